This design comes from an exercise in tuning for small area, a short achievable clock period and few clock cycles per item on the open sky130 flow, not from production work. Where RTL was checked, it was by simulation tests only, not by an equivalence proof against the original. The runs stand in the order in which they began. Some may have run side by side, so a run need not build on the results above it, and the first need not be the original design. The series may have gaps, and a smaller design here may also do less where the tests do not look. Only the layout flow was run in runs 2, 3, 5, 7 to 10, 12, 13, 15, 17 to 23, 25, 26, 28, 29, 33, 36 to 43, 46 to 54, 56 to 63, 65 to 68, 72, 73, 77 to 80, 82, 83, 85 to 93, 95 to 97, 100, 116, 117, 119, 123 to 126, 132 to 134, 136, 137, 141 and 142; the RTL was not checked for function there. Power and IR drop assume default switching activity.

==> flow/config.mk <==
export PLATFORM = sky130hd
export DESIGN_NAME = Out_of_Order_divider
export DESIGN_NICKNAME = Out_of_Order_divider
export VERILOG_FILES = /design/flow/design.v
export SDC_FILE = /design/flow/constraint.sdc
export NUM_CORES = 4
export LEC_CHECK = 0
export CAP_MARGIN = 20
export CORE_MARGIN = 2
export CORE_UTILIZATION = 40
export PLACE_DENSITY = 0.6
export SLEW_MARGIN = 20
==> flow/constraint.sdc <==
create_clock -name core_clock -period 6.0 [get_ports {clk}]
set_input_delay 1.2000 -clock core_clock [delete_from_list [all_inputs] [get_ports {clk}]]
set_output_delay 1.2000 -clock core_clock [all_outputs]
set_load 0.01 [all_outputs]
==> flow/design.v <==
module single_divider (Xin, Yin, Start, Ack, Clk, Reset, 
				       Quotient, Remainder, tag_in, tag_out, state);
input [7:0] Xin, Yin;
input [2:0] tag_in;
input Start, Ack, Clk, Reset;
output [2:0] state;
output [7:0] Quotient, Remainder;
output [2:0] tag_out;
reg [7:0] Quotient;   
reg [7:0] X, Y;
reg [2:0] state;
reg [2:0] tag_out;
localparam
INITIAL = 3'b001,
COMPUTE	= 3'b010,
DONE_S	= 3'b100;
always @(posedge Clk, posedge Reset) 
  begin  : CU_n_DU
    if (Reset)
       begin
        	state <= INITIAL;
	      X <= 8'hXX;         
	      Y <= 8'hXX;	    
	      Quotient <= 8'hXX;  
       end
    else
       begin
         (* full_case, parallel_case *)
         case (state)
	        INITIAL	: 
	          begin
		         if (Start)
		           state <= COMPUTE;
		           X <= Xin;
		           Y <= Yin;
		           Quotient <= 0;
				   tag_out <= tag_in;
	          end
	        COMPUTE	:
	          begin
		         if (X < Y)
		           state <= DONE_S;
		         if (!(X < Y))
		           begin
		             X <= X - Y;
		             Quotient <= Quotient + 1;
		           end
 	          end
	        DONE_S	:
	          begin  
		         if (Ack)
		           state <= INITIAL;
	          end    
      endcase
    end 
  end
assign Remainder = X;
assign Done = (state == DONE_S) ;
endmodule   
`timescale 1 ns / 100 ps
module Out_of_Order_divider (clk, rst,start, memory_write_complete, dd_addr, dd_data, qr_we, qr_addr, qr_data);
input clk, rst, start;
output memory_write_complete;
output [4:0] dd_addr;
input [15:0] dd_data;
output qr_we;
output [4:0] qr_addr;
output [15:0] qr_data;
reg [4:0] mem_dd_pointer, mem_qr_pointer;  
reg memory_read_complete;
wire memory_write_complete; 
reg [3:0] ack_from_OoE_div, start_from_OoE_div; 
wire [2:0] single_div_states [0:3];  
wire [7:0] dividend_of_OoE_div; 
wire [7:0] divisor_of_OoE_div; 
wire [7:0] quotient_of_OoE_div [0:3]; 
wire [7:0] remainder_of_OoE_div [0:3]; 
wire no_divider_available; 
wire [2:0] rob_tag_from_OoE_div; 
wire [2:0] rob_tag_to_OoE_div [0:3]; 
reg [3:0] rob_wp, rob_rp;
reg [15:0] rob_qr [0:7]; 
reg [7:0] rob_ready; 
wire [3:0] rob_depth;
wire rob_full;
wire stall;
integer i,j,k;
reg found_signal_for_dispatch, found_signal_for_issue_1, found_signal_for_issue_2; 
reg [2:0] state;
localparam
Initial  = 3'b001,
Execution = 3'b010,
Complete = 3'b100,
Qi = 3'b001,
Qc = 3'b010,
Qd = 3'b100;
single_divider divider0 (.Xin(dividend_of_OoE_div), .Yin(divisor_of_OoE_div), .Start(start_from_OoE_div[0]),.Ack(ack_from_OoE_div[0]),.Clk(clk),.Reset(rst),.Quotient(quotient_of_OoE_div[0]), .Remainder(remainder_of_OoE_div[0]), .tag_in(rob_tag_from_OoE_div), .tag_out(rob_tag_to_OoE_div[0]), .state(single_div_states[0]));
single_divider divider1 (.Xin(dividend_of_OoE_div), .Yin(divisor_of_OoE_div), .Start(start_from_OoE_div[1]),.Ack(ack_from_OoE_div[1]),.Clk(clk),.Reset(rst),.Quotient(quotient_of_OoE_div[1]), .Remainder(remainder_of_OoE_div[1]), .tag_in(rob_tag_from_OoE_div), .tag_out(rob_tag_to_OoE_div[1]), .state(single_div_states[1]));
single_divider divider2 (.Xin(dividend_of_OoE_div), .Yin(divisor_of_OoE_div), .Start(start_from_OoE_div[2]),.Ack(ack_from_OoE_div[2]),.Clk(clk),.Reset(rst),.Quotient(quotient_of_OoE_div[2]), .Remainder(remainder_of_OoE_div[2]), .tag_in(rob_tag_from_OoE_div), .tag_out(rob_tag_to_OoE_div[2]), .state(single_div_states[2]));
single_divider divider3 (.Xin(dividend_of_OoE_div), .Yin(divisor_of_OoE_div), .Start(start_from_OoE_div[3]),.Ack(ack_from_OoE_div[3]),.Clk(clk),.Reset(rst),.Quotient(quotient_of_OoE_div[3]), .Remainder(remainder_of_OoE_div[3]), .tag_in(rob_tag_from_OoE_div), .tag_out(rob_tag_to_OoE_div[3]), .state(single_div_states[3]));
assign rob_depth = rob_wp - rob_rp;
assign rob_full = (rob_depth==4'b1000); 
assign no_divider_available = (single_div_states[0]!=Qi)&&(single_div_states[1]!=Qi)&&(single_div_states[2]!=Qi)&&(single_div_states[3]!=Qi);
assign stall = rob_full || no_divider_available;
assign memory_write_complete = (state == Complete);
assign	dd_addr = mem_dd_pointer;
assign	dividend_of_OoE_div = dd_data[15:8]; 
assign	divisor_of_OoE_div  = dd_data[7:0]; 
assign	qr_we = (state == Execution) && (rob_ready[rob_rp[2:0]] == 1'b1);
assign	qr_addr = mem_qr_pointer;
assign	qr_data = rob_qr[rob_rp[2:0]];
assign	rob_tag_from_OoE_div = rob_wp[2:0]; 
always @(posedge clk, posedge rst)
begin
if (rst) 
     begin
	     state <= Initial;
	     mem_dd_pointer <= 5'bxxxxx;  
         mem_qr_pointer <= 5'bxxxxx;
         rob_wp <= 4'bxxxx;
         rob_rp <= 4'bxxxx;
         rob_ready <= 8'hxx;
	     memory_read_complete <= 1'bx;
     end
else
  begin	
    case(state)
      Initial:
        begin
	     mem_dd_pointer <= 5'b00000;
         mem_qr_pointer <= 5'b00000;
         rob_wp <= 4'b0000;
         rob_rp <= 4'b0000;
         rob_ready <= 8'h00;
	     memory_read_complete <= 1'b0;
	     if (start)
	     state <= Execution;
	    end   
      Execution:	   
		begin   
		if ( !stall )
            begin 			 
				rob_wp <= rob_wp + 1; 
				mem_dd_pointer <= mem_dd_pointer + 1; 
				if (mem_dd_pointer == 5'b11111)
					memory_read_complete <= 1'b1;  
     		end
	    if (rob_ready[rob_rp[2:0]] == 1'b1)
          begin		
            rob_ready[rob_rp[2:0]] <= 1'b0; 
			rob_rp <= rob_rp + 1;   
			mem_qr_pointer <= mem_qr_pointer + 1; 
			if (mem_qr_pointer == 5'b11111)
				 state <= Complete; 
		  end
	     found_signal_for_issue_1 = 1'b0;     
	     for (k=0;k<=3;k=k+1)
          begin
              if ((single_div_states[k]== Qd)&&(found_signal_for_issue_1==1'b0))
                 begin
                    rob_qr[rob_tag_to_OoE_div[k]][15:8] <= quotient_of_OoE_div[k];			   
			        rob_qr[rob_tag_to_OoE_div[k]][7:0] <= remainder_of_OoE_div[k];
			        found_signal_for_issue_1 = 1'b1; 
					rob_ready[rob_tag_to_OoE_div[k]] <= 1'b1; 
			     end
		  end	
	   end
      Complete:
	    begin
	    state <= Initial;
	    end
    endcase	
   end	      
end
always@(*)
begin
		found_signal_for_dispatch = 1'b0;
		start_from_OoE_div = 4'b0000;  
        if ((stall == 1'b0)&&(memory_read_complete == 1'b0)&&(state == Execution))
            begin 
	            for (i=0;i<=3;i=i+1) 
					 begin
						  if ((single_div_states[i] == Qi)&&(found_signal_for_dispatch==1'b0))
								begin
									start_from_OoE_div[i] = 1'b1; 
									found_signal_for_dispatch = 1'b1;	 
								end
					 end 
            end	
			found_signal_for_issue_2 = 1'b0; 
			ack_from_OoE_div = 4'b0000;
			for (i=0;i<=3;i=i+1) begin
				if ((single_div_states[i] == Qd)&&(found_signal_for_issue_2==1'b0)) begin
					found_signal_for_issue_2 = 1'b1;
					ack_from_OoE_div[i] = 1'b1;
				end
			end
end
endmodule
==> flow/run.sh <==
#!/bin/bash
# synth_recipe.tcl (not shown) runs the flow's synth.tcl, then flattens the netlist and writes it again
# the make line also repeats each setting of config.mk as NAME=value (left out here)
make -C /OpenROAD-flow-scripts/flow DESIGN_CONFIG=/design/flow/config.mk WORK_HOME=/design/flow/orfs CLKGATE_MAP_FILE= SYNTH_SCRIPT=/design/flow/synth_recipe.tcl finish
==> metrics.md, run 1 <==
| Metric | Value |
|---|---|
| Synthesized flop and latch total | `278` |
| Crit path time final | `4.98 ns` |
| Initial core utilization | `40.5%` |
| Worst-Skew Late Latency | `0.58 ns` |
| Largest net degree at the start of global routing | `106` |
| Flop-to-flop setup slack | `2.44 ns` |
| Final setup vio count | `0` |
| Clock Pin Slew Worst Setup and Hold Paths | `0.05 ns` |
| Syn. warnings | `5` |
| Outcome | `timing/DRC/antenna clean` |
| Hold crit path type | `reg -> reg` |
| Sequential area share after synthesis | `40.7%` |
| Met2 Use GR | `40.3%` |
| Crit start category | `register` |
| Met3 Resource Use GR | `6.49%` |
| Post-synth net total | `2166` |
| Design area | `20800 um2` |
| Via count | `16900` |
| CP dominant cell by count | `ha_1` |
| Full die area | `48800 um2` |
| Req. time, crit path | `4.80 ns` |
| Grt ovf | `0` |
| Met1 GRT Util | `37.0%` |
| RSZ-0062 raised after global routing | `false` |
| Maximum clock insertion buffer count | `3` |
| Core ar. | `46500 um2` |
| Kind of critical path | `reg -> out` |
| Quantity of I/O buffers inserted on ports | `46` |
| Number of global-route vias before repair | `15700` |
| Max Slew Vio Count | `0` |
| Peak Freq | `201 MHz` |
| Max FFs per register | `128` |
| # IOs | `47` |
| Area contributors post-synth | `edfxtp_1 22%, dfrtp_1 18%, mux2i_1 7.1%` |
| Worst path bufs/invs | `3` |
| Number of vias per cell | `6.46` |
| TritonCTS buffer count | `35` |
| Post-route DRC | `0` |
| Clk root buf | `clkbuf_16` |
| Worst Setup End Kind | `output port` |
| Detail Placement HPWL | `44100 um` |
| Antenna Cells | `0` |
| WP depth | `9` |
| Most frequently used flop master after synthesis | `edfxtp_1` |
| Post-CTS setup buffers | `0` |
| Worst EP arrival | `3.78 ns` |
| Hold depth | `2` |
| Worst path top cell family by delay | `buffers and inverters` |
| GP Congestion | `0.886` |
| Cts hold-fix bufs | `0` |
| Post-Syn Area | `18800 um2` |
| CP max stage delay | `0.76 ns` |
| Fin. Hold Viols | `0` |
| Skew final | `0.0361 ns` |
| Global-route wire length before repair | `100000 um` |
| Ys async rst share | `49.6%` |
| Total negative slack | `0 ns` |
| Row count | `79` |
| Critical-path top delay cell | `ha_1` |
| Post-placement cell area | `19500 um2` |
| Max_cap viols | `0` |
| DR iter-0 viols | `2333` |
| CTS tree | `built` |
| Yosys top cell area share | `22.3%` |
| H-tree depth | `2` |
| Syn_area_per_cell | `9.11 um2` |
| Drt total wl | `67500 um` |
| Post-CTS Resized | `0` |
| WL/cell | `25.8 um` |
| CP Cell Sequence | `inv_1, ha_1, ha_1, nor3_1, nand2_1, buf_4, nor2_1, a41oi_1, clkdlybuf4s50_1` |
| Initial antenna violation count | `0` |
| Fillers | `4534` |
| Layout Nets | `2086` |
| Syn Inst Count | `2065` |
| Syn-to-layout area delta | `10.3%` |
| Yosys cell types | `73` |
| Die X | `221 um` |
| CTS sink cnt | `278` |
| TritonRoute pass-1 iters | `7` |
| Worst Max-Slew Pin Slew | `1.26 ns` |
| Overall routing resource usage | `26.7%` |
| GRT busiest layer | `met2` |
| Critical Path Fanout Max | `29` |
| Largest area contributor in the netlist | `edfxtp_1` |
| Slew margin rel. | `16.2%` |
| Die height | `221 um` |
| Post-synth EDFFs | `140` |
| Share of cells above drive strength 1 | `8.85%` |
| DRT antenna net count | `0` |
| Period utilization | `82.9%` |
| R2R depth | `9` |
==> worst paths after layout <==
| kind | start | end |
|---|---|---|
| min reg2reg | divider3.Y[0]$_DFFE_PP0P_ | divider3.Y[0]$_DFFE_PP0P_ |
| max | rob_rp[1]$_DFFE_PP0P_ | qr_data[2] |
| min in group asynchronous | rst | mem_qr_pointer[1]$_DFFE_PP0P_ |
| min | divider3.Y[0]$_DFFE_PP0P_ | divider3.Y[0]$_DFFE_PP0P_ |
| max reg2reg | divider1.X[0]$_DFFE_PP0P_ | divider1.X[6]$_DFFE_PP0P_ |
| max in group asynchronous | rst | divider2.Quotient[6]$_DFFE_PP0P_ |
==> cell type report <==
class                           instances  area (um2)  share of cell area (%)
Clock buffer                           47         992                    4.78
Clock inverter                         16         208                    1.00
Inverter                               74         283                    1.36
Multi-Input combinational cell       1506       10000                    48.3
Sequential cell                       278        7660                    36.9
Tap cell                              607         759                    3.66
Timing Repair Buffer                   90         823                    3.97
==> kinds of logic (layout without fill, tap and decap cells) <==
logic type,after synthesis,after routing,share of synthesized area (%)
compound gates,615,615,22.2
simple gates,604,604,14.4
buf+inv,281,227,6.15
flops,278,278,40.7
mux,160,160,8.75
fa+ha+maj,82,82,5.61
xor+xnor,45,45,2.10
==> through the flow <==
step	setup slack (ns)	utilization (%)	instances	hold WS [ns]
after floorplan	1.03	-	2065	0.452
after global placement	1.79	42.0	2554	0.481
after detailed placement	1.71	42.0	2554	0.475
after CTS	1.12	44.6	2617	0.488
after global routing	0.829	44.7	2618	0.518
final	1.02	44.7	2618	0.485
==> cell usage in the layout, fill, tap and decap left out, types with 9 or more instances in the layout <==
| cell | instances |
|---|---|
| and2_1 | 15 |
| mux2_2 | 26 |
| dfrtp_1 | 132 |
| a211oi_2 | 20 |
| xor2_1 | 16 |
| o21ai_0 | 206 |
| nand2_1 | 242 |
| o2111ai_1 | 10 |
| buf_4 | 42 |
| nand3_1 | 52 |
| a222oi_1 | 16 |
| a21oi_1 | 72 |
| nor2_1 | 166 |
| a31oi_1 | 35 |
| xnor2_1 | 29 |
| nor3_1 | 16 |
| edfxtp_1 | 140 |
| clkbuf_16 | 36 |
| clkdlybuf4s50_1 | 46 |
| o211ai_1 | 48 |
| o21a_1 | 9 |
| inv_1 | 72 |
| ha_1 | 78 |
| nand2b_1 | 12 |
| a311oi_1 | 9 |
| nand4_1 | 10 |
| and3_1 | 29 |
| mux2i_1 | 133 |
| nor2b_1 | 9 |
| o31ai_1 | 9 |
| a211oi_1 | 34 |
| a22oi_1 | 65 |
| a221o_1 | 31 |
==> synth_stat cells, types with 10 or more instances <==
cell	instances
a221o_1	31
dfrtp_1	133
mux2i_1	133
nand3_1	55
o31ai_1	10
xnor2_1	29
nand4_1	10
xor2_1	16
nor3_1	17
nand2b_1	12
and2_1	15
o21ai_0	206
a222oi_1	16
a21oi_1	72
a211oi_2	20
edfxtp_1	140
mux2_2	26
a22oi_1	65
ha_1	78
nand2_1	242
inv_1	73
buf_1	18
a31oi_1	35
o2111ai_1	10
o211ai_1	48
and3_1	29
nor2_1	167
a211oi_1	34
buf_2	24
clkbuf_1	154
==> worst register-to-register path: stages (launching register included) <==
cell and delay (ns):
dfrtp_1 0.71, inv_1 0.15, ha_1 0.27, fa_1 0.41
nor2b_1 0.18, o2111a_1 0.22, o41a_1 0.40, o21ai_0 0.18
nand2_1 0.50, mux2_2 0.41
==> layer usage <==
metal / part of all wire (%) / up-vias / routed length (um)
met4: 4.0 / 0 / 2670
met2: 43 / 1014 / 29100
met3: 11 / 182 / 7690
met5: 0 / - / 0
li1: - / 7426 / -
met1: 42 / 8280 / 28000
Testbench counts, summed over its fixed seeds: cycles 87,457, jobs 192.
Power of run 1 is not shown: the default activity estimate is doubtful for this run.
--- run 2: outline of the changes from run 1 ---
flow/design.v: 199 -> 105 lines; modules unchanged: 0
  single_divider: edited, 59 -> 69 lines, shown in part
  Out_of_Order_divider: edited, 139 -> 35 lines, not shown
==> module single_divider, changes in run 2, first 30 of 129 lines <==
@@ -1,59 +1,69 @@
-module single_divider (Xin, Yin, Start, Ack, Clk, Reset, 
-				       Quotient, Remainder, tag_in, tag_out, state);
-input [7:0] Xin, Yin;
-input [2:0] tag_in;
-input Start, Ack, Clk, Reset;
-output [2:0] state;
-output [7:0] Quotient, Remainder;
-output [2:0] tag_out;
-reg [7:0] Quotient;   
-reg [7:0] X, Y;
-reg [2:0] state;
-reg [2:0] tag_out;
-localparam
-INITIAL = 3'b001,
-COMPUTE	= 3'b010,
-DONE_S	= 3'b100;
-always @(posedge Clk, posedge Reset) 
-  begin  : CU_n_DU
-    if (Reset)
-       begin
-        	state <= INITIAL;
-	      X <= 8'hXX;         
-	      Y <= 8'hXX;	    
-	      Quotient <= 8'hXX;  
-       end
-    else
-       begin
-         (* full_case, parallel_case *)
-         case (state)
==> run 2 against run 1 <==
Fmax fell by 12%. Still clean on timing, DRC and antenna. First-iteration DRC count fell by 98%. Hold slack got worse by 0.15 ns. Highest routed layer unchanged. Final area fell by 81%.
==> metrics.md, run 2 <==
| Metric | Value |
|---|---|
| Outcome | `timing/DRC/antenna clean (unchanged)` |
| Layout Nets | `436 (was 2086)` |
| Synthesized flop and latch total | `54 (was 278)` |
| Worst-Skew Late Latency | `0.31 ns (was 0.58 ns)` |
| Cts hold-fix bufs | `0 (unchanged)` |
| Non-CTS buffers | `47 (was 90)` |
| Final setup vio count | `0 (unchanged)` |
| DR WL met2 | `2890 um (was 29100 um)` |
| Top sig layer | `met4 (unchanged)` |
| Crit start category | `register (unchanged)` |
| Worst path bufs/invs | `2 (was 3)` |
| Core ar. | `7810 um2 (was 46500 um2)` |
| Met1 GRT Util | `19.4% (was 37.0%)` |
| Post-route DRC | `0 (unchanged)` |
| Hold path start | `divider.a3[0]$_DFF_P_ (was divider3.Y[0]$_DFFE_PP0P_)` |
| Syn_area_per_cell | `10.2 um2 (was 9.11 um2)` |
| DRT antenna net count | `0 (unchanged)` |
| Die X | `94.1 um (was 221 um)` |
| Data buffer area share | `11.9% (was 3.97%)` |
| Clk root buf | `clkbuf_8 (was clkbuf_16)` |
| Overall routing resource usage | `15.2% (was 26.7%)` |
| Post-synthesis simple-gate area fraction | `9.33% (was 14.4%)` |
| Worst Setup End Kind | `output port (unchanged)` |
[run 2: cell count changes after synthesis, sizes merged, moves of 120 or more]
cell | before | now
nand2 | 242 | 10
o21ai | 208 | 16
clkbuf | 155 | 0
nor2 | 169 | 26
edfxtp | 140 | 0
mux2i | 133 | 5
dfrtp | 133 | 13
[run 2: per-stage QoR]
step	utilization (%)	area (um2)	total power (uW)	std cells
after floorplan	-	3250	835	319
after global placement	49.0	3820	1040	465
after detailed placement	49.0	3820	1050	465
after CTS	50.4	3940	1300	473
after global routing	50.4	3940	1380	473
final	50.4	3940	1290	473
[run 2: worst paths after layout]
kind | end | slack, ns
max in group asynchronous | wr_ptr[4]$_DFFE_PP0P_ | 4.49
min in group asynchronous | valid[0]$_DFF_PP0_ | 1.20
setup reg to reg | divider.r6[2]$_DFF_P_ | 0.77
setup / recovery | qr_data[6] | 0.36
hold / removal | divider.a6[0]$_DFF_P_ | 0.33
hold reg to reg | divider.a6[0]$_DFF_P_ | 0.33
--- run 3: outline of the changes from run 2 ---
flow/design.v: 105 -> 201 lines; modules unchanged: 1
  single_divider: edited, 69 -> 165 lines, not shown
==> run 3 against run 2 <==
The layout now fails its checks (negative setup slack). Combinational power fell by 8.9%. Sequential power barely moved. Sequential share of layout area fell by 0.46 points. Critical endpoint unchanged.
==> metrics.md, run 3 <==
| Metric | Value |
|---|---|
| Outcome | `failed layout checks (was timing/DRC/antenna clean)` |
| SO Viols | `negative setup slack` |
| M1 WL | `2230 um (was 2970 um)` |
| TritonRoute pass-1 iters | `4 (unchanged)` |
| DRT antenna net count | `0 (unchanged)` |
| Worst path bufs/invs | `6 (was 2)` |
| Non-filler cells, final | `437 (was 473)` |
| Core ar. | `6790 um2 (was 7810 um2)` |
| Hold crit path type | `reg -> reg (unchanged)` |
| Final setup vio count | `9 (was 0)` |
| Compound-Gate Fraction of Synth Area | `7.19% (was 13.4%)` |
| RSZ-0062 raised after global routing | `true (was false)` |
| Kind of critical path | `reg -> out (unchanged)` |
| Post-synth EDFFs | `0 (unchanged)` |
| Setup ws final | `-1.16 ns (was 0.365 ns)` |
| Layout Nets | `399 (was 436)` |
| Overall routing resource usage | `14.8% (was 15.2%)` |
| Total negative slack | `-9.82 ns (was 0 ns)` |
| Post-route DRC | `0 (unchanged)` |
| Non-CTS buffers | `86 (was 47)` |
| GP Congestion | `0.842 (was 0.871)` |
| Register area | `1150 um2 (about the same)` |
| Max_cap viols | `0 (unchanged)` |
run 3: cell count changes after synthesis, sizes merged, moves of 11 or more:
cell and delta:
ha -27, nor2 -16, fa +20, mux2 -11
xnor2 -11, a21oi -13
run 3: through the flow:
step,setup slack (ns),util (%),area (um2)
3_5_place_dp,-1.29,54.5,3700
4_1_cts,-1.24,57.5,3900
5_1_grt,-1.35,59.2,4020
6_report,-1.16,59.2,4020
3_3_place_gp,-1.21,54.5,3700
2_1_floorplan,-0.700,-,2940
run 3: worst paths after layout:
path,cells past startpoint,endpoint,start
setup / recovery,24,qr_data[6],divider.a6[1]$_DFF_P_
hold / removal,0,divider.a6[1]$_DFF_P_,divider.a3[1]$_DFF_P_
setup reg to reg,29,divider.r6[2]$_DFF_P_,divider.a3[4]$_DFF_P_
hold reg to reg,0,divider.a6[1]$_DFF_P_,divider.a3[1]$_DFF_P_
max in group asynchronous,2,valid[1]$_DFF_PP0_,rst
min in group asynchronous,2,rd_ptr[4]$_DFFE_PP0P_,rst
--- run 4: outline of the changes from run 3 ---
flow/design.v: 201 -> 105 lines; modules unchanged: 1
  single_divider: edited, 165 -> 69 lines, not shown
==> run 4 against run 3 <==
The run now finishes clean. Hold slack improved by 0.0018 ns. Die area increased by 15%. Global-route usage increased by 0.40 points. Critical path type unchanged. Largest power group unchanged. Highest routed layer unchanged. Power increased by 4.6%.
==> metrics.md, run 4 <==
| Metric | Value |
|---|---|
| Met1 GRT Util | `19.4% (was 17.7%)` |
| Syn Inst Count | `319 (was 254)` |
| Req. time, crit path | `4.80 ns (about the same)` |
| Yosys cell types | `51 (was 40)` |
| Reg-to-reg endpoint | `divider.r6[2]$_DFF_P_ (unchanged)` |
| Register area | `1150 um2 (about the same)` |
| Cts hold-fix bufs | `0 (unchanged)` |
| Clock Pin Slew Worst Setup and Hold Paths | `0.09 ns (about the same)` |
| Count leader, synth | `dfxtp_1 (unchanged)` |
| Outcome | `timing/DRC/antenna clean (was failed layout checks)` |
| CP dominant cell by count | `mux2_2 (was fa_2)` |
| Fin util | `50.4% (was 59.2%)` |
| CP max stage delay | `0.48 ns (was 0.39 ns)` |
| Hold depth | `0 (unchanged)` |
| DRT antenna net count | `0 (unchanged)` |
| Critical-path top delay cell | `clkdlybuf4s50_1 (was fa_2)` |
| Worst EP arrival | `4.44 ns (was 5.96 ns)` |
| Skew final | `0.00473 ns (was 0.0117 ns)` |
| Layout Nets | `436 (was 399)` |
| Setup ws final | `0.365 ns (was -1.16 ns)` |
| WL/cell | `13.1 um (was 12.2 um)` |
| Maximum clock insertion buffer count | `2 (unchanged)` |
| Hold endpoint | `divider.a6[0]$_DFF_P_ (was divider.a6[1]$_DFF_P_)` |
| # IOs | `47 (unchanged)` |
| RSZ-0062 raised after global routing | `false (was true)` |
| Layout clock buffer count | `5 (was 7)` |
| Period utilization | `93.9% (was 119%)` |
| Met3 Resource Use GR | `2.81% (was 3.11%)` |
| Post-placement cell area | `3820 um2 (was 3700 um2)` |
| TritonCTS buffer count | `5 (unchanged)` |
| Worst path bufs/invs | `2 (was 6)` |
| Hold path start | `divider.a3[0]$_DFF_P_ (was divider.a3[1]$_DFF_P_)` |
| TritonRoute pass-1 iters | `4 (unchanged)` |
| Share of cells above drive strength 1 | `12.1% (was 40.2%)` |
-- run 4: cell count changes after synthesis, sizes merged, moves of 7 or more --
cell,previous run,this run
ha,13,40
fa,27,7
nor2,10,26
a21oi,5,18
mux2,16,27
xnor2,5,16
o21ai,9,16
-- run 4: logic make-up (layout without fill, tap and decap cells) --
logic type                 count (synthesis)  count (layout)  share of synthesized area, %
xor gates and xnor gates                  23              23                          6.20
adders and majority gates                 47              47                          19.7
DFF                                       54              54                          35.3
and+or+nand+nor                           61              61                          9.33
muxes                                     32              32                          11.3
buffers and inverters                     39              91                          4.78
AOI/OAI and AO/OA                         63              63                          13.4
-- run 4: metrics by stage --
stage	total power, uW	cells	hold WS (ns)
4_1_cts	1300	473	0.336
2_1_floorplan	835	319	0.310
5_1_grt	1380	473	0.340
3_3_place_gp	1040	465	0.310
3_5_place_dp	1050	465	0.312
6_report	1290	473	0.334
Testbench counts for the RTL of run 4, summed over its fixed seeds: cycles 6,528, jobs 192.
--- run 5: outline of the changes from run 4 ---
flow/design.v: 105 -> 101 lines; modules unchanged: 0
  single_divider: edited, 69 -> 65 lines, not shown
  Out_of_Order_divider: edited, 35 -> 35 lines, not shown
==> run 5 against run 4 <==
The layout now fails its checks (negative setup slack). Flip-flop and latch count decreased by 22. Critical path depth grew 15. Final cell count is 21% higher. Critical endpoint is now qr_data[2]. Largest power group unchanged.
==> metrics.md, run 5 <==
| Metric | Value |
|---|---|
| Leading cell kind | `multi-input combinational cells (unchanged)` |
| Drt total wl | `8270 um (was 6210 um)` |
| Maximum clock insertion buffer count | `2 (unchanged)` |
| Compound-Gate Fraction of Synth Area | `17.2% (was 13.4%)` |
| Overall routing resource usage | `21.2% (was 15.2%)` |
| Mux share of post-synthesis cell area | `9.93% (was 11.3%)` |
| Post-synthesis adder-cell area fraction | `22.5% (was 19.7%)` |
| Total negative slack | `-13.13 ns (was 0 ns)` |
| Clock Pin Slew Worst Setup and Hold Paths | `0.07 ns (was 0.09 ns)` |
| Post-Syn Area | `2850 um2 (was 3250 um2)` |
| Final setup vio count | `9 (was 0)` |
| TritonRoute pass-1 iters | `4 (unchanged)` |
| Critical Path Fanout Max | `6 (was 10)` |
| Setup ws final | `-1.54 ns (was 0.365 ns)` |
| Share of cells above drive strength 1 | `47.7% (was 12.1%)` |
| Req. time, crit path | `4.80 ns (about the same)` |
| Max_cap viols | `0 (unchanged)` |
| SO Viols | `negative setup slack` |
| CTS sink cnt | `32 (was 54)` |
| Post-synthesis simple-gate area fraction | `13.9% (was 9.33%)` |
| Signal inverters | `38 (was 36)` |
| Via count | `2907 (was 2358)` |
| Outcome | `failed layout checks (was timing/DRC/antenna clean)` |
-- run 5: cell count changes after synthesis, moves of 3 or more --
cell | before | now
nor2b_1 | 4 | 8
a21oi_1 | 18 | 15
nor3_1 | 1 | 5
xor2_1 | 7 | 4
o21a_1 | 2 | 6
mux2_2 | 24 | 18
a221o_1 | 0 | 3
dfxtp_1 | 41 | 20
-- run 5: timing repair --
item                                    in CTS  in global routing
endpoints found under the setup margin      13                 14
gates cloned                                 0                  0
setup buffers                               14                 10
resized for setup                           87                 26
pin swaps                                   22                  8
hold buffers                                 0                  0
-- run 5: critical path, delay by kind of cell (launching register included) --
kind / cells / cell delay [ns]
compound gates: 10 / 2.27
mux: 4 / 1.34
fa+ha+maj: 4 / 1.01
buf+inv: 6 / 0.50
flops: 1 / 0.37
simple gates: 4 / 0.54
-- run 5: routing by layer --
metal  vias up  track usage [%]
met2        78             36.2
met4         0             5.51
met5         -                0
met1      1371             27.5
li1       1435                -
met3        23             4.10
--- run 6: outline of the changes from run 5 ---
flow/design.v: 101 -> 105 lines; modules unchanged: 0
  single_divider: edited, 65 -> 69 lines, not shown
  Out_of_Order_divider: edited, 35 -> 35 lines, not shown
--- a/flow/config.mk
+++ b/flow/config.mk
@@ -5,6 +5,7 @@
 export SDC_FILE = /design/flow/constraint.sdc
 export NUM_CORES = 4
 export LEC_CHECK = 0
+export ABC_AREA = 1
 export CAP_MARGIN = 20
 export CORE_MARGIN = 2
 export CORE_UTILIZATION = 40
==> run 6 against run 5 <==
Now clean on timing, DRC and antenna. Final cell count grew 9.9%. Synthesized cell count grew 52%. Critical endpoint is now qr_data[3]. Clock power grew 27%.
==> metrics.md, run 6 <==
| Metric | Value |
|---|---|
| Outcome | `timing/DRC/antenna clean (was failed layout checks)` |
| TAP cells | `108 (was 96)` |
| Layout clock buffer count | `6 (unchanged)` |
| DR WL met2 | `3430 um (was 4000 um)` |
| Share of cells above drive strength 1 | `4.40% (was 47.7%)` |
| WL/cell | `11.5 um (was 14.4 um)` |
| Largest net degree at the start of global routing | `18 (was 13)` |
| Number of vias per cell | `4.67 (was 5.06)` |
| Most common cell after layout, fill and taps aside | `nand2_1 (was buf_4)` |
| Period utilization | `86.0% (was 126%)` |
| TritonCTS buffer count | `5 (unchanged)` |
| R2R depth | `27 (was 4)` |
| DRT antenna net count | `0 (unchanged)` |
| Worst path top cell family by delay | `simple AND/OR/NAND/NOR gates (was compound AO/OA/AOI/OAI gates)` |
| Full die area | `9620 um2 (was 7810 um2)` |
| CTS tree | `built (unchanged)` |
| Max_cap viols | `0 (unchanged)` |
| Syn-to-layout area delta | `19.7% (was 70.5%)` |
| Drt total wl | `7280 um (was 8270 um)` |
| Clock-cell share | `2.86% (was 2.21%)` |
| Global-route wire length before repair | `12800 um (was 12900 um)` |
| Commonest cells in the netlist | `132 x nand2_1, 82 x inv_1, 41 x dfxtp_1 (was 40 x ha_1, 36 x inv_1, 24 x nor2_1)` |
| Leading cell kind | `multi-input combinational cells (unchanged)` |
-- run 6: per-stage QoR --
stage	instances	util, %	instance area [um2]	setup WS, ns
3_5_place_dp	623	47.7	4120	1.20
3_3_place_gp	623	47.7	4120	1.22
6_report	631	49.1	4240	0.841
5_1_grt	631	49.1	4240	0.566
2_1_floorplan	472	-	3540	2.11
4_1_cts	631	49.1	4240	0.837
-- run 6: cells by family (layout without fill, tap and decap cells) --
| logic type | Yosys count | in the layout | synth area share (%) |
|---|---|---|---|
| AO/OA/AOI/OAI | 33 | 33 | 5.80 |
| XOR/XNOR | 19 | 19 | 4.70 |
| adder cells (fa/ha/maj) | 47 | 47 | 18.1 |
| buffers and inverters | 86 | 137 | 9.40 |
| flip-flops | 54 | 54 | 32.4 |
| AND/OR/NAND/NOR | 231 | 231 | 29.0 |
| multiplexers | 2 | 2 | 0.636 |
Testbench counts for the RTL of run 6, summed over its fixed seeds: cycles 6,528, jobs 192.
--- run 7: outline of the changes from run 6 ---
flow/design.v: 105 -> 113 lines; modules unchanged: 1
  single_divider: edited, 69 -> 77 lines, not shown
--- a/flow/config.mk
+++ b/flow/config.mk
@@ -5,7 +5,6 @@
 export SDC_FILE = /design/flow/constraint.sdc
 export NUM_CORES = 4
 export LEC_CHECK = 0
-export ABC_AREA = 1
 export CAP_MARGIN = 20
 export CORE_MARGIN = 2
 export CORE_UTILIZATION = 40
==> run 7 against run 6 <==
Still clean on timing, DRC and antenna. Clock skew up 0.0055 ns. Non-clock buffer count up 2. Register-to-register slack worse by 0.37 ns. Combinational power down about 10%. Critical path depth down 4. Fmax down 8.8%. Critical path type unchanged. Critical endpoint is now qr_data[2]. Largest power group unchanged.
==> metrics.md, run 7 <==
| Metric | Value |
|---|---|
| Skew final | `0.0128 ns (was 0.00726 ns)` |
| Ys async rst share | `24.1% (unchanged)` |
| Core ar. | `8180 um2 (was 8640 um2)` |
| Post-synthesis simple-gate area fraction | `12.0% (was 29.0%)` |
| Share of cells above drive strength 1 | `11.7% (was 4.40%)` |
| Syn Inst Count | `340 (was 472)` |
| CTS sink cnt | `54 (unchanged)` |
| Full die area | `9100 um2 (was 9620 um2)` |
| CTS tree | `built (unchanged)` |
| Initial antenna violation count | `0 (unchanged)` |
| Antenna Cells | `0 (unchanged)` |
| DRT antenna net count | `0 (unchanged)` |
| Fin Hold WS | `0.335 ns (about the same)` |
| Layout clock buffer count | `5 (was 6)` |
| TritonRoute pass-1 iters | `4 (unchanged)` |
| Post-route DRC | `0 (unchanged)` |
| Sequential area share after synthesis | `34.3% (was 32.4%)` |
| Die height | `95.4 um (was 98.1 um)` |
| Die X | `95.4 um (was 98.1 um)` |
| Share of cell area taken by multi-input logic gates | `49.6% (was 48.6%)` |
| Commonest cells in the netlist | `46 x inv_1, 41 x dfxtp_1, 39 x ha_1 (was 132 x nand2_1, 82 x inv_1, 41 x dfxtp_1)` |
| Outcome | `timing/DRC/antenna clean (unchanged)` |
| Yosys top cell area share | `24.6% (was 23.2%)` |
| DR iter-0 viols | `54 (was 105)` |
| WL/cell | `12.8 um (was 11.5 um)` |
| Peak Freq | `177 MHz (was 194 MHz)` |
| Global-route wire length before repair | `10700 um (was 12800 um)` |
| Area of the multi-input gates | `1990 um2 (was 2060 um2)` |
| Max Slew Vio Count | `0 (unchanged)` |
| CP max stage delay | `0.47 ns (was 0.53 ns)` |
| Fin util | `49.1% (about the same)` |
| Critical Path Fanout Max | `9 (was 10)` |
| Period utilization | `94.2% (was 86.0%)` |
| Flop-to-flop setup slack | `1.15 ns (was 1.52 ns)` |
[run 7: path summary, 6_finish.rpt]
kind                            cells after the start                     to                   from
worst min register to register                      0  divider.q6[4]$_DFF_P_  divider.q3[1]$_DFF_P_
worst max register to register                     18  divider.r6[4]$_DFF_P_  divider.d3[0]$_DFF_P_
max in group asynchronous                           2  rd_ptr[2]$_DFFE_PP0P_                    rst
worst max-delay path                               13             qr_data[2]  divider.d6[1]$_DFF_P_
worst min-delay path                                0  divider.q6[4]$_DFF_P_  divider.q3[1]$_DFF_P_
min in group asynchronous                           2  wr_ptr[4]$_DFFE_PP0P_                    rst
[run 7: per-layer routing]
metal / vias to the layer above / global-route usage [%] / part of all wire, %
met4: 0 / 4.76 / 1.6
met5: - / 0 / 0
met3: 7 / 1.98 / 2.2
li1: 1293 / - / -
met1: 1172 / 17.1 / 46
met2: 29 / 28.1 / 50
--- run 8: outline of the changes from run 7 ---
flow/design.v: 113 -> 109 lines; modules unchanged: 0
  single_divider: edited, 77 -> 73 lines, not shown
  Out_of_Order_divider: edited, 35 -> 35 lines, not shown
==> run 8 against run 7 <==
Final area grew 11%. Still clean. Largest cell class unchanged. Non-clock buffer count decreased by 2. Hold slack lost 0.011 ns. Register-to-register slack better by 1.0 ns. Die area up 9.5%.
==> metrics.md, run 8 <==
| Metric | Value |
|---|---|
| Req. time, crit path | `4.80 ns (about the same)` |
| Detail Placement HPWL | `5350 um (was 5290 um)` |
| Register area | `1550 um2 (was 1150 um2)` |
| Crit path time final | `5.62 ns (was 5.65 ns)` |
| Met1 GRT Util | `19.1% (was 17.1%)` |
| Most frequently used flop master after synthesis | `dfxtp_1 (unchanged)` |
| Share of cells above drive strength 1 | `11.5% (was 11.7%)` |
| Worst path top cell family by delay | `compound AO/OA/AOI/OAI gates (unchanged)` |
| Outcome | `timing/DRC/antenna clean (unchanged)` |
| Sequential area share after synthesis | `42.2% (was 34.3%)` |
| Top sig layer | `met4 (unchanged)` |
| Compound-Gate Fraction of Synth Area | `12.5% (was 15.0%)` |
| Total negative slack | `0 ns (unchanged)` |
| M1 WL | `3150 um (was 2950 um)` |
| Multi-input gates | `233 (was 236)` |
| Most frequent cells in the layout | `60 x dfxtp_1, 46 x clkdlybuf4s50_1, 41 x inv_1, 40 x ha_1 (was 46 x inv_1, 46 x clkdlybuf4s50_1, 41 x dfxtp_1, 39 x ha_1, 24 x nor2_1)` |
| # IOs | `47 (unchanged)` |
| Quantity of I/O buffers inserted on ports | `46 (unchanged)` |
| Final setup vio count | `0 (unchanged)` |
| Die height | `99.9 um (was 95.4 um)` |
| DR WL met2 | `3140 um (was 3200 um)` |
| Area of the multi-input gates | `1960 um2 (was 1990 um2)` |
| Met2 Use GR | `23.4% (was 28.1%)` |
[run 8: timing repair]
action | 4_1_cts | 5_1_grt
endpoints found under the setup margin | 0 | 8
hold endpoints to repair | 0 | 0
setup buffers | 0 | 0
gates resized for setup | 0 | 2
[run 8: path summary, 6_finish.rpt]
kind                                       startpoint  slack [ns]  depth (start not counted)                    end
worst max-delay path            divider.d6[4]$_DFF_P_        0.38                         13             qr_data[6]
worst min-delay path            divider.a4[1]$_DFF_P_        0.32                          0  divider.a6[1]$_DFF_P_
worst max register to register  divider.a4[3]$_DFF_P_        2.17                         13  divider.r6[4]$_DFF_P_
worst min register to register  divider.a4[1]$_DFF_P_        0.32                          0  divider.a6[1]$_DFF_P_
max in group asynchronous                         rst        4.49                          2  wr_ptr[2]$_DFFE_PP0P_
min in group asynchronous                         rst        1.17                          2  rd_ptr[2]$_DFFE_PP0P_
--- run 9: outline of the changes from run 8 ---
flow/design.v: 109 -> 105 lines; modules unchanged: 0
  single_divider: edited, 73 -> 69 lines, not shown
  Out_of_Order_divider: edited, 35 -> 35 lines, not shown
==> run 9 against run 8 <==
The layout now fails its checks (negative setup slack). Via count increased by 6.1%. Register-to-register slack lost 0.92 ns. Critical path depth increased by 11. Synthesized cell count down 7.1%. Sequential power down 27%. Critical endpoint is now qr_data[1]. Largest power group unchanged.
==> metrics.md, run 9 <==
| Metric | Value |
|---|---|
| Leading cell kind | `multi-input combinational cells (unchanged)` |
| WL/cell | `13.2 um (was 13.0 um)` |
| Layout clock buffer count | `7 (was 10)` |
| Clock-cell share | `1.95% (was 4.87%)` |
| Met2 Use GR | `32.6% (was 23.4%)` |
| SO Viols | `negative setup slack` |
| Clock Pin Slew Worst Setup and Hold Paths | `0.09 ns (was 0.08 ns)` |
| Pre-CTS WS | `-0.553 ns (was 0.575 ns)` |
| Hold crit path type | `reg -> reg (unchanged)` |
| Sequential area share after synthesis | `33.9% (was 42.2%)` |
| Design area | `4820 um2 (was 4470 um2)` |
| Slew margin rel. | `64.0% (was 47.8%)` |
| Hold endpoint | `divider.a5[2]$_DFF_P_ (was divider.a6[1]$_DFF_P_)` |
| Final setup vio count | `8 (was 0)` |
| Crit start category | `register (unchanged)` |
| Max_cap viols | `0 (unchanged)` |
| DRT antenna net count | `0 (unchanged)` |
| Met1 GRT Util | `21.8% (was 19.1%)` |
| Setup ws final | `-0.0852 ns (was 0.377 ns)` |
| Outcome | `failed layout checks (was timing/DRC/antenna clean)` |
| Kind of critical path | `reg -> out (unchanged)` |
| Reg-to-reg endpoint | `divider.r5[3]$_DFF_P_ (was divider.r6[4]$_DFF_P_)` |
| Area of the multi-input gates | `2270 um2 (was 1960 um2)` |
run 9: worst max-delay path, stage by stage, from the launching register on:
cell	delay (ns)
dfxtp_2	0.32
inv_2	0.06
ha_4	0.13
inv_2	0.03
fa_2	0.33
a211o_1	0.25
a21oi_2	0.20
a2111oi_4	0.08
buf_4	0.17
mux2i_2	0.20
ha_1	0.29
o21bai_2	0.21
nor2_2	0.08
a21oi_4	0.23
buf_6	0.14
mux2i_4	0.26
ha_4	0.23
nor2b_4	0.12
o31a_1	0.29
o31ai_4	0.25
a21oi_4	0.10
buf_6	0.14
buf_6	0.11
mux2i_2	0.18
buf_2	0.16
run 9: kinds of logic after synthesis:
family | count (synthesis) | share of synthesized area (%)
AO/OA/AOI/OAI | 67 | 14.4
AND/OR/NAND/NOR | 64 | 10.4
flip-flops | 52 | 33.9
adder cells (fa/ha/maj) | 47 | 19.6
buffers and inverters | 45 | 5.55
multiplexers | 31 | 10.5
XOR/XNOR | 21 | 5.63
--- run 10: outline of the changes from run 9 ---
flow/design.v: 105 -> 109 lines; modules unchanged: 0
  single_divider: edited, 69 -> 73 lines, not shown
  Out_of_Order_divider: edited, 35 -> 35 lines, not shown
==> run 10 against run 9 <==
The run now finishes clean. Critical path depth down 10. Final cell count down 6.6%. First-iteration DRC count up 33%. Clock power up 64%. Critical path type is now in -> reg. Critical endpoint is now divider.r3[2]$_DFF_P_.
==> metrics.md, run 10 <==
| Metric | Value |
|---|---|
| Via count | `2517 (was 2760)` |
| Total negative slack | `0 ns (was -0.326 ns)` |
| Worst setup startpoint | `dd_data[3] (was divider.a5[2]$_DFF_P_)` |
| Top sig layer | `met4 (unchanged)` |
| Reg-to-reg endpoint | `divider.r7[5]$_DFF_P_ (was divider.r5[3]$_DFF_P_)` |
| Outcome | `timing/DRC/antenna clean (was failed layout checks)` |
| Post-synth EDFFs | `0 (unchanged)` |
| Hold crit path type | `reg -> reg (unchanged)` |
| Worst setup path end | `divider.r3[2]$_DFF_P_ (was qr_data[1])` |
| Clk root buf | `clkbuf_8 (unchanged)` |
| Overall routing resource usage | `13.9% (was 18.1%)` |
| WL/cell | `12.3 um (was 13.2 um)` |
| CP max stage delay | `0.55 ns (was 0.33 ns)` |
| Initial core utilization | `41.1% (was 41.8%)` |
| Worst path bufs/invs | `1 (was 7)` |
| Cts hold-fix bufs | `0 (unchanged)` |
| Slew margin rel. | `56.2% (was 64.0%)` |
| Period utilization | `87.4% (was 101%)` |
| Critical Path Fanout Max | `4 (was 5)` |
| Hold endpoint | `divider.a5[2]$_DFF_P_ (unchanged)` |
| Die X | `101 um (was 94.4 um)` |
| Maximum clock insertion buffer count | `2 (unchanged)` |
| Core ar. | `9200 um2 (was 7810 um2)` |
[run 10: cell type report]
cell class	count	area (um2)
Tap cell	111	139
Clock inverter	6	38.8
Multi-Input combinational cell	225	1980
Clock buffer	10	128
Sequential cell	77	1610
Timing Repair Buffer	46	460
Inverter	47	176
Fill cell	844	4660
[run 10: logic make-up (layout without fill, tap and decap cells)]
group / after synthesis / after routing / share of synthesized area (%)
buf+inv: 48 / 109 / 4.87
simple gates: 56 / 56 / 8.21
fa+ha+maj: 47 / 47 / 16.9
flops: 77 / 77 / 42.6
xor+xnor: 22 / 22 / 5.10
compound gates: 61 / 61 / 10.9
mux: 39 / 39 / 11.3
[run 10: through the flow]
step | instance area, um2 | setup slack, ns | std cells | total power [uW]
floorplan | 3780 | 1.20 | 350 | 1020
global placement | 4370 | 0.584 | 506 | 1220
detailed placement | 4370 | 0.429 | 506 | 1230
CTS | 4540 | 0.803 | 522 | 1560
global route | 4540 | 0.590 | 522 | 1650
finish | 4540 | 0.756 | 522 | 1540
--- run 11: outline of the changes from run 10 ---
flow/design.v: 109 -> 105 lines; modules unchanged: 0
  single_divider: edited, 73 -> 69 lines, not shown
  Out_of_Order_divider: edited, 35 -> 35 lines, not shown
--- a/flow/config.mk
+++ b/flow/config.mk
@@ -5,8 +5,10 @@
 export SDC_FILE = /design/flow/constraint.sdc
 export NUM_CORES = 4
 export LEC_CHECK = 0
+export ABC_CLOCK_PERIOD_IN_PS = 4000
 export CAP_MARGIN = 20
 export CORE_MARGIN = 2
 export CORE_UTILIZATION = 40
 export PLACE_DENSITY = 0.6
+export SETUP_SLACK_MARGIN = 1.5
 export SLEW_MARGIN = 20
==> run 11 against run 10 <==
Count of clock-buffer cells in the layout shrank 4. Setup slack better by 0.52 ns. Largest power group is now combinational cells. Die area decreased by 14%. Flip-flop and latch count down 23. Power fell by 2.7%. Critical path type is now reg -> reg. Hold slack better by 0.011 ns.
==> metrics.md, run 11 <==
| Metric | Value |
|---|---|
| Signal inverters | `36 (was 47)` |
| Peak Freq | `212 MHz (was 191 MHz)` |
| Final setup vio count | `0 (unchanged)` |
| Grt ovf | `0 (unchanged)` |
| Syn-to-layout area delta | `53.6% (was 20.1%)` |
| CP dominant cell by count | `ha_4` |
| DR WL met2 | `4100 um (was 3100 um)` |
| Slew margin rel. | `67.0% (was 56.2%)` |
| Post-synth net total | `385 (was 416)` |
| WL/cell | `15.1 um (was 12.3 um)` |
| Compound-Gate Fraction of Synth Area | `13.4% (was 10.9%)` |
| Req. time, crit path | `6.21 ns (was 6.24 ns)` |
| Reg-to-reg endpoint | `divider.r6[1]$_DFF_P_ (was divider.r7[5]$_DFF_P_)` |
| Outcome | `timing/DRC/antenna clean (unchanged)` |
| Yosys top cell area share | `25.3% (was 33.4%)` |
| Core ar. | `7810 um2 (was 9200 um2)` |
| Clock Pin Slew Worst Setup and Hold Paths | `0.10 ns (was 0.08 ns)` |
| CTS tree | `built (unchanged)` |
| Cells after DPL | `464 (was 506)` |
| TAP cells | `102 (was 111)` |
| WL met3 | `201 um (was 205 um)` |
| Die X | `94.1 um (was 101 um)` |
| Worst setup path end | `divider.r6[1]$_DFF_P_ (was divider.r3[2]$_DFF_P_)` |
==> run 11: repair_timing <==
action | in CTS | in global routing
setup buffers | 33 | 14
hold endpoints to repair | 0 | 0
endpoints found under the setup margin | 20 | 19
resized for setup | 124 | 66
pin swaps | 38 | 32
==> run 11: where the power goes <==
part	switching [uW]	internal, uW	leakage [uW]
clock network	125	95.2	0.0000478
registers	53.9	418	0.000487
logic	343	467	0.00161
total	521	981	0.00215
==> run 11: worst min-delay path by stage <==
stage,from,to,cells past startpoint
after floorplan,divider.a3[0]$_DFF_P_,divider.a6[0]$_DFF_P_,0
after global placement,divider.a3[0]$_DFF_P_,divider.a6[0]$_DFF_P_,0
after detailed placement,divider.a3[0]$_DFF_P_,divider.a6[0]$_DFF_P_,0
after CTS,divider.a3[0]$_DFF_P_,divider.a6[0]$_DFF_P_,0
after global routing,divider.a3[0]$_DFF_P_,divider.a6[0]$_DFF_P_,0
final,divider.a3[0]$_DFF_P_,divider.a6[0]$_DFF_P_,0
Testbench counts for the RTL of run 11, summed over its fixed seeds: cycles 6,528, jobs 192.
--- run 12: outline of the changes from run 11 ---
flow/design.v: 105 -> 109 lines; modules unchanged: 0
  single_divider: edited, 69 -> 73 lines, not shown
  Out_of_Order_divider: edited, 35 -> 35 lines, not shown
--- a/flow/config.mk
+++ b/flow/config.mk
@@ -5,10 +5,10 @@
 export SDC_FILE = /design/flow/constraint.sdc
 export NUM_CORES = 4
 export LEC_CHECK = 0
-export ABC_CLOCK_PERIOD_IN_PS = 4000
+export ABC_CLOCK_PERIOD_IN_PS = 3000
 export CAP_MARGIN = 20
 export CORE_MARGIN = 2
 export CORE_UTILIZATION = 40
 export PLACE_DENSITY = 0.6
-export SETUP_SLACK_MARGIN = 1.5
+export SETUP_SLACK_MARGIN = 2.5
 export SLEW_MARGIN = 20
==> run 12 against run 11 <==
Area after synthesis grew 13%. Wire length grew 1.4%. Global-route usage shrank 0.33 points. Combinational power grew 5.3%. Utilization shrank 5.4 points. Setup slack gained 0.13 ns. Synthesized cell count grew 10%. Final area grew 3.3%. Critical path type is now reg -> out. Critical endpoint is now qr_data[4]. Largest cell class unchanged. Highest routed layer unchanged.
==> metrics.md, run 12 <==
| Metric | Value |
|---|---|
| Top sig layer | `met4 (unchanged)` |
| Cts hold-fix bufs | `0 (unchanged)` |
| Cells after DPL | `502 (was 464)` |
| Count leader, synth | `dfxtp_1 (unchanged)` |
| Compound-Gate Fraction of Synth Area | `12.5% (was 13.4%)` |
| M1 WL | `3630 um (was 3260 um)` |
| Reg-to-reg endpoint | `divider.r6[5]$_DFF_P_ (was divider.r6[1]$_DFF_P_)` |
| Most frequent cells in the layout | `52 x dfxtp_1, 37 x clkdlybuf4s50_1, 31 x inv_1, 28 x buf_4, 25 x ha_1 (was 37 x buf_4, 34 x clkdlybuf4s50_1, 29 x dfxtp_1)` |
| Total negative slack | `0 ns (unchanged)` |
| Post-synth net total | `418 (was 385)` |
| Peak Freq | `217 MHz (was 212 MHz)` |
| Worst setup path end | `qr_data[4] (was divider.r6[1]$_DFF_P_)` |
| Grt ovf | `0 (unchanged)` |
| DR iter-0 viols | `46 (was 63)` |
| Largest family of logic cells by synthesized area | `adder cells (unchanged)` |
| Slew margin rel. | `65.3% (was 67.0%)` |
| Layout Nets | `501 (was 482)` |
| Mux share of post-synthesis cell area | `8.78% (was 11.3%)` |
| Outcome | `timing/DRC/antenna clean (unchanged)` |
| GRT busiest layer | `met2 (unchanged)` |
| Yosys cell types | `45 (was 51)` |
| Hold crit path type | `reg -> reg (unchanged)` |
| Quantity of I/O buffers inserted on ports | `46 (unchanged)` |
-- run 12: worst reg2reg max path: stages, from the launching register on --
cell	delay, ns
dfxtp_1	0.35
inv_1	0.08
ha_1	0.30
nand2b_1	0.18
a211oi_4	0.28
o21bai_4	0.13
nand4_1	0.17
o311ai_4	0.15
ha_1	0.34
nand4_1	0.14
a2111oi_2	0.38
nor2_1	0.11
buf_4	0.15
inv_2	0.09
mux2_2	0.36
-- run 12: layout make-up --
type / count / area [um2] / area share [%]
multi-input cells: 233 / 2360 / 45.8
clock inverters: 6 / 115 / 2.23
well taps: 108 / 135 / 2.62
inverters: 41 / 161 / 3.13
repair buffers: 76 / 692 / 13.4
clock buffers: 10 / 128 / 2.48
flip-flops and latches: 74 / 1560 / 30.3
-- run 12: repair_timing --
action                                  CTS  global route
endpoints found under the setup margin   17            17
pin swaps                                20            17
resized for setup                        88            28
buffers inserted                         23             7
==> inputs of run 13 (changes only) <==
--- a/flow/config.mk
+++ b/flow/config.mk
@@ -5,7 +5,6 @@
 export SDC_FILE = /design/flow/constraint.sdc
 export NUM_CORES = 4
 export LEC_CHECK = 0
-export ABC_CLOCK_PERIOD_IN_PS = 3000
 export CAP_MARGIN = 20
 export CORE_MARGIN = 2
 export CORE_UTILIZATION = 40
==> run 13 against run 12 <==
Power unchanged. Synthesized cell count unchanged. Register-to-register slack about the same. Largest cell class unchanged. Final area unchanged. Critical endpoint unchanged. Clock skew unchanged. Still clean on timing, DRC and antenna. Flip-flop and latch count did not move. Utilization stayed put. Combinational power is essentially flat. Sequential share of layout area did not move.
==> metrics.md, run 13 <==
| Metric | Value |
|---|---|
| Outcome | `timing/DRC/antenna clean (unchanged)` |
| Leading cell kind | `multi-input combinational cells (unchanged)` |
| Total negative slack | `0 ns (unchanged)` |
| Number of vias per cell | `5.14 (unchanged)` |
| Core ar. | `8810 um2 (unchanged)` |
| Antenna Cells | `0 (unchanged)` |
| Comb power frac | `44.0% (about the same)` |
| WL/cell | `14.5 um (unchanged)` |
| Initial antenna violation count | `0 (unchanged)` |
| Sequential cell area share | `30.3% (unchanged)` |
| Kind of critical path | `reg -> out (unchanged)` |
| Worst setup startpoint | `divider.a6[1]$_DFF_P_ (unchanged)` |
| CTS tree | `built (unchanged)` |
| Hold path start | `divider.a4[1]$_DFF_P_ (unchanged)` |
| Share of cells above drive strength 1 | `33.9% (unchanged)` |
| Syn Inst Count | `352 (unchanged)` |
| Die height | `99.9 um (unchanged)` |
| Most frequently used flop master after synthesis | `dfxtp_1 (unchanged)` |
| Seq power | `621 uW (about the same)` |
| Switch Pwr | `605 uW (unchanged)` |
| H-tree depth | `3 (unchanged)` |
| Largest net degree at the start of global routing | `15 (unchanged)` |
| Non-CTS buffers | `76 (unchanged)` |
==> run 13: logic make-up (layout without fill, tap and decap cells) <==
logic type / count (synthesis) / in the layout / synth area share, %
XOR/XNOR: 23 / 23 / 5.48
flip-flops: 74 / 74 / 42.2
multiplexers: 29 / 29 / 8.78
adder cells (fa/ha/maj): 47 / 47 / 17.4
AND/OR/NAND/NOR: 66 / 66 / 8.82
buffers and inverters: 45 / 133 / 4.83
AO/OA/AOI/OAI: 68 / 68 / 12.5
==> run 13: path summary, 6_finish.rpt <==
| kind | to | slack [ns] | cells past startpoint |
|---|---|---|---|
| setup / recovery | qr_data[4] | 1.40 | 15 |
| hold / removal | divider.a6[1]$_DFF_P_ | 0.33 | 0 |
| setup reg to reg | divider.r6[5]$_DFF_P_ | 2.67 | 14 |
| hold reg to reg | divider.a6[1]$_DFF_P_ | 0.33 | 0 |
| max in group asynchronous | rd_ptr[0]$_DFFE_PP0P_ | 4.45 | 2 |
| min in group asynchronous | rd_ptr[4]$_DFFE_PP0P_ | 1.19 | 2 |
--- run 14: outline of the changes from run 13 ---
flow/design.v: 109 -> 105 lines; modules unchanged: 0
  single_divider: edited, 73 -> 69 lines, not shown
  Out_of_Order_divider: edited, 35 -> 35 lines, not shown
--- a/flow/config.mk
+++ b/flow/config.mk
@@ -9,5 +9,5 @@
 export CORE_MARGIN = 2
 export CORE_UTILIZATION = 40
 export PLACE_DENSITY = 0.6
-export SETUP_SLACK_MARGIN = 2.5
+export SETUP_SLACK_MARGIN = 1.5
 export SLEW_MARGIN = 20
==> run 14 against run 13 <==
Final area down 3.2%. First-iteration DRC count up 37%. Die area down 11%. Power down 22%. Utilization up 5.4 points. Largest cell class unchanged. Highest routed layer unchanged.
==> metrics.md, run 14 <==
| Metric | Value |
|---|---|
| Syn_area_per_cell | `10.2 um2 (was 10.4 um2)` |
| Quantity of I/O buffers inserted on ports | `46 (unchanged)` |
| WL/cell | `15.1 um (was 14.5 um)` |
| Hold crit path type | `reg -> reg (unchanged)` |
| Post-synth EDFFs | `0 (unchanged)` |
| H-tree depth | `2 (was 3)` |
| Seq power | `472 uW (was 621 uW)` |
| Power, Total | `1500 uW (was 1940 uW)` |
| Syn-to-layout area delta | `53.6% (was 40.2%)` |
| Worst EP arrival | `4.94 ns (was 3.40 ns)` |
| Initial core utilization | `41.6% (was 41.7%)` |
| DR iter-0 viols | `63 (was 46)` |
| Ys async rst share | `24.1% (was 18.9%)` |
| Area of the multi-input gates | `2600 um2 (was 2360 um2)` |
| Flop-to-flop setup slack | `1.27 ns (was 2.67 ns)` |
| Fillers | `617 (was 739)` |
| WP depth | `23 (was 15)` |
| Outcome | `timing/DRC/antenna clean (unchanged)` |
| Layout Nets | `482 (was 501)` |
| Total negative slack | `0 ns (unchanged)` |
| Hold endpoint | `divider.a6[0]$_DFF_P_ (was divider.a6[1]$_DFF_P_)` |
| Clock Pin Slew Worst Setup and Hold Paths | `0.10 ns (was 0.08 ns)` |
| CP Cell Sequence | `inv_2, ha_4, inv_2, fa_2, a211oi_2, nor2_2, o2111ai_4, buf_6, nor2_4, a21o_4, ha_4, a32oi_4, a31oi_4, o211ai_4, mux2i_4, ha_4, a21o_1, a21oi_2, a21boi_1, o21a_1, o21ai_4, buf_12, mux2_4 (was inv_2, ha_4, inv_2, fa_2, a211oi_2, o21bai_1, a21oi_1, xnor2_1, mux2_4, ha_4, nand4_1, o21ai_4, buf_6, mux2_4, buf_6)` |
run 14: cell types whose count changed in the layout (fill, tap and decap cells not counted), sizes merged, moves of 4 or more:
cell	previous run	this run
dfxtp	60	41
buf	39	55
inv	41	37
a21oi	23	18
run 14: layer usage:
layer / vias up / wire (um)
met5: - / 0
met4: 0 / 293
met3: 19 / 201
met2: 50 / 4100
met1: 1251 / 3260
li1: 1299 / -
run 14: metrics by stage:
step | cell area (um2) | utilization (%)
CTS | 4610 | 59.1
finish | 4990 | 63.9
floorplan | 3280 | -
global placement | 3850 | 49.3
global route | 4990 | 63.9
detailed placement | 3850 | 49.3
run 14: kinds of logic after synthesis:
kind of cell,count (synthesis),synth area share [%]
buffers and inverters,39,4.78
adders and majority gates,47,19.7
and+or+nand+nor,61,9.33
muxes,32,11.3
DFF,54,35.3
AOI/OAI and AO/OA,63,13.4
xor gates and xnor gates,23,6.20
Testbench counts for the RTL of run 14, summed over its fixed seeds: cycles 6,528, jobs 192.
--- run 15: outline of the changes from run 14 ---
flow/design.v: 105 -> 209 lines; modules unchanged: 1
  single_divider: edited, 69 -> 173 lines, not shown
--- a/flow/config.mk
+++ b/flow/config.mk
@@ -9,5 +9,4 @@
 export CORE_MARGIN = 2
 export CORE_UTILIZATION = 40
 export PLACE_DENSITY = 0.6
-export SETUP_SLACK_MARGIN = 1.5
 export SLEW_MARGIN = 20
==> run 15 against run 14 <==
Sequential power barely moved. Flip-flop and latch count is the same. Fmax decreased by 17%. Via count down 0.65%. Power fell by 15%. Clock skew is 0.0013 ns lower. Largest power group unchanged.
==> metrics.md, run 15 <==
| Metric | Value |
|---|---|
| Skew final | `0.00709 ns (was 0.00844 ns)` |
| Number of global-route vias before repair | `2535 (was 2614)` |
| Syn-to-layout area delta | `22.6% (was 53.6%)` |
| Syn Inst Count | `352 (was 319)` |
| Count leader, synth | `dfxtp_1 (unchanged)` |
| Non-filler cells, final | `508 (was 519)` |
| Max_cap viols | `0 (unchanged)` |
| Initial core utilization | `40.7% (was 41.6%)` |
| Met3 Resource Use GR | `2.71% (was 2.57%)` |
| Die height | `94.9 um (was 94.1 um)` |
| Worst Max-Slew Pin Slew | `0.836 ns (was 0.495 ns)` |
| CP max stage delay | `0.54 ns (was 0.35 ns)` |
| Period utilization | `95.3% (was 78.8%)` |
| Power share of the clock group | `20.5% (was 14.6%)` |
| Critical-path top delay cell | `clkdlybuf4s50_1 (was fa_2)` |
| Clock-cell share | `2.99% (was 1.98%)` |
| Crit start category | `register (unchanged)` |
| Fin Hold WS | `0.337 ns (was 0.334 ns)` |
| Slew margin rel. | `43.8% (was 67.0%)` |
| Most frequently used flop master after synthesis | `dfxtp_1 (unchanged)` |
| Clk root buf | `clkbuf_8 (unchanged)` |
| Row count | `33 (was 32)` |
| Outcome | `timing/DRC/antenna clean (unchanged)` |
[run 15: changes by cell type after synthesis, sizes merged, moves of 7 or more]
cell | before | now
ha | 40 | 30
xor2 | 7 | 19
xnor2 | 16 | 34
inv | 36 | 21
nand2 | 10 | 26
fa | 7 | 0
a21oi | 18 | 10
nand3 | 1 | 9
mux2 | 27 | 4
clkbuf | 0 | 7
[run 15: final timing paths]
check / startpoint / end / slack (ns)
worst max register to register: divider.d3[5]$_DFF_P_ / divider.r6[1]$_DFF_P_ / 0.39
worst min-delay path: divider.a3[1]$_DFF_P_ / divider.a6[1]$_DFF_P_ / 0.34
min in group asynchronous: rst / valid[0]$_DFF_PP0_ / 1.20
worst min register to register: divider.a3[1]$_DFF_P_ / divider.a6[1]$_DFF_P_ / 0.34
max in group asynchronous: rst / rd_ptr[3]$_DFFE_PP0P_ / 4.47
worst max-delay path: divider.r6[0]$_DFF_P_ / qr_data[1] / 0.28
--- run 16: outline of the changes from run 15 ---
flow/design.v: 209 -> 101 lines; modules unchanged: 0
  single_divider: edited, 173 -> 69 lines, not shown
  Out_of_Order_divider: edited, 35 -> 31 lines, not shown
==> run 16 against run 15 <==
Still clean. Flip-flop and latch count is 6 lower. Final area is 5.7% lower. Fmax is 5.1% higher. Clock power is 11% lower. Sequential power is 14% lower. Critical path depth is 4 lower. Clock skew is 0.0038 ns lower. Area after synthesis is 3.2% lower.
==> metrics.md, run 16 <==
| Metric | Value |
|---|---|
| Post-route DRC | `0 (unchanged)` |
| Outcome | `timing/DRC/antenna clean (unchanged)` |
| Largest net degree at the start of global routing | `16 (was 20)` |
| Share of cells above drive strength 1 | `10.4% (was 7.94%)` |
| Full die area | `8740 um2 (was 9010 um2)` |
| TritonCTS buffer count | `5 (unchanged)` |
| DR iter-0 viols | `69 (was 131)` |
| R2R depth | `20 (was 18)` |
| Global-route wire length before repair | `10600 um (was 11300 um)` |
| Row count | `32 (was 33)` |
| Ys async rst share | `14.6% (was 24.1%)` |
| Initial core utilization | `41.5% (was 40.7%)` |
| DRT antenna net count | `0 (unchanged)` |
| Post-synth EDFFs | `0 (unchanged)` |
| Quantity of I/O buffers inserted on ports | `46 (unchanged)` |
| Yosys cell types | `52 (was 57)` |
| Skew final | `0.00325 ns (was 0.00709 ns)` |
| Setup ws final | `0.558 ns (was 0.283 ns)` |
| Power Clock | `232 uW (was 261 uW)` |
| Slew margin rel. | `52.4% (was 43.8%)` |
| Kind of critical path | `reg -> out (unchanged)` |
| Worst path bufs/invs | `2 (was 3)` |
| Worst path top cell family by delay | `compound AO/OA/AOI/OAI gates (unchanged)` |
## run 16: cell types whose count changed after synthesis, sizes merged, moves of 10 or more
cell and delta:
mux2 +20, xnor2 -18, inv +22, a21oi +10, ha +11, xor2 -13
nand2 -13
## run 16: logic make-up (layout without fill, tap and decap cells)
family	Yosys count	count (layout)	share of synthesized area (%)
compound gates	73	73	14.7
simple gates	68	68	10.7
buf+inv	55	97	7.46
fa+ha+maj	48	48	20.4
flops	48	48	31.1
mux	28	28	9.69
xor+xnor	22	22	6.02
## run 16: routing by layer
layer | vias up | global-route usage [%] | part of all wire (%) | routed length [um]
li1 | 1256 | - | - | -
met1 | 1122 | 20.4 | 49 | 3070
met2 | 40 | 25.7 | 46 | 2900
met3 | 7 | 1.93 | 3.0 | 189
met4 | 0 | 4.78 | 1.3 | 82
met5 | - | 0 | 0 | 0
## run 16: cell type report
type	count	area [um2]
clock buffer	5	68.8
inverter	43	161
timing repair buffer	46	460
multi-input combinational	239	1970
fill	726	3900
clock inverter	3	42.5
sequential	48	996
tap	102	128
Testbench counts for the RTL of run 16, summed over its fixed seeds: cycles 6,528, jobs 192.
--- run 17: outline of the changes from run 16 ---
flow/design.v: 101 -> 97 lines; modules unchanged: 0
  single_divider: edited, 69 -> 65 lines, not shown
  Out_of_Order_divider: edited, 31 -> 31 lines, not shown
==> run 17 against run 16 <==
The layout now fails its checks (negative setup slack). Sequential power down 38%. Non-clock buffer count increased by 127. Register-to-register slack improved by 3.1 ns. Setup slack worse by 1.9 ns. Largest cell class unchanged.
==> metrics.md, run 17 <==
| Metric | Value |
|---|---|
| Outcome | `failed layout checks (was timing/DRC/antenna clean)` |
| SO Viols | `negative setup slack` |
| Post-route DRC | `0 (unchanged)` |
| Area contributors post-synth | `ha_1 17%, dfxtp_1 14%, dfrtp_1 6.2% (was dfxtp_1 26%, ha_1 16%, mux2_2 8.4%)` |
| Post-synthesis simple-gate area fraction | `17.3% (was 10.7%)` |
| Final setup vio count | `9 (was 0)` |
| Setup ws final | `-1.30 ns (was 0.558 ns)` |
| Period utilization | `122% (was 90.7%)` |
| Max FFs per register | `8` |
| Drt total wl | `8330 um (was 6240 um)` |
| Worst-Skew Late Latency | `0.26 ns (was 0.30 ns)` |
| Comb power frac | `72.3% (was 49.8%)` |
| Met1 GRT Util | `27.1% (was 20.4%)` |
| Syn_area_per_cell | `8.29 um2 (was 9.37 um2)` |
| Maximum clock insertion buffer count | `2 (unchanged)` |
| Full die area | `7710 um2 (was 8740 um2)` |
| Via count | `2966 (was 2425)` |
| Post-Syn Area | `2810 um2 (was 3200 um2)` |
| DRT antenna net count | `0 (unchanged)` |
| M1 WL | `3660 um (was 3070 um)` |
| Largest net degree at the start of global routing | `15 (was 16)` |
| Data buffer area share | `29.5% (was 12.0%)` |
| FF-to-FF Start | `cnt[0]$_DFFE_PP0P_ (was divider.d3[0]$_DFF_P_)` |
## run 17: cell types whose count changed after synthesis, moves of 4 or more
cell | before | now
a21o_1 | 5 | 9
dfxtp_1 | 41 | 20
xnor2_1 | 16 | 7
nand2b_1 | 2 | 7
mux2_2 | 24 | 10
xor2_1 | 6 | 10
nor2_1 | 23 | 34
## run 17: what timing repair did
| item | 4_1_cts | 5_1_grt |
|---|---|---|
| pin swaps | 26 | 8 |
| endpoints found under the hold margin | 0 | 0 |
| resized for setup | 96 | 22 |
| buffers inserted | 23 | 3 |
| setup endpoints to repair | 12 | 15 |
## run 17: through the flow
step                worst slack [ns]  utilization (%)  hold slack, ns  std cells  power (uW)
floorplan                     -0.953                -           0.502        339         720
global placement               -1.44             63.8           0.548        569        1050
detailed placement             -1.59             63.8           0.557        569        1060
CTS                            -1.25             70.0           0.570        595        1240
global route                   -1.51             71.7           0.619        598        1370
finish                         -1.30             71.7           0.566        598        1280
==> inputs of run 18 (changes only) <==
--- a/flow/design.v
+++ b/flow/design.v
@@ -26,21 +26,21 @@
 wire [3:0] pr3 = {r3, a3[4]};
 wire ge3 = (d3[7:4] == 0) && (pr3 >= d3[3:0]);
 wire [3:0] nr3 = ge3 ? (pr3 - d3[3:0]) : pr3;
-reg [3:0] r4;
-always @(posedge Clk) r4 <= nr3;
-reg [3:0] q4;
-always @(posedge Clk) q4 <= {q3, ge3};
-reg [3:0] a4;
-always @(posedge Clk) a4 <= a3[3:0];
-reg [7:0] d4;
-always @(posedge Clk) d4 <= d3;
+wire [3:0] r4 = nr3;
+wire [3:0] q4 = {q3, ge3};
+wire [3:0] a4 = a3[3:0];
+wire [7:0] d4 = d3;
 wire [4:0] pr4 = {r4, a4[3]};
 wire ge4 = (d4[7:5] == 0) && (pr4 >= d4[4:0]);
 wire [4:0] nr4 = ge4 ? (pr4 - d4[4:0]) : pr4;
-wire [4:0] r5 = nr4;
-wire [4:0] q5 = {q4, ge4};
-wire [2:0] a5 = a4[2:0];
-wire [7:0] d5 = d4;
+reg [4:0] r5;
+always @(posedge Clk) r5 <= nr4;
+reg [4:0] q5;
+always @(posedge Clk) q5 <= {q4, ge4};
+reg [2:0] a5;
+always @(posedge Clk) a5 <= a4[2:0];
+reg [7:0] d5;
+always @(posedge Clk) d5 <= d4;
 wire [5:0] pr5 = {r5, a5[2]};
 wire ge5 = (d5[7:6] == 0) && (pr5 >= d5[5:0]);
 wire [5:0] nr5 = ge5 ? (pr5 - d5[5:0]) : pr5;
==> run 18 against run 17 <==
Hold slack better by 0.0046 ns. Synthesized cell count down 1.8%. Still fails the layout checks on negative setup slack. Area after synthesis up 3.7%. Via count down 3.1%. Combinational power down 2.6%. Flip-flop and latch count up 1.
==> metrics.md, run 18 <==
| Metric | Value |
|---|---|
| Total negative slack | `-1.57 ns (was -10.78 ns)` |
| Final setup vio count | `12 (was 9)` |
| Kind of critical path | `reg -> out (unchanged)` |
| Post-synth EDFFs | `0 (unchanged)` |
| WL met3 | `119 um (was 224 um)` |
| Max_cap viols | `0 (unchanged)` |
| Post-placement cell area | `4180 um2 (was 4330 um2)` |
| Count leader, synth | `inv_1 (unchanged)` |
| Worst Max-Slew Pin Slew | `0.450 ns (was 0.311 ns)` |
| WP depth | `23 (was 28)` |
| Mux share of post-synthesis cell area | `10.5% (was 6.68%)` |
| Fillers | `611 (was 530)` |
| Setup ws final | `-0.208 ns (was -1.30 ns)` |
| Detail Placement HPWL | `6110 um (was 6430 um)` |
| SO Viols | `negative setup slack (unchanged)` |
| Outcome | `failed layout checks (unchanged)` |
| Most common cell after layout, fill and taps aside | `buf_4 (unchanged)` |
| Switching part of the total power | `37.9% (was 39.1%)` |
| Critical Path Fanout Max | `5 (was 6)` |
| Pre-CTS WS | `-0.887 ns (was -1.59 ns)` |
| Design area | `4850 um2 (was 4870 um2)` |
| Worst-Skew Late Latency | `0.26 ns (about the same)` |
| Via count | `2873 (was 2966)` |
| Sequential area share after synthesis | `20.4% (was 20.5%)` |
| Non-filler cells, final | `599 (was 598)` |
| Fin. Hold Viols | `0 (unchanged)` |
| Maximum clock insertion buffer count | `2 (unchanged)` |
| Initial core utilization | `40.8% (was 41.4%)` |
| Hold depth | `1 (unchanged)` |
| Share of cells above drive strength 1 | `47.2% (was 48.0%)` |
| Syn. warnings | `2 (unchanged)` |
| DR iter-0 viols | `32 (was 77)` |
| Post-CTS setup buffers | `24 (was 23)` |
| Worst Setup End Kind | `output port (unchanged)` |
[run 18: cell count changes after synthesis, moves of 3 or more]
| cell | before | now |
|---|---|---|
| mux2i_1 | 6 | 13 |
| xnor2_1 | 7 | 15 |
| nor2_1 | 34 | 21 |
| or2_2 | 4 | 1 |
| o21ai_0 | 19 | 11 |
| nand2b_1 | 7 | 2 |
| a21oi_2 | 0 | 3 |
| nand2_1 | 13 | 16 |
| and2_1 | 3 | 0 |
| and3_1 | 5 | 1 |
| a31oi_1 | 0 | 3 |
[run 18: final cells by class]
| cell class | instances | share of cell area, % |
|---|---|---|
| Sequential cell | 28 | 12.3 |
| Tap cell | 99 | 2.55 |
| Clock buffer | 4 | 1.14 |
| Timing Repair Buffer | 172 | 29.4 |
| Multi-Input combinational cell | 250 | 51.0 |
| Inverter | 46 | 3.56 |
[run 18: routing by layer]
metal,vias to the layer above,global-route usage [%]
met5,-,0
met4,0,4.07
met3,8,1.29
met2,43,39.9
met1,1334,24.8
li1,1488,-
--- run 19: outline of the changes from run 18 ---
flow/design.v: 97 -> 101 lines; modules unchanged: 0
  single_divider: edited, 65 -> 69 lines, not shown
  Out_of_Order_divider: edited, 31 -> 31 lines, not shown
==> run 19 against run 18 <==
The layout still fails its checks (negative setup slack). Power is 6.0% higher. Sequential power grew 66%. First-iteration DRC count increased by 110%. Non-clock buffer count is 77 lower. Global-route usage down 2.5 points. Hold slack worse by 0.23 ns. Final cell count shrank 9.3%. Fmax up 3.2%. Synthesized cell count up 4.5%. Highest routed layer unchanged. Area after synthesis is 12% higher. Combinational power down 22%.
==> metrics.md, run 19 <==
| Metric | Value |
|---|---|
| Outcome | `failed layout checks (unchanged)` |
| Pre-CTS WS | `-0.121 ns (was -0.887 ns)` |
| Most common cell after layout, fill and taps aside | `clkdlybuf4s50_1 (was buf_4)` |
| Hold depth | `0 (was 1)` |
| Via count | `2727 (was 2873)` |
| Post-placement cell area | `4100 um2 (was 4180 um2)` |
| Largest family of logic cells by synthesized area | `adder cells (unchanged)` |
| Setup ws final | `-0.0140 ns (was -0.208 ns)` |
| Worst setup startpoint | `divider.a3[4]$_DFF_P_ (was divider.a5[2]$_DFF_P_)` |
| Crit path time final | `6.01 ns (was 6.21 ns)` |
| Layout Nets | `507 (was 566)` |
| Clk root buf | `clkbuf_8 (unchanged)` |
| Final setup vio count | `2 (was 12)` |
| DR iter-0 viols | `67 (was 32)` |
| Number of global-route vias before repair | `2654 (was 2891)` |
| SO Viols | `negative setup slack (unchanged)` |
| Most frequently used flop master after synthesis | `dfxtp_1 (unchanged)` |
| Design area | `4450 um2 (was 4850 um2)` |
| Critical Path Fanout Max | `5 (unchanged)` |
| Area contributors post-synth | `dfxtp_1 26%, ha_1 16%, dfrtp_1 5.4% (was ha_1 17%, dfxtp_1 14%, dfrtp_1 6.0%)` |
| Antenna Cells | `0 (unchanged)` |
| Worst setup path end | `divider.r7[2]$_DFF_P_ (was qr_data[3])` |
| Flop-to-flop setup slack | `-0.01 ns (was 4.08 ns)` |
==> run 19: cell types whose count changed after synthesis, moves of 4 or more <==
cell | before | now
a21o_1 | 10 | 5
dfxtp_1 | 21 | 42
nand2_1 | 16 | 11
nand2b_1 | 2 | 8
mux2i_1 | 13 | 9
nor2_1 | 21 | 29
o21ai_0 | 11 | 18
==> run 19: cell type report <==
class / count / area, um2 / share of cell area [%]
tap: 102 / 128 / 2.87
multi-input combinational: 245 / 2190 / 49.2
sequential: 49 / 1020 / 22.9
inverter: 44 / 165 / 3.71
timing repair buffer: 95 / 851 / 19.1
clock buffer: 5 / 68.8 / 1.55
clock inverter: 3 / 28.8 / 0.647
==> run 19: metal layers <==
metal / wire, um / part of all wire [%]
met1: 3480 / 45
met2: 3820 / 50
met3: 256 / 3.3
met4: 102 / 1.3
met5: 0 / 0
==> run 19: where the power goes <==
| group | switching (uW) | internal [uW] |
|---|---|---|
| Clock | 131 | 87.5 |
| Combinational | 309 | 393 |
| Sequential | 50.5 | 372 |
==> inputs of run 20 (changes only) <==
--- a/flow/design.v
+++ b/flow/design.v
@@ -19,21 +19,21 @@
 wire [2:0] pr2 = {r2, a2[5]};
 wire ge2 = (d2[7:3] == 0) && (pr2 >= d2[2:0]);
 wire [2:0] nr2 = ge2 ? (pr2 - d2[2:0]) : pr2;
-reg [2:0] r3;
-always @(posedge Clk) r3 <= nr2;
-reg [2:0] q3;
-always @(posedge Clk) q3 <= {q2, ge2};
-reg [4:0] a3;
-always @(posedge Clk) a3 <= a2[4:0];
-reg [7:0] d3;
-always @(posedge Clk) d3 <= d2;
+wire [2:0] r3 = nr2;
+wire [2:0] q3 = {q2, ge2};
+wire [4:0] a3 = a2[4:0];
+wire [7:0] d3 = d2;
 wire [3:0] pr3 = {r3, a3[4]};
 wire ge3 = (d3[7:4] == 0) && (pr3 >= d3[3:0]);
 wire [3:0] nr3 = ge3 ? (pr3 - d3[3:0]) : pr3;
-wire [3:0] r4 = nr3;
-wire [3:0] q4 = {q3, ge3};
-wire [3:0] a4 = a3[3:0];
-wire [7:0] d4 = d3;
+reg [3:0] r4;
+always @(posedge Clk) r4 <= nr3;
+reg [3:0] q4;
+always @(posedge Clk) q4 <= {q3, ge3};
+reg [3:0] a4;
+always @(posedge Clk) a4 <= a3[3:0];
+reg [7:0] d4;
+always @(posedge Clk) d4 <= d3;
 wire [4:0] pr4 = {r4, a4[3]};
 wire ge4 = (d4[7:5] == 0) && (pr4 >= d4[4:0]);
 wire [4:0] nr4 = ge4 ? (pr4 - d4[4:0]) : pr4;
==> run 20 against run 19 <==
Now clean on timing, DRC and antenna. Utilization fell by 6.1 points. Setup slack improved by 0.38 ns. Clock power shrank 6%. Count of clock-buffer cells in the layout did not move. Register-to-register slack better by 0.61 ns. Critical path depth shrank 2. Fmax grew 6.8%. Largest power group unchanged. Highest routed layer unchanged.
==> metrics.md, run 20 <==
| Metric | Value |
|---|---|
| Syn. warnings | `2 (unchanged)` |
| Initial core utilization | `40.8% (was 41.7%)` |
| Global-route wire length before repair | `11700 um (was 12500 um)` |
| Mux share of post-synthesis cell area | `10.1% (was 8.16%)` |
| Comb power frac | `48.7% (was 52.2%)` |
| WL/cell | `13.1 um (was 14.1 um)` |
| Req. time, crit path | `6.19 ns (was 6.21 ns)` |
| CTS tree | `built (unchanged)` |
| Sequential share of power | `34.8% (was 31.5%)` |
| Fillers | `766 (was 729)` |
| Fin Hold WS | `0.336 ns (about the same)` |
| Slew margin rel. | `42.7% (was 51.3%)` |
| Worst setup startpoint | `dd_data[7] (was divider.a3[4]$_DFF_P_)` |
| Crit path time final | `5.63 ns (was 6.01 ns)` |
| Count leader, synth | `dfxtp_1` |
| Quantity of I/O buffers inserted on ports | `46 (unchanged)` |
| CP max stage delay | `0.57 ns (was 0.37 ns)` |
| Worst-Skew Late Latency | `0.30 ns (was 0.32 ns)` |
| Outcome | `timing/DRC/antenna clean (was failed layout checks)` |
| Top sig layer | `met4 (unchanged)` |
| WP depth | `23 (was 25)` |
| Largest net degree at the start of global routing | `19 (unchanged)` |
| Worst path bufs/invs | `4 (was 3)` |
| Row count | `33 (was 32)` |
| P_int | `800 uW (was 852 uW)` |
| Period utilization | `93.9% (was 100%)` |
| Cts hold-fix bufs | `0 (unchanged)` |
| Worst EP arrival | `5.83 ns (was 6.22 ns)` |
| Syn Inst Count | `348 (unchanged)` |
| Number of vias per cell | `4.96 (was 5.02)` |
| Post-CTS Resized | `7 (was 6)` |
| Share of cells above drive strength 1 | `17.4% (was 26.1%)` |
| Final setup vio count | `0 (was 2)` |
| Met1 GRT Util | `22.1% (was 23.5%)` |
## run 20: changes by cell type after synthesis, moves of 2 or more
cell	delta
mux2_1	-2
xor2_1	+2
nand2b_1	-2
o21ai_2	+2
nor4_1	+5
a21oi_1	+2
nor3_1	-4
xnor2_1	-2
mux2_2	+8
a21o_1	+2
a211oi_1	-2
o21ai_0	-4
## run 20: cell type report
class / count / area share, %
Tap cell: 105 / 3.19
Clock inverter: 3 / 0.638
Multi-Input combinational cell: 245 / 50.2
Clock buffer: 5 / 1.67
Sequential cell: 50 / 25.1
Inverter: 43 / 3.92
Timing Repair Buffer: 67 / 15.2
## run 20: stage by stage
stage                     total power [uW]  setup TNS [ns]  instance area [um2]
after floorplan                        831               0                 3300
after global placement                1030           -1.65                 3970
after detailed placement              1040           -2.19                 3970
after CTS                             1250               0                 4090
after global routing                  1340               0                 4120
final                                 1240               0                 4120
--- run 21: outline of the changes from run 20 ---
flow/design.v: 101 -> 93 lines; modules unchanged: 0
  single_divider: edited, 69 -> 61 lines, not shown
  Out_of_Order_divider: edited, 31 -> 31 lines, not shown
==> run 21 against run 20 <==
The layout now fails its checks (negative setup slack). Utilization up 14 points. Largest cell class unchanged. Final cell count up 42%. Sequential share of layout area down 15 points. Die area up 11%. Fmax down 7.7%. Critical endpoint is now qr_data[5]. Clock power down 51%. Flip-flop and latch count down 23.
==> metrics.md, run 21 <==
| Metric | Value |
|---|---|
| Fin. Hold Viols | `0 (unchanged)` |
| Synthesized flop and latch total | `27 (was 50)` |
| Setup ws final | `-0.102 ns (was 0.369 ns)` |
| Cells after DPL | `713 (was 509)` |
| Fin Hold WS | `0.551 ns (was 0.336 ns)` |
| Post-Syn Area | `3670 um2 (was 3300 um2)` |
| Die X | `99.8 um (was 94.8 um)` |
| Hold crit path type | `reg -> reg (unchanged)` |
| Non-filler cells, final | `737 (was 518)` |
| SO Viols | `negative setup slack` |
| Mux share of post-synthesis cell area | `5.32% (was 10.1%)` |
| Data buffer area share | `27.5% (was 15.2%)` |
| Share of cells above drive strength 1 | `36.7% (was 17.4%)` |
| WL/cell | `15.5 um (was 13.1 um)` |
| Outcome | `failed layout checks (was timing/DRC/antenna clean)` |
| Final setup vio count | `5 (was 0)` |
| Global-route wire length before repair | `18500 um (was 11700 um)` |
| Largest family of logic cells by synthesized area | `adder cells (unchanged)` |
| Power share of the clock group | `6.8% (was 16.5%)` |
| CTS sink cnt | `27 (was 50)` |
| Antenna Cells | `0 (unchanged)` |
| Req. time, crit path | `4.80 ns (was 6.19 ns)` |
| Pre-CTS WS | `-0.581 ns (was -0.476 ns)` |
==> run 21: power by group through the flow <==
| stage | Clock [uW] | Sequential [uW] | Combinational, uW |
|---|---|---|---|
| CTS | 103 | 254 | 1080 |
| global route | 112 | 261 | 1230 |
| global placement | 0 | 256 | 1010 |
| detailed placement | 0 | 258 | 1020 |
| finish | 100 | 254 | 1130 |
| floorplan | 0 | 242 | 571 |
==> run 21: critical path, delay by kind of cell, from the launching register on <==
family | cells | cell delay (ns)
AND/OR/NAND/NOR | 3 | 0.61
buffers and inverters | 8 | 0.94
flip-flops | 1 | 0.35
XOR/XNOR | 1 | 0.10
adder cells (fa/ha/maj) | 3 | 1.01
AO/OA/AOI/OAI | 11 | 1.62
==> run 21: routing by layer <==
metal / GRT usage [%] / vias to the layer above / routed length (um)
li1: - / 1970 / -
met1: 27.2 / 1809 / 4810
met2: 43.7 / 67 / 6090
met3: 1.60 / 18 / 287
met4: 7.38 / 0 / 246
met5: 0 / - / 0
--- run 22: outline of the changes from run 21 ---
flow/design.v: 93 -> 92 lines; modules unchanged: 1
  single_divider: edited, 61 -> 60 lines, not shown
==> run 22 against run 21 <==
Still fails the layout checks on negative setup slack. Power up 32%. Non-clock buffer count up 68. First-iteration DRC count up 150%. Fmax down 19%. Largest power group unchanged.
==> metrics.md, run 22 <==
| Metric | Value |
|---|---|
| Outcome | `failed layout checks (unchanged)` |
| SO Viols | `negative setup slack (unchanged)` |
| Quantity of I/O buffers inserted on ports | `46 (unchanged)` |
| DRT antenna net count | `0 (unchanged)` |
| Post-CTS setup buffers | `27 (was 13)` |
| Core ar. | `9770 um2 (was 8810 um2)` |
| Worst path top cell family by delay | `compound AO/OA/AOI/OAI gates (unchanged)` |
| Fin. Hold Viols | `0 (unchanged)` |
| Most frequently used flop master after synthesis | `dfxtp_1 (unchanged)` |
| Syn_area_per_cell | `8.18 um2 (was 8.32 um2)` |
| Power, Total | `1950 uW (was 1480 uW)` |
| P_int | `1100 uW (was 873 uW)` |
| Most common cell after layout, fill and taps aside | `buf_4 (unchanged)` |
| M1 WL | `6160 um (was 4810 um)` |
| Worst-Skew Late Latency | `0.29 ns (was 0.26 ns)` |
| CTS sink cnt | `25 (was 27)` |
| Setup ws final | `-1.53 ns (was -0.102 ns)` |
| Initial antenna violation count | `0 (unchanged)` |
| Post-route DRC | `0 (unchanged)` |
| Most frequent cells in the layout | `196 x buf_4, 44 x ha_1, 40 x inv_1, 36 x clkdlybuf4s50_1, 28 x nor2_1 (was 142 x buf_4, 53 x ha_1, 49 x inv_1, 32 x clkdlybuf4s50_1, 31 x nor2_1)` |
| Max Slew Vio Count | `0 (unchanged)` |
| Critical Path Fanout Max | `8 (unchanged)` |
| Final setup vio count | `10 (was 5)` |
## run 22: cell type report
class                   count  share of cell area (%)
flip-flops and latches     25                    7.57
repair buffers            264                    30.1
well taps                 133                    2.32
multi-input cells         410                    57.0
clock buffers               3                   0.576
inverters                  44                    2.37
clock inverters             1                   0.122
## run 22: final timing paths
| path | start | to | slack, ns | cells after the start |
|---|---|---|---|---|
| setup / recovery | divider.d_p1[1]$_DFF_P_ | qr_data[4] | -1.53 | 28 |
| hold / removal | cnt[4]$_DFFE_PP0P_ | cnt[4]$_DFFE_PP0P_ | 0.56 | 1 |
| setup reg to reg | cnt[0]$_DFFE_PP0P_ | cnt[0]$_DFFE_PP0P_ | 4.18 | 7 |
| hold reg to reg | cnt[4]$_DFFE_PP0P_ | cnt[4]$_DFFE_PP0P_ | 0.56 | 1 |
| max in group asynchronous | rst | cnt[1]$_DFFE_PP0P_ | 4.63 | 2 |
| min in group asynchronous | rst | cnt[3]$_DFFE_PP0P_ | 1.13 | 2 |
--- run 23: outline of the changes from run 22 ---
flow/design.v: 92 -> 93 lines; modules unchanged: 1
  single_divider: edited, 60 -> 61 lines, not shown
==> run 23 against run 22 <==
Still fails the layout checks on negative setup slack. Via count down 23%. Clock skew is 0.015 ns lower. Hold slack gained 0.048 ns. Synthesized cell count shrank 14%. Non-clock buffer count is 59 lower. Wire length is 28% lower. Flip-flop and latch count grew 1. Die area shrank 8.7%. Final area is 19% lower.
==> metrics.md, run 23 <==
| Metric | Value |
|---|---|
| Post-synth net total | `509 (was 590)` |
| RSZ-0062 raised after global routing | `true (unchanged)` |
| SO Viols | `negative setup slack (unchanged)` |
| Via count | `3694 (was 4788)` |
| CP max stage delay | `0.59 ns (was 0.53 ns)` |
| Share of cell area taken by multi-input logic gates | `55.9% (was 57.0%)` |
| Outcome | `failed layout checks (unchanged)` |
| Share of cells above drive strength 1 | `40.8% (was 48.2%)` |
| Count leader, synth | `ha_1 (unchanged)` |
| TritonRoute pass-1 iters | `4 (was 5)` |
| R2R depth | `6 (was 7)` |
| Antenna Cells | `0 (unchanged)` |
| Largest net degree at the start of global routing | `16 (was 17)` |
| Cells after DPL | `687 (was 832)` |
| Hold path start | `cnt[5]$_DFFE_PP0P_ (was cnt[4]$_DFFE_PP0P_)` |
| Switch Pwr | `619 uW (was 850 uW)` |
| Most frequently used flop master after synthesis | `dfxtp_1 (unchanged)` |
| CTS tree | `built (unchanged)` |
| Worst-Skew Late Latency | `0.28 ns (was 0.29 ns)` |
| Die height | `99.8 um (was 104 um)` |
| Final setup vio count | `9 (was 10)` |
| Syn_area_per_cell | `8.68 um2 (was 8.18 um2)` |
| Setup ws final | `-1.61 ns (was -1.53 ns)` |
[run 23: cell count changes in the layout (fill, tap and decap cells not counted), moves of 8 or more]
cell | before | now
a21oi_2 | 15 | 4
buf_4 | 196 | 154
buf_6 | 24 | 11
ha_4 | 21 | 9
inv_1 | 40 | 28
mux2_2 | 2 | 12
nand4_1 | 9 | 1
[run 23: worst max-delay path, delay by kind of cell, from the launching register on]
kind / cells / cell delay, ns
fa+ha+maj: 5 / 1.52
compound gates: 10 / 1.47
buf+inv: 12 / 1.43
mux: 3 / 0.86
flops: 1 / 0.39
simple gates: 4 / 0.31
xor+xnor: 1 / 0.11
[run 23: layer usage]
layer,vias to the layer above,GRT usage [%],share of wire (%),routed length [um]
li1,1877,-,-,-
met1,1718,26.6,43,4630
met2,78,41.5,52,5610
met3,21,2.16,3.2,341
met4,0,6.53,2.0,219
met5,-,0,0,0
[run 23: cell families after synthesis]
logic type / Yosys count
fa+ha+maj: 68
mux: 30
simple gates: 103
compound gates: 105
xor+xnor: 42
flops: 26
buf+inv: 49
==> inputs of run 24 (changes only) <==
==> flow/design.v: back to that of run 16 <==
==> flow/flow/run.sh (new file) <==
#!/bin/bash
# The standard layout, with every input and output port buffered by a
# sky130_fd_sc_hd__buf_2 instead of the resizer's default choice.
set -euo pipefail
bash standard.sh BUFFER_PORTS_ARGS="-buffer_cell sky130_fd_sc_hd__buf_2" finish > standard.log 2>&1
==> flow/standard.sh (new file) <==
#!/bin/bash
# synth_recipe.tcl (not shown) runs the flow's synth.tcl, then flattens the netlist and writes it again
# the make line also repeats each setting of config.mk as NAME=value (left out here)
make -C /OpenROAD-flow-scripts/flow DESIGN_CONFIG=/design/flow/config.mk WORK_HOME=/design/flow/orfs CLKGATE_MAP_FILE= SYNTH_SCRIPT=/design/flow/synth_recipe.tcl "${@:-finish}"
removed: flow/run.sh
==> run 24 against run 23 <==
Now clean on timing, DRC and antenna. Final cell count fell by 33%. Critical endpoint unchanged. Setup slack improved by 2.4 ns. Clock power rose by 26%. Fmax increased by 46%. Critical path type unchanged. Combinational power down 54%. Synthesized cell count down 19%. Flip-flop and latch count increased by 22. Global-route usage shrank 6.8 points. Utilization is 20 points lower.
==> metrics.md, run 24 <==
| Metric | Value |
|---|---|
| Yosys cell types | `52 (was 64)` |
| Post-Syn Area | `3200 um2 (was 3670 um2)` |
| Detail Placement HPWL | `5250 um (was 8580 um)` |
| Skew final | `0.00558 ns (was 0.00279 ns)` |
| Yosys top cell area share | `25.6% (was 19.4%)` |
| P_int | `729 uW (was 965 uW)` |
| Max_cap viols | `0 (unchanged)` |
| Outcome | `timing/DRC/antenna clean (was failed layout checks)` |
| Most frequent cells in the layout | `46 x buf_2, 41 x inv_1, 41 x ha_1, 41 x dfxtp_1, 24 x mux2_2 (was 154 x buf_4, 48 x ha_1, 35 x clkdlybuf4s50_1, 28 x inv_1, 27 x nand2_1)` |
| Fillers | `734 (was 730)` |
| Kind of critical path | `reg -> out (unchanged)` |
| Hold crit path type | `reg -> reg (unchanged)` |
| Worst path top cell family by delay | `compound AO/OA/AOI/OAI gates (was adder cells)` |
| Syn Inst Count | `342 (was 423)` |
| Post-synth net total | `409 (was 509)` |
| Grt ovf | `0 (unchanged)` |
| TritonCTS buffer count | `5 (was 3)` |
| Largest net degree at the start of global routing | `15 (was 16)` |
| Post-CTS setup buffers | `0 (was 29)` |
| Full die area | `8740 um2 (was 9960 um2)` |
| Setup ws final | `0.796 ns (was -1.61 ns)` |
| Most common cell after layout, fill and taps aside | `buf_2 (was buf_4)` |
| Area contributors post-synth | `dfxtp_1 26%, ha_1 16%, mux2_2 8.4% (was ha_1 19%, dfxtp_1 10%, xnor2_1 5.5%)` |
==> run 24: cell count changes in the layout (fill, tap and decap cells not counted), moves of 11 or more <==
cell,delta
mux2_2,+12
buf_2,+42
inv_1,+13
dfxtp_1,+27
buf_6,-11
buf_4,-154
nand2_1,-14
clkdlybuf4s50_1,-35
==> run 24: layer usage <==
layer	routed length, um	global-route usage, %	up-vias
li1	-	-	1250
met1	3040	21.1	1111
met2	2970	25.2	34
met3	173	2.18	7
met4	88	4.04	0
met5	0	0	-
==> run 24: cells by family after synthesis <==
group                    after synthesis  share of synthesized area (%)
XOR/XNOR                              22                           6.02
multiplexers                          28                           9.69
adder cells (fa/ha/maj)               48                           20.4
buffers and inverters                 55                           7.46
AO/OA/AOI/OAI                         73                           14.7
AND/OR/NAND/NOR                       68                           10.7
flip-flops                            48                           31.1
==> run 24: layout make-up <==
type	instances	area share, %
tap	102	3.56
inverter	43	4.50
timing repair buffer	46	6.42
clock buffer	8	2.79
multi-input combinational	239	54.9
sequential	48	27.8
Testbench counts for the RTL of run 24, summed over its fixed seeds: cycles 6,528, jobs 192.
--- run 25: outline of the changes from run 24 ---
flow/design.v: 101 -> 97 lines; modules unchanged: 0
  single_divider: edited, 69 -> 65 lines, not shown
  Out_of_Order_divider: edited, 31 -> 31 lines, not shown
==> flow/flow/run.sh (replaced) <==
#!/bin/bash
# The standard layout, with every input and output port buffered by a
# sky130_fd_sc_hd__buf_1 instead of the resizer's default choice.
set -euo pipefail
bash standard.sh BUFFER_PORTS_ARGS="-buffer_cell sky130_fd_sc_hd__buf_1"  finish > standard.log 2>&1
==> run 25 against run 24 <==
Flip-flop and latch count is 21 lower. Largest cell class unchanged. Now fails the layout checks on negative setup slack. Setup slack worse by 2.2 ns. Critical path depth is 17 higher.
==> metrics.md, run 25 <==
| Metric | Value |
|---|---|
| Max Slew Vio Count | `0 (unchanged)` |
| H-tree depth | `1 (was 2)` |
| SO Viols | `negative setup slack` |
| Worst Max-Slew Pin Slew | `0.321 ns (was 0.662 ns)` |
| CTS tree | `built (unchanged)` |
| Seq cells | `27 (was 48)` |
| TritonRoute pass-1 iters | `4 (was 5)` |
| Final setup vio count | `9 (was 0)` |
| Full die area | `7710 um2 (was 8740 um2)` |
| CTS sink cnt | `27 (was 48)` |
| Period utilization | `123% (was 86.7%)` |
| Peak Freq | `136 MHz (was 192 MHz)` |
| Most common cell after layout, fill and taps aside | `buf_4 (was buf_2)` |
| Outcome | `failed layout checks (was timing/DRC/antenna clean)` |
| Req. time, crit path | `4.80 ns (about the same)` |
| Setup ws final | `-1.37 ns (was 0.796 ns)` |
| Post-synth EDFFs | `0 (unchanged)` |
| Synthesized flop and latch total | `27 (was 48)` |
| Largest net degree at the start of global routing | `16 (was 15)` |
| Clock Pin Slew Worst Setup and Hold Paths | `0.09 ns (was 0.08 ns)` |
| RSZ-0062 raised after global routing | `true (was false)` |
| Skew final | `0.000649 ns (was 0.00558 ns)` |
| # IOs | `47 (unchanged)` |
==> run 25: cell count changes in the layout (fill, tap and decap cells not counted), moves of 7 or more <==
| cell | before | now |
|---|---|---|
| buf_4 | 0 | 112 |
| buf_2 | 46 | 6 |
| buf_1 | 0 | 37 |
| dfxtp_1 | 41 | 15 |
| mux2_2 | 24 | 6 |
| ha_1 | 41 | 24 |
| ha_4 | 0 | 14 |
| buf_6 | 0 | 11 |
| a21oi_1 | 19 | 9 |
| inv_1 | 41 | 31 |
| xnor2_1 | 16 | 7 |
| nor2_2 | 0 | 7 |
==> run 25: logic make-up after synthesis <==
logic type / count (synthesis) / synth area share (%)
AO/OA/AOI/OAI: 82 / 19.2
adder cells (fa/ha/maj): 46 / 22.3
flip-flops: 27 / 20.5
XOR/XNOR: 17 / 5.30
buffers and inverters: 55 / 8.72
multiplexers: 17 / 6.68
AND/OR/NAND/NOR: 95 / 17.3
==> inputs of run 26 (changes only) <==
--- a/flow/design.v
+++ b/flow/design.v
@@ -26,21 +26,21 @@
 wire [3:0] pr3 = {r3, a3[4]};
 wire ge3 = (d3[7:4] == 0) && (pr3 >= d3[3:0]);
 wire [3:0] nr3 = ge3 ? (pr3 - d3[3:0]) : pr3;
-reg [3:0] r4;
-always @(posedge Clk) r4 <= nr3;
-reg [3:0] q4;
-always @(posedge Clk) q4 <= {q3, ge3};
-reg [3:0] a4;
-always @(posedge Clk) a4 <= a3[3:0];
-reg [7:0] d4;
-always @(posedge Clk) d4 <= d3;
+wire [3:0] r4 = nr3;
+wire [3:0] q4 = {q3, ge3};
+wire [3:0] a4 = a3[3:0];
+wire [7:0] d4 = d3;
 wire [4:0] pr4 = {r4, a4[3]};
 wire ge4 = (d4[7:5] == 0) && (pr4 >= d4[4:0]);
 wire [4:0] nr4 = ge4 ? (pr4 - d4[4:0]) : pr4;
-wire [4:0] r5 = nr4;
-wire [4:0] q5 = {q4, ge4};
-wire [2:0] a5 = a4[2:0];
-wire [7:0] d5 = d4;
+reg [4:0] r5;
+always @(posedge Clk) r5 <= nr4;
+reg [4:0] q5;
+always @(posedge Clk) q5 <= {q4, ge4};
+reg [2:0] a5;
+always @(posedge Clk) a5 <= a4[2:0];
+reg [7:0] d5;
+always @(posedge Clk) d5 <= d4;
 wire [5:0] pr5 = {r5, a5[2]};
 wire ge5 = (d5[7:6] == 0) && (pr5 >= d5[5:0]);
 wire [5:0] nr5 = ge5 ? (pr5 - d5[5:0]) : pr5;
==> run 26 against run 25 <==
Fmax grew 21%. Wire length decreased by 7.0%. Critical path depth down 6. Final cell count is 3.2% lower. Still fails the layout checks on negative setup slack. Clock skew about the same. Utilization decreased by 4.9 points. Critical path type unchanged. First-iteration DRC count shrank 19%. Count of clock-buffer cells in the layout did not move. Non-clock buffer count is 19 lower. Final area down 2.5%.
==> metrics.md, run 26 <==
| Metric | Value |
|---|---|
| Total negative slack | `-0.677 ns (was -11.61 ns)` |
| Final setup vio count | `11 (was 9)` |
| Post-placement cell area | `3740 um2 (was 4000 um2)` |
| Syn_area_per_cell | `8.75 um2 (was 8.29 um2)` |
| Worst setup path end | `qr_data[6] (was qr_data[3])` |
| Post-CTS setup buffers | `20 (was 21)` |
| Initial core utilization | `40.8% (was 41.4%)` |
| Overall routing resource usage | `19.6% (was 22.4%)` |
| Fin. Hold Viols | `0 (unchanged)` |
| Layout Nets | `542 (was 564)` |
| Post-CTS Resized | `59 (was 49)` |
| Clk root buf | `clkbuf_8 (unchanged)` |
| CTS sink cnt | `28 (was 27)` |
| Outcome | `failed layout checks (unchanged)` |
| Pre-CTS WS | `-0.497 ns (was -1.39 ns)` |
| Post-synth net total | `398 (was 404)` |
| Worst EP arrival | `4.90 ns (was 6.17 ns)` |
| Core ar. | `7140 um2 (was 6790 um2)` |
| Setup ws final | `-0.103 ns (was -1.37 ns)` |
| Drt total wl | `7930 um (was 8520 um)` |
| Non-filler cells, final | `575 (was 594)` |
| Sequential area share after synthesis | `20.4% (was 20.5%)` |
| Period utilization | `102% (was 123%)` |
| Cells after DPL | `541 (was 563)` |
| Fin Hold WS | `0.570 ns (was 0.562 ns)` |
| Design area | `4510 um2 (was 4620 um2)` |
| Compound-Gate Fraction of Synth Area | `19.2% (about the same)` |
| Initial antenna violation count | `0 (unchanged)` |
| SO Viols | `negative setup slack (unchanged)` |
| Max_cap viols | `0 (unchanged)` |
| Kind of critical path | `reg -> out (unchanged)` |
| Die height | `89.4 um (was 87.8 um)` |
| Detail Placement HPWL | `5780 um (was 6520 um)` |
| Post-route DRC | `0 (unchanged)` |
## run 26: power breakdown
group / switching [uW] / internal [uW]
clock network: 57.8 / 89.3
registers: 39.6 / 216
logic: 381 / 439
## run 26: area by class of cell
cell class	count	area [um2]	share of cell area (%)
clock inverters	1	30.0	0.666
inverters	46	173	3.83
well taps	99	124	2.75
multi-input cells	249	2500	55.4
repair buffers	149	1050	23.2
flip-flops and latches	28	598	13.3
clock buffers	3	41.3	0.916
## run 26: per-layer routing
layer  vias up  track usage, %  routed length, um
met3         8            1.20                149
met4         0            5.02                 77
met1      1277            25.8               3470
met2        37            35.0               4230
met5         -               0                  0
li1       1446               -                  -
## run 26: worst max-delay path, delay by kind of cell, from the launching register on
kind	cells	cell delay, ns
AOI/OAI and AO/OA	7	1.18
buffers and inverters	7	0.77
adders and majority gates	4	1.03
muxes	2	0.65
DFF	1	0.33
and+or+nand+nor	5	0.65
--- run 27: outline of the changes from run 26 ---
flow/design.v: 97 -> 101 lines; modules unchanged: 0
  single_divider: edited, 65 -> 69 lines, not shown
  Out_of_Order_divider: edited, 31 -> 31 lines, not shown
==> flow/flow/run.sh (replaced) <==
#!/bin/bash
# The standard layout, with every input and output port buffered by a
# sky130_fd_sc_hd__buf_1 instead of the resizer's default choice.
set -euo pipefail
bash standard.sh BUFFER_PORTS_ARGS="-buffer_cell sky130_fd_sc_hd__buf_1" finish > standard.log 2>&1
==> run 27 against run 26 <==
Now clean on timing, DRC and antenna. Wire length fell by 18%. Sequential power rose by 59%. Combinational power fell by 36%. Register-to-register slack got worse by 3.1 ns. Fmax rose by 18%. Global-route usage fell by 4.1 points. Hold slack got worse by 0.24 ns. Area after synthesis rose by 9.9%. Power fell by 7.6%. Largest cell class unchanged. Largest power group unchanged.
==> metrics.md, run 27 <==
| Metric | Value |
|---|---|
| Outcome | `timing/DRC/antenna clean (was failed layout checks)` |
| Non-filler cells, final | `486 (was 575)` |
| FF-to-FF Start | `divider.d3[1]$_DFF_P_ (was cnt[0]$_DFFE_PP0P_)` |
| Fin. Hold Viols | `0 (unchanged)` |
| Hold crit path type | `reg -> reg (unchanged)` |
| Sequential area share after synthesis | `31.1% (was 20.4%)` |
| Kind of critical path | `reg -> out (unchanged)` |
| Hold endpoint | `divider.q6[5]$_DFF_P_ (was cnt[4]$_DFFE_PP0P_)` |
| Peak Freq | `193 MHz (was 164 MHz)` |
| Ys async rst share | `14.6% (was 25.0%)` |
| Top Consumer | `combinational cells (unchanged)` |
| Syn. warnings | `2 (unchanged)` |
| Power Clock | `195 uW (was 147 uW)` |
| Met3 Resource Use GR | `2.10% (was 1.20%)` |
| Yosys cell types | `52 (was 55)` |
| # IOs | `47 (unchanged)` |
| Largest area contributor in the netlist | `dfxtp_1 (was ha_1)` |
| CP dominant cell by count | `o21a_1` |
| Worst EP arrival | `3.99 ns (was 4.90 ns)` |
| Period utilization | `86.6% (was 102%)` |
| Synthesized flop and latch total | `48 (was 28)` |
| Largest net degree at the start of global routing | `15 (was 17)` |
| Antenna Cells | `0 (unchanged)` |
run 27: changes by cell type after synthesis, sizes merged, moves of 3 or more:
cell / before / now
a21o: 10 / 5
dfxtp: 21 / 41
mux2: 15 / 24
mux2i: 13 / 4
nand2: 17 / 13
nand3: 6 / 2
nor3: 8 / 5
o2111ai: 3 / 0
o21ai: 14 / 18
o21bai: 4 / 1
o22ai: 0 / 3
run 27: layout make-up:
type	instances	area (um2)	area share, %
flip-flops and latches	48	996	28.3
repair buffers	46	173	4.91
well taps	102	128	3.63
inverters	43	161	4.59
clock buffers	6	82.6	2.35
clock inverters	2	10.0	0.284
multi-input cells	239	1970	55.9
run 27: kinds of logic (layout without fill, tap and decap cells):
group	Yosys count	after routing	share of synthesized area, %
buffers and inverters	55	97	7.46
XOR/XNOR	22	22	6.02
flip-flops	48	48	31.1
AND/OR/NAND/NOR	68	68	10.7
multiplexers	28	28	9.69
AO/OA/AOI/OAI	73	73	14.7
adder cells (fa/ha/maj)	48	48	20.4
Testbench counts for the RTL of run 27, summed over its fixed seeds: cycles 6,528, jobs 192.
==> inputs of run 28 (changes only) <==
--- a/flow/design.v
+++ b/flow/design.v
@@ -44,21 +44,21 @@
 wire [5:0] pr5 = {r5, a5[2]};
 wire ge5 = (d5[7:6] == 0) && (pr5 >= d5[5:0]);
 wire [5:0] nr5 = ge5 ? (pr5 - d5[5:0]) : pr5;
-reg [5:0] r6;
-always @(posedge Clk) r6 <= nr5;
-reg [5:0] q6;
-always @(posedge Clk) q6 <= {q5, ge5};
-reg [1:0] a6;
-always @(posedge Clk) a6 <= a5[1:0];
-reg [7:0] d6;
-always @(posedge Clk) d6 <= d5;
+wire [5:0] r6 = nr5;
+wire [5:0] q6 = {q5, ge5};
+wire [1:0] a6 = a5[1:0];
+wire [7:0] d6 = d5;
 wire [6:0] pr6 = {r6, a6[1]};
 wire ge6 = (d6[7:7] == 0) && (pr6 >= d6[6:0]);
 wire [6:0] nr6 = ge6 ? (pr6 - d6[6:0]) : pr6;
-wire [6:0] r7 = nr6;
-wire [6:0] q7 = {q6, ge6};
-wire [0:0] a7 = a6[0:0];
-wire [7:0] d7 = d6;
+reg [6:0] r7;
+always @(posedge Clk) r7 <= nr6;
+reg [6:0] q7;
+always @(posedge Clk) q7 <= {q6, ge6};
+reg [0:0] a7;
+always @(posedge Clk) a7 <= a6[0:0];
+reg [7:0] d7;
+always @(posedge Clk) d7 <= d6;
 wire [7:0] pr7 = {r7, a7[0]};
 wire ge7 = 1'b1 && (pr7 >= d7[7:0]);
 wire [7:0] nr7 = ge7 ? (pr7 - d7[7:0]) : pr7;
==> flow/flow/run.sh (replaced) <==
#!/bin/bash
# The standard layout, with every input and output port buffered by a
# sky130_fd_sc_hd__buf_1 instead of the resizer's default choice.
set -euo pipefail
bash standard.sh BUFFER_PORTS_ARGS="-buffer_cell sky130_fd_sc_hd__buf_1"  finish > standard.log 2>&1
==> run 28 against run 27 <==
Now fails the layout checks on negative setup slack. Synthesized cell count up 1.8%. Sequential power increased by 4%. Highest routed layer unchanged. Combinational power is 11% higher. Count of clock-buffer cells in the layout shrank 1. Fmax shrank 14%. Die area grew 1.5%. Clock power increased by 9%. Global-route usage up 1.7 points.
==> metrics.md, run 28 <==
| Metric | Value |
|---|---|
| Detail Placement HPWL | `5810 um (was 5280 um)` |
| # IOs | `47 (unchanged)` |
| Max_cap viols | `0 (unchanged)` |
| DR iter-0 viols | `74 (was 61)` |
| Final setup vio count | `4 (was 0)` |
| Sequential share of power | `34.7% (was 36.0%)` |
| Fin Hold WS | `0.338 ns (was 0.330 ns)` |
| Syn-to-layout area delta | `29.0% (was 9.84%)` |
| Req. time, crit path | `6.20 ns (was 4.80 ns)` |
| WL met3 | `260 um (was 178 um)` |
| Syn Inst Count | `348 (was 342)` |
| SO Viols | `negative setup slack` |
| Number of global-route vias before repair | `2707 (was 2362)` |
| Fin util | `53.7% (was 45.5%)` |
| DR WL met2 | `3590 um (was 3010 um)` |
| Post-synth net total | `415 (was 409)` |
| Core ar. | `7810 um2 (was 7730 um2)` |
| Flop-to-flop setup slack | `-0.04 ns (was 1.00 ns)` |
| Kind of critical path | `reg -> reg (was reg -> out)` |
| Setup ws final | `-0.0443 ns (was 0.806 ns)` |
| Cells after DPL | `513 (was 478)` |
| Outcome | `failed layout checks (was timing/DRC/antenna clean)` |
| Grt ovf | `0 (unchanged)` |
==> run 28: changes by cell type in the layout (fill, tap and decap cells not counted), sizes merged, moves of 4 or more <==
cell / before / now
nor3: 5 / 12
buf: 46 / 99
nor2: 23 / 29
xnor2: 16 / 12
mux2: 24 / 14
mux2i: 4 / 10
nand2b: 2 / 8
==> run 28: cell families after synthesis <==
logic type                 Yosys count  synth area share, %
buffers and inverters               54                 7.08
adders and majority gates           48                 20.1
DFF                                 49                 31.2
and+or+nand+nor                     84                 13.7
xor gates and xnor gates            17                 4.58
AOI/OAI and AO/OA                   72                 15.1
muxes                               24                 8.16
==> run 28: layout make-up <==
type / count / area (um2) / area share (%)
Timing Repair Buffer: 99 / 593 / 14.1
Clock inverter: 3 / 28.8 / 0.686
Sequential cell: 49 / 1020 / 24.3
Inverter: 44 / 165 / 3.94
Tap cell: 102 / 128 / 3.04
Multi-Input combinational cell: 245 / 2190 / 52.2
Clock buffer: 5 / 68.8 / 1.64
==> inputs of run 29 (changes only) <==
--- a/flow/design.v
+++ b/flow/design.v
@@ -19,21 +19,21 @@
 wire [2:0] pr2 = {r2, a2[5]};
 wire ge2 = (d2[7:3] == 0) && (pr2 >= d2[2:0]);
 wire [2:0] nr2 = ge2 ? (pr2 - d2[2:0]) : pr2;
-reg [2:0] r3;
-always @(posedge Clk) r3 <= nr2;
-reg [2:0] q3;
-always @(posedge Clk) q3 <= {q2, ge2};
-reg [4:0] a3;
-always @(posedge Clk) a3 <= a2[4:0];
-reg [7:0] d3;
-always @(posedge Clk) d3 <= d2;
+wire [2:0] r3 = nr2;
+wire [2:0] q3 = {q2, ge2};
+wire [4:0] a3 = a2[4:0];
+wire [7:0] d3 = d2;
 wire [3:0] pr3 = {r3, a3[4]};
 wire ge3 = (d3[7:4] == 0) && (pr3 >= d3[3:0]);
 wire [3:0] nr3 = ge3 ? (pr3 - d3[3:0]) : pr3;
-wire [3:0] r4 = nr3;
-wire [3:0] q4 = {q3, ge3};
-wire [3:0] a4 = a3[3:0];
-wire [7:0] d4 = d3;
+reg [3:0] r4;
+always @(posedge Clk) r4 <= nr3;
+reg [3:0] q4;
+always @(posedge Clk) q4 <= {q3, ge3};
+reg [3:0] a4;
+always @(posedge Clk) a4 <= a3[3:0];
+reg [7:0] d4;
+always @(posedge Clk) d4 <= d3;
 wire [4:0] pr4 = {r4, a4[3]};
 wire ge4 = (d4[7:5] == 0) && (pr4 >= d4[4:0]);
 wire [4:0] nr4 = ge4 ? (pr4 - d4[4:0]) : pr4;
==> run 29 against run 28 <==
The run now finishes clean. Utilization is 7.3 points lower. Final area is 10% lower. Setup slack better by 0.35 ns. Sequential power is 2% higher. Register-to-register slack better by 0.79 ns. Power is 4.0% lower. Clock power is 15% higher. Hold slack worse by 0.0038 ns. Critical path depth is 5 lower. Fmax is 6.1% higher. Final cell count is 6.6% lower. Critical path type is now in -> reg. Critical endpoint is now divider.r4[3]$_DFF_P_. Largest cell class unchanged. Largest power group unchanged.
==> metrics.md, run 29 <==
| Metric | Value |
|---|---|
| DRT antenna net count | `0 (unchanged)` |
| Core ar. | `8090 um2 (was 7810 um2)` |
| Hold path start | `divider.a4[0]$_DFF_P_ (was divider.q3[2]$_DFF_P_)` |
| Die height | `94.8 um (was 94.2 um)` |
| Initial antenna violation count | `0 (unchanged)` |
| Total negative slack | `0 ns (was -0.112 ns)` |
| CTS tree | `built (unchanged)` |
| Syn Inst Count | `348 (unchanged)` |
| CP max stage delay | `0.55 ns (was 0.40 ns)` |
| Worst Setup End Kind | `register (unchanged)` |
| Sequential share of power | `36.9% (was 34.7%)` |
| Yosys top cell area share | `26.1% (was 25.9%)` |
| Fin. Hold Viols | `0 (unchanged)` |
| P_comb | `495 uW (was 584 uW)` |
| FF-to-FF Start | `divider.d4[1]$_DFF_P_ (was divider.a3[4]$_DFF_P_)` |
| Pre-CTS WS | `-0.112 ns (was -0.180 ns)` |
| Max Slew Vio Count | `0 (unchanged)` |
| Outcome | `timing/DRC/antenna clean (was failed layout checks)` |
| Design area | `3760 um2 (was 4190 um2)` |
| Maximum clock insertion buffer count | `2 (unchanged)` |
| Commonest cells in the netlist | `43 x dfxtp_1, 41 x ha_1, 41 x inv_1 (was 42 x dfxtp_1, 42 x inv_1, 41 x ha_1)` |
| WP depth | `23 (was 28)` |
| Post-Synth XOR/XNOR Area | `4.51% (was 4.58%)` |
==> run 29: cell count changes after synthesis, moves of 4 or more <==
cell     change
nor3_1       -4
nor4_1       +5
mux2_2       +8
o21ai_0      -4
==> run 29: layout make-up <==
type,instances,area [um2]
fillers,787,4330
multi-input cells,245,2040
flip-flops and latches,50,1040
repair buffers,60,278
inverters,43,161
well taps,105,131
clock buffers,5,68.8
clock inverters,3,47.5
==> run 29: what timing repair did <==
| action | 4_1_cts | 5_1_grt |
|---|---|---|
| endpoints found under the setup margin | 0 | 3 |
| resized for setup | 0 | 2 |
| hold buffers | 0 | 0 |
| buffers inserted | 0 | 0 |
==> run 29: metal layers <==
layer | up-vias | track usage [%] | routed length, um
li1 | 1303 | - | -
met1 | 1156 | 20.3 | 3170
met2 | 42 | 26.9 | 3100
met3 | 4 | 2.63 | 208
met4 | 0 | 4.35 | 57
met5 | - | 0 | 0
--- run 30: outline of the changes from run 29 ---
flow/design.v: 101 -> 101 lines; modules unchanged: 1
  single_divider: edited, 69 -> 69 lines, not shown
==> flow/flow/run.sh (replaced) <==
#!/bin/bash
# The standard layout, with every input and output port buffered by a
# sky130_fd_sc_hd__buf_1 instead of the resizer's default choice.
set -euo pipefail
bash standard.sh BUFFER_PORTS_ARGS="-buffer_cell sky130_fd_sc_hd__buf_1" finish > standard.log 2>&1
--- a/flow/config.mk
+++ b/flow/config.mk
@@ -9,4 +9,5 @@
 export CORE_MARGIN = 2
 export CORE_UTILIZATION = 40
 export PLACE_DENSITY = 0.6
+export SETUP_SLACK_MARGIN = 1.0
 export SLEW_MARGIN = 20
==> run 30 against run 29 <==
Critical endpoint is now qr_data[6]. Wire length increased by 3.8%. Count of clock-buffer cells in the layout grew 1. Synthesized cell count is 1.7% lower. Global-route usage shrank 0.13 points. Sequential share of layout area is 0.53 points lower. Largest power group unchanged. Hold slack got worse by 0.0039 ns. Sequential power shrank 4.9%. Utilization up 1.4 points. Final area down 1.6%. Clock power down about 20%.
==> metrics.md, run 30 <==
| Metric | Value |
|---|---|
| Syn_area_per_cell | `9.37 um2 (was 9.48 um2)` |
| Hold path start | `divider.q3[2]$_DFF_P_ (was divider.a4[0]$_DFF_P_)` |
| Worst path top cell family by delay | `compound AO/OA/AOI/OAI gates (was simple AND/OR/NAND/NOR gates)` |
| Slew margin rel. | `52.4% (was 43.1%)` |
| R2R depth | `19 (was 20)` |
| Total negative slack | `0 ns (unchanged)` |
| Yosys cell types | `52 (was 48)` |
| Syn. warnings | `2 (unchanged)` |
| Post-synth EDFFs | `0 (unchanged)` |
| Crit start category | `register (was input port)` |
| Seq power | `410 uW (was 431 uW)` |
| Worst Setup End Kind | `output port (was register)` |
| Peak Freq | `206 MHz (was 176 MHz)` |
| Syn-to-layout area delta | `15.5% (was 14.0%)` |
| Kind of critical path | `reg -> out (was in -> reg)` |
| CP Cell Sequence | `inv_1, ha_1, nor2b_1, o31a_1, a311o_1, mux2_4, ha_4, and3_1, o31a_1, o22ai_4, or4_1, o21a_1, buf_1 (was buf_1, or4_4, or3_4, nor3_2, mux2i_1, ha_1, a21oi_1, buf_4, nor2_4, mux2_4, inv_1, ha_1, a21o_1, a21oi_1, or3_1, mux2i_1, buf_4, fa_1, a21o_1, a21o_1, a21oi_1, nor2_2, mux2_2)` |
| Detail Placement HPWL | `5280 um (was 5520 um)` |
| Most frequently used flop master after synthesis | `dfxtp_1 (unchanged)` |
| Overall routing resource usage | `15.5% (was 15.7%)` |
| WL/cell | `13.9 um (was 12.8 um)` |
| Yosys top cell area share | `25.6% (was 26.1%)` |
| Reg-to-reg endpoint | `divider.r6[4]$_DFF_P_ (was divider.r7[6]$_DFF_P_)` |
| Final setup vio count | `0 (unchanged)` |
| Commonest cells in the netlist | `41 x dfxtp_1, 41 x ha_1, 41 x inv_1 (was 43 x dfxtp_1, 41 x ha_1, 41 x inv_1)` |
| Skew final | `0.00774 ns (was 0.00777 ns)` |
| Compound-Gate Fraction of Synth Area | `14.7% (was 14.6%)` |
| Hold crit path type | `reg -> reg (unchanged)` |
| Worst setup path end | `qr_data[6] (was divider.r4[3]$_DFF_P_)` |
| Post-synthesis adder-cell area fraction | `20.4% (was 19.8%)` |
| Max_cap viols | `0 (unchanged)` |
| Comb power frac | `48.5% (was 42.3%)` |
| # IOs | `47 (unchanged)` |
| Critical Path Fanout Max | `8 (was 6)` |
| DRT antenna net count | `0 (unchanged)` |
| FF-to-FF Start | `divider.d3[1]$_DFF_P_ (was divider.d4[1]$_DFF_P_)` |
| WP depth | `13 (was 23)` |
| Largest family of logic cells by synthesized area | `adder cells (unchanged)` |
| Syn Inst Count | `342 (was 348)` |
| GP Congestion | `0.867 (was 0.802)` |
| Sequential area share after synthesis | `31.1% (was 31.4%)` |
| P_comb | `569 uW (was 495 uW)` |
| Post-placement cell area | `3430 um2 (was 3630 um2)` |
| CTS sink cnt | `48 (was 50)` |
| P_int | `722 uW (was 735 uW)` |
| Hold depth | `0 (unchanged)` |
| Grt ovf | `0 (unchanged)` |
| Critical-path top delay cell | `or4_1 (was or4_4)` |
| Worst setup startpoint | `divider.d6[1]$_DFF_P_ (was dd_data[5])` |
| Clock Pin Slew Worst Setup and Hold Paths | `0.08 ns (was 0.10 ns)` |
| Quantity of I/O buffers inserted on ports | `46 (unchanged)` |
| Number of global-route vias before repair | `2372 (was 2443)` |
| Power share of the clock group | `16.5% (was 20.9%)` |
| Worst-Skew Late Latency | `0.30 ns (was 0.31 ns)` |
| Worst Max-Slew Pin Slew | `0.708 ns (was 0.845 ns)` |
| Synthesized flop and latch total | `48 (was 50)` |
| Layout Nets | `454 (was 472)` |
| Flop-to-flop setup slack | `1.27 ns (was 0.75 ns)` |
| Largest net degree at the start of global routing | `15 (was 18)` |
| Outcome | `timing/DRC/antenna clean (unchanged)` |
| Most common cell after layout, fill and taps aside | `buf_1 (unchanged)` |
| DR iter-0 viols | `88 (was 98)` |
| Row count | `32 (was 33)` |
| Die height | `93.5 um (was 94.8 um)` |
| Core ar. | `7730 um2 (was 8090 um2)` |
| Fillers | `758 (was 787)` |
| Cts hold-fix bufs | `0 (unchanged)` |
| Sequential share of power | `35.0% (was 36.9%)` |
| Max Slew Vio Count | `0 (unchanged)` |
| Post-synth net total | `409 (was 415)` |
| Ys async rst share | `14.6% (was 14.0%)` |
| CP dominant cell by count | `o31a_1` |
run 30: what timing repair did:
action                                  4_1_cts  5_1_grt
endpoints found under the setup margin        6       14
gates cloned                                  0        0
resized for setup                             2       29
setup buffers                                 1        3
pin swaps                                     1        5
run 30: layout make-up:
cell class	count	area (um2)	share of cell area, %
sequential	48	1000	27.0
multi-input combinational	239	2110	57.2
tap	102	128	3.45
timing repair buffer	50	203	5.48
clock buffer	6	82.6	2.23
clock inverter	2	10.0	0.271
inverter	43	161	4.36
run 30: per-layer routing:
layer | wire length [um] | track usage (%) | vias to the layer above
li1 | - | - | 1265
met1 | 3230 | 20.8 | 1187
met2 | 3230 | 25.7 | 51
met3 | 254 | 2.10 | 8
met4 | 80 | 5.27 | 0
met5 | 0 | 0 | -
Testbench counts for the RTL of run 30, summed over its fixed seeds: cycles 6,528, jobs 192.
==> inputs of run 31 (changes only) <==
--- a/flow/config.mk
+++ b/flow/config.mk
@@ -9,5 +9,5 @@
 export CORE_MARGIN = 2
 export CORE_UTILIZATION = 40
 export PLACE_DENSITY = 0.6
-export SETUP_SLACK_MARGIN = 1.0
+export SETUP_SLACK_MARGIN = 0.5
 export SLEW_MARGIN = 20
==> run 31 against run 30 <==
Largest power group unchanged. Synthesized cell count unchanged. Critical path depth rose by 1. Final cell count down 0.82%. Sequential share of layout area rose by 1.3 points. Still clean on timing, DRC and antenna. First-iteration DRC count decreased by 31%. Area after synthesis did not move. Via count fell by 1.8%.
==> metrics.md, run 31 <==
| Metric | Value |
|---|---|
| RSZ-0062 raised after global routing | `false (unchanged)` |
| Grt ovf | `0 (unchanged)` |
| Via count | `2465 (was 2511)` |
| TritonRoute pass-1 iters | `4 (unchanged)` |
| Fin Hold WS | `0.330 ns (was 0.331 ns)` |
| Power share of the clock group | `17.2% (was 16.5%)` |
| TAP cells | `102 (unchanged)` |
| Area of the multi-input gates | `1970 um2 (was 2110 um2)` |
| Yosys top cell area share | `25.6% (unchanged)` |
| Crit path time final | `5.19 ns (was 4.86 ns)` |
| Final setup vio count | `0 (unchanged)` |
| Met3 Resource Use GR | `2.10% (unchanged)` |
| Outcome | `timing/DRC/antenna clean (unchanged)` |
| Critical Path Fanout Max | `8 (unchanged)` |
| Post-placement cell area | `3430 um2 (unchanged)` |
| Most frequent cells in the layout | `46 x buf_1, 41 x inv_1, 41 x ha_1, 41 x dfxtp_1, 24 x mux2_2 (was 46 x buf_1, 40 x inv_1, 38 x dfxtp_1, 32 x ha_1, 23 x mux2_2)` |
| Non-filler cells, final | `486 (was 490)` |
| Max Slew Vio Count | `0 (unchanged)` |
| Data buffer area share | `4.91% (was 5.48%)` |
| CTS tree | `built (unchanged)` |
| Slew margin rel. | `51.9% (was 52.4%)` |
| # IOs | `47 (unchanged)` |
| Met1 GRT Util | `20.8% (unchanged)` |
run 31: cell count changes in the layout (fill, tap and decap cells not counted), sizes merged:
cell / delta
buf: -4
run 31: final timing paths:
| check | start | end | slack (ns) |
|---|---|---|---|
| max | divider.d6[4]$_DFF_P_ | qr_data[6] | 0.81 |
| min | divider.q3[2]$_DFF_P_ | divider.q6[5]$_DFF_P_ | 0.33 |
| max reg2reg | divider.d3[1]$_DFF_P_ | divider.r6[4]$_DFF_P_ | 1.00 |
| min reg2reg | divider.q3[2]$_DFF_P_ | divider.q6[5]$_DFF_P_ | 0.33 |
| max in group asynchronous | rst | cnt[3]$_DFFE_PP0P_ | 4.97 |
| min in group asynchronous | rst | cnt[4]$_DFFE_PP0P_ | 0.80 |
run 31: kinds of logic (layout without fill, tap and decap cells):
group,count (synthesis),after routing,synth area share [%]
simple gates,68,68,10.7
flops,48,48,31.1
mux,28,28,9.69
buf+inv,55,97,7.46
fa+ha+maj,48,48,20.4
xor+xnor,22,22,6.02
compound gates,73,73,14.7
==> inputs of run 32 (changes only) <==
==> flow/flow/run.sh (replaced) <==
#!/bin/bash
# The standard layout, with every input and output port buffered by a
# sky130_fd_sc_hd__buf_1 instead of the resizer's default choice.
set -euo pipefail
bash standard.sh BUFFER_PORTS_ARGS="-buffer_cell sky130_fd_sc_hd__buf_1" ADDER_MAP_FILE= finish > standard.log 2>&1
--- a/flow/config.mk
+++ b/flow/config.mk
@@ -9,5 +9,4 @@
 export CORE_MARGIN = 2
 export CORE_UTILIZATION = 40
 export PLACE_DENSITY = 0.6
-export SETUP_SLACK_MARGIN = 0.5
 export SLEW_MARGIN = 20
==> run 32 against run 31 <==
Highest routed layer unchanged. Clock skew barely moved. Sequential share of layout area shrank 0.34 points. Wire length grew 2.7%. Non-clock buffer count rose by 1. Area after synthesis is 3.1% higher. Die area grew 3.0%. Final area grew 1.5%. Fmax is 5.7% lower. Register-to-register slack gained 0.14 ns. Sequential power is 4% higher. Still clean.
==> metrics.md, run 32 <==
| Metric | Value |
|---|---|
| Outcome | `timing/DRC/antenna clean (unchanged)` |
| Post-synthesis simple-gate area fraction | `21.8% (was 10.7%)` |
| Full die area | `9000 um2 (was 8740 um2)` |
| Post-Syn Area | `3300 um2 (was 3200 um2)` |
| Maximum clock insertion buffer count | `2 (unchanged)` |
| Period utilization | `91.8% (was 86.6%)` |
| Switching part of the total power | `38.4% (was 38.6%)` |
| Hold endpoint | `divider.a6[1]$_DFF_P_ (was divider.q6[5]$_DFF_P_)` |
| Syn. warnings | `2 (unchanged)` |
| Overall routing resource usage | `15.5% (about the same)` |
| Top Consumer | `sequential cells (was combinational cells)` |
| Grt ovf | `0 (unchanged)` |
| Switch Pwr | `392 uW (was 436 uW)` |
| WL met3 | `255 um (was 178 um)` |
| Post-synth net total | `419 (was 409)` |
| Crit path time final | `5.51 ns (was 5.19 ns)` |
| Largest family of logic cells by synthesized area | `simple AND/OR/NAND/NOR gates (was adder cells)` |
| Largest net degree at the start of global routing | `19 (was 15)` |
| Power, Total | `1020 uW (was 1130 uW)` |
| Largest area contributor in the netlist | `dfxtp_1 (unchanged)` |
| P_comb | `396 uW (was 528 uW)` |
| WL/cell | `12.5 um (was 13.3 um)` |
| Post-synthesis adder-cell area fraction | `3.98% (was 20.4%)` |
## run 32: critical path, cell delays in order (launching register included)
cell	delay [ns]
dfxtp_2	0.44
nor2b_1	0.29
maj3_1	0.28
a21oi_1	0.08
maj3_1	0.41
a21o_2	0.33
a211oi_1	0.25
a22oi_1	0.16
a31oi_1	0.29
o311ai_0	0.19
o2111ai_1	0.14
and3_1	0.37
mux2i_1	0.23
nand2_1	0.07
a22oi_1	0.16
xnor2_1	0.14
buf_1	0.17
## run 32: final cells by class
class	count	area, um2	share of cell area [%]
Timing Repair Buffer	47	180	5.05
Sequential cell	48	998	28.0
Clock inverter	2	13.8	0.386
Inverter	20	77.6	2.17
Clock buffer	6	82.6	2.31
Tap cell	105	131	3.68
Multi-Input combinational cell	304	2090	58.4
## run 32: layer usage
metal,GRT usage (%),up-vias
li1,-,1446
met2,26.9,54
met5,0,-
met1,20.1,1233
met4,3.26,0
met3,2.71,5
--- run 33: outline of the changes from run 32 ---
flow/design.v: 101 -> 190 lines; modules unchanged: 1
  single_divider: edited, 69 -> 158 lines, not shown
==> run 33 against run 32 <==
Global-route usage grew 0.37 points. Via count shrank 1.9%. Sequential share of layout area grew 1.2 points. Highest routed layer unchanged. Still clean. Utilization grew 0.47 points. Fmax grew 1.0%. Wire length shrank 1.2%. Final cell count shrank 4.1%.
==> metrics.md, run 33 <==
| Metric | Value |
|---|---|
| Outcome | `timing/DRC/antenna clean (unchanged)` |
| Fin. Hold Viols | `0 (unchanged)` |
| Seq power | `421 uW (was 425 uW)` |
| # IOs | `47 (unchanged)` |
| Max Slew Vio Count | `0 (unchanged)` |
| Critical-path top delay cell | `or4_1 (was dfxtp_2)` |
| Power Clock | `200 uW (about the same)` |
| DR WL met2 | `3110 um (was 3240 um)` |
| DR iter-0 viols | `147 (was 140)` |
| Non-CTS buffers | `46 (was 47)` |
| CP dominant cell by count | `o211ai_2` |
| Skew final | `0.0100 ns (was 0.00977 ns)` |
| Worst Max-Slew Pin Slew | `0.631 ns (was 0.657 ns)` |
| Power, Total | `1020 uW (about the same)` |
| Post-Synth XOR/XNOR Area | `13.1% (was 15.6%)` |
| R2R depth | `15 (unchanged)` |
| Slew margin rel. | `57.9% (was 55.9%)` |
| Maximum clock insertion buffer count | `2 (unchanged)` |
| Data buffer area share | `5.06% (was 5.05%)` |
| Syn. warnings | `2 (unchanged)` |
| TAP cells | `102 (was 105)` |
| Largest family of logic cells by synthesized area | `simple AND/OR/NAND/NOR gates (unchanged)` |
| Hold crit path type | `reg -> reg (unchanged)` |
-- run 33: changes by cell type in the layout (fill, tap and decap cells not counted), sizes merged, moves of 4 or more --
cell,before,now
xnor2,39,35
a2111oi,5,1
nor2,40,30
maj3,13,6
xor2,20,11
inv,20,25
nor2b,13,9
a21oi,11,18
nor3,15,11
-- run 33: path summary, 6_finish.rpt --
check | start | to | slack, ns
worst min-delay path | divider.q_p1[2]$_DFF_P_ | divider.q_p2[5]$_DFF_P_ | 0.33
max in group asynchronous | rst | cnt[3]$_DFFE_PP0P_ | 5.00
worst min register to register | divider.q_p1[2]$_DFF_P_ | divider.q_p2[5]$_DFF_P_ | 0.33
worst max register to register | divider.d_p1[0]$_DFF_P_ | divider.r_p2[1]$_DFF_P_ | 1.59
worst max-delay path | divider.a_p2[1]$_DFF_P_ | qr_data[1] | 0.55
min in group asynchronous | rst | run$_DFFE_PP0P_ | 0.79
==> inputs of run 34 (changes only) <==
==> flow/design.v: back to that of run 16 <==
==> flow/flow/run.sh (replaced) <==
#!/bin/bash
# The standard layout, with every input and output port buffered by a
# sky130_fd_sc_hd__buf_1 instead of the resizer's default choice.
set -euo pipefail
bash standard.sh BUFFER_PORTS_ARGS="-buffer_cell sky130_fd_sc_hd__buf_1" finish > standard.log 2>&1
--- a/flow/config.mk
+++ b/flow/config.mk
@@ -8,5 +8,7 @@
 export CAP_MARGIN = 20
 export CORE_MARGIN = 2
 export CORE_UTILIZATION = 40
+export CTS_CLUSTER_DIAMETER = 200
+export CTS_CLUSTER_SIZE = 50
 export PLACE_DENSITY = 0.6
 export SLEW_MARGIN = 20
==> run 34 against run 33 <==
Critical path depth fell by 1. Die area up 2.0%. Count of clock-buffer cells in the layout shrank 1. Combinational power is 32% higher. Synthesized cell count shrank 8.8%. Final area grew 3.2%. Non-clock buffer count unchanged. Sequential power shrank 3%.
==> metrics.md, run 34 <==
| Metric | Value |
|---|---|
| Post-synth EDFFs | `0 (unchanged)` |
| Clk root buf | `clkbuf_8 (unchanged)` |
| Hold crit path type | `reg -> reg (unchanged)` |
| Largest area contributor in the netlist | `dfxtp_1 (unchanged)` |
| Outcome | `timing/DRC/antenna clean (unchanged)` |
| Comb power frac | `46.8% (was 39.1%)` |
| DRT antenna net count | `0 (unchanged)` |
| Most frequently used flop master after synthesis | `dfxtp_1 (unchanged)` |
| Worst EP arrival | `3.99 ns (was 4.25 ns)` |
| GP Congestion | `0.867 (was 0.926)` |
| Yosys top cell area share | `25.6% (was 26.2%)` |
| Post-placement cell area | `3430 um2 (was 3310 um2)` |
| Most common cell after layout, fill and taps aside | `buf_1 (unchanged)` |
| Drt total wl | `6480 um (was 6570 um)` |
| Peak Freq | `193 MHz (was 183 MHz)` |
| Core ar. | `7730 um2 (was 7650 um2)` |
| Ys async rst share | `14.6% (unchanged)` |
| Fillers | `777 (was 787)` |
| Fin util | `45.5% (was 44.6%)` |
| Clock Pin Slew Worst Setup and Hold Paths | `0.08 ns (was 0.09 ns)` |
| Hold path start | `divider.q3[2]$_DFF_P_ (was divider.q_p1[2]$_DFF_P_)` |
| Syn-to-layout area delta | `9.84% (was 8.65%)` |
| Seq power | `407 uW (was 421 uW)` |
| DR iter-0 viols | `61 (was 147)` |
| Overall routing resource usage | `15.5% (was 15.8%)` |
| Worst-Skew Late Latency | `0.30 ns (about the same)` |
| Final setup vio count | `0 (unchanged)` |
| Post-CTS Resized | `0 (unchanged)` |
| Syn Inst Count | `342 (was 375)` |
| P_int | `693 uW (was 627 uW)` |
| CP dominant cell by count | `o21a_1 (was o211ai_2)` |
| Skew final | `0.00940 ns (was 0.0100 ns)` |
| H-tree depth | `2 (unchanged)` |
| Yosys cell types | `52 (was 71)` |
run 34: per-layer routing:
layer  vias up  track usage [%]  wire [um]
li1       1259                -          -
met1      1165             20.8       3210
met2        35             25.5       3010
met3         6             2.10        178
met4         0             5.27         77
met5         -                0          0
run 34: layout make-up:
cell class / count / area [um2] / share of cell area, %
clock buffer: 6 / 82.6 / 2.35
multi-input combinational: 239 / 1970 / 55.9
clock inverter: 2 / 10.0 / 0.284
inverter: 43 / 161 / 4.59
timing repair buffer: 46 / 173 / 4.91
tap: 102 / 128 / 3.63
sequential: 48 / 996 / 28.3
run 34: kinds of logic (layout without fill, tap and decap cells):
family	after synthesis	after routing	share of synthesized area [%]
muxes	28	28	9.69
adders and majority gates	48	48	20.4
AOI/OAI and AO/OA	73	73	14.7
DFF	48	48	31.1
and+or+nand+nor	68	68	10.7
buffers and inverters	55	97	7.46
xor gates and xnor gates	22	22	6.02
Testbench counts for the RTL of run 34, summed over its fixed seeds: cycles 6,528, jobs 192.
==> inputs of run 35 (changes only) <==
--- a/flow/config.mk
+++ b/flow/config.mk
@@ -7,8 +7,6 @@
 export LEC_CHECK = 0
 export CAP_MARGIN = 20
 export CORE_MARGIN = 2
-export CORE_UTILIZATION = 40
-export CTS_CLUSTER_DIAMETER = 200
-export CTS_CLUSTER_SIZE = 50
-export PLACE_DENSITY = 0.6
+export CORE_UTILIZATION = 60
+export PLACE_DENSITY = 0.8
 export SLEW_MARGIN = 20
==> run 35 against run 34 <==
Fmax hardly changed. Clock power shrank 4%. First-iteration DRC count rose by 15%. Utilization increased by 22 points. Non-clock buffer count unchanged.
==> metrics.md, run 35 <==
| Metric | Value |
|---|---|
| Worst Max-Slew Pin Slew | `0.722 ns (was 0.716 ns)` |
| Post-synth EDFFs | `0 (unchanged)` |
| Commonest cells in the netlist | `41 x dfxtp_1, 41 x ha_1, 41 x inv_1 (unchanged)` |
| CP max stage delay | `0.55 ns (about the same)` |
| Clk root buf | `clkbuf_8 (unchanged)` |
| Outcome | `timing/DRC/antenna clean (unchanged)` |
| Via count | `2455 (was 2465)` |
| Overall routing resource usage | `22.1% (was 15.5%)` |
| Full die area | `5940 um2 (was 8740 um2)` |
| Non-filler cells, final | `454 (was 486)` |
| Die height | `77.1 um (was 93.5 um)` |
| Drt total wl | `6310 um (was 6480 um)` |
| CP dominant cell by count | `o21a_1 (unchanged)` |
| DR iter-0 viols | `70 (was 61)` |
| Post-CTS setup buffers | `0 (unchanged)` |
| Max_cap viols | `0 (unchanged)` |
| P_int | `685 uW (was 693 uW)` |
| Top Consumer | `combinational cells (unchanged)` |
| Flop-to-flop setup slack | `0.96 ns (was 1.00 ns)` |
| Switch Pwr | `443 uW (was 436 uW)` |
| TritonRoute pass-1 iters | `4 (unchanged)` |
| Power, Total | `1130 uW (about the same)` |
| Power share of the clock group | `16.7% (was 17.2%)` |
| Clock Pin Slew Worst Setup and Hold Paths | `0.08 ns (about the same)` |
| Worst-Skew Late Latency | `0.30 ns (about the same)` |
| Fin Hold WS | `0.332 ns (was 0.330 ns)` |
| Req. time, crit path | `4.80 ns (about the same)` |
| Peak Freq | `192 MHz (was 193 MHz)` |
| Fin util | `67.6% (was 45.5%)` |
| Mux share of post-synthesis cell area | `9.69% (unchanged)` |
| Share of cells above drive strength 1 | `10.2% (was 10.4%)` |
| Row count | `26 (was 32)` |
| Global-route wire length before repair | `10800 um (about the same)` |
| Crit path time final | `5.20 ns (was 5.19 ns)` |
==> run 35: cell counts after synthesis <==
Identical to the previous run, type by type.
==> run 35: metal layers <==
metal | share of wire, % | track usage [%] | vias up
met4 | 1.8 | 6.25 | 0
met2 | 49 | 38.4 | 55
met5 | 0 | 0 | -
met1 | 46 | 28.1 | 1132
li1 | - | - | 1255
met3 | 3.5 | 4.00 | 13
==> run 35: final timing paths <==
check	startpoint	end
max	divider.d6[4]$_DFF_P_	qr_data[6]
min in group asynchronous	rst	run$_DFFE_PP0P_
min	divider.q3[2]$_DFF_P_	divider.q6[5]$_DFF_P_
min reg2reg	divider.q3[2]$_DFF_P_	divider.q6[5]$_DFF_P_
max in group asynchronous	rst	cnt[5]$_DFFE_PP0P_
max reg2reg	divider.d3[0]$_DFF_P_	divider.r6[5]$_DFF_P_
==> run 35: cell type report <==
type	count	area, um2
clock buffer	6	72.6
sequential	48	996
multi-input combinational	239	1970
clock inverter	2	16.3
fill	452	1670
timing repair buffer	46	173
tap	70	87.6
inverter	43	161
--- run 36: outline of the changes from run 35 ---
flow/design.v: 101 -> 110 lines; modules unchanged: 1
  single_divider: edited, 69 -> 78 lines, not shown
==> flow/flow/run.sh (replaced) <==
#!/bin/bash
# The standard layout, with every input and output port buffered by a
# sky130_fd_sc_hd__buf_1 instead of the resizer's default choice.
set -euo pipefail
bash standard.sh BUFFER_PORTS_ARGS="-buffer_cell sky130_fd_sc_hd__buf_1" ADDER_MAP_FILE= finish > standard.log 2>&1
--- a/flow/config.mk
+++ b/flow/config.mk
@@ -7,6 +7,6 @@
 export LEC_CHECK = 0
 export CAP_MARGIN = 20
 export CORE_MARGIN = 2
-export CORE_UTILIZATION = 60
-export PLACE_DENSITY = 0.8
+export CORE_UTILIZATION = 40
+export PLACE_DENSITY = 0.6
 export SLEW_MARGIN = 20
==> run 36 against run 35 <==
Register-to-register slack gained 0.13 ns. Setup slack got worse by 0.28 ns. Sequential power rose by 4%. Flip-flop and latch count is the same. Global-route usage is 4.7 points lower. Power shrank 0.82%. Combinational power fell by about 20%. Final area increased by 2.3%. Largest cell class unchanged.
==> metrics.md, run 36 <==
| Metric | Value |
|---|---|
| Outcome | `timing/DRC/antenna clean (unchanged)` |
| Skew final | `0.00912 ns (was 0.00897 ns)` |
| Full die area | `8890 um2 (was 5940 um2)` |
| Worst-Skew Late Latency | `0.31 ns (was 0.30 ns)` |
| Kind of critical path | `reg -> out (unchanged)` |
| Overall routing resource usage | `17.4% (was 22.1%)` |
| Met2 Use GR | `30.5% (was 38.4%)` |
| Worst EP arrival | `4.27 ns (was 4.00 ns)` |
| Max_cap viols | `0 (unchanged)` |
| Compound-Gate Fraction of Synth Area | `21.6% (was 14.7%)` |
| Die height | `94.3 um (was 77.1 um)` |
| CTS sink cnt | `48 (unchanged)` |
| Post-synth EDFFs | `0 (unchanged)` |
| Maximum clock insertion buffer count | `2 (unchanged)` |
| Commonest cells in the netlist | `42 x nand2_1, 41 x dfxtp_1, 37 x xnor2_1 (was 41 x dfxtp_1, 41 x ha_1, 41 x inv_1)` |
| Switching part of the total power | `38.2% (was 39.3%)` |
| Post-synthesis simple-gate area fraction | `23.8% (was 10.7%)` |
| CP dominant cell by count | `nand2_1 (was o21a_1)` |
| Final setup vio count | `0 (unchanged)` |
| Synthesized flop and latch total | `48 (unchanged)` |
| Post-synthesis adder-cell area fraction | `2.23% (was 20.4%)` |
| Hold path start | `divider.a_p1[1]$_DFF_P_ (was divider.q3[2]$_DFF_P_)` |
| Most frequently used flop master after synthesis | `dfxtp_1 (unchanged)` |
-- run 36: cell types whose count changed in the layout (fill, tap and decap cells not counted), moves of 7 or more --
cell,delta
ha_1,-41
nand2_1,+29
mux2_2,-23
xnor2_1,+21
inv_1,-18
nor2_1,+13
nand3_1,+10
and3_1,+9
nor3_1,+9
fa_1,-7
-- run 36: layout make-up --
cell class,count,area (um2)
clock inverter,2,38.8
fill,792,4250
inverter,26,97.6
clock buffer,6,93.8
sequential,48,996
timing repair buffer,46,173
multi-input combinational,303,2030
tap,102,128
-- run 36: routing by layer --
| metal | wire [um] | vias to the layer above | part of all wire, % |
|---|---|---|---|
| met5 | 0 | - | 0 |
| met4 | 137 | 0 | 1.9 |
| li1 | - | 1468 | - |
| met1 | 3360 | 1327 | 46 |
| met3 | 379 | 12 | 5.2 |
| met2 | 3440 | 83 | 47 |
-- run 36: what timing repair did --
item                                    CTS  global route
endpoints found under the setup margin    0             1
resized for setup                         0             1
setup buffers                             0             0
--- run 37: outline of the changes from run 36 ---
flow/design.v: 110 -> 182 lines; modules unchanged: 0
  single_divider: edited, 78 -> 150 lines, not shown
  Out_of_Order_divider: edited, 31 -> 31 lines, not shown
==> run 37 against run 36 <==
Now fails the layout checks on negative setup slack. Sequential share of layout area is 13 points lower. Global-route usage increased by 2.4 points. Die area fell by 4.6%. Critical endpoint is now qr_data[2]. Largest power group unchanged.
==> metrics.md, run 37 <==
| Metric | Value |
|---|---|
| Outcome | `failed layout checks (was timing/DRC/antenna clean)` |
| SO Viols | `negative setup slack` |
| Final setup vio count | `7 (was 0)` |
| Critical-path top delay cell | `a311oi_4 (was a21oi_1)` |
| Largest net degree at the start of global routing | `17 (was 20)` |
| Pre-CTS WS | `0.0909 ns (was 0.818 ns)` |
| Max Slew Vio Count | `0 (unchanged)` |
| Worst Max-Slew Pin Slew | `0.604 ns (was 0.701 ns)` |
| Antenna Cells | `0 (unchanged)` |
| Commonest cells in the netlist | `33 x nor2_1, 33 x xnor2_1, 32 x nand2_1 (was 42 x nand2_1, 41 x dfxtp_1, 37 x xnor2_1)` |
| Area of the multi-input gates | `2520 um2 (was 2030 um2)` |
| TritonRoute pass-1 iters | `4 (was 5)` |
| TritonCTS buffer count | `3 (was 5)` |
| Layout Nets | `500 (was 449)` |
| Clock-cell share | `1.80% (was 3.73%)` |
| Reg-to-reg endpoint | `cnt[2]$_DFFE_PP0P_ (was divider.r_p2[1]$_DFF_P_)` |
| Worst-Skew Late Latency | `0.27 ns (was 0.31 ns)` |
| Flop-to-flop setup slack | `3.81 ns (was 1.09 ns)` |
| Data buffer area share | `13.4% (was 4.86%)` |
| Yosys top cell area share | `13.5% (was 25.2%)` |
| Setup ws final | `-0.223 ns (was 0.525 ns)` |
| Post-route DRC | `0 (unchanged)` |
| Sequential area share after synthesis | `19.2% (was 30.6%)` |
run 37: changes by cell type in the layout (fill, tap and decap cells not counted), moves of 6 or more:
| cell | delta |
|---|---|
| nand2_1 | -12 |
| xnor2_1 | -6 |
| buf_1 | -8 |
| nor2_2 | +6 |
| dfxtp_1 | -24 |
| o21ai_0 | +8 |
| buf_2 | +6 |
| buf_4 | +44 |
| nor2_1 | -9 |
run 37: cells by family after synthesis:
kind of cell | after synthesis | share of synthesized area [%]
mux | 2 | 0.685
buf+inv | 57 | 8.14
flops | 28 | 19.2
simple gates | 156 | 26.2
fa+ha+maj | 7 | 2.50
xor+xnor | 41 | 12.1
compound gates | 122 | 31.3
run 37: timing repair:
item / in CTS / in global routing
gates resized for setup: 35 / 36
setup endpoints to repair: 7 / 9
pin swaps: 26 / 27
setup buffers: 9 / 7
run 37: where the power goes:
| group | total, uW | internal [uW] | switching [uW] |
|---|---|---|---|
| sequential | 268 | 217 | 51.6 |
| combinational | 562 | 249 | 313 |
| clock | 147 | 89.3 | 58.2 |
--- run 38: outline of the changes from run 37 ---
flow/design.v: 182 -> 182 lines; modules unchanged: 1
  single_divider: edited, 150 -> 150 lines, not shown
==> run 38 against run 37 <==
Still fails the layout checks on negative setup slack. Critical path type unchanged. Hold slack got worse by 0.021 ns. Utilization increased by 6.3 points. Sequential share of layout area decreased by 2.1 points.
==> metrics.md, run 38 <==
| Metric | Value |
|---|---|
| Cells after DPL | `631 (was 563)` |
| Signal inverters | `24 (was 29)` |
| Grt ovf | `0 (unchanged)` |
| Worst Max-Slew Pin Slew | `0.607 ns (was 0.604 ns)` |
| Outcome | `failed layout checks (unchanged)` |
| Final setup vio count | `9 (was 7)` |
| Fin Hold WS | `0.566 ns (was 0.586 ns)` |
| Global-route wire length before repair | `15200 um (was 14100 um)` |
| SO Viols | `negative setup slack (unchanged)` |
| Setup ws final | `-1.12 ns (was -0.223 ns)` |
| Max_cap viols | `0 (unchanged)` |
| Area contributors post-synth | `dfxtp_1 13%, xnor2_1 11%, nand2_1 5.8% (was dfxtp_1 14%, xnor2_1 9.3%, dfrtp_1 5.6%)` |
| Compound-Gate Fraction of Synth Area | `31.0% (was 31.3%)` |
| Non-CTS buffers | `155 (was 91)` |
| TritonCTS buffer count | `3 (unchanged)` |
| Non-filler cells, final | `647 (was 582)` |
| Row count | `32 (unchanged)` |
| Post-synth EDFFs | `0 (unchanged)` |
| Post-placement cell area | `4090 um2 (was 3490 um2)` |
| Post-route DRC | `0 (unchanged)` |
| Post-synthesis adder-cell area fraction | `2.66% (was 2.50%)` |
| Share of cells above drive strength 1 | `37.2% (was 28.7%)` |
| Most frequent cells in the layout | `104 x buf_4, 47 x nand2_1, 37 x buf_1, 33 x xnor2_1, 32 x nor2_1 (was 44 x buf_4, 38 x buf_1, 31 x xnor2_1, 30 x nand2_1, 27 x nor2_1)` |
run 38: cell count changes after synthesis, sizes merged, moves of 5 or more:
| cell | change |
|---|---|
| o211ai | +5 |
| nand2b | -9 |
| a21oi | -8 |
| a32oi | +6 |
| and2 | -5 |
| nand4 | -6 |
| nand2 | +15 |
run 38: worst max-delay path by stage:
stage               slack [ns]         end  depth (start not counted)                     from
floorplan                -0.50  qr_data[1]                         23  divider.d_p1[0]$_DFF_P_
global placement         -0.89  qr_data[1]                         24  divider.d_p1[0]$_DFF_P_
detailed placement       -0.93  qr_data[1]                         24  divider.d_p1[0]$_DFF_P_
CTS                      -1.07  qr_data[7]                         27  divider.a_p1[3]$_DFF_P_
global route             -1.37  qr_data[1]                         25  divider.a_p1[3]$_DFF_P_
finish                   -1.12  qr_data[1]                         26  divider.a_p1[3]$_DFF_P_
run 38: routing by layer:
metal	vias to the layer above	track usage, %	wire length (um)
met5	-	0	0
met4	0	9.95	356
met3	33	1.64	286
met2	98	40.9	4870
met1	1629	24.2	3780
li1	1762	-	-
--- run 39: outline of the changes from run 38 ---
flow/design.v: 182 -> 94 lines; modules unchanged: 1
  single_divider: edited, 150 -> 62 lines, not shown
==> run 39 against run 38 <==
Critical path depth decreased by 9. Now clean on timing, DRC and antenna. Final area increased by 2.0%. Hold slack improved by 0.014 ns. Utilization decreased by 6.2 points. Setup slack improved by 1.2 ns.
==> metrics.md, run 39 <==
| Metric | Value |
|---|---|
| Seq power | `271 uW (was 252 uW)` |
| Power, Total | `1040 uW (was 1030 uW)` |
| Fin util | `52.3% (was 58.5%)` |
| Worst Setup End Kind | `output port (unchanged)` |
| WL met3 | `525 um (was 286 um)` |
| Clock Pin Slew Worst Setup and Hold Paths | `0.10 ns (about the same)` |
| Comb power frac | `59.8% (was 65.4%)` |
| Post-Syn Area | `3560 um2 (was 3110 um2)` |
| H-tree depth | `1 (unchanged)` |
| Sequential area share after synthesis | `16.7% (was 18.5%)` |
| RSZ-0062 raised after global routing | `true (unchanged)` |
| Post-route DRC | `0 (unchanged)` |
| Worst path top cell family by delay | `compound AO/OA/AOI/OAI gates (unchanged)` |
| Quantity of I/O buffers inserted on ports | `46 (unchanged)` |
| Ys async rst share | `25.0% (was 25.9%)` |
| Largest family of logic cells by synthesized area | `compound AO/OA/AOI/OAI gates (unchanged)` |
| Grt ovf | `0 (unchanged)` |
| Peak Freq | `168 MHz (was 140 MHz)` |
| Switching part of the total power | `43.2% (was 43.3%)` |
| Worst EP arrival | `4.74 ns (was 5.92 ns)` |
| Outcome | `timing/DRC/antenna clean (was failed layout checks)` |
| Setup ws final | `0.0568 ns (was -1.12 ns)` |
| Slew margin rel. | `25.9% (was 59.1%)` |
| Yosys top cell area share | `11.8% (was 12.9%)` |
| Power Clock | `148 uW (was 104 uW)` |
| Compound-Gate Fraction of Synth Area | `34.7% (was 31.0%)` |
| Row count | `34 (was 32)` |
| Drt total wl | `10800 um (was 9290 um)` |
| Post-CTS Resized | `18 (was 22)` |
| Pre-CTS WS | `0.0558 ns (was -0.933 ns)` |
| Full die area | `9680 um2 (was 8490 um2)` |
| Most frequently used flop master after synthesis | `dfxtp_1 (unchanged)` |
| Largest net degree at the start of global routing | `21 (was 18)` |
| Period utilization | `99.1% (was 119%)` |
[run 39: cell type report]
| class | count | area [um2] |
|---|---|---|
| flip-flops and latches | 28 | 607 |
| inverters | 28 | 105 |
| clock buffers | 3 | 41.3 |
| multi-input cells | 395 | 3000 |
| well taps | 108 | 135 |
| fillers | 866 | 4140 |
| clock inverters | 1 | 30.0 |
| repair buffers | 104 | 622 |
[run 39: worst paths after layout]
check | end | startpoint | cells after the start
max | qr_data[1] | divider.a_p1[2]$_DFF_P_ | 17
min | cnt[4]$_DFFE_PP0P_ | cnt[4]$_DFFE_PP0P_ | 1
max reg2reg | cnt[0]$_DFFE_PP0P_ | cnt[0]$_DFFE_PP0P_ | 5
min reg2reg | cnt[4]$_DFFE_PP0P_ | cnt[4]$_DFFE_PP0P_ | 1
max in group asynchronous | cnt[2]$_DFFE_PP0P_ | rst | 2
min in group asynchronous | cnt[5]$_DFFE_PP0P_ | rst | 2
--- run 40: outline of the changes from run 39 ---
flow/design.v: 94 -> 190 lines; modules unchanged: 0
  single_divider: edited, 62 -> 158 lines, not shown
  Out_of_Order_divider: edited, 31 -> 31 lines, not shown
==> run 40 against run 39 <==
Now fails the layout checks on negative setup slack. Synthesized cell count down 26%. Via count decreased by 32%. Die area is 16% lower. Area after synthesis down 17%. Largest power group unchanged.
==> metrics.md, run 40 <==
| Metric | Value |
|---|---|
| Outcome | `failed layout checks (was timing/DRC/antenna clean)` |
| SO Viols | `negative setup slack` |
| CTS sink cnt | `47 (was 28)` |
| Largest area contributor in the netlist | `dfxtp_1 (unchanged)` |
| Clk root buf | `clkbuf_8 (unchanged)` |
| TritonCTS buffer count | `5 (was 3)` |
| Cts hold-fix bufs | `0 (unchanged)` |
| Worst Setup End Kind | `output port (unchanged)` |
| Final setup vio count | `9 (was 0)` |
| TAP cells | `99 (was 108)` |
| Data buffer area share | `16.8% (was 13.7%)` |
| Setup ws final | `-0.525 ns (was 0.0568 ns)` |
| Power share of the clock group | `17.9% (was 14.2%)` |
| Multi-input gates | `270 (was 395)` |
| Top Consumer | `combinational cells (unchanged)` |
| GRT busiest layer | `met2 (unchanged)` |
| Overall routing resource usage | `17.2% (was 21.6%)` |
| Hold path start | `divider.q_p1[0]$_DFF_P_ (was cnt[4]$_DFFE_PP0P_)` |
| Post-synth EDFFs | `0 (unchanged)` |
| Worst path top cell family by delay | `simple AND/OR/NAND/NOR gates (was compound AO/OA/AOI/OAI gates)` |
| DRT antenna net count | `0 (unchanged)` |
| Global-route wire length before repair | `11600 um (was 17700 um)` |
| Number of global-route vias before repair | `2664 (was 3729)` |
-- run 40: cell types whose count changed after synthesis, sizes merged, moves of 8 or more --
| cell | previous run | this run |
|---|---|---|
| clkbuf | 19 | 9 |
| xnor2 | 27 | 37 |
| dfxtp | 21 | 40 |
| a21oi | 27 | 12 |
| a31oi | 9 | 1 |
| nand3 | 16 | 8 |
| maj3 | 4 | 16 |
| o21ai | 26 | 15 |
| nor3 | 21 | 9 |
-- run 40: logic make-up after synthesis --
kind of cell	count (synthesis)	synth area share, %
compound gates	68	17.1
fa+ha+maj	16	5.62
flops	47	33.0
mux	2	0.677
simple gates	132	21.5
buf+inv	43	6.68
xor+xnor	52	15.4
-- run 40: per-stage QoR --
stage | hold WS, ns | cell area [um2] | TNS (ns)
6_report | 0.332 | 3890 | -3.80
5_1_grt | 0.341 | 3890 | -5.88
4_1_cts | 0.336 | 3860 | -2.99
3_5_place_dp | 0.314 | 3640 | -1.34
3_3_place_gp | 0.312 | 3640 | -1.01
2_1_floorplan | 0.310 | 3060 | -0.115
--- run 41: outline of the changes from run 40 ---
flow/design.v: 190 -> 190 lines; modules unchanged: 1
  single_divider: edited, 158 -> 158 lines, not shown
==> run 41 against run 40 <==
Now clean on timing, DRC and antenna. Wire length is 18% higher. Utilization is 11 points lower. Die area is 21% higher. Clock power is 31% higher. Non-clock buffer count is 59 lower. Flip-flop and latch count is 3 higher. Final cell count is 0.54% lower. Final area is 3.1% lower. Register-to-register slack worse by 0.19 ns. Global-route usage is 0.99 points lower. Area after synthesis is 22% higher. Sequential share of layout area is 2.3 points higher.
==> metrics.md, run 41 <==
| Metric | Value |
|---|---|
| Outcome | `timing/DRC/antenna clean (was failed layout checks)` |
| Comb power frac | `37.7% (was 45.6%)` |
| Synthesized flop and latch total | `50 (was 47)` |
| Met1 GRT Util | `21.3% (was 19.4%)` |
| Clk root buf | `clkbuf_8 (unchanged)` |
| # IOs | `47 (unchanged)` |
| Cts hold-fix bufs | `0 (unchanged)` |
| Share of cells above drive strength 1 | `11.8% (was 25.8%)` |
| Crit path time final | `5.20 ns (was 6.52 ns)` |
| Power Clock | `254 uW (was 194 uW)` |
| P_int | `696 uW (was 688 uW)` |
| Hold path start | `divider.q_p1[0]$_DFF_P_ (unchanged)` |
| Max_cap viols | `0 (unchanged)` |
| Worst Max-Slew Pin Slew | `0.697 ns (was 0.595 ns)` |
| Die X | `98.9 um (was 90.0 um)` |
| Period utilization | `86.7% (was 109%)` |
| Met3 Resource Use GR | `1.91% (was 3.44%)` |
| Grt ovf | `0 (unchanged)` |
| CTS tree | `built (unchanged)` |
| Non-filler cells, final | `550 (was 553)` |
| CTS sink cnt | `50 (was 47)` |
| Pre-CTS WS | `0.916 ns (was -0.224 ns)` |
| Fillers | `893 (was 709)` |
run 41: cell types whose count changed in the layout (fill, tap and decap cells not counted), sizes merged, moves of 4 or more:
| cell | delta |
|---|---|
| buf | -57 |
| inv | +12 |
| nand2 | -11 |
| nor2 | +9 |
| a211oi | +7 |
| a21oi | +7 |
| xor2 | -7 |
| nor3 | +6 |
| maj3 | -5 |
| a21o | +4 |
| a31oi | +4 |
| o211ai | +4 |
run 41: kinds of logic after synthesis:
logic type	Yosys count	share of synthesized area (%)
muxes	6	1.84
and+or+nand+nor	133	19.0
AOI/OAI and AO/OA	112	26.1
xor gates and xnor gates	43	10.5
buffers and inverters	59	10.8
adders and majority gates	11	3.13
DFF	50	28.8
run 41: final cells by class:
class | count | area (um2) | share of cell area, %
clock inverters | 2 | 38.8 | 1.03
inverters | 32 | 123 | 3.25
clock buffers | 6 | 82.6 | 2.19
repair buffers | 47 | 180 | 4.77
well taps | 108 | 135 | 3.58
flip-flops and latches | 50 | 1040 | 27.5
multi-input cells | 305 | 2180 | 57.7
--- run 42: outline of the changes from run 41 ---
flow/design.v: 190 -> 190 lines; modules unchanged: 1
  single_divider: edited, 158 -> 158 lines, not shown
==> run 42 against run 41 <==
Sequential share of layout area rose by 2.0 points. Hold slack got worse by 0.0034 ns. Utilization up 1.9 points. Wire length fell by 14%. Clock skew up 0.0084 ns. Final area fell by 8.5%. Final cell count shrank 6.9%. First-iteration DRC count shrank 4.3%. Flip-flop and latch count fell by 1. Setup slack lost 0.31 ns. Synthesized cell count decreased by 10%. Register-to-register slack worse by 0.79 ns. Critical path type is now reg -> reg.
==> metrics.md, run 42 <==
| Metric | Value |
|---|---|
| Post-route DRC | `0 (unchanged)` |
| Post-synthesis simple-gate area fraction | `22.8% (was 19.0%)` |
| Critical Path Fanout Max | `11 (was 7)` |
| Data buffer area share | `6.08% (was 4.77%)` |
| Clk root buf | `clkbuf_8 (unchanged)` |
| Grt ovf | `0 (unchanged)` |
| Area contributors post-synth | `dfxtp_1 27%, xnor2_1 10%, dfrtp_1 5.6% (was dfxtp_1 24%, xnor2_1 8.5%, dfrtp_1 4.9%)` |
| Die X | `92.4 um (was 98.9 um)` |
| RSZ-0062 raised after global routing | `false (unchanged)` |
| Worst-Skew Late Latency | `0.31 ns (was 0.30 ns)` |
| CP dominant cell by count | `or3_4 (was maj3_1)` |
| Synthesized flop and latch total | `49 (was 50)` |
| Max Slew Vio Count | `0 (unchanged)` |
| Top sig layer | `met4 (unchanged)` |
| Post-Syn Area | `3120 um2 (was 3600 um2)` |
| Outcome | `timing/DRC/antenna clean (unchanged)` |
| TAP cells | `102 (was 108)` |
| Comb power frac | `35.7% (was 37.7%)` |
| Seq power | `427 uW (was 438 uW)` |
| P_comb | `370 uW (was 419 uW)` |
| Hold crit path type | `reg -> reg (unchanged)` |
| Req. time, crit path | `6.18 ns (was 4.80 ns)` |
| Met2 Use GR | `26.8% (was 27.3%)` |
[run 42: cell count changes in the layout (fill, tap and decap cells not counted), moves of 5 or more]
cell,delta
a211oi_2,-6
a21oi_1,-5
inv_1,-6
nand2_1,-6
nor2_1,-9
[run 42: path summary, 6_finish.rpt]
path | end | start | cells after the start
min in group asynchronous | cnt[3]$_DFFE_PP0P_ | rst | 2
setup / recovery | divider.r_p2[5]$_DFF_P_ | divider.d_p1[5]$_DFF_P_ | 19
setup reg to reg | divider.r_p2[5]$_DFF_P_ | divider.d_p1[5]$_DFF_P_ | 19
hold reg to reg | divider.q_p2[4]$_DFF_P_ | divider.q_p1[0]$_DFF_P_ | 0
hold / removal | divider.q_p2[4]$_DFF_P_ | divider.q_p1[0]$_DFF_P_ | 0
max in group asynchronous | cnt[0]$_DFFE_PP0P_ | rst | 2
[run 42: stage by stage]
stage,instance area [um2],cells
final,3450,512
after global routing,3450,512
after CTS,3450,512
after detailed placement,3340,504
after global placement,3340,504
after floorplan,3120,371
--- run 43: outline of the changes from run 42 ---
flow/design.v: 190 -> 190 lines; modules unchanged: 1
  single_divider: edited, 158 -> 158 lines, not shown
==> run 43 against run 42 <==
Still clean on timing, DRC and antenna. Power is 2.1% lower. Flip-flop and latch count is the same. Die area unchanged. Synthesized cell count is the same. Global-route usage down 1.5 points. Sequential power is 1% lower. Final area is 1.4% lower. Sequential share of layout area increased by 0.43 points. Highest routed layer unchanged.
==> metrics.md, run 43 <==
| Metric | Value |
|---|---|
| Post-synthesis adder-cell area fraction | `1.68% (was 2.88%)` |
| Initial core utilization | `40.8% (unchanged)` |
| Non-CTS buffers | `47 (was 51)` |
| Synthesized flop and latch total | `49 (unchanged)` |
| Post-CTS setup buffers | `0 (unchanged)` |
| Syn_area_per_cell | `8.42 um2 (unchanged)` |
| Area of the multi-input gates | `1890 um2 (about the same)` |
| Comb power frac | `35.6% (was 35.7%)` |
| Post-synthesis simple-gate area fraction | `23.2% (was 22.8%)` |
| Clock-cell share | `3.27% (was 3.22%)` |
| Die X | `92.4 um (unchanged)` |
| Hold crit path type | `reg -> reg (unchanged)` |
| P_comb | `362 uW (was 370 uW)` |
| Post-synth net total | `390 (unchanged)` |
| Final setup vio count | `0 (unchanged)` |
| Critical Path Fanout Max | `12 (was 11)` |
| Data buffer area share | `5.29% (was 6.08%)` |
| Pre-CTS WS | `0.792 ns (was 0.531 ns)` |
| Clk root buf | `clkbuf_8 (unchanged)` |
| GP Congestion | `0.806 (was 0.900)` |
| Period utilization | `91.2% (was 91.8%)` |
| Ys async rst share | `14.3% (unchanged)` |
| Clock Pin Slew Worst Setup and Hold Paths | `0.09 ns (was 0.08 ns)` |
| Register area | `1020 um2 (unchanged)` |
| Drt total wl | `6320 um (was 6880 um)` |
| DRT antenna net count | `0 (unchanged)` |
| Full die area | `8530 um2 (unchanged)` |
| Layout Nets | `421 (was 428)` |
| Row count | `32 (unchanged)` |
| Hold depth | `0 (unchanged)` |
| Post-Syn Area | `3120 um2 (unchanged)` |
| Outcome | `timing/DRC/antenna clean (unchanged)` |
| WL/cell | `12.5 um (was 13.4 um)` |
| Antenna Cells | `0 (unchanged)` |
## run 43: cell count changes after synthesis, sizes merged, moves of 4 or more
cell / before / now
or4: 5 / 1
nand3: 7 / 12
a311oi: 4 / 0
o211ai: 5 / 1
maj3: 9 / 5
nand2b: 5 / 14
xor2: 7 / 11
nand2: 29 / 39
nor3: 17 / 10
o21ai: 19 / 14
buf: 11 / 17
## run 43: kinds of logic after synthesis
| kind of cell | after synthesis |
|---|---|
| XOR/XNOR | 45 |
| buffers and inverters | 45 |
| AND/OR/NAND/NOR | 142 |
| multiplexers | 4 |
| adder cells (fa/ha/maj) | 5 |
| flip-flops | 49 |
| AO/OA/AOI/OAI | 81 |
## run 43: per-layer routing
layer	track usage (%)	routed length, um
met4	4.73	75
met5	0	0
met2	26.0	3180
met3	2.03	158
met1	19.2	2910
## run 43: what timing repair did
action	in CTS	in global routing
hold buffers	0	0
gates resized for setup	0	1
endpoints found under the setup margin	0	1
==> inputs of run 44 (changes only) <==
==> flow/design.v: back to that of run 16 <==
==> flow/flow/run.sh (replaced) <==
#!/bin/bash
# The standard layout, with every input and output port buffered by a
# sky130_fd_sc_hd__buf_1 instead of the resizer's default choice.
set -euo pipefail
bash standard.sh BUFFER_PORTS_ARGS="-buffer_cell sky130_fd_sc_hd__buf_1" finish > standard.log 2>&1
--- a/flow/config.mk
+++ b/flow/config.mk
@@ -9,4 +9,5 @@
 export CORE_MARGIN = 2
 export CORE_UTILIZATION = 40
 export PLACE_DENSITY = 0.6
+export SETUP_SLACK_MARGIN = 2.0
 export SLEW_MARGIN = 20
==> run 44 against run 43 <==
Wire length up 23%. Fmax up 18%. Global-route usage up 2.9 points.
==> metrics.md, run 44 <==
| Metric | Value |
|---|---|
| Clk root buf | `clkbuf_8 (unchanged)` |
| Fin util | `61.6% (was 44.5%)` |
| Cts hold-fix bufs | `0 (unchanged)` |
| Outcome | `timing/DRC/antenna clean (unchanged)` |
| Clock-cell share | `2.26% (was 3.27%)` |
| Hold crit path type | `reg -> reg (unchanged)` |
| H-tree depth | `2 (unchanged)` |
| Pre-CTS WS | `1.31 ns (was 0.792 ns)` |
| Post-synth net total | `409 (was 390)` |
| Hold endpoint | `divider.a6[1]$_DFF_P_ (was divider.q_p2[2]$_DFF_P_)` |
| Global-route wire length before repair | `12400 um (was 10600 um)` |
| Period utilization | `77.2% (was 91.2%)` |
| Worst path top cell family by delay | `compound AO/OA/AOI/OAI gates (unchanged)` |
| Design area | `4760 um2 (was 3400 um2)` |
| Post-Syn Area | `3200 um2 (was 3120 um2)` |
| Syn Inst Count | `342 (was 371)` |
| Leading cell kind | `multi-input combinational cells (unchanged)` |
| Maximum clock insertion buffer count | `2 (unchanged)` |
| Peak Freq | `216 MHz (was 183 MHz)` |
| Crit path time final | `4.63 ns (was 5.47 ns)` |
| DR iter-0 viols | `77 (was 133)` |
| Sequential cell area share | `21.3% (was 29.8%)` |
| Power, Total | `1430 uW (was 1020 uW)` |
| TritonRoute pass-1 iters | `4 (unchanged)` |
| Non-CTS buffers | `115 (was 47)` |
| Worst setup path end | `qr_data[6] (was qr_data[1])` |
| Worst-Skew Late Latency | `0.30 ns (about the same)` |
| Data buffer area share | `16.4% (was 5.29%)` |
| Switching part of the total power | `35.9% (was 36.2%)` |
| Setup ws final | `1.37 ns (was 0.529 ns)` |
| Worst Max-Slew Pin Slew | `0.678 ns (was 0.614 ns)` |
| WL/cell | `14.0 um (was 12.5 um)` |
| Fin. Hold Viols | `0 (unchanged)` |
| Syn_area_per_cell | `9.37 um2 (was 8.42 um2)` |
==> run 44: cell count changes in the layout (fill, tap and decap cells not counted), moves of 10 or more <==
cell	before	now
buf_1	46	36
ha_1	0	20
nand2_1	38	9
ha_4	0	20
nor2_1	31	16
buf_4	1	59
buf_6	0	14
dfxtp_2	0	12
nand3_1	12	1
mux2_4	0	19
dfxtp_1	42	28
xnor2_1	34	16
nand2b_1	13	2
==> run 44: logic make-up (layout without fill, tap and decap cells) <==
group	count (synthesis)	after routing	share of synthesized area (%)
AOI/OAI and AO/OA	73	73	14.7
xor gates and xnor gates	22	22	6.02
adders and majority gates	48	48	20.4
buffers and inverters	55	166	7.46
DFF	48	48	31.1
muxes	28	28	9.69
and+or+nand+nor	68	68	10.7
==> run 44: power groups by stage <==
stage	Sequential [uW]	Combinational (uW)	Clock, uW
after floorplan	397	494	0
after global routing	422	870	247
after global placement	416	566	0
after CTS	413	719	233
final	413	791	229
after detailed placement	417	574	0
Testbench counts for the RTL of run 44, summed over its fixed seeds: cycles 6,528, jobs 192.
==> inputs of run 45 (changes only) <==
--- a/flow/config.mk
+++ b/flow/config.mk
@@ -9,5 +9,5 @@
 export CORE_MARGIN = 2
 export CORE_UTILIZATION = 40
 export PLACE_DENSITY = 0.6
-export SETUP_SLACK_MARGIN = 2.0
+export SETUP_SLACK_MARGIN = 1.5
 export SLEW_MARGIN = 20
==> run 45 against run 44 <==
Still clean. Register-to-register slack got worse by 0.12 ns. Non-clock buffer count decreased by 39. Flip-flop and latch count unchanged. Clock power increased by 3%. First-iteration DRC count decreased by 43%. Final cell count decreased by 7.0%. Power decreased by 9.0%. Utilization decreased by 6.9 points. Count of clock-buffer cells in the layout increased by 2. Critical path depth unchanged. Critical endpoint unchanged.
==> metrics.md, run 45 <==
| Metric | Value |
|---|---|
| Peak Freq | `214 MHz (was 216 MHz)` |
| Worst-Skew Late Latency | `0.30 ns (about the same)` |
| Mux share of post-synthesis cell area | `9.69% (unchanged)` |
| Row count | `32 (unchanged)` |
| Grt ovf | `0 (unchanged)` |
| Post-CTS setup buffers | `17 (was 53)` |
| GP Congestion | `0.869 (was 0.844)` |
| Syn-to-layout area delta | `31.9% (was 48.6%)` |
| Largest family of logic cells by synthesized area | `adder cells (unchanged)` |
| Number of vias per cell | `5.08 (was 4.95)` |
| Critical Path Fanout Max | `3 (unchanged)` |
| DR iter-0 viols | `44 (was 77)` |
| Hold endpoint | `divider.a6[1]$_DFF_P_ (unchanged)` |
| Antenna Cells | `0 (unchanged)` |
| Largest area contributor in the netlist | `dfxtp_1 (unchanged)` |
| Total negative slack | `0 ns (unchanged)` |
| Global-route wire length before repair | `11700 um (was 12400 um)` |
| Most common cell after layout, fill and taps aside | `buf_1 (was buf_4)` |
| Crit start category | `register (unchanged)` |
| Hold depth | `0 (unchanged)` |
| Clk root buf | `clkbuf_8 (unchanged)` |
| Outcome | `timing/DRC/antenna clean (unchanged)` |
| Syn_area_per_cell | `9.37 um2 (unchanged)` |
## run 45: routing by layer
layer	routed length (um)	global-route usage [%]	vias up	share of wire (%)
li1	-	-	1311	-
met1	3290	20.3	1221	42
met2	3980	28.6	64	51
met3	264	2.90	24	3.4
met4	294	9.31	0	3.8
met5	0	0	-	0
## run 45: power breakdown
part | internal [uW] | switching [uW]
logic | 328 | 327
registers | 360 | 53.2
clock network | 130 | 105
## run 45: stage by stage
stage | cells | cell area (um2) | setup WS, ns | hold WS (ns)
2_1_floorplan | 342 | 3210 | 1.51 | 0.310
3_3_place_gp | 478 | 3430 | 1.06 | 0.312
3_5_place_dp | 478 | 3430 | 1.08 | 0.314
4_1_cts | 503 | 3940 | 1.28 | 0.330
5_1_grt | 516 | 4230 | 1.12 | 0.335
6_report | 516 | 4230 | 1.33 | 0.328
## run 45: cell type report
cell class,instances,area (um2)
fill,665,3500
multi-input combinational,239,2380
sequential,48,1020
timing repair buffer,76,409
inverter,43,171
tap,102,128
clock buffer,8,121
==> inputs of run 46 (changes only) <==
==> flow/design.v: back to that of run 33 <==
==> flow/flow/run.sh (replaced) <==
#!/bin/bash
# The standard layout, with every input and output port buffered by a
# sky130_fd_sc_hd__buf_1 instead of the resizer's default choice.
set -euo pipefail
bash standard.sh BUFFER_PORTS_ARGS="-buffer_cell sky130_fd_sc_hd__buf_1" ADDER_MAP_FILE= finish > standard.log 2>&1
--- a/flow/config.mk
+++ b/flow/config.mk
@@ -9,5 +9,5 @@
 export CORE_MARGIN = 2
 export CORE_UTILIZATION = 40
 export PLACE_DENSITY = 0.6
-export SETUP_SLACK_MARGIN = 1.5
+export SETUP_SLACK_MARGIN = 1.0
 export SLEW_MARGIN = 20
==> run 46 against run 45 <==
Highest routed layer unchanged. Hold slack improved by 0.00063 ns. Area after synthesis is 2.0% lower. Critical path type unchanged. Clock power is 15% lower. Non-clock buffer count decreased by 19. Critical path depth increased by 2. Register-to-register slack better by 0.09 ns.
==> metrics.md, run 46 <==
| Metric | Value |
|---|---|
| Outcome | `timing/DRC/antenna clean (unchanged)` |
| Ys async rst share | `14.6% (unchanged)` |
| Post-CTS Resized | `15 (was 54)` |
| Post-route DRC | `0 (unchanged)` |
| Number of vias per cell | `5.29 (was 5.08)` |
| Kind of critical path | `reg -> out (unchanged)` |
| TritonRoute pass-1 iters | `5 (was 7)` |
| Critical-path top delay cell | `or4_1 (was or4_4)` |
| Die height | `92.6 um (was 93.5 um)` |
| TritonCTS buffer count | `5 (unchanged)` |
| Setup ws final | `0.968 ns (was 1.33 ns)` |
| Comb power frac | `41.0% (was 50.3%)` |
| Worst path top cell family by delay | `compound AO/OA/AOI/OAI gates (unchanged)` |
| Syn_area_per_cell | `8.37 um2 (was 9.37 um2)` |
| Row count | `32 (unchanged)` |
| Cts hold-fix bufs | `0 (unchanged)` |
| Worst EP arrival | `3.83 ns (was 3.47 ns)` |
| Syn-to-layout area delta | `13.5% (was 31.9%)` |
| Worst Setup End Kind | `output port (unchanged)` |
| WP depth | `16 (was 14)` |
| Maximum clock insertion buffer count | `2 (unchanged)` |
| Crit start category | `register (unchanged)` |
| Hold depth | `0 (unchanged)` |
| Fin util | `46.6% (was 54.7%)` |
| Fillers | `769 (was 665)` |
| DR iter-0 viols | `136 (was 44)` |
| Count leader, synth | `dfxtp_1` |
| P_int | `649 uW (was 818 uW)` |
| Commonest cells in the netlist | `41 x dfxtp_1, 35 x nand2_1, 34 x xnor2_1 (was 41 x dfxtp_1, 41 x ha_1, 41 x inv_1)` |
| GP Congestion | `0.926 (was 0.869)` |
| Max Slew Vio Count | `0 (unchanged)` |
| Via count | `2758 (was 2620)` |
| Syn. warnings | `2 (unchanged)` |
| M1 WL | `3120 um (was 3290 um)` |
[run 46: cell count changes after synthesis, moves of 5 or more]
cell | previous run | this run
xor2_1 | 6 | 11
mux2_2 | 24 | 0
inv_1 | 41 | 24
fa_1 | 7 | 0
ha_1 | 41 | 0
clkbuf_1 | 2 | 7
nand3_1 | 2 | 10
nand2b_1 | 2 | 11
nand2_1 | 13 | 35
nor3_1 | 4 | 10
xnor2_1 | 16 | 34
nor2_1 | 23 | 30
[run 46: cell type report]
| type | instances | area, um2 | area share (%) |
|---|---|---|---|
| sequential | 48 | 1010 | 28.3 |
| timing repair buffer | 57 | 259 | 7.27 |
| inverter | 25 | 96.3 | 2.71 |
| clock inverter | 1 | 8.76 | 0.246 |
| tap | 102 | 128 | 3.58 |
| multi-input combinational | 281 | 1980 | 55.5 |
| clock buffer | 7 | 86.3 | 2.42 |
[run 46: routing by layer]
metal,vias up,global-route usage (%)
met5,-,0
met3,15,2.36
met1,1273,21.5
met2,78,27.9
met4,0,6.47
li1,1392,-
==> inputs of run 47 (changes only) <==
--- a/flow/config.mk
+++ b/flow/config.mk
@@ -9,5 +9,5 @@
 export CORE_MARGIN = 2
 export CORE_UTILIZATION = 40
 export PLACE_DENSITY = 0.6
-export SETUP_SLACK_MARGIN = 1.0
+export SETUP_SLACK_MARGIN = 1.5
 export SLEW_MARGIN = 20
==> run 47 against run 46 <==
Clock power is essentially flat. Wire length rose by 1.1%. Combinational power is 6.3% higher. Fmax is 0.92% higher. Critical endpoint unchanged. Area after synthesis is the same. Clock skew up 0.0011 ns. Register-to-register slack improved by 0.25 ns. Critical path type unchanged. Largest cell class unchanged. Power up 2.9%. Flip-flop and latch count did not move. Count of clock-buffer cells in the layout down 1.
==> metrics.md, run 47 <==
| Metric | Value |
|---|---|
| Skew final | `0.0111 ns (was 0.0100 ns)` |
| P_comb | `459 uW (was 432 uW)` |
| Largest net degree at the start of global routing | `18 (unchanged)` |
| Post-synth net total | `394 (unchanged)` |
| Post-CTS Resized | `27 (was 15)` |
| Fillers | `740 (was 769)` |
| Post-Syn Area | `3140 um2 (unchanged)` |
| Slew margin rel. | `57.5% (was 58.1%)` |
| Number of global-route vias before repair | `2566 (was 2513)` |
| Switching part of the total power | `38.8% (was 38.4%)` |
| Critical-path top delay cell | `or4_4 (was or4_1)` |
| Met3 Resource Use GR | `2.20% (was 2.36%)` |
| Outcome | `timing/DRC/antenna clean (unchanged)` |
| FF-to-FF Start | `divider.d_p1[0]$_DFF_P_ (unchanged)` |
| Drt total wl | `6920 um (was 6850 um)` |
| Post-synthesis adder-cell area fraction | `1.99% (unchanged)` |
| Initial core utilization | `41.0% (unchanged)` |
| Initial antenna violation count | `0 (unchanged)` |
| Design area | `3630 um2 (was 3560 um2)` |
| Area contributors post-synth | `dfxtp_1 26%, xnor2_1 9.5%, dfrtp_1 5.6% (unchanged)` |
| Setup ws final | `1.01 ns (was 0.968 ns)` |
| Worst Max-Slew Pin Slew | `0.637 ns (was 0.628 ns)` |
| Quantity of I/O buffers inserted on ports | `46 (unchanged)` |
## run 47: kinds of logic after synthesis
family                     after synthesis
AOI/OAI and AO/OA                       88
xor gates and xnor gates                46
adders and majority gates                6
buffers and inverters                   46
DFF                                     48
muxes                                    3
and+or+nand+nor                        138
## run 47: final cells by class
cell class	instances	share of cell area, %
clock buffer	6	2.27
clock inverter	2	0.379
inverter	25	2.65
multi-input combinational	281	56.2
sequential	48	27.7
tap	102	3.51
timing repair buffer	57	7.33
## run 47: worst min-delay path by stage
stage,end,slack (ns),cells past startpoint
floorplan,divider.a_p2[0]$_DFF_P_,0.31,0
global placement,divider.q_p2[3]$_DFF_P_,0.31,0
detailed placement,divider.q_p2[3]$_DFF_P_,0.31,0
CTS,divider.q_p2[3]$_DFF_P_,0.32,0
global route,divider.q_p2[3]$_DFF_P_,0.34,0
finish,divider.q_p2[3]$_DFF_P_,0.33,0
--- run 48: outline of the changes from run 47 ---
flow/design.v: 190 -> 198 lines; modules unchanged: 0
  single_divider: edited, 158 -> 166 lines, not shown
  Out_of_Order_divider: edited, 31 -> 31 lines, not shown
--- a/flow/config.mk
+++ b/flow/config.mk
@@ -9,5 +9,4 @@
 export CORE_MARGIN = 2
 export CORE_UTILIZATION = 40
 export PLACE_DENSITY = 0.6
-export SETUP_SLACK_MARGIN = 1.5
 export SLEW_MARGIN = 20
==> run 48 against run 47 <==
Largest cell class unchanged. Still clean on timing, DRC and antenna. Fmax down 3.9%. Largest power group is now sequential cells. Sequential share of layout area up 11 points. Critical path type unchanged. Power up 21%. Area after synthesis up 5.9%. Clock skew down 0.0024 ns.
==> metrics.md, run 48 <==
| Metric | Value |
|---|---|
| Outcome | `timing/DRC/antenna clean (unchanged)` |
| DR iter-0 viols | `64 (was 148)` |
| Syn Inst Count | `360 (was 375)` |
| Syn-to-layout area delta | `13.2% (was 15.8%)` |
| Max Slew Vio Count | `0 (unchanged)` |
| Req. time, crit path | `4.80 ns (about the same)` |
| Worst EP arrival | `3.99 ns (was 3.79 ns)` |
| Sequential share of power | `45.1% (was 38.9%)` |
| Post-Synth XOR/XNOR Area | `12.3% (was 13.1%)` |
| # IOs | `47 (unchanged)` |
| Period utilization | `86.4% (was 83.1%)` |
| Post-Syn Area | `3320 um2 (was 3140 um2)` |
| Worst path top cell family by delay | `adder cells (was compound AO/OA/AOI/OAI gates)` |
| Compound-Gate Fraction of Synth Area | `15.6% (was 21.1%)` |
| Yosys cell types | `64 (was 71)` |
| Most frequently used flop master after synthesis | `dfxtp_1 (unchanged)` |
| Worst Setup End Kind | `output port (unchanged)` |
| Critical-path top delay cell | `maj3_1 (was or4_4)` |
| Cells after DPL | `499 (was 502)` |
| Layout Nets | `424 (was 437)` |
| Mux share of post-synthesis cell area | `1.39% (was 0.957%)` |
| Hold depth | `0 (unchanged)` |
| Crit path time final | `5.19 ns (was 4.99 ns)` |
| Post-placement cell area | `3560 um2 (was 3320 um2)` |
| Max_cap viols | `0 (unchanged)` |
| Fin Hold WS | `0.329 ns (was 0.326 ns)` |
| Setup ws final | `0.813 ns (was 1.01 ns)` |
| Hold crit path type | `reg -> reg (unchanged)` |
| Non-filler cells, final | `515 (was 521)` |
| Switching part of the total power | `33.2% (was 38.8%)` |
| Cts hold-fix bufs | `0 (unchanged)` |
| P_comb | `339 uW (was 459 uW)` |
| Synthesized flop and latch total | `71 (was 48)` |
| Number of vias per cell | `4.94 (was 5.14)` |
-- run 48: cell types whose count changed in the layout (fill, tap and decap cells not counted), sizes merged, moves of 5 or more --
cell	before	now
dfxtp	41	64
buf	57	46
a21oi	18	11
nand2b	11	4
maj3	6	11
-- run 48: layout make-up --
cell class | instances | area (um2) | area share (%)
Clock buffer | 9 | 124 | 3.29
Clock inverter | 7 | 78.8 | 2.10
Inverter | 26 | 97.6 | 2.59
Multi-Input combinational cell | 251 | 1700 | 45.2
Sequential cell | 71 | 1460 | 38.7
Tap cell | 105 | 131 | 3.49
Timing Repair Buffer | 46 | 173 | 4.59
-- run 48: per-layer routing --
| layer | track usage (%) | wire [um] | vias to the layer above |
|---|---|---|---|
| li1 | - | - | 1333 |
| met1 | 16.7 | 2700 | 1157 |
| met2 | 23.9 | 2950 | 48 |
| met3 | 4.11 | 247 | 5 |
| met4 | 5.19 | 59 | 0 |
| met5 | 0 | 0 | - |
--- run 49: outline of the changes from run 48 ---
flow/design.v: 198 -> 198 lines; modules unchanged: 1
  single_divider: edited, 166 -> 166 lines, not shown
==> run 49 against run 48 <==
Register-to-register slack better by 0.88 ns. Critical path type unchanged. Utilization hardly changed. Wire length is 5.7% higher. Largest cell class unchanged. Still clean. Largest power group unchanged. Hold slack hardly changed.
==> metrics.md, run 49 <==
| Metric | Value |
|---|---|
| Worst Max-Slew Pin Slew | `0.663 ns (was 0.821 ns)` |
| Ys async rst share | `10.0% (was 9.86%)` |
| Antenna Cells | `0 (unchanged)` |
| Overall routing resource usage | `14.1% (was 14.0%)` |
| Outcome | `timing/DRC/antenna clean (unchanged)` |
| Initial core utilization | `41.5% (was 40.9%)` |
| Max Slew Vio Count | `0 (unchanged)` |
| Hold crit path type | `reg -> reg (unchanged)` |
| Most frequently used flop master after synthesis | `dfxtp_1 (unchanged)` |
| Number of vias per cell | `5.15 (was 4.94)` |
| Critical Path Fanout Max | `7 (unchanged)` |
| Hold path start | `divider.q_p2[2]$_DFF_P_ (was divider.q_p1[0]$_DFF_P_)` |
| Syn-to-layout area delta | `11.3% (was 13.2%)` |
| Hold depth | `0 (unchanged)` |
| Yosys cell types | `70 (was 64)` |
| Kind of critical path | `reg -> out (unchanged)` |
| Post-CTS setup buffers | `0 (unchanged)` |
| Peak Freq | `200 MHz (was 193 MHz)` |
| Switch Pwr | `440 uW (was 433 uW)` |
| Maximum clock insertion buffer count | `2 (unchanged)` |
| Skew final | `0.0102 ns (was 0.00868 ns)` |
| Power share of the clock group | `28.4% (was 28.9%)` |
| Met1 GRT Util | `17.9% (was 16.7%)` |
-- run 49: logic make-up (layout without fill, tap and decap cells) --
| logic type | after synthesis | after routing | synth area share, % |
|---|---|---|---|
| AO/OA/AOI/OAI | 82 | 82 | 17.9 |
| XOR/XNOR | 45 | 45 | 11.4 |
| adder cells (fa/ha/maj) | 11 | 11 | 3.41 |
| buffers and inverters | 44 | 85 | 5.73 |
| flip-flops | 70 | 70 | 41.7 |
| multiplexers | 2 | 2 | 0.762 |
| AND/OR/NAND/NOR | 126 | 126 | 19.1 |
-- run 49: per-stage QoR --
stage	hold WS [ns]	instance area [um2]	instances
final	0.329	3840	526
after global routing	0.336	3840	526
after CTS	0.330	3840	526
after detailed placement	0.312	3640	510
after global placement	0.311	3640	510
after floorplan	0.310	3450	380
-- run 49: final cells by class --
class / count / share of cell area (%)
repair buffers: 46 / 4.50
inverters: 23 / 2.25
well taps: 105 / 3.42
multi-input cells: 266 / 47.3
clock buffers: 9 / 3.23
clock inverters: 7 / 1.89
flip-flops and latches: 70 / 37.4
--- run 50: outline of the changes from run 49 ---
flow/design.v: 198 -> 198 lines; modules unchanged: 1
  single_divider: edited, 166 -> 166 lines, not shown
==> run 50 against run 49 <==
Fmax up 5.2%. Register-to-register slack better by 0.37 ns. Synthesized cell count down 9.2%. Final area down 5.0%. Flip-flop and latch count up 2. Hold slack worse by 0.011 ns. Count of clock-buffer cells in the layout up 1. Via count down 11%. Clock skew about the same.
==> metrics.md, run 50 <==
| Metric | Value |
|---|---|
| Die X | `94.0 um (was 96.8 um)` |
| Fillers | `756 (was 828)` |
| Detail Placement HPWL | `4440 um (was 4750 um)` |
| Full die area | `8830 um2 (was 9380 um2)` |
| Switching part of the total power | `32.1% (was 33.7%)` |
| Signal inverters | `26 (was 23)` |
| WL/cell | `11.6 um (was 12.0 um)` |
| Switch Pwr | `412 uW (was 440 uW)` |
| Final setup vio count | `0 (unchanged)` |
| Antenna Cells | `0 (unchanged)` |
| Comb power frac | `25.8% (was 26.7%)` |
| Kind of critical path | `reg -> out (unchanged)` |
| Multi-input gates | `231 (was 266)` |
| Register area | `1480 um2 (was 1440 um2)` |
| Flop-to-flop setup slack | `2.68 ns (was 2.31 ns)` |
| Fin. Hold Viols | `0 (unchanged)` |
| Initial core utilization | `41.7% (was 41.5%)` |
| Post-synth EDFFs | `0 (unchanged)` |
| Sequential area share after synthesis | `45.6% (was 41.7%)` |
| Row count | `32 (was 33)` |
| Worst setup path end | `qr_data[5] (was qr_data[4])` |
| Outcome | `timing/DRC/antenna clean (unchanged)` |
| Maximum clock insertion buffer count | `2 (unchanged)` |
| Fin util | `46.9% (was 46.2%)` |
| Power, Total | `1280 uW (was 1300 uW)` |
| Syn. warnings | `2 (unchanged)` |
| Number of global-route vias before repair | `2262 (was 2498)` |
| Leading cell kind | `multi-input combinational cells (unchanged)` |
| Post-Syn Area | `3240 um2 (was 3450 um2)` |
| Hold path start | `divider.q_p1[2]$_DFF_P_ (was divider.q_p2[2]$_DFF_P_)` |
| M1 WL | `2540 um (was 2930 um)` |
| Non-filler cells, final | `494 (was 526)` |
| Initial antenna violation count | `0 (unchanged)` |
| Via count | `2403 (was 2709)` |
run 50: worst min-delay path by stage:
stage               depth (start not counted)                 endpoint  slack, ns
floorplan                                   0  divider.a_p2[0]$_DFF_P_       0.31
global placement                            0  divider.a_p2[1]$_DFF_P_       0.31
detailed placement                          0  divider.q_p3[4]$_DFF_P_       0.31
CTS                                         0  divider.q_p2[4]$_DFF_P_       0.32
global route                                0  divider.a_p2[1]$_DFF_P_       0.33
finish                                      0  divider.q_p2[4]$_DFF_P_       0.32
run 50: metrics by stage:
step	worst slack (ns)	area [um2]
floorplan	1.81	3240
finish	1.24	3640
CTS	1.23	3640
detailed placement	1.62	3460
global placement	1.68	3460
global route	1.04	3640
run 50: logic make-up (layout without fill, tap and decap cells):
kind of cell,count (synthesis),after routing,synth area share [%]
buf+inv,42,89,5.79
simple gates,105,105,16.3
flops,72,72,45.6
mux,5,5,1.62
compound gates,60,60,13.3
fa+ha+maj,13,13,4.40
xor+xnor,48,48,13.0
--- run 51: outline of the changes from run 50 ---
flow/design.v: 198 -> 206 lines; modules unchanged: 0
  single_divider: edited, 166 -> 174 lines, not shown
  Out_of_Order_divider: edited, 31 -> 31 lines, not shown
==> run 51 against run 50 <==
Register-to-register slack got worse by 0.07 ns. Highest routed layer unchanged. Sequential share of layout area grew 4.2 points. Largest power group unchanged. Hold slack better by 0.0083 ns. Setup slack better by 0.028 ns. Non-clock buffer count decreased by 1. Via count up 10%. Clock skew grew 0.0019 ns. Critical path depth did not move. Still clean. Power is 9.7% higher. Critical path type unchanged.
==> metrics.md, run 51 <==
| Metric | Value |
|---|---|
| GP Congestion | `0.852 (was 0.818)` |
| Reg-to-reg endpoint | `divider.r_p3[4]$_DFF_P_ (was divider.r_p2[2]$_DFF_P_)` |
| Outcome | `timing/DRC/antenna clean (unchanged)` |
| Core ar. | `9110 um2 (was 7770 um2)` |
| Yosys top cell area share | `44.8% (was 40.2%)` |
| Fin Hold WS | `0.326 ns (was 0.318 ns)` |
| Data buffer area share | `4.21% (was 4.94%)` |
| Post-Syn Area | `3700 um2 (was 3240 um2)` |
| Total negative slack | `0 ns (unchanged)` |
| Leading cell kind | `sequential cells (was multi-input combinational cells)` |
| Clk root buf | `clkbuf_8 (unchanged)` |
| Fillers | `885 (was 756)` |
| RSZ-0062 raised after global routing | `false (unchanged)` |
| Met1 GRT Util | `15.0% (was 15.6%)` |
| Power, Total | `1410 uW (was 1280 uW)` |
| Non-filler cells, final | `542 (was 494)` |
| Count leader, synth | `dfxtp_1 (unchanged)` |
| DRT antenna net count | `0 (unchanged)` |
| Antenna Cells | `0 (unchanged)` |
| Syn. warnings | `2 (unchanged)` |
| Slew margin rel. | `52.0% (was 54.6%)` |
| WL met3 | `266 um (was 201 um)` |
| Most frequent cells in the layout | `83 x dfxtp_1, 46 x buf_1, 40 x xnor2_1, 39 x nor2_1, 29 x inv_1 (was 65 x dfxtp_1, 46 x buf_1, 34 x xnor2_1, 27 x nor2_1, 25 x inv_1)` |
run 51: worst max path at each step:
stage	to	slack, ns	depth (start not counted)	start
after floorplan	qr_data[0]	1.79	10	divider.d_p4[0]$_DFF_P_
after global placement	qr_data[0]	1.68	11	divider.d_p4[0]$_DFF_P_
after detailed placement	qr_data[0]	1.63	11	divider.d_p4[0]$_DFF_P_
after CTS	qr_data[0]	1.21	11	divider.d_p4[0]$_DFF_P_
after global routing	qr_data[0]	1.05	11	divider.d_p4[0]$_DFF_P_
final	qr_data[0]	1.27	11	divider.d_p4[0]$_DFF_P_
run 51: power by group:
group          internal [uW]  switching (uW)
Combinational            149             175
Sequential               658            57.1
Clock                    157             214
Total                    963             446
run 51: worst register-to-register path, cell delays in order, from the launching register on:
cell       delay, ns
dfxtp_1         0.47
inv_1           0.17
a222oi_1        0.40
o21a_1          0.29
a211oi_1        0.10
nor4_1          0.64
a2111oi_2       0.12
o32ai_2         0.36
a221o_1         0.36
mux2i_1         0.20
o311ai_0        0.12
--- run 52: outline of the changes from run 51 ---
flow/design.v: 206 -> 156 lines; modules unchanged: 0
  single_divider: edited, 174 -> 124 lines, not shown
  Out_of_Order_divider: edited, 31 -> 31 lines, not shown
==> run 52 against run 51 <==
Still clean. Fmax down 15%. Register-to-register slack worse by 0.98 ns. Global-route usage up 3.8 points. Wire length up 31%. Power down 29%. Critical path type unchanged. Highest routed layer unchanged.
==> metrics.md, run 52 <==
| Metric | Value |
|---|---|
| Switch Pwr | `390 uW (was 446 uW)` |
| Worst setup startpoint | `divider.d_p2[0]$_DFF_P_ (was divider.d_p4[0]$_DFF_P_)` |
| Initial core utilization | `41.5% (was 40.7%)` |
| Clk root buf | `clkbuf_8 (unchanged)` |
| Fin util | `44.6% (was 45.1%)` |
| Cells after DPL | `538 (was 526)` |
| Yosys cell types | `79 (was 60)` |
| P_comb | `378 uW (was 323 uW)` |
| Post-CTS setup buffers | `0 (unchanged)` |
| Post-Syn Area | `3440 um2 (was 3700 um2)` |
| Maximum clock insertion buffer count | `2 (unchanged)` |
| Share of cells above drive strength 1 | `8.16% (was 9.51%)` |
| Largest area contributor in the netlist | `dfxtp_1 (unchanged)` |
| Post-CTS Resized | `0 (unchanged)` |
| Setup ws final | `0.437 ns (was 1.27 ns)` |
| M1 WL | `3600 um (was 2620 um)` |
| Outcome | `timing/DRC/antenna clean (unchanged)` |
| Post-route DRC | `0 (unchanged)` |
| Critical Path Fanout Max | `12 (was 7)` |
| RSZ-0062 raised after global routing | `false (unchanged)` |
| Number of vias per cell | `5.56 (was 4.88)` |
| Total negative slack | `0 ns (unchanged)` |
| Sequential area share after synthesis | `28.9% (was 49.6%)` |
| Crit start category | `register (unchanged)` |
| Commonest cells in the netlist | `41 x dfxtp_1, 33 x nand2_1, 30 x xnor2_1 (was 83 x dfxtp_1, 40 x xnor2_1, 39 x nor2_1)` |
| Pre-CTS WS | `0.791 ns (was 1.63 ns)` |
| Worst setup path end | `qr_data[1] (was qr_data[0])` |
| Max_cap viols | `0 (unchanged)` |
| Via count | `3037 (was 2646)` |
| CTS sink cnt | `48 (was 90)` |
| Row count | `33 (was 35)` |
| Global-route wire length before repair | `13100 um (was 10100 um)` |
| Crit path time final | `5.56 ns (was 4.73 ns)` |
| Comb power frac | `37.6% (was 22.9%)` |
[run 52: per-layer routing]
| layer | global-route usage [%] | up-vias |
|---|---|---|
| li1 | - | 1532 |
| met1 | 21.3 | 1437 |
| met5 | 0 | - |
| met4 | 4.98 | 0 |
| met3 | 2.10 | 8 |
| met2 | 28.2 | 60 |
[run 52: cell type report]
class                      instances  area, um2
multi-input combinational        318       2220
clock inverter                     2       13.8
tap                              105        131
inverter                          21       78.8
clock buffer                       6       82.6
sequential                        48        996
timing repair buffer              46        173
fill                             839       4600
[run 52: cells by family (layout without fill, tap and decap cells)]
family | Yosys count | after routing | share of synthesized area [%]
multiplexers | 6 | 6 | 1.78
buffers and inverters | 48 | 75 | 6.47
AO/OA/AOI/OAI | 105 | 105 | 23.8
AND/OR/NAND/NOR | 152 | 152 | 24.6
flip-flops | 48 | 48 | 28.9
XOR/XNOR | 48 | 48 | 12.2
adder cells (fa/ha/maj) | 7 | 7 | 2.14
--- run 53: outline of the changes from run 52 ---
flow/design.v: 156 -> 172 lines; modules unchanged: 1
  single_divider: edited, 124 -> 140 lines, not shown
==> run 53 against run 52 <==
Still clean. Fmax shrank 2.6%. Non-clock buffer count grew 19. Synthesized cell count fell by 9.4%. Setup slack lost 0.15 ns. Register-to-register slack worse by 1.3 ns. Count of clock-buffer cells in the layout did not move. Clock power up 18%. Clock skew is 0.00095 ns lower.
==> metrics.md, run 53 <==
| Metric | Value |
|---|---|
| Post-synth net total | `394 (was 433)` |
| P_comb | `396 uW (was 378 uW)` |
| Power, Total | `1060 uW (was 1010 uW)` |
| Post-synth EDFFs | `0 (unchanged)` |
| Met1 GRT Util | `23.7% (was 21.3%)` |
| Crit path time final | `5.71 ns (was 5.56 ns)` |
| Grt ovf | `0 (unchanged)` |
| Fin. Hold Viols | `0 (unchanged)` |
| Post-Syn Area | `3160 um2 (was 3440 um2)` |
| Non-filler cells, final | `528 (was 546)` |
| Ys async rst share | `14.3% (was 14.6%)` |
| Outcome | `timing/DRC/antenna clean (unchanged)` |
| CTS sink cnt | `49 (was 48)` |
| Worst setup startpoint | `divider.d_p1[1]$_DFF_P_ (was divider.d_p2[0]$_DFF_P_)` |
| Worst path bufs/invs | `1 (unchanged)` |
| Power Clock | `242 uW (was 205 uW)` |
| Number of global-route vias before repair | `2506 (was 2826)` |
| Post-route DRC | `0 (unchanged)` |
| Most frequently used flop master after synthesis | `dfxtp_1 (unchanged)` |
| Antenna Cells | `0 (unchanged)` |
| Layout Nets | `444 (was 459)` |
| Overall routing resource usage | `17.0% (was 16.3%)` |
| Design area | `3670 um2 (was 3700 um2)` |
-- run 53: final cells by class --
class / instances / area (um2) / share of cell area [%]
Clock buffer: 6 / 72.6 / 1.98
Clock inverter: 2 / 38.8 / 1.06
Inverter: 22 / 82.6 / 2.25
Multi-Input combinational cell: 282 / 2010 / 54.8
Sequential cell: 49 / 1020 / 27.8
Tap cell: 102 / 128 / 3.48
Timing Repair Buffer: 65 / 315 / 8.60
-- run 53: worst paths after layout --
kind,endpoint,slack [ns],depth (start not counted)
setup / recovery,divider.r_p2[0]$_DFF_P_,0.29,20
hold / removal,divider.a_p2$_DFF_P_,0.33,0
setup reg to reg,divider.r_p2[0]$_DFF_P_,0.29,20
hold reg to reg,divider.a_p2$_DFF_P_,0.33,0
max in group asynchronous,cnt[1]$_DFFE_PP0P_,5.02,2
min in group asynchronous,cnt[3]$_DFFE_PP0P_,0.78,2
--- run 54: outline of the changes from run 53 ---
flow/design.v: 172 -> 172 lines; modules unchanged: 1
  single_divider: edited, 140 -> 140 lines, not shown
==> run 54 against run 53 <==
Still clean on timing, DRC and antenna. Via count grew 17%. Flip-flop and latch count grew 1. Clock power down 14%. Power down 0.60%. First-iteration DRC count is 55% higher. Setup slack better by 0.57 ns. Sequential power increased by 4%. Count of clock-buffer cells in the layout fell by 1. Critical path depth is 6 lower. Clock skew shrank 0.0085 ns. Utilization down 3.9 points. Non-clock buffer count is 18 lower. Critical endpoint is now qr_data[5].
==> metrics.md, run 54 <==
| Metric | Value |
|---|---|
| Fin. Hold Viols | `0 (unchanged)` |
| Req. time, crit path | `4.80 ns (was 6.21 ns)` |
| Share of cells above drive strength 1 | `9.53% (was 14.1%)` |
| Clk root buf | `clkbuf_8 (unchanged)` |
| Row count | `34 (was 32)` |
| Worst-Skew Late Latency | `0.30 ns (was 0.31 ns)` |
| Outcome | `timing/DRC/antenna clean (unchanged)` |
| Drt total wl | `8510 um (was 7190 um)` |
| Post-Syn Area | `3500 um2 (was 3160 um2)` |
| Power share of the clock group | `19.8% (was 22.8%)` |
| Largest net degree at the start of global routing | `21 (was 17)` |
| Post-synth EDFFs | `0 (unchanged)` |
| Largest area contributor in the netlist | `dfxtp_1 (unchanged)` |
| Post-Synth XOR/XNOR Area | `11.0% (was 12.4%)` |
| Crit start category | `register (unchanged)` |
| Compound-Gate Fraction of Synth Area | `27.4% (was 22.6%)` |
| Max Slew Vio Count | `0 (unchanged)` |
| TritonRoute pass-1 iters | `5 (was 4)` |
| Global-route wire length before repair | `14200 um (was 11900 um)` |
| Worst Setup End Kind | `output port (was register)` |
| P_comb | `407 uW (was 396 uW)` |
| Register area | `1040 um2 (was 1020 um2)` |
| Post-synthesis simple-gate area fraction | `20.3% (was 23.3%)` |
[run 54: layout make-up]
cell class	instances	area share [%]
clock buffer	5	1.83
inverter	27	2.73
multi-input combinational	319	58.7
sequential	50	27.6
timing repair buffer	47	4.79
clock inverter	3	0.765
tap	108	3.59
[run 54: cells by family (layout without fill, tap and decap cells)]
family,after synthesis,in the layout
buffers and inverters,55,82
AO/OA/AOI/OAI,121,121
adder cells (fa/ha/maj),11,11
multiplexers,4,4
AND/OR/NAND/NOR,140,140
flip-flops,50,50
XOR/XNOR,43,43
[run 54: worst max-delay path, cell delays in order (launching register included)]
cell	delay [ns]
dfxtp_1	0.32
nor2b_1	0.15
maj3_1	0.39
maj3_1	0.40
maj3_1	0.41
maj3_1	0.39
nor2_1	0.14
a21o_1	0.15
nor2_1	0.05
nor2_1	0.08
a21oi_1	0.08
maj3_1	0.48
nor3b_1	0.27
xor2_1	0.16
buf_1	0.16
--- run 55: outline of the changes from run 54 ---
flow/design.v: 172 -> 180 lines; modules unchanged: 0
  single_divider: edited, 140 -> 148 lines, not shown
  Out_of_Order_divider: edited, 31 -> 31 lines, not shown
==> run 55 against run 54 <==
Fmax is 17% higher. Critical path type unchanged. Count of clock-buffer cells in the layout increased by 4. Die area fell by 4.2%. Register-to-register slack improved by 1.9 ns. Clock power up 100%. Final cell count decreased by 8.4%. Wire length is 33% lower. Largest power group unchanged. Clock skew increased by 0.0027 ns.
==> metrics.md, run 55 <==
| Metric | Value |
|---|---|
| M1 WL | `2530 um (was 3980 um)` |
| R2R depth | `10 (was 16)` |
| Largest area contributor in the netlist | `dfxtp_1 (unchanged)` |
| Number of global-route vias before repair | `2207 (was 2940)` |
| Initial antenna violation count | `0 (unchanged)` |
| Count leader, synth | `dfxtp_1 (unchanged)` |
| Compound-Gate Fraction of Synth Area | `14.0% (was 27.4%)` |
| Top sig layer | `met4 (unchanged)` |
| # IOs | `47 (unchanged)` |
| Largest net degree at the start of global routing | `15 (was 21)` |
| Post-CTS setup buffers | `0 (unchanged)` |
| DRT antenna net count | `0 (unchanged)` |
| H-tree depth | `3 (was 2)` |
| Area of the multi-input gates | `1690 um2 (was 2210 um2)` |
| Grt ovf | `0 (unchanged)` |
| Number of vias per cell | `4.88 (was 5.75)` |
| Overall routing resource usage | `13.6% (was 17.7%)` |
| Fillers | `812 (was 875)` |
| Period utilization | `73.0% (was 85.7%)` |
| Fin util | `46.4% (was 43.8%)` |
| Worst-Skew Late Latency | `0.34 ns (was 0.30 ns)` |
| Slew margin rel. | `61.2% (was 45.5%)` |
| Critical-path top delay cell | `maj3_2 (was maj3_1)` |
| Total negative slack | `0 ns (unchanged)` |
| Quantity of I/O buffers inserted on ports | `46 (unchanged)` |
| Yosys cell types | `62 (was 85)` |
| Global-route wire length before repair | `9640 um (was 14200 um)` |
| Outcome | `timing/DRC/antenna clean (unchanged)` |
| Worst path bufs/invs | `1 (unchanged)` |
| FF-to-FF Start | `divider.d_p1[0]$_DFF_P_ (was divider.d_p1[3]$_DFF_P_)` |
| Hold crit path type | `reg -> reg (unchanged)` |
| Share of cells above drive strength 1 | `10.3% (was 9.53%)` |
| Row count | `33 (was 34)` |
| Area contributors post-synth | `dfxtp_1 39%, xnor2_1 8.9%, dfrtp_1 5.2% (was dfxtp_1 25%, xnor2_1 8.5%, dfrtp_1 5.0%)` |
run 55: changes by cell type in the layout (fill, tap and decap cells not counted), sizes merged, moves of 6 or more:
cell | previous run | this run
dfxtp | 43 | 65
nor2b | 3 | 14
nor2 | 34 | 24
nand2 | 42 | 33
xor2 | 8 | 17
o211ai | 11 | 5
run 55: cell type report:
class	count	area share, %
inverter	27	2.67
clock inverter	7	2.74
tap	105	3.46
multi-input combinational	246	44.4
timing repair buffer	46	4.55
clock buffer	9	3.26
sequential	72	38.9
run 55: power breakdown:
part	internal (uW)	total (uW)	switching [uW]	leakage, uW
sequential	531	595	64.6	0.000623
combinational	147	324	177	0.000728
clock	239	421	183	0.000108
run 55: routing by layer:
layer	vias up	track usage [%]
li1	1302	-
met1	1133	15.8
met2	51	23.2
met3	11	3.79
met4	0	6.43
met5	-	0
Testbench counts for the RTL of run 55, summed over its fixed seeds: cycles 6,720, jobs 192.
--- run 56: outline of the changes from run 55 ---
flow/design.v: 180 -> 180 lines; modules unchanged: 1
  single_divider: edited, 148 -> 148 lines, not shown
==> run 56 against run 55 <==
Register-to-register slack lost 0.67 ns. Sequential power shrank 2%. Flip-flop and latch count shrank 2. Hold slack lost 0.0016 ns.
==> metrics.md, run 56 <==
| Metric | Value |
|---|---|
| Outcome | `timing/DRC/antenna clean (unchanged)` |
| Via count | `2630 (was 2497)` |
| Grt ovf | `0 (unchanged)` |
| Syn. warnings | `2 (unchanged)` |
| Syn-to-layout area delta | `11.3% (was 13.4%)` |
| H-tree depth | `3 (unchanged)` |
| Top sig layer | `met4 (unchanged)` |
| Total negative slack | `0 ns (unchanged)` |
| Count leader, synth | `dfxtp_1 (unchanged)` |
| Yosys top cell area share | `37.4% (was 38.9%)` |
| Antenna Cells | `0 (unchanged)` |
| RSZ-0062 raised after global routing | `false (unchanged)` |
| Max_cap viols | `0 (unchanged)` |
| Worst-Skew Late Latency | `0.33 ns (was 0.34 ns)` |
| Post-CTS setup buffers | `0 (unchanged)` |
| Most common cell after layout, fill and taps aside | `dfxtp_1 (unchanged)` |
| Compound-Gate Fraction of Synth Area | `16.0% (was 14.0%)` |
| Post-Syn Area | `3370 um2 (was 3350 um2)` |
| Syn Inst Count | `380 (was 359)` |
| Ys async rst share | `10.0% (was 9.72%)` |
| Non-filler cells, final | `529 (was 512)` |
| Slew margin rel. | `52.7% (was 61.2%)` |
| Sequential cell area share | `38.3% (was 38.9%)` |
==> run 56: changes by cell type in the layout (fill, tap and decap cells not counted), moves of 3 or more <==
cell / change
a211oi_1: +3
clkbuf_1: +3
inv_1: -3
inv_2: +3
nand2_1: +5
nor2_1: +8
nor2b_1: -4
o21ai_1: +3
xnor2_1: -3
xor2_1: -5
==> run 56: worst paths after layout <==
path,to,depth (start not counted),startpoint
max,qr_data[1],13,divider.d_p3[0]$_DFF_P_
max reg2reg,divider.r_p3[1]$_DFF_P_,12,divider.d_p2[0]$_DFF_P_
min,divider.q_p3[4]$_DFF_P_,0,divider.q_p2[2]$_DFF_P_
min in group asynchronous,cnt[2]$_DFFE_PP0P_,2,rst
max in group asynchronous,cnt[0]$_DFFE_PP0P_,2,rst
min reg2reg,divider.q_p3[4]$_DFF_P_,0,divider.q_p2[2]$_DFF_P_
--- run 57: outline of the changes from run 56 ---
flow/design.v: 180 -> 172 lines; modules unchanged: 0
  single_divider: edited, 148 -> 140 lines, not shown
  Out_of_Order_divider: edited, 31 -> 31 lines, not shown
==> run 57 against run 56 <==
Combinational power increased by 13%. Global-route usage increased by 3.2 points. Largest power group unchanged. Synthesized cell count increased by 6.1%. Hold slack better by 0.0062 ns. Power shrank 20%. Still clean. Flip-flop and latch count shrank 22. Count of clock-buffer cells in the layout decreased by 7. Wire length up 21%. Utilization fell by 0.31 points. Critical endpoint unchanged. Sequential power shrank 28%. Critical path depth is 3 higher.
==> metrics.md, run 57 <==
| Metric | Value |
|---|---|
| Drt total wl | `7210 um (was 5960 um)` |
| Post-route DRC | `0 (unchanged)` |
| Worst EP arrival | `4.52 ns (was 3.76 ns)` |
| Hold endpoint | `divider.a_p2[0]$_DFF_P_ (was divider.q_p3[4]$_DFF_P_)` |
| Layout Nets | `456 (was 438)` |
| Largest area contributor in the netlist | `dfxtp_1 (unchanged)` |
| CP max stage delay | `0.44 ns (was 0.39 ns)` |
| Synthesized flop and latch total | `48 (was 70)` |
| Crit path time final | `5.72 ns (was 4.96 ns)` |
| Ys async rst share | `14.6% (was 10.0%)` |
| Outcome | `timing/DRC/antenna clean (unchanged)` |
| Switching part of the total power | `38.1% (was 33.6%)` |
| Power share of the clock group | `20.0% (was 25.8%)` |
| Power Clock | `201 uW (was 323 uW)` |
| Die X | `94.3 um (was 95.8 um)` |
| Number of global-route vias before repair | `2647 (was 2343)` |
| Max_cap viols | `0 (unchanged)` |
| Met2 Use GR | `27.7% (was 25.1%)` |
| Die height | `94.3 um (was 95.8 um)` |
| Met1 GRT Util | `22.3% (was 15.5%)` |
| Critical Path Fanout Max | `9 (was 7)` |
| # IOs | `47 (unchanged)` |
| P_int | `625 uW (was 833 uW)` |
==> run 57: changes by cell type in the layout (fill, tap and decap cells not counted), moves of 4 or more <==
cell / change
a21oi_1: +9
clkbuf_8: -4
dfxtp_1: -22
maj3_2: -4
nand3_1: +8
nor2_1: +9
nor3_1: -4
o21ai_1: -4
==> run 57: routing by layer <==
metal / share of wire, % / up-vias / wire length, um
met5: 0 / - / 0
met4: 2.9 / 0 / 212
met3: 4.0 / 15 / 288
met2: 47 / 64 / 3360
met1: 46 / 1268 / 3350
li1: - / 1477 / -
==> run 57: area by class of cell <==
| type | instances | area, um2 | area share, % |
|---|---|---|---|
| sequential | 48 | 996 | 28.0 |
| timing repair buffer | 49 | 195 | 5.49 |
| tap | 102 | 128 | 3.59 |
| clock buffer | 6 | 82.6 | 2.32 |
| clock inverter | 2 | 13.8 | 0.387 |
| inverter | 29 | 109 | 3.06 |
| multi-input combinational | 304 | 2030 | 57.1 |
--- run 58: outline of the changes from run 57 ---
flow/design.v: 172 -> 206 lines; modules unchanged: 0
  single_divider: edited, 140 -> 174 lines, not shown
  Out_of_Order_divider: edited, 31 -> 31 lines, not shown
==> run 58 against run 57 <==
Register-to-register slack better by 1.0 ns. Clock power is 67% higher. Critical path type unchanged. Die area increased by 9.3%. Setup slack gained 0.88 ns. Highest routed layer unchanged. Fmax up 18%. Largest power group unchanged.
==> metrics.md, run 58 <==
| Metric | Value |
|---|---|
| P_int | `839 uW (was 625 uW)` |
| Max_cap viols | `0 (unchanged)` |
| Switching part of the total power | `34.8% (was 38.1%)` |
| Design area | `3920 um2 (was 3550 um2)` |
| Register area | `1480 um2 (was 996 um2)` |
| Share of cell area taken by multi-input logic gates | `47.6% (was 57.1%)` |
| Post-synthesis adder-cell area fraction | `3.60% (was 2.99%)` |
| Setup ws final | `1.17 ns (was 0.284 ns)` |
| Outcome | `timing/DRC/antenna clean (unchanged)` |
| Die height | `98.6 um (was 94.3 um)` |
| Fin util | `45.0% (was 45.5%)` |
| Crit path time final | `4.83 ns (was 5.72 ns)` |
| Clock-cell share | `4.37% (was 2.71%)` |
| Critical Path Fanout Max | `7 (was 9)` |
| Power, Total | `1290 uW (was 1010 uW)` |
| Layout clock buffer count | `10 (was 6)` |
| Peak Freq | `207 MHz (was 175 MHz)` |
| Syn-to-layout area delta | `9.54% (was 8.93%)` |
| Slew margin rel. | `37.7% (was 62.0%)` |
| Area contributors post-synth | `dfxtp_1 36%, xnor2_1 8.1%, dfrtp_1 4.9% (was dfxtp_1 25%, xnor2_1 8.3%, dfrtp_1 5.4%)` |
| Req. time, crit path | `4.80 ns (about the same)` |
| Pre-CTS WS | `1.46 ns (was 0.614 ns)` |
| Syn_area_per_cell | `8.82 um2 (was 8.10 um2)` |
==> run 58: cell count changes after synthesis, moves of 4 or more <==
cell	previous run	this run
a21oi_1	18	13
buf_4	11	6
clkbuf_1	6	16
dfxtp_1	41	65
mux2i_1	5	0
nand2_1	38	33
nand3_1	15	8
nand4_1	4	0
nor2b_1	6	16
o22ai_1	4	0
xor2_1	9	14
==> run 58: final timing paths <==
check                      slack (ns)                 endpoint               startpoint
max reg2reg                      2.19  divider.r_p2[1]$_DFF_P_  divider.d_p1[0]$_DFF_P_
max                              1.17               qr_data[0]  divider.d_p3[0]$_DFF_P_
min                              0.33  divider.a_p2[1]$_DFF_P_  divider.a_p1[1]$_DFF_P_
min reg2reg                      0.33  divider.a_p2[1]$_DFF_P_  divider.a_p1[1]$_DFF_P_
min in group asynchronous        0.75       cnt[1]$_DFFE_PP0P_                      rst
max in group asynchronous        5.04       cnt[5]$_DFFE_PP0P_                      rst
--- run 59: outline of the changes from run 58 ---
flow/design.v: 206 -> 216 lines; modules unchanged: 1
  single_divider: edited, 174 -> 184 lines, not shown
==> run 59 against run 58 <==
Setup slack worse by 0.16 ns. Critical path depth unchanged. Clock power is 12% higher. Via count shrank 2.3%. Clock skew increased by 0.0064 ns. Utilization up 1.6 points. Flip-flop and latch count did not move. Final cell count is 4.4% lower. Die area fell by 3.2%. Area after synthesis decreased by 3.3%. Fmax decreased by 3.3%. Non-clock buffer count is the same. Critical endpoint unchanged. Largest cell class unchanged.
==> metrics.md, run 59 <==
| Metric | Value |
|---|---|
| Flop-to-flop setup slack | `1.89 ns (was 2.19 ns)` |
| Post-CTS Resized | `0 (unchanged)` |
| Post-Synth XOR/XNOR Area | `10.6% (was 11.5%)` |
| Hold crit path type | `reg -> reg (unchanged)` |
| Kind of critical path | `reg -> out (unchanged)` |
| CTS sink cnt | `72 (unchanged)` |
| Number of vias per cell | `5.23 (was 5.12)` |
| Ys async rst share | `9.72% (unchanged)` |
| Switch Pwr | `450 uW (was 447 uW)` |
| Power share of the clock group | `28.2% (was 26.2%)` |
| Clock Pin Slew Worst Setup and Hold Paths | `0.08 ns (about the same)` |
| Met1 GRT Util | `19.4% (was 19.6%)` |
| Via count | `2752 (was 2816)` |
| Post-route DRC | `0 (unchanged)` |
| Worst path top cell family by delay | `adder cells (unchanged)` |
| RSZ-0062 raised after global routing | `false (unchanged)` |
| Outcome | `timing/DRC/antenna clean (unchanged)` |
| CP max stage delay | `0.41 ns (about the same)` |
| FF-to-FF Start | `divider.a_p1[3]$_DFF_P_ (was divider.d_p1[0]$_DFF_P_)` |
| Yosys cell types | `65 (was 67)` |
| Top Consumer | `sequential cells (unchanged)` |
| P_comb | `359 uW (was 356 uW)` |
| Most frequently used flop master after synthesis | `dfxtp_1 (unchanged)` |
## run 59: cell count changes in the layout (fill, tap and decap cells not counted), moves of 4 or more
cell and delta:
maj3_1 +4, nor2_1 -8, nand2_1 -8, xnor2_1 -5, nor2b_1 -9, o31ai_1 +4
## run 59: logic make-up (layout without fill, tap and decap cells)
family	count (synthesis)	in the layout
flip-flops	72	72
XOR/XNOR	42	42
multiplexers	4	4
buffers and inverters	46	89
AO/OA/AOI/OAI	83	83
adder cells (fa/ha/maj)	13	13
AND/OR/NAND/NOR	118	118
## run 59: metrics by stage
stage	std cells	hold WS (ns)	power, uW	util [%]	worst slack, ns
after floorplan	378	0.310	897	-	1.66
after global placement	510	0.311	960	44.2	1.40
after detailed placement	510	0.312	968	44.2	1.30
after CTS	526	0.328	1350	46.5	0.948
after global routing	526	0.337	1420	46.5	0.708
final	526	0.327	1330	46.5	1.00
--- run 60: outline of the changes from run 59 ---
flow/design.v: 216 -> 202 lines; modules unchanged: 0
  single_divider: edited, 184 -> 170 lines, not shown
  Out_of_Order_divider: edited, 31 -> 31 lines, not shown
==> run 60 against run 59 <==
Largest power group unchanged. Global-route usage increased by 1.6 points. Wire length increased by 16%. Combinational power increased by 18%. Critical endpoint is now qr_data[1]. Register-to-register slack got worse by 0.49 ns. Clock skew decreased by 0.0033 ns. Fmax decreased by 6.9%. Final area decreased by 3.0%. Power decreased by 21%. First-iteration DRC count increased by 110%. Count of clock-buffer cells in the layout decreased by 4. Setup slack got worse by 0.37 ns.
==> metrics.md, run 60 <==
| Metric | Value |
|---|---|
| Most frequently used flop master after synthesis | `dfxtp_1 (unchanged)` |
| P_comb | `425 uW (was 359 uW)` |
| Outcome | `timing/DRC/antenna clean (unchanged)` |
| Top sig layer | `met4 (unchanged)` |
| Die X | `97.5 um (was 97.0 um)` |
| Final setup vio count | `0 (unchanged)` |
| RSZ-0062 raised after global routing | `false (unchanged)` |
| CTS tree | `built (unchanged)` |
| Antenna Cells | `0 (unchanged)` |
| Initial antenna violation count | `0 (unchanged)` |
| M1 WL | `3570 um (was 3090 um)` |
| Initial core utilization | `40.7% (was 41.7%)` |
| Met1 GRT Util | `20.6% (was 19.4%)` |
| Most common cell after layout, fill and taps aside | `buf_1 (was dfxtp_1)` |
| Seq cells | `48 (was 72)` |
| Maximum clock insertion buffer count | `2 (unchanged)` |
| Design area | `3740 um2 (was 3860 um2)` |
| DR WL met2 | `3940 um (was 3090 um)` |
| Hold depth | `0 (unchanged)` |
| Peak Freq | `186 MHz (was 200 MHz)` |
| CP dominant cell by count | `a221o_1 (was maj3_1)` |
| Crit start category | `register (unchanged)` |
| Row count | `34 (was 33)` |
==> run 60: cell types whose count changed after synthesis, sizes merged, moves of 5 or more <==
cell and delta:
dfxtp -24, o21ai +12, xor2 -9, nor2b +7, o31ai -7, nand2 +6, a31oi +5, clkbuf +5
mux2i +5, nand3 +5, nand4 +5, nor3 +5, or2 +5
==> run 60: worst paths after layout <==
check | startpoint | end | slack, ns
worst max-delay path | divider.a_p2[1]$_DFF_P_ | qr_data[1] | 0.63
worst min-delay path | divider.a_p1[1]$_DFF_P_ | divider.a_p2[1]$_DFF_P_ | 0.33
worst max register to register | divider.d_p1[0]$_DFF_P_ | divider.r_p2[1]$_DFF_P_ | 1.40
worst min register to register | divider.a_p1[1]$_DFF_P_ | divider.a_p2[1]$_DFF_P_ | 0.33
max in group asynchronous | rst | cnt[3]$_DFFE_PP0P_ | 5.00
min in group asynchronous | rst | run$_DFFE_PP0P_ | 0.79
--- run 61: outline of the changes from run 60 ---
flow/design.v: 202 -> 198 lines; modules unchanged: 1
  single_divider: edited, 170 -> 166 lines, not shown
==> run 61 against run 60 <==
Flip-flop and latch count increased by 2. Non-clock buffer count unchanged. Sequential share of layout area increased by 3.3 points. Via count decreased by 13%. Critical path depth decreased by 2. Critical path type unchanged. Highest routed layer unchanged.
==> metrics.md, run 61 <==
| Metric | Value |
|---|---|
| FF-to-FF Start | `divider.d_p1[0]$_DFF_P_ (unchanged)` |
| Yosys top cell area share | `27.1% (was 23.5%)` |
| Worst Max-Slew Pin Slew | `0.832 ns (was 0.708 ns)` |
| Number of vias per cell | `5.19 (was 5.54)` |
| Outcome | `timing/DRC/antenna clean (unchanged)` |
| Max_cap viols | `0 (unchanged)` |
| Post-Syn Area | `3170 um2 (was 3500 um2)` |
| Syn. warnings | `2 (unchanged)` |
| Hold depth | `0 (unchanged)` |
| Worst setup path end | `qr_data[3] (was qr_data[1])` |
| Fin util | `45.1% (was 43.6%)` |
| Die X | `93.0 um (was 97.5 um)` |
| WL/cell | `13.3 um (was 13.9 um)` |
| Sequential cell area share | `29.9% (was 26.6%)` |
| Power, Total | `1020 uW (was 1060 uW)` |
| Post-CTS Resized | `0 (unchanged)` |
| Kind of critical path | `reg -> out (unchanged)` |
| Initial antenna violation count | `0 (unchanged)` |
| Max Slew Vio Count | `0 (unchanged)` |
| Synthesized flop and latch total | `50 (was 48)` |
| Number of global-route vias before repair | `2494 (was 3012)` |
| Pre-CTS WS | `0.939 ns (was 0.996 ns)` |
| M1 WL | `3400 um (was 3570 um)` |
-- run 61: changes by cell type after synthesis, moves of 6 or more --
cell / previous run / this run
nor2_1: 32 / 39
nor3_1: 17 / 10
o21ai_0: 22 / 14
a31oi_1: 9 / 3
a21oi_1: 14 / 8
nor2b_1: 14 / 7
xnor2_1: 32 / 47
-- run 61: power by group --
part	switching (uW)	internal (uW)	leakage (uW)	total [uW]
Sequential	57.4	378	0.000439	435
Combinational	218	166	0.000778	383
Clock	107	93.1	0.0000515	200
-- run 61: cell families (layout without fill, tap and decap cells) --
group,count (synthesis),count (layout),synth area share [%]
XOR/XNOR,53,53,14.6
AO/OA/AOI/OAI,79,79,19.0
buffers and inverters,47,81,6.55
multiplexers,3,3,0.986
AND/OR/NAND/NOR,137,137,21.7
adder cells (fa/ha/maj),14,14,4.50
flip-flops,50,50,32.7
--- run 62: outline of the changes from run 61 ---
flow/design.v: 198 -> 198 lines; modules unchanged: 1
  single_divider: edited, 166 -> 166 lines, not shown
==> run 62 against run 61 <==
Sequential power shrank 2%. Global-route usage grew 0.36 points. Clock power grew 27%. Final area grew 5.1%. Fmax shrank 6.4%. Area after synthesis grew 3.8%. Utilization shrank 0.078 points. First-iteration DRC count grew 58%. Via count grew 6.9%. Power grew 3.0%. Critical path type is now reg -> reg. Largest cell class unchanged. Largest power group unchanged.
==> metrics.md, run 62 <==
| Metric | Value |
|---|---|
| DR iter-0 viols | `172 (was 109)` |
| Flop-to-flop setup slack | `0.45 ns (was 1.18 ns)` |
| Outcome | `timing/DRC/antenna clean (unchanged)` |
| Worst Max-Slew Pin Slew | `0.536 ns (was 0.832 ns)` |
| Most common cell after layout, fill and taps aside | `buf_1 (was xnor2_1)` |
| Yosys cell types | `76 (was 66)` |
| Clock Pin Slew Worst Setup and Hold Paths | `0.11 ns (was 0.09 ns)` |
| Post-synth EDFFs | `0 (unchanged)` |
| Number of vias per cell | `5.36 (was 5.19)` |
| Worst-Skew Late Latency | `0.31 ns (was 0.30 ns)` |
| P_comb | `371 uW (was 383 uW)` |
| Sequential share of power | `40.5% (was 42.8%)` |
| Power share of the clock group | `24.1% (was 19.6%)` |
| Syn Inst Count | `397 (was 383)` |
| Sequential area share after synthesis | `30.9% (was 32.7%)` |
| Most frequently used flop master after synthesis | `dfxtp_1 (unchanged)` |
| Hold depth | `0 (unchanged)` |
| Post-CTS Resized | `0 (unchanged)` |
| Overall routing resource usage | `16.8% (was 16.4%)` |
| Drt total wl | `7370 um (was 6930 um)` |
| Via count | `2883 (was 2696)` |
| Detail Placement HPWL | `5680 um (was 5340 um)` |
| Final setup vio count | `0 (unchanged)` |
[run 62: changes by cell type after synthesis, moves of 4 or more]
| cell | delta |
|---|---|
| a211o_1 | -4 |
| o211ai_1 | +4 |
| o31ai_1 | +4 |
| xnor2_1 | -11 |
| clkinv_1 | +4 |
| nor4_1 | +5 |
| nand2_1 | -7 |
| nor2_1 | +5 |
| a21oi_1 | +4 |
[run 62: kinds of logic after synthesis]
kind of cell	count (synthesis)	synth area share, %
flip-flops	49	30.9
AO/OA/AOI/OAI	96	22.0
buffers and inverters	53	7.56
AND/OR/NAND/NOR	134	21.0
multiplexers	9	3.00
XOR/XNOR	45	12.2
adder cells (fa/ha/maj)	11	3.38
[run 62: cell type report]
class / instances / area [um2] / area share (%)
Clock buffer: 5 / 68.8 / 1.89
Timing Repair Buffer: 53 / 225 / 6.19
Tap cell: 105 / 131 / 3.61
Sequential cell: 49 / 1020 / 27.9
Multi-Input combinational cell: 295 / 2040 / 56.2
Clock inverter: 3 / 50.0 / 1.37
Inverter: 28 / 105 / 2.89
--- run 63: outline of the changes from run 62 ---
flow/design.v: 198 -> 198 lines; modules unchanged: 1
  single_divider: edited, 166 -> 166 lines, not shown
==> run 63 against run 62 <==
Utilization increased by 0.16 points. Clock skew decreased by 0.0067 ns. Register-to-register slack improved by 0.88 ns. Critical path depth decreased by 6. Critical endpoint is now qr_data[1].
==> metrics.md, run 63 <==
| Metric | Value |
|---|---|
| Number of global-route vias before repair | `3024 (was 2644)` |
| CP Cell Sequence | `clkinvlp_4, a21o_1, a21boi_0, a311oi_1, or3_4, a41oi_1, nand4b_1, o2111ai_1, nand3_1, maj3_1, o221ai_4, o21ai_1, o211ai_1, xor2_1, buf_1 (was nor2b_4, maj3_2, o211a_4, mux2_4, or2_1, o31a_1, o21a_2, or4_1, nand4_2, o221ai_2, a41oi_2, o31a_4, inv_2, and3_4, o21a_1, o211ai_1, a22oi_2, a211oi_1, o41a_1, mux2i_1, nand4_1)` |
| Worst-Skew Late Latency | `0.30 ns (was 0.31 ns)` |
| Mux share of post-synthesis cell area | `1.15% (was 3.00%)` |
| Hold depth | `0 (unchanged)` |
| Die height | `97.2 um (was 94.7 um)` |
| GP Congestion | `0.882 (was 0.839)` |
| Overall routing resource usage | `17.1% (was 16.8%)` |
| Post-synthesis adder-cell area fraction | `2.31% (was 3.38%)` |
| Req. time, crit path | `4.80 ns (was 6.18 ns)` |
| Synthesized flop and latch total | `48 (was 49)` |
| Sequential area share after synthesis | `28.7% (was 30.9%)` |
| Design area | `3750 um2 (was 3640 um2)` |
| # IOs | `47 (unchanged)` |
| RSZ-0062 raised after global routing | `false (unchanged)` |
| Post-Syn Area | `3470 um2 (was 3290 um2)` |
| CTS tree | `built (unchanged)` |
| Power, Total | `1030 uW (was 1050 uW)` |
| Final setup vio count | `0 (unchanged)` |
| Syn. warnings | `2 (unchanged)` |
| Crit start category | `register (unchanged)` |
| Largest net degree at the start of global routing | `18 (unchanged)` |
| Outcome | `timing/DRC/antenna clean (unchanged)` |
run 63: changes by cell type in the layout (fill, tap and decap cells not counted), sizes merged, moves of 5 or more:
cell / before / now
xnor2: 37 / 28
inv: 25 / 30
nor2b: 6 / 13
nor4: 9 / 4
xor2: 8 / 17
buf: 53 / 47
nor2: 44 / 37
nand2: 27 / 46
run 63: timing repair:
action                                  in CTS  in global routing
endpoints found under the setup margin       0                  8
hold buffers                                 0                  0
resized for setup                            0                  5
endpoints found under the hold margin        0                  0
run 63: worst max-delay path by stage:
stage,to,slack [ns],cells after the start
final,qr_data[1],0.48,15
after global routing,qr_data[1],0.02,15
after floorplan,qr_data[1],1.07,16
after detailed placement,qr_data[1],0.43,15
after CTS,qr_data[1],0.09,15
after global placement,qr_data[1],0.58,15
run 63: metal layers:
layer	global-route usage [%]	part of all wire (%)
met1	21.8	47
met5	0	0
met3	2.37	3.5
met2	28.7	47
met4	7.58	2.7
==> inputs of run 64 (changes only) <==
==> flow/design.v: back to that of run 55 <==
==> flow/flow/run.sh (replaced) <==
#!/bin/bash
# Layout flow: the standard layout (standard.sh: ORFS from synthesis to
# finish) with two changes to how the layout is made:
#  - synthesis leaves the adders to ABC (ADDER_MAP_FILE empty, so no full- or
#    half-adder cells are extracted) and ABC restructures the divider's borrow
#    chains for delay; the registers come out exactly as in the standard run;
#  - every input and output port is buffered by a sky130_fd_sc_hd__buf_1.
# The tools' full output goes to standard.log; ORFS keeps its per-step logs
# under orfs/logs.
set -euo pipefail
bash standard.sh BUFFER_PORTS_ARGS="-buffer_cell sky130_fd_sc_hd__buf_1" ADDER_MAP_FILE= finish > standard.log 2>&1
==> run 64 against run 63 <==
Still clean on timing, DRC and antenna. Register-to-register slack better by 1.7 ns. Flip-flop and latch count up 24. Via count down 20%. Global-route usage down 3.5 points. Sequential power up about 40%. Final cell count down 9.4%. Synthesized cell count down 16%. Critical path depth down 4. Utilization up 1.3 points. Count of clock-buffer cells in the layout up 3. Critical path type unchanged.
==> metrics.md, run 64 <==
| Metric | Value |
|---|---|
| Outcome | `timing/DRC/antenna clean (unchanged)` |
| Global-route wire length before repair | `9640 um (was 13800 um)` |
| Comb power frac | `24.2% (was 39.4%)` |
| Syn Inst Count | `359 (was 429)` |
| Post-CTS Resized | `0 (unchanged)` |
| Fin Hold WS | `0.329 ns (was 0.332 ns)` |
| Yosys cell types | `62 (was 78)` |
| Overall routing resource usage | `13.6% (was 17.1%)` |
| Setup ws final | `1.62 ns (was 0.485 ns)` |
| WP depth | `11 (was 15)` |
| Worst path top cell family by delay | `adder cells (was compound AO/OA/AOI/OAI gates)` |
| Die X | `95.5 um (was 97.2 um)` |
| Initial core utilization | `41.0% (was 41.9%)` |
| P_comb | `324 uW (was 407 uW)` |
| Power, Total | `1340 uW (was 1030 uW)` |
| Drt total wl | `5690 um (was 7940 um)` |
| Critical Path Fanout Max | `7 (was 10)` |
| Post-placement cell area | `3570 um2 (was 3620 um2)` |
| Initial antenna violation count | `0 (unchanged)` |
| Kind of critical path | `reg -> out (unchanged)` |
| Hold endpoint | `divider.q_p3[3]$_DFF_P_ (was divider.a_p2[1]$_DFF_P_)` |
| Max Slew Vio Count | `0 (unchanged)` |
| CP Cell Sequence | `nor2b_1, maj3_2, maj3_2, maj3_2, maj3_2, a21oi_2, maj3_1, maj3_4, nand2_1, xnor2_1, buf_1 (was clkinvlp_4, a21o_1, a21boi_0, a311oi_1, or3_4, a41oi_1, nand4b_1, o2111ai_1, nand3_1, maj3_1, o221ai_4, o21ai_1, o211ai_1, xor2_1, buf_1)` |
## run 64: final cells by class
type / count / area (um2) / area share [%]
well taps: 105 / 131 / 3.46
clock inverters: 7 / 104 / 2.74
multi-input cells: 246 / 1690 / 44.4
inverters: 27 / 101 / 2.67
clock buffers: 9 / 124 / 3.26
flip-flops and latches: 72 / 1480 / 38.9
repair buffers: 46 / 173 / 4.55
## run 64: routing by layer
layer / track usage (%) / up-vias / share of wire [%]
met1: 15.8 / 1133 / 45
li1: - / 1302 / -
met5: 0 / - / 0
met4: 6.43 / 0 / 2.2
met2: 23.2 / 51 / 49
met3: 3.79 / 11 / 4.3
## run 64: kinds of logic (layout without fill, tap and decap cells)
family | Yosys count | count (layout) | share of synthesized area, %
DFF | 72 | 72 | 44.1
AOI/OAI and AO/OA | 62 | 62 | 14.0
muxes | 2 | 2 | 0.635
adders and majority gates | 13 | 13 | 4.30
and+or+nand+nor | 118 | 118 | 18.1
xor gates and xnor gates | 51 | 51 | 13.3
buffers and inverters | 41 | 89 | 5.53
Testbench counts for the RTL of run 64, summed over its fixed seeds: cycles 6,720, jobs 192.
--- run 65: outline of the changes from run 64 ---
flow/design.v: 180 -> 194 lines; modules unchanged: 1
  single_divider: edited, 148 -> 162 lines, not shown
==> flow/flow/run.sh (replaced) <==
#!/bin/bash
# The standard layout, with every input and output port buffered by a
# sky130_fd_sc_hd__buf_1 instead of the resizer's default choice.
set -euo pipefail
bash standard.sh BUFFER_PORTS_ARGS="-buffer_cell sky130_fd_sc_hd__buf_1" ADDER_MAP_FILE= finish > standard.log 2>&1
==> run 65 against run 64 <==
Final cell count increased by 8.2%. First-iteration DRC count fell by 29%. Sequential share of layout area decreased by 5.3 points. Synthesized cell count grew 12%. Clock power fell by 12%. Clock skew up 0.00089 ns. Area after synthesis rose by 6.7%. Highest routed layer unchanged. Sequential power shrank 5.9%. Utilization fell by 0.53 points. Flip-flop and latch count is 7 lower. Via count up 18%.
==> metrics.md, run 65 <==
| Metric | Value |
|---|---|
| Fin util | `45.9% (was 46.4%)` |
| Worst-Skew Late Latency | `0.33 ns (was 0.34 ns)` |
| Sequential share of power | `41.7% (was 44.4%)` |
| Full die area | `9700 um2 (was 9120 um2)` |
| Total negative slack | `0 ns (unchanged)` |
| Post-CTS Resized | `0 (unchanged)` |
| Most common cell after layout, fill and taps aside | `dfxtp_1 (unchanged)` |
| Seq power | `560 uW (was 595 uW)` |
| Comb power frac | `30.9% (was 24.2%)` |
| Maximum clock insertion buffer count | `2 (unchanged)` |
| Outcome | `timing/DRC/antenna clean (unchanged)` |
| Initial antenna violation count | `0 (unchanged)` |
| TritonCTS buffer count | `9 (unchanged)` |
| Pre-CTS WS | `1.53 ns (was 1.95 ns)` |
| Clk root buf | `clkbuf_8 (unchanged)` |
| Commonest cells in the netlist | `58 x dfxtp_1, 34 x xnor2_1, 28 x nand2_1 (was 65 x dfxtp_1, 34 x xnor2_1, 33 x nand2_1)` |
| Post-route DRC | `0 (unchanged)` |
| Skew final | `0.00675 ns (was 0.00586 ns)` |
| DR iter-0 viols | `99 (was 140)` |
| Critical-path top delay cell | `nor4_1 (was maj3_2)` |
| Power Clock | `369 uW (was 421 uW)` |
| Die height | `98.5 um (was 95.5 um)` |
| Layout Nets | `460 (was 421)` |
run 65: kinds of logic (layout without fill, tap and decap cells):
kind of cell	after synthesis	after routing	share of synthesized area, %
AND/OR/NAND/NOR	125	125	18.8
adder cells (fa/ha/maj)	8	8	2.28
XOR/XNOR	50	50	12.5
buffers and inverters	41	85	5.01
flip-flops	65	65	37.4
multiplexers	4	4	1.19
AO/OA/AOI/OAI	109	109	22.8
run 65: cell type report:
cell class	instances	share of cell area [%]
Timing Repair Buffer	46	4.33
Multi-Input combinational cell	296	51.6
Inverter	23	2.17
Sequential cell	65	33.5
Tap cell	108	3.39
Clock inverter	6	1.73
Clock buffer	10	3.20
run 65: critical path, delay by kind of cell:
| family | cells | cell delay (ns) |
|---|---|---|
| AOI/OAI and AO/OA | 5 | 1.51 |
| xor gates and xnor gates | 1 | 0.15 |
| adders and majority gates | 1 | 0.30 |
| buffers and inverters | 1 | 0.10 |
| and+or+nand+nor | 4 | 1.22 |
--- run 66: outline of the changes from run 65 ---
flow/design.v: 194 -> 194 lines; modules unchanged: 1
  single_divider: edited, 162 -> 162 lines, not shown
==> run 66 against run 65 <==
Still clean. Synthesized cell count shrank 1.2%. Via count decreased by 0.98%. Die area decreased by 4.5%. Count of clock-buffer cells in the layout is the same. Area after synthesis down 4.7%. Sequential share of layout area increased by 1.3 points. Largest power group unchanged.
==> metrics.md, run 66 <==
| Metric | Value |
|---|---|
| CTS sink cnt | `64 (was 65)` |
| Share of cells above drive strength 1 | `7.76% (was 8.07%)` |
| Area of the multi-input gates | `1910 um2 (was 2060 um2)` |
| Compound-Gate Fraction of Synth Area | `22.4% (was 22.8%)` |
| Post-synth EDFFs | `0 (unchanged)` |
| Clock-cell share | `4.53% (was 4.93%)` |
| Outcome | `timing/DRC/antenna clean (unchanged)` |
| Yosys top cell area share | `33.5% (was 32.5%)` |
| Full die area | `9270 um2 (was 9700 um2)` |
| Layout Nets | `452 (was 460)` |
| WP depth | `15 (was 12)` |
| WL/cell | `13.1 um (was 13.2 um)` |
| Largest family of logic cells by synthesized area | `compound AO/OA/AOI/OAI gates (unchanged)` |
| Post-synthesis adder-cell area fraction | `1.84% (was 2.28%)` |
| Antenna Cells | `0 (unchanged)` |
| Comb power frac | `29.8% (was 30.9%)` |
| DRT antenna net count | `0 (unchanged)` |
| Worst Setup End Kind | `register (unchanged)` |
| Core ar. | `8220 um2 (was 8680 um2)` |
| Synthesized flop and latch total | `64 (was 65)` |
| Most frequent cells in the layout | `57 x dfxtp_1, 46 x buf_1, 37 x nand2_1, 28 x nor2_1 (was 58 x dfxtp_1, 46 x buf_1, 34 x xnor2_1, 28 x nand2_1)` |
| CP dominant cell by count | `o31ai_1` |
| Register area | `1320 um2 (was 1340 um2)` |
[run 66: cell types whose count changed after synthesis, moves of 6 or more]
| cell | delta |
|---|---|
| xnor2_1 | -16 |
| a21oi_1 | -12 |
| nand2_1 | +9 |
| a211oi_1 | -7 |
| nor2b_1 | -7 |
| xor2_1 | +7 |
| nor3_1 | +6 |
| o21ai_0 | +6 |
[run 66: power groups by stage]
stage	combinational [uW]	clock, uW	sequential (uW)
4_1_cts	380	335	563
3_5_place_dp	379	0	574
2_1_floorplan	320	0	546
6_report	376	322	563
3_3_place_gp	373	0	572
5_1_grt	430	350	575
[run 66: logic make-up (layout without fill, tap and decap cells)]
group | Yosys count | after routing
simple gates | 137 | 137
compound gates | 104 | 104
flops | 64 | 64
buf+inv | 43 | 84
xor+xnor | 40 | 40
fa+ha+maj | 6 | 6
mux | 3 | 3
[run 66: per-layer routing]
layer	vias to the layer above	global-route usage, %	wire, um
li1	1485	-	-
met4	0	6.07	87
met2	64	29.7	3580
met5	-	0	0
met1	1362	18.5	3080
met3	11	4.70	359
--- run 67: outline of the changes from run 66 ---
flow/design.v: 194 -> 186 lines; modules unchanged: 0
  single_divider: edited, 162 -> 154 lines, not shown
  Out_of_Order_divider: edited, 31 -> 31 lines, not shown
==> run 67 against run 66 <==
Power decreased by 0.74%. Die area increased by 2.5%. Flip-flop and latch count decreased by 21. Hold slack improved by 0.0036 ns. Combinational power increased by 55%. Non-clock buffer count increased by 49.
==> metrics.md, run 67 <==
| Metric | Value |
|---|---|
| Hold crit path type | `reg -> reg (unchanged)` |
| FF-to-FF Start | `divider.a_p1[3]$_DFF_P_ (was divider.d_p1[0]$_DFF_P_)` |
| CTS tree | `built (unchanged)` |
| R2R depth | `24 (was 15)` |
| P_int | `767 uW (was 799 uW)` |
| Outcome | `timing/DRC/antenna clean (unchanged)` |
| Overall routing resource usage | `20.1% (was 16.5%)` |
| Yosys top cell area share | `20.6% (was 33.5%)` |
| Share of cells above drive strength 1 | `25.5% (was 7.76%)` |
| Worst Setup End Kind | `register (unchanged)` |
| Critical Path Fanout Max | `5 (was 16)` |
| Detail Placement HPWL | `7210 um (was 5420 um)` |
| P_comb | `582 uW (was 376 uW)` |
| Most frequently used flop master after synthesis | `dfxtp_1 (unchanged)` |
| Quantity of I/O buffers inserted on ports | `46 (unchanged)` |
| Cells after DPL | `589 (was 527)` |
| Post-CTS Resized | `9 (was 0)` |
| Skew final | `0.00882 ns (was 0.00841 ns)` |
| Req. time, crit path | `6.23 ns (was 6.22 ns)` |
| Fin Hold WS | `0.333 ns (was 0.329 ns)` |
| Crit start category | `register (unchanged)` |
| WL/cell | `16.2 um (was 13.1 um)` |
| Clk root buf | `clkbuf_8 (unchanged)` |
run 67: cell types whose count changed in the layout (fill, tap and decap cells not counted), sizes merged, moves of 5 or more:
| cell | delta |
|---|---|
| o22ai | +5 |
| o21a | +5 |
| dfxtp | -21 |
| xor2 | -13 |
| nand2b | -5 |
| xnor2 | +15 |
| buf | +49 |
| clkbuf | -5 |
| o21ai | -6 |
| nand2 | +10 |
run 67: per-layer routing:
metal  global-route usage, %  vias to the layer above  part of all wire [%]
li1                        -                     1712                     -
met1                    24.8                     1654                    42
met2                    35.5                       94                    52
met3                    2.95                       24                   3.3
met4                    7.16                        0                   2.4
met5                       0                        -                     0
run 67: area by class of cell:
cell class | instances | area share [%]
flip-flops and latches | 43 | 20.3
multi-input cells | 334 | 59.5
repair buffers | 95 | 12.2
clock inverters | 3 | 1.60
well taps | 108 | 3.03
inverters | 22 | 1.85
clock buffers | 5 | 1.55
--- run 68: outline of the changes from run 67 ---
flow/design.v: 186 -> 176 lines; modules unchanged: 0
  single_divider: edited, 154 -> 144 lines, not shown
  Out_of_Order_divider: edited, 31 -> 31 lines, not shown
==> run 68 against run 67 <==
Synthesized cell count is 1.4% higher. Final area is 6.3% lower. Setup slack better by 0.96 ns. First-iteration DRC count is 31% lower. Power is 10% higher. Largest cell class unchanged. Highest routed layer unchanged.
==> metrics.md, run 68 <==
| Metric | Value |
|---|---|
| Outcome | `timing/DRC/antenna clean (unchanged)` |
| Fillers | `944 (was 820)` |
| Post-Syn Area | `3780 um2 (was 3490 um2)` |
| Post-synthesis simple-gate area fraction | `20.0% (was 22.3%)` |
| Fin util | `45.4% (was 51.8%)` |
| Quantity of I/O buffers inserted on ports | `46 (unchanged)` |
| Post-route DRC | `0 (unchanged)` |
| WP depth | `14 (was 24)` |
| Most common cell after layout, fill and taps aside | `dfxtp_1 (was buf_4)` |
| Comb power frac | `31.0% (was 46.5%)` |
| Compound-Gate Fraction of Synth Area | `23.2% (was 30.4%)` |
| WL met3 | `398 um (was 330 um)` |
| Power share of the clock group | `27.0% (was 22.2%)` |
| Sequential share of power | `42.1% (was 31.3%)` |
| Leading cell kind | `multi-input combinational cells (unchanged)` |
| Share of cell area taken by multi-input logic gates | `53.1% (was 59.5%)` |
| Hold crit path type | `reg -> reg (unchanged)` |
| Most frequently used flop master after synthesis | `dfxtp_1 (unchanged)` |
| Most frequent cells in the layout | `59 x dfxtp_1, 46 x buf_1, 40 x nand2_1, 36 x nor2_1, 33 x xnor2_1 (was 48 x buf_4, 46 x buf_1, 44 x nand2_1, 33 x dfxtp_1, 31 x xnor2_1)` |
| Req. time, crit path | `6.23 ns (about the same)` |
| Setup ws final | `1.19 ns (was 0.225 ns)` |
| Post-synth EDFFs | `0 (unchanged)` |
| Yosys top cell area share | `31.2% (was 20.6%)` |
run 68: path summary, 6_finish.rpt:
check / from / endpoint / slack (ns)
setup reg to reg: divider.d_p1[6]$_DFF_P_ / divider.r_p2[6]$_DFF_P_ / 1.19
hold / removal: divider.q_p1[3]$_DFF_P_ / divider.q_p2[6]$_DFF_P_ / 0.32
max in group asynchronous: rst / cnt[0]$_DFFE_PP0P_ / 5.03
hold reg to reg: divider.q_p1[3]$_DFF_P_ / divider.q_p2[6]$_DFF_P_ / 0.32
min in group asynchronous: rst / cnt[2]$_DFFE_PP0P_ / 0.76
setup / recovery: divider.d_p1[6]$_DFF_P_ / divider.r_p2[6]$_DFF_P_ / 1.19
run 68: power groups by stage:
| stage | Clock [uW] | Sequential [uW] | Combinational [uW] |
|---|---|---|---|
| final | 372 | 579 | 427 |
| after global routing | 404 | 592 | 483 |
| after CTS | 387 | 579 | 430 |
| after detailed placement | 0 | 588 | 428 |
| after global placement | 0 | 588 | 421 |
| after floorplan | 0 | 573 | 358 |
--- run 69: outline of the changes from run 68 ---
flow/design.v: 176 -> 184 lines; modules unchanged: 0
  single_divider: edited, 144 -> 152 lines, not shown
  Out_of_Order_divider: edited, 31 -> 31 lines, not shown
==> run 69 against run 68 <==
Still clean. Sequential power increased by 24%. Clock power increased by 6.5%. Setup slack improved by 1.4 ns. Area after synthesis is essentially flat. Combinational power shrank 21%. Final cell count decreased by 5.7%. Sequential share of layout area increased by 9.4 points.
==> metrics.md, run 69 <==
| Metric | Value |
|---|---|
| Cts hold-fix bufs | `0 (unchanged)` |
| Hold crit path type | `reg -> reg (unchanged)` |
| Seq power | `717 uW (was 579 uW)` |
| Top Consumer | `sequential cells (unchanged)` |
| Skew final | `0.0156 ns (was 0.00435 ns)` |
| Commonest cells in the netlist | `79 x dfxtp_1, 37 x xnor2_1, 35 x nand2_1 (was 59 x dfxtp_1, 40 x nand2_1, 36 x nor2_1)` |
| Outcome | `timing/DRC/antenna clean (unchanged)` |
| Crit start category | `input port (was register)` |
| Worst setup startpoint | `dd_data[4] (was divider.d_p1[6]$_DFF_P_)` |
| RSZ-0062 raised after global routing | `false (unchanged)` |
| CTS tree | `built (unchanged)` |
| Max_cap viols | `0 (unchanged)` |
| Number of global-route vias before repair | `2598 (was 3064)` |
| Syn_area_per_cell | `9.60 um2 (was 8.68 um2)` |
| Hold depth | `0 (unchanged)` |
| Critical-path top delay cell | `or4_1 (unchanged)` |
| Post-synthesis simple-gate area fraction | `15.7% (was 20.0%)` |
| Worst Setup End Kind | `register (unchanged)` |
| Antenna Cells | `0 (unchanged)` |
| Setup ws final | `2.63 ns (was 1.19 ns)` |
| Largest area contributor in the netlist | `dfxtp_1 (unchanged)` |
| Post-placement cell area | `4000 um2 (was 3970 um2)` |
| Switch Pwr | `485 uW (was 459 uW)` |
==> run 69: cell families after synthesis <==
logic type	Yosys count
and+or+nand+nor	117
AOI/OAI and AO/OA	86
DFF	86
xor gates and xnor gates	50
buffers and inverters	42
adders and majority gates	12
muxes	1
==> run 69: how the worst max path moves through the flow <==
stage	endpoint
floorplan	divider.r_p1[1]$_DFF_P_
global placement	divider.r_p1[1]$_DFF_P_
detailed placement	divider.r_p1[1]$_DFF_P_
CTS	divider.r_p3[1]$_DFF_P_
global route	divider.r_p1[1]$_DFF_P_
finish	divider.r_p1[1]$_DFF_P_
==> run 69: routing by layer <==
metal,up-vias,share of wire (%)
met3,11,3.4
met5,-,0
met1,1298,45
met2,38,50
li1,1444,-
met4,0,1.7
==> run 69: final cells by class <==
cell class                 instances  area, um2  share of cell area, %
clock inverter                     7       75.1                   1.79
timing repair buffer              46        173                   4.12
tap                              111        139                   3.31
clock buffer                       9        124                   2.95
multi-input combinational        266       1840                   43.8
sequential                        86       1760                   41.9
inverter                          24       90.1                   2.15
Testbench counts for the RTL of run 69, summed over its fixed seeds: cycles 6,912, jobs 192.
==> inputs of run 70 (changes only) <==
==> flow/design.v: back to that of run 55 <==
--- a/flow/config.mk
+++ b/flow/config.mk
@@ -9,4 +9,5 @@
 export CORE_MARGIN = 2
 export CORE_UTILIZATION = 40
 export PLACE_DENSITY = 0.6
+export SETUP_SLACK_MARGIN = 2.5
 export SLEW_MARGIN = 20
==> run 70 against run 69 <==
Flip-flop and latch count down 14. Clock power increased by 6.6%. First-iteration DRC count rose by 110%. Still clean on timing, DRC and antenna. Clock skew shrank 0.0096 ns. Register-to-register slack improved by 0.44 ns.
==> metrics.md, run 70 <==
| Metric | Value |
|---|---|
| Outcome | `timing/DRC/antenna clean (unchanged)` |
| Design area | `4120 um2 (was 4200 um2)` |
| Post-Synth XOR/XNOR Area | `13.3% (was 11.6%)` |
| Row count | `33 (was 35)` |
| Share of cell area taken by multi-input logic gates | `44.7% (was 43.8%)` |
| WL/cell | `11.6 um (was 12.2 um)` |
| Non-filler cells, final | `529 (was 549)` |
| DR WL met2 | `3180 um (was 3350 um)` |
| Share of cells above drive strength 1 | `22.6% (was 8.45%)` |
| Count leader, synth | `dfxtp_1 (unchanged)` |
| CTS sink cnt | `72 (was 86)` |
| Layout Nets | `438 (was 452)` |
| Max_cap viols | `0 (unchanged)` |
| Number of global-route vias before repair | `2417 (was 2598)` |
| Hold path start | `divider.a_p2[0]$_DFF_P_ (was divider.q_p2[3]$_DFF_P_)` |
| Clk root buf | `clkbuf_8 (unchanged)` |
| WP depth | `11 (was 12)` |
| GP Congestion | `0.893 (was 0.846)` |
| Yosys top cell area share | `38.9% (was 41.8%)` |
| Clock Pin Slew Worst Setup and Hold Paths | `0.07 ns (was 0.10 ns)` |
| Sequential area share after synthesis | `44.1% (was 46.4%)` |
| Number of vias per cell | `4.84 (was 5.08)` |
| Worst path top cell family by delay | `adder cells (was simple AND/OR/NAND/NOR gates)` |
run 70: cell count changes in the layout (fill, tap and decap cells not counted), moves of 4 or more:
cell     delta
buf_1      -13
buf_4      +14
xnor2_2     +7
nand2_1     -9
dfxtp_1    -17
nand2_2     +6
nor3_1      +6
or3_1       -4
a21oi_1     -5
buf_2       +9
xnor2_1    -10
inv_1       +4
xor2_1      +4
o21a_1      -5
run 70: worst register-to-register path: stages, from the launching register on:
cell and delay [ns]:
dfxtp_1 0.39, nor2b_4 0.17, maj3_2 0.34, o21a_1 0.24, o311ai_0 0.30, o2111ai_1 0.30, o31ai_4 0.36, a31oi_2 0.16
maj3_2 0.33, xnor2_1 0.13, a21oi_1 0.08
run 70: what timing repair did:
action	CTS	global route
pin swaps	14	13
buffers inserted	12	4
cloned	0	1
resized for setup	17	23
setup endpoints to repair	12	13
run 70: power breakdown:
part           switching [uW]  total (uW)  internal, uW
sequential               67.9         599           531
combinational             195         384           189
clock                     166         422           256
Testbench counts for the RTL of run 70, summed over its fixed seeds: cycles 6,720, jobs 192.
==> inputs of run 71 (changes only) <==
--- a/flow/config.mk
+++ b/flow/config.mk
@@ -9,5 +9,5 @@
 export CORE_MARGIN = 2
 export CORE_UTILIZATION = 40
 export PLACE_DENSITY = 0.6
-export SETUP_SLACK_MARGIN = 2.5
+export SETUP_SLACK_MARGIN = 2.0
 export SLEW_MARGIN = 20
==> run 71 against run 70 <==
Critical path depth unchanged. First-iteration DRC count down 42%. Clock power barely moved. Wire length is 3.1% lower.
==> metrics.md, run 71 <==
| Metric | Value |
|---|---|
| Critical-path top delay cell | `maj3_2 (unchanged)` |
| Post-placement cell area | `3570 um2 (was 3650 um2)` |
| Syn Inst Count | `359 (unchanged)` |
| Full die area | `9120 um2 (unchanged)` |
| Design area | `3970 um2 (was 4120 um2)` |
| Area of the multi-input gates | `1730 um2 (was 1840 um2)` |
| Cts hold-fix bufs | `0 (unchanged)` |
| Most common cell after layout, fill and taps aside | `dfxtp_1 (unchanged)` |
| CTS tree | `built (unchanged)` |
| Met1 GRT Util | `15.7% (was 16.1%)` |
| Final setup vio count | `0 (unchanged)` |
| Die X | `95.5 um (unchanged)` |
| Worst path top cell family by delay | `adder cells (unchanged)` |
| Total negative slack | `0 ns (unchanged)` |
| Switch Pwr | `439 uW (was 429 uW)` |
| Core ar. | `8180 um2 (unchanged)` |
| Layout Nets | `433 (was 438)` |
| Switching part of the total power | `31.5% (was 30.5%)` |
| Largest area contributor in the netlist | `dfxtp_1 (unchanged)` |
| Clock Pin Slew Worst Setup and Hold Paths | `0.08 ns (was 0.07 ns)` |
| Number of vias per cell | `4.84 (about the same)` |
| GRT busiest layer | `met2 (unchanged)` |
| Skew final | `0.00607 ns (was 0.00596 ns)` |
| Post-Syn Area | `3350 um2 (unchanged)` |
| Hold path start | `divider.q_p2[2]$_DFF_P_ (was divider.a_p2[0]$_DFF_P_)` |
| Non-filler cells, final | `524 (was 529)` |
| Kind of critical path | `reg -> out (unchanged)` |
| Max Slew Vio Count | `0 (unchanged)` |
| Hold crit path type | `reg -> reg (unchanged)` |
| DR iter-0 viols | `110 (was 189)` |
| Outcome | `timing/DRC/antenna clean (unchanged)` |
| Hold endpoint | `divider.q_p3[3]$_DFF_P_ (was divider.a_p3$_DFF_P_)` |
| # IOs | `47 (unchanged)` |
| Slew margin rel. | `60.2% (was 60.5%)` |
## run 71: cell counts after synthesis
No cell type changed its count.
## run 71: cell families (layout without fill, tap and decap cells)
logic type | count (synthesis) | in the layout | share of synthesized area [%]
simple gates | 118 | 118 | 18.1
buf+inv | 41 | 101 | 5.53
fa+ha+maj | 13 | 13 | 4.30
xor+xnor | 51 | 51 | 13.3
compound gates | 62 | 62 | 14.0
mux | 2 | 2 | 0.635
flops | 72 | 72 | 44.1
## run 71: metal layers
metal	vias up	share of wire (%)
met2	42	49
met1	1158	45
met5	-	0
li1	1327	-
met3	9	3.4
met4	0	2.0
## run 71: final cells by class
cell class	count	area share, %
clock buffers	9	3.12
inverters	27	2.56
flip-flops and latches	72	37.3
multi-input cells	246	43.7
clock inverters	7	2.62
repair buffers	58	7.35
well taps	105	3.31
## run 71: repair_timing
action                     CTS  global route
resized for setup           20             6
setup endpoints to repair    9             9
setup buffers                9             3
pin swaps                   10            12
cloned                       0             0
--- run 72: outline of the changes from run 71 ---
flow/design.v: 180 -> 194 lines; modules unchanged: 1
  single_divider: edited, 148 -> 162 lines, not shown
==> run 72 against run 71 <==
Final area is 1.2% higher. Hold slack worse by 0.0020 ns. Clock power decreased by 13%. Clock skew rose by 0.00079 ns. Via count grew 16%. Area after synthesis is 6.7% higher. Combinational power increased by 11%. Power decreased by 3.5%. Utilization decreased by 2.3 points. Global-route usage rose by 1.6 points. Critical path type is now in -> reg.
==> metrics.md, run 72 <==
| Metric | Value |
|---|---|
| Post-synthesis simple-gate area fraction | `18.8% (was 18.1%)` |
| Count leader, synth | `dfxtp_1 (unchanged)` |
| Met3 Resource Use GR | `2.98% (was 3.79%)` |
| Area of the multi-input gates | `2080 um2 (was 1730 um2)` |
| Register area | `1340 um2 (was 1480 um2)` |
| Worst EP arrival | `4.06 ns (was 3.05 ns)` |
| Full die area | `9700 um2 (was 9120 um2)` |
| TritonCTS buffer count | `9 (unchanged)` |
| Pre-CTS WS | `1.53 ns (was 1.95 ns)` |
| R2R depth | `13 (was 10)` |
| Flop-to-flop setup slack | `2.30 ns (was 3.04 ns)` |
| Post-Synth XOR/XNOR Area | `12.5% (was 13.3%)` |
| Clock Pin Slew Worst Setup and Hold Paths | `0.07 ns (was 0.08 ns)` |
| TritonRoute pass-1 iters | `4 (unchanged)` |
| Cells after DPL | `538 (was 496)` |
| Via count | `2933 (was 2536)` |
| Syn_area_per_cell | `8.89 um2 (was 9.33 um2)` |
| GP Congestion | `0.908 (was 0.873)` |
| Die X | `98.5 um (was 95.5 um)` |
| Outcome | `timing/DRC/antenna clean (unchanged)` |
| Post-CTS Resized | `1 (was 20)` |
| Non-filler cells, final | `554 (was 524)` |
| Sequential area share after synthesis | `37.4% (was 44.1%)` |
run 72: layout make-up:
type / instances / share of cell area (%)
well taps: 108 / 3.37
flip-flops and latches: 65 / 33.3
multi-input cells: 296 / 51.9
repair buffers: 46 / 4.40
inverters: 23 / 2.15
clock inverters: 6 / 1.72
clock buffers: 10 / 3.18
run 72: report_power, final:
part           total [uW]  switching, uW  internal, uW
Combinational         417            240           177
Clock                 369            175           193
Sequential            560           64.5           495
run 72: critical path, stage by stage:
cell and delay (ns):
buf_1 0.32, nor2_1 0.15, a31oi_1 0.18, o22ai_1 0.13, a21oi_2 0.25, maj3_1 0.22
a221oi_1 0.09, nor3_1 0.36, nand2_1 0.15, a221oi_2 0.40, o21ai_0 0.15, a311oi_1 0.33
xnor2_1 0.15
run 72: layer usage:
metal  vias up  routed length, um  share of wire [%]
met5         -                  0                  0
met4         0                148                2.0
met3        12                277                3.8
met2        62               3430                 47
met1      1347               3490                 48
li1       1512                  -                  -
==> inputs of run 73 (changes only) <==
--- a/flow/config.mk
+++ b/flow/config.mk
@@ -9,5 +9,5 @@
 export CORE_MARGIN = 2
 export CORE_UTILIZATION = 40
 export PLACE_DENSITY = 0.6
-export SETUP_SLACK_MARGIN = 2.0
+export SETUP_SLACK_MARGIN = 2.5
 export SLEW_MARGIN = 20
==> run 73 against run 72 <==
Flip-flop and latch count is the same. Hold slack better by 0.00052 ns. First-iteration DRC count is 4.3% lower. Final cell count is 4.2% higher. Global-route usage is 1.4 points higher. Setup slack better by 0.27 ns. Sequential power about the same. Area after synthesis unchanged. Clock skew is 0.0011 ns higher. Largest power group unchanged.
==> metrics.md, run 73 <==
| Metric | Value |
|---|---|
| Final setup vio count | `0 (unchanged)` |
| Synthesized flop and latch total | `65 (unchanged)` |
| Die X | `98.5 um (unchanged)` |
| Critical-path top delay cell | `nor4_4 (was a221oi_2)` |
| Clk root buf | `clkbuf_8 (unchanged)` |
| Outcome | `timing/DRC/antenna clean (unchanged)` |
| Commonest cells in the netlist | `58 x dfxtp_1, 34 x xnor2_1, 28 x nand2_1 (unchanged)` |
| GP Congestion | `0.926 (was 0.908)` |
| Worst path top cell family by delay | `compound AO/OA/AOI/OAI gates (unchanged)` |
| Post-Syn Area | `3570 um2 (unchanged)` |
| Via count | `3128 (was 2933)` |
| P_comb | `503 uW (was 417 uW)` |
| Post-route DRC | `0 (unchanged)` |
| Syn_area_per_cell | `8.89 um2 (unchanged)` |
| RSZ-0062 raised after global routing | `true (unchanged)` |
| Worst-Skew Late Latency | `0.34 ns (was 0.33 ns)` |
| Post-synth net total | `421 (unchanged)` |
| Design area | `4570 um2 (was 4010 um2)` |
| CP Cell Sequence | `buf_1, nor4_4, nand2_2, o22ai_2, a21oi_2, maj3_1, a221oi_2, nor3_2, nand2_1, a221oi_4, and3_1, a311oi_2, xnor2_1 (was buf_1, nor2_1, a31oi_1, o22ai_1, a21oi_2, maj3_1, a221oi_1, nor3_1, nand2_1, a221oi_2, o21ai_0, a311oi_1, xnor2_1)` |
| Worst Setup End Kind | `register (unchanged)` |
| Power share of the clock group | `25.9% (was 27.4%)` |
| Top Consumer | `sequential cells (unchanged)` |
| Fin Hold WS | `0.328 ns (was 0.327 ns)` |
==> run 73: logic make-up after synthesis <==
kind of cell / count (synthesis) / synth area share [%]
simple gates: 125 / 18.8
flops: 65 / 37.4
xor+xnor: 50 / 12.5
compound gates: 109 / 22.8
buf+inv: 41 / 5.01
fa+ha+maj: 8 / 2.28
mux: 4 / 1.19
==> run 73: metal layers <==
metal,track usage (%),part of all wire (%),vias to the layer above
met2,29.5,51,69
met5,0,0,-
li1,-,-,1554
met1,19.9,44,1487
met4,6.43,2.1,0
met3,4.04,3.8,18
==> run 73: per-stage QoR <==
step                      setup slack [ns]  std cells  util (%)
after CTS                             2.50        568      49.4
final                                 2.48        577      52.7
after global placement                1.87        538      44.2
after floorplan                       2.50        402         -
after global routing                  2.35        577      52.7
after detailed placement              1.77        538      44.2
==> run 73: cell type report <==
cell class              count  area share (%)
inverters                  23            1.94
clock buffers              10            3.01
clock inverters             6            1.48
well taps                 108            2.96
multi-input cells         296            53.2
repair buffers             69            7.83
flip-flops and latches     65            29.6
==> inputs of run 74 (changes only) <==
==> flow/design.v: back to that of run 69 <==
==> flow/flow/run.sh (replaced) <==
#!/bin/bash
# Layout flow: the standard layout (standard.sh: ORFS from synthesis to
# finish) with two changes to how the layout is made:
#  - synthesis leaves the adders to ABC (ADDER_MAP_FILE empty, so no full- or
#    half-adder cells are extracted) and ABC restructures the divider's borrow
#    chains for delay; the registers come out exactly as in the standard run;
#  - every input and output port is buffered by a sky130_fd_sc_hd__buf_1.
# The tools' full output goes to standard.log; ORFS keeps its per-step logs
# under orfs/logs.
set -euo pipefail
bash standard.sh BUFFER_PORTS_ARGS="-buffer_cell sky130_fd_sc_hd__buf_1" ADDER_MAP_FILE= finish > standard.log 2>&1
--- a/flow/config.mk
+++ b/flow/config.mk
@@ -9,5 +9,4 @@
 export CORE_MARGIN = 2
 export CORE_UTILIZATION = 40
 export PLACE_DENSITY = 0.6
-export SETUP_SLACK_MARGIN = 2.5
 export SLEW_MARGIN = 20
==> run 74 against run 73 <==
Sequential power increased by 27%. Largest power group unchanged. Via count decreased by 11%. Synthesized cell count decreased by 2.0%. Sequential share of layout area increased by 12 points. Flip-flop and latch count increased by 21. Fmax increased by 4.5%. Largest cell class unchanged. Critical path depth decreased by 1. Critical endpoint unchanged.
==> metrics.md, run 74 <==
| Metric | Value |
|---|---|
| CTS tree | `built (unchanged)` |
| Critical-path top delay cell | `or4_1 (was nor4_4)` |
| Power, Total | `1450 uW (was 1440 uW)` |
| WL/cell | `12.2 um (was 14.3 um)` |
| DRT antenna net count | `0 (unchanged)` |
| Outcome | `timing/DRC/antenna clean (unchanged)` |
| DR WL met2 | `3350 um (was 4160 um)` |
| Crit path time final | `3.37 ns (was 3.52 ns)` |
| Mux share of post-synthesis cell area | `0.265% (was 1.19%)` |
| Total negative slack | `0 ns (unchanged)` |
| Sequential area share after synthesis | `46.4% (was 37.4%)` |
| Critical Path Fanout Max | `5 (unchanged)` |
| Layout clock buffer count | `9 (was 10)` |
| Seq power | `717 uW (was 563 uW)` |
| Detail Placement HPWL | `4980 um (was 5710 um)` |
| Fin util | `45.6% (was 52.7%)` |
| Hold crit path type | `reg -> reg (unchanged)` |
| Req. time, crit path | `6.31 ns (was 6.26 ns)` |
| Compound-Gate Fraction of Synth Area | `17.6% (was 22.8%)` |
| CP max stage delay | `0.59 ns (was 0.38 ns)` |
| WL met3 | `230 um (was 314 um)` |
| Commonest cells in the netlist | `79 x dfxtp_1, 37 x xnor2_1, 35 x nand2_1 (was 58 x dfxtp_1, 34 x xnor2_1, 28 x nand2_1)` |
| Core ar. | `9200 um2 (was 8680 um2)` |
run 74: cell types whose count changed in the layout (fill, tap and decap cells not counted), moves of 5 or more:
cell,change
dfxtp_1,+27
buf_4,-22
nand2_1,+12
a21oi_1,-7
xnor2_1,+7
and2_1,-6
o21a_1,+6
and3_1,-5
buf_1,+5
nand2_2,-5
xnor2_2,-5
run 74: path summary, 6_finish.rpt:
check	startpoint	to	slack, ns	cells after the start
max	dd_data[4]	divider.r_p1[1]$_DFF_P_	2.63	12
min	divider.q_p2[3]$_DFF_P_	divider.q_p3[5]$_DFF_P_	0.33	0
max reg2reg	divider.d_p2[1]$_DFF_P_	divider.r_p3[1]$_DFF_P_	2.64	11
min reg2reg	divider.q_p2[3]$_DFF_P_	divider.q_p3[5]$_DFF_P_	0.33	0
max in group asynchronous	rst	cnt[2]$_DFFE_PP0P_	5.06	2
min in group asynchronous	rst	cnt[1]$_DFFE_PP0P_	0.72	2
Testbench counts for the RTL of run 74, summed over its fixed seeds: cycles 6,912, jobs 192.
==> inputs of run 75 (changes only) <==
==> flow/flow/run.sh (replaced) <==
#!/bin/bash
# The standard layout, with every input and output port buffered by a
# sky130_fd_sc_hd__buf_1 instead of the resizer's default choice.
set -euo pipefail
bash standard.sh BUFFER_PORTS_ARGS="-buffer_cell sky130_fd_sc_hd__buf_1" ADDER_MAP_FILE= finish > standard.log 2>&1
--- a/flow/config.mk
+++ b/flow/config.mk
@@ -9,4 +9,5 @@
 export CORE_MARGIN = 2
 export CORE_UTILIZATION = 40
 export PLACE_DENSITY = 0.6
+export SETUP_SLACK_MARGIN = 3.0
 export SLEW_MARGIN = 20
==> run 75 against run 74 <==
Count of clock-buffer cells in the layout stayed put. Global-route usage is 0.25 points higher. Highest routed layer unchanged. Wire length is 5.4% higher. Clock power is 2% higher. Combinational power is 15% higher. First-iteration DRC count is 40% lower. Synthesized cell count stayed put. Critical path type unchanged. Non-clock buffer count is 20 higher. Largest power group unchanged. Critical path depth stayed put. Fmax is 9.6% higher. Still clean.
==> metrics.md, run 75 <==
| Metric | Value |
|---|---|
| Hold depth | `0 (unchanged)` |
| Pre-CTS WS | `2.43 ns (was 2.27 ns)` |
| Kind of critical path | `in -> reg (unchanged)` |
| Setup ws final | `2.92 ns (was 2.63 ns)` |
| Worst path top cell family by delay | `simple AND/OR/NAND/NOR gates (unchanged)` |
| Clk root buf | `clkbuf_8 (unchanged)` |
| FF-to-FF Start | `divider.d_p2[2]$_DFF_P_ (was divider.d_p2[1]$_DFF_P_)` |
| CP max stage delay | `0.55 ns (was 0.59 ns)` |
| Full die area | `10300 um2 (unchanged)` |
| Worst path bufs/invs | `1 (unchanged)` |
| Fin. Hold Viols | `0 (unchanged)` |
| Worst-Skew Late Latency | `0.36 ns (about the same)` |
| Yosys top cell area share | `41.8% (unchanged)` |
| Comb power frac | `25.8% (was 23.3%)` |
| Peak Freq | `325 MHz (was 297 MHz)` |
| Syn-to-layout area delta | `22.0% (was 10.9%)` |
| WL/cell | `12.4 um (was 12.2 um)` |
| Outcome | `timing/DRC/antenna clean (unchanged)` |
| Row count | `35 (unchanged)` |
| Met2 Use GR | `24.4% (was 24.0%)` |
| Post-CTS setup buffers | `8 (was 0)` |
| RSZ-0062 raised after global routing | `true (was false)` |
| CTS sink cnt | `86 (unchanged)` |
## run 75: cell types whose count changed in the layout (fill, tap and decap cells not counted), moves of 5 or more
cell	before	now
nand2_1	35	30
nand2_2	0	5
buf_4	0	19
dfxtp_1	79	66
dfxtp_4	0	6
dfxtp_2	0	7
## run 75: logic make-up (layout without fill, tap and decap cells)
kind of cell | count (synthesis) | count (layout) | synth area share, %
simple gates | 117 | 117 | 15.7
fa+ha+maj | 12 | 12 | 3.37
xor+xnor | 50 | 50 | 11.6
compound gates | 86 | 86 | 17.6
flops | 86 | 86 | 46.4
buf+inv | 42 | 106 | 4.99
mux | 1 | 1 | 0.265
## run 75: layout make-up
type	instances	area, um2	share of cell area (%)
multi-input combinational	266	2070	44.9
timing repair buffer	66	327	7.08
clock buffer	9	124	2.68
clock inverter	7	76.3	1.65
inverter	24	90.1	1.95
tap	111	139	3.01
sequential	86	1790	38.7
## run 75: per-layer routing
layer	up-vias	wire, um
li1	1492	-
met1	1353	3110
met2	39	3630
met3	7	220
met4	0	99
met5	-	0
==> inputs of run 76 (changes only) <==
--- a/flow/config.mk
+++ b/flow/config.mk
@@ -9,5 +9,5 @@
 export CORE_MARGIN = 2
 export CORE_UTILIZATION = 40
 export PLACE_DENSITY = 0.6
-export SETUP_SLACK_MARGIN = 3.0
+export SETUP_SLACK_MARGIN = 3.3
 export SLEW_MARGIN = 20
==> run 76 against run 75 <==
Still clean on timing, DRC and antenna. Critical path depth stayed put. Sequential share of layout area is 2.2 points lower. Utilization is 3.1 points higher. Register-to-register slack better by 0.08 ns. Final cell count is 4.0% higher. Wire length is 9.5% higher. Area after synthesis stayed put. Synthesized cell count stayed put. Flip-flop and latch count stayed put. Critical path type unchanged. Highest routed layer unchanged.
==> metrics.md, run 76 <==
| Metric | Value |
|---|---|
| Switch Pwr | `539 uW (was 513 uW)` |
| Critical Path Fanout Max | `5 (unchanged)` |
| Top Consumer | `sequential cells (unchanged)` |
| GP Congestion | `0.829 (was 0.843)` |
| Outcome | `timing/DRC/antenna clean (unchanged)` |
| Post-placement cell area | `4120 um2 (was 4030 um2)` |
| Met3 Resource Use GR | `4.42% (was 3.73%)` |
| Worst path top cell family by delay | `simple AND/OR/NAND/NOR gates (unchanged)` |
| Most frequent cells in the layout | `66 x dfxtp_1, 45 x buf_1, 40 x buf_4, 34 x xnor2_1, 24 x nand2_1 (was 66 x dfxtp_1, 46 x buf_1, 34 x xnor2_1, 30 x nand2_1, 23 x inv_1)` |
| Crit start category | `input port (unchanged)` |
| FF-to-FF Start | `divider.d_p3[0]$_DFF_P_ (was divider.d_p2[2]$_DFF_P_)` |
| Syn Inst Count | `394 (unchanged)` |
| RSZ-0062 raised after global routing | `true (unchanged)` |
| Initial core utilization | `41.1% (unchanged)` |
| GRT busiest layer | `met2 (unchanged)` |
| DRT antenna net count | `0 (unchanged)` |
| WL/cell | `13.1 um (was 12.4 um)` |
| Detail Placement HPWL | `5070 um (was 4970 um)` |
| Grt ovf | `0 (unchanged)` |
| Pre-CTS WS | `2.44 ns (was 2.43 ns)` |
| Post-route DRC | `0 (unchanged)` |
| Most frequently used flop master after synthesis | `dfxtp_1 (unchanged)` |
| Initial antenna violation count | `0 (unchanged)` |
-- run 76: cell counts after synthesis --
No cell type changed its count.
-- run 76: what timing repair did --
action / in CTS / in global routing
cloned: 0 / 0
buffers inserted: 27 / 16
hold buffers: 0 / 0
setup endpoints to repair: 27 / 26
pin swaps: 36 / 24
gates resized for setup: 44 / 26
-- run 76: final timing paths --
path	endpoint	slack [ns]	cells past startpoint
max	divider.r_p1[1]$_DFF_P_	2.83	12
min	divider.a_p2[2]$_DFF_P_	0.33	0
max reg2reg	divider.r_p4[5]$_DFF_P_	3.07	11
min reg2reg	divider.a_p2[2]$_DFF_P_	0.33	0
max in group asynchronous	cnt[3]$_DFFE_PP0P_	5.05	2
min in group asynchronous	cnt[1]$_DFFE_PP0P_	0.71	2
-- run 76: cell families after synthesis --
kind of cell    synth area share [%]
fa+ha+maj                       3.37
simple gates                    15.7
xor+xnor                        11.6
compound gates                  17.6
flops                           46.4
buf+inv                         4.99
mux                            0.265
--- run 77: outline of the changes from run 76 ---
flow/design.v: 184 -> 192 lines; modules unchanged: 0
  single_divider: edited, 152 -> 160 lines, not shown
  Out_of_Order_divider: edited, 31 -> 31 lines, not shown
--- a/flow/config.mk
+++ b/flow/config.mk
@@ -9,5 +9,4 @@
 export CORE_MARGIN = 2
 export CORE_UTILIZATION = 40
 export PLACE_DENSITY = 0.6
-export SETUP_SLACK_MARGIN = 3.3
 export SLEW_MARGIN = 20
==> run 77 against run 76 <==
Still clean on timing, DRC and antenna. Power is 3.1% higher. Final area decreased by 3.7%. Clock power down 3%. Sequential share of layout area rose by 9.1 points. Sequential power increased by 23%. Area after synthesis rose by 13%. Hold slack lost 0.0063 ns. Count of clock-buffer cells in the layout is the same. First-iteration DRC count up 46%. Global-route usage decreased by 1.1 points. Non-clock buffer count decreased by 43. Critical path type is now reg -> reg.
==> metrics.md, run 77 <==
| Metric | Value |
|---|---|
| Multi-input gates | `279 (was 266)` |
| DRT antenna net count | `0 (unchanged)` |
| Most frequently used flop master after synthesis | `dfxtp_1 (unchanged)` |
| Skew final | `0.0157 ns (was 0.0151 ns)` |
| Via count | `2957 (was 3018)` |
| Worst-Skew Late Latency | `0.36 ns (was 0.37 ns)` |
| Crit start category | `register (was input port)` |
| CTS tree | `built (unchanged)` |
| Fillers | `1018 (was 851)` |
| TritonRoute pass-1 iters | `4 (unchanged)` |
| Cts hold-fix bufs | `0 (unchanged)` |
| Design area | `4720 um2 (was 4900 um2)` |
| Die X | `108 um (was 101 um)` |
| Syn-to-layout area delta | `10.1% (was 29.6%)` |
| Clock Pin Slew Worst Setup and Hold Paths | `0.11 ns (about the same)` |
| H-tree depth | `3 (unchanged)` |
| CTS sink cnt | `106 (was 86)` |
| Fin Hold WS | `0.325 ns (was 0.332 ns)` |
| Seq cells | `106 (was 86)` |
| Fin. Hold Viols | `0 (unchanged)` |
| R2R depth | `11 (unchanged)` |
| Hold depth | `0 (unchanged)` |
| Share of cells above drive strength 1 | `11.2% (was 31.2%)` |
| Number of vias per cell | `4.85 (was 5.10)` |
| Worst Setup End Kind | `register (unchanged)` |
| Initial core utilization | `41.4% (was 41.1%)` |
| Register area | `2160 um2 (was 1790 um2)` |
| Post-CTS Resized | `0 (was 44)` |
| Outcome | `timing/DRC/antenna clean (unchanged)` |
| Hold crit path type | `reg -> reg (unchanged)` |
| Crit path time final | `3.34 ns (was 3.17 ns)` |
| # IOs | `47 (unchanged)` |
| Worst EP arrival | `3.60 ns (was 3.48 ns)` |
| Data buffer area share | `3.66% (was 10.4%)` |
[run 77: cells by family (layout without fill, tap and decap cells)]
kind of cell	count (synthesis)	in the layout	synth area share, %
multiplexers	6	6	1.49
buffers and inverters	42	89	4.43
adder cells (fa/ha/maj)	14	14	3.62
AND/OR/NAND/NOR	136	136	16.2
AO/OA/AOI/OAI	74	74	14.0
XOR/XNOR	49	49	10.0
flip-flops	106	106	50.3
[run 77: metal layers]
layer | vias to the layer above | part of all wire [%] | global-route usage (%)
met2 | 68 | 51 | 24.5
met5 | - | 0 | 0
li1 | 1528 | - | -
met1 | 1352 | 43 | 16.1
met4 | 0 | 1.5 | 5.22
met3 | 9 | 4.2 | 3.39
[run 77: report_power, final]
part           leakage, uW  switching, uW  total, uW  internal, uW
Clock            0.0000904            236        391           155
Sequential        0.000907           86.5        872           785
Combinational     0.000825            193        364           170
--- run 78: outline of the changes from run 77 ---
flow/design.v: 192 -> 202 lines; modules unchanged: 0
  single_divider: edited, 160 -> 170 lines, not shown
  Out_of_Order_divider: edited, 31 -> 31 lines, not shown
==> run 78 against run 77 <==
Synthesized cell count decreased by 12%. Register-to-register slack lost 0.08 ns. Combinational power fell by 7.7%. Power down 9.5%. Flip-flop and latch count fell by 20. Sequential power is 18% lower. Largest power group unchanged. Wire length fell by 19%. Clock skew down 0.0081 ns.
==> metrics.md, run 78 <==
| Metric | Value |
|---|---|
| Outcome | `timing/DRC/antenna clean (unchanged)` |
| Initial core utilization | `40.5% (was 41.4%)` |
| Area of the multi-input gates | `1750 um2 (was 1940 um2)` |
| Most common cell after layout, fill and taps aside | `dfxtp_1 (unchanged)` |
| Kind of critical path | `reg -> reg (unchanged)` |
| Layout clock buffer count | `12 (was 9)` |
| Antenna Cells | `0 (unchanged)` |
| Final setup vio count | `0 (unchanged)` |
| Clk root buf | `clkbuf_8 (unchanged)` |
| DRT antenna net count | `0 (unchanged)` |
| M1 WL | `2770 um (was 3210 um)` |
| Drt total wl | `6090 um (was 7480 um)` |
| Syn_area_per_cell | `9.78 um2 (was 10.0 um2)` |
| Overall routing resource usage | `13.1% (was 13.9%)` |
| Die height | `100 um (was 108 um)` |
| Non-CTS buffers | `46 (unchanged)` |
| Clock-cell share | `5.31% (was 3.74%)` |
| Post-synth EDFFs | `0 (unchanged)` |
| Largest net degree at the start of global routing | `15 (was 19)` |
| Core ar. | `9110 um2 (was 10400 um2)` |
| Post-synth net total | `396 (was 446)` |
| Mux share of post-synthesis cell area | `0% (was 1.49%)` |
| Register area | `1760 um2 (was 2160 um2)` |
[run 78: power breakdown]
group | internal (uW) | total [uW] | switching, uW
registers | 649 | 713 | 64.6
clock network | 230 | 424 | 194
logic | 151 | 336 | 185
total | 1030 | 1470 | 443
[run 78: through the flow]
stage	hold slack [ns]	cell area, um2	utilization [%]	power [uW]	setup WS (ns)
after global routing	0.338	4130	45.3	1570	2.24
final	0.326	4130	45.3	1470	2.58
after CTS	0.332	4130	45.3	1500	2.58
after detailed placement	0.312	3910	42.9	1070	2.60
after floorplan	0.310	3690	-	1010	2.97
after global placement	0.312	3910	42.9	1060	2.64
[run 78: logic make-up after synthesis]
| group | Yosys count |
|---|---|
| simple gates | 114 |
| flops | 86 |
| compound gates | 83 |
| xor+xnor | 45 |
| buf+inv | 39 |
| fa+ha+maj | 10 |
--- run 79: outline of the changes from run 78 ---
flow/design.v: 202 -> 202 lines; modules unchanged: 1
  single_divider: edited, 170 -> 170 lines, not shown
==> run 79 against run 78 <==
Final area grew 1.6%. Still clean on timing, DRC and antenna. Synthesized cell count is 6.4% higher. Setup slack got worse by 0.32 ns. Hold slack gained 0.0061 ns.
==> metrics.md, run 79 <==
| Metric | Value |
|---|---|
| TritonCTS buffer count | `9 (unchanged)` |
| Reg-to-reg endpoint | `divider.r_p4[3]$_DFF_P_ (was divider.r_p3[1]$_DFF_P_)` |
| Worst setup startpoint | `divider.a_p3[1]$_DFF_P_ (was divider.d_p2[0]$_DFF_P_)` |
| Post-synthesis adder-cell area fraction | `2.19% (was 2.82%)` |
| Post-placement cell area | `3990 um2 (was 3910 um2)` |
| Quantity of I/O buffers inserted on ports | `46 (unchanged)` |
| Area contributors post-synth | `dfxtp_1 40%, xnor2_1 7.4%, dfrtp_1 4.6% (was dfxtp_1 43%, xnor2_1 8.5%, dfrtp_1 4.7%)` |
| Hold endpoint | `divider.q_p4[4]$_DFF_P_ (was divider.q_p4[2]$_DFF_P_)` |
| Most common cell after layout, fill and taps aside | `dfxtp_1 (unchanged)` |
| TritonRoute pass-1 iters | `4 (unchanged)` |
| Post-synth EDFFs | `0 (unchanged)` |
| Slew margin rel. | `58.8% (was 62.8%)` |
| Outcome | `timing/DRC/antenna clean (unchanged)` |
| RSZ-0062 raised after global routing | `false (unchanged)` |
| Syn. warnings | `2 (unchanged)` |
| Power share of the clock group | `28.0% (was 28.8%)` |
| Period utilization | `62.3% (was 57.0%)` |
| CTS sink cnt | `83 (was 86)` |
| Ys async rst share | `8.43% (was 8.14%)` |
| Detail Placement HPWL | `5350 um (was 4540 um)` |
| R2R depth | `12 (unchanged)` |
| WL/cell | `12.7 um (was 11.4 um)` |
| Hold crit path type | `reg -> reg (unchanged)` |
## run 79: changes by cell type after synthesis, sizes merged, moves of 4 or more
cell,before,now
a21oi,20,14
nand2,36,31
nor2,26,31
nor4,1,5
o211ai,0,7
xnor2,36,32
xor2,9,13
## run 79: final cells by class
cell class / instances / area [um2]
tap: 111 / 139
clock buffer: 9 / 124
sequential: 83 / 1700
clock inverter: 7 / 81.3
multi-input combinational: 278 / 1890
timing repair buffer: 46 / 173
fill: 923 / 5000
inverter: 24 / 90.1
## run 79: power by group through the flow
stage	Sequential [uW]	Clock, uW	Combinational, uW
2_1_floorplan	687	0	303
3_3_place_gp	696	0	357
3_5_place_dp	698	0	361
4_1_cts	685	427	363
5_1_grt	695	449	402
6_report	685	407	360
## run 79: layer usage
metal / track usage, % / up-vias
met1: 16.9 / 1343
met5: 0 / -
met2: 26.4 / 40
met4: 6.76 / 0
li1: - / 1480
met3: 3.26 / 6
--- run 80: outline of the changes from run 79 ---
flow/design.v: 202 -> 184 lines; modules unchanged: 1
  single_divider: edited, 170 -> 152 lines, not shown
==> run 80 against run 79 <==
Still clean. Via count down 1.5%. Critical path depth up 4. Utilization up 0.83 points. Critical endpoint is now divider.r_p2[1]$_DFF_P_.
==> metrics.md, run 80 <==
| Metric | Value |
|---|---|
| DR iter-0 viols | `108 (was 98)` |
| Sequential cell area share | `41.4% (was 40.5%)` |
| Post-placement cell area | `4040 um2 (was 3990 um2)` |
| Antenna Cells | `0 (unchanged)` |
| Ys async rst share | `8.05% (was 8.43%)` |
| Power share of the clock group | `31.2% (was 28.0%)` |
| DRT antenna net count | `0 (unchanged)` |
| Commonest cells in the netlist | `80 x dfxtp_1, 38 x nor2_1, 36 x xnor2_1 (was 76 x dfxtp_1, 32 x xnor2_1, 31 x nand2_1, 31 x nor2_1, 22 x inv_1)` |
| Global-route wire length before repair | `12200 um (was 12300 um)` |
| CP dominant cell by count | `a211oi_2` |
| Period utilization | `83.7% (was 62.3%)` |
| Detail Placement HPWL | `5330 um (was 5350 um)` |
| Quantity of I/O buffers inserted on ports | `46 (unchanged)` |
| WL met3 | `298 um (was 199 um)` |
| Worst path top cell family by delay | `compound AO/OA/AOI/OAI gates (unchanged)` |
| Full die area | `10300 um2 (was 10200 um2)` |
| Power Clock | `486 uW (was 407 uW)` |
| Outcome | `timing/DRC/antenna clean (unchanged)` |
| TritonCTS buffer count | `9 (unchanged)` |
| Drt total wl | `7150 um (was 7070 um)` |
| Syn-to-layout area delta | `12.6% (was 11.1%)` |
| Most frequent cells in the layout | `80 x dfxtp_1, 46 x buf_1, 38 x nor2_1, 36 x xnor2_1, 29 x nand2_1 (was 76 x dfxtp_1, 46 x buf_1, 32 x xnor2_1, 31 x nor2_1, 31 x nand2_1)` |
| Fin. Hold Viols | `0 (unchanged)` |
## run 80: worst min path at each step
stage | startpoint | slack, ns | endpoint
detailed placement | divider.q_p3[2]$_DFF_P_ | 0.31 | divider.q_p4[3]$_DFF_P_
floorplan | divider.a_p1[0]$_DFF_P_ | 0.31 | divider.a_p2[0]$_DFF_P_
global placement | divider.q_p2[4]$_DFF_P_ | 0.31 | divider.q_p3[5]$_DFF_P_
CTS | divider.q_p3[4]$_DFF_P_ | 0.31 | divider.q_p4[5]$_DFF_P_
global route | divider.q_p3[4]$_DFF_P_ | 0.32 | divider.q_p4[5]$_DFF_P_
finish | divider.q_p3[4]$_DFF_P_ | 0.31 | divider.q_p4[5]$_DFF_P_
## run 80: logic make-up (layout without fill, tap and decap cells)
logic type                 after synthesis  after routing
and+or+nand+nor                        139            139
DFF                                     87             87
AOI/OAI and AO/OA                       72             72
xor gates and xnor gates                44             44
buffers and inverters                   36             83
adders and majority gates                9              9
muxes                                    4              4
==> inputs of run 81 (changes only) <==
==> flow/design.v: back to that of run 69 <==
==> flow/flow/run.sh (replaced) <==
#!/bin/bash
# The standard layout, with every input and output port buffered by a
# sky130_fd_sc_hd__buf_1 instead of the resizer's default choice.
set -euo pipefail
bash standard.sh BUFFER_PORTS_ARGS="-buffer_cell sky130_fd_sc_hd__buf_1"  finish > standard.log 2>&1
==> run 81 against run 80 <==
Combinational power increased by 23%. Clock power decreased by 23%. Sequential power decreased by 2%. Power decreased by 2.9%. Non-clock buffer count increased by 1. Critical path depth increased by 3. Flip-flop and latch count decreased by 1.
==> metrics.md, run 81 <==
| Metric | Value |
|---|---|
| Power, Total | `1510 uW (was 1560 uW)` |
| Skew final | `0.00951 ns (was 0.0131 ns)` |
| Period utilization | `93.2% (was 83.7%)` |
| Full die area | `9750 um2 (was 10300 um2)` |
| Cells after DPL | `468 (was 551)` |
| Post-synthesis adder-cell area fraction | `19.2% (was 2.40%)` |
| Clk root buf | `clkbuf_8 (unchanged)` |
| Fin. Hold Viols | `0 (unchanged)` |
| Number of vias per cell | `4.62 (was 4.98)` |
| Layout Nets | `432 (was 452)` |
| # IOs | `47 (unchanged)` |
| Largest net degree at the start of global routing | `14 (was 16)` |
| Outcome | `timing/DRC/antenna clean (unchanged)` |
| Share of cells above drive strength 1 | `8.56% (was 11.4%)` |
| Fin Hold WS | `0.322 ns (was 0.315 ns)` |
| CP dominant cell by count | `fa_1 (was a211oi_2)` |
| Row count | `34 (was 35)` |
| Syn. warnings | `2 (unchanged)` |
| Post-route DRC | `0 (unchanged)` |
| Reg-to-reg endpoint | `divider.r_p3[1]$_DFF_P_ (was divider.r_p2[1]$_DFF_P_)` |
| Sequential area share after synthesis | `48.9% (was 46.6%)` |
| Most common cell after layout, fill and taps aside | `dfxtp_1 (unchanged)` |
| Post-CTS Resized | `0 (unchanged)` |
run 81: cell count changes after synthesis, sizes merged, moves of 6 or more:
cell	delta
buf	-6
xnor2	-32
mux2	+7
ha	+20
maj3	-9
nand2	-7
nor2	-18
nor3	-6
a21oi	-8
nor2b	-6
o21ai	-11
fa	+22
inv	+30
nand3	-6
run 81: power breakdown:
group	internal (uW)	total (uW)	leakage, uW	switching [uW]
Clock	187	372	0.0000842	185
Combinational	189	427	0.000992	237
Sequential	656	713	0.000741	57.5
Total	1030	1510	0.00182	480
run 81: area by class of cell:
type | instances | area [um2] | share of cell area (%)
flip-flops and latches | 86 | 1760 | 43.8
multi-input cells | 176 | 1570 | 39.1
inverters | 51 | 191 | 4.78
repair buffers | 47 | 180 | 4.50
well taps | 108 | 135 | 3.37
clock buffers | 10 | 128 | 3.19
clock inverters | 4 | 50.0 | 1.25
Testbench counts for the RTL of run 81, summed over its fixed seeds: cycles 6,912, jobs 192.
--- run 82: outline of the changes from run 81 ---
flow/design.v: 184 -> 202 lines; modules unchanged: 1
  single_divider: edited, 152 -> 170 lines, not shown
==> run 82 against run 81 <==
Non-clock buffer count decreased by 1. Wire length is 18% lower. Area after synthesis decreased by 6.5%. Flip-flop and latch count is the same. Final cell count decreased by 10%. Sequential share of layout area up 2.2 points. Count of clock-buffer cells in the layout stayed put. Still clean. Combinational power is 19% lower. Sequential power fell by 2%.
==> metrics.md, run 82 <==
| Metric | Value |
|---|---|
| Outcome | `timing/DRC/antenna clean (unchanged)` |
| Slew margin rel. | `56.2% (was 65.3%)` |
| Worst path bufs/invs | `3 (unchanged)` |
| Most frequently used flop master after synthesis | `dfxtp_1 (unchanged)` |
| M1 WL | `2020 um (was 2500 um)` |
| Core ar. | `8180 um2 (was 8720 um2)` |
| Non-CTS buffers | `46 (was 47)` |
| Met3 Resource Use GR | `4.51% (was 4.75%)` |
| Post-synthesis adder-cell area fraction | `21.5% (was 19.2%)` |
| Grt ovf | `0 (unchanged)` |
| Share of cells above drive strength 1 | `10.4% (was 8.56%)` |
| Final setup vio count | `0 (unchanged)` |
| Syn. warnings | `2 (unchanged)` |
| Multi-input gates | `132 (was 176)` |
| Critical-path top delay cell | `fa_1 (unchanged)` |
| Worst path top cell family by delay | `adder cells (unchanged)` |
| Syn_area_per_cell | `12.2 um2 (was 11.1 um2)` |
| Sequential share of power | `47.4% (was 47.2%)` |
| Post-CTS Resized | `0 (unchanged)` |
| WL/cell | `10.5 um (was 11.5 um)` |
| Top sig layer | `met4 (unchanged)` |
| DR iter-0 viols | `46 (was 60)` |
| Req. time, crit path | `6.25 ns (was 6.23 ns)` |
==> run 82: stage by stage <==
stage / cells / util, % / cell area (um2) / hold WS [ns] / power, uW
finish: 432 / 46.6 / 3810 / 0.327 / 1470
global route: 432 / 46.6 / 3810 / 0.339 / 1600
CTS: 432 / 46.6 / 3810 / 0.333 / 1500
floorplan: 275 / - / 3360 / 0.310 / 991
detailed placement: 416 / 43.9 / 3590 / 0.312 / 1070
global placement: 416 / 43.9 / 3590 / 0.313 / 1060
==> run 82: worst register-to-register path: cells and delay by family, from the launching register on <==
family	cells	cell delay (ns)
buf+inv	3	0.19
flops	1	0.37
mux	2	0.52
simple gates	2	0.29
fa+ha+maj	12	4.03
==> run 82: power by group through the flow <==
stage                     Combinational (uW)  Sequential, uW  Clock (uW)
after floorplan                          271             720           0
after global routing                     415             711         470
after global placement                   344             712           0
final                                    346             697         426
after detailed placement                 354             714           0
after CTS                                355             700         444
--- run 83: outline of the changes from run 82 ---
flow/design.v: 202 -> 210 lines; modules unchanged: 0
  single_divider: edited, 170 -> 178 lines, not shown
  Out_of_Order_divider: edited, 31 -> 31 lines, not shown
==> run 83 against run 82 <==
Critical path depth unchanged. First-iteration DRC count increased by 48%. Wire length rose by 26%. Final cell count rose by 19%. Power grew 13%. Sequential share of layout area up 3.5 points. Synthesized cell count is 20% higher. Global-route usage increased by 0.21 points. Sequential power is 24% higher. Clock skew is 0.0046 ns higher.
==> metrics.md, run 83 <==
| Metric | Value |
|---|---|
| Hold depth | `0 (unchanged)` |
| Post-Syn Area | `3890 um2 (was 3360 um2)` |
| Most common cell after layout, fill and taps aside | `dfxtp_1 (unchanged)` |
| Yosys cell types | `40 (was 33)` |
| TritonCTS buffer count | `9 (unchanged)` |
| Post-route DRC | `0 (unchanged)` |
| Max_cap viols | `0 (unchanged)` |
| Die X | `103 um (was 95.6 um)` |
| Max Slew Vio Count | `0 (unchanged)` |
| Via count | `2233 (was 1833)` |
| Share of cells above drive strength 1 | `8.40% (was 10.4%)` |
| Outcome | `timing/DRC/antenna clean (unchanged)` |
| Core ar. | `9590 um2 (was 8180 um2)` |
| Largest family of logic cells by synthesized area | `adder cells (unchanged)` |
| Initial core utilization | `40.6% (was 41.1%)` |
| Multi-input gates | `160 (was 132)` |
| Top Consumer | `sequential cells (unchanged)` |
| Worst path bufs/invs | `4 (was 3)` |
| Compound-Gate Fraction of Synth Area | `8.87% (was 2.27%)` |
| Worst setup startpoint | `divider.d_p2[0]$_DFF_P_ (unchanged)` |
| Data buffer area share | `3.97% (was 4.53%)` |
| Commonest cells in the netlist | `99 x dfxtp_1, 53 x inv_1, 28 x fa_1 (was 79 x dfxtp_1, 46 x inv_1, 28 x fa_1)` |
| Initial antenna violation count | `0 (unchanged)` |
==> run 83: per-layer routing <==
layer | wire [um] | track usage (%) | up-vias
li1 | - | - | 1154
met1 | 2530 | 14.0 | 1031
met4 | 138 | 7.69 | 0
met2 | 2850 | 19.8 | 38
met5 | 0 | 0 | -
met3 | 224 | 2.98 | 10
==> run 83: cell families after synthesis <==
| kind of cell | Yosys count |
|---|---|
| AOI/OAI and AO/OA | 56 |
| DFF | 106 |
| buffers and inverters | 64 |
| and+or+nand+nor | 48 |
| muxes | 12 |
| xor gates and xnor gates | 5 |
| adders and majority gates | 39 |
==> run 83: through the flow <==
| step | util, % | area, um2 | setup slack, ns |
|---|---|---|---|
| floorplan | - | 3890 | 0.879 |
| global placement | 43.4 | 4160 | 0.830 |
| detailed placement | 43.4 | 4160 | 0.708 |
| CTS | 45.4 | 4350 | 0.670 |
| global route | 45.4 | 4350 | 0.338 |
| finish | 45.4 | 4350 | 0.712 |
==> inputs of run 84 (changes only) <==
==> flow/design.v: back to that of run 69 <==
==> flow/flow/run.sh (replaced) <==
#!/bin/bash
# The standard layout, with every input and output port buffered by a
# sky130_fd_sc_hd__buf_1 instead of the resizer's default choice.
set -euo pipefail
bash standard.sh BUFFER_PORTS_ARGS="-buffer_cell sky130_fd_sc_hd__buf_1" ADDER_MAP_FILE= finish > standard.log 2>&1
--- a/flow/config.mk
+++ b/flow/config.mk
@@ -8,5 +8,7 @@
 export CAP_MARGIN = 20
 export CORE_MARGIN = 2
 export CORE_UTILIZATION = 40
+export CTS_CLUSTER_DIAMETER = 100
+export CTS_CLUSTER_SIZE = 40
 export PLACE_DENSITY = 0.6
 export SLEW_MARGIN = 20
==> run 84 against run 83 <==
Synthesized cell count increased by 19%. Combinational power shrank 11%. Critical path type is now in -> reg. Sequential share of layout area decreased by 7.7 points. Power decreased by 13%. Clock power down 4%. First-iteration DRC count grew 32%.
==> metrics.md, run 84 <==
| Metric | Value |
|---|---|
| DR WL met2 | `3350 um (was 2850 um)` |
| Number of global-route vias before repair | `2598 (was 2219)` |
| Outcome | `timing/DRC/antenna clean (unchanged)` |
| GP Congestion | `0.846 (was 0.884)` |
| Syn-to-layout area delta | `10.9% (was 11.8%)` |
| Sequential share of power | `49.4% (was 52.2%)` |
| M1 WL | `3000 um (was 2530 um)` |
| Post-synth EDFFs | `0 (unchanged)` |
| Kind of critical path | `in -> reg (was reg -> reg)` |
| Post-route DRC | `0 (unchanged)` |
| Overall routing resource usage | `14.0% (was 12.0%)` |
| Detail Placement HPWL | `4980 um (was 4410 um)` |
| P_int | `965 uW (was 1120 uW)` |
| Grt ovf | `0 (unchanged)` |
| Initial antenna violation count | `0 (unchanged)` |
| Die X | `101 um (was 103 um)` |
| Compound-Gate Fraction of Synth Area | `17.6% (was 8.87%)` |
| Data buffer area share | `4.12% (was 3.97%)` |
| WL/cell | `12.2 um (was 11.2 um)` |
| Switching part of the total power | `33.4% (was 32.5%)` |
| Fillers | `896 (was 899)` |
| Peak Freq | `297 MHz (was 189 MHz)` |
| Max_cap viols | `0 (unchanged)` |
| Seq power | `717 uW (was 867 uW)` |
| Period utilization | `56.2% (was 88.1%)` |
| Global-route wire length before repair | `11400 um (was 9740 um)` |
| TritonCTS buffer count | `9 (unchanged)` |
| Hold crit path type | `reg -> reg (unchanged)` |
| Max Slew Vio Count | `0 (unchanged)` |
| Initial core utilization | `41.1% (was 40.6%)` |
| Pre-CTS WS | `2.27 ns (was 0.708 ns)` |
| DRT antenna net count | `0 (unchanged)` |
| Comb power frac | `23.3% (was 22.8%)` |
| Area contributors post-synth | `dfxtp_1 42%, xnor2_1 8.6%, dfrtp_1 4.6% (was dfxtp_1 51%, fa_1 14%, inv_1 5.1%)` |
==> run 84: stage by stage <==
stage	power [uW]	instances	utilization, %	hold WS [ns]	area (um2)
2_1_floorplan	1010	394	-	0.310	3780
3_3_place_gp	1060	533	43.5	0.311	4000
3_5_place_dp	1070	533	43.5	0.312	4000
4_1_cts	1480	549	45.6	0.329	4200
5_1_grt	1560	549	45.6	0.333	4200
6_report	1450	549	45.6	0.330	4200
==> run 84: final timing paths <==
path	start	end	depth (start not counted)
max in group asynchronous	rst	cnt[2]$_DFFE_PP0P_	2
setup reg to reg	divider.d_p2[1]$_DFF_P_	divider.r_p3[1]$_DFF_P_	11
hold reg to reg	divider.q_p2[3]$_DFF_P_	divider.q_p3[5]$_DFF_P_	0
setup / recovery	dd_data[4]	divider.r_p1[1]$_DFF_P_	12
min in group asynchronous	rst	cnt[1]$_DFFE_PP0P_	2
hold / removal	divider.q_p2[3]$_DFF_P_	divider.q_p3[5]$_DFF_P_	0
Testbench counts for the RTL of run 84, summed over its fixed seeds: cycles 6,912, jobs 192.
==> run 85: too many edits to list; what changed since run 84 <==
flow/design.v: 184 -> 252 lines; modules unchanged: 1
  single_divider: edited, 152 -> 220 lines, not shown
--- a/flow/config.mk
+++ b/flow/config.mk
@@ -8,7 +8,5 @@
 export CAP_MARGIN = 20
 export CORE_MARGIN = 2
 export CORE_UTILIZATION = 40
-export CTS_CLUSTER_DIAMETER = 100
-export CTS_CLUSTER_SIZE = 40
 export PLACE_DENSITY = 0.6
 export SLEW_MARGIN = 20
==> run 85 against run 84 <==
Final cell count is 9.5% higher. Clock power hardly changed. Setup slack worse by 0.51 ns. Flip-flop and latch count stayed put. First-iteration DRC count is 44% higher. Utilization is 0.60 points lower. Non-clock buffer count stayed put. Count of clock-buffer cells in the layout stayed put. Register-to-register slack worse by 0.52 ns. Final area is 3.0% higher. Sequential share of layout area is 1.2 points lower. Area after synthesis is 3.0% higher.
==> metrics.md, run 85 <==
| Metric | Value |
|---|---|
| Comb power frac | `24.7% (was 23.3%)` |
| CTS sink cnt | `86 (unchanged)` |
| Post-Syn Area | `3900 um2 (was 3780 um2)` |
| Post-Synth XOR/XNOR Area | `9.44% (was 11.6%)` |
| Final setup vio count | `0 (unchanged)` |
| Antenna Cells | `0 (unchanged)` |
| Post-synthesis simple-gate area fraction | `17.9% (was 15.7%)` |
| Largest area contributor in the netlist | `dfxtp_1 (unchanged)` |
| Register area | `1760 um2 (unchanged)` |
| P_int | `972 uW (was 965 uW)` |
| Design area | `4320 um2 (was 4200 um2)` |
| Clock Pin Slew Worst Setup and Hold Paths | `0.09 ns (was 0.10 ns)` |
| Maximum clock insertion buffer count | `2 (unchanged)` |
| Outcome | `timing/DRC/antenna clean (unchanged)` |
| Area contributors post-synth | `dfxtp_1 41%, xnor2_1 6.1%, dfrtp_1 4.5% (was dfxtp_1 42%, xnor2_1 8.6%, dfrtp_1 4.6%)` |
| Met3 Resource Use GR | `2.92% (was 4.07%)` |
| Clock-cell share | `4.58% (was 4.74%)` |
| Post-synth net total | `447 (was 413)` |
| Seq cells | `86 (unchanged)` |
| Post-CTS setup buffers | `0 (unchanged)` |
| Post-CTS Resized | `0 (unchanged)` |
| Multi-input gates | `294 (was 266)` |
| Signal inverters | `26 (was 24)` |
## run 85: changes by cell type after synthesis, moves of 4 or more
| cell | previous run | this run |
|---|---|---|
| a21oi_1 | 14 | 18 |
| nand2_1 | 35 | 40 |
| nand3_1 | 8 | 3 |
| nor2_1 | 23 | 28 |
| o21ai_0 | 16 | 24 |
| xnor2_1 | 37 | 27 |
## run 85: worst max-delay path: stages, from the launching register on
cell and delay (ns):
dfxtp_1 0.60, nor2b_4 0.10, maj3_2 0.38, o211a_1 0.28, o21ai_2 0.21, nand2_2 0.12
inv_2 0.17, a21boi_0 0.16, nor3_4 0.28, a21oi_2 0.14, o32ai_1 0.31, a211oi_1 0.11
o211a_1 0.17, or2_4 0.27, a31oi_1 0.17, nand4_1 0.21
## run 85: metrics by stage
step                      power [uW]  worst slack, ns
after global routing            1590             1.78
after CTS                       1500             2.17
after floorplan                 1030             2.32
after global placement          1090             2.12
after detailed placement        1100             2.00
final                           1480             2.12
--- run 86: outline of the changes from run 85 ---
flow/design.v: 252 -> 216 lines; modules unchanged: 1
  single_divider: edited, 220 -> 184 lines, not shown
==> run 86 against run 85 <==
Critical path depth shrank 4. Die area shrank 4.2%. Still clean on timing, DRC and antenna. Wire length shrank 8.9%. Count of clock-buffer cells in the layout is the same. Largest cell class unchanged. Clock power grew 16%. Final area shrank 3.5%.
==> metrics.md, run 86 <==
| Metric | Value |
|---|---|
| Outcome | `timing/DRC/antenna clean (unchanged)` |
| Global-route wire length before repair | `11200 um (was 12200 um)` |
| Number of vias per cell | `5.09 (about the same)` |
| Yosys cell types | `64 (was 67)` |
| GRT busiest layer | `met2 (unchanged)` |
| Grt ovf | `0 (unchanged)` |
| Sequential area share after synthesis | `47.1% (was 45.1%)` |
| TAP cells | `111 (was 133)` |
| Crit path time final | `3.52 ns (was 3.88 ns)` |
| Ys async rst share | `8.14% (unchanged)` |
| Antenna Cells | `0 (unchanged)` |
| GP Congestion | `0.872 (was 0.867)` |
| Worst Setup End Kind | `register (unchanged)` |
| Fin. Hold Viols | `0 (unchanged)` |
| Met1 GRT Util | `15.8% (was 16.9%)` |
| Via count | `2768 (was 3057)` |
| Switching part of the total power | `31.2% (was 34.3%)` |
| Maximum clock insertion buffer count | `2 (unchanged)` |
| Seq cells | `86 (unchanged)` |
| Synthesized flop and latch total | `86 (unchanged)` |
| DR iter-0 viols | `89 (was 130)` |
| CTS tree | `built (unchanged)` |
| Met2 Use GR | `23.5% (was 25.5%)` |
## run 86: cell types whose count changed in the layout (fill, tap and decap cells not counted), moves of 3 or more
cell	before	now
a21boi_0	4	1
maj3_2	3	6
nand2_1	40	23
nand3_1	3	8
nor2_1	28	22
nor4_1	5	2
o21ai_0	24	15
xnor2_1	27	32
## run 86: path summary, 6_finish.rpt
check                                        start                 endpoint  depth (start not counted)
max                        divider.d_p2[0]$_DFF_P_  divider.r_p3[5]$_DFF_P_                         11
max in group asynchronous                      rst          run$_DFFE_PP0P_                          2
min in group asynchronous                      rst       cnt[1]$_DFFE_PP0P_                          2
max reg2reg                divider.d_p2[0]$_DFF_P_  divider.r_p3[5]$_DFF_P_                         11
min                        divider.q_p3[2]$_DFF_P_  divider.q_p4[3]$_DFF_P_                          0
min reg2reg                divider.q_p3[2]$_DFF_P_  divider.q_p4[3]$_DFF_P_                          0
## run 86: layer usage
metal	part of all wire, %	vias to the layer above
met5	0	-
met4	3.6	0
met3	4.2	23
met2	48	60
met1	44	1260
li1	-	1425
--- run 87: outline of the changes from run 86 ---
flow/design.v: 216 -> 210 lines; modules unchanged: 1
  single_divider: edited, 184 -> 178 lines, not shown
==> run 87 against run 86 <==
Still clean. Register-to-register slack better by 0.19 ns. Sequential share of layout area decreased by 1.1 points. Non-clock buffer count is the same. Die area grew 3.4%. Setup slack better by 0.19 ns. Largest cell class unchanged. Highest routed layer unchanged.
==> metrics.md, run 87 <==
| Metric | Value |
|---|---|
| Outcome | `timing/DRC/antenna clean (unchanged)` |
| Ys async rst share | `8.14% (unchanged)` |
| Leading cell kind | `multi-input combinational cells (unchanged)` |
| Grt ovf | `0 (unchanged)` |
| H-tree depth | `3 (unchanged)` |
| Hold depth | `0 (unchanged)` |
| Worst path top cell family by delay | `compound AO/OA/AOI/OAI gates (unchanged)` |
| Max_cap viols | `0 (unchanged)` |
| Die height | `102 um (was 101 um)` |
| Clock Pin Slew Worst Setup and Hold Paths | `0.10 ns (was 0.09 ns)` |
| Seq power | `713 uW (was 710 uW)` |
| Period utilization | `55.5% (was 58.7%)` |
| Non-CTS buffers | `46 (unchanged)` |
| Reg-to-reg endpoint | `divider.r_p3[1]$_DFF_P_ (was divider.r_p3[5]$_DFF_P_)` |
| # IOs | `47 (unchanged)` |
| Share of cells above drive strength 1 | `6.96% (was 8.55%)` |
| RSZ-0062 raised after global routing | `false (unchanged)` |
| Syn_area_per_cell | `9.23 um2 (was 9.63 um2)` |
| Overall routing resource usage | `14.1% (was 14.0%)` |
| Worst path bufs/invs | `0 (unchanged)` |
| Critical Path Fanout Max | `15 (was 10)` |
| Layout clock buffer count | `9 (unchanged)` |
| CTS sink cnt | `86 (unchanged)` |
[run 87: layer usage]
layer  routed length, um  share of wire [%]  GRT usage [%]
met5                   0                  0              0
met4                 106                1.6           6.15
met3                 269                4.1           3.90
met2                3140                 47           22.3
met1                3120                 47           18.0
[run 87: cells by family (layout without fill, tap and decap cells)]
kind of cell / Yosys count / after routing
and+or+nand+nor: 133 / 133
AOI/OAI and AO/OA: 92 / 92
DFF: 86 / 86
xor gates and xnor gates: 48 / 48
buffers and inverters: 46 / 88
adders and majority gates: 12 / 12
muxes: 1 / 1
[run 87: per-stage QoR]
step	setup slack, ns	hold slack [ns]	instances	instance area [um2]	power (uW)
3_5_place_dp	2.35	0.312	573	4080	1070
4_1_cts	2.67	0.334	589	4280	1480
2_1_floorplan	2.73	0.310	418	3860	1020
3_3_place_gp	2.50	0.311	573	4080	1070
6_report	2.67	0.333	589	4280	1460
5_1_grt	2.37	0.338	589	4280	1570
--- run 88: outline of the changes from run 87 ---
flow/design.v: 210 -> 167 lines; modules unchanged: 1
  single_divider: edited, 178 -> 135 lines, not shown
==> run 88 against run 87 <==
Power up 5.0%. Utilization down 0.60 points. Die area up 2.0%. Final area up 3.0%. Final cell count up 1.5%. Largest power group unchanged. Highest routed layer unchanged. Hold slack worse by 0.0070 ns. Critical path depth unchanged.
==> metrics.md, run 88 <==
| Metric | Value |
|---|---|
| CTS sink cnt | `86 (unchanged)` |
| Area of the multi-input gates | `1980 um2 (was 1890 um2)` |
| Post-CTS setup buffers | `0 (unchanged)` |
| Worst path bufs/invs | `0 (unchanged)` |
| Clk root buf | `clkbuf_8 (unchanged)` |
| Row count | `36 (was 35)` |
| Hold endpoint | `divider.a_p2[1]$_DFF_P_ (was divider.q_p4[1]$_DFF_P_)` |
| Outcome | `timing/DRC/antenna clean (unchanged)` |
| Max Slew Vio Count | `0 (unchanged)` |
| Critical Path Fanout Max | `13 (was 15)` |
| Non-filler cells, final | `598 (was 589)` |
| Count leader, synth | `dfxtp_1 (unchanged)` |
| Fillers | `933 (was 899)` |
| Skew final | `0.00811 ns (was 0.0120 ns)` |
| Detail Placement HPWL | `5450 um (was 5070 um)` |
| Met1 GRT Util | `18.9% (was 18.0%)` |
| Full die area | `10700 um2 (was 10400 um2)` |
| Peak Freq | `287 MHz (was 300 MHz)` |
| Register area | `1760 um2 (unchanged)` |
| Quantity of I/O buffers inserted on ports | `46 (unchanged)` |
| Post-synth net total | `440 (was 437)` |
| Via count | `3008 (was 2892)` |
| Met3 Resource Use GR | `3.63% (was 3.90%)` |
[run 88: final cells by class]
class | instances | area share [%]
tap | 133 | 3.77
clock inverter | 4 | 1.76
inverter | 27 | 2.30
sequential | 86 | 39.8
clock buffer | 12 | 3.52
multi-input combinational | 290 | 44.9
timing repair buffer | 46 | 3.92
[run 88: where the power goes]
| part | leakage, uW | internal, uW | total [uW] | switching, uW |
|---|---|---|---|---|
| combinational | 0.000846 | 160 | 358 | 198 |
| clock | 0.000117 | 260 | 456 | 197 |
| sequential | 0.000740 | 648 | 717 | 69.1 |
| total | 0.00170 | 1070 | 1530 | 464 |
[run 88: cell families after synthesis]
logic type | after synthesis
buffers and inverters | 45
adder cells (fa/ha/maj) | 8
XOR/XNOR | 41
AO/OA/AOI/OAI | 97
multiplexers | 5
flip-flops | 86
AND/OR/NAND/NOR | 139
--- run 89: outline of the changes from run 88 ---
flow/design.v: 167 -> 184 lines; modules unchanged: 1
  single_divider: edited, 135 -> 152 lines, not shown
==> run 89 against run 88 <==
Still clean on timing, DRC and antenna. Non-clock buffer count unchanged. Count of clock-buffer cells in the layout is 2 lower. Die area is 1.9% lower. Setup slack got worse by 0.87 ns. Final area fell by 2.4%. Global-route usage is 0.41 points higher. Area after synthesis decreased by 1.9%. Utilization up 0.83 points. Via count rose by 3.1%.
==> metrics.md, run 89 <==
| Metric | Value |
|---|---|
| Global-route wire length before repair | `12800 um (was 12600 um)` |
| Syn. warnings | `2 (unchanged)` |
| Number of vias per cell | `5.18 (was 5.03)` |
| TritonCTS buffer count | `9 (unchanged)` |
| GRT busiest layer | `met2 (unchanged)` |
| Yosys cell types | `64 (was 75)` |
| Post-synth EDFFs | `0 (unchanged)` |
| Pre-CTS WS | `1.70 ns (was 2.39 ns)` |
| Drt total wl | `7530 um (was 7220 um)` |
| GP Congestion | `0.912 (was 0.869)` |
| Overall routing resource usage | `15.5% (was 15.1%)` |
| WL/cell | `12.6 um (was 12.1 um)` |
| Synthesized flop and latch total | `85 (was 86)` |
| CTS tree | `built (unchanged)` |
| Outcome | `timing/DRC/antenna clean (unchanged)` |
| Commonest cells in the netlist | `78 x dfxtp_1, 37 x xnor2_1, 36 x nor2_1 (was 79 x dfxtp_1, 33 x xnor2_1, 28 x nor2_1)` |
| DRT antenna net count | `0 (unchanged)` |
| Fillers | `925 (was 933)` |
| Grt ovf | `0 (unchanged)` |
| Number of global-route vias before repair | `2911 (was 2788)` |
| Power, Total | `1470 uW (was 1530 uW)` |
| Compound-Gate Fraction of Synth Area | `17.7% (was 18.7%)` |
| Die height | `102 um (was 103 um)` |
-- run 89: cell families after synthesis --
group,count (synthesis)
xor+xnor,46
compound gates,98
buf+inv,43
simple gates,141
fa+ha+maj,6
flops,85
mux,8
-- run 89: power by group --
part | switching (uW) | internal [uW]
clock | 206 | 210
sequential | 66.7 | 641
combinational | 197 | 154
total | 470 | 1000
-- run 89: layer usage --
metal	up-vias	routed length (um)
li1	1570	-
met1	1422	3190
met5	-	0
met2	92	3770
met4	0	211
met3	17	361
-- run 89: area by class of cell --
type / instances / area, um2 / share of cell area, %
sequential: 85 / 1740 / 40.3
multi-input combinational: 299 / 1930 / 44.9
clock buffer: 10 / 138 / 3.20
tap: 129 / 161 / 3.75
inverter: 24 / 90.1 / 2.09
timing repair buffer: 46 / 173 / 4.01
clock inverter: 6 / 72.6 / 1.69
--- run 90: outline of the changes from run 89 ---
flow/design.v: 184 -> 167 lines; modules unchanged: 1
  single_divider: edited, 152 -> 135 lines, not shown
==> run 90 against run 89 <==
Still clean. Non-clock buffer count stayed put. Final area shrank 3.8%. Sequential share of layout area increased by 2.1 points. Utilization decreased by 1.1 points. Via count fell by 6.2%. Fmax up 20%. Critical path depth down 2. Setup slack better by 0.72 ns. Wire length decreased by 4.0%. Clock skew down 0.0049 ns. Global-route usage is 0.14 points lower. Count of clock-buffer cells in the layout up 1.
==> metrics.md, run 90 <==
| Metric | Value |
|---|---|
| WL/cell | `13.1 um (was 12.6 um)` |
| Most common cell after layout, fill and taps aside | `dfxtp_1 (unchanged)` |
| Sequential cell area share | `42.4% (was 40.3%)` |
| Outcome | `timing/DRC/antenna clean (unchanged)` |
| Post-CTS Resized | `0 (unchanged)` |
| Layout Nets | `454 (was 484)` |
| Core ar. | `9150 um2 (was 9280 um2)` |
| Worst path top cell family by delay | `compound AO/OA/AOI/OAI gates (was simple AND/OR/NAND/NOR gates)` |
| Switch Pwr | `470 uW (about the same)` |
| Post-placement cell area | `3950 um2 (was 4090 um2)` |
| GP Congestion | `0.919 (was 0.912)` |
| Syn_area_per_cell | `9.47 um2 (was 9.05 um2)` |
| Fin. Hold Viols | `0 (unchanged)` |
| Power Clock | `383 uW (was 416 uW)` |
| Worst Setup End Kind | `register (unchanged)` |
| Hold endpoint | `divider.q_p4[7]$_DFF_P_ (was divider.q_p4[1]$_DFF_P_)` |
| Non-filler cells, final | `551 (was 599)` |
| Area contributors post-synth | `dfxtp_1 42%, xnor2_1 5.9%, dfrtp_1 4.7% (was dfxtp_1 40%, xnor2_1 8.4%, dfrtp_1 4.5%)` |
| Drt total wl | `7230 um (was 7530 um)` |
| Number of global-route vias before repair | `2668 (was 2911)` |
| Critical Path Fanout Max | `9 (was 12)` |
| Post-CTS setup buffers | `0 (unchanged)` |
| Kind of critical path | `reg -> reg (unchanged)` |
## run 90: cell types whose count changed after synthesis, moves of 4 or more
cell / change
nor2_1: -12
o211ai_1: -7
xnor2_1: -12
xor2_1: +6
a21oi_1: -9
nand2b_1: +4
maj3_1: -4
maj3_2: +9
## run 90: cell families after synthesis
kind of cell | after synthesis | share of synthesized area [%]
xor+xnor | 40 | 9.39
mux | 4 | 1.07
simple gates | 119 | 15.7
flops | 86 | 47.1
fa+ha+maj | 11 | 3.25
compound gates | 92 | 18.4
buf+inv | 42 | 5.03
## run 90: per-layer routing
metal | track usage [%] | wire length, um | share of wire, % | vias to the layer above
met4 | 4.85 | 91 | 1.3 | 0
met2 | 26.1 | 3500 | 48 | 87
li1 | - | - | - | 1471
met5 | 0 | 0 | 0 | -
met1 | 18.6 | 3250 | 45 | 1341
met3 | 4.85 | 392 | 5.4 | 10
==> inputs of run 91 (changes only) <==
==> flow/design.v: back to that of run 78 <==
--- a/flow/config.mk
+++ b/flow/config.mk
@@ -8,5 +8,6 @@
 export CAP_MARGIN = 20
 export CORE_MARGIN = 2
 export CORE_UTILIZATION = 40
+export GPL_TIMING_DRIVEN = 1
 export PLACE_DENSITY = 0.6
 export SLEW_MARGIN = 20
==> run 91 against run 90 <==
Final area fell by 0.39%. Clock skew fell by 0.0018 ns. Sequential share of layout area rose by 0.17 points. Largest cell class is now sequential cells. First-iteration DRC count decreased by 56%. Hold slack lost 0.0056 ns. Highest routed layer unchanged. Synthesized cell count is 4.3% lower. Largest power group unchanged. Final cell count is 2.9% lower.
==> metrics.md, run 91 <==
| Metric | Value |
|---|---|
| Syn-to-layout area delta | `11.9% (was 11.1%)` |
| Grt ovf | `0 (unchanged)` |
| Syn Inst Count | `377 (was 394)` |
| Worst setup startpoint | `divider.d_p2[0]$_DFF_P_ (was divider.d_p2[1]$_DFF_P_)` |
| CP Cell Sequence | `nand2b_1, o211a_4, or3_1, a22oi_2, xnor2_1, or3_1, a221o_1, o31ai_2, o41ai_4, nor3_1, a311oi_2, xnor2_1 (was inv_1, a211oi_1, or4_1, a31oi_1, a21oi_1, a21oi_1, a311o_1, a2111o_1, a31oi_2, nand3_1, xor2_1)` |
| Number of global-route vias before repair | `2443 (was 2668)` |
| Layout Nets | `438 (was 454)` |
| Full die area | `10000 um2 (was 10100 um2)` |
| Worst Max-Slew Pin Slew | `0.556 ns (was 0.466 ns)` |
| Signal inverters | `24 (was 26)` |
| RSZ-0062 raised after global routing | `false (unchanged)` |
| Share of cell area taken by multi-input logic gates | `42.4% (was 43.1%)` |
| DRT antenna net count | `0 (unchanged)` |
| Met2 Use GR | `23.2% (was 26.1%)` |
| TAP cells | `111 (unchanged)` |
| Worst path bufs/invs | `0 (was 1)` |
| Critical Path Fanout Max | `10 (was 9)` |
| Ys async rst share | `8.14% (unchanged)` |
| CP max stage delay | `0.56 ns (was 0.57 ns)` |
| Leading cell kind | `sequential cells (was multi-input combinational cells)` |
| Worst-Skew Late Latency | `0.35 ns (was 0.36 ns)` |
| Row count | `35 (unchanged)` |
| Final setup vio count | `0 (unchanged)` |
| Cts hold-fix bufs | `0 (unchanged)` |
| Yosys top cell area share | `42.9% (was 42.4%)` |
| Area of the multi-input gates | `1750 um2 (was 1790 um2)` |
| Sequential cell area share | `42.6% (was 42.4%)` |
| Syn_area_per_cell | `9.78 um2 (was 9.47 um2)` |
| Clock-cell share | `5.31% (was 4.62%)` |
| Mux share of post-synthesis cell area | `0% (was 1.07%)` |
| GP Congestion | `0.816 (was 0.919)` |
| Post-synthesis adder-cell area fraction | `2.82% (was 3.25%)` |
| Detail Placement HPWL | `4540 um (was 5450 um)` |
| Share of cells above drive strength 1 | `9.67% (was 7.50%)` |
| Post-CTS Resized | `0 (unchanged)` |
| Power, Total | `1470 uW (was 1450 uW)` |
| Flop-to-flop setup slack | `2.58 ns (was 2.38 ns)` |
| # IOs | `47 (unchanged)` |
| Worst Setup End Kind | `register (unchanged)` |
| TritonRoute pass-1 iters | `4 (unchanged)` |
| WL/cell | `11.4 um (was 13.1 um)` |
| Slew margin rel. | `62.8% (was 68.7%)` |
| Kind of critical path | `reg -> reg (unchanged)` |
| TritonCTS buffer count | `9 (unchanged)` |
| Most frequently used flop master after synthesis | `dfxtp_1 (unchanged)` |
| Syn. warnings | `2 (unchanged)` |
| CTS tree | `built (unchanged)` |
| Commonest cells in the netlist | `79 x dfxtp_1, 36 x xnor2_1, 35 x nand2_1 (was 79 x dfxtp_1, 33 x nand2_1, 26 x inv_1)` |
| Global-route wire length before repair | `10600 um (was 12400 um)` |
| Worst path top cell family by delay | `compound AO/OA/AOI/OAI gates (unchanged)` |
| Design area | `4130 um2 (was 4140 um2)` |
| DR WL met2 | `3030 um (was 3500 um)` |
| Skew final | `0.00764 ns (was 0.00947 ns)` |
| Synthesized flop and latch total | `86 (unchanged)` |
| Crit path time final | `3.42 ns (was 3.62 ns)` |
| Count leader, synth | `dfxtp_1 (unchanged)` |
| Outcome | `timing/DRC/antenna clean (unchanged)` |
| Crit start category | `register (unchanged)` |
| Largest net degree at the start of global routing | `15 (was 16)` |
| Clk root buf | `clkbuf_8 (unchanged)` |
| Top sig layer | `met4 (unchanged)` |
| Post-Synth XOR/XNOR Area | `10.7% (was 9.39%)` |
| Reg-to-reg endpoint | `divider.r_p3[1]$_DFF_P_ (was divider.r_p3[5]$_DFF_P_)` |
| Pre-CTS WS | `2.60 ns (was 2.35 ns)` |
| Clock Pin Slew Worst Setup and Hold Paths | `0.08 ns (about the same)` |
| Met3 Resource Use GR | `3.97% (was 4.85%)` |
| Critical-path top delay cell | `o41ai_4 (was dfxtp_1)` |
| Most frequent cells in the layout | `79 x dfxtp_1, 46 x buf_1, 36 x xnor2_1, 35 x nand2_1, 26 x nor2_1 (was 79 x dfxtp_1, 46 x buf_1, 33 x nand2_1, 26 x inv_1, 25 x xnor2_1)` |
| M1 WL | `2770 um (was 3250 um)` |
| Drt total wl | `6090 um (was 7230 um)` |
| Post-placement cell area | `3910 um2 (was 3950 um2)` |
## run 91: worst min path at each step
stage | startpoint | endpoint | slack, ns | cells after the start
after CTS | divider.q_p2[0]$_DFF_P_ | divider.q_p3[2]$_DFF_P_ | 0.33 | 0
after global placement | divider.q_p1[0]$_DFF_P_ | divider.q_p2[2]$_DFF_P_ | 0.31 | 0
after detailed placement | divider.q_p3[6]$_DFF_P_ | divider.q_p4[7]$_DFF_P_ | 0.31 | 0
final | divider.q_p3[1]$_DFF_P_ | divider.q_p4[2]$_DFF_P_ | 0.33 | 0
after floorplan | divider.a_p1[0]$_DFF_P_ | divider.a_p2[0]$_DFF_P_ | 0.31 | 0
after global routing | divider.q_p3[0]$_DFF_P_ | divider.q_p4[1]$_DFF_P_ | 0.34 | 0
## run 91: where the power goes
group / switching (uW) / internal, uW / total [uW]
registers: 64.6 / 649 / 713
logic: 185 / 151 / 336
clock network: 194 / 230 / 424
==> inputs of run 92 (changes only) <==
--- a/flow/config.mk
+++ b/flow/config.mk
@@ -7,7 +7,6 @@
 export LEC_CHECK = 0
 export CAP_MARGIN = 20
 export CORE_MARGIN = 2
-export CORE_UTILIZATION = 40
-export GPL_TIMING_DRIVEN = 1
-export PLACE_DENSITY = 0.6
+export CORE_UTILIZATION = 55
+export PLACE_DENSITY = 0.75
 export SLEW_MARGIN = 20
==> run 92 against run 91 <==
Flip-flop and latch count stayed put. Global-route usage up 4.9 points. Largest cell class unchanged. First-iteration DRC count fell by 20%. Sequential share of layout area rose by 0.58 points. Setup slack improved by 0.015 ns. Critical endpoint unchanged.
==> metrics.md, run 92 <==
| Metric | Value |
|---|---|
| Comb power frac | `23.2% (was 22.8%)` |
| Met2 Use GR | `30.7% (was 23.2%)` |
| Post-synth net total | `396 (unchanged)` |
| Power, Total | `1460 uW (was 1470 uW)` |
| R2R depth | `12 (unchanged)` |
| DR WL met2 | `2890 um (was 3030 um)` |
| CP max stage delay | `0.54 ns (was 0.56 ns)` |
| Switch Pwr | `469 uW (was 443 uW)` |
| Ys async rst share | `8.14% (unchanged)` |
| Outcome | `timing/DRC/antenna clean (unchanged)` |
| Worst EP arrival | `3.69 ns (was 3.70 ns)` |
| Signal inverters | `24 (unchanged)` |
| DR iter-0 viols | `71 (was 89)` |
| WL met3 | `168 um (was 193 um)` |
| Final setup vio count | `0 (unchanged)` |
| Met1 GRT Util | `20.3% (was 14.5%)` |
| Synthesized flop and latch total | `86 (unchanged)` |
| Pre-CTS WS | `2.49 ns (was 2.60 ns)` |
| Grt ovf | `0 (unchanged)` |
| Hold crit path type | `reg -> reg (unchanged)` |
| Worst Max-Slew Pin Slew | `0.526 ns (was 0.556 ns)` |
| FF-to-FF Start | `divider.d_p2[0]$_DFF_P_ (unchanged)` |
| Req. time, crit path | `6.29 ns (was 6.28 ns)` |
==> run 92: cell counts after synthesis <==
Identical to the previous run, type by type.
==> run 92: worst min path at each step <==
stage	endpoint	slack [ns]	from	depth (start not counted)
after global placement	divider.q_p2[3]$_DFF_P_	0.31	divider.q_p1[1]$_DFF_P_	0
after detailed placement	divider.q_p3[3]$_DFF_P_	0.31	divider.q_p2[1]$_DFF_P_	0
final	divider.q_p2[4]$_DFF_P_	0.33	divider.q_p1[2]$_DFF_P_	0
after CTS	divider.q_p4[4]$_DFF_P_	0.33	divider.q_p3[3]$_DFF_P_	0
after floorplan	divider.a_p2[0]$_DFF_P_	0.31	divider.a_p1[0]$_DFF_P_	0
after global routing	divider.q_p4[4]$_DFF_P_	0.33	divider.q_p3[3]$_DFF_P_	0
==> run 92: power groups by stage <==
stage	combinational (uW)	sequential, uW	clock [uW]
2_1_floorplan	284	722	0
3_3_place_gp	331	723	0
6_report	338	712	406
4_1_cts	341	714	415
3_5_place_dp	339	726	0
5_1_grt	384	725	440
==> inputs of run 93 (changes only) <==
--- a/flow/config.mk
+++ b/flow/config.mk
@@ -7,6 +7,7 @@
 export LEC_CHECK = 0
 export CAP_MARGIN = 20
 export CORE_MARGIN = 2
-export CORE_UTILIZATION = 55
-export PLACE_DENSITY = 0.75
+export CORE_UTILIZATION = 40
+export PLACE_DENSITY = 0.6
+export SETUP_SLACK_MARGIN = 2.8
 export SLEW_MARGIN = 20
==> run 93 against run 92 <==
Still clean on timing, DRC and antenna. Synthesized cell count unchanged. Clock skew decreased by 0.0025 ns. Combinational power increased by 8.9%.
==> metrics.md, run 93 <==
| Metric | Value |
|---|---|
| Most frequently used flop master after synthesis | `dfxtp_1 (unchanged)` |
| Total negative slack | `0 ns (unchanged)` |
| Skew final | `0.00735 ns (was 0.00982 ns)` |
| Die X | `100 um (was 85.9 um)` |
| Cts hold-fix bufs | `0 (unchanged)` |
| Largest family of logic cells by synthesized area | `compound AO/OA/AOI/OAI gates (unchanged)` |
| Switch Pwr | `457 uW (was 469 uW)` |
| Most common cell after layout, fill and taps aside | `dfxtp_1 (unchanged)` |
| Layout Nets | `449 (was 438)` |
| Share of cells above drive strength 1 | `19.3% (was 9.91%)` |
| DR iter-0 viols | `71 (unchanged)` |
| Ys async rst share | `8.14% (unchanged)` |
| Outcome | `timing/DRC/antenna clean (unchanged)` |
| Req. time, crit path | `6.24 ns (was 6.29 ns)` |
| Compound-Gate Fraction of Synth Area | `18.8% (unchanged)` |
| Final setup vio count | `0 (unchanged)` |
| Syn-to-layout area delta | `18.6% (was 10.4%)` |
| P_comb | `368 uW (was 338 uW)` |
| Count leader, synth | `dfxtp_1 (unchanged)` |
| Post-CTS Resized | `6 (was 0)` |
| Post-placement cell area | `3910 um2 (was 3860 um2)` |
| Hold depth | `0 (unchanged)` |
| TritonCTS buffer count | `9 (unchanged)` |
## run 93: cell count changes in the layout (fill, tap and decap cells not counted), moves of 3 or more
cell and change:
buf_4 +10, dfxtp_1 -11, dfxtp_2 +9, inv_6 -4
maj3_1 -3, maj3_2 +3, nor2_1 -4, nor2_2 +4
nor2b_1 -3, nor3_1 -3
## run 93: area by class of cell
cell class / instances / area share (%)
Tap cell: 111 / 3.18
Timing Repair Buffer: 57 / 5.92
Multi-Input combinational cell: 252 / 43.2
Inverter: 24 / 2.06
Sequential cell: 86 / 40.6
Clock inverter: 4 / 1.20
Clock buffer: 12 / 3.81
## run 93: routing by layer
| layer | track usage [%] | part of all wire, % |
|---|---|---|
| met4 | 5.37 | 1.5 |
| met1 | 14.4 | 44 |
| met5 | 0 | 0 |
| met3 | 3.97 | 2.9 |
| met2 | 23.5 | 52 |
--- run 94: outline of the changes from run 93 ---
flow/design.v: 202 -> 184 lines; modules unchanged: 1
  single_divider: edited, 170 -> 152 lines, not shown
--- a/flow/config.mk
+++ b/flow/config.mk
@@ -7,7 +7,6 @@
 export LEC_CHECK = 0
 export CAP_MARGIN = 20
 export CORE_MARGIN = 2
-export CORE_UTILIZATION = 40
-export PLACE_DENSITY = 0.6
-export SETUP_SLACK_MARGIN = 2.8
+export CORE_UTILIZATION = 55
+export PLACE_DENSITY = 0.75
 export SLEW_MARGIN = 20
==> run 94 against run 93 <==
Highest routed layer unchanged. Sequential share of layout area increased by 1.2 points. Wire length decreased by 0.38%. Critical path type is now in -> reg. Synthesized cell count increased by 4.5%. Area after synthesis increased by 2.6%. Setup slack got worse by 0.21 ns. First-iteration DRC count increased by 87%. Largest power group unchanged. Register-to-register slack got worse by 0.17 ns. Clock skew decreased by 0.00067 ns.
==> metrics.md, run 94 <==
| Metric | Value |
|---|---|
| Outcome | `timing/DRC/antenna clean (unchanged)` |
| Fin. Hold Viols | `0 (unchanged)` |
| Hold path start | `divider.q_p1[2]$_DFF_P_ (was divider.q_p3[1]$_DFF_P_)` |
| Design area | `4210 um2 (was 4370 um2)` |
| Post-placement cell area | `3960 um2 (was 3910 um2)` |
| Crit path time final | `3.40 ns (was 3.19 ns)` |
| P_comb | `339 uW (was 368 uW)` |
| Worst Max-Slew Pin Slew | `0.561 ns (was 0.425 ns)` |
| Ys async rst share | `8.14% (unchanged)` |
| Fin util | `62.6% (was 48.0%)` |
| Syn-to-layout area delta | `11.2% (was 18.6%)` |
| H-tree depth | `3 (unchanged)` |
| Post-route DRC | `0 (unchanged)` |
| Hold depth | `0 (unchanged)` |
| Worst path top cell family by delay | `simple AND/OR/NAND/NOR gates (was compound AO/OA/AOI/OAI gates)` |
| Worst Setup End Kind | `register (unchanged)` |
| Detail Placement HPWL | `4730 um (was 4540 um)` |
| Mux share of post-synthesis cell area | `0.265% (was 0%)` |
| Pre-CTS WS | `2.24 ns (was 2.60 ns)` |
| CP max stage delay | `0.58 ns (was 0.36 ns)` |
| Seq power | `715 uW (about the same)` |
| Worst path bufs/invs | `1 (was 3)` |
| Grt ovf | `0 (unchanged)` |
==> run 94: cell types whose count changed after synthesis, sizes merged, moves of 3 or more <==
| cell | previous run | this run |
|---|---|---|
| a211o | 3 | 0 |
| a211oi | 1 | 4 |
| a21oi | 20 | 17 |
| a41oi | 0 | 3 |
| and2 | 5 | 1 |
| buf | 13 | 10 |
| clkbuf | 2 | 8 |
| nand4 | 1 | 4 |
| nor2 | 26 | 23 |
| nor2b | 7 | 10 |
| o211ai | 0 | 4 |
| or4 | 0 | 3 |
| xor2 | 9 | 13 |
==> run 94: area by class of cell <==
cell class	count	area [um2]
Tap cell	80	100
Clock buffer	9	124
Timing Repair Buffer	46	173
Sequential cell	86	1760
Inverter	24	90.1
Multi-Input combinational cell	266	1840
Clock inverter	7	125
Fill cell	584	2510
==> run 94: routing by layer <==
layer	global-route usage [%]	vias up
li1	-	1450
met1	20.7	1343
met2	31.2	56
met3	5.02	14
met4	7.67	0
met5	0	-
Testbench counts for the RTL of run 94, summed over its fixed seeds: cycles 6,912, jobs 192.
--- run 95: outline of the changes from run 94 ---
flow/design.v: 184 -> 202 lines; modules unchanged: 1
  single_divider: edited, 152 -> 170 lines, not shown
--- a/flow/config.mk
+++ b/flow/config.mk
@@ -9,4 +9,5 @@
 export CORE_MARGIN = 2
 export CORE_UTILIZATION = 55
 export PLACE_DENSITY = 0.75
+export SETUP_SLACK_MARGIN = 2.8
 export SLEW_MARGIN = 20
==> run 95 against run 94 <==
Non-clock buffer count rose by 9. Critical path depth stayed put. Still clean on timing, DRC and antenna. Final area up 1.5%. Sequential share of layout area down 0.050 points.
==> metrics.md, run 95 <==
| Metric | Value |
|---|---|
| DRT antenna net count | `0 (unchanged)` |
| Post-CTS Resized | `6 (was 0)` |
| Via count | `2735 (was 2863)` |
| Peak Freq | `317 MHz (was 294 MHz)` |
| Outcome | `timing/DRC/antenna clean (unchanged)` |
| Non-filler cells, final | `510 (was 518)` |
| Mux share of post-synthesis cell area | `0% (was 0.265%)` |
| Number of global-route vias before repair | `2532 (was 2566)` |
| TritonCTS buffer count | `9 (unchanged)` |
| Total negative slack | `0 ns (unchanged)` |
| Fin util | `66.5% (was 62.6%)` |
| Count leader, synth | `dfxtp_1 (unchanged)` |
| Yosys top cell area share | `42.9% (was 41.8%)` |
| Share of cells above drive strength 1 | `18.5% (was 8.45%)` |
| Die X | `85.9 um (was 86.9 um)` |
| Power share of the clock group | `27.4% (was 32.0%)` |
| Switch Pwr | `484 uW (was 465 uW)` |
| Syn-to-layout area delta | `15.8% (was 11.2%)` |
| Overall routing resource usage | `18.2% (was 18.0%)` |
| Max_cap viols | `0 (unchanged)` |
| CP dominant cell by count | `or3_4 (was a21oi_1)` |
| Grt ovf | `0 (unchanged)` |
| CP Cell Sequence | `nor2b_2, o211a_4, or3_4, a22oi_2, xnor2_2, or3_4, a221o_1, o31ai_4, o41ai_4, buf_4, a311oi_2, xnor2_1 (was buf_1, or4_1, or3_1, o21bai_1, a21oi_1, o21a_1, maj3_1, nor3_1, nand3_1, a21boi_0, o221ai_1, a21oi_1)` |
## run 95: changes by cell type after synthesis, sizes merged, moves of 4 or more
cell	before	now
and2	1	5
clkbuf	8	2
o211ai	4	0
xor2	13	9
## run 95: cell type report
class | instances | area (um2) | share of cell area (%)
tap | 77 | 96.3 | 2.26
multi-input combinational | 252 | 1860 | 43.4
timing repair buffer | 55 | 241 | 5.65
sequential | 86 | 1780 | 41.7
clock buffer | 10 | 149 | 3.49
inverter | 24 | 90.1 | 2.11
clock inverter | 6 | 57.6 | 1.35
## run 95: metal layers
layer  global-route usage (%)  share of wire, %
met4                     10.4               2.5
met2                     31.2                51
met1                     20.4                43
met3                     4.52               3.0
met5                        0                 0
## run 95: metrics by stage
| step | hold slack, ns | worst slack, ns |
|---|---|---|
| after floorplan | 0.310 | 2.97 |
| after global routing | 0.328 | 2.70 |
| after global placement | 0.310 | 2.63 |
| after CTS | 0.331 | 2.79 |
| final | 0.331 | 2.85 |
| after detailed placement | 0.312 | 2.49 |
==> inputs of run 96 (changes only) <==
--- a/flow/config.mk
+++ b/flow/config.mk
@@ -7,7 +7,7 @@
 export LEC_CHECK = 0
 export CAP_MARGIN = 20
 export CORE_MARGIN = 2
-export CORE_UTILIZATION = 55
-export PLACE_DENSITY = 0.75
-export SETUP_SLACK_MARGIN = 2.8
+export CORE_UTILIZATION = 40
+export PLACE_DENSITY = 0.6
+export SETUP_SLACK_MARGIN = 2.5
 export SLEW_MARGIN = 20
==> run 96 against run 95 <==
Die area up 36%. Power down 0.82%. Setup slack worse by 0.096 ns. Largest cell class unchanged. Final cell count up 5.1%.
==> metrics.md, run 96 <==
| Metric | Value |
|---|---|
| Outcome | `timing/DRC/antenna clean (unchanged)` |
| TAP cells | `111 (was 77)` |
| CP dominant cell by count | `or3_1 (was or3_4)` |
| Fin util | `45.5% (was 66.5%)` |
| Layout clock buffer count | `12 (was 10)` |
| Share of cells above drive strength 1 | `10.8% (was 18.5%)` |
| Worst EP arrival | `3.53 ns (was 3.40 ns)` |
| Pre-CTS WS | `2.60 ns (was 2.49 ns)` |
| Register area | `1760 um2 (was 1780 um2)` |
| Full die area | `10000 um2 (was 7380 um2)` |
| Hold crit path type | `reg -> reg (unchanged)` |
| TritonRoute pass-1 iters | `4 (was 23)` |
| Sequential cell area share | `42.4% (was 41.7%)` |
| Comb power frac | `22.9% (was 24.6%)` |
| Met1 GRT Util | `14.5% (was 20.4%)` |
| Die height | `100 um (was 85.9 um)` |
| Post-synthesis simple-gate area fraction | `15.1% (unchanged)` |
| Quantity of I/O buffers inserted on ports | `46 (unchanged)` |
| Compound-Gate Fraction of Synth Area | `18.8% (unchanged)` |
| # IOs | `47 (unchanged)` |
| Max Slew Vio Count | `0 (unchanged)` |
| Largest family of logic cells by synthesized area | `compound AO/OA/AOI/OAI gates (unchanged)` |
| Data buffer area share | `4.34% (was 5.65%)` |
| Share of cell area taken by multi-input logic gates | `42.4% (was 43.4%)` |
| Total negative slack | `0 ns (unchanged)` |
| Signal inverters | `24 (unchanged)` |
| WL/cell | `11.4 um (was 12.1 um)` |
| Crit start category | `register (unchanged)` |
| Grt ovf | `0 (unchanged)` |
| Yosys cell types | `68 (unchanged)` |
| Worst-Skew Late Latency | `0.35 ns (was 0.36 ns)` |
| Area contributors post-synth | `dfxtp_1 43%, xnor2_1 8.5%, dfrtp_1 4.7% (unchanged)` |
| Area of the multi-input gates | `1760 um2 (was 1860 um2)` |
| Top Consumer | `sequential cells (unchanged)` |
-- run 96: cell count changes in the layout (fill, tap and decap cells not counted), sizes merged --
cell    delta
clkinv     +3
clkbuf     +1
buf        -7
inv        -6
bufinv     +1
-- run 96: how the worst max path moves through the flow --
stage	from	to	slack, ns	cells past startpoint
global route	divider.d_p2[0]$_DFF_P_	divider.r_p3[1]$_DFF_P_	2.53	12
detailed placement	dd_data[1]	divider.r_p1[1]$_DFF_P_	2.60	10
finish	divider.a_p2[2]$_DFF_P_	divider.r_p3[1]$_DFF_P_	2.75	12
CTS	divider.d_p2[0]$_DFF_P_	divider.r_p3[1]$_DFF_P_	2.58	12
floorplan	divider.d_p2[0]$_DFF_P_	divider.r_p3[1]$_DFF_P_	2.97	13
global placement	dd_data[1]	divider.r_p1[1]$_DFF_P_	2.64	10
-- run 96: through the flow --
step,instance area (um2),cells
6_report,4150,536
5_1_grt,4150,536
4_1_cts,4130,535
3_5_place_dp,3910,519
3_3_place_gp,3910,519
2_1_floorplan,3690,377
==> inputs of run 97 (changes only) <==
--- a/flow/config.mk
+++ b/flow/config.mk
@@ -9,5 +9,5 @@
 export CORE_MARGIN = 2
 export CORE_UTILIZATION = 40
 export PLACE_DENSITY = 0.6
-export SETUP_SLACK_MARGIN = 2.5
+export SETUP_SLACK_MARGIN = 3.0
 export SLEW_MARGIN = 20
==> run 97 against run 96 <==
Setup slack improved by 0.15 ns. Highest routed layer unchanged. Final area increased by 12%. Sequential share of layout area decreased by 4.0 points. Flip-flop and latch count unchanged. Area after synthesis unchanged. Final cell count increased by 4.9%. Utilization increased by 5.5 points. Wire length increased by 14%. First-iteration DRC count decreased by 25%.
==> metrics.md, run 97 <==
| Metric | Value |
|---|---|
| Critical Path Fanout Max | `5 (was 7)` |
| GP Congestion | `0.818 (was 0.816)` |
| Count leader, synth | `dfxtp_1 (unchanged)` |
| Yosys top cell area share | `42.9% (unchanged)` |
| Antenna Cells | `0 (unchanged)` |
| Skew final | `0.00975 ns (was 0.00767 ns)` |
| WP depth | `13 (was 12)` |
| Quantity of I/O buffers inserted on ports | `46 (unchanged)` |
| Fin Hold WS | `0.325 ns (was 0.326 ns)` |
| Row count | `35 (unchanged)` |
| Met1 GRT Util | `14.9% (was 14.5%)` |
| Number of global-route vias before repair | `2571 (was 2443)` |
| Share of cell area taken by multi-input logic gates | `44.1% (was 42.4%)` |
| Max_cap viols | `0 (unchanged)` |
| DRT antenna net count | `0 (unchanged)` |
| Syn_area_per_cell | `9.78 um2 (unchanged)` |
| DR iter-0 viols | `66 (was 88)` |
| Outcome | `timing/DRC/antenna clean (unchanged)` |
| Worst setup path end | `divider.r_p3[1]$_DFF_P_ (unchanged)` |
| Hold depth | `0 (unchanged)` |
| Full die area | `10000 um2 (unchanged)` |
| Non-filler cells, final | `562 (was 536)` |
| Share of cells above drive strength 1 | `27.7% (was 10.8%)` |
## run 97: cell counts after synthesis
No cell type changed its count.
## run 97: logic make-up after synthesis
group | Yosys count | share of synthesized area [%]
flops | 86 | 47.6
fa+ha+maj | 10 | 2.82
compound gates | 83 | 18.8
buf+inv | 39 | 4.95
xor+xnor | 45 | 10.7
simple gates | 114 | 15.1
## run 97: stage by stage
stage               util, %  cell area (um2)
floorplan                 -             3690
global placement       42.9             3910
detailed placement     42.9             3910
CTS                    47.7             4340
global route           51.1             4650
finish                 51.1             4650
## run 97: what timing repair did
action                                 4_1_cts  5_1_grt
resized for setup                           38       48
hold buffers                                 0        0
setup endpoints to repair                   20       20
pin swaps                                   14       24
endpoints found under the hold margin        0        0
buffers inserted                            13       14
## run 97: power by group
group / switching (uW) / leakage, uW / internal [uW] / total [uW]
Clock: 203 / 0.0000931 / 195 / 398
Sequential: 68.1 / 0.000742 / 648 / 716
Combinational: 221 / 0.000963 / 195 / 416
==> inputs of run 98 (changes only) <==
--- a/flow/design.v
+++ b/flow/design.v
@@ -178,24 +178,19 @@
 output [4:0] qr_addr;
 output [15:0] qr_data;
 reg [5:0] cnt;
-reg run;
-wire last = run && (cnt == 6'd35);
+wire last = cnt[5] && (cnt[1:0] == 2'd3);
 always @(posedge clk, posedge rst)
 begin
-  if (rst) begin
+  if (rst)
     cnt <= 6'd0;
-    run <= 1'b0;
-  end else if (last) begin
+  else if (last)
     cnt <= 6'd0;
-    run <= 1'b0;
-  end else if (start || run) begin
+  else if (start || cnt != 6'd0)
     cnt <= cnt + 6'd1;
-    run <= 1'b1;
-  end
 end
 wire [5:0] wcnt = cnt - 6'd4;
 assign dd_addr = cnt[4:0];
-assign qr_we = run && (cnt >= 6'd4);
+assign qr_we = (cnt >= 6'd4);
 assign qr_addr = wcnt[4:0];
 assign memory_write_complete = last;
 single_divider divider (.Clk(clk), .a_in(dd_data[15:8]), .d_in(dd_data[7:0]), .q_out(qr_data[15:8]), .r_out(qr_data[7:0]));
--- a/flow/config.mk
+++ b/flow/config.mk
@@ -9,5 +9,5 @@
 export CORE_MARGIN = 2
 export CORE_UTILIZATION = 40
 export PLACE_DENSITY = 0.6
-export SETUP_SLACK_MARGIN = 3.0
+export SETUP_SLACK_MARGIN = 2.8
 export SLEW_MARGIN = 20
==> run 98 against run 97 <==
Still clean. Setup slack worse by 0.16 ns. Critical path depth did not move. Final cell count shrank 6.9%. Clock power fell by 4%. Power shrank 5.3%. Global-route usage down 0.80 points. Highest routed layer unchanged.
==> metrics.md, run 98 <==
| Metric | Value |
|---|---|
| Slew margin rel. | `63.8% (was 69.5%)` |
| Worst path bufs/invs | `1 (was 2)` |
| Pre-CTS WS | `2.38 ns (was 2.50 ns)` |
| Design area | `4270 um2 (was 4650 um2)` |
| Quantity of I/O buffers inserted on ports | `46 (unchanged)` |
| Post-Syn Area | `3580 um2 (was 3690 um2)` |
| Skew final | `0.00869 ns (was 0.00975 ns)` |
| TritonRoute pass-1 iters | `4 (unchanged)` |
| Full die area | `9730 um2 (was 10000 um2)` |
| Core ar. | `8720 um2 (was 9110 um2)` |
| Hold path start | `divider.a_p1[2]$_DFF_P_ (was divider.q_p3[0]$_DFF_P_)` |
| Worst Setup End Kind | `register (unchanged)` |
| Post-CTS Resized | `7 (was 38)` |
| Outcome | `timing/DRC/antenna clean (unchanged)` |
| Fin util | `48.9% (was 51.1%)` |
| Clk root buf | `clkbuf_8 (unchanged)` |
| CTS sink cnt | `85 (was 86)` |
| DR iter-0 viols | `61 (was 66)` |
| Post-Synth XOR/XNOR Area | `11.5% (was 10.7%)` |
| Grt ovf | `0 (unchanged)` |
| Crit start category | `register (unchanged)` |
| Sequential area share after synthesis | `48.3% (was 47.6%)` |
| Reg-to-reg endpoint | `divider.r_p3[1]$_DFF_P_ (unchanged)` |
| Die height | `98.6 um (was 100 um)` |
| GP Congestion | `0.827 (was 0.818)` |
| CP dominant cell by count | `o41ai_4 (was a22o_1)` |
| Peak Freq | `307 MHz (was 323 MHz)` |
| Setup ws final | `2.74 ns (was 2.91 ns)` |
| Syn-to-layout area delta | `19.1% (was 26.1%)` |
| Post-synthesis adder-cell area fraction | `3.18% (was 2.82%)` |
| Hold depth | `0 (unchanged)` |
| Post-synth EDFFs | `0 (unchanged)` |
| Syn. warnings | `2 (unchanged)` |
| Largest area contributor in the netlist | `dfxtp_1 (unchanged)` |
## run 98: cell count changes after synthesis, sizes merged, moves of 3 or more
| cell | change |
|---|---|
| nand2 | -4 |
| xor2 | +4 |
| o21ai | -3 |
| or3 | -3 |
| a21oi | -6 |
## run 98: power breakdown
part | total, uW | leakage, uW | internal (uW) | switching [uW]
Sequential | 706 | 0.000735 | 640 | 65.9
Clock | 382 | 0.0000947 | 161 | 221
Combinational | 363 | 0.000789 | 167 | 196
Total | 1450 | 0.00162 | 968 | 483
## run 98: final cells by class
type / count / area [um2]
multi-input cells: 235 / 1830
clock buffers: 9 / 124
clock inverters: 7 / 65.1
repair buffers: 57 / 267
flip-flops and latches: 85 / 1760
inverters: 22 / 82.6
fillers: 805 / 4450
well taps: 108 / 135
## run 98: routing by layer
metal / wire length [um] / track usage, %
met1: 2640 / 13.8
met2: 3080 / 22.2
met3: 198 / 3.62
met4: 127 / 6.74
met5: 0 / 0
Testbench counts for the RTL of run 98, summed over its fixed seeds: cycles 6,912, jobs 192.
==> inputs of run 99 (changes only) <==
--- a/flow/config.mk
+++ b/flow/config.mk
@@ -9,5 +9,4 @@
 export CORE_MARGIN = 2
 export CORE_UTILIZATION = 40
 export PLACE_DENSITY = 0.6
-export SETUP_SLACK_MARGIN = 2.8
 export SLEW_MARGIN = 20
==> run 99 against run 98 <==
Wire length shrank 5.1%. Synthesized cell count is the same. Via count shrank 2.3%. Die area is the same. Critical path depth shrank 1. Global-route usage shrank 0.10 points. Combinational power shrank 8.5%. Register-to-register slack lost 0.14 ns. Count of clock-buffer cells in the layout is the same. Final area shrank 6.6%. Area after synthesis is the same. Fmax shrank 4.1%.
==> metrics.md, run 99 <==
| Metric | Value |
|---|---|
| Post-CTS Resized | `0 (was 7)` |
| Post-synth net total | `376 (unchanged)` |
| Layout Nets | `418 (was 429)` |
| TritonRoute pass-1 iters | `4 (unchanged)` |
| Post-synth EDFFs | `0 (unchanged)` |
| Final setup vio count | `0 (unchanged)` |
| Crit path time final | `3.40 ns (was 3.26 ns)` |
| Total negative slack | `0 ns (unchanged)` |
| Clk root buf | `clkbuf_8 (unchanged)` |
| Largest family of logic cells by synthesized area | `compound AO/OA/AOI/OAI gates (unchanged)` |
| Max_cap viols | `0 (unchanged)` |
| WP depth | `12 (was 13)` |
| Syn. warnings | `2 (unchanged)` |
| Quantity of I/O buffers inserted on ports | `46 (unchanged)` |
| Hold depth | `0 (unchanged)` |
| Outcome | `timing/DRC/antenna clean (unchanged)` |
| Count leader, synth | `dfxtp_1 (unchanged)` |
| Maximum clock insertion buffer count | `2 (unchanged)` |
| Worst-Skew Late Latency | `0.35 ns (was 0.36 ns)` |
| Pre-CTS WS | `2.38 ns (unchanged)` |
| Antenna Cells | `0 (unchanged)` |
| RSZ-0062 raised after global routing | `false (was true)` |
| Mux share of post-synthesis cell area | `0.314% (unchanged)` |
| Syn_area_per_cell | `10.0 um2 (unchanged)` |
| Skew final | `0.00931 ns (was 0.00869 ns)` |
| DRT antenna net count | `0 (unchanged)` |
| GP Congestion | `0.827 (unchanged)` |
| Cells after DPL | `496 (unchanged)` |
| Post-route DRC | `0 (unchanged)` |
| Fin. Hold Viols | `0 (unchanged)` |
| Synthesized flop and latch total | `85 (unchanged)` |
| CTS tree | `built (unchanged)` |
| Signal inverters | `22 (unchanged)` |
| Non-CTS buffers | `46 (was 57)` |
## run 99: cell counts after synthesis
Identical to the previous run, type by type.
## run 99: worst paths after layout
check                           slack, ns                       to
worst max register to register       2.60  divider.r_p3[1]$_DFF_P_
worst max-delay path                 2.60  divider.r_p3[1]$_DFF_P_
worst min-delay path                 0.33  divider.a_p2[0]$_DFF_P_
min in group asynchronous            0.72       cnt[1]$_DFFE_PP0P_
worst min register to register       0.33  divider.a_p2[0]$_DFF_P_
max in group asynchronous            5.09       cnt[4]$_DFFE_PP0P_
## run 99: where the power goes
group	internal, uW	switching (uW)	total, uW
sequential	640	63.8	704
combinational	148	184	332
clock	161	220	381
## run 99: metrics by stage
step	area (um2)	total power, uW	util, %	hold WS [ns]
3_3_place_gp	3800	1040	43.5	0.310
5_1_grt	3990	1510	45.7	0.334
2_1_floorplan	3580	994	-	0.310
4_1_cts	3990	1440	45.7	0.333
6_report	3990	1420	45.7	0.333
3_5_place_dp	3800	1050	43.5	0.312
==> inputs of run 100 (changes only) <==
--- a/flow/design.v
+++ b/flow/design.v
@@ -178,19 +178,24 @@
 output [4:0] qr_addr;
 output [15:0] qr_data;
 reg [5:0] cnt;
-wire last = cnt[5] && (cnt[1:0] == 2'd3);
+reg run;
+wire last = run && (cnt == 6'd35);
 always @(posedge clk, posedge rst)
 begin
-  if (rst)
+  if (rst) begin
     cnt <= 6'd0;
-  else if (last)
+    run <= 1'b0;
+  end else if (last) begin
     cnt <= 6'd0;
-  else if (start || cnt != 6'd0)
+    run <= 1'b0;
+  end else if (start || run) begin
     cnt <= cnt + 6'd1;
+    run <= 1'b1;
+  end
 end
 wire [5:0] wcnt = cnt - 6'd4;
 assign dd_addr = cnt[4:0];
-assign qr_we = (cnt >= 6'd4);
+assign qr_we = run && (cnt >= 6'd4);
 assign qr_addr = wcnt[4:0];
 assign memory_write_complete = last;
 single_divider divider (.Clk(clk), .a_in(dd_data[15:8]), .d_in(dd_data[7:0]), .q_out(qr_data[15:8]), .r_out(qr_data[7:0]));
--- a/flow/config.mk
+++ b/flow/config.mk
@@ -7,6 +7,7 @@
 export LEC_CHECK = 0
 export CAP_MARGIN = 20
 export CORE_MARGIN = 2
-export CORE_UTILIZATION = 40
-export PLACE_DENSITY = 0.6
+export CORE_UTILIZATION = 50
+export PLACE_DENSITY = 0.7
+export SETUP_SLACK_MARGIN = 2.8
 export SLEW_MARGIN = 20
==> run 100 against run 99 <==
Setup slack improved by 0.22 ns. Combinational power rose by 11%. Synthesized cell count increased by 5.6%. Critical endpoint unchanged.
==> metrics.md, run 100 <==
| Metric | Value |
|---|---|
| Outcome | `timing/DRC/antenna clean (unchanged)` |
| Area contributors post-synth | `dfxtp_1 43%, xnor2_1 8.5%, dfrtp_1 4.7% (was dfxtp_1 44%, xnor2_1 8.3%, dfrtp_1 4.2%)` |
| Worst Setup End Kind | `register (unchanged)` |
| RSZ-0062 raised after global routing | `true (was false)` |
| Core ar. | `7210 um2 (was 8720 um2)` |
| Pre-CTS WS | `2.53 ns (was 2.38 ns)` |
| Final setup vio count | `0 (unchanged)` |
| Layout Nets | `446 (was 418)` |
| Post-placement cell area | `3890 um2 (was 3800 um2)` |
| Worst path bufs/invs | `1 (was 0)` |
| Initial antenna violation count | `0 (unchanged)` |
| Post-Syn Area | `3690 um2 (was 3580 um2)` |
| GRT busiest layer | `met2 (unchanged)` |
| WL/cell | `11.8 um (was 11.2 um)` |
| Row count | `31 (was 34)` |
| Post-CTS setup buffers | `1 (was 0)` |
| Max Slew Vio Count | `0 (unchanged)` |
| GP Congestion | `0.839 (was 0.827)` |
| Syn_area_per_cell | `9.78 um2 (was 10.0 um2)` |
| TritonRoute pass-1 iters | `4 (unchanged)` |
| TritonCTS buffer count | `9 (unchanged)` |
| Post-CTS Resized | `7 (was 0)` |
| Max_cap viols | `0 (unchanged)` |
| Sequential share of power | `48.4% (was 49.7%)` |
| Top Consumer | `sequential cells (unchanged)` |
| Clk root buf | `clkbuf_8 (unchanged)` |
| Largest net degree at the start of global routing | `15 (was 18)` |
| Kind of critical path | `reg -> reg (unchanged)` |
| Period utilization | `52.9% (was 56.6%)` |
| Drt total wl | `6280 um (was 5740 um)` |
| H-tree depth | `3 (unchanged)` |
| DR WL met2 | `3240 um (was 2850 um)` |
| Yosys top cell area share | `42.9% (was 44.1%)` |
| Top sig layer | `met4 (unchanged)` |
| Clock Pin Slew Worst Setup and Hold Paths | `0.08 ns (was 0.09 ns)` |
| Met2 Use GR | `27.3% (was 21.8%)` |
| R2R depth | `13 (was 12)` |
| Count leader, synth | `dfxtp_1 (unchanged)` |
| Seq power | `717 uW (was 704 uW)` |
| Peak Freq | `315 MHz (was 294 MHz)` |
| Syn-to-layout area delta | `17.4% (was 11.3%)` |
| Post-synth EDFFs | `0 (unchanged)` |
| Detail Placement HPWL | `4490 um (was 4380 um)` |
| Most frequent cells in the layout | `67 x dfxtp_1, 46 x buf_1, 35 x nand2_1, 33 x xnor2_1, 25 x nor2_1 (was 79 x dfxtp_1, 46 x buf_1, 34 x xnor2_1, 31 x nand2_1, 26 x nor2_1)` |
| Full die area | `8080 um2 (was 9730 um2)` |
| Number of vias per cell | `5.07 (was 4.84)` |
| Skew final | `0.00701 ns (was 0.00931 ns)` |
| Reg-to-reg endpoint | `divider.r_p3[1]$_DFF_P_ (unchanged)` |
| Maximum clock insertion buffer count | `2 (unchanged)` |
| Post-route DRC | `0 (unchanged)` |
| Initial core utilization | `51.1% (was 41.1%)` |
| Non-filler cells, final | `531 (was 512)` |
| CP max stage delay | `0.53 ns (was 0.56 ns)` |
| Fillers | `639 (was 833)` |
| Cts hold-fix bufs | `0 (unchanged)` |
| Comb power frac | `24.8% (was 23.4%)` |
| Via count | `2694 (was 2476)` |
| Total negative slack | `0 ns (unchanged)` |
| Design area | `4330 um2 (was 3990 um2)` |
| Hold endpoint | `divider.q_p4[3]$_DFF_P_ (was divider.a_p2[0]$_DFF_P_)` |
| WL met3 | `201 um (was 185 um)` |
| Worst setup startpoint | `divider.d_p2[7]$_DFF_P_ (was divider.d_p2[0]$_DFF_P_)` |
| Die X | `89.9 um (was 98.6 um)` |
| Fin Hold WS | `0.330 ns (was 0.333 ns)` |
| Flop-to-flop setup slack | `2.83 ns (was 2.60 ns)` |
| Worst path top cell family by delay | `compound AO/OA/AOI/OAI gates (unchanged)` |
| Worst EP arrival | `3.45 ns (was 3.69 ns)` |
| M1 WL | `2760 um (was 2550 um)` |
| Switch Pwr | `457 uW (was 467 uW)` |
| P_int | `1020 uW (was 949 uW)` |
| Global-route wire length before repair | `10300 um (was 9870 um)` |
==> run 100: cell count changes after synthesis, moves of 3 or more <==
| cell | change |
|---|---|
| a21oi_1 | +6 |
| nand2_1 | +4 |
| xor2_1 | -4 |
| o21ai_0 | +3 |
| or3_1 | +3 |
==> run 100: logic make-up (layout without fill, tap and decap cells) <==
group                      Yosys count  after routing  synth area share, %
xor gates and xnor gates            45             45                 10.7
buffers and inverters               39             94                 4.95
adders and majority gates           10             10                 2.82
DFF                                 86             86                 47.6
and+or+nand+nor                    114            114                 15.1
AOI/OAI and AO/OA                   83             83                 18.8
==> run 100: cell type report <==
cell class / instances / area [um2] / area share, %
Clock buffer: 11 / 141 / 3.27
Timing Repair Buffer: 54 / 233 / 5.38
Sequential cell: 86 / 1780 / 41.0
Tap cell: 99 / 124 / 2.86
Inverter: 24 / 90.1 / 2.08
Clock inverter: 5 / 57.6 / 1.33
Multi-Input combinational cell: 252 / 1910 / 44.0
==> inputs of run 101 (changes only) <==
--- a/flow/design.v
+++ b/flow/design.v
@@ -178,24 +178,19 @@
 output [4:0] qr_addr;
 output [15:0] qr_data;
 reg [5:0] cnt;
-reg run;
-wire last = run && (cnt == 6'd35);
+wire last = cnt[5] && (cnt[1:0] == 2'd3);
 always @(posedge clk, posedge rst)
 begin
-  if (rst) begin
+  if (rst)
     cnt <= 6'd0;
-    run <= 1'b0;
-  end else if (last) begin
+  else if (last)
     cnt <= 6'd0;
-    run <= 1'b0;
-  end else if (start || run) begin
+  else if (start || cnt != 6'd0)
     cnt <= cnt + 6'd1;
-    run <= 1'b1;
-  end
 end
 wire [5:0] wcnt = cnt - 6'd4;
 assign dd_addr = cnt[4:0];
-assign qr_we = run && (cnt >= 6'd4);
+assign qr_we = (cnt >= 6'd4);
 assign qr_addr = wcnt[4:0];
 assign memory_write_complete = last;
 single_divider divider (.Clk(clk), .a_in(dd_data[15:8]), .d_in(dd_data[7:0]), .q_out(qr_data[15:8]), .r_out(qr_data[7:0]));
--- a/flow/config.mk
+++ b/flow/config.mk
@@ -7,7 +7,6 @@
 export LEC_CHECK = 0
 export CAP_MARGIN = 20
 export CORE_MARGIN = 2
-export CORE_UTILIZATION = 50
-export PLACE_DENSITY = 0.7
-export SETUP_SLACK_MARGIN = 2.8
+export CORE_UTILIZATION = 55
+export PLACE_DENSITY = 0.75
 export SLEW_MARGIN = 20
==> run 101 against run 100 <==
Global-route usage increased by 1.4 points. Final area is 8.4% lower. Area after synthesis fell by 2.9%. Count of clock-buffer cells in the layout is 2 lower. Critical endpoint unchanged. Largest cell class is now sequential cells.
==> metrics.md, run 101 <==
| Metric | Value |
|---|---|
| Hold path start | `divider.q_p3[0]$_DFF_P_ (was divider.q_p3[2]$_DFF_P_)` |
| Worst EP arrival | `3.68 ns (was 3.45 ns)` |
| Final setup vio count | `0 (unchanged)` |
| Period utilization | `56.4% (was 52.9%)` |
| Maximum clock insertion buffer count | `2 (unchanged)` |
| Cts hold-fix bufs | `0 (unchanged)` |
| Most frequently used flop master after synthesis | `dfxtp_1 (unchanged)` |
| Antenna Cells | `0 (unchanged)` |
| WL/cell | `12.1 um (was 11.8 um)` |
| DRT antenna net count | `0 (unchanged)` |
| Skew final | `0.00740 ns (was 0.00701 ns)` |
| Outcome | `timing/DRC/antenna clean (unchanged)` |
| Hold endpoint | `divider.q_p4[1]$_DFF_P_ (was divider.q_p4[3]$_DFF_P_)` |
| Top Consumer | `sequential cells (unchanged)` |
| Sequential share of power | `48.6% (was 48.4%)` |
| Post-synth EDFFs | `0 (unchanged)` |
| Largest family of logic cells by synthesized area | `compound AO/OA/AOI/OAI gates (unchanged)` |
| Full die area | `7170 um2 (was 8080 um2)` |
| Share of cells above drive strength 1 | `10.6% (was 19.2%)` |
| Layout Nets | `418 (was 446)` |
| Largest net degree at the start of global routing | `18 (was 15)` |
| Req. time, crit path | `6.29 ns (was 6.27 ns)` |
| CTS sink cnt | `85 (was 86)` |
-- run 101: cell types whose count changed after synthesis, sizes merged, moves of 3 or more --
cell	previous run	this run
a21oi	20	14
xor2	9	13
o21ai	20	17
or3	6	3
nand2	36	32
-- run 101: per-layer routing --
layer,up-vias,part of all wire [%],wire [um]
met5,-,0,0
met4,0,2.0,114
met3,17,4.7,270
met2,60,54,3160
met1,1192,39,2260
li1,1295,-,-
-- run 101: cell type report --
cell class                 count  area [um2]  area share, %
clock buffer                   9         124           3.12
clock inverter                 7        85.1           2.14
tap                           77        96.3           2.43
timing repair buffer          46         173           4.35
inverter                      22        82.6           2.08
multi-input combinational    235        1680           42.2
sequential                    85        1730           43.6
-- run 101: worst max-delay path: cells and delay by family, from the launching register on --
family / cells / cell delay, ns
AOI/OAI and AO/OA: 6 / 1.55
xor gates and xnor gates: 2 / 0.40
DFF: 1 / 0.50
and+or+nand+nor: 4 / 0.87
Testbench counts for the RTL of run 101, summed over its fixed seeds: cycles 6,912, jobs 192.
==> inputs of run 102 (changes only) <==
==> flow/flow/run.sh (replaced) <==
#!/bin/bash
# Layout flow: the standard layout (standard.sh: ORFS from synthesis to
# finish) with two changes to how the layout is made:
#  - synthesis leaves the adders to ABC (ADDER_MAP_FILE empty, so no full- or
#    half-adder cells are extracted) and ABC restructures the divider's borrow
#    chains for delay; the registers come out exactly as in the standard run;
#  - every input and output port is buffered by a sky130_fd_sc_hd__buf_1.
# The tools' full output goes to standard.log; ORFS keeps its per-step logs
# under orfs/logs.
set -euo pipefail
bash standard.sh BUFFER_PORTS_ARGS="-buffer_cell sky130_fd_sc_hd__buf_1" ADDER_MAP_FILE= finish > standard.log 2>&1
--- a/flow/config.mk
+++ b/flow/config.mk
@@ -7,6 +7,6 @@
 export LEC_CHECK = 0
 export CAP_MARGIN = 20
 export CORE_MARGIN = 2
-export CORE_UTILIZATION = 55
-export PLACE_DENSITY = 0.75
+export CORE_UTILIZATION = 40
+export PLACE_DENSITY = 0.6
 export SLEW_MARGIN = 20
==> run 102 against run 101 <==
Critical path depth is the same. Final cell count up 6.4%. Sequential power about the same. Critical endpoint unchanged. Largest power group unchanged.
==> metrics.md, run 102 <==
| Metric | Value |
|---|---|
| Core ar. | `8720 um2 (was 6310 um2)` |
| TritonCTS buffer count | `9 (unchanged)` |
| Hold path start | `divider.a_p1[0]$_DFF_P_ (was divider.q_p3[0]$_DFF_P_)` |
| RSZ-0062 raised after global routing | `false (unchanged)` |
| Req. time, crit path | `6.29 ns (about the same)` |
| Number of vias per cell | `4.84 (was 5.33)` |
| Yosys top cell area share | `44.1% (unchanged)` |
| Slew margin rel. | `44.4% (was 61.5%)` |
| Overall routing resource usage | `12.6% (was 16.7%)` |
| Initial antenna violation count | `0 (unchanged)` |
| WL met3 | `185 um (was 270 um)` |
| Post-Synth XOR/XNOR Area | `11.5% (unchanged)` |
| Comb power frac | `23.4% (was 23.1%)` |
| Maximum clock insertion buffer count | `2 (unchanged)` |
| Quantity of I/O buffers inserted on ports | `46 (unchanged)` |
| Syn. warnings | `2 (unchanged)` |
| Outcome | `timing/DRC/antenna clean (unchanged)` |
| Syn-to-layout area delta | `11.3% (was 10.8%)` |
| Pre-CTS WS | `2.38 ns (was 2.62 ns)` |
| Worst Setup End Kind | `register (unchanged)` |
| Commonest cells in the netlist | `79 x dfxtp_1, 34 x xnor2_1, 31 x nand2_1 (unchanged)` |
| Post-route DRC | `0 (unchanged)` |
| Via count | `2476 (was 2564)` |
==> run 102: cell types whose count changed in the layout (fill, tap and decap cells not counted), sizes merged <==
cell      delta
bufinv       -1
clkinv       +1
clkinvlp     +1
inv          -1
==> run 102: cell families (layout without fill, tap and decap cells) <==
family                   count (synthesis)  in the layout
AO/OA/AOI/OAI                           71             71
adder cells (fa/ha/maj)                 11             11
buffers and inverters                   37             84
flip-flops                              85             85
multiplexers                             1              1
AND/OR/NAND/NOR                        105            105
XOR/XNOR                                47             47
==> run 102: area by class of cell <==
class,count,area (um2),area share [%]
inverter,22,82.6,2.07
multi-input combinational,235,1680,42.0
timing repair buffer,46,173,4.33
tap,108,135,3.39
sequential,85,1730,43.4
clock buffer,9,124,3.11
clock inverter,7,65.1,1.63
==> run 102: power groups by stage <==
stage	combinational (uW)	sequential, uW	clock [uW]
final	332	704	381
after global routing	373	716	420
after CTS	337	704	397
after detailed placement	336	718	0
after global placement	329	715	0
after floorplan	285	710	0
==> inputs of run 103 (changes only) <==
==> flow/flow/run.sh (replaced) <==
#!/bin/bash
# The standard layout, with every input and output port buffered by a
# sky130_fd_sc_hd__buf_1 instead of the resizer's default choice.
set -euo pipefail
bash standard.sh BUFFER_PORTS_ARGS="-buffer_cell sky130_fd_sc_hd__buf_1" ADDER_MAP_FILE= finish > standard.log 2>&1
--- a/flow/config.mk
+++ b/flow/config.mk
@@ -9,4 +9,5 @@
 export CORE_MARGIN = 2
 export CORE_UTILIZATION = 40
 export PLACE_DENSITY = 0.6
+export SETUP_SLACK_MARGIN = 2.2
 export SLEW_MARGIN = 20
==> run 103 against run 102 <==
Wire length is the same. Sequential share of layout area is the same. First-iteration DRC count is the same. Flip-flop and latch count is the same. Via count is the same. Non-clock buffer count is the same. Setup slack is the same. Sequential power is essentially flat. Largest cell class unchanged. Highest routed layer unchanged.
==> metrics.md, run 103 <==
| Metric | Value |
|---|---|
| Outcome | `timing/DRC/antenna clean (unchanged)` |
| Mux share of post-synthesis cell area | `0.314% (unchanged)` |
| Syn. warnings | `2 (unchanged)` |
| Post-synthesis adder-cell area fraction | `3.18% (unchanged)` |
| GP Congestion | `0.827 (unchanged)` |
| P_int | `949 uW (unchanged)` |
| Detail Placement HPWL | `4380 um (unchanged)` |
| Most frequent cells in the layout | `79 x dfxtp_1, 46 x buf_1, 34 x xnor2_1, 31 x nand2_1, 26 x nor2_1 (unchanged)` |
| Die X | `98.6 um (unchanged)` |
| Crit path time final | `3.40 ns (unchanged)` |
| Met1 GRT Util | `13.9% (unchanged)` |
| Hold crit path type | `reg -> reg (unchanged)` |
| Ys async rst share | `7.06% (unchanged)` |
| Largest net degree at the start of global routing | `18 (unchanged)` |
| Sequential area share after synthesis | `48.3% (unchanged)` |
| Met2 Use GR | `21.8% (unchanged)` |
| Worst-Skew Late Latency | `0.35 ns (about the same)` |
| Power, Total | `1420 uW (unchanged)` |
| Maximum clock insertion buffer count | `2 (unchanged)` |
| Row count | `34 (unchanged)` |
| Design area | `3990 um2 (unchanged)` |
| TritonCTS buffer count | `9 (unchanged)` |
| Number of vias per cell | `4.84 (unchanged)` |
| Fillers | `833 (unchanged)` |
| Post-Syn Area | `3580 um2 (unchanged)` |
| Layout Nets | `418 (unchanged)` |
| # IOs | `47 (unchanged)` |
| Full die area | `9730 um2 (unchanged)` |
| Initial core utilization | `41.1% (unchanged)` |
| WL met3 | `185 um (unchanged)` |
| Worst Max-Slew Pin Slew | `0.813 ns (unchanged)` |
| Count leader, synth | `dfxtp_1 (unchanged)` |
| Sequential share of power | `49.7% (about the same)` |
| Period utilization | `56.6% (unchanged)` |
-- run 103: worst min path at each step --
stage / start / endpoint / slack [ns] / cells after the start
floorplan: divider.a_p1[0]$_DFF_P_ / divider.a_p2[0]$_DFF_P_ / 0.31 / 0
global placement: divider.q_p2[4]$_DFF_P_ / divider.q_p3[6]$_DFF_P_ / 0.31 / 0
detailed placement: divider.q_p1[1]$_DFF_P_ / divider.q_p2[3]$_DFF_P_ / 0.31 / 0
CTS: divider.q_p2[0]$_DFF_P_ / divider.q_p3[2]$_DFF_P_ / 0.33 / 0
global route: divider.q_p2[0]$_DFF_P_ / divider.q_p3[2]$_DFF_P_ / 0.33 / 0
finish: divider.a_p1[0]$_DFF_P_ / divider.a_p2[0]$_DFF_P_ / 0.33 / 0
-- run 103: worst max-delay path: cells and delay by family, from the launching register on --
kind | cells | cell delay (ns)
xor+xnor | 2 | 0.41
simple gates | 4 | 0.86
flops | 1 | 0.50
compound gates | 6 | 1.56
==> inputs of run 104 (changes only) <==
--- a/flow/config.mk
+++ b/flow/config.mk
@@ -9,5 +9,5 @@
 export CORE_MARGIN = 2
 export CORE_UTILIZATION = 40
 export PLACE_DENSITY = 0.6
-export SETUP_SLACK_MARGIN = 2.2
+export SETUP_SLACK_MARGIN = 2.5
 export SLEW_MARGIN = 20
==> run 104 against run 103 <==
Non-clock buffer count unchanged. Final cell count unchanged. Hold slack unchanged. Count of clock-buffer cells in the layout unchanged. Wire length up 0.56%. Critical path type unchanged. Critical endpoint unchanged. Highest routed layer unchanged.
==> metrics.md, run 104 <==
| Metric | Value |
|---|---|
| Maximum clock insertion buffer count | `2 (unchanged)` |
| # IOs | `47 (unchanged)` |
| Cts hold-fix bufs | `0 (unchanged)` |
| Max_cap viols | `0 (unchanged)` |
| Worst-Skew Late Latency | `0.36 ns (was 0.35 ns)` |
| Syn. warnings | `2 (unchanged)` |
| DR iter-0 viols | `67 (unchanged)` |
| Sequential area share after synthesis | `48.3% (unchanged)` |
| Count leader, synth | `dfxtp_1 (unchanged)` |
| WL/cell | `11.3 um (was 11.2 um)` |
| Outcome | `timing/DRC/antenna clean (unchanged)` |
| Worst setup startpoint | `divider.d_p2[6]$_DFF_P_ (was divider.d_p2[0]$_DFF_P_)` |
| Switching part of the total power | `33.1% (was 33.0%)` |
| Detail Placement HPWL | `4380 um (unchanged)` |
| Antenna Cells | `0 (unchanged)` |
| GRT busiest layer | `met2 (unchanged)` |
| Crit start category | `register (unchanged)` |
| Req. time, crit path | `6.29 ns (about the same)` |
| Mux share of post-synthesis cell area | `0.314% (unchanged)` |
| Post-synth net total | `376 (unchanged)` |
| Syn-to-layout area delta | `11.8% (was 11.3%)` |
| M1 WL | `2570 um (was 2550 um)` |
| Total negative slack | `0 ns (unchanged)` |
-- run 104: area by class of cell --
type                    instances  area, um2  share of cell area [%]
multi-input cells             235       1690                    42.2
inverters                      22       82.6                    2.06
repair buffers                 46        173                    4.31
well taps                     108        135                    3.37
flip-flops and latches         85       1740                    43.3
clock inverters                 7       65.1                    1.62
clock buffers                   9        124                    3.09
-- run 104: metrics by stage --
stage	hold slack (ns)	cell area (um2)	std cells	util, %	power [uW]
after global routing	0.334	4010	512	45.9	1510
after floorplan	0.310	3580	357	-	994
after global placement	0.310	3800	496	43.5	1040
after detailed placement	0.312	3800	496	43.5	1050
after CTS	0.333	3990	512	45.7	1440
final	0.333	4010	512	45.9	1420
-- run 104: critical path, delay by kind of cell (launching register included) --
| kind | cells | cell delay (ns) |
|---|---|---|
| AO/OA/AOI/OAI | 8 | 2.04 |
| AND/OR/NAND/NOR | 2 | 0.42 |
| flip-flops | 1 | 0.37 |
| XOR/XNOR | 2 | 0.36 |
==> inputs of run 105 (changes only) <==
--- a/flow/config.mk
+++ b/flow/config.mk
@@ -7,7 +7,7 @@
 export LEC_CHECK = 0
 export CAP_MARGIN = 20
 export CORE_MARGIN = 2
-export CORE_UTILIZATION = 40
-export PLACE_DENSITY = 0.6
+export CORE_UTILIZATION = 55
+export PLACE_DENSITY = 0.75
 export SETUP_SLACK_MARGIN = 2.5
 export SLEW_MARGIN = 20
==> run 105 against run 104 <==
Utilization grew 17 points. Still clean. First-iteration DRC count rose by 31%. Via count is 3.2% higher. Highest routed layer unchanged.
==> metrics.md, run 105 <==
| Metric | Value |
|---|---|
| Sequential share of power | `48.4% (was 49.6%)` |
| Post-placement cell area | `3760 um2 (was 3800 um2)` |
| DRT antenna net count | `0 (unchanged)` |
| # IOs | `47 (unchanged)` |
| Final setup vio count | `0 (unchanged)` |
| Initial core utilization | `56.7% (was 41.1%)` |
| Worst Setup End Kind | `register (unchanged)` |
| Period utilization | `55.3% (was 54.3%)` |
| Clk root buf | `clkbuf_8 (unchanged)` |
| Sequential area share after synthesis | `48.3% (unchanged)` |
| Top sig layer | `met4 (unchanged)` |
| DR WL met2 | `3230 um (was 2840 um)` |
| Critical Path Fanout Max | `10 (was 8)` |
| Count leader, synth | `dfxtp_1 (unchanged)` |
| Slew margin rel. | `61.5% (was 44.4%)` |
| H-tree depth | `3 (unchanged)` |
| Outcome | `timing/DRC/antenna clean (unchanged)` |
| Die height | `84.7 um (was 98.6 um)` |
| Commonest cells in the netlist | `79 x dfxtp_1, 34 x xnor2_1, 31 x nand2_1 (unchanged)` |
| Worst-Skew Late Latency | `0.35 ns (was 0.36 ns)` |
| Area contributors post-synth | `dfxtp_1 44%, xnor2_1 8.3%, dfrtp_1 4.2% (unchanged)` |
| Critical-path top delay cell | `dfxtp_1 (was o41ai_4)` |
| Largest net degree at the start of global routing | `18 (unchanged)` |
==> run 105: cell counts after synthesis <==
No cell type changed its count.
==> run 105: layer usage <==
layer  up-vias  track usage, %
met5         -               0
met4         0            6.78
met3        13            5.80
met2        48            31.7
met1      1194            16.4
li1       1299               -
==> run 105: logic make-up (layout without fill, tap and decap cells) <==
logic type,count (synthesis),in the layout,synth area share [%]
AO/OA/AOI/OAI,71,71,17.4
XOR/XNOR,47,47,11.5
adder cells (fa/ha/maj),11,11,3.18
buffers and inverters,37,86,4.89
flip-flops,85,85,48.3
multiplexers,1,1,0.314
AND/OR/NAND/NOR,105,105,14.4
==> run 105: area by class of cell <==
class | instances | area, um2
clock buffers | 9 | 124
clock inverters | 7 | 85.1
fillers | 535 | 2320
inverters | 22 | 82.6
multi-input cells | 235 | 1690
flip-flops and latches | 85 | 1730
well taps | 77 | 96.3
repair buffers | 48 | 188
==> run 105: timing repair <==
item / in CTS / in global routing
setup endpoints to repair: 0 / 1
resized for setup: 0 / 3
setup buffers: 0 / 2
==> inputs of run 106 (changes only) <==
==> flow/flow/run.sh (replaced) <==
#!/bin/bash
# Layout flow: the standard layout (standard.sh: ORFS from synthesis to
# finish) with two changes to how the layout is made:
#  - synthesis leaves the adders to ABC (ADDER_MAP_FILE empty, so no full- or
#    half-adder cells are extracted) and ABC restructures the divider's borrow
#    chains for delay; the registers come out exactly as in the standard run;
#  - every input and output port is buffered by a sky130_fd_sc_hd__buf_1.
# The tools' full output goes to standard.log; ORFS keeps its per-step logs
# under orfs/logs.
set -euo pipefail
bash standard.sh BUFFER_PORTS_ARGS="-buffer_cell sky130_fd_sc_hd__buf_1" ADDER_MAP_FILE= finish > standard.log 2>&1
--- a/flow/config.mk
+++ b/flow/config.mk
@@ -7,7 +7,7 @@
 export LEC_CHECK = 0
 export CAP_MARGIN = 20
 export CORE_MARGIN = 2
-export CORE_UTILIZATION = 55
-export PLACE_DENSITY = 0.75
+export CORE_UTILIZATION = 40
+export PLACE_DENSITY = 0.6
 export SETUP_SLACK_MARGIN = 2.5
 export SLEW_MARGIN = 20
==> run 106 against run 105 <==
Clock power is 7.3% lower. Hold slack better by 0.0044 ns. Critical endpoint is now divider.r_p3[1]$_DFF_P_. First-iteration DRC count shrank 24%. Final cell count is 6.0% higher. Fmax rose by 1.8%. Sequential power about the same. Power shrank 2.6%.
==> metrics.md, run 106 <==
| Metric | Value |
|---|---|
| Layout Nets | `418 (was 420)` |
| Hold endpoint | `divider.a_p2[0]$_DFF_P_ (was divider.q_p4[1]$_DFF_P_)` |
| Design area | `4010 um2 (was 4000 um2)` |
| Post-placement cell area | `3800 um2 (was 3760 um2)` |
| Max Slew Vio Count | `0 (unchanged)` |
| Syn. warnings | `2 (unchanged)` |
| TritonRoute pass-1 iters | `4 (unchanged)` |
| Skew final | `0.00972 ns (was 0.00708 ns)` |
| Hold crit path type | `reg -> reg (unchanged)` |
| Count leader, synth | `dfxtp_1 (unchanged)` |
| Worst-Skew Late Latency | `0.36 ns (was 0.35 ns)` |
| Worst setup path end | `divider.r_p3[1]$_DFF_P_ (was divider.r_p2[1]$_DFF_P_)` |
| Outcome | `timing/DRC/antenna clean (unchanged)` |
| Reg-to-reg endpoint | `divider.r_p3[1]$_DFF_P_ (was divider.r_p2[1]$_DFF_P_)` |
| Share of cells above drive strength 1 | `12.1% (was 11.8%)` |
| Power, Total | `1420 uW (was 1460 uW)` |
| Fin util | `45.9% (was 63.3%)` |
| Crit path time final | `3.26 ns (was 3.32 ns)` |
| Fin. Hold Viols | `0 (unchanged)` |
| Cells after DPL | `496 (was 465)` |
| Worst Max-Slew Pin Slew | `0.813 ns (was 0.563 ns)` |
| WL/cell | `11.3 um (was 12.2 um)` |
| Post-route DRC | `0 (unchanged)` |
## run 106: repair_timing
item / in CTS / in global routing
resized for setup: 0 / 7
hold buffers: 0 / 0
endpoints found under the setup margin: 0 / 2
## run 106: power by group
part           switching (uW)  total (uW)  internal [uW]
combinational             184         333            149
clock                     221         382            161
sequential               64.2         704            640
total                     470        1420            950
## run 106: per-layer routing
| layer | track usage, % | part of all wire, % |
|---|---|---|
| met4 | 6.74 | 2.6 |
| met5 | 0 | 0 |
| met2 | 21.8 | 49 |
| met1 | 13.9 | 44 |
| met3 | 3.62 | 3.6 |
## run 106: layout make-up
| class | count | area (um2) | share of cell area [%] |
|---|---|---|---|
| sequential | 85 | 1740 | 43.3 |
| inverter | 22 | 82.6 | 2.06 |
| clock buffer | 9 | 124 | 3.09 |
| multi-input combinational | 235 | 1690 | 42.2 |
| timing repair buffer | 46 | 173 | 4.31 |
| clock inverter | 7 | 65.1 | 1.62 |
| tap | 108 | 135 | 3.37 |
==> inputs of run 107 (changes only) <==
==> flow/flow/run.sh (replaced) <==
#!/bin/bash
set -euo pipefail
bash standard.sh BUFFER_PORTS_ARGS="-buffer_cell sky130_fd_sc_hd__buf_1" ADDER_MAP_FILE= CTS_ARGS="-sink_clustering_enable -repair_clock_nets -dont_use_dummy_load" finish > standard.log 2>&1
==> run 107 against run 106 <==
Sequential power is essentially flat. Utilization shrank 0.77 points. Power shrank 5.9%. Critical path depth did not move. First-iteration DRC count unchanged. Global-route usage fell by 0.089 points. Sequential share of layout area is 0.68 points higher. Fmax barely moved. Clock power shrank 22%. Final cell count shrank 1.4%. Area after synthesis unchanged. Hold slack got worse by 0.028 ns. Critical endpoint unchanged. Highest routed layer unchanged.
==> metrics.md, run 107 <==
| Metric | Value |
|---|---|
| Worst path top cell family by delay | `compound AO/OA/AOI/OAI gates (unchanged)` |
| # IOs | `47 (unchanged)` |
| Outcome | `timing/DRC/antenna clean (unchanged)` |
| Share of cells above drive strength 1 | `10.1% (was 12.1%)` |
| Power share of the clock group | `22.3% (was 26.9%)` |
| Cts hold-fix bufs | `0 (unchanged)` |
| Skew final | `0.0316 ns (was 0.00972 ns)` |
| Full die area | `9730 um2 (unchanged)` |
| Final setup vio count | `0 (unchanged)` |
| Cells after DPL | `496 (unchanged)` |
| Number of global-route vias before repair | `2307 (was 2316)` |
| Register area | `1730 um2 (was 1740 um2)` |
| Number of vias per cell | `4.87 (was 4.84)` |
| P_int | `924 uW (was 950 uW)` |
| Detail Placement HPWL | `4380 um (unchanged)` |
| Syn-to-layout area delta | `9.95% (was 11.8%)` |
| TAP cells | `108 (unchanged)` |
| Total negative slack | `0 ns (unchanged)` |
| Syn_area_per_cell | `10.0 um2 (unchanged)` |
| Crit start category | `register (unchanged)` |
| Reg-to-reg endpoint | `divider.r_p3[1]$_DFF_P_ (unchanged)` |
| DRT antenna net count | `0 (unchanged)` |
| Largest area contributor in the netlist | `dfxtp_1 (unchanged)` |
run 107: stage by stage:
stage | hold slack [ns] | setup slack [ns]
final | 0.305 | 2.74
after global routing | 0.308 | 2.50
after CTS | 0.310 | 2.59
after detailed placement | 0.312 | 2.38
after global placement | 0.310 | 2.47
after floorplan | 0.310 | 2.97
run 107: metal layers:
metal,share of wire [%],global-route usage [%],vias to the layer above
li1,-,-,1288
met1,44,13.8,1121
met2,50,21.6,39
met3,3.5,3.62,11
met4,2.2,6.74,0
met5,0,0,-
run 107: logic make-up after synthesis:
group / share of synthesized area, %
AND/OR/NAND/NOR: 14.4
buffers and inverters: 4.89
multiplexers: 0.314
AO/OA/AOI/OAI: 17.4
adder cells (fa/ha/maj): 3.18
XOR/XNOR: 11.5
flip-flops: 48.3
run 107: power by group through the flow:
stage / sequential (uW) / combinational, uW / clock (uW)
floorplan: 710 / 285 / 0
global placement: 715 / 329 / 0
detailed placement: 718 / 336 / 0
CTS: 705 / 337 / 316
global route: 716 / 375 / 335
finish: 705 / 333 / 298
==> inputs of run 108 (changes only) <==
==> flow/flow/run.sh (replaced) <==
#!/bin/bash
set -euo pipefail
bash standard.sh BUFFER_PORTS_ARGS="-buffer_cell sky130_fd_sc_hd__buf_1" ADDER_MAP_FILE= CTS_ARGS="-sink_clustering_enable -repair_clock_nets -dont_use_dummy_load -sink_clustering_size 30 -sink_clustering_max_diameter 200" finish > standard.log 2>&1
==> run 108 against run 107 <==
Still clean on timing, DRC and antenna. Die area unchanged. Clock power about the same. Setup slack unchanged. Critical endpoint unchanged. Largest cell class unchanged. Largest power group unchanged. Highest routed layer unchanged.
==> metrics.md, run 108 <==
| Metric | Value |
|---|---|
| Outcome | `timing/DRC/antenna clean (unchanged)` |
| Comb power frac | `24.9% (about the same)` |
| Most common cell after layout, fill and taps aside | `dfxtp_1 (unchanged)` |
| Global-route wire length before repair | `9780 um (unchanged)` |
| TritonCTS buffer count | `9 (unchanged)` |
| Power share of the clock group | `22.3% (about the same)` |
| Syn_area_per_cell | `10.0 um2 (unchanged)` |
| Layout Nets | `418 (unchanged)` |
| Ys async rst share | `7.06% (unchanged)` |
| Count leader, synth | `dfxtp_1 (unchanged)` |
| Req. time, crit path | `6.27 ns (about the same)` |
| Syn-to-layout area delta | `9.95% (unchanged)` |
| Layout clock buffer count | `9 (unchanged)` |
| Worst setup path end | `divider.r_p3[1]$_DFF_P_ (unchanged)` |
| Skew final | `0.0316 ns (unchanged)` |
| Post-CTS setup buffers | `0 (unchanged)` |
| Area contributors post-synth | `dfxtp_1 44%, xnor2_1 8.3%, dfrtp_1 4.2% (unchanged)` |
| Crit start category | `register (unchanged)` |
| Switching part of the total power | `30.9% (unchanged)` |
| H-tree depth | `3 (unchanged)` |
| Row count | `34 (unchanged)` |
| Peak Freq | `307 MHz (unchanged)` |
| Clk root buf | `clkbuf_8 (unchanged)` |
| DRT antenna net count | `0 (unchanged)` |
| Clock-cell share | `3.14% (unchanged)` |
| Full die area | `9730 um2 (unchanged)` |
| Quantity of I/O buffers inserted on ports | `46 (unchanged)` |
| Post-synth net total | `376 (unchanged)` |
| Sequential cell area share | `44.0% (unchanged)` |
| P_int | `924 uW (unchanged)` |
| Sequential area share after synthesis | `48.3% (unchanged)` |
| Synthesized flop and latch total | `85 (unchanged)` |
| CTS sink cnt | `85 (unchanged)` |
| # IOs | `47 (unchanged)` |
-- run 108: cell counts after synthesis --
Identical to the previous run, type by type.
-- run 108: cells by family (layout without fill, tap and decap cells) --
kind of cell | count (synthesis) | in the layout | synth area share [%]
mux | 1 | 1 | 0.314
flops | 85 | 85 | 48.3
xor+xnor | 47 | 47 | 11.5
fa+ha+maj | 11 | 11 | 3.18
buf+inv | 37 | 77 | 4.89
compound gates | 71 | 71 | 17.4
simple gates | 105 | 105 | 14.4
-- run 108: critical path: stages, from the launching register on --
cell,delay [ns]
dfxtp_1,0.36
or2_1,0.30
a211oi_4,0.34
o221ai_4,0.21
a21oi_1,0.20
xnor2_1,0.23
o21a_1,0.20
a221o_1,0.16
o31ai_2,0.10
o41ai_4,0.56
nor3_1,0.12
a311oi_2,0.28
xnor2_1,0.14
-- run 108: through the flow --
step / area, um2 / power, uW
finish: 3940 / 1340
global route: 3940 / 1430
CTS: 3920 / 1360
detailed placement: 3800 / 1050
global placement: 3800 / 1040
floorplan: 3580 / 994
==> inputs of run 109 (changes only) <==
==> flow/flow/run.sh (replaced) <==
#!/bin/bash
set -euo pipefail
bash standard.sh BUFFER_PORTS_ARGS="-buffer_cell sky130_fd_sc_hd__buf_1" ADDER_MAP_FILE= CTS_ARGS="-sink_clustering_enable -repair_clock_nets -dont_use_dummy_load" finish > standard.log 2>&1
--- a/flow/config.mk
+++ b/flow/config.mk
@@ -5,6 +5,7 @@
 export SDC_FILE = /design/flow/constraint.sdc
 export NUM_CORES = 4
 export LEC_CHECK = 0
+export ABC_AREA = 1
 export CAP_MARGIN = 20
 export CORE_MARGIN = 2
 export CORE_UTILIZATION = 40
==> run 109 against run 108 <==
Final cell count is 11% higher. Die area is 6.1% lower. Synthesized cell count is 15% higher. Wire length is 5.4% lower. Non-clock buffer count stayed put. Setup slack better by 0.15 ns. Critical endpoint is now divider.r_p1[2]$_DFF_P_. Global-route usage is 0.53 points higher. Sequential power is 2% lower. Critical path depth is 6 higher. Via count is 2.0% higher. Still clean. First-iteration DRC count is 10% lower. Fmax is 4.7% higher.
==> metrics.md, run 109 <==
| Metric | Value |
|---|---|
| Power, Total | `1320 uW (was 1340 uW)` |
| Register area | `1730 um2 (about the same)` |
| Most common cell after layout, fill and taps aside | `nand2_1 (was dfxtp_1)` |
| Post-route DRC | `0 (unchanged)` |
| Clk root buf | `clkbuf_8 (unchanged)` |
| Most frequently used flop master after synthesis | `dfxtp_1 (unchanged)` |
| Switch Pwr | `415 uW (was 412 uW)` |
| CP max stage delay | `0.22 ns (was 0.56 ns)` |
| Hold endpoint | `divider.q_p3[3]$_DFF_P_ (was divider.q_p3[2]$_DFF_P_)` |
| RSZ-0062 raised after global routing | `false (unchanged)` |
| Via count | `2508 (was 2459)` |
| Max_cap viols | `0 (unchanged)` |
| Pre-CTS WS | `2.43 ns (was 2.38 ns)` |
| Syn_area_per_cell | `8.16 um2 (was 10.0 um2)` |
| P_int | `900 uW (was 924 uW)` |
| Number of global-route vias before repair | `2223 (was 2307)` |
| GRT busiest layer | `met2 (unchanged)` |
| WL met3 | `194 um (was 202 um)` |
| Initial core utilization | `41.0% (was 41.1%)` |
| Fin. Hold Viols | `0 (unchanged)` |
| Global-route wire length before repair | `9080 um (was 9780 um)` |
| Power Clock | `300 uW (was 298 uW)` |
| Outcome | `timing/DRC/antenna clean (unchanged)` |
-- run 109: cell types whose count changed in the layout (fill, tap and decap cells not counted), sizes merged, moves of 9 or more --
cell	before	now
nand2	32	107
inv	22	59
xnor2	34	14
nand3	6	19
nor2	26	38
or2	3	15
o21ai	17	28
maj3	11	1
a21oi	14	5
nor2b	9	0
-- run 109: what timing repair did --
action                                  in CTS  in global routing
resized for setup                            0                  1
hold endpoints to repair                     0                  0
endpoints found under the setup margin       0                  3
-- run 109: cells by family after synthesis --
kind of cell	after synthesis	synth area share, %
buffers and inverters	67	8.39
AND/OR/NAND/NOR	188	25.4
flip-flops	85	51.6
AO/OA/AOI/OAI	47	8.05
XOR/XNOR	23	6.23
adder cells (fa/ha/maj)	1	0.336
-- run 109: layout make-up --
cell class                 count  area share (%)
sequential                    85            46.4
multi-input combinational    259            36.1
inverter                      59            6.00
timing repair buffer          46            4.63
tap                          105            3.52
clock buffer                   9            3.32
==> inputs of run 110 (changes only) <==
--- a/flow/config.mk
+++ b/flow/config.mk
@@ -10,5 +10,4 @@
 export CORE_MARGIN = 2
 export CORE_UTILIZATION = 40
 export PLACE_DENSITY = 0.6
-export SETUP_SLACK_MARGIN = 2.5
 export SLEW_MARGIN = 20
==> run 110 against run 109 <==
Final area decreased by 0.17%. Clock skew barely moved. Non-clock buffer count stayed put. Wire length decreased by 0.18%. Flip-flop and latch count did not move. Critical path depth unchanged. Count of clock-buffer cells in the layout unchanged. Setup slack worse by 0.090 ns. Power hardly changed. Register-to-register slack about the same. Die area is the same. Fmax decreased by 2.8%. Critical endpoint unchanged. Largest cell class unchanged.
==> metrics.md, run 110 <==
| Metric | Value |
|---|---|
| Detail Placement HPWL | `4260 um (unchanged)` |
| CP dominant cell by count | `inv_1 (unchanged)` |
| Die height | `95.6 um (unchanged)` |
| Worst-Skew Late Latency | `0.35 ns (about the same)` |
| Peak Freq | `312 MHz (was 322 MHz)` |
| Compound-Gate Fraction of Synth Area | `8.05% (unchanged)` |
| Post-synth EDFFs | `0 (unchanged)` |
| Outcome | `timing/DRC/antenna clean (unchanged)` |
| CP Cell Sequence | `buf_1, nor2_1, inv_1, nor4_1, inv_1, nor2_1, inv_1, a21oi_1, o21ai_0, o21ai_0, inv_1, nand2_1, nand2_1, o21ai_0, nand3_1, nand3_1, inv_1, o32ai_1 (was buf_1, nor2_1, inv_1, nor4_2, inv_1, nor2_1, inv_1, a21oi_1, o21ai_0, o21ai_0, inv_1, nand2_1, nand2_1, o21ai_0, nand3_1, nand3_1, inv_1, o32ai_1)` |
| Grt ovf | `0 (unchanged)` |
| Kind of critical path | `in -> reg (unchanged)` |
| Layout Nets | `479 (unchanged)` |
| Clock Pin Slew Worst Setup and Hold Paths | `0.09 ns (about the same)` |
| Most frequently used flop master after synthesis | `dfxtp_1 (unchanged)` |
| Setup ws final | `2.80 ns (was 2.89 ns)` |
| Post-CTS setup buffers | `0 (unchanged)` |
| Row count | `33 (unchanged)` |
| TritonCTS buffer count | `9 (unchanged)` |
| Register area | `1730 um2 (unchanged)` |
| Core ar. | `8180 um2 (unchanged)` |
| Post-synth net total | `430 (unchanged)` |
| Skew final | `0.0265 ns (about the same)` |
| Total negative slack | `0 ns (unchanged)` |
run 110: cell counts after synthesis:
No cell type changed its count.
run 110: cells by family after synthesis:
family	Yosys count
and+or+nand+nor	188
DFF	85
buffers and inverters	67
AOI/OAI and AO/OA	47
xor gates and xnor gates	23
adders and majority gates	1
run 110: per-stage QoR:
step           total power, uW  util, %  instances  cell area (um2)  hold WS [ns]
6_report                  1310     45.6        563             3730         0.308
5_1_grt                   1420     45.6        563             3730         0.319
4_1_cts                   1340     45.6        563             3730         0.309
3_5_place_dp              1030     44.1        554             3600         0.313
3_3_place_gp              1020     44.1        554             3600         0.312
2_1_floorplan              972        -        411             3360         0.310
run 110: power breakdown:
group | switching [uW] | total [uW] | internal [uW]
registers | 51.0 | 692 | 641
clock network | 165 | 299 | 134
logic | 199 | 323 | 125
total | 415 | 1310 | 900
run 110: routing by layer:
metal,GRT usage (%),vias to the layer above,share of wire (%)
li1,-,1362,-
met1,14.3,1091,46
met2,22.5,45,48
met3,3.48,9,3.6
met4,7.38,0,2.1
met5,0,-,0
==> inputs of run 111 (changes only) <==
--- a/flow/config.mk
+++ b/flow/config.mk
@@ -10,4 +10,5 @@
 export CORE_MARGIN = 2
 export CORE_UTILIZATION = 40
 export PLACE_DENSITY = 0.6
+export SETUP_SLACK_MARGIN = 2.0
 export SLEW_MARGIN = 20
==> run 111 against run 110 <==
Largest cell class unchanged. Via count stayed put. Synthesized cell count stayed put. Utilization stayed put. Register-to-register slack hardly changed. Sequential power hardly changed.
==> metrics.md, run 111 <==
| Metric | Value |
|---|---|
| Outcome | `timing/DRC/antenna clean (unchanged)` |
| R2R depth | `27 (unchanged)` |
| # IOs | `47 (unchanged)` |
| CTS tree | `built (unchanged)` |
| Post-placement cell area | `3600 um2 (unchanged)` |
| CP max stage delay | `0.32 ns (about the same)` |
| Most common cell after layout, fill and taps aside | `nand2_1 (unchanged)` |
| Most frequently used flop master after synthesis | `dfxtp_1 (unchanged)` |
| Slew margin rel. | `57.8% (unchanged)` |
| Commonest cells in the netlist | `93 x nand2_1, 79 x dfxtp_1, 53 x inv_1 (unchanged)` |
| Switching part of the total power | `31.5% (unchanged)` |
| Post-route DRC | `0 (unchanged)` |
| GP Congestion | `0.841 (unchanged)` |
| Layout Nets | `479 (unchanged)` |
| Global-route wire length before repair | `9080 um (unchanged)` |
| Post-Syn Area | `3360 um2 (unchanged)` |
| Clk root buf | `clkbuf_8 (unchanged)` |
| Hold path start | `divider.q_p2[1]$_DFF_P_ (unchanged)` |
| WL met3 | `194 um (unchanged)` |
| Met2 Use GR | `22.5% (unchanged)` |
| Quantity of I/O buffers inserted on ports | `46 (unchanged)` |
| RSZ-0062 raised after global routing | `false (unchanged)` |
| Worst setup startpoint | `dd_data[4] (unchanged)` |
[run 111: cell counts after synthesis]
No cell type changed its count.
[run 111: cell type report]
cell class / count / area share, %
multi-input combinational: 259 / 36.0
tap: 105 / 3.53
sequential: 85 / 46.5
inverter: 59 / 6.01
clock buffer: 9 / 3.32
timing repair buffer: 46 / 4.63
[run 111: cell families after synthesis]
family | count (synthesis) | share of synthesized area [%]
xor gates and xnor gates | 23 | 6.23
adders and majority gates | 1 | 0.336
AOI/OAI and AO/OA | 47 | 8.05
and+or+nand+nor | 188 | 25.4
DFF | 85 | 51.6
buffers and inverters | 67 | 8.39
[run 111: worst min-delay path by stage]
stage	endpoint	cells after the start
global route	divider.q_p3[3]$_DFF_P_	0
global placement	divider.a_p2[0]$_DFF_P_	0
finish	divider.q_p3[3]$_DFF_P_	0
floorplan	divider.a_p2[0]$_DFF_P_	0
detailed placement	divider.q_p2[4]$_DFF_P_	0
CTS	divider.q_p3[3]$_DFF_P_	0
==> inputs of run 112 (changes only) <==
--- a/flow/config.mk
+++ b/flow/config.mk
@@ -10,5 +10,5 @@
 export CORE_MARGIN = 2
 export CORE_UTILIZATION = 40
 export PLACE_DENSITY = 0.6
-export SETUP_SLACK_MARGIN = 2.0
+export SETUP_SLACK_MARGIN = 2.8
 export SLEW_MARGIN = 20
==> run 112 against run 111 <==
Critical path depth fell by 3. Critical endpoint is now divider.r_p1[0]$_DFF_P_. Register-to-register slack barely moved. Setup slack improved by 0.25 ns.
==> metrics.md, run 112 <==
| Metric | Value |
|---|---|
| Outcome | `timing/DRC/antenna clean (unchanged)` |
| Met1 GRT Util | `14.3% (unchanged)` |
| Register area | `1730 um2 (unchanged)` |
| Post-route DRC | `0 (unchanged)` |
| Number of global-route vias before repair | `2234 (was 2223)` |
| Pre-CTS WS | `2.43 ns (unchanged)` |
| Syn_area_per_cell | `8.16 um2 (unchanged)` |
| Worst-Skew Late Latency | `0.35 ns (about the same)` |
| WP depth | `15 (was 18)` |
| H-tree depth | `3 (unchanged)` |
| Switching part of the total power | `31.6% (was 31.5%)` |
| Max Slew Vio Count | `0 (unchanged)` |
| GRT busiest layer | `met2 (unchanged)` |
| Antenna Cells | `0 (unchanged)` |
| Die X | `95.6 um (unchanged)` |
| Met2 Use GR | `22.7% (was 22.5%)` |
| Power Clock | `299 uW (about the same)` |
| Syn Inst Count | `411 (unchanged)` |
| Fin. Hold Viols | `0 (unchanged)` |
| Fin util | `45.8% (was 45.6%)` |
| Final setup vio count | `0 (unchanged)` |
| Setup ws final | `3.05 ns (was 2.80 ns)` |
| Top sig layer | `met4 (unchanged)` |
| Worst Setup End Kind | `register (unchanged)` |
| # IOs | `47 (unchanged)` |
| Largest family of logic cells by synthesized area | `simple AND/OR/NAND/NOR gates (unchanged)` |
| Power share of the clock group | `22.8% (about the same)` |
| Count leader, synth | `nand2_1 (unchanged)` |
| CP dominant cell by count | `o21ai_0 (was inv_1)` |
| Max_cap viols | `0 (unchanged)` |
| WL/cell | `9.62 um (was 9.60 um)` |
| Hold crit path type | `reg -> reg (unchanged)` |
| Post-placement cell area | `3600 um2 (unchanged)` |
| Initial core utilization | `41.0% (unchanged)` |
## run 112: cell counts after synthesis
No cell type changed its count.
## run 112: cell type report
cell class,count,share of cell area (%)
clock buffer,9,3.31
inverter,59,5.99
multi-input combinational,259,36.3
sequential,85,46.3
tap,105,3.51
timing repair buffer,46,4.62
## run 112: final timing paths
check / startpoint / endpoint / slack, ns
max: dd_data[6] / divider.r_p1[0]$_DFF_P_ / 3.05
min: divider.q_p2[1]$_DFF_P_ / divider.q_p3[3]$_DFF_P_ / 0.31
max reg2reg: divider.d_p2[0]$_DFF_P_ / divider.r_p3[4]$_DFF_P_ / 3.25
min reg2reg: divider.q_p2[1]$_DFF_P_ / divider.q_p3[3]$_DFF_P_ / 0.31
max in group asynchronous: rst / cnt[1]$_DFFE_PP0P_ / 5.07
min in group asynchronous: rst / cnt[3]$_DFFE_PP0P_ / 0.74
==> inputs of run 113 (changes only) <==
==> flow/flow/run.sh (replaced) <==
#!/bin/bash
# Layout flow: the standard layout (standard.sh: ORFS from synthesis to
# finish) with two changes to how the layout is made:
#  - synthesis leaves the adders to ABC (ADDER_MAP_FILE empty, so no full- or
#    half-adder cells are extracted) and ABC restructures the divider's borrow
#    chains for delay; the registers come out exactly as in the standard run;
#  - every input and output port is buffered by a sky130_fd_sc_hd__buf_1;
#  - clock tree synthesis inserts no dummy loads (-dont_use_dummy_load).
# The tools' full output goes to standard.log; ORFS keeps its per-step logs
# under orfs/logs.
set -euo pipefail
bash standard.sh BUFFER_PORTS_ARGS="-buffer_cell sky130_fd_sc_hd__buf_1" ADDER_MAP_FILE= \
  CTS_ARGS="-sink_clustering_enable -repair_clock_nets -dont_use_dummy_load" finish > standard.log 2>&1
==> run 113 against run 112 <==
Combinational power about the same. Setup slack unchanged. Sequential share of layout area unchanged. Synthesized cell count unchanged. Count of clock-buffer cells in the layout unchanged. Area after synthesis unchanged. Clock skew unchanged. Register-to-register slack about the same. Global-route usage unchanged. Power unchanged. First-iteration DRC count unchanged. Utilization unchanged.
==> metrics.md, run 113 <==
| Metric | Value |
|---|---|
| Initial antenna violation count | `0 (unchanged)` |
| Fin Hold WS | `0.308 ns (unchanged)` |
| Register area | `1730 um2 (unchanged)` |
| Layout Nets | `479 (unchanged)` |
| Row count | `33 (unchanged)` |
| Comb power frac | `24.6% (about the same)` |
| Cts hold-fix bufs | `0 (unchanged)` |
| DR WL met2 | `2630 um (unchanged)` |
| Setup ws final | `3.05 ns (unchanged)` |
| Maximum clock insertion buffer count | `2 (unchanged)` |
| Most frequent cells in the layout | `93 x nand2_1, 79 x dfxtp_1, 53 x inv_1, 46 x buf_1, 38 x nor2_1 (unchanged)` |
| Most common cell after layout, fill and taps aside | `nand2_1 (unchanged)` |
| Number of vias per cell | `4.45 (unchanged)` |
| Antenna Cells | `0 (unchanged)` |
| Period utilization | `49.2% (unchanged)` |
| Slew margin rel. | `57.8% (unchanged)` |
| FF-to-FF Start | `divider.d_p2[0]$_DFF_P_ (unchanged)` |
| Power, Total | `1320 uW (unchanged)` |
| Fillers | `819 (unchanged)` |
| TritonRoute pass-1 iters | `4 (unchanged)` |
| WP depth | `15 (unchanged)` |
| Outcome | `timing/DRC/antenna clean (unchanged)` |
| Worst Max-Slew Pin Slew | `0.631 ns (unchanged)` |
==> run 113: cell counts in the layout (fill, tap and decap cells not counted) <==
No cell type changed its count.
==> run 113: cells by family (layout without fill, tap and decap cells) <==
family,after synthesis,count (layout),synth area share (%)
AND/OR/NAND/NOR,188,188,25.4
buffers and inverters,67,114,8.39
flip-flops,85,85,51.6
adder cells (fa/ha/maj),1,1,0.336
AO/OA/AOI/OAI,47,47,8.05
XOR/XNOR,23,23,6.23
==> run 113: power groups by stage <==
stage	registers (uW)	logic, uW	clock network (uW)
after floorplan	709	263	0
after global placement	702	320	0
after detailed placement	705	327	0
after CTS	692	328	317
after global routing	703	380	341
final	692	324	299
==> run 113: layout make-up <==
type	instances	area share (%)
Inverter	59	5.99
Timing Repair Buffer	46	4.62
Clock buffer	9	3.31
Tap cell	105	3.51
Multi-Input combinational cell	259	36.3
Sequential cell	85	46.3
==> inputs of run 114 (changes only) <==
==> flow/flow/run.sh (replaced) <==
#!/bin/bash
set -euo pipefail
bash standard.sh BUFFER_PORTS_ARGS="-buffer_cell sky130_fd_sc_hd__buf_1" ADDER_MAP_FILE= CTS_ARGS="-sink_clustering_enable -repair_clock_nets -dont_use_dummy_load" finish > standard.log 2>&1
--- a/flow/config.mk
+++ b/flow/config.mk
@@ -10,5 +10,5 @@
 export CORE_MARGIN = 2
 export CORE_UTILIZATION = 40
 export PLACE_DENSITY = 0.6
-export SETUP_SLACK_MARGIN = 2.8
+export SETUP_SLACK_MARGIN = 3.4
 export SLEW_MARGIN = 20
==> run 114 against run 113 <==
Still clean on timing, DRC and antenna. Clock power is 1% higher. Setup slack improved by 0.15 ns. Global-route usage rose by 1.2 points. Register-to-register slack better by 0.10 ns. Utilization up 6.7 points. Sequential power increased by 0.7%. Critical endpoint is now divider.r_p1[2]$_DFF_P_. Largest cell class unchanged. Highest routed layer unchanged.
==> metrics.md, run 114 <==
| Metric | Value |
|---|---|
| Number of global-route vias before repair | `2324 (was 2234)` |
| Clk root buf | `clkbuf_8 (unchanged)` |
| Slew margin rel. | `46.7% (was 57.8%)` |
| Period utilization | `46.6% (was 49.2%)` |
| Area contributors post-synth | `dfxtp_1 47%, nand2_1 10%, inv_1 5.9% (unchanged)` |
| Cts hold-fix bufs | `0 (unchanged)` |
| RSZ-0062 raised after global routing | `true (was false)` |
| R2R depth | `27 (unchanged)` |
| Initial antenna violation count | `0 (unchanged)` |
| WL met3 | `204 um (was 194 um)` |
| Sequential share of power | `50.5% (was 52.6%)` |
| Syn Inst Count | `411 (unchanged)` |
| Met1 GRT Util | `15.5% (was 14.3%)` |
| Worst Setup End Kind | `register (unchanged)` |
| Syn. warnings | `2 (unchanged)` |
| Non-filler cells, final | `591 (was 563)` |
| Outcome | `timing/DRC/antenna clean (unchanged)` |
| Post-placement cell area | `3630 um2 (was 3600 um2)` |
| Global-route wire length before repair | `10000 um (was 9120 um)` |
| Ys async rst share | `7.06% (unchanged)` |
| Post-synth net total | `430 (unchanged)` |
| TritonRoute pass-1 iters | `4 (unchanged)` |
| Cells after DPL | `554 (unchanged)` |
==> run 114: cell count changes in the layout (fill, tap and decap cells not counted), moves of 7 or more <==
cell     change
inv_1        -7
o21ai_0     -13
dfxtp_1      -7
buf_4       +26
nand2_2     +21
nand3_1      -7
nand2_1     -26
==> run 114: area by class of cell <==
cell class                      instances  area, um2
Fill cell                             792       3890
Sequential cell                        85       1750
Multi-Input combinational cell        259       1650
Timing Repair Buffer                   73        395
Inverter                               59        236
Tap cell                              105        131
Clock buffer                            9        124
Timing Repair inverter                  1       7.51
==> run 114: kinds of logic after synthesis <==
kind of cell             synth area share [%]
AO/OA/AOI/OAI                            8.05
XOR/XNOR                                 6.23
adder cells (fa/ha/maj)                 0.336
buffers and inverters                    8.39
AND/OR/NAND/NOR                          25.4
flip-flops                               51.6
==> run 114: worst register-to-register path: cells and delay by family (launching register included) <==
kind / cells / cell delay (ns)
and+or+nand+nor: 24 / 1.82
DFF: 1 / 0.38
AOI/OAI and AO/OA: 1 / 0.21
buffers and inverters: 2 / 0.12
==> inputs of run 115 (changes only) <==
--- a/flow/config.mk
+++ b/flow/config.mk
@@ -10,5 +10,5 @@
 export CORE_MARGIN = 2
 export CORE_UTILIZATION = 40
 export PLACE_DENSITY = 0.6
-export SETUP_SLACK_MARGIN = 3.4
+export SETUP_SLACK_MARGIN = 3.1
 export SLEW_MARGIN = 20
==> run 115 against run 114 <==
Flip-flop and latch count stayed put. Critical path type unchanged. Highest routed layer unchanged. Via count is 6.7% lower. Final cell count is 3.9% lower. Clock power hardly changed. Synthesized cell count stayed put. Setup slack worse by 0.11 ns. Sequential share of layout area is 3.7 points higher. Hold slack better by 0.012 ns. Sequential power is 0.6% lower. Count of clock-buffer cells in the layout stayed put.
==> metrics.md, run 115 <==
| Metric | Value |
|---|---|
| Setup ws final | `3.09 ns (was 3.20 ns)` |
| Syn. warnings | `2 (unchanged)` |
| Worst setup startpoint | `dd_data[3] (was dd_data[6])` |
| Most frequently used flop master after synthesis | `dfxtp_1 (unchanged)` |
| Syn_area_per_cell | `8.16 um2 (unchanged)` |
| Quantity of I/O buffers inserted on ports | `46 (unchanged)` |
| Drt total wl | `5540 um (was 6230 um)` |
| Design area | `3910 um2 (was 4290 um2)` |
| WL/cell | `9.76 um (was 10.5 um)` |
| Slew margin rel. | `58.6% (was 46.7%)` |
| Fillers | `824 (was 792)` |
| Outcome | `timing/DRC/antenna clean (unchanged)` |
| Mux share of post-synthesis cell area | `0% (unchanged)` |
| DRT antenna net count | `0 (unchanged)` |
| WP depth | `17 (was 13)` |
| Worst path top cell family by delay | `simple AND/OR/NAND/NOR gates (was buffers and inverters)` |
| Non-filler cells, final | `568 (was 591)` |
| Worst setup path end | `divider.r_p1[0]$_DFF_P_ (was divider.r_p1[2]$_DFF_P_)` |
| Clock Pin Slew Worst Setup and Hold Paths | `0.08 ns (was 0.09 ns)` |
| Count leader, synth | `nand2_1 (unchanged)` |
| Yosys top cell area share | `47.1% (unchanged)` |
| TritonRoute pass-1 iters | `4 (unchanged)` |
| RSZ-0062 raised after global routing | `true (unchanged)` |
==> run 115: final cells by class <==
| type | instances | area (um2) | area share [%] |
|---|---|---|---|
| Tap cell | 105 | 131 | 3.36 |
| Timing Repair Buffer | 51 | 235 | 6.02 |
| Sequential cell | 85 | 1740 | 44.4 |
| Inverter | 59 | 224 | 5.73 |
| Clock buffer | 9 | 124 | 3.17 |
| Multi-Input combinational cell | 259 | 1460 | 37.3 |
==> run 115: timing repair <==
action	CTS	global route
pin swaps	0	9
hold buffers	0	0
endpoints found under the setup margin	2	21
resized for setup	1	41
endpoints found under the hold margin	0	0
setup buffers	0	5
==> run 115: metal layers <==
layer | share of wire, % | vias up
li1 | - | 1374
met1 | 44 | 1103
met2 | 50 | 39
met3 | 4.1 | 10
met4 | 2.4 | 0
met5 | 0 | -
==> run 115: power breakdown <==
| part | switching, uW | internal (uW) |
|---|---|---|
| Sequential | 51.2 | 641 |
| Combinational | 204 | 135 |
| Clock | 166 | 134 |
| Total | 421 | 910 |
--- run 116: outline of the changes from run 115 ---
flow/design.v: 197 -> 189 lines; modules unchanged: 0
  single_divider: edited, 170 -> 162 lines, not shown
  Out_of_Order_divider: edited, 26 -> 26 lines, not shown
--- a/flow/config.mk
+++ b/flow/config.mk
@@ -10,5 +10,5 @@
 export CORE_MARGIN = 2
 export CORE_UTILIZATION = 40
 export PLACE_DENSITY = 0.6
-export SETUP_SLACK_MARGIN = 3.1
+export SETUP_SLACK_MARGIN = 2.8
 export SLEW_MARGIN = 20
==> run 116 against run 115 <==
Highest routed layer unchanged. Still clean. Utilization up 5.0 points. Die area fell by 8.7%. Power decreased by 7.7%.
==> metrics.md, run 116 <==
| Metric | Value |
|---|---|
| Post-synth net total | `433 (was 430)` |
| Top Consumer | `sequential cells (unchanged)` |
| Kind of critical path | `in -> reg (unchanged)` |
| Largest net degree at the start of global routing | `15 (unchanged)` |
| Max Slew Vio Count | `0 (unchanged)` |
| Post-synthesis adder-cell area fraction | `0.697% (was 0.336%)` |
| CTS tree | `built (unchanged)` |
| Initial core utilization | `41.6% (was 41.0%)` |
| Pre-CTS WS | `2.18 ns (was 2.68 ns)` |
| Outcome | `timing/DRC/antenna clean (unchanged)` |
| Detail Placement HPWL | `4340 um (was 4190 um)` |
| Total negative slack | `0 ns (unchanged)` |
| Yosys cell types | `40 (was 32)` |
| Final setup vio count | `0 (unchanged)` |
| Count leader, synth | `nand2_1 (unchanged)` |
| Post-CTS setup buffers | `23 (was 0)` |
| Grt ovf | `0 (unchanged)` |
| Sequential area share after synthesis | `43.0% (was 51.6%)` |
| Hold path start | `divider.a_p1[1]$_DFF_P_ (unchanged)` |
| DR WL met2 | `3000 um (was 2760 um)` |
| Largest family of logic cells by synthesized area | `simple AND/OR/NAND/NOR gates (unchanged)` |
| Largest area contributor in the netlist | `dfxtp_1 (unchanged)` |
| H-tree depth | `3 (unchanged)` |
[run 116: changes by cell type after synthesis, sizes merged, moves of 3 or more]
cell   previous run  this run
a31oi            10         6
o21ai            28        12
or2              15        12
nor2             38        28
nor3              2         5
nand2           107       150
nand3            19        28
xnor2            14        10
dfxtp            79        58
[run 116: layout make-up]
type | instances | area (um2)
clock buffer | 9 | 124
fill | 714 | 3460
inverter | 60 | 225
multi-input combinational | 284 | 1600
sequential | 64 | 1320
tap | 99 | 124
timing repair buffer | 83 | 477
[run 116: worst max-delay path: stages]
cell and delay (ns):
buf_8 0.10, nor4_4 0.31, nand2_2 0.12, nor2_4 0.18
nand2_2 0.08, o21ai_2 0.13, inv_2 0.05, buf_4 0.13
buf_4 0.12, buf_4 0.13, buf_4 0.12, buf_4 0.12
buf_4 0.12, buf_4 0.12, buf_4 0.12, buf_4 0.12
buf_4 0.12, o2111ai_1 0.09, nand2_1 0.08
--- run 117: outline of the changes from run 116 ---
flow/design.v: 189 -> 205 lines; modules unchanged: 0
  single_divider: edited, 162 -> 178 lines, not shown
  Out_of_Order_divider: edited, 26 -> 26 lines, not shown
==> run 117 against run 116 <==
Flip-flop and latch count grew 43. Clock skew increased by 0.0036 ns. First-iteration DRC count is 32% lower. Power up 27%. Global-route usage decreased by 4.7 points. Critical path depth down 7. Combinational power shrank about 10%. Sequential share of layout area rose by 16 points. Area after synthesis grew 29%. Die area grew 28%. Largest power group unchanged. Highest routed layer unchanged.
==> metrics.md, run 117 <==
| Metric | Value |
|---|---|
| Outcome | `timing/DRC/antenna clean (unchanged)` |
| Number of vias per cell | `4.27 (was 4.54)` |
| Number of global-route vias before repair | `2329 (was 2558)` |
| Die X | `103 um (was 91.3 um)` |
| Met2 Use GR | `20.6% (was 25.4%)` |
| R2R depth | `16 (was 28)` |
| Yosys top cell area share | `51.3% (was 38.0%)` |
| Initial core utilization | `40.7% (was 41.6%)` |
| Clock Pin Slew Worst Setup and Hold Paths | `0.09 ns (was 0.06 ns)` |
| Area contributors post-synth | `dfxtp_1 51%, nand2_1 10%, xnor2_1 6.7% (was dfxtp_1 38%, nand2_1 16%, inv_1 6.9%)` |
| Cts hold-fix bufs | `0 (unchanged)` |
| Hold path start | `divider.a_p1[0]$_DFF_P_ (was divider.a_p1[1]$_DFF_P_)` |
| Post-Syn Area | `3940 um2 (was 3050 um2)` |
| Hold endpoint | `divider.a_p2[0]$_DFF_P_ (was divider.a_p2[1]$_DFF_P_)` |
| Syn. warnings | `2 (unchanged)` |
| Largest area contributor in the netlist | `dfxtp_1 (unchanged)` |
| Post-CTS setup buffers | `0 (was 23)` |
| Power, Total | `1560 uW (was 1230 uW)` |
| Pre-CTS WS | `2.83 ns (was 2.18 ns)` |
| Maximum clock insertion buffer count | `2 (unchanged)` |
| TritonRoute pass-1 iters | `4 (unchanged)` |
| Met3 Resource Use GR | `4.30% (was 4.23%)` |
| Most common cell after layout, fill and taps aside | `nand2_1 (unchanged)` |
run 117: cells by family after synthesis:
group | share of synthesized area, %
and+or+nand+nor | 23.1
DFF | 55.1
buffers and inverters | 7.43
xor gates and xnor gates | 8.22
AOI/OAI and AO/OA | 5.37
adders and majority gates | 0.794
run 117: cell type report:
type,count,area (um2)
Clock buffer,9,124
Fill cell,972,5330
Inverter,62,233
Multi-Input combinational cell,268,1480
Sequential cell,107,2170
Tap cell,133,166
Timing Repair Buffer,47,180
run 117: power groups by stage:
stage | sequential [uW] | clock (uW) | combinational (uW)
floorplan | 873 | 0 | 311
global placement | 867 | 0 | 383
detailed placement | 870 | 0 | 389
CTS | 853 | 343 | 390
global route | 865 | 367 | 444
finish | 851 | 323 | 384
run 117: worst max-delay path: stages:
cell and delay (ns):
buf_1 0.08, nor2_1 0.17, nand2_1 0.09, nor3_1 0.37, o221ai_1 0.24, o21ai_0 0.32, nor2_1 0.09, nand3b_1 0.16
nand3_1 0.11, inv_1 0.10, nand2_1 0.06, o21ai_0 0.06
--- run 118: outline of the changes from run 117 ---
flow/design.v: 205 -> 179 lines; modules unchanged: 0
  single_divider: edited, 178 -> 152 lines, not shown
  Out_of_Order_divider: edited, 26 -> 26 lines, not shown
==> run 118 against run 117 <==
Setup slack got worse by 0.053 ns. Die area shrank 14%. Hold slack improved by 0.0021 ns. Fmax down 1.9%. Critical endpoint is now divider.r_p1[0]$_DFF_P_. Sequential power decreased by 19%.
==> metrics.md, run 118 <==
| Metric | Value |
|---|---|
| TritonRoute pass-1 iters | `4 (unchanged)` |
| GRT busiest layer | `met2 (unchanged)` |
| Met1 GRT Util | `14.8% (was 11.3%)` |
| Top Consumer | `sequential cells (unchanged)` |
| Number of vias per cell | `4.46 (was 4.27)` |
| DRT antenna net count | `0 (unchanged)` |
| Layout Nets | `488 (was 514)` |
| Core ar. | `8220 um2 (was 9680 um2)` |
| Detail Placement HPWL | `4270 um (was 4370 um)` |
| Power Clock | `303 uW (was 323 uW)` |
| CTS tree | `built (unchanged)` |
| P_comb | `333 uW (was 384 uW)` |
| Outcome | `timing/DRC/antenna clean (unchanged)` |
| Full die area | `9210 um2 (was 10700 um2)` |
| Mux share of post-synthesis cell area | `0% (unchanged)` |
| Period utilization | `47.9% (was 47.0%)` |
| Cells after DPL | `563 (was 617)` |
| RSZ-0062 raised after global routing | `false (unchanged)` |
| Overall routing resource usage | `13.0% (was 11.0%)` |
| Post-synth net total | `439 (was 464)` |
| Cts hold-fix bufs | `0 (unchanged)` |
| Worst EP arrival | `3.14 ns (was 3.05 ns)` |
| Antenna Cells | `0 (unchanged)` |
| M1 WL | `2520 um (was 2320 um)` |
| Crit start category | `input port (unchanged)` |
| Fin Hold WS | `0.311 ns (was 0.309 ns)` |
| H-tree depth | `3 (unchanged)` |
| Worst-Skew Late Latency | `0.36 ns (was 0.34 ns)` |
| Flop-to-flop setup slack | `3.24 ns (was 3.82 ns)` |
| Post-Synth XOR/XNOR Area | `5.70% (was 8.22%)` |
| Met2 Use GR | `22.7% (was 20.6%)` |
| Sequential area share after synthesis | `51.2% (was 55.1%)` |
| Post-synthesis simple-gate area fraction | `25.3% (was 23.1%)` |
| Clk root buf | `clkbuf_8 (unchanged)` |
==> run 118: layout make-up <==
type / instances / area [um2]
Timing Repair Buffer: 46 / 173
Clock buffer: 9 / 124
Multi-Input combinational cell: 264 / 1360
Inverter: 63 / 239
Sequential cell: 85 / 1730
Fill cell: 846 / 4460
Tap cell: 105 / 131
==> run 118: final timing paths <==
path	start	to	cells past startpoint
max	dd_data[3]	divider.r_p1[0]$_DFF_P_	14
min	divider.q_p1[1]$_DFF_P_	divider.q_p2[3]$_DFF_P_	0
max reg2reg	divider.d_p2[2]$_DFF_P_	divider.r_p3[2]$_DFF_P_	28
min reg2reg	divider.q_p1[1]$_DFF_P_	divider.q_p2[3]$_DFF_P_	0
max in group asynchronous	rst	cnt[2]$_DFFE_PP0P_	2
min in group asynchronous	rst	cnt[3]$_DFFE_PP0P_	2
==> run 118: repair_timing <==
item,4_1_cts,5_1_grt
endpoints found under the setup margin,0,1
gates resized for setup,0,1
endpoints found under the hold margin,0,0
Testbench counts for the RTL of run 118, summed over its fixed seeds: cycles 6,912, jobs 192.
--- run 119: outline of the changes from run 118 ---
flow/design.v: 179 -> 175 lines; modules unchanged: 0
  single_divider: edited, 152 -> 148 lines, not shown
  Out_of_Order_divider: edited, 26 -> 26 lines, not shown
==> run 119 against run 118 <==
Still clean on timing, DRC and antenna. Final area is 8.3% higher. Area after synthesis decreased by 2.5%. Setup slack got worse by 0.83 ns. Die area down 2.4%. Hold slack improved by 0.0027 ns. Critical path type is now reg -> out. Critical endpoint is now qr_data[0]. Largest cell class is now multi-input combinational cells. Highest routed layer unchanged.
==> metrics.md, run 119 <==
| Metric | Value |
|---|---|
| Outcome | `timing/DRC/antenna clean (unchanged)` |
| Hold endpoint | `divider.q_p2[2]$_DFF_P_ (was divider.q_p2[3]$_DFF_P_)` |
| Register area | `1450 um2 (was 1730 um2)` |
| Post-placement cell area | `3590 um2 (was 3630 um2)` |
| Drt total wl | `6080 um (was 5430 um)` |
| CTS tree | `built (unchanged)` |
| Fin util | `50.3% (was 45.7%)` |
| Worst-Skew Late Latency | `0.33 ns (was 0.36 ns)` |
| Power, Total | `1320 uW (about the same)` |
| Fin. Hold Viols | `0 (unchanged)` |
| Sequential area share after synthesis | `44.0% (was 51.2%)` |
| Syn_area_per_cell | `7.71 um2 (was 8.06 um2)` |
| Setup ws final | `2.29 ns (was 3.13 ns)` |
| Synthesized flop and latch total | `71 (was 85)` |
| Syn. warnings | `2 (unchanged)` |
| Count leader, synth | `nand2_1 (unchanged)` |
| Max_cap viols | `0 (unchanged)` |
| Post-route DRC | `0 (unchanged)` |
| Full die area | `8990 um2 (was 9210 um2)` |
| Die height | `94.8 um (was 96.0 um)` |
| TritonCTS buffer count | `9 (unchanged)` |
| Reg-to-reg endpoint | `divider.r_p2[3]$_DFF_P_ (was divider.r_p3[2]$_DFF_P_)` |
| Largest area contributor in the netlist | `dfxtp_1 (unchanged)` |
==> run 119: cell count changes in the layout (fill, tap and decap cells not counted), sizes merged, moves of 6 or more <==
| cell | before | now |
|---|---|---|
| buf | 46 | 64 |
| dfxtp | 79 | 65 |
| nand2 | 110 | 123 |
| nand3 | 19 | 27 |
| nor2 | 45 | 39 |
| xnor2 | 8 | 14 |
==> run 119: where the power goes <==
group | switching, uW | leakage (uW) | internal, uW
clock | 139 | 0.0000647 | 133
combinational | 277 | 0.00132 | 204
sequential | 40.7 | 0.000615 | 527
==> run 119: area by class of cell <==
type                       count  area share (%)
multi-input combinational    284            42.8
timing repair buffer          68            9.04
sequential                    71            35.7
clock buffer                   9            3.04
inverter                      67            6.18
tap                          105            3.23
==> run 119: metal layers <==
layer / part of all wire (%) / vias up / wire length (um)
met1: 42 / 1210 / 2550
li1: - / 1464 / -
met2: 54 / 27 / 3280
met3: 2.5 / 7 / 151
met4: 1.7 / 0 / 103
met5: 0 / - / 0
==> inputs of run 120 (changes only) <==
==> flow/design.v: back to that of run 118 <==
--- a/flow/config.mk
+++ b/flow/config.mk
@@ -10,5 +10,5 @@
 export CORE_MARGIN = 2
 export CORE_UTILIZATION = 40
 export PLACE_DENSITY = 0.6
-export SETUP_SLACK_MARGIN = 2.8
+export SETUP_SLACK_MARGIN = 2.5
 export SLEW_MARGIN = 20
==> run 120 against run 119 <==
Critical path depth shrank 1. Power is essentially flat. Register-to-register slack lost 0.45 ns. Sequential share of layout area grew 10 points. Still clean. Highest routed layer unchanged. Global-route usage shrank 1.3 points.
==> metrics.md, run 120 <==
| Metric | Value |
|---|---|
| Critical-path top delay cell | `o221ai_1 (was dfxtp_2)` |
| Detail Placement HPWL | `4270 um (was 4440 um)` |
| Syn_area_per_cell | `8.06 um2 (was 7.71 um2)` |
| TritonRoute pass-1 iters | `4 (unchanged)` |
| Initial antenna violation count | `0 (unchanged)` |
| Full die area | `9210 um2 (was 8990 um2)` |
| Fin. Hold Viols | `0 (unchanged)` |
| Non-filler cells, final | `572 (was 604)` |
| Period utilization | `48.9% (was 61.8%)` |
| Pre-CTS WS | `2.64 ns (was 2.46 ns)` |
| FF-to-FF Start | `divider.d_p2[2]$_DFF_P_ (was divider.d_p1[0]$_DFF_P_)` |
| Share of cells above drive strength 1 | `9.21% (was 25.3%)` |
| Number of vias per cell | `4.46 (was 4.48)` |
| Total negative slack | `0 ns (unchanged)` |
| Cts hold-fix bufs | `0 (unchanged)` |
| DR iter-0 viols | `69 (was 98)` |
| Most common cell after layout, fill and taps aside | `nand2_1 (unchanged)` |
| # IOs | `47 (unchanged)` |
| Outcome | `timing/DRC/antenna clean (unchanged)` |
| CTS tree | `built (unchanged)` |
| CP Cell Sequence | `buf_1, nor4_1, nand2_1, nor2_1, o221ai_1, o221ai_1, nand2_1, inv_1, nor2_1, inv_1, o21bai_1, nor2_1, nand2_1, a22o_1 (was inv_2, or2_4, nand2_4, o21ai_4, a21oi_2, inv_2, a21oi_2, o21bai_2, a211o_1, o211ai_1, buf_4, o21ai_4, o21ai_2, o21ai_2, buf_2)` |
| Met2 Use GR | `22.7% (was 26.9%)` |
| Max Slew Vio Count | `0 (unchanged)` |
run 120: cell count changes in the layout (fill, tap and decap cells not counted), moves of 10 or more:
cell	before	now
buf_4	21	0
nand2_2	25	8
dfxtp_1	64	79
buf_1	35	46
nor2_1	34	45
o21ai_0	6	17
nand2_1	89	99
run 120: final cells by class:
type                            instances  area, um2
Clock buffer                            9        124
Fill cell                             848       4460
Inverter                               63        239
Multi-Input combinational cell        264       1360
Sequential cell                        85       1730
Tap cell                              105        131
Timing Repair Buffer                   46        173
run 120: where the power goes:
group	internal (uW)	leakage [uW]	switching, uW
Combinational	125	0.00103	208
Clock	134	0.0000647	169
Sequential	642	0.000731	44.7
run 120: stage by stage:
stage,hold WS (ns),power [uW],utilization [%]
after global placement,0.310,1030,44.2
after detailed placement,0.312,1040,44.2
final,0.311,1320,45.7
after CTS,0.311,1350,45.7
after floorplan,0.310,976,-
after global routing,0.320,1430,45.7
Testbench counts for the RTL of run 120, summed over its fixed seeds: cycles 6,912, jobs 192.
==> inputs of run 121 (changes only) <==
--- a/flow/config.mk
+++ b/flow/config.mk
@@ -10,5 +10,5 @@
 export CORE_MARGIN = 2
 export CORE_UTILIZATION = 40
 export PLACE_DENSITY = 0.6
-export SETUP_SLACK_MARGIN = 2.5
+export SETUP_SLACK_MARGIN = 3.0
 export SLEW_MARGIN = 20
==> run 121 against run 120 <==
Still clean on timing, DRC and antenna. Hold slack improved by 0.0049 ns. Via count up 0.12%. Synthesized cell count is the same. Fmax is 6.2% higher. Utilization is 0.27 points higher. Sequential share of layout area fell by 0.24 points. Critical path depth unchanged. Global-route usage stayed put. Register-to-register slack gained 0.04 ns. Count of clock-buffer cells in the layout stayed put. Clock skew fell by 0.0026 ns. Critical path type unchanged.
==> metrics.md, run 121 <==
| Metric | Value |
|---|---|
| DR WL met2 | `2600 um (was 2590 um)` |
| Syn_area_per_cell | `8.06 um2 (unchanged)` |
| Worst-Skew Late Latency | `0.36 ns (about the same)` |
| Syn Inst Count | `420 (unchanged)` |
| Sequential share of power | `51.8% (was 51.9%)` |
| R2R depth | `25 (was 28)` |
| Switching part of the total power | `31.9% (about the same)` |
| DRT antenna net count | `0 (unchanged)` |
| CP max stage delay | `0.25 ns (was 0.29 ns)` |
| Crit start category | `input port (unchanged)` |
| Post-synth EDFFs | `0 (unchanged)` |
| Crit path time final | `2.76 ns (was 2.93 ns)` |
| Detail Placement HPWL | `4270 um (unchanged)` |
| Switch Pwr | `423 uW (was 422 uW)` |
| Maximum clock insertion buffer count | `2 (unchanged)` |
| Outcome | `timing/DRC/antenna clean (unchanged)` |
| H-tree depth | `3 (unchanged)` |
| Syn. warnings | `2 (unchanged)` |
| Most common cell after layout, fill and taps aside | `nand2_1 (unchanged)` |
| Largest net degree at the start of global routing | `17 (unchanged)` |
| CTS tree | `built (unchanged)` |
| WP depth | `14 (unchanged)` |
| P_comb | `334 uW (was 333 uW)` |
run 121: cell types whose count changed in the layout (fill, tap and decap cells not counted):
cell | previous run | this run
nor2_2 | 0 | 3
nand3_2 | 0 | 1
o221ai_2 | 0 | 1
nand2_1 | 99 | 98
dfxtp_2 | 0 | 1
nor2_1 | 45 | 42
nand3_1 | 19 | 18
nand2_2 | 8 | 9
dfxtp_1 | 79 | 78
o221ai_1 | 2 | 1
run 121: kinds of logic (layout without fill, tap and decap cells):
group / after synthesis / count (layout) / synth area share (%)
DFF: 85 / 85 / 51.2
xor gates and xnor gates: 22 / 22 / 5.70
buffers and inverters: 71 / 118 / 8.73
and+or+nand+nor: 194 / 194 / 25.3
AOI/OAI and AO/OA: 47 / 47 / 8.73
adders and majority gates: 1 / 1 / 0.333
run 121: final cells by class:
class	count	area share [%]
clock buffers	9	3.28
multi-input cells	264	36.5
flip-flops and latches	85	45.9
well taps	105	3.48
inverters	63	6.33
repair buffers	46	4.57
==> inputs of run 122 (changes only) <==
==> flow/flow/run.sh (replaced) <==
#!/bin/bash
# Layout flow: the standard layout (standard.sh: ORFS from synthesis to
# finish) with three changes to how the layout is made:
#  - synthesis leaves the adders to ABC (ADDER_MAP_FILE empty, so no full- or
#    half-adder cells are extracted) and ABC restructures the divider's borrow
#    chains for delay; the registers come out exactly as in the standard run;
#  - every input and output port is buffered by a sky130_fd_sc_hd__buf_1;
#  - clock tree synthesis inserts no dummy loads (-dont_use_dummy_load).
# The tools' full output goes to standard.log; ORFS keeps its per-step logs
# under orfs/logs.
set -euo pipefail
bash standard.sh BUFFER_PORTS_ARGS="-buffer_cell sky130_fd_sc_hd__buf_1" ADDER_MAP_FILE= \
  CTS_ARGS="-sink_clustering_enable -repair_clock_nets -dont_use_dummy_load" finish > standard.log 2>&1
--- a/flow/config.mk
+++ b/flow/config.mk
@@ -10,5 +10,5 @@
 export CORE_MARGIN = 2
 export CORE_UTILIZATION = 40
 export PLACE_DENSITY = 0.6
-export SETUP_SLACK_MARGIN = 3.0
+export SETUP_SLACK_MARGIN = 2.8
 export SLEW_MARGIN = 20
==> run 122 against run 121 <==
Final area decreased by 0.53%. Wire length increased by 0.20%. Sequential share of layout area increased by 0.21 points. Area after synthesis unchanged. Flip-flop and latch count unchanged. Count of clock-buffer cells in the layout unchanged. Sequential power about the same. Critical endpoint unchanged. Utilization decreased by 0.24 points.
==> metrics.md, run 122 <==
| Metric | Value |
|---|---|
| TritonCTS buffer count | `9 (unchanged)` |
| Seq cells | `85 (unchanged)` |
| CTS tree | `built (unchanged)` |
| Top Consumer | `sequential cells (unchanged)` |
| Data buffer area share | `4.60% (was 4.57%)` |
| H-tree depth | `3 (unchanged)` |
| Non-filler cells, final | `572 (unchanged)` |
| Number of global-route vias before repair | `2248 (unchanged)` |
| Layout clock buffer count | `9 (unchanged)` |
| Total negative slack | `0 ns (unchanged)` |
| Row count | `33 (unchanged)` |
| Pre-CTS WS | `2.64 ns (unchanged)` |
| Hold path start | `divider.q_p1[1]$_DFF_P_ (unchanged)` |
| Switching part of the total power | `31.9% (about the same)` |
| Max_cap viols | `0 (unchanged)` |
| Worst Max-Slew Pin Slew | `0.604 ns (was 0.601 ns)` |
| Post-synth EDFFs | `0 (unchanged)` |
| Via count | `2551 (was 2553)` |
| Area contributors post-synth | `dfxtp_1 47%, nand2_1 11%, inv_1 6.3% (unchanged)` |
| CP max stage delay | `0.29 ns (was 0.25 ns)` |
| Power share of the clock group | `22.9% (about the same)` |
| Post-synthesis adder-cell area fraction | `0.333% (unchanged)` |
| Mux share of post-synthesis cell area | `0% (unchanged)` |
| Leading cell kind | `sequential cells (unchanged)` |
| Global-route wire length before repair | `9290 um (unchanged)` |
| Ys async rst share | `7.06% (unchanged)` |
| R2R depth | `28 (was 25)` |
| Worst path bufs/invs | `3 (unchanged)` |
| Final setup vio count | `0 (unchanged)` |
| Number of vias per cell | `4.46 (about the same)` |
| Syn. warnings | `2 (unchanged)` |
| Outcome | `timing/DRC/antenna clean (unchanged)` |
| Overall routing resource usage | `13.0% (unchanged)` |
| Flop-to-flop setup slack | `3.24 ns (was 3.28 ns)` |
run 122: cell types whose count changed in the layout (fill, tap and decap cells not counted):
cell / before / now
dfxtp_1: 78 / 79
dfxtp_2: 1 / 0
nand2_1: 98 / 99
nand2_2: 9 / 8
nand3_1: 18 / 19
nand3_2: 1 / 0
nor2_1: 42 / 44
nor2_2: 3 / 1
o221ai_1: 1 / 2
o221ai_2: 1 / 0
run 122: metrics by stage:
step / hold slack (ns) / util, %
after floorplan: 0.310 / -
after global placement: 0.310 / 44.2
after detailed placement: 0.312 / 44.2
after CTS: 0.311 / 45.7
after global routing: 0.320 / 45.7
final: 0.311 / 45.7
run 122: worst reg2reg max path, delay by kind of cell, from the launching register on:
kind	cells	cell delay, ns
and+or+nand+nor	27	2.10
DFF	1	0.43
buffers and inverters	1	0.10
run 122: metal layers:
metal	wire, um	GRT usage, %
met2	2600	22.7
met3	199	3.29
met4	117	6.43
met1	2520	14.8
met5	0	0
--- run 123: outline of the changes from run 122 ---
flow/design.v: 179 -> 127 lines; modules unchanged: 1
  single_divider: edited, 152 -> 100 lines, not shown
==> flow/flow/run.sh (replaced) <==
#!/bin/bash
set -euo pipefail
bash standard.sh BUFFER_PORTS_ARGS="-buffer_cell sky130_fd_sc_hd__buf_1" ADDER_MAP_FILE= CTS_ARGS="-sink_clustering_enable -repair_clock_nets -dont_use_dummy_load" finish > standard.log 2>&1
==> run 123 against run 122 <==
Final area is 19% higher. Sequential share of layout area decreased by 7.2 points. Final cell count rose by 33%. Hold slack better by 0.0055 ns. Die area rose by 19%. Wire length grew 35%. Fmax grew 6.9%. Setup slack improved by 0.18 ns. Flip-flop and latch count did not move. Critical path type unchanged. Highest routed layer unchanged.
==> metrics.md, run 123 <==
| Metric | Value |
|---|---|
| Outcome | `timing/DRC/antenna clean (unchanged)` |
| Most frequently used flop master after synthesis | `dfxtp_1 (unchanged)` |
| WL/cell | `9.60 um (was 9.49 um)` |
| Initial antenna violation count | `0 (unchanged)` |
| Quantity of I/O buffers inserted on ports | `46 (unchanged)` |
| Layout clock buffer count | `9 (unchanged)` |
| Post-synth EDFFs | `0 (unchanged)` |
| Syn. warnings | `2 (unchanged)` |
| Post-route DRC | `0 (unchanged)` |
| Kind of critical path | `in -> reg (unchanged)` |
| Seq cells | `85 (unchanged)` |
| Cells after DPL | `753 (was 563)` |
| Critical Path Fanout Max | `4 (was 5)` |
| Max_cap viols | `0 (unchanged)` |
| Seq power | `689 uW (was 686 uW)` |
| Cts hold-fix bufs | `0 (unchanged)` |
| Total negative slack | `0 ns (unchanged)` |
| Post-synth net total | `601 (was 439)` |
| Worst path bufs/invs | `1 (was 3)` |
| Number of global-route vias before repair | `3338 (was 2248)` |
| TritonCTS buffer count | `9 (unchanged)` |
| Syn-to-layout area delta | `10.0% (was 11.1%)` |
| Yosys cell types | `38 (unchanged)` |
run 123: final timing paths:
kind | startpoint | endpoint | slack (ns) | depth (start not counted)
worst max-delay path | dd_data[3] | divider.r_p1[1]$_DFF_P_ | 3.31 | 11
worst max register to register | divider.d_p2[4]$_DFF_P_ | divider.r_p3[5]$_DFF_P_ | 3.75 | 15
max in group asynchronous | rst | cnt[3]$_DFFE_PP0P_ | 5.07 | 2
worst min-delay path | divider.q_p2[0]$_DFF_P_ | divider.q_p3[2]$_DFF_P_ | 0.32 | 0
worst min register to register | divider.q_p2[0]$_DFF_P_ | divider.q_p3[2]$_DFF_P_ | 0.32 | 0
min in group asynchronous | rst | cnt[1]$_DFFE_PP0P_ | 0.74 | 2
run 123: cell families (layout without fill, tap and decap cells):
family / after synthesis / in the layout
AO/OA/AOI/OAI: 35 / 35
XOR/XNOR: 12 / 12
adder cells (fa/ha/maj): 1 / 1
buffers and inverters: 103 / 150
flip-flops: 85 / 85
AND/OR/NAND/NOR: 346 / 346
--- run 124: outline of the changes from run 123 ---
flow/design.v: 127 -> 211 lines; modules unchanged: 1
  single_divider: edited, 100 -> 184 lines, not shown
==> run 124 against run 123 <==
Critical path type unchanged. Global-route usage down 1.4 points. Area after synthesis decreased by 9.5%. Utilization up 0.56 points. Critical endpoint is now divider.r_p1[0]$_DFF_P_. Sequential power fell by 1%. Clock skew up 0.010 ns. Fmax down 5.1%. Clock power hardly changed. Setup slack worse by 0.14 ns. First-iteration DRC count fell by 15%. Critical path depth up 1. Sequential share of layout area increased by 3.9 points. Wire length shrank 16%.
==> metrics.md, run 124 <==
| Metric | Value |
|---|---|
| Syn-to-layout area delta | `10.3% (was 10.0%)` |
| Cts hold-fix bufs | `0 (unchanged)` |
| TritonRoute pass-1 iters | `4 (unchanged)` |
| Worst path bufs/invs | `2 (was 1)` |
| Sequential area share after synthesis | `47.3% (was 42.8%)` |
| Power Clock | `299 uW (about the same)` |
| Commonest cells in the netlist | `127 x nand2_1, 79 x dfxtp_1, 57 x inv_1 (was 187 x nand2_1, 82 x inv_1, 79 x dfxtp_1)` |
| Worst setup startpoint | `dd_data[4] (was dd_data[3])` |
| Top Consumer | `sequential cells (unchanged)` |
| Synthesized flop and latch total | `85 (unchanged)` |
| GP Congestion | `0.848 (was 0.844)` |
| Cells after DPL | `628 (was 753)` |
| Clk root buf | `clkbuf_8 (unchanged)` |
| Fin util | `45.9% (was 45.3%)` |
| Post-Syn Area | `3660 um2 (was 4050 um2)` |
| WL/cell | `9.61 um (was 9.60 um)` |
| Via count | `2998 (was 3466)` |
| Outcome | `timing/DRC/antenna clean (unchanged)` |
| Req. time, crit path | `6.22 ns (was 6.30 ns)` |
| DR iter-0 viols | `100 (was 117)` |
| Syn_area_per_cell | `7.62 um2 (was 6.95 um2)` |
| Skew final | `0.0319 ns (was 0.0218 ns)` |
| Layout clock buffer count | `9 (unchanged)` |
[run 124: changes by cell type after synthesis, moves of 3 or more]
cell,before,now
inv_1,82,57
o21ai_1,1,8
nor2_1,54,42
nand2_4,3,0
nor3_1,1,5
xor2_1,10,14
nand2_1,187,127
or2_2,2,5
o21ai_0,13,9
xnor2_1,2,5
nand3_2,7,2
nand3_1,59,49
[run 124: cells by family (layout without fill, tap and decap cells)]
family	Yosys count	after routing	share of synthesized area, %
and+or+nand+nor	263	263	32.5
DFF	85	85	47.3
AOI/OAI and AO/OA	41	41	7.48
buffers and inverters	73	121	8.20
xor gates and xnor gates	19	19	4.54
[run 124: per-layer routing]
layer	vias to the layer above	share of wire (%)	GRT usage [%]
met5	-	0	0
met4	0	1.5	4.74
met3	9	3.6	4.01
met2	39	50	24.1
met1	1341	45	14.7
li1	1609	-	-
--- run 125: outline of the changes from run 124 ---
flow/design.v: 211 -> 151 lines; modules unchanged: 1
  single_divider: edited, 184 -> 124 lines, not shown
==> run 125 against run 124 <==
Clock power barely moved. Setup slack improved by 0.19 ns. Largest cell class is now multi-input combinational cells. Global-route usage rose by 0.54 points. Synthesized cell count rose by 3.5%. First-iteration DRC count fell by 15%.
==> metrics.md, run 125 <==
| Metric | Value |
|---|---|
| Outcome | `timing/DRC/antenna clean (unchanged)` |
| CTS sink cnt | `85 (unchanged)` |
| Count leader, synth | `nand2_1 (unchanged)` |
| Mux share of post-synthesis cell area | `0% (unchanged)` |
| Pre-CTS WS | `2.96 ns (was 2.83 ns)` |
| Switching part of the total power | `33.7% (was 31.7%)` |
| Post-CTS Resized | `0 (unchanged)` |
| Row count | `35 (was 34)` |
| Worst-Skew Late Latency | `0.36 ns (was 0.35 ns)` |
| Crit path time final | `2.65 ns (was 2.83 ns)` |
| TritonCTS buffer count | `9 (unchanged)` |
| Number of global-route vias before repair | `2806 (was 2651)` |
| Worst EP arrival | `2.89 ns (was 3.06 ns)` |
| Global-route wire length before repair | `11400 um (was 10800 um)` |
| WL/cell | `9.45 um (was 9.61 um)` |
| Final setup vio count | `0 (unchanged)` |
| Non-filler cells, final | `673 (was 637)` |
| WP depth | `13 (was 12)` |
| Drt total wl | `6360 um (was 6120 um)` |
| Compound-Gate Fraction of Synth Area | `6.91% (was 7.48%)` |
| Post-Syn Area | `3820 um2 (was 3660 um2)` |
| Syn_area_per_cell | `7.67 um2 (was 7.62 um2)` |
| DRT antenna net count | `0 (unchanged)` |
| Initial antenna violation count | `0 (unchanged)` |
| Syn-to-layout area delta | `10.3% (about the same)` |
| GRT busiest layer | `met2 (unchanged)` |
| Power, Total | `1400 uW (was 1290 uW)` |
| Ys async rst share | `7.06% (unchanged)` |
| Reg-to-reg endpoint | `divider.r_p3[3]$_DFF_P_ (was divider.r_p2[0]$_DFF_P_)` |
| Layout Nets | `565 (was 550)` |
| Hold depth | `0 (unchanged)` |
| Clk root buf | `clkbuf_8 (unchanged)` |
| Cts hold-fix bufs | `0 (unchanged)` |
| Post-synth net total | `517 (was 500)` |
| Crit start category | `input port (unchanged)` |
| Worst Setup End Kind | `register (unchanged)` |
| Hold endpoint | `divider.a_p2[0]$_DFF_P_ (was divider.q_p4[5]$_DFF_P_)` |
| Kind of critical path | `in -> reg (unchanged)` |
| Comb power frac | `29.1% (was 24.3%)` |
| FF-to-FF Start | `divider.d_p2[7]$_DFF_P_ (was divider.d_p1[0]$_DFF_P_)` |
| # IOs | `47 (unchanged)` |
| Req. time, crit path | `6.24 ns (was 6.22 ns)` |
| Fin Hold WS | `0.311 ns (was 0.307 ns)` |
| Core ar. | `9240 um2 (was 8810 um2)` |
| Largest net degree at the start of global routing | `19 (was 20)` |
| Switch Pwr | `472 uW (was 410 uW)` |
| Post-route DRC | `0 (unchanged)` |
| WL met3 | `236 um (was 221 um)` |
| P_int | `929 uW (was 883 uW)` |
| Post-placement cell area | `4090 um2 (was 3920 um2)` |
| Top sig layer | `met4 (unchanged)` |
| Maximum clock insertion buffer count | `2 (unchanged)` |
| Met3 Resource Use GR | `3.86% (was 4.01%)` |
| Most frequently used flop master after synthesis | `dfxtp_1 (unchanged)` |
| Initial core utilization | `41.3% (was 41.6%)` |
| DR WL met2 | `3250 um (was 3050 um)` |
| Max_cap viols | `0 (unchanged)` |
| Yosys cell types | `41 (was 39)` |
| Antenna Cells | `0 (unchanged)` |
| Largest family of logic cells by synthesized area | `simple AND/OR/NAND/NOR gates (unchanged)` |
| Quantity of I/O buffers inserted on ports | `46 (unchanged)` |
| Sequential area share after synthesis | `45.3% (was 47.3%)` |
| Sequential share of power | `49.4% (was 52.6%)` |
| Period utilization | `44.1% (was 47.2%)` |
| Via count | `3000 (was 2998)` |
| Area contributors post-synth | `dfxtp_1 41%, nand2_1 13%, inv_1 7.2% (was dfxtp_1 43%, nand2_1 13%, nand3_1 6.7%)` |
| Worst Max-Slew Pin Slew | `0.841 ns (was 0.608 ns)` |
| GP Congestion | `0.865 (was 0.848)` |
| Share of cells above drive strength 1 | `11.9% (was 8.88%)` |
| Hold crit path type | `reg -> reg (unchanged)` |
| M1 WL | `2740 um (was 2750 um)` |
-- run 125: cell type report --
class,count,area (um2)
flip-flops and latches,85,1730
clock buffers,9,124
inverters,76,285
well taps,129,161
fillers,970,5030
repair buffers,46,173
multi-input cells,328,1740
-- run 125: how the worst max path moves through the flow --
stage                     slack (ns)                      end  startpoint
after global routing            3.04  divider.r_p1[1]$_DFF_P_  dd_data[6]
final                           3.35  divider.r_p1[1]$_DFF_P_  dd_data[6]
after floorplan                 3.37  divider.r_p1[1]$_DFF_P_  dd_data[6]
after detailed placement        2.96  divider.r_p1[1]$_DFF_P_  dd_data[6]
after global placement          3.07  divider.r_p1[1]$_DFF_P_  dd_data[6]
after CTS                       3.33  divider.r_p1[1]$_DFF_P_  dd_data[6]
-- run 125: power groups by stage --
stage	Combinational, uW	Clock (uW)	Sequential, uW
2_1_floorplan	332	0	715
3_3_place_gp	405	0	705
3_5_place_dp	413	0	707
4_1_cts	415	314	694
5_1_grt	476	334	705
6_report	408	300	693
--- run 126: outline of the changes from run 125 ---
flow/design.v: 151 -> 132 lines; modules unchanged: 1
  single_divider: edited, 124 -> 105 lines, not shown
==> run 126 against run 125 <==
Still clean on timing, DRC and antenna. Global-route usage rose by 1.5 points. Synthesized cell count rose by 7.2%. Via count rose by 6.9%. Critical path depth did not move. Area after synthesis rose by 1.9%. Setup slack improved by 0.055 ns. Clock skew fell by 0.0095 ns. Final area rose by 1.9%. Critical endpoint is now divider.r_p1[2]$_DFF_P_. Largest cell class unchanged. Highest routed layer unchanged.
==> metrics.md, run 126 <==
| Metric | Value |
|---|---|
| Switching part of the total power | `34.3% (was 33.7%)` |
| CTS tree | `built (unchanged)` |
| Clock-cell share | `2.89% (was 2.94%)` |
| Syn_area_per_cell | `7.29 um2 (was 7.67 um2)` |
| Syn. warnings | `2 (unchanged)` |
| Commonest cells in the netlist | `166 x nand2_1, 79 x dfxtp_1, 62 x inv_1 (was 130 x nand2_1, 79 x dfxtp_1, 73 x inv_1)` |
| DR WL met2 | `3500 um (was 3250 um)` |
| Power share of the clock group | `21.4% (about the same)` |
| Worst path bufs/invs | `2 (unchanged)` |
| Max Slew Vio Count | `0 (unchanged)` |
| GRT busiest layer | `met2 (unchanged)` |
| Final setup vio count | `0 (unchanged)` |
| Post-CTS Resized | `0 (unchanged)` |
| Post-synth net total | `553 (was 517)` |
| Crit path time final | `2.59 ns (was 2.65 ns)` |
| Share of cell area taken by multi-input logic gates | `42.3% (was 41.3%)` |
| Post-Synth XOR/XNOR Area | `4.05% (was 4.06%)` |
| Number of global-route vias before repair | `3048 (was 2806)` |
| Worst path top cell family by delay | `simple AND/OR/NAND/NOR gates (unchanged)` |
| Syn-to-layout area delta | `10.3% (about the same)` |
| Outcome | `timing/DRC/antenna clean (unchanged)` |
| CP Cell Sequence | `buf_1, nor3_1, nand2_1, nor2_1, o221ai_1, o21ai_0, nand2_1, nand3_1, nand2_1, nand2_1, nand2_1, inv_1, o32ai_1 (was buf_1, nor2_1, nor3b_1, nand2_1, nor2_1, o221ai_1, o21ai_0, or2_2, nand3_1, nand3_1, inv_1, a21oi_1, a31oi_1)` |
| Flop-to-flop setup slack | `3.66 ns (was 3.64 ns)` |
| Clk root buf | `clkbuf_8 (unchanged)` |
| WL met3 | `219 um (was 236 um)` |
| Synthesized flop and latch total | `85 (unchanged)` |
| Largest area contributor in the netlist | `dfxtp_1 (unchanged)` |
| Cts hold-fix bufs | `0 (unchanged)` |
| Power, Total | `1410 uW (was 1400 uW)` |
| Die height | `103 um (was 102 um)` |
| Total negative slack | `0 ns (unchanged)` |
| Hold crit path type | `reg -> reg (unchanged)` |
| Met3 Resource Use GR | `3.66% (was 3.86%)` |
| Die X | `103 um (was 102 um)` |
| Peak Freq | `386 MHz (was 378 MHz)` |
| H-tree depth | `3 (unchanged)` |
| Full die area | `10500 um2 (was 10300 um2)` |
| Seq cells | `85 (unchanged)` |
| # IOs | `47 (unchanged)` |
| Post-CTS setup buffers | `0 (unchanged)` |
| Fillers | `967 (was 970)` |
| Initial antenna violation count | `0 (unchanged)` |
| Antenna Cells | `0 (unchanged)` |
| Core ar. | `9330 um2 (was 9240 um2)` |
| Fin. Hold Viols | `0 (unchanged)` |
| Fin Hold WS | `0.316 ns (was 0.311 ns)` |
| Post-synthesis adder-cell area fraction | `0% (unchanged)` |
| Clock Pin Slew Worst Setup and Hold Paths | `0.08 ns (about the same)` |
| Most frequently used flop master after synthesis | `dfxtp_1 (unchanged)` |
| Global-route wire length before repair | `12600 um (was 11400 um)` |
| Register area | `1730 um2 (unchanged)` |
| Worst Max-Slew Pin Slew | `0.809 ns (was 0.841 ns)` |
| Comb power frac | `29.5% (was 29.1%)` |
| Largest net degree at the start of global routing | `16 (was 19)` |
| Design area | `4290 um2 (was 4210 um2)` |
| Leading cell kind | `multi-input combinational cells (unchanged)` |
| Non-CTS buffers | `46 (unchanged)` |
| Initial core utilization | `41.7% (was 41.3%)` |
| Sequential area share after synthesis | `44.5% (was 45.3%)` |
| CTS sink cnt | `85 (unchanged)` |
| Post-placement cell area | `4170 um2 (was 4090 um2)` |
| WL/cell | `9.84 um (was 9.45 um)` |
| Maximum clock insertion buffer count | `2 (unchanged)` |
| Top sig layer | `met4 (unchanged)` |
| Mux share of post-synthesis cell area | `0% (unchanged)` |
| Post-synthesis simple-gate area fraction | `35.5% (was 34.5%)` |
| Switch Pwr | `483 uW (was 472 uW)` |
| Met1 GRT Util | `16.5% (was 14.7%)` |
| Area contributors post-synth | `dfxtp_1 41%, nand2_1 16%, inv_1 6.0% (was dfxtp_1 41%, nand2_1 13%, inv_1 7.2%)` |
| Pre-CTS WS | `3.02 ns (was 2.96 ns)` |
| Crit start category | `input port (unchanged)` |
==> run 126: changes by cell type after synthesis, sizes merged, moves of 2 or more <==
cell / before / now
a21oi: 9 / 15
nand2: 154 / 183
nand3: 45 / 50
nand3b: 2 / 4
or2: 8 / 5
==> run 126: worst reg2reg max path: stages (launching register included) <==
cell and delay (ns):
dfxtp_1 0.43, nand2_1 0.14, a21oi_1 0.27, o21ai_1 0.16, nand2_1 0.21, nand2_1 0.10
o21ai_1 0.13, nand2_1 0.11, nand2_1 0.14, nor2_1 0.06, nand3_1 0.09, nand2_1 0.07
nand2_2 0.15, inv_2 0.08, nand2_1 0.06, nand2_1 0.04
==> run 126: power groups by stage <==
stage / Clock (uW) / Combinational [uW] / Sequential [uW]
6_report: 301 / 416 / 691
5_1_grt: 338 / 483 / 705
4_1_cts: 318 / 421 / 693
3_5_place_dp: 0 / 420 / 706
3_3_place_gp: 0 / 412 / 703
2_1_floorplan: 0 / 336 / 710
==> inputs of run 127 (changes only) <==
==> flow/design.v: back to that of run 118 <==
--- a/flow/config.mk
+++ b/flow/config.mk
@@ -10,5 +10,5 @@
 export CORE_MARGIN = 2
 export CORE_UTILIZATION = 40
 export PLACE_DENSITY = 0.6
-export SETUP_SLACK_MARGIN = 2.8
+export SETUP_SLACK_MARGIN = 3.2
 export SLEW_MARGIN = 20
==> run 127 against run 126 <==
Highest routed layer unchanged. Die area is 13% lower. Final area is 7.1% lower. Still clean. Largest power group unchanged. Register-to-register slack worse by 0.28 ns.
==> metrics.md, run 127 <==
| Metric | Value |
|---|---|
| Largest family of logic cells by synthesized area | `simple AND/OR/NAND/NOR gates (unchanged)` |
| Global-route wire length before repair | `9600 um (was 12600 um)` |
| H-tree depth | `3 (unchanged)` |
| CP Cell Sequence | `buf_6, nor4_4, nand2_2, a2111o_1, nand2_2, xor2_2, nand2_2, o21a_1, o21bai_2, nor2_4, a22o_1 (was buf_1, nor3_1, nand2_1, nor2_1, o221ai_1, o21ai_0, nand2_1, nand3_1, nand2_1, nand2_1, nand2_1, inv_1, o32ai_1)` |
| Detail Placement HPWL | `4320 um (was 5760 um)` |
| Clk root buf | `clkbuf_8 (unchanged)` |
| Max Slew Vio Count | `0 (unchanged)` |
| Leading cell kind | `sequential cells (was multi-input combinational cells)` |
| Final setup vio count | `0 (unchanged)` |
| Yosys cell types | `38 (was 35)` |
| Area contributors post-synth | `dfxtp_1 47%, nand2_1 11%, inv_1 6.3% (was dfxtp_1 41%, nand2_1 16%, inv_1 6.0%)` |
| Die X | `96.0 um (was 103 um)` |
| Drt total wl | `5740 um (was 6990 um)` |
| Outcome | `timing/DRC/antenna clean (unchanged)` |
| Overall routing resource usage | `13.4% (was 15.3%)` |
| DR iter-0 viols | `47 (was 111)` |
| Compound-Gate Fraction of Synth Area | `8.73% (was 7.17%)` |
| Syn-to-layout area delta | `17.9% (was 10.3%)` |
| Most frequent cells in the layout | `88 x nand2_1, 73 x dfxtp_1, 54 x inv_1, 44 x buf_1, 40 x nor2_1 (was 166 x nand2_1, 79 x dfxtp_1, 62 x inv_1, 46 x nand3_1, 46 x buf_1)` |
| Syn. warnings | `2 (unchanged)` |
| Post-CTS Resized | `1 (was 0)` |
| Post-Syn Area | `3380 um2 (was 3890 um2)` |
| Non-filler cells, final | `579 (was 710)` |
run 127: power by group:
part | total [uW] | switching (uW) | internal (uW) | leakage (uW)
combinational | 357 | 220 | 137 | 0.00110
sequential | 688 | 46.0 | 642 | 0.000731
clock | 303 | 169 | 134 | 0.0000647
total | 1350 | 435 | 913 | 0.00190
run 127: worst max-delay path by stage:
stage / end / slack, ns / cells past startpoint
3_3_place_gp: divider.r_p1[0]$_DFF_P_ / 2.90 / 14
2_1_floorplan: divider.r_p1[0]$_DFF_P_ / 3.14 / 13
5_1_grt: divider.r_p1[0]$_DFF_P_ / 3.15 / 14
4_1_cts: divider.r_p1[0]$_DFF_P_ / 3.22 / 11
6_report: divider.r_p1[0]$_DFF_P_ / 3.26 / 11
3_5_place_dp: divider.r_p1[0]$_DFF_P_ / 2.76 / 14
run 127: routing by layer:
layer  GRT usage (%)  vias up  wire length, um
li1                -     1401                -
met1            14.6     1142             2480
met2            23.4       47             2850
met3            4.46       15              238
met4            6.67        0              179
met5               0        -                0
Testbench counts for the RTL of run 127, summed over its fixed seeds: cycles 6,912, jobs 192.
==> inputs of run 128 (changes only) <==
--- a/flow/config.mk
+++ b/flow/config.mk
@@ -8,7 +8,7 @@
 export ABC_AREA = 1
 export CAP_MARGIN = 20
 export CORE_MARGIN = 2
-export CORE_UTILIZATION = 40
-export PLACE_DENSITY = 0.6
-export SETUP_SLACK_MARGIN = 3.2
+export CORE_UTILIZATION = 55
+export PLACE_DENSITY = 0.75
+export SETUP_SLACK_MARGIN = 3.0
 export SLEW_MARGIN = 20
==> run 128 against run 127 <==
Clock power decreased by 2%. Highest routed layer unchanged. Largest cell class unchanged. Final cell count decreased by 5.9%. Global-route usage increased by 4.1 points. Power decreased by 1.7%. Sequential share of layout area increased by 2.0 points. Combinational power decreased by 4%.
==> metrics.md, run 128 <==
| Metric | Value |
|---|---|
| Outcome | `timing/DRC/antenna clean (unchanged)` |
| Syn_area_per_cell | `8.06 um2 (unchanged)` |
| Die height | `82.4 um (was 96.0 um)` |
| P_int | `906 uW (was 913 uW)` |
| Seq cells | `85 (unchanged)` |
| Setup ws final | `3.21 ns (was 3.26 ns)` |
| Post-CTS Resized | `0 (was 1)` |
| Post-Syn Area | `3380 um2 (unchanged)` |
| Top sig layer | `met4 (unchanged)` |
| Top Consumer | `sequential cells (unchanged)` |
| Switch Pwr | `420 uW (was 435 uW)` |
| Area contributors post-synth | `dfxtp_1 47%, nand2_1 11%, inv_1 6.3% (unchanged)` |
| Largest net degree at the start of global routing | `18 (was 17)` |
| Fin Hold WS | `0.308 ns (was 0.305 ns)` |
| CTS tree | `built (unchanged)` |
| Max Slew Vio Count | `0 (unchanged)` |
| Full die area | `6790 um2 (was 9210 um2)` |
| Fillers | `495 (was 819)` |
| Detail Placement HPWL | `4180 um (was 4320 um)` |
| Syn Inst Count | `420 (unchanged)` |
| DR WL met2 | `2820 um (was 2850 um)` |
| Sequential area share after synthesis | `51.2% (unchanged)` |
| Quantity of I/O buffers inserted on ports | `46 (unchanged)` |
| Crit start category | `input port (unchanged)` |
| Initial antenna violation count | `0 (unchanged)` |
| Non-CTS buffers | `49 (was 53)` |
| Hold depth | `0 (unchanged)` |
| Max_cap viols | `0 (unchanged)` |
| Grt ovf | `0 (unchanged)` |
| Layout Nets | `491 (was 495)` |
| Drt total wl | `5430 um (was 5740 um)` |
| Total negative slack | `0 ns (unchanged)` |
| Seq power | `686 uW (was 688 uW)` |
| Period utilization | `46.6% (was 45.7%)` |
[run 128: kinds of logic after synthesis]
family,after synthesis,synth area share (%)
simple gates,194,25.3
flops,85,51.2
buf+inv,71,8.73
compound gates,47,8.73
xor+xnor,22,5.70
fa+ha+maj,1,0.333
[run 128: path summary, 6_finish.rpt]
check                                        start                 endpoint  slack [ns]
min                        divider.q_p2[1]$_DFF_P_  divider.q_p3[3]$_DFF_P_        0.31
max in group asynchronous                      rst       cnt[5]$_DFFE_PP0P_        5.07
min in group asynchronous                      rst       cnt[0]$_DFFE_PP0P_        0.74
max                                     dd_data[3]  divider.r_p1[0]$_DFF_P_        3.21
max reg2reg                divider.d_p2[2]$_DFF_P_  divider.r_p3[2]$_DFF_P_        3.31
min reg2reg                divider.q_p2[1]$_DFF_P_  divider.q_p3[3]$_DFF_P_        0.31
==> inputs of run 129 (changes only) <==
==> flow/flow/run.sh (replaced) <==
#!/bin/bash
# Layout flow: the standard layout (standard.sh: ORFS from synthesis to
# finish) with three changes to how the layout is made:
#  - synthesis leaves the adders to ABC (ADDER_MAP_FILE empty, so no full- or
#    half-adder cells are extracted) and ABC restructures the divider's borrow
#    chains for delay; the registers come out exactly as in the standard run;
#  - every input and output port is buffered by a sky130_fd_sc_hd__buf_1;
#  - clock tree synthesis inserts no dummy loads (-dont_use_dummy_load).
# The tools' full output goes to standard.log; ORFS keeps its per-step logs
# under orfs/logs.
set -euo pipefail
bash standard.sh BUFFER_PORTS_ARGS="-buffer_cell sky130_fd_sc_hd__buf_1" ADDER_MAP_FILE= \
  CTS_ARGS="-sink_clustering_enable -repair_clock_nets -dont_use_dummy_load" finish > standard.log 2>&1
--- a/flow/config.mk
+++ b/flow/config.mk
@@ -8,7 +8,7 @@
 export ABC_AREA = 1
 export CAP_MARGIN = 20
 export CORE_MARGIN = 2
-export CORE_UTILIZATION = 55
-export PLACE_DENSITY = 0.75
+export CORE_UTILIZATION = 40
+export PLACE_DENSITY = 0.6
 export SETUP_SLACK_MARGIN = 3.0
 export SLEW_MARGIN = 20
==> run 129 against run 128 <==
Wire length decreased by 0.26%. Sequential power about the same. Hold slack improved by 0.0082 ns. Synthesized cell count is the same. Count of clock-buffer cells in the layout is the same. Clock skew increased by 0.0048 ns. Final cell count grew 5.0%. Flip-flop and latch count unchanged. Die area rose by 36%. Via count decreased by 3.1%. Register-to-register slack lost 0.03 ns. Highest routed layer unchanged. Sequential share of layout area rose by 0.17 points.
==> metrics.md, run 129 <==
| Metric | Value |
|---|---|
| Outcome | `timing/DRC/antenna clean (unchanged)` |
| Grt ovf | `0 (unchanged)` |
| Worst Setup End Kind | `register (unchanged)` |
| Skew final | `0.0325 ns (was 0.0277 ns)` |
| Period utilization | `46.0% (was 46.6%)` |
| Top Consumer | `sequential cells (unchanged)` |
| Number of global-route vias before repair | `2248 (was 2260)` |
| Post-synth net total | `439 (unchanged)` |
| Row count | `33 (was 28)` |
| Maximum clock insertion buffer count | `2 (unchanged)` |
| Cells after DPL | `563 (was 533)` |
| Initial core utilization | `41.2% (was 57.1%)` |
| Kind of critical path | `in -> reg (unchanged)` |
| Worst setup startpoint | `dd_data[3] (unchanged)` |
| Antenna Cells | `0 (unchanged)` |
| CP dominant cell by count | `nand2_1 (unchanged)` |
| Worst setup path end | `divider.r_p1[0]$_DFF_P_ (unchanged)` |
| Largest net degree at the start of global routing | `17 (was 18)` |
| Post-CTS Resized | `0 (unchanged)` |
| Crit start category | `input port (unchanged)` |
| Full die area | `9210 um2 (was 6790 um2)` |
| Worst path bufs/invs | `3 (unchanged)` |
| Final setup vio count | `0 (unchanged)` |
-- run 129: layout make-up --
type	instances	area (um2)	area share, %
tap	105	131	3.48
multi-input combinational	264	1380	36.5
sequential	85	1730	45.9
inverter	63	239	6.33
timing repair buffer	46	173	4.57
clock buffer	9	124	3.28
-- run 129: logic make-up (layout without fill, tap and decap cells) --
logic type,Yosys count,in the layout,synth area share (%)
and+or+nand+nor,194,194,25.3
DFF,85,85,51.2
buffers and inverters,71,118,8.73
AOI/OAI and AO/OA,47,47,8.73
xor gates and xnor gates,22,22,5.70
adders and majority gates,1,1,0.333
-- run 129: how the worst min path moves through the flow --
stage,endpoint
after detailed placement,divider.q_p4[6]$_DFF_P_
final,divider.q_p2[3]$_DFF_P_
after global placement,divider.a_p2[0]$_DFF_P_
after global routing,divider.q_p3[6]$_DFF_P_
after floorplan,divider.a_p2[0]$_DFF_P_
after CTS,divider.q_p2[3]$_DFF_P_
==> inputs of run 130 (changes only) <==
==> flow/flow/run.sh (replaced) <==
#!/bin/bash
set -euo pipefail
bash standard.sh BUFFER_PORTS_ARGS="-buffer_cell sky130_fd_sc_hd__buf_1" ADDER_MAP_FILE= CTS_ARGS="-sink_clustering_enable -repair_clock_nets -dont_use_dummy_load" finish > standard.log 2>&1
--- a/flow/config.mk
+++ b/flow/config.mk
@@ -10,5 +10,5 @@
 export CORE_MARGIN = 2
 export CORE_UTILIZATION = 40
 export PLACE_DENSITY = 0.6
-export SETUP_SLACK_MARGIN = 3.0
+export SETUP_SLACK_MARGIN = 3.1
 export SLEW_MARGIN = 20
==> run 130 against run 129 <==
Area after synthesis did not move. Sequential power hardly changed. First-iteration DRC count is 2.9% lower. Largest power group unchanged. Critical path depth decreased by 2. Still clean on timing, DRC and antenna. Count of clock-buffer cells in the layout stayed put. Final cell count up 0.70%.
==> metrics.md, run 130 <==
| Metric | Value |
|---|---|
| Max Slew Vio Count | `0 (unchanged)` |
| Critical Path Fanout Max | `5 (unchanged)` |
| Die X | `96.0 um (unchanged)` |
| Post-placement cell area | `3630 um2 (about the same)` |
| Layout Nets | `492 (was 488)` |
| Number of vias per cell | `4.47 (was 4.46)` |
| Yosys top cell area share | `46.7% (unchanged)` |
| Hold crit path type | `reg -> reg (unchanged)` |
| Register area | `1750 um2 (was 1730 um2)` |
| Post-route DRC | `0 (unchanged)` |
| Worst Setup End Kind | `register (unchanged)` |
| FF-to-FF Start | `divider.d_p2[2]$_DFF_P_ (was divider.r_p2[0]$_DFF_P_)` |
| P_comb | `345 uW (was 334 uW)` |
| Area of the multi-input gates | `1440 um2 (was 1380 um2)` |
| Detail Placement HPWL | `4330 um (was 4270 um)` |
| RSZ-0062 raised after global routing | `true (was false)` |
| Hold depth | `0 (unchanged)` |
| Post-Syn Area | `3380 um2 (unchanged)` |
| Ys async rst share | `7.06% (unchanged)` |
| Antenna Cells | `0 (unchanged)` |
| Global-route wire length before repair | `9580 um (was 9290 um)` |
| P_int | `906 uW (was 902 uW)` |
| Outcome | `timing/DRC/antenna clean (unchanged)` |
-- run 130: cells by family (layout without fill, tap and decap cells) --
logic type                 Yosys count  count (layout)  share of synthesized area (%)
xor gates and xnor gates            22              22                           5.70
AOI/OAI and AO/OA                   47              47                           8.73
and+or+nand+nor                    194             194                           25.3
DFF                                 85              85                           51.2
buffers and inverters               71             122                           8.73
adders and majority gates            1               1                          0.333
-- run 130: cell type report --
type / count / area share (%)
multi-input cells: 264 / 37.1
clock buffers: 9 / 3.19
repair buffers: 50 / 5.22
well taps: 105 / 3.38
inverters: 63 / 6.15
flip-flops and latches: 85 / 44.9
-- run 130: stage by stage --
step	utilization (%)	hold WS (ns)	setup WS, ns
floorplan	-	0.310	3.13
global placement	44.2	0.310	2.89
detailed placement	44.2	0.312	2.76
CTS	45.7	0.303	3.16
global route	47.3	0.303	3.05
finish	47.3	0.299	3.17
-- run 130: timing repair --
item	4_1_cts	5_1_grt
setup endpoints to repair	0	12
setup buffers	0	4
gates resized for setup	0	29
hold buffers	0	0
==> inputs of run 131 (changes only) <==
--- a/flow/config.mk
+++ b/flow/config.mk
@@ -8,7 +8,7 @@
 export ABC_AREA = 1
 export CAP_MARGIN = 20
 export CORE_MARGIN = 2
-export CORE_UTILIZATION = 40
-export PLACE_DENSITY = 0.6
-export SETUP_SLACK_MARGIN = 3.1
+export CORE_UTILIZATION = 50
+export PLACE_DENSITY = 0.7
+export SETUP_SLACK_MARGIN = 3.0
 export SLEW_MARGIN = 20
==> run 131 against run 130 <==
Clock power fell by 3%. Count of clock-buffer cells in the layout did not move. Power fell by 0.66%. Utilization rose by 12 points. First-iteration DRC count rose by 26%. Via count rose by 0.19%. Clock skew fell by 0.0077 ns. Non-clock buffer count fell by 1. Final cell count fell by 5.0%. Critical path depth fell by 1. Final area fell by 2.2%.
==> metrics.md, run 131 <==
| Metric | Value |
|---|---|
| Outcome | `timing/DRC/antenna clean (unchanged)` |
| Hold depth | `0 (unchanged)` |
| Total negative slack | `0 ns (unchanged)` |
| TritonRoute pass-1 iters | `4 (was 6)` |
| Mux share of post-synthesis cell area | `0% (unchanged)` |
| Crit path time final | `2.82 ns (was 2.83 ns)` |
| Worst setup startpoint | `dd_data[3] (was dd_data[7])` |
| Count leader, synth | `nand2_1 (unchanged)` |
| H-tree depth | `3 (unchanged)` |
| Post-Synth XOR/XNOR Area | `5.70% (unchanged)` |
| Maximum clock insertion buffer count | `2 (unchanged)` |
| Clk root buf | `clkbuf_8 (unchanged)` |
| Worst-Skew Late Latency | `0.35 ns (was 0.36 ns)` |
| Syn-to-layout area delta | `12.2% (was 14.8%)` |
| Req. time, crit path | `6.22 ns (was 6.26 ns)` |
| R2R depth | `28 (was 27)` |
| Largest area contributor in the netlist | `dfxtp_1 (unchanged)` |
| Row count | `29 (was 33)` |
| Post-synth EDFFs | `0 (unchanged)` |
| Slew margin rel. | `49.8% (about the same)` |
| Fin. Hold Viols | `0 (unchanged)` |
| Clock Pin Slew Worst Setup and Hold Paths | `0.06 ns (was 0.09 ns)` |
| Antenna Cells | `0 (unchanged)` |
==> run 131: cell types whose count changed in the layout (fill, tap and decap cells not counted), sizes merged <==
cell  delta
buf      -1
==> run 131: routing by layer <==
metal	vias to the layer above	GRT usage (%)	share of wire, %	routed length [um]
met5	-	0	0	0
met4	0	10.4	3.0	165
met3	11	3.71	3.5	195
met2	54	28.6	49	2730
met1	1118	17.7	44	2450
li1	1398	-	-	-
==> run 131: area by class of cell <==
cell class | count | area, um2
Timing Repair Buffer | 49 | 195
Fill cell | 606 | 2660
Inverter | 63 | 239
Tap cell | 77 | 96.3
Clock buffer | 9 | 124
Sequential cell | 85 | 1740
Multi-Input combinational cell | 264 | 1410
==> run 131: where the power goes <==
part,internal (uW),total [uW],switching (uW)
combinational,128,344,216
sequential,642,686,44.1
clock,134,297,163
==> run 131: worst max-delay path: cells and delay by family <==
family / cells / cell delay [ns]
xor gates and xnor gates: 1 / 0.19
AOI/OAI and AO/OA: 4 / 0.87
buffers and inverters: 1 / 0.09
and+or+nand+nor: 5 / 0.69
--- run 132: outline of the changes from run 131 ---
flow/design.v: 179 -> 131 lines; modules unchanged: 1
  single_divider: edited, 152 -> 104 lines, not shown
--- a/flow/config.mk
+++ b/flow/config.mk
@@ -8,7 +8,7 @@
 export ABC_AREA = 1
 export CAP_MARGIN = 20
 export CORE_MARGIN = 2
-export CORE_UTILIZATION = 50
-export PLACE_DENSITY = 0.7
+export CORE_UTILIZATION = 40
+export PLACE_DENSITY = 0.6
 export SETUP_SLACK_MARGIN = 3.0
 export SLEW_MARGIN = 20
==> run 132 against run 131 <==
Hold slack gained 0.00093 ns. Global-route usage shrank 1.3 points. Sequential power grew 0.6%. Setup slack gained 0.15 ns. Count of clock-buffer cells in the layout is the same. Area after synthesis grew 17%.
==> metrics.md, run 132 <==
| Metric | Value |
|---|---|
| Most frequently used flop master after synthesis | `dfxtp_1 (unchanged)` |
| Cells after DPL | `725 (was 535)` |
| Row count | `36 (was 29)` |
| Non-filler cells, final | `734 (was 547)` |
| Number of vias per cell | `4.48 (was 4.72)` |
| Worst path top cell family by delay | `compound AO/OA/AOI/OAI gates (unchanged)` |
| Hold crit path type | `reg -> reg (unchanged)` |
| # IOs | `47 (unchanged)` |
| Layout clock buffer count | `9 (unchanged)` |
| Number of global-route vias before repair | `3072 (was 2442)` |
| Fin. Hold Viols | `0 (unchanged)` |
| Sequential area share after synthesis | `43.8% (was 51.2%)` |
| Max_cap viols | `0 (unchanged)` |
| WP depth | `14 (was 11)` |
| Worst setup path end | `divider.r_p1[2]$_DFF_P_ (was divider.r_p1[0]$_DFF_P_)` |
| Post-placement cell area | `4230 um2 (was 3600 um2)` |
| Initial antenna violation count | `0 (unchanged)` |
| Data buffer area share | `3.96% (was 5.14%)` |
| Clock-cell share | `2.84% (was 3.26%)` |
| CP max stage delay | `0.23 ns (was 0.32 ns)` |
| Reg-to-reg endpoint | `divider.r_p3[1]$_DFF_P_ (was divider.r_p3[2]$_DFF_P_)` |
| GP Congestion | `0.909 (was 0.843)` |
| Outcome | `timing/DRC/antenna clean (unchanged)` |
==> run 132: cell count changes after synthesis, moves of 8 or more <==
| cell | previous run | this run |
|---|---|---|
| nor2_1 | 45 | 53 |
| nand2_2 | 8 | 20 |
| inv_1 | 57 | 85 |
| nand3_1 | 19 | 45 |
| nand2_1 | 99 | 168 |
==> run 132: worst reg2reg max path, cell delays in order, from the launching register on <==
cell and delay [ns]:
dfxtp_1 0.42, inv_1 0.11, nand2_1 0.10, nand2_2 0.11, nor2_4 0.17, nand3_4 0.10, a21boi_2 0.29, nand3_2 0.13
nand2_2 0.12, nand2_2 0.05, nand2_2 0.09, nand3_1 0.08, nand2_1 0.10, inv_2 0.05, nand2_4 0.09, nand2_4 0.09
nand2_1 0.08, nand2_1 0.05
==> run 132: report_power, final <==
| group | internal [uW] | switching (uW) |
|---|---|---|
| Sequential | 643 | 47.1 |
| Clock | 134 | 162 |
| Combinational | 146 | 263 |
--- run 133: outline of the changes from run 132 ---
flow/design.v: 131 -> 164 lines; modules unchanged: 1
  single_divider: edited, 104 -> 137 lines, not shown
==> run 133 against run 132 <==
Critical endpoint is now divider.r_p1[0]$_DFF_P_. Still clean. Sequential share of layout area rose by 4.0 points. Largest power group unchanged. First-iteration DRC count down 45%. Count of clock-buffer cells in the layout is the same. Area after synthesis down 9.7%. Sequential power shrank 0.7%.
==> metrics.md, run 133 <==
| Metric | Value |
|---|---|
| R2R depth | `27 (was 17)` |
| Commonest cells in the netlist | `79 x dfxtp_1, 78 x nand2_1, 50 x inv_1 (was 168 x nand2_1, 85 x inv_1, 79 x dfxtp_1)` |
| Crit path time final | `2.69 ns (was 2.67 ns)` |
| FF-to-FF Start | `divider.d_p2[0]$_DFF_P_ (was divider.d_p2[3]$_DFF_P_)` |
| H-tree depth | `3 (unchanged)` |
| Hold path start | `divider.a_p1[0]$_DFF_P_ (unchanged)` |
| WP depth | `15 (was 14)` |
| Most common cell after layout, fill and taps aside | `dfxtp_1 (was nand2_1)` |
| Fin Hold WS | `0.322 ns (was 0.326 ns)` |
| Sequential area share after synthesis | `48.5% (was 43.8%)` |
| Share of cell area taken by multi-input logic gates | `39.3% (was 41.8%)` |
| Clk root buf | `clkbuf_8 (unchanged)` |
| Clock-cell share | `3.13% (was 2.84%)` |
| Largest net degree at the start of global routing | `16 (was 18)` |
| Quantity of I/O buffers inserted on ports | `46 (unchanged)` |
| RSZ-0062 raised after global routing | `false (unchanged)` |
| Peak Freq | `371 MHz (was 374 MHz)` |
| Yosys cell types | `48 (was 39)` |
| Switch Pwr | `434 uW (was 472 uW)` |
| Number of global-route vias before repair | `2368 (was 3072)` |
| Worst-Skew Late Latency | `0.34 ns (about the same)` |
| Pre-CTS WS | `2.65 ns (was 2.96 ns)` |
| CP max stage delay | `0.19 ns (was 0.23 ns)` |
| Area of the multi-input gates | `1560 um2 (was 1820 um2)` |
| Worst setup path end | `divider.r_p1[0]$_DFF_P_ (was divider.r_p1[2]$_DFF_P_)` |
| Via count | `2598 (was 3287)` |
| Critical-path top delay cell | `nor3_2 (was o21ai_0)` |
| Most frequent cells in the layout | `79 x dfxtp_1, 78 x nand2_1, 50 x inv_1, 46 x buf_1, 40 x nor2_1 (was 168 x nand2_1, 85 x inv_1, 79 x dfxtp_1, 53 x nor2_1, 46 x buf_1)` |
| CTS sink cnt | `85 (unchanged)` |
| Synthesized flop and latch total | `85 (unchanged)` |
| Detail Placement HPWL | `4360 um (was 5850 um)` |
| TAP cells | `108 (was 133)` |
| Setup ws final | `3.31 ns (was 3.33 ns)` |
| Slew margin rel. | `60.4% (was 64.1%)` |
| Clock Pin Slew Worst Setup and Hold Paths | `0.07 ns (was 0.09 ns)` |
| Seq power | `685 uW (was 690 uW)` |
| Flop-to-flop setup slack | `3.35 ns (was 3.65 ns)` |
| Kind of critical path | `in -> reg (unchanged)` |
| Initial antenna violation count | `0 (unchanged)` |
| Syn-to-layout area delta | `11.0% (was 10.3%)` |
| Maximum clock insertion buffer count | `2 (unchanged)` |
| Register area | `1730 um2 (unchanged)` |
| CTS tree | `built (unchanged)` |
| Syn_area_per_cell | `8.43 um2 (was 7.13 um2)` |
| Post-Syn Area | `3570 um2 (was 3950 um2)` |
| CP Cell Sequence | `buf_1, nor3_2, nand2_1, nor2_1, inv_1, nor2_2, a21boi_1, o21ai_1, o21ai_1, inv_1, nand2_1, o211ai_1, nand2_1, o21ai_1, o21ai_0 (was buf_1, nor2_1, nand4_1, nor2_1, o221ai_1, o21ai_0, inv_1, nand2_1, nand2_1, o21ai_0, nand2_1, nand3_1, inv_1, o21ai_0)` |
| Worst path top cell family by delay | `simple AND/OR/NAND/NOR gates (was compound AO/OA/AOI/OAI gates)` |
| Outcome | `timing/DRC/antenna clean (unchanged)` |
| Syn. warnings | `2 (unchanged)` |
| Row count | `34 (was 36)` |
| Die X | `98.4 um (was 103 um)` |
| Hold depth | `0 (unchanged)` |
| Fin util | `45.6% (was 45.0%)` |
| Ys async rst share | `7.06% (unchanged)` |
| Syn Inst Count | `423 (was 554)` |
| Reg-to-reg endpoint | `divider.r_p3[6]$_DFF_P_ (was divider.r_p3[1]$_DFF_P_)` |
| TritonRoute pass-1 iters | `4 (unchanged)` |
| Hold endpoint | `divider.a_p2[0]$_DFF_P_ (unchanged)` |
| Worst setup startpoint | `dd_data[5] (was dd_data[3])` |
| Global-route wire length before repair | `9370 um (was 12500 um)` |
| Die height | `98.4 um (was 103 um)` |
| P_comb | `362 uW (was 409 uW)` |
| Worst Setup End Kind | `register (unchanged)` |
| Power share of the clock group | `22.1% (was 21.2%)` |
| Post-CTS Resized | `0 (unchanged)` |
| Comb power frac | `27.0% (was 29.3%)` |
| Max_cap viols | `0 (unchanged)` |
| Skew final | `0.0160 ns (was 0.0283 ns)` |
| Post-synth EDFFs | `0 (unchanged)` |
| TritonCTS buffer count | `9 (unchanged)` |
| Cells after DPL | `569 (was 725)` |
run 133: changes by cell type after synthesis, moves of 3 or more:
cell | previous run | this run
nand2_1 | 168 | 78
inv_1 | 85 | 50
nand3_1 | 45 | 18
nor2_1 | 53 | 41
o21ai_1 | 1 | 9
inv_2 | 5 | 9
nand2_4 | 5 | 9
o21ai_0 | 12 | 15
or2_2 | 3 | 6
xor2_1 | 8 | 11
run 133: cells by family after synthesis:
| group | Yosys count | synth area share, % |
|---|---|---|
| xor+xnor | 20 | 5.12 |
| buf+inv | 69 | 8.28 |
| fa+ha+maj | 1 | 0.316 |
| compound gates | 48 | 8.45 |
| flops | 85 | 48.5 |
| simple gates | 200 | 29.3 |
run 133: layer usage:
| layer | global-route usage (%) | vias up | share of wire, % |
|---|---|---|---|
| met5 | 0 | - | 0 |
| met4 | 5.80 | 0 | 2.2 |
| met3 | 3.90 | 10 | 3.9 |
| met2 | 21.9 | 39 | 51 |
| met1 | 12.1 | 1142 | 43 |
| li1 | - | 1407 | - |
--- run 134: outline of the changes from run 133 ---
flow/design.v: 164 -> 179 lines; modules unchanged: 1
  single_divider: edited, 137 -> 152 lines, not shown
==> run 134 against run 133 <==
Area after synthesis up 5.2%. Fmax grew 0.92%. Count of clock-buffer cells in the layout unchanged. Utilization fell by 0.34 points. Non-clock buffer count stayed put.
==> metrics.md, run 134 <==
| Metric | Value |
|---|---|
| Clock Pin Slew Worst Setup and Hold Paths | `0.07 ns (about the same)` |
| Crit path time final | `2.67 ns (was 2.69 ns)` |
| Worst setup startpoint | `divider.d_p1[2]$_DFF_P_ (was dd_data[5])` |
| Area contributors post-synth | `dfxtp_1 42%, nand2_1 8.5%, nand2_2 5.5% (was dfxtp_1 44%, nand2_1 8.2%, inv_1 5.3%)` |
| Post-route DRC | `0 (unchanged)` |
| P_comb | `370 uW (was 362 uW)` |
| TritonRoute pass-1 iters | `5 (was 4)` |
| Overall routing resource usage | `13.7% (was 11.9%)` |
| Critical-path top delay cell | `dfxtp_1 (was nor3_2)` |
| Ys async rst share | `7.14% (was 7.06%)` |
| Final setup vio count | `0 (unchanged)` |
| Crit start category | `register (was input port)` |
| Row count | `35 (was 34)` |
| Syn Inst Count | `452 (was 423)` |
| Sequential area share after synthesis | `45.6% (was 48.5%)` |
| CTS tree | `built (unchanged)` |
| Fin. Hold Viols | `0 (unchanged)` |
| Non-filler cells, final | `610 (was 578)` |
| Grt ovf | `0 (unchanged)` |
| Post-Synth XOR/XNOR Area | `4.87% (was 5.12%)` |
| Synthesized flop and latch total | `84 (was 85)` |
| Initial core utilization | `41.0% (was 41.1%)` |
| Worst-Skew Late Latency | `0.35 ns (was 0.34 ns)` |
| GP Congestion | `0.849 (was 0.762)` |
| DRT antenna net count | `0 (unchanged)` |
| Power Clock | `295 uW (was 296 uW)` |
| Count leader, synth | `nand2_1 (was dfxtp_1)` |
| Max Slew Vio Count | `0 (unchanged)` |
| Most common cell after layout, fill and taps aside | `nand2_1 (was dfxtp_1)` |
| CTS sink cnt | `84 (was 85)` |
| Register area | `1720 um2 (was 1730 um2)` |
| Post-synthesis adder-cell area fraction | `0% (was 0.316%)` |
| CP max stage delay | `0.49 ns (was 0.19 ns)` |
| Maximum clock insertion buffer count | `2 (unchanged)` |
| Syn. warnings | `2 (unchanged)` |
| Full die area | `10200 um2 (was 9690 um2)` |
| Share of cells above drive strength 1 | `20.6% (was 17.2%)` |
| H-tree depth | `3 (unchanged)` |
| Number of vias per cell | `4.50 (was 4.49)` |
| Post-synth EDFFs | `0 (unchanged)` |
| Most frequently used flop master after synthesis | `dfxtp_1 (unchanged)` |
| Mux share of post-synthesis cell area | `0% (unchanged)` |
| Worst Setup End Kind | `register (unchanged)` |
| Commonest cells in the netlist | `85 x nand2_1, 78 x dfxtp_1, 52 x inv_1 (was 79 x dfxtp_1, 78 x nand2_1, 50 x inv_1)` |
| Core ar. | `9150 um2 (was 8680 um2)` |
| FF-to-FF Start | `divider.d_p1[2]$_DFF_P_ (was divider.d_p2[0]$_DFF_P_)` |
| Peak Freq | `375 MHz (was 371 MHz)` |
| CP Cell Sequence | `inv_2, nor2_1, nor3_4, nand2_2, nand2_1, nand2_2, nand2_1, nand2_4, nand2_2, nand2_4, nand2_4, nand2_4, inv_2, nand2_1, nand2_1, nor2_1, inv_2, and2_4, nand2_2, nand2_2, nand2_4, nand2_4, nand2_1, nand2_1 (was buf_1, nor3_2, nand2_1, nor2_1, inv_1, nor2_2, a21boi_1, o21ai_1, o21ai_1, inv_1, nand2_1, o211ai_1, nand2_1, o21ai_1, o21ai_0)` |
| Global-route wire length before repair | `11000 um (was 9370 um)` |
| Clk root buf | `clkbuf_8 (unchanged)` |
| Seq power | `680 uW (was 685 uW)` |
| Outcome | `timing/DRC/antenna clean (unchanged)` |
| Largest net degree at the start of global routing | `16 (unchanged)` |
| Sequential share of power | `50.6% (was 51.0%)` |
| Max_cap viols | `0 (unchanged)` |
| Critical Path Fanout Max | `7 (was 5)` |
| WL met3 | `234 um (was 211 um)` |
| Die X | `101 um (was 98.4 um)` |
| Met3 Resource Use GR | `4.51% (was 3.90%)` |
| Power share of the clock group | `22.0% (was 22.1%)` |
| Post-synth net total | `471 (was 442)` |
| Pre-CTS WS | `3.24 ns (was 2.65 ns)` |
| Period utilization | `44.5% (was 44.9%)` |
| Top sig layer | `met4 (unchanged)` |
| Post-CTS Resized | `0 (unchanged)` |
| RSZ-0062 raised after global routing | `true (was false)` |
| Met1 GRT Util | `15.4% (was 12.1%)` |
| Hold path start | `divider.a_p1[2]$_DFF_P_ (was divider.a_p1[0]$_DFF_P_)` |
| P_int | `904 uW (was 909 uW)` |
| Die height | `101 um (was 98.4 um)` |
| Area of the multi-input gates | `1740 um2 (was 1560 um2)` |
## run 134: cell types whose count changed in the layout (fill, tap and decap cells not counted), moves of 3 or more
cell / change
or2_2: -4
nand2_4: +8
o21ai_1: -4
nor3_1: +3
nand3_1: +7
o21ai_0: -6
nand2_2: +13
dfxtp_1: -4
inv_2: +3
nand2_1: +6
a21oi_1: -3
## run 134: metrics by stage
stage | power (uW) | hold WS [ns] | area [um2]
after detailed placement | 1070 | 0.313 | 4010
after global placement | 1060 | 0.312 | 4010
after global routing | 1460 | 0.337 | 4140
final | 1350 | 0.327 | 4140
after CTS | 1370 | 0.330 | 4130
after floorplan | 1000 | 0.310 | 3750
## run 134: layout make-up
cell class | count | share of cell area, %
Inverter | 65 | 6.07
Timing Repair Buffer | 46 | 4.17
Sequential cell | 84 | 41.5
Multi-Input combinational cell | 295 | 42.0
Clock buffer | 9 | 2.99
Tap cell | 111 | 3.35
--- run 135: outline of the changes from run 134 ---
flow/design.v: 179 -> 180 lines; modules unchanged: 1
  single_divider: edited, 152 -> 153 lines, not shown
==> run 135 against run 134 <==
Power decreased by 3.9%. Wire length decreased by 17%. Hold slack got worse by 0.013 ns. Sequential share of layout area increased by 5.1 points. First-iteration DRC count increased by 67%. Global-route usage decreased by 0.48 points. Clock power decreased by 2%. Critical path type is now in -> reg. Largest cell class is now sequential cells. Largest power group unchanged.
==> metrics.md, run 135 <==
| Metric | Value |
|---|---|
| Maximum clock insertion buffer count | `2 (unchanged)` |
| Fin. Hold Viols | `0 (unchanged)` |
| Outcome | `timing/DRC/antenna clean (unchanged)` |
| CTS tree | `built (unchanged)` |
| Power Clock | `290 uW (was 295 uW)` |
| Syn_area_per_cell | `8.13 um2 (was 8.30 um2)` |
| Worst setup startpoint | `dd_data[3] (was divider.d_p1[2]$_DFF_P_)` |
| Worst setup path end | `divider.r_p1[0]$_DFF_P_ (was divider.r_p2[1]$_DFF_P_)` |
| Layout clock buffer count | `9 (unchanged)` |
| Sequential share of power | `52.8% (was 50.6%)` |
| P_int | `893 uW (was 904 uW)` |
| Crit start category | `input port (was register)` |
| Non-CTS buffers | `46 (unchanged)` |
| Flop-to-flop setup slack | `3.34 ns (was 3.33 ns)` |
| Setup ws final | `3.26 ns (was 3.33 ns)` |
| Kind of critical path | `in -> reg (was reg -> reg)` |
| Worst Max-Slew Pin Slew | `0.603 ns (was 0.634 ns)` |
| Met2 Use GR | `24.4% (was 23.7%)` |
| M1 WL | `2190 um (was 2760 um)` |
| Critical Path Fanout Max | `6 (was 7)` |
| TritonCTS buffer count | `9 (unchanged)` |
| Crit path time final | `2.74 ns (was 2.67 ns)` |
| Worst Setup End Kind | `register (unchanged)` |
-- run 135: cell count changes after synthesis, moves of 4 or more --
| cell | before | now |
|---|---|---|
| nand2_2 | 33 | 11 |
| nand2_4 | 17 | 3 |
| o21ai_0 | 6 | 19 |
| o21ai_1 | 9 | 1 |
| nand2_1 | 85 | 101 |
| a21oi_1 | 6 | 13 |
| or2_2 | 2 | 7 |
| inv_2 | 12 | 5 |
| nor3_1 | 6 | 0 |
| nand3_2 | 4 | 0 |
-- run 135: what timing repair did --
action,CTS,global route
endpoints found under the setup margin,0,19
endpoints found under the hold margin,0,0
resized for setup,0,9
hold buffers,0,0
-- run 135: cell families after synthesis --
logic type	share of synthesized area, %
xor gates and xnor gates	5.20
DFF	51.8
AOI/OAI and AO/OA	7.97
buffers and inverters	7.97
adders and majority gates	0.337
and+or+nand+nor	26.7
Testbench counts for the RTL of run 135, summed over its fixed seeds: cycles 6,912, jobs 192.
--- run 136: outline of the changes from run 135 ---
flow/design.v: 180 -> 163 lines; modules unchanged: 1
  single_divider: edited, 153 -> 136 lines, not shown
==> run 136 against run 135 <==
Setup slack better by 0.053 ns. Sequential share of layout area is 3.9 points lower. Final cell count up 8.5%. Non-clock buffer count is 1 higher. Global-route usage up 0.44 points. First-iteration DRC count down 43%. Via count up 11%. Critical endpoint is now divider.r_p3[5]$_DFF_P_. Largest cell class unchanged. Highest routed layer unchanged.
==> metrics.md, run 136 <==
| Metric | Value |
|---|---|
| # IOs | `47 (unchanged)` |
| Met3 Resource Use GR | `4.57% (was 4.03%)` |
| Outcome | `timing/DRC/antenna clean (unchanged)` |
| M1 WL | `2840 um (was 2190 um)` |
| Clk root buf | `clkbuf_8 (unchanged)` |
| Non-filler cells, final | `611 (was 563)` |
| Kind of critical path | `reg -> reg (was in -> reg)` |
| Pre-CTS WS | `3.12 ns (was 2.72 ns)` |
| Non-CTS buffers | `47 (was 46)` |
| Seq cells | `84 (was 85)` |
| Sequential cell area share | `42.7% (was 46.5%)` |
| Yosys cell types | `40 (was 37)` |
| Commonest cells in the netlist | `93 x nand2_1, 78 x dfxtp_1, 61 x inv_1 (was 101 x nand2_1, 79 x dfxtp_1, 49 x inv_1)` |
| Worst-Skew Late Latency | `0.36 ns (was 0.35 ns)` |
| Skew final | `0.0219 ns (was 0.0227 ns)` |
| Largest net degree at the start of global routing | `18 (unchanged)` |
| Design area | `4030 um2 (was 3730 um2)` |
| Via count | `2770 (was 2487)` |
| Total negative slack | `0 ns (unchanged)` |
| Most frequently used flop master after synthesis | `dfxtp_1 (unchanged)` |
| Area of the multi-input gates | `1620 um2 (was 1360 um2)` |
| TAP cells | `108 (was 105)` |
| Number of vias per cell | `4.53 (was 4.42)` |
-- run 136: kinds of logic (layout without fill, tap and decap cells) --
| family | after synthesis | in the layout | synth area share, % |
|---|---|---|---|
| buf+inv | 77 | 123 | 9.12 |
| xor+xnor | 26 | 26 | 6.47 |
| flops | 84 | 84 | 47.1 |
| compound gates | 53 | 53 | 9.22 |
| simple gates | 217 | 217 | 28.1 |
-- run 136: worst max-delay path, stage by stage, from the launching register on --
cell,delay [ns]
dfxtp_1,0.40
inv_1,0.08
nor2_1,0.11
nand2_1,0.09
o21ai_2,0.09
nand2_2,0.06
o21ai_2,0.07
nand2_1,0.08
o21ai_2,0.08
nand2_2,0.07
nand2_2,0.12
nand2_4,0.11
nand2_2,0.10
xor2_1,0.18
nand2_1,0.10
a21oi_2,0.23
o21ai_2,0.09
nand2_1,0.06
nand2_1,0.08
nand2_4,0.14
inv_1,0.10
nand2_1,0.06
nand2_1,0.04
--- run 137: outline of the changes from run 136 ---
flow/design.v: 163 -> 179 lines; modules unchanged: 1
  single_divider: edited, 136 -> 152 lines, not shown
==> run 137 against run 136 <==
Still clean. Setup slack got worse by 0.028 ns. Count of clock-buffer cells in the layout did not move. Non-clock buffer count did not move. Wire length fell by 5.1%.
==> metrics.md, run 137 <==
| Metric | Value |
|---|---|
| GP Congestion | `0.790 (was 0.855)` |
| Count leader, synth | `nand2_1 (unchanged)` |
| Antenna Cells | `0 (unchanged)` |
| Power, Total | `1400 uW (was 1360 uW)` |
| Hold endpoint | `divider.q_p4[2]$_DFF_P_ (was divider.a_p2[1]$_DFF_P_)` |
| Critical Path Fanout Max | `5 (was 11)` |
| Flop-to-flop setup slack | `3.43 ns (was 3.32 ns)` |
| Largest area contributor in the netlist | `dfxtp_1 (unchanged)` |
| WL met3 | `195 um (was 222 um)` |
| Syn-to-layout area delta | `10.3% (was 10.7%)` |
| WL/cell | `9.58 um (was 10.1 um)` |
| Ys async rst share | `7.14% (unchanged)` |
| Post-placement cell area | `3940 um2 (was 3860 um2)` |
| Grt ovf | `0 (unchanged)` |
| Kind of critical path | `in -> reg (was reg -> reg)` |
| Outcome | `timing/DRC/antenna clean (unchanged)` |
| Skew final | `0.0144 ns (was 0.0219 ns)` |
| Quantity of I/O buffers inserted on ports | `46 (unchanged)` |
| Post-route DRC | `0 (unchanged)` |
| Max Slew Vio Count | `0 (unchanged)` |
| Cts hold-fix bufs | `0 (unchanged)` |
| Die height | `100 um (was 99.3 um)` |
| Top sig layer | `met4 (unchanged)` |
| Area contributors post-synth | `dfxtp_1 42%, nand2_1 11%, inv_1 6.3% (was dfxtp_1 43%, nand2_1 9.6%, inv_1 6.3%)` |
| Seq power | `677 uW (was 684 uW)` |
| Global-route wire length before repair | `10600 um (was 10900 um)` |
| Yosys cell types | `45 (was 40)` |
| Cells after DPL | `605 (was 601)` |
| CTS sink cnt | `84 (unchanged)` |
| Most frequent cells in the layout | `113 x nand2_1, 78 x dfxtp_1, 62 x inv_1, 46 x buf_1, 31 x nor2_1 (was 93 x nand2_1, 75 x dfxtp_1, 61 x inv_1, 48 x nor2_1, 46 x buf_1)` |
| RSZ-0062 raised after global routing | `false (unchanged)` |
| Share of cells above drive strength 1 | `14.3% (was 13.7%)` |
| TritonCTS buffer count | `9 (unchanged)` |
| Syn. warnings | `2 (unchanged)` |
[run 137: changes by cell type after synthesis, sizes merged, moves of 3 or more]
cell,before,now
o211ai,3,0
nor2,50,37
maj3,0,3
nand2,121,141
o21ai,29,18
nand3,23,32
xor2,15,9
xnor2,11,15
nor3,7,2
[run 137: layout make-up]
cell class	count	area, um2
tap	111	139
inverter	68	259
timing repair buffer	47	180
sequential	84	1710
fill	918	5030
multi-input combinational	295	1670
clock buffer	9	124
[run 137: logic make-up (layout without fill, tap and decap cells)]
kind of cell	Yosys count	count (layout)	share of synthesized area [%]
AND/OR/NAND/NOR	227	227	31.1
XOR/XNOR	24	24	5.68
AO/OA/AOI/OAI	41	41	7.10
flip-flops	84	84	46.2
buffers and inverters	77	124	9.09
adder cells (fa/ha/maj)	3	3	0.811
==> inputs of run 138 (changes only) <==
==> flow/design.v: back to that of run 135 <==
==> flow/flow/run.sh (replaced) <==
#!/bin/bash
# Layout flow: the standard layout (standard.sh: ORFS from synthesis to
# finish) with three changes to how the layout is made:
#  - synthesis leaves the adders to ABC (ADDER_MAP_FILE empty, so no full- or
#    half-adder cells are extracted) and ABC restructures the divider's borrow
#    chains for delay; the registers come out exactly as in the standard run;
#  - every input and output port is buffered by a sky130_fd_sc_hd__buf_1;
#  - clock tree synthesis inserts no dummy loads (-dont_use_dummy_load).
# The tools' full output goes to standard.log; ORFS keeps its per-step logs
# under orfs/logs.
set -euo pipefail
bash standard.sh BUFFER_PORTS_ARGS="-buffer_cell sky130_fd_sc_hd__buf_1" ADDER_MAP_FILE= \
  CTS_ARGS="-sink_clustering_enable -repair_clock_nets -dont_use_dummy_load" finish > standard.log 2>&1
==> run 138 against run 137 <==
Critical path type unchanged. Clock skew up 0.0083 ns. Register-to-register slack worse by 0.09 ns. Synthesized cell count down 9.9%. Die area down 9.4%. Hold slack worse by 0.013 ns. Final area down 8.6%. Flip-flop and latch count up 1. First-iteration DRC count up 90%. Final cell count down 8.3%. Critical path depth down 2. Still clean.
==> metrics.md, run 138 <==
| Metric | Value |
|---|---|
| Max Slew Vio Count | `0 (unchanged)` |
| Outcome | `timing/DRC/antenna clean (unchanged)` |
| Area contributors post-synth | `dfxtp_1 47%, nand2_1 11%, inv_1 5.5% (was dfxtp_1 42%, nand2_1 11%, inv_1 6.3%)` |
| Fin util | `45.7% (was 44.8%)` |
| Number of global-route vias before repair | `2311 (was 2602)` |
| Layout Nets | `479 (was 524)` |
| Syn. warnings | `2 (unchanged)` |
| WP depth | `12 (was 14)` |
| Fin. Hold Viols | `0 (unchanged)` |
| Post-synth net total | `430 (was 475)` |
| Power share of the clock group | `22.4% (was 20.9%)` |
| Post-Syn Area | `3340 um2 (was 3700 um2)` |
| CTS tree | `built (unchanged)` |
| Req. time, crit path | `6.25 ns (was 6.24 ns)` |
| Total negative slack | `0 ns (unchanged)` |
| Design area | `3730 um2 (was 4080 um2)` |
| Most common cell after layout, fill and taps aside | `nand2_1 (unchanged)` |
| Die height | `95.4 um (was 100 um)` |
| Peak Freq | `365 MHz (was 369 MHz)` |
| Worst EP arrival | `2.99 ns (was 2.96 ns)` |
| Ys async rst share | `7.06% (was 7.14%)` |
| WL/cell | `9.17 um (was 9.58 um)` |
| Initial antenna violation count | `0 (unchanged)` |
## run 138: layer usage
layer  GRT usage, %  share of wire (%)  vias up
met1           13.8                 42     1073
met5              0                  0        -
met2           24.4                 52       33
li1               -                  -     1372
met4           5.71                1.8        0
met3           4.03                4.0        9
## run 138: repair_timing
action / 4_1_cts / 5_1_grt
hold buffers: 0 / 0
endpoints found under the setup margin: 0 / 19
buffers inserted: 0 / 0
resized for setup: 0 / 9
## run 138: cells by family after synthesis
group           after synthesis  synth area share (%)
fa+ha+maj                     1                 0.337
compound gates               46                  7.97
buf+inv                      63                  7.97
flops                        85                  51.8
xor+xnor                     19                  5.20
simple gates                197                  26.7
## run 138: cell type report
type | count | area, um2
fillers | 831 | 4440
flip-flops and latches | 85 | 1740
multi-input cells | 263 | 1360
inverters | 55 | 209
repair buffers | 46 | 173
well taps | 105 | 131
clock buffers | 9 | 124
Testbench counts for the RTL of run 138, summed over its fixed seeds: cycles 6,912, jobs 192.
==> inputs of run 139 (changes only) <==
==> flow/flow/run.sh (replaced) <==
#!/bin/bash
set -euo pipefail
bash standard.sh BUFFER_PORTS_ARGS="-buffer_cell sky130_fd_sc_hd__buf_1" ADDER_MAP_FILE= CTS_ARGS="-sink_clustering_enable -repair_clock_nets -dont_use_dummy_load" finish > standard.log 2>&1
--- a/flow/config.mk
+++ b/flow/config.mk
@@ -10,5 +10,5 @@
 export CORE_MARGIN = 2
 export CORE_UTILIZATION = 40
 export PLACE_DENSITY = 0.6
-export SETUP_SLACK_MARGIN = 3.0
+export SETUP_SLACK_MARGIN = 3.2
 export SLEW_MARGIN = 20
==> run 139 against run 138 <==
Critical endpoint unchanged. Power up 2.9%. Final cell count up 1.2%. Via count up 4.1%. Area after synthesis did not move. Combinational power grew 9.7%. Utilization rose by 2.1 points.
==> metrics.md, run 139 <==
| Metric | Value |
|---|---|
| Largest net degree at the start of global routing | `16 (was 18)` |
| Worst-Skew Late Latency | `0.35 ns (about the same)` |
| Global-route wire length before repair | `9140 um (was 9370 um)` |
| Post-synth net total | `430 (unchanged)` |
| GP Congestion | `0.791 (was 0.817)` |
| Yosys cell types | `37 (unchanged)` |
| Slew margin rel. | `68.3% (was 59.7%)` |
| Top sig layer | `met4 (unchanged)` |
| Worst Setup End Kind | `register (unchanged)` |
| WP depth | `12 (unchanged)` |
| Area contributors post-synth | `dfxtp_1 47%, nand2_1 11%, inv_1 5.5% (unchanged)` |
| Req. time, crit path | `6.25 ns (about the same)` |
| DRT antenna net count | `0 (unchanged)` |
| Multi-input gates | `263 (unchanged)` |
| Clock Pin Slew Worst Setup and Hold Paths | `0.08 ns (was 0.09 ns)` |
| CP dominant cell by count | `nand2_1` |
| Register area | `1740 um2 (about the same)` |
| Data buffer area share | `6.09% (was 4.62%)` |
| Total negative slack | `0 ns (unchanged)` |
| Seq cells | `85 (unchanged)` |
| RSZ-0062 raised after global routing | `true (was false)` |
| Number of vias per cell | `4.54 (was 4.42)` |
| Maximum clock insertion buffer count | `2 (unchanged)` |
| Max Slew Vio Count | `0 (unchanged)` |
| # IOs | `47 (unchanged)` |
| TritonRoute pass-1 iters | `4 (unchanged)` |
| Worst EP arrival | `2.87 ns (was 2.99 ns)` |
| Fin. Hold Viols | `0 (unchanged)` |
| Peak Freq | `382 MHz (was 365 MHz)` |
| Ys async rst share | `7.06% (unchanged)` |
| FF-to-FF Start | `divider.d_p2[2]$_DFF_P_ (was divider.d_p2[0]$_DFF_P_)` |
| CP max stage delay | `0.27 ns (was 0.28 ns)` |
| WL met3 | `209 um (was 205 um)` |
| Outcome | `timing/DRC/antenna clean (unchanged)` |
==> run 139: cell counts after synthesis <==
No cell type changed its count.
==> run 139: timing repair <==
item                       4_1_cts  5_1_grt
buffers inserted                 0        7
pin swaps                        0       10
setup endpoints to repair        2       22
gates resized for setup          2       37
==> run 139: per-stage QoR <==
| step | util, % | worst slack [ns] | cells | hold slack [ns] | power [uW] |
|---|---|---|---|---|---|
| final | 47.8 | 3.38 | 570 | 0.323 | 1330 |
| after global routing | 47.8 | 3.16 | 570 | 0.328 | 1430 |
| after CTS | 45.5 | 3.24 | 563 | 0.328 | 1320 |
| after detailed placement | 43.9 | 2.82 | 554 | 0.312 | 1020 |
| after global placement | 43.9 | 2.91 | 554 | 0.312 | 1010 |
| after floorplan | - | 3.20 | 411 | 0.310 | 962 |
==> run 139: where the power goes <==
| part | internal [uW] | leakage [uW] | switching [uW] |
|---|---|---|---|
| logic | 138 | 0.00102 | 213 |
| clock network | 134 | 0.0000647 | 161 |
| registers | 640 | 0.000731 | 43.6 |
==> inputs of run 140 (changes only) <==
--- a/flow/config.mk
+++ b/flow/config.mk
@@ -10,5 +10,5 @@
 export CORE_MARGIN = 2
 export CORE_UTILIZATION = 40
 export PLACE_DENSITY = 0.6
-export SETUP_SLACK_MARGIN = 3.2
+export SETUP_SLACK_MARGIN = 2.8
 export SLEW_MARGIN = 20
==> run 140 against run 139 <==
Sequential power about the same. Global-route usage is 0.22 points higher. Utilization is 2.3 points lower. Hold slack worse by 0.0080 ns. Register-to-register slack got worse by 0.09 ns. Still clean. Flip-flop and latch count stayed put. First-iteration DRC count grew 30%. Combinational power shrank 9.4%. Power is 2.9% lower. Sequential share of layout area up 1.9 points. Fmax fell by 9.5%.
==> metrics.md, run 140 <==
| Metric | Value |
|---|---|
| Power share of the clock group | `22.4% (was 22.2%)` |
| # IOs | `47 (unchanged)` |
| GRT busiest layer | `met2 (unchanged)` |
| Area of the multi-input gates | `1350 um2 (was 1460 um2)` |
| Max Slew Vio Count | `0 (unchanged)` |
| Top Consumer | `sequential cells (unchanged)` |
| Multi-input gates | `263 (unchanged)` |
| Post-CTS Resized | `0 (was 2)` |
| Clock-cell share | `3.33% (was 3.17%)` |
| Met3 Resource Use GR | `4.03% (was 3.56%)` |
| Synthesized flop and latch total | `85 (unchanged)` |
| Yosys top cell area share | `47.3% (unchanged)` |
| Sequential share of power | `52.9% (was 51.4%)` |
| DR WL met2 | `2680 um (was 2900 um)` |
| Outcome | `timing/DRC/antenna clean (unchanged)` |
| Pre-CTS WS | `2.72 ns (was 2.82 ns)` |
| Die height | `95.4 um (unchanged)` |
| Share of cells above drive strength 1 | `9.83% (was 17.6%)` |
| M1 WL | `2170 um (was 2250 um)` |
| Worst Setup End Kind | `register (unchanged)` |
| DRT antenna net count | `0 (unchanged)` |
| Row count | `33 (unchanged)` |
| Quantity of I/O buffers inserted on ports | `46 (unchanged)` |
run 140: worst paths after layout:
check,depth (start not counted),startpoint,endpoint,slack (ns)
hold reg to reg,0,divider.q_p3[1]$_DFF_P_,divider.q_p4[2]$_DFF_P_,0.31
hold / removal,0,divider.q_p3[1]$_DFF_P_,divider.q_p4[2]$_DFF_P_,0.31
setup reg to reg,25,divider.d_p2[2]$_DFF_P_,divider.r_p3[1]$_DFF_P_,3.31
min in group asynchronous,2,rst,cnt[4]$_DFFE_PP0P_,0.74
setup / recovery,12,dd_data[3],divider.r_p1[0]$_DFF_P_,3.10
max in group asynchronous,2,rst,cnt[1]$_DFFE_PP0P_,5.05
run 140: metrics by stage:
stage | instance area (um2) | instances | util (%) | power [uW]
floorplan | 3340 | 411 | - | 962
global placement | 3590 | 554 | 43.9 | 1010
detailed placement | 3590 | 554 | 43.9 | 1020
CTS | 3710 | 563 | 45.4 | 1310
global route | 3720 | 563 | 45.5 | 1390
finish | 3720 | 563 | 45.5 | 1290
==> inputs of run 141 (changes only) <==
--- a/flow/design.v
+++ b/flow/design.v
@@ -25,18 +25,11 @@
 wire [1:0] qq2 = {qq1, ge_1};
 wire [5:0] aa2 = aa1[5:0];
 wire [2:0] x2 = {r2, aa2[5:5]};
-wire [3:0] b_2;
-wire [2:0] df_2;
-assign b_2[0] = 1'b0;
-assign df_2[0] = x2[0] ^ d_in[0] ^ b_2[0];
-assign b_2[1] = (~x2[0] & d_in[0]) | (~(x2[0] ^ d_in[0]) & b_2[0]);
-assign df_2[1] = x2[1] ^ d_in[1] ^ b_2[1];
-assign b_2[2] = (~x2[1] & d_in[1]) | (~(x2[1] ^ d_in[1]) & b_2[1]);
-assign df_2[2] = x2[2] ^ d_in[2] ^ b_2[2];
-assign b_2[3] = (~x2[2] & d_in[2]) | (~(x2[2] ^ d_in[2]) & b_2[2]);
-wire ge_2 = (d_in[7:3] == 0) && !b_2[3];
-wire [2:0] r3 = ge_2 ? df_2 : x2;
-wire [2:0] qq3 = {qq2, ge_2};
+wire [3:0] t_2_1 = {1'b0, x2} - {1'b0, d_in[2:0]};
+wire ge_2_1 = (d_in[7:3] == 0) && !t_2_1[3];
+wire [2:0] df_2_1 = t_2_1[2:0];
+wire [2:0] r3 = ge_2_1 ? df_2_1 : x2;
+wire [2:0] qq3 = {qq2, ge_2_1};
 wire [4:0] aa3 = aa2[4:0];
 reg [2:0] r_p1;
 always @(posedge Clk) r_p1 <= r3;
--- a/flow/config.mk
+++ b/flow/config.mk
@@ -10,5 +10,5 @@
 export CORE_MARGIN = 2
 export CORE_UTILIZATION = 40
 export PLACE_DENSITY = 0.6
-export SETUP_SLACK_MARGIN = 2.8
+export SETUP_SLACK_MARGIN = 3.0
 export SLEW_MARGIN = 20
==> run 141 against run 140 <==
Clock power rose by 2%. Utilization fell by 0.58 points. Hold slack improved by 0.0079 ns. Area after synthesis rose by 4.0%. Combinational power rose by 9.1%. Flip-flop and latch count did not move. Sequential power barely moved. Highest routed layer unchanged.
==> metrics.md, run 141 <==
| Metric | Value |
|---|---|
| Fin. Hold Viols | `0 (unchanged)` |
| TritonRoute pass-1 iters | `4 (unchanged)` |
| Post-placement cell area | `3730 um2 (was 3590 um2)` |
| Fin util | `44.9% (was 45.5%)` |
| Yosys cell types | `43 (was 37)` |
| Synthesized flop and latch total | `85 (unchanged)` |
| # IOs | `47 (unchanged)` |
| R2R depth | `27 (was 25)` |
| Initial core utilization | `40.5% (was 40.9%)` |
| Worst path bufs/invs | `3 (was 1)` |
| Slew margin rel. | `48.7% (was 58.4%)` |
| Period utilization | `44.8% (was 48.3%)` |
| Kind of critical path | `in -> reg (unchanged)` |
| Max_cap viols | `0 (unchanged)` |
| Worst setup startpoint | `dd_data[3] (unchanged)` |
| Number of global-route vias before repair | `2412 (was 2311)` |
| Syn-to-layout area delta | `10.9% (was 11.2%)` |
| Hold crit path type | `reg -> reg (unchanged)` |
| Die X | `97.2 um (was 95.4 um)` |
| Pre-CTS WS | `2.78 ns (was 2.72 ns)` |
| Outcome | `timing/DRC/antenna clean (unchanged)` |
| WL/cell | `9.41 um (was 9.17 um)` |
| Crit path time final | `2.69 ns (was 2.90 ns)` |
==> run 141: metal layers <==
layer | track usage (%) | routed length, um | vias up
li1 | - | - | 1359
met1 | 12.1 | 2280 | 1132
met2 | 23.0 | 2750 | 30
met3 | 2.59 | 187 | 7
met4 | 7.69 | 97 | 0
met5 | 0 | 0 | -
==> run 141: cell type report <==
class                   instances  area (um2)  share of cell area, %
flip-flops and latches         85        1730                   44.9
repair buffers                 46         173                   4.48
multi-input cells             258        1470                   38.0
inverters                      59         226                   5.87
clock buffers                   9         124                   3.21
well taps                     108         135                   3.50
==> run 141: logic make-up after synthesis <==
logic type      Yosys count  synth area share (%)
flops                    85                  49.8
buf+inv                  67                  8.17
compound gates           44                  7.74
xor+xnor                 21                  5.51
simple gates            191                  28.2
fa+ha+maj                 2                 0.612
==> run 141: report_power, final <==
| part | switching [uW] | total (uW) | internal, uW |
|---|---|---|---|
| sequential | 42.9 | 685 | 642 |
| clock | 163 | 297 | 134 |
| combinational | 217 | 347 | 130 |
| total | 423 | 1330 | 906 |
--- run 142: outline of the changes from run 141 ---
flow/design.v: 173 -> 165 lines; modules unchanged: 1
  single_divider: edited, 146 -> 138 lines, not shown
==> run 142 against run 141 <==
Sequential power rose by 0.6%. Flip-flop and latch count is the same. Utilization barely moved. Hold slack worse by 0.0034 ns. Setup slack lost 0.059 ns. Fmax decreased by 2.2%. Final cell count increased by 15%. First-iteration DRC count up 79%. Power increased by 3.5%. Largest cell class unchanged.
==> metrics.md, run 142 <==
| Metric | Value |
|---|---|
| Outcome | `timing/DRC/antenna clean (unchanged)` |
| TritonRoute pass-1 iters | `5 (was 4)` |
| # IOs | `47 (unchanged)` |
| Critical Path Fanout Max | `6 (was 4)` |
| Mux share of post-synthesis cell area | `0% (unchanged)` |
| Hold crit path type | `reg -> reg (unchanged)` |
| Seq power | `689 uW (was 685 uW)` |
| Hold path start | `divider.q_p1[0]$_DFF_P_ (unchanged)` |
| Syn Inst Count | `487 (was 410)` |
| Top Consumer | `sequential cells (unchanged)` |
| FF-to-FF Start | `divider.r_p2[1]$_DFF_P_ (was divider.d_p2[0]$_DFF_P_)` |
| Fin Hold WS | `0.319 ns (was 0.323 ns)` |
| Max Slew Vio Count | `0 (unchanged)` |
| GP Congestion | `0.851 (was 0.787)` |
| Post-synthesis adder-cell area fraction | `0% (was 0.612%)` |
| P_int | `917 uW (was 906 uW)` |
| RSZ-0062 raised after global routing | `false (unchanged)` |
| Worst EP arrival | `2.95 ns (was 2.91 ns)` |
| Max_cap viols | `0 (unchanged)` |
| Largest area contributor in the netlist | `dfxtp_1 (unchanged)` |
| Switching part of the total power | `33.3% (was 31.8%)` |
| Quantity of I/O buffers inserted on ports | `46 (unchanged)` |
| Kind of critical path | `in -> reg (unchanged)` |
==> run 142: worst max-delay path, stage by stage <==
cell and delay, ns:
buf_1 0.08, nor4_1 0.25, nand2_1 0.11, nor2_1 0.26, o211ai_1 0.14, nand2_1 0.13, xor2_1 0.24, nand2_1 0.12
nand3_1 0.12, o21ai_1 0.14, nand2_1 0.09, o21ai_0 0.07
==> run 142: layer usage <==
metal	part of all wire, %	up-vias	global-route usage (%)
li1	-	1595	-
met1	44	1286	13.3
met2	51	32	26.0
met3	3.2	9	3.62
met4	1.8	0	6.43
met5	0	-	0
==> run 142: layout make-up <==
cell class / count / area (um2)
Tap cell: 111 / 139
Fill cell: 956 / 5020
Clock buffer: 9 / 124
Multi-Input combinational cell: 314 / 1600
Sequential cell: 85 / 1730
Timing Repair Buffer: 51 / 210
Inverter: 77 / 289
==> run 142: what timing repair did <==
action | 4_1_cts | 5_1_grt
setup buffers | 0 | 5
gates resized for setup | 0 | 1
endpoints found under the setup margin | 0 | 7
endpoints found under the hold margin | 0 | 0
--- run 143: outline of the changes from run 142 ---
flow/design.v: 165 -> 180 lines; modules unchanged: 1
  single_divider: edited, 138 -> 153 lines, not shown
==> flow/flow/run.sh (replaced) <==
#!/bin/bash
set -euo pipefail
bash standard.sh BUFFER_PORTS_ARGS="-buffer_cell sky130_fd_sc_hd__buf_1" ADDER_MAP_FILE= CTS_ARGS="-sink_clustering_enable -repair_clock_nets -dont_use_dummy_load -sink_clustering_size 40 -sink_clustering_max_diameter 300 -buf_list sky130_fd_sc_hd__clkbuf_16" finish > standard.log 2>&1
==> run 143 against run 142 <==
Fmax fell by 0.74%. Sequential share of layout area rose by 2.9 points. Setup slack got worse by 0.020 ns. Sequential power fell by 0.7%. Count of clock-buffer cells in the layout did not move. Clock power rose by 46%. Critical path type unchanged. Critical endpoint is now divider.r_p1[0]$_DFF_P_.
==> metrics.md, run 143 <==
| Metric | Value |
|---|---|
| Global-route wire length before repair | `9400 um (was 10900 um)` |
| Worst setup path end | `divider.r_p1[0]$_DFF_P_ (was divider.r_p1[1]$_DFF_P_)` |
| CTS sink cnt | `85 (unchanged)` |
| DR iter-0 viols | `104 (was 77)` |
| Period utilization | `46.1% (was 45.8%)` |
| Sequential area share after synthesis | `51.8% (was 46.6%)` |
| Pre-CTS WS | `2.72 ns (was 2.94 ns)` |
| Antenna Cells | `0 (unchanged)` |
| CTS tree | `built (unchanged)` |
| Yosys top cell area share | `47.3% (was 42.6%)` |
| CP max stage delay | `0.28 ns (was 0.26 ns)` |
| Peak Freq | `361 MHz (was 364 MHz)` |
| Crit path time final | `2.77 ns (was 2.75 ns)` |
| Total negative slack | `0 ns (unchanged)` |
| Hold crit path type | `reg -> reg (unchanged)` |
| Power, Total | `1440 uW (was 1370 uW)` |
| Post-Syn Area | `3340 um2 (was 3710 um2)` |
| Outcome | `timing/DRC/antenna clean (unchanged)` |
| Worst Setup End Kind | `register (unchanged)` |
| Syn Inst Count | `411 (was 487)` |
| Post-synthesis adder-cell area fraction | `0.337% (was 0%)` |
| Syn_area_per_cell | `8.13 um2 (was 7.62 um2)` |
| Design area | `3830 um2 (was 4090 um2)` |
run 143: changes by cell type in the layout (fill, tap and decap cells not counted), moves of 4 or more:
cell and change:
clkbuf_16 +9, nand2_2 -7, nand2_1 -35, o21ai_2 -6
nor3_1 -4, buf_4 -5, nand3_2 -9, nand3_1 -13
clkbuf_8 -9, nand3b_1 +4, inv_1 -26, o21ai_0 +9
run 143: layout make-up:
| type | count | area (um2) | share of cell area [%] |
|---|---|---|---|
| timing repair buffer | 46 | 173 | 4.51 |
| inverter | 55 | 209 | 5.45 |
| clock buffer | 9 | 225 | 5.88 |
| sequential | 85 | 1740 | 45.3 |
| tap | 105 | 131 | 3.43 |
| multi-input combinational | 263 | 1360 | 35.5 |
run 143: cell families after synthesis:
| group | Yosys count |
|---|---|
| xor+xnor | 19 |
| simple gates | 197 |
| buf+inv | 63 |
| compound gates | 46 |
| fa+ha+maj | 1 |
| flops | 85 |
Testbench counts for the RTL of run 143, summed over its fixed seeds: cycles 6,912, jobs 192.
==> inputs of run 144 (changes only) <==
==> flow/flow/run.sh (replaced) <==
#!/bin/bash
set -euo pipefail
bash standard.sh BUFFER_PORTS_ARGS="-buffer_cell sky130_fd_sc_hd__buf_1" ADDER_MAP_FILE= CTS_ARGS="-sink_clustering_enable -repair_clock_nets -dont_use_dummy_load -sink_clustering_size 40 -sink_clustering_max_diameter 300" finish > standard.log 2>&1
==> run 144 against run 143 <==
Via count is 0.36% lower. Clock power shrank 33%. Synthesized cell count unchanged. Still clean. Largest power group unchanged. Non-clock buffer count unchanged.
==> metrics.md, run 144 <==
| Metric | Value |
|---|---|
| TritonCTS buffer count | `9 (unchanged)` |
| Design area | `3730 um2 (was 3830 um2)` |
| DR iter-0 viols | `95 (was 104)` |
| Hold path start | `divider.q_p3[1]$_DFF_P_ (unchanged)` |
| Number of global-route vias before repair | `2311 (was 2323)` |
| Outcome | `timing/DRC/antenna clean (unchanged)` |
| Reg-to-reg endpoint | `divider.r_p3[1]$_DFF_P_ (unchanged)` |
| Fin. Hold Viols | `0 (unchanged)` |
| Full die area | `9100 um2 (unchanged)` |
| Post-synth net total | `430 (unchanged)` |
| P_int | `893 uW (was 1020 uW)` |
| CP Cell Sequence | `buf_1, nor4_1, nand2_1, nor2_2, o211ai_1, a21oi_1, nor2_1, a21oi_1, o21ai_1, nor2_2, nand2_1, a22o_1 (unchanged)` |
| Cts hold-fix bufs | `0 (unchanged)` |
| Hold crit path type | `reg -> reg (unchanged)` |
| Power, Total | `1290 uW (was 1440 uW)` |
| Clock Pin Slew Worst Setup and Hold Paths | `0.09 ns (was 0.07 ns)` |
| Crit path time final | `2.74 ns (was 2.77 ns)` |
| CTS tree | `built (unchanged)` |
| Antenna Cells | `0 (unchanged)` |
| P_comb | `320 uW (about the same)` |
| Grt ovf | `0 (unchanged)` |
| Yosys top cell area share | `47.3% (unchanged)` |
| Syn Inst Count | `411 (unchanged)` |
| Area contributors post-synth | `dfxtp_1 47%, nand2_1 11%, inv_1 5.5% (unchanged)` |
| Number of vias per cell | `4.42 (was 4.43)` |
| Syn_area_per_cell | `8.13 um2 (unchanged)` |
| Quantity of I/O buffers inserted on ports | `46 (unchanged)` |
| Final setup vio count | `0 (unchanged)` |
| Worst Max-Slew Pin Slew | `0.603 ns (was 0.617 ns)` |
| Global-route wire length before repair | `9370 um (was 9400 um)` |
| Non-filler cells, final | `563 (unchanged)` |
| Comb power frac | `24.7% (was 22.2%)` |
| Fillers | `831 (was 821)` |
| Worst setup startpoint | `dd_data[3] (unchanged)` |
run 144: cell counts after synthesis:
Identical to the previous run, type by type.
run 144: cell families after synthesis:
family          count (synthesis)  synth area share, %
fa+ha+maj                       1                0.337
buf+inv                        63                 7.97
simple gates                  197                 26.7
compound gates                 46                 7.97
flops                          85                 51.8
xor+xnor                       19                 5.20
run 144: routing by layer:
metal	track usage, %	routed length, um
met1	13.8	2190
met2	24.4	2670
met3	4.03	205
met4	5.71	95
met5	0	0
run 144: area by class of cell:
class	instances	area [um2]	area share [%]
Sequential cell	85	1740	46.5
Inverter	55	209	5.60
Timing Repair Buffer	46	173	4.62
Tap cell	105	131	3.52
Clock buffer	9	124	3.32
Multi-Input combinational cell	263	1360	36.4
run 144: timing repair:
item,in CTS,in global routing
setup buffers,0,0
endpoints found under the setup margin,0,19
gates resized for setup,0,9
==> inputs of run 145 (changes only) <==
==> flow/flow/run.sh (replaced) <==
#!/bin/bash
set -euo pipefail
bash standard.sh BUFFER_PORTS_ARGS="-buffer_cell sky130_fd_sc_hd__buf_1" ADDER_MAP_FILE= CTS_ARGS="-sink_clustering_enable -repair_clock_nets -dont_use_dummy_load" finish > standard.log 2>&1
--- a/flow/config.mk
+++ b/flow/config.mk
@@ -9,6 +9,6 @@
 export CAP_MARGIN = 20
 export CORE_MARGIN = 2
 export CORE_UTILIZATION = 40
-export PLACE_DENSITY = 0.6
+export PLACE_DENSITY = 0.5
 export SETUP_SLACK_MARGIN = 3.0
 export SLEW_MARGIN = 20
==> run 145 against run 144 <==
Fmax is 0.88% higher. Count of clock-buffer cells in the layout unchanged. Critical path depth is the same. Global-route usage up 0.85 points. Die area unchanged. Wire length rose by 6.3%. Clock power up 4%. Area after synthesis unchanged. Power is 1.1% higher. Largest power group unchanged.
==> metrics.md, run 145 <==
| Metric | Value |
|---|---|
| Yosys top cell area share | `47.3% (unchanged)` |
| Most frequent cells in the layout | `101 x nand2_1, 76 x dfxtp_1, 49 x inv_1, 46 x buf_1, 35 x nor2_1 (was 101 x nand2_1, 76 x dfxtp_1, 49 x inv_1, 46 x buf_1, 36 x nor2_1)` |
| Cts hold-fix bufs | `0 (unchanged)` |
| Area contributors post-synth | `dfxtp_1 47%, nand2_1 11%, inv_1 5.5% (unchanged)` |
| Initial core utilization | `40.9% (unchanged)` |
| Core ar. | `8180 um2 (unchanged)` |
| WL/cell | `9.73 um (was 9.17 um)` |
| # IOs | `47 (unchanged)` |
| Non-filler cells, final | `564 (was 563)` |
| Sequential area share after synthesis | `51.8% (unchanged)` |
| Worst EP arrival | `2.95 ns (was 2.99 ns)` |
| Most common cell after layout, fill and taps aside | `nand2_1 (unchanged)` |
| Worst Setup End Kind | `register (unchanged)` |
| Outcome | `timing/DRC/antenna clean (unchanged)` |
| Hold path start | `divider.q_p2[1]$_DFF_P_ (was divider.q_p3[1]$_DFF_P_)` |
| FF-to-FF Start | `divider.d_p2[0]$_DFF_P_ (unchanged)` |
| Quantity of I/O buffers inserted on ports | `46 (unchanged)` |
| DR iter-0 viols | `67 (was 95)` |
| Worst path bufs/invs | `1 (unchanged)` |
| WP depth | `12 (unchanged)` |
| Antenna Cells | `0 (unchanged)` |
| Grt ovf | `0 (unchanged)` |
| Commonest cells in the netlist | `101 x nand2_1, 79 x dfxtp_1, 49 x inv_1 (unchanged)` |
-- run 145: routing by layer --
metal / vias to the layer above / GRT usage [%] / share of wire [%]
met5: - / 0 / 0
met4: 0 / 4.64 / 0.84
met3: 5 / 4.74 / 3.7
met2: 31 / 25.1 / 51
met1: 1109 / 15.7 / 45
li1: 1369 / - / -
-- run 145: cell type report --
| cell class | count | area share (%) |
|---|---|---|
| clock buffer | 9 | 3.29 |
| multi-input combinational | 263 | 36.7 |
| timing repair buffer | 47 | 4.79 |
| inverter | 55 | 5.56 |
| sequential | 85 | 46.2 |
| tap | 105 | 3.49 |
-- run 145: cell families (layout without fill, tap and decap cells) --
kind of cell	Yosys count	in the layout	synth area share, %
and+or+nand+nor	197	197	26.7
xor gates and xnor gates	19	19	5.20
DFF	85	85	51.8
AOI/OAI and AO/OA	46	46	7.97
adders and majority gates	1	1	0.337
buffers and inverters	63	111	7.97
-- run 145: power breakdown --
group	internal, uW	switching (uW)	total (uW)
Combinational	121	202	323
Clock	134	168	302
Sequential	640	42.5	683
==> inputs of run 146 (changes only) <==
--- a/flow/config.mk
+++ b/flow/config.mk
@@ -9,6 +9,6 @@
 export CAP_MARGIN = 20
 export CORE_MARGIN = 2
 export CORE_UTILIZATION = 40
-export PLACE_DENSITY = 0.5
+export PLACE_DENSITY = 0.7
 export SETUP_SLACK_MARGIN = 3.0
 export SLEW_MARGIN = 20
==> run 146 against run 145 <==
Power fell by 0.62%. Critical path type unchanged. Hold slack barely moved. Clock power fell by 3%. Largest cell class unchanged. Synthesized cell count did not move. Flip-flop and latch count did not move. Area after synthesis did not move. Final area fell by 0.87%. Still clean.
==> metrics.md, run 146 <==
| Metric | Value |
|---|---|
| Outcome | `timing/DRC/antenna clean (unchanged)` |
| Most frequent cells in the layout | `101 x nand2_1, 77 x dfxtp_1, 49 x inv_1, 46 x buf_1, 36 x nor2_1 (was 101 x nand2_1, 76 x dfxtp_1, 49 x inv_1, 46 x buf_1, 35 x nor2_1)` |
| Mux share of post-synthesis cell area | `0% (unchanged)` |
| Switch Pwr | `406 uW (was 412 uW)` |
| Req. time, crit path | `6.22 ns (was 6.24 ns)` |
| Skew final | `0.0182 ns (was 0.0250 ns)` |
| Non-filler cells, final | `563 (was 564)` |
| P_int | `893 uW (was 895 uW)` |
| Share of cells above drive strength 1 | `10.9% (was 12.2%)` |
| R2R depth | `27 (unchanged)` |
| Critical Path Fanout Max | `6 (unchanged)` |
| Post-CTS setup buffers | `0 (unchanged)` |
| Largest net degree at the start of global routing | `16 (was 19)` |
| Synthesized flop and latch total | `85 (unchanged)` |
| Hold endpoint | `divider.q_p3[4]$_DFF_P_ (was divider.q_p3[3]$_DFF_P_)` |
| Antenna Cells | `0 (unchanged)` |
| DR iter-0 viols | `80 (was 67)` |
| Number of vias per cell | `4.59 (was 4.46)` |
| Switching part of the total power | `31.2% (was 31.5%)` |
| Period utilization | `46.0% (was 45.2%)` |
| GRT busiest layer | `met2 (unchanged)` |
| Largest family of logic cells by synthesized area | `simple AND/OR/NAND/NOR gates (unchanged)` |
| Global-route wire length before repair | `9400 um (was 9890 um)` |
-- run 146: repair_timing --
action | in CTS | in global routing
hold buffers | 0 | 0
endpoints found under the setup margin | 0 | 19
gates resized for setup | 0 | 7
-- run 146: metrics by stage --
step / worst slack [ns] / utilization (%) / area (um2) / hold WS [ns] / total power [uW]
final: 3.24 / 45.6 / 3730 / 0.313 / 1300
after global routing: 2.95 / 45.6 / 3730 / 0.321 / 1400
after CTS: 3.10 / 45.4 / 3710 / 0.317 / 1310
after detailed placement: 2.74 / 43.9 / 3590 / 0.312 / 1020
after global placement: 2.91 / 43.9 / 3590 / 0.312 / 1010
after floorplan: 3.17 / - / 3340 / 0.310 / 962
-- run 146: final cells by class --
class	count	area (um2)	share of cell area [%]
clock buffer	9	124	3.32
inverter	55	209	5.61
multi-input combinational	263	1360	36.4
sequential	85	1730	46.5
tap	105	131	3.52
timing repair buffer	46	173	4.63
==> inputs of run 147 (changes only) <==
--- a/flow/config.mk
+++ b/flow/config.mk
@@ -8,7 +8,7 @@
 export ABC_AREA = 1
 export CAP_MARGIN = 20
 export CORE_MARGIN = 2
-export CORE_UTILIZATION = 40
-export PLACE_DENSITY = 0.7
+export CORE_UTILIZATION = 30
+export PLACE_DENSITY = 0.6
 export SETUP_SLACK_MARGIN = 3.0
 export SLEW_MARGIN = 20
==> run 147 against run 146 <==
Still clean on timing, DRC and antenna. Power grew 0.14%. Global-route usage shrank 3.2 points. Fmax grew 1.5%. Via count shrank 3.7%. Utilization shrank 11 points. First-iteration DRC count shrank 64%. Combinational power is essentially flat. Count of clock-buffer cells in the layout is the same.
==> metrics.md, run 147 <==
| Metric | Value |
|---|---|
| R2R depth | `24 (was 27)` |
| Period utilization | `45.3% (was 46.0%)` |
| H-tree depth | `3 (unchanged)` |
| Ys async rst share | `7.06% (unchanged)` |
| Worst EP arrival | `2.95 ns (was 2.98 ns)` |
| Largest net degree at the start of global routing | `17 (was 16)` |
| # IOs | `47 (unchanged)` |
| CP max stage delay | `0.25 ns (was 0.30 ns)` |
| RSZ-0062 raised after global routing | `false (was true)` |
| Hold endpoint | `divider.q_p4[1]$_DFF_P_ (was divider.q_p3[4]$_DFF_P_)` |
| Worst-Skew Late Latency | `0.35 ns (was 0.34 ns)` |
| Initial core utilization | `30.8% (was 40.9%)` |
| WP depth | `12 (unchanged)` |
| Post-Syn Area | `3340 um2 (unchanged)` |
| Hold crit path type | `reg -> reg (unchanged)` |
| Design area | `3770 um2 (was 3730 um2)` |
| Outcome | `timing/DRC/antenna clean (unchanged)` |
| Most frequent cells in the layout | `101 x nand2_1, 77 x dfxtp_1, 49 x inv_1, 46 x buf_1, 36 x nor2_1 (unchanged)` |
| Setup ws final | `3.28 ns (was 3.24 ns)` |
| Crit start category | `input port (unchanged)` |
| Global-route wire length before repair | `9340 um (was 9400 um)` |
| Most common cell after layout, fill and taps aside | `nand2_1 (unchanged)` |
| Kind of critical path | `in -> reg (unchanged)` |
-- run 147: cell types whose count changed in the layout (fill, tap and decap cells not counted) --
cell     delta
a21oi_1     +1
a21oi_2     -1
o21ai_0     +1
o21ai_1     -1
-- run 147: routing by layer --
metal	vias up	track usage, %	routed length [um]
met5	-	0	0
met4	0	4.61	97
met3	7	3.62	264
met2	41	18.3	2730
met1	1062	10.1	2390
li1	1379	-	-
-- run 147: repair_timing --
| action | in CTS | in global routing |
|---|---|---|
| hold buffers | 0 | 0 |
| gates resized for setup | 0 | 5 |
| endpoints found under the setup margin | 0 | 16 |
-- run 147: report_power, final --
group / switching, uW / internal [uW] / leakage, uW
sequential: 43.0 / 640 / 0.000731
combinational: 204 / 119 / 0.000961
clock: 161 / 134 / 0.0000647
total: 408 / 893 / 0.00176
-- run 147: area by class of cell --
type | count | area [um2]
fill | 1146 | 7070
sequential | 85 | 1730
multi-input combinational | 263 | 1350
inverter | 55 | 209
tap | 140 | 175
timing repair buffer | 46 | 173
clock buffer | 9 | 124
==> inputs of run 148 (changes only) <==
--- a/flow/config.mk
+++ b/flow/config.mk
@@ -8,7 +8,8 @@
 export ABC_AREA = 1
 export CAP_MARGIN = 20
 export CORE_MARGIN = 2
-export CORE_UTILIZATION = 30
+export CORE_UTILIZATION = 40
 export PLACE_DENSITY = 0.6
 export SETUP_SLACK_MARGIN = 3.0
 export SLEW_MARGIN = 20
+export TNS_END_PERCENT = 100
==> run 148 against run 147 <==
Still clean. Clock power shrank 2%. Final cell count shrank 5.9%. Synthesized cell count stayed put. Sequential power about the same. Count of clock-buffer cells in the layout unchanged. Wire length shrank 5.8%. Largest cell class unchanged. Largest power group unchanged.
==> metrics.md, run 148 <==
| Metric | Value |
|---|---|
| Row count | `33 (was 38)` |
| Post-placement cell area | `3590 um2 (was 3630 um2)` |
| Most frequently used flop master after synthesis | `dfxtp_1 (unchanged)` |
| DRT antenna net count | `0 (unchanged)` |
| Cells after DPL | `554 (was 589)` |
| Syn_area_per_cell | `8.13 um2 (unchanged)` |
| Synthesized flop and latch total | `85 (unchanged)` |
| Largest net degree at the start of global routing | `18 (was 17)` |
| Crit path time final | `2.74 ns (was 2.72 ns)` |
| Critical-path top delay cell | `nor4_1 (unchanged)` |
| Worst EP arrival | `2.99 ns (was 2.95 ns)` |
| Post-synthesis simple-gate area fraction | `26.7% (unchanged)` |
| Power share of the clock group | `22.4% (was 22.7%)` |
| Worst Max-Slew Pin Slew | `0.603 ns (was 0.668 ns)` |
| Power, Total | `1290 uW (was 1300 uW)` |
| Mux share of post-synthesis cell area | `0% (unchanged)` |
| Non-filler cells, final | `563 (was 598)` |
| Most frequent cells in the layout | `101 x nand2_1, 76 x dfxtp_1, 49 x inv_1, 46 x buf_1, 36 x nor2_1 (was 101 x nand2_1, 77 x dfxtp_1, 49 x inv_1, 46 x buf_1, 36 x nor2_1)` |
| Worst path top cell family by delay | `simple AND/OR/NAND/NOR gates (unchanged)` |
| Fin Hold WS | `0.314 ns (was 0.326 ns)` |
| Outcome | `timing/DRC/antenna clean (unchanged)` |
| # IOs | `47 (unchanged)` |
| Number of global-route vias before repair | `2311 (was 2291)` |
-- run 148: power by group through the flow --
stage / registers, uW / logic, uW / clock network (uW)
after floorplan: 701 / 260 / 0
after global placement: 694 / 313 / 0
after detailed placement: 697 / 320 / 0
after CTS: 684 / 322 / 307
after global routing: 693 / 371 / 331
final: 683 / 320 / 290
-- run 148: area by class of cell --
type | count | area (um2)
flip-flops and latches | 85 | 1740
fillers | 831 | 4440
clock buffers | 9 | 124
inverters | 55 | 209
multi-input cells | 263 | 1360
repair buffers | 46 | 173
well taps | 105 | 131
-- run 148: metal layers --
| metal | track usage, % | vias up | part of all wire (%) |
|---|---|---|---|
| li1 | - | 1372 | - |
| met1 | 13.8 | 1073 | 42 |
| met2 | 24.4 | 33 | 52 |
| met3 | 4.03 | 9 | 4.0 |
| met4 | 5.71 | 0 | 1.8 |
| met5 | 0 | - | 0 |
-- run 148: timing repair --
action	in CTS	in global routing
setup endpoints to repair	0	19
resized for setup	0	9
setup buffers	0	0

[re-timing with driven ports]
In the flow no input, the clock included, has a driving cell. The finished layouts below were timed again as built, in two steps.
Step 1: set_driving_cell puts a clkbuf_16 on clk and a buf_2 on each other input, an assumption about the parent block.
Step 2 times the ports against the registers' clock, not the clock port: input delays grow and output delays shrink by t, the midpoint of the rising clock arrivals with the driver on.
Three values: ideal ports, drivers, drivers and shift; two values: the first two.
run	t, ns	setup slack, ns	hold slack, ns
run 1	0.615	1.024 / 0.969 / 1.584	0.485 / 0.485 / 0.485
run 2	0.332	0.365 / 0.336 / 0.588	0.334 / 0.334 / 0.334
run 3	0.321	-1.161 / -1.188 / -0.867	0.332 / 0.332 / 0.332
run 4	0.332	0.365 / 0.336 / 0.588	0.334 / 0.334 / 0.334
run 5	0.308	-1.538 / -1.568 / -1.260	0.494 / 0.494 / 0.494
run 6	0.329	0.841 / 0.812 / 1.141	0.335 / 0.335 / 0.335
run 7	0.334	0.346 / 0.316 / 0.650	0.335 / 0.335 / 0.335
run 8	0.370	0.377 / 0.351 / 0.721	0.325 / 0.325 / 0.325
run 9	0.323	-0.085 / -0.112 / 0.210	0.330 / 0.330 / 0.330
run 10	0.375	0.756 / 0.764 / 0.389	0.322 / 0.322 / 0.322
run 11	0.340	1.273 / 1.273 / 1.273	0.334 / 0.334 / 0.334
run 12	0.360	1.400 / 1.371 / 1.731	0.326 / 0.326 / 0.326
run 13	0.360	1.400 / 1.371 / 1.731	0.326 / 0.326 / 0.326
run 14	0.340	1.273 / 1.273 / 1.273	0.334 / 0.334 / 0.334
run 15	0.335	0.283 / 0.252 / 0.389	0.337 / 0.337 / 0.337
run 16	0.327	0.558 / 0.531 / 0.663	0.335 / 0.335 / 0.335
run 17	0.292	-1.295 / -1.323 / -1.031	0.566 / 0.566 / 0.566
run 18	0.290	-0.208 / -0.235 / -0.411	0.570 / 0.570 / 0.570
run 19	0.344	-0.014 / -0.014 / -0.014	0.336 / 0.336 / 0.336
run 20	0.330	0.369 / 0.380 / 0.051	0.336 / 0.336 / 0.336
run 21	0.289	-0.102 / -0.128 / -0.162	0.551 / 0.551 / 0.551
run 22	0.316	-1.530 / -1.562 / -1.246	0.562 / 0.562 / 0.562
run 23	0.321	-1.612 / -1.644 / -1.323	0.610 / 0.610 / 0.610
run 24	0.313	0.796 / 0.768 / 0.845	0.326 / 0.326 / 0.326
run 25	0.293	-1.370 / -1.394 / -1.101	0.562 / 0.562 / 0.562
run 26	0.297	-0.103 / -0.131 / -0.368	0.570 / 0.570 / 0.570
run 27	0.326	0.806 / 0.776 / 0.858	0.330 / 0.330 / 0.330
run 28	0.340	-0.044 / -0.044 / -0.044	0.338 / 0.338 / 0.338
run 29	0.331	0.303 / 0.309 / -0.022	0.335 / 0.335 / 0.335
run 30	0.325	1.140 / 1.111 / 1.001	0.331 / 0.331 / 0.331
run 31	0.326	0.806 / 0.776 / 0.858	0.330 / 0.330 / 0.330
run 32	0.321	0.492 / 0.462 / 0.783	0.330 / 0.330 / 0.330
run 33	0.320	0.547 / 0.517 / 0.837	0.333 / 0.333 / 0.333
run 34	0.326	0.806 / 0.776 / 0.858	0.330 / 0.330 / 0.330
run 35	0.321	0.804 / 0.781 / 0.904	0.332 / 0.332 / 0.332
run 36	0.328	0.525 / 0.498 / 0.826	0.335 / 0.335 / 0.335
run 37	0.298	-0.223 / -0.252 / 0.046	0.586 / 0.586 / 0.586
run 38	0.291	-1.124 / -1.149 / -0.858	0.566 / 0.566 / 0.566
run 39	0.299	0.057 / 0.029 / 0.290	0.580 / 0.580 / 0.580
run 40	0.319	-0.525 / -0.554 / -0.235	0.332 / 0.332 / 0.332
run 41	0.332	0.796 / 0.766 / 0.912	0.335 / 0.335 / 0.335
run 42	0.334	0.490 / 0.490 / 0.490	0.332 / 0.332 / 0.332
run 43	0.324	0.529 / 0.503 / 0.827	0.332 / 0.332 / 0.332
run 44	0.328	1.369 / 1.339 / 1.613	0.330 / 0.330 / 0.330
run 45	0.326	1.332 / 1.302 / 1.350	0.328 / 0.328 / 0.328
run 46	0.321	0.968 / 0.939 / 1.260	0.328 / 0.328 / 0.328
run 47	0.325	1.014 / 0.986 / 1.310	0.326 / 0.326 / 0.326
run 48	0.364	0.813 / 0.786 / 1.150	0.329 / 0.329 / 0.329
run 49	0.368	0.996 / 0.968 / 1.336	0.329 / 0.329 / 0.329
run 50	0.367	1.241 / 1.211 / 1.578	0.318 / 0.318 / 0.318
run 51	0.379	1.269 / 1.236 / 1.615	0.326 / 0.326 / 0.326
run 52	0.330	0.437 / 0.407 / 0.736	0.333 / 0.333 / 0.333
run 53	0.331	0.288 / 0.288 / 0.288	0.333 / 0.333 / 0.333
run 54	0.330	0.858 / 0.828 / 1.057	0.333 / 0.333 / 0.333
run 55	0.369	1.618 / 1.589 / 1.958	0.329 / 0.329 / 0.329
run 56	0.355	1.044 / 1.020 / 1.375	0.328 / 0.328 / 0.328
run 57	0.323	0.284 / 0.255 / 0.577	0.334 / 0.334 / 0.334
run 58	0.366	1.166 / 1.136 / 1.416	0.326 / 0.326 / 0.326
run 59	0.369	1.002 / 0.971 / 1.271	0.327 / 0.327 / 0.327
run 60	0.325	0.633 / 0.605 / 0.930	0.333 / 0.333 / 0.333
run 61	0.320	0.802 / 0.776 / 0.909	0.334 / 0.334 / 0.334
run 62	0.336	0.449 / 0.449 / 0.449	0.334 / 0.334 / 0.334
run 63	0.322	0.485 / 0.457 / 0.779	0.332 / 0.332 / 0.332
run 64	0.369	1.618 / 1.589 / 1.958	0.329 / 0.329 / 0.329
run 65	0.361	1.785 / 1.794 / 1.433	0.327 / 0.327 / 0.327
run 66	0.370	1.201 / 1.201 / 1.201	0.329 / 0.329 / 0.329
run 67	0.329	0.225 / 0.225 / 0.225	0.333 / 0.333 / 0.333
run 68	0.364	1.185 / 1.185 / 0.854	0.322 / 0.322 / 0.322
run 69	0.387	2.628 / 2.638 / 2.251	0.330 / 0.330 / 0.330
run 70	0.362	1.776 / 1.746 / 2.108	0.327 / 0.327 / 0.327
run 71	0.369	1.751 / 1.723 / 2.072	0.329 / 0.329 / 0.329
run 72	0.361	2.202 / 2.207 / 1.846	0.327 / 0.327 / 0.327
run 73	0.364	2.477 / 2.488 / 2.124	0.328 / 0.328 / 0.328
run 74	0.387	2.628 / 2.638 / 2.251	0.330 / 0.330 / 0.330
run 75	0.385	2.923 / 2.928 / 2.544	0.331 / 0.331 / 0.331
run 76	0.398	2.826 / 2.840 / 2.442	0.332 / 0.332 / 0.332
run 77	0.382	2.658 / 2.658 / 2.658	0.325 / 0.325 / 0.325
run 78	0.375	2.581 / 2.581 / 2.521	0.326 / 0.326 / 0.326
run 79	0.377	2.265 / 2.265 / 2.265	0.332 / 0.332 / 0.332
run 80	0.374	0.980 / 0.980 / 0.980	0.315 / 0.315 / 0.315
run 81	0.370	0.408 / 0.408 / 0.408	0.322 / 0.322 / 0.322
run 82	0.376	0.511 / 0.511 / 0.511	0.327 / 0.327 / 0.327
run 83	0.390	0.712 / 0.712 / 0.712	0.321 / 0.321 / 0.321
run 84	0.387	2.628 / 2.638 / 2.251	0.330 / 0.330 / 0.330
run 85	0.380	2.120 / 2.120 / 2.001	0.334 / 0.334 / 0.334
run 86	0.386	2.476 / 2.476 / 2.214	0.331 / 0.331 / 0.331
run 87	0.385	2.669 / 2.669 / 2.305	0.333 / 0.333 / 0.333
run 88	0.383	2.519 / 2.519 / 2.340	0.326 / 0.326 / 0.326
run 89	0.376	1.654 / 1.654 / 1.654	0.318 / 0.318 / 0.318
run 90	0.382	2.375 / 2.375 / 2.352	0.331 / 0.331 / 0.331
run 91	0.375	2.581 / 2.581 / 2.521	0.326 / 0.326 / 0.326
run 92	0.382	2.595 / 2.595 / 2.437	0.332 / 0.332 / 0.332
run 93	0.373	2.814 / 2.814 / 2.557	0.327 / 0.327 / 0.327
run 94	0.376	2.602 / 2.608 / 2.232	0.332 / 0.332 / 0.332
run 95	0.383	2.849 / 2.849 / 2.634	0.331 / 0.331 / 0.331
run 96	0.374	2.753 / 2.753 / 2.521	0.326 / 0.326 / 0.326
run 97	0.370	2.906 / 2.906 / 2.803	0.325 / 0.325 / 0.325
run 98	0.385	2.741 / 2.741 / 2.705	0.330 / 0.330 / 0.330
run 99	0.381	2.601 / 2.601 / 2.402	0.333 / 0.333 / 0.333
run 100	0.369	2.825 / 2.825 / 2.630	0.330 / 0.330 / 0.330
run 101	0.380	2.616 / 2.616 / 2.616	0.329 / 0.329 / 0.329
run 102	0.381	2.601 / 2.601 / 2.402	0.333 / 0.333 / 0.333
run 103	0.381	2.601 / 2.601 / 2.402	0.333 / 0.333 / 0.333
run 104	0.388	2.741 / 2.741 / 2.402	0.333 / 0.333 / 0.333
run 105	0.379	2.682 / 2.682 / 2.682	0.329 / 0.329 / 0.329
run 106	0.388	2.741 / 2.741 / 2.402	0.333 / 0.333 / 0.333
run 107	0.370	2.743 / 2.743 / 2.386	0.305 / 0.305 / 0.305
run 108	0.370	2.743 / 2.743 / 2.386	0.305 / 0.305 / 0.305
run 109	0.365	2.890 / 2.901 / 2.536	0.308 / 0.308 / 0.308
run 110	0.365	2.800 / 2.811 / 2.446	0.308 / 0.308 / 0.308
run 111	0.365	2.800 / 2.811 / 2.446	0.308 / 0.308 / 0.308
run 112	0.365	3.051 / 3.062 / 2.697	0.308 / 0.308 / 0.308
run 113	0.365	3.051 / 3.062 / 2.697	0.308 / 0.308 / 0.308
run 114	0.369	3.202 / 3.211 / 2.842	0.311 / 0.311 / 0.311
run 115	0.365	3.089 / 3.081 / 2.715	0.323 / 0.323 / 0.323
run 116	0.357	2.648 / 2.636 / 2.278	0.327 / 0.327 / 0.327
run 117	0.366	3.180 / 3.190 / 2.824	0.309 / 0.309 / 0.309
run 118	0.372	3.126 / 3.136 / 2.764	0.311 / 0.311 / 0.311
run 119	0.356	2.293 / 2.264 / 2.593	0.314 / 0.314 / 0.314
run 120	0.372	3.065 / 3.075 / 2.703	0.311 / 0.311 / 0.311
run 121	0.370	3.238 / 3.247 / 2.876	0.316 / 0.316 / 0.316
run 122	0.372	3.126 / 3.136 / 2.764	0.311 / 0.311 / 0.311
run 123	0.372	3.311 / 3.314 / 2.942	0.317 / 0.317 / 0.317
run 124	0.370	3.167 / 3.181 / 2.810	0.307 / 0.307 / 0.307
run 125	0.377	3.354 / 3.362 / 2.986	0.311 / 0.311 / 0.311
run 126	0.380	3.409 / 3.414 / 3.043	0.316 / 0.316 / 0.316
run 127	0.374	3.258 / 3.257 / 2.883	0.305 / 0.305 / 0.305
run 128	0.371	3.206 / 3.216 / 2.845	0.308 / 0.308 / 0.308
run 129	0.370	3.238 / 3.247 / 2.876	0.316 / 0.316 / 0.316
run 130	0.378	3.172 / 3.183 / 2.805	0.299 / 0.299 / 0.299
run 131	0.363	3.179 / 3.188 / 2.825	0.325 / 0.325 / 0.325
run 132	0.368	3.328 / 3.341 / 2.973	0.326 / 0.326 / 0.326
run 133	0.359	3.308 / 3.317 / 2.958	0.322 / 0.322 / 0.322
run 134	0.366	3.332 / 3.332 / 3.332	0.327 / 0.327 / 0.327
run 135	0.365	3.263 / 3.275 / 2.910	0.314 / 0.314 / 0.314
run 136	0.369	3.316 / 3.316 / 3.316	0.327 / 0.327 / 0.327
run 137	0.360	3.288 / 3.300 / 2.939	0.327 / 0.327 / 0.327
run 138	0.365	3.263 / 3.275 / 2.910	0.314 / 0.314 / 0.314
run 139	0.362	3.379 / 3.387 / 3.024	0.323 / 0.323 / 0.323
run 140	0.364	3.103 / 3.115 / 2.751	0.315 / 0.315 / 0.315
run 141	0.370	3.313 / 3.318 / 2.947	0.323 / 0.323 / 0.323
run 142	0.376	3.254 / 3.264 / 2.888	0.319 / 0.319 / 0.319
run 143	0.355	3.234 / 3.249 / 2.894	0.317 / 0.317 / 0.317
run 144	0.365	3.263 / 3.275 / 2.910	0.314 / 0.314 / 0.314
run 145	0.367	3.286 / 3.297 / 2.930	0.313 / 0.313 / 0.313
run 146	0.357	3.239 / 3.247 / 2.890	0.313 / 0.313 / 0.313
run 147	0.368	3.280 / 3.288 / 2.920	0.326 / 0.326 / 0.326
run 148	0.365	3.263 / 3.275 / 2.910	0.314 / 0.314 / 0.314
Met with ideal ports but missed after step 2: setup timing in run 29. The setup slack of run 76, which loses most, moves by +0.014 ns with the drivers and by -0.384 ns with both steps.
